Context: an optimization exercise on an open-source flow, tuned for small area, a short achievable clock period and few clock cycles. The choices shown serve that exercise and are no tape-out recipe. RTL that was checked went through simulation tests only; none was proved equivalent to the original. The runs stand in the order in which they began. Some may have run side by side, so a run need not build on the results above it, and the first need not be the original design. Not every run is shown, and edits may drop behaviour that the tests do not exercise. For runs 2, 10, 14, 15, 17, 20, 22 to 26, 34 to 38 and 41, only the layout was checked, not whether the RTL still works.

### config.mk
export PLATFORM = sky130hd
export DESIGN_NAME = std_fp_smult_pipe
export DESIGN_NICKNAME = std_fp_smult_pipe
export VERILOG_FILES = /design/flow/design.v
export SDC_FILE = /design/flow/constraint.sdc
export NUM_CORES = 4
export LEC_CHECK = 0
export CAP_MARGIN = 20
export CORE_MARGIN = 2
export CORE_UTILIZATION = 40
export SLEW_MARGIN = 20
### constraint.sdc
create_clock -name core_clock -period 7.5 [get_ports {clk}]
set_input_delay 1.5000 -clock core_clock [delete_from_list [all_inputs] [get_ports {clk}]]
set_output_delay 1.5000 -clock core_clock [all_outputs]
set_load 0.01 [all_outputs]
### design.v
module std_fp_mult_pipe #(
    parameter WIDTH = 32,
    parameter INT_WIDTH = 16,
    parameter FRAC_WIDTH = 16,
    parameter SIGNED = 0
) (
    input  logic [WIDTH-1:0] left,
    input  logic [WIDTH-1:0] right,
    input  logic             go,
    input  logic             clk,
    input  logic             reset,
    output logic [WIDTH-1:0] out,
    output logic             done
);
  logic [WIDTH-1:0]          rtmp;
  logic [WIDTH-1:0]          ltmp;
  logic [(WIDTH << 1) - 1:0] out_tmp;
  logic done_buf[2:0];
  assign done = done_buf[2];
  assign out = out_tmp[(WIDTH << 1) - INT_WIDTH - 1 : WIDTH - INT_WIDTH];
  logic start;
  assign start = go & done_buf[0] == 0 & done_buf[1] == 0;
  always_ff @(posedge clk) begin
    if (start)
      done_buf[0] <= 1;
    else
      done_buf[0] <= 0;
  end
  always_ff @(posedge clk) begin
    if (go) begin
      done_buf[2] <= done_buf[1];
      done_buf[1] <= done_buf[0];
    end else begin
      done_buf[2] <= 0;
      done_buf[1] <= 0;
    end
  end
  always_ff @(posedge clk) begin
    if (reset) begin
      rtmp <= 0;
      ltmp <= 0;
      out_tmp <= 0;
    end else if (go) begin
      if (SIGNED) begin
        rtmp <= $signed(right);
        ltmp <= $signed(left);
        out_tmp <= $signed(
          { {WIDTH{ltmp[WIDTH-1]}}, ltmp} *
          { {WIDTH{rtmp[WIDTH-1]}}, rtmp}
        );
      end else begin
        rtmp <= right;
        ltmp <= left;
        out_tmp <= ltmp * rtmp;
      end
    end else begin
      rtmp <= 0;
      ltmp <= 0;
      out_tmp <= out_tmp;
    end
  end
endmodule
module std_fp_smult_pipe #(
    parameter WIDTH = 32,
    parameter INT_WIDTH = 16,
    parameter FRAC_WIDTH = 16
) (
    input  [WIDTH-1:0]              left,
    input  [WIDTH-1:0]              right,
    input  logic                    reset,
    input  logic                    go,
    input  logic                    clk,
    output logic [WIDTH-1:0]        out,
    output logic                    done
);
  std_fp_mult_pipe #(
    .WIDTH(WIDTH),
    .INT_WIDTH(INT_WIDTH),
    .FRAC_WIDTH(FRAC_WIDTH),
    .SIGNED(1)
  ) comp (
    .clk(clk),
    .done(done),
    .reset(reset),
    .go(go),
    .left(left),
    .right(right),
    .out(out)
  );
endmodule
### run.sh
#!/bin/bash
# synth_recipe.tcl (not shown) runs the flow's synth.tcl, then flattens the netlist and writes it again
# the make line also repeats each setting of config.mk as NAME=value (left out here)
make -C /OpenROAD-flow-scripts/flow DESIGN_CONFIG=/design/flow/config.mk WORK_HOME=/design/flow/orfs CLKGATE_MAP_FILE= SYNTH_SCRIPT=/design/flow/synth_recipe.tcl finish
==> results of run 1 <==
## cell usage in the layout, fill, tap and decap left out, types with 9 or more instances in the layout
master,netlist,routed
a21o_1,25,25
a21oi_1,37,34
and2_1,532,532
buf_12,0,38
buf_4,0,105
clkbuf_16,0,10
clkdlybuf4s50_1,0,97
dfxtp_1,99,86
dfxtp_2,0,12
fa_1,838,838
ha_1,163,162
inv_1,786,785
mux2i_1,20,20
nand2_1,446,446
nand2b_1,14,14
nand3_1,10,10
nand4_1,9,9
nor2_1,38,36
nor2b_1,14,13
o21ai_0,23,22
xnor2_1,47,47
xor2_1,20,20
## per-layer routing
metal / vias to the layer above / track usage, %
li1: 9778 / -
met1: 11500 / 28.5
met2: 373 / 37.5
met3: 67 / 2.09
met4: 0 / 5.98
met5: - / 0
## through the flow
step                      TNS, ns  hold slack [ns]  instances  setup WS, ns  utilization, %
after floorplan                 0            0.389       3391         0.216               -
after detailed placement  -0.0381            0.405       4492       -0.0381            44.3
after global routing      -0.0477            0.436       4509       -0.0365            44.8
final                           0            0.412       4509         0.236            44.8
after CTS                       0            0.417       4508        0.0108            44.7
after global placement          0            0.397       4492        0.0427            44.3
## worst min-delay path by stage
stage	start	to	slack, ns	cells past startpoint
after CTS	comp.done_buf[1]	comp.done_buf[0]	0.42	1
after global placement	comp.done_buf[0]	comp.done_buf[0]	0.40	1
final	comp.done_buf[1]	comp.done_buf[0]	0.41	1
after floorplan	comp.done_buf[1]	comp.done_buf[0]	0.39	1
after global routing	comp.done_buf[1]	comp.done_buf[0]	0.44	1
after detailed placement	comp.done_buf[1]	comp.done_buf[0]	0.40	1
## worst reg2reg max path: stages, from the launching register on
cell     delay (ns)
dfxtp_1        0.36
buf_12         0.21
buf_4          0.22
and2_1         0.15
fa_1           0.44
fa_1           0.42
fa_1           0.49
inv_1          0.05
fa_1           0.47
inv_1          0.05
fa_1           0.49
fa_1           0.51
fa_1           0.54
fa_1           0.43
ha_1           0.30
a21oi_1        0.28
o21ai_0        0.25
nor2_1         0.18
a31oi_1        0.14
buf_4          0.19
o21ai_0        0.19
nand2_1        0.09
and2_1         0.19
or3_1          0.31
a31o_2         0.24
## cells by family after synthesis
group | share of synthesized area (%)
DFF | 6.24
muxes | 0.630
xor gates and xnor gates | 1.85
buffers and inverters | 11.6
AOI/OAI and AO/OA | 2.74
adders and majority gates | 59.2
and+or+nand+nor | 17.8
## registers in the layout, summed over array words and instances, names as in the netlist
| register | flops |
|---|---|
| comp.done_buf | 3 |
| comp.ltmp | 32 |
| comp.out_tmp | 32 |
| comp.rtmp | 32 |
## layout make-up
| class | count | area share, % |
|---|---|---|
| Sequential cell | 99 | 5.66 |
| Clock inverter | 6 | 0.163 |
| Multi-Input combinational cell | 2313 | 74.1 |
| Clock buffer | 10 | 0.676 |
| Tap cell | 1050 | 3.72 |
| Inverter | 786 | 8.34 |
| Timing Repair Buffer | 245 | 7.30 |
## repair_timing
item | CTS | global route
gates resized for setup | 2 | 38
pin swaps | 0 | 2
gates cloned | 0 | 1
setup endpoints to repair | 2 | 16
==> results list, run 1 <==
- Vias in the first global route: 24100
* Time the final worst path needs with I/O delays and setup: 7.26 ns
- Final number of setup-violating endpoints: 0
* Overall die area: a little over 80000 sq um
- Global-route wire length before repair: about 140000 microns
* Setup repair after global routing missed its margin: yes
- The final count of hold timing violations is 0.
- The number of setup buffers added after CTS is 0.
- By area the synthesized netlist is led by fa_1, and2_1, inv_1, ha_1, dfxtp_1.
- Count of vias placed by the detailed router: 21700
- The HPWL after detailed placement is roughly 70000 microns.
- Final WL: 82700 microns
- During placement, the flow inserted port buffers numbering 99.
- Number of clock buffers inserted by TritonCTS: 9
- Compared with the post-synthesis result, the final layout area differs by 11.3%.
- Static timing analysis puts the maximum clock frequency at about 140 MHz.
* Most frequent cell after synthesis: fa_1
- Top cells by count, synth: fa_1, inv_1, and2_1
- Counting buffers and inverters, the worst setup path is 24 cells deep.
- Clock-pin slew was measured on the worst setup and hold paths at 0.09 ns.
* Post-Synthesis Cell Area: 31800 sq um
* Total non-filler cell area in the finished layout: 35400 sq um
* Area used by sequential logic in the layout: roughly 2000 sq um
- Arrival @ worst endpoint: 7.58 ns
- The initial utilization of the core area, before any placement, comes to 40.3%.
- Met3 layer wire length in the routed design: roughly 2800 microns
- The die is between 200 and 300 microns tall.
- In this run the cell area measured after placement is between 30000 and 40000 sq um.
- Traced cell by cell, the critical path runs through buf_12 -> buf_4 -> and2_1 -> fa_1 -> fa_1 -> fa_1 -> inv_1 -> fa_1 -> inv_1 -> fa_1 -> fa_1 -> fa_1 -> fa_1 -> ha_1 -> a21oi_1 -> o21ai_0 -> nor2_1 -> a31oi_1 -> buf_4 -> o21ai_0 -> nand2_1 -> and2_1 -> or3_1 -> a31o_2.
- Slowest stage cell, crit path: fa_1
- The clock drives 99 sinks.
- Worst setup slack for register-to-register paths: 0.24 ns
* Post-synthesis cell type count: slightly above 50
* Worst setup SP type: register
* Final weighted congestion in routability-driven placement: 0.868
- By startpoint and endpoint, the worst setup path is classified as register to register.
- Required time worst endpoint: 7.81 ns
- Cell taking the most area after synthesis: fa_1
* Root buffer cell: clkbuf_16
- Cell repeated most along the worst path: fa_1
- Among cell families on the critical path, the largest total delay comes from adder cells.
- Clock tree from TritonCTS: built
- Number of storage elements in the synthesis netlist: 99
* Sum of routed wire segments on met1: 35400 microns
* Clk Latency, worst-skew pair: 0.41 ns
* Largest incremental delay on the critical path: 0.54 ns
- First-pass iteration count of the detailed router: 5
- Number of top-level design ports: 100
* EDFF count, synth: 0
- Critical path buffer and inverter count: 5
* Fin nets: 4522
- For the pin with the worst max-slew slack, the measured transition is 0.883 ns.
- The post-route netlist has under 10% of its cells at a drive strength greater than 1.
- Routed wire length on met2: 42500 microns
- Avg Synthesized Cell Area: 9.37 sq um
* Area of combinational cells with multiple inputs: 26200 sq um
* Die width: 286 microns
- Aggregate global-route resource usage: 21.5%
- The critical path starts at comp.ltmp[8].
* Number of antenna cells inserted: 0
- Crit path capture: comp.out_tmp[43]
* Via density per instance: 4.81
* Most used DFF post-synth: dfxtp_1
- In the synthesized netlist, the number of instances is between 3000 and 4000.
- Measured in cells, the most critical reg-to-reg path has a length of 24.
- In this run the worst path has a maximum fanout of 28.
* Sequential cell area fraction in the yosys report: 6.24%
- Classification of the worst-slack hold path: register to register
* Reg2Reg Capture Point: comp.out_tmp[43]
* Initial antenna violation count: 0
* Worst Skew: 0.0114 ns
- After detailed routing, the average wire length per cell comes to between 15 and 20 microns.
- Summed over its instances, the top area cell type makes up a little over half of the synthesized netlist area.
- Worst slew margin: 41.1%
* Top sig layer: met4
- The floorplan has slightly above 100 rows.
- Number of max-slew violations in the final report: 0
- For this run the aggregate overflow at the end of global routing stands at 0.
- Maximum number of pins on one net before global-route repair: 60
* H-Tree Level Count: 3
* Drt first-iter violations: 1050
- Worst setup EP type: register
- Run status: no timing/DRC/antenna violations
* Final worst path period share: 96.9%
- The tool flagged a number of max-cap violations equal to 0.
- The clock passes through at most 2 buffers.
* Area of the core region: 78900 sq um
* FILL cells: 7698
* # hold bufs at CTS: 0
* Fraction of registers with async set/reset: 0%
* Number of design rule violations left after detail routing: 0
- Synth Warn #: 2
* Origin of the critical flop-to-flop path: comp.ltmp[8]
* Final ANT Viol Nets: 0
Testbench counts, summed over its fixed seeds: cycles 12,008.
Power of run 1 is not shown: the default activity estimate is doubtful for this run.
## Run 2: large edit since run 1, in outline
design.v: 90 -> 2708 lines; modules unchanged: 0
  std_fp_smult_pipe: edited, 28 -> 2708 lines, not shown
  removed: std_fp_mult_pipe
==> run 2 against run 1 <==
- design area is 11% lower
- still clean
- cell count increased by 9.2%
- synthesized cell count increased by 25%
- die area shrank 5.6%
- sequential cell count is 33 lower
==> results list, run 2 <==
- Run status: no timing/DRC/antenna violations (unchanged)
* Worst setup SP type: input pin (was register)
- Setup repair after global routing missed its margin: no (was yes)
* Max Cap Viol: 0 (unchanged)
- Max Clock Freq: 155 MHz (was 138 MHz)
- The category of the most critical setup path is input pin to register (was register to register).
- The most common library cell in the layout ignoring fill and taps was nand2_1 (was fa_1).
* Initial standard-cell utilization of the core: 40.3% (about the same)
- The number of flops mapped to enable cells by yosys was 0 (unchanged).
* Die height: 278 microns (was 286 microns)
* Fin nets: 4474 (was 4522)
- Post-CTS setup buffer count: 0 (unchanged)
- The number of setup violations in the final report came to 0 (unchanged).
- Number of clock buffers inserted by TritonCTS: 9 (unchanged)
- Post-Synthesis Cell Area: 30000 sq um (was 31800 sq um)
- Top cells by count, synth: nand2_1, clkbuf_1, a21oi_1 (was fa_1, inv_1, and2_1).
- The slew at the pin closest to its max-slew limit came to 1.05 ns (was 0.883 ns).
- Share of the synthesized area in the top cell type: 24.9% (was 52.8%)
- Area of the core region: 74300 sq um (was 78900 sq um)
- Required time worst endpoint: 7.76 ns (was 7.81 ns)
- The layout cell share with drive strength beyond 1 was 6.63% (was 5.90%).
- The total die area came to 77100 sq um (was 81700 sq um).
- The worst max-slew margin expressed relative to the limit was 30.1% (was 41.1%).
- Top area cells in the synthesized netlist: fa_1, nand2_1, maj3_1, a21oi_1, clkbuf_1 (was fa_1, and2_1, inv_1, ha_1, dfxtp_1).
- Classification of the worst-slack hold path: input pin to register (was register to register)
- CTS-repair resized insts: 0 (was 2)
- The post-route minimum period was 6.44 ns (was 7.26 ns).
* GRT Residual Overflow: 0 (unchanged)
- Clk pin slew, worst setup/hold paths: 0.06 ns (was 0.09 ns)
- Area used by sequential logic in the layout: 1320 sq um (was 2000 sq um)
- Initial antenna violation count: 6 (was 0)
- The horizontal extent of the die is 278 microns (was 286 microns).
- The wire length of the first global-routing pass came to 179000 microns (was 135000 microns).
* Clock tree from TritonCTS: built (unchanged)
- Critical-path maximum fanout: 13 (was 28)
- The most common cell in the synthesized netlist is nand2_1 (was fa_1).
* Fraction of registers with async set/reset: 0% (unchanged)
- The relative area change from synthesis to final layout was 5.44% (was 11.3%).
* Std cell rows: 100 (was 103)
- Number of top-level design ports: 100 (unchanged)
- The most used flip-flop cell after synthesis is dfxtp_1 (unchanged).
* Final ANT Viol Nets: 0 (unchanged)
- The final count of hold timing violations is 0 (unchanged).
- H-Tree Level Count: 3 (unchanged)
* Total negative slack: 0 ns (unchanged)
- The root cell of the clock tree was clkbuf_16 (unchanged).
- Final worst path period share: 85.8% (was 96.9%)
* Aggregate global-route resource usage: 30.0% (was 21.5%)
* Final weighted congestion in routability-driven placement: 0.935 (was 0.868)
* Half-perimeter wire length after placement: 87400 microns (was 69800 microns)
- Maximum number of pins on one net before global-route repair: 184 (was 60)
- The number of buffers added on ports was 99 (unchanged).
- Highest-count cells in the layout ignoring fill and taps: nand2_1, a21oi_1, fa_1 (was fa_1, inv_1, and2_1).
- Via density per instance: 6.26 (was 4.81)
* Post-synthesis cell count: 4224 (was 3391)
- Number of storage elements in the synthesis netlist: 66 (was 99)
- Area of combinational cells with multiple inputs: 25200 sq um (was 26200 sq um)
- The total via count after detailed routing was 30800 (was 21700).
* Number of design rule violations left after detail routing: 0 (unchanged)
- The endpoint type of the worst setup path was a register (unchanged).
- The first-pass iteration count of the detailed router is 6 (was 5).
* Drt first-iter violations: 4059 (was 1050)
- The total clock sinks came to 66 (was 99).
* Cell taking the most area after synthesis: fa_1 (unchanged)
* Arrival @ worst endpoint: 6.69 ns (was 7.58 ns)
- The number of fill cells is 7708 (was 7698).
* Final WL: 117000 microns (was 82700 microns)
* Avg Synthesized Cell Area: 7.09 sq um (was 9.37 sq um)
- Top flop regs: ra x32, rb x32 (was comp.ltmp x32, comp.out_tmp x32, comp.rtmp x32)
* Maximum buffer depth of the clock tree: 2 (unchanged)
- Mean routed wirelength per cell: 23.8 microns (was 18.3 microns)
* Post-synthesis cell type count: 67 (was 51)
- Sequential cell area fraction in the yosys report: 4.41% (was 6.24%)
- Vias in the first global route: 27900 (was 24100)
- The yosys synthesis warning count came to 1 (was 2).
- Number of max-slew violations in the final report: 0 (unchanged)
- # hold bufs at CTS: 0 (unchanged)
run 2: cell types whose count changed after synthesis, moves of 153 or more:
cell and change:
nor2_1 +153, o21ai_0 +234, nand2_1 +174, and2_1 -507
clkbuf_1 +262, maj3_1 +189, a21oi_1 +338, o22ai_1 +188
fa_1 -466, inv_1 -423, a22oi_1 +196
run 2: path summary, 6_finish.rpt:
| check | start | to | slack, ns | cells past startpoint |
|---|---|---|---|---|
| setup / recovery | right[20] | rb[13] | 1.06 | 15 |
| hold / removal | reset | done_r | 1.68 | 2 |
run 2: cells by family (layout without fill, tap and decap cells):
group                    after synthesis  after routing  share of synthesized area [%]
multiplexers                          18             18                          0.605
other                                  0              5                              0
flip-flops                            66             66                           4.41
XOR/XNOR                              73             73                           2.13
AO/OA/AOI/OAI                       1423           1423                           31.0
adder cells (fa/ha/maj)              651            651                           34.9
buffers and inverters                932            658                           11.7
AND/OR/NAND/NOR                     1061           1061                           15.3
run 2: worst max-delay path: stages:
cell	delay (ns)
clkdlybuf4s50_1	0.67
buf_4	0.33
nor2b_1	0.52
nand2_1	0.10
o21ai_0	0.10
nand2_1	0.08
o221ai_1	0.16
fa_1	0.50
fa_1	0.44
fa_1	0.43
fa_1	0.46
fa_1	0.51
fa_1	0.54
inv_1	0.04
ha_1	0.30
run 2: metrics by stage:
stage | worst slack, ns | util, % | instance area, sq um | hold WS, ns | instances
floorplan | 1.44 | - | 30000 | 1.57 | 4224
global placement | 0.783 | 42.1 | 31300 | 2.03 | 4903
detailed placement | 0.711 | 42.1 | 31300 | 2.07 | 4903
CTS | 1.12 | 42.5 | 31600 | 1.66 | 4919
global route | 0.788 | 42.5 | 31600 | 1.69 | 4924
finish | 1.06 | 42.5 | 31600 | 1.68 | 4924
run 2: layer usage:
layer | part of all wire [%] | wire length (microns) | track usage (%)
met1 | 41 | 48400 | 41.5
met2 | 45 | 52200 | 46.1
met3 | 8.3 | 9750 | 3.36
met4 | 5.8 | 6780 | 15.9
met5 | 0.011 | 13 | 0
run 2: cell type report:
class	count	area share, %
clock buffer	10	0.725
timing repair buffer	275	7.06
inverter	367	4.36
antenna	5	0.0396
tap	969	3.84
sequential	66	4.18
multi-input combinational	3226	79.7
clock inverter	6	0.135
Power of run 2 is not shown: the default activity estimate is doubtful for this run.
## Run 3: large edit since run 2, in outline
design.v: 2708 -> 3254 lines; modules unchanged: 0
  std_fp_smult_pipe: edited, 2708 -> 3237 lines, not shown
  mul_fa: new, 4 lines, not shown
  mul_x: new, 3 lines
  mul_s: new, 3 lines
  mul_sn: new, 3 lines, not shown
  mul_ha: new, 4 lines, not shown
==> module mul_x as of run 3 <==
module mul_x (input a, input n, output y);
  assign y = a ^ n;
endmodule
==> module mul_s as of run 3 <==
module mul_s (input a, input b, input p, input q, output y);
  assign y = (a & p) | (b & q);
endmodule
--- a/config.mk
+++ b/config.mk
@@ -9,3 +9,4 @@
 export CORE_MARGIN = 2
 export CORE_UTILIZATION = 40
 export SLEW_MARGIN = 20
+export SYNTH_HIERARCHICAL = 1
==> run 3 against run 2 <==
- global-route usage decreased by 3.0 points
- area after synthesis decreased by 32%
- largest cell class unchanged
- first-iteration DRC count decreased by 59%
==> results list, run 3 <==
- Run status: no timing/DRC/antenna violations (unchanged).
- The post-route minimum period is 6.41 ns (was 6.44 ns).
* Clk pin slew, worst setup/hold paths: 0.05 ns (was 0.06 ns)
- Top flop regs: ra x32, rb x32 (unchanged).
- Aggregate global-route resource usage: 27.1% (was 30.0%)
* FILL cells: 4821 (was 7708)
- Setup repair after global routing missed its margin: no (unchanged).
- The horizontal extent of the die came to 230 microns (was 278 microns).
- Final number of setup-violating endpoints: 0 (unchanged)
- Post-synthesis cell type count: 59 (was 67)
* Mean routed wirelength per cell: 26.5 microns (was 23.8 microns)
- Number of placed instances, taps included: 2684 (was 4903)
* Global-route wire length before repair: 109000 microns (was 179000 microns)
* Clock Sinks: 66 (unchanged)
* Worst setup EP type: register (unchanged)
* CTS-repair resized insts: 0 (unchanged)
* Fraction of final layout cells sized beyond drive strength 1: 8.79% (was 6.63%)
* Sequential cell area fraction in the yosys report: 6.46% (was 4.41%)
* Crit path capture: rb[13] (unchanged)
* Number of antenna cells inserted: 0 (was 5)
- Max Clock Freq: 156 MHz (was 155 MHz)
* Final ANT Viol Nets: 0 (unchanged)
- Die height: 230 microns (was 278 microns)
- The area share of the largest cell type after synthesis came to 37.0% (was 24.9%).
- The starting density of the core is 40.7% (was 40.3%).
- The number of instances in the synthesized netlist came to 1816 (was 4224).
- Worst setup SP type: input pin (unchanged)
- Highest-count cells in the layout ignoring fill and taps: xor2_1, a22o_1, fa_1 (was nand2_1, a21oi_1, fa_1)
* Leading cell type in the layout, fill and taps excluded: xor2_1 (was nand2_1)
- Cell taking the most area after synthesis: fa_1 (unchanged)
- Maximum number of pins on one net before global-route repair: 34 (was 184)
- The total of hold buffers inserted after clock tree synthesis came to 0 (unchanged).
- The number of flops mapped to enable cells by yosys came to 0 (unchanged).
* Layout area overhead: 14.6% (was 5.44%)
- Largest incremental delay on the critical path: 0.59 ns (was 0.67 ns)
- Arrival @ worst endpoint: 6.64 ns (was 6.69 ns)
* H-Tree Level Count: 3 (unchanged)
- The post-detailed-route DRC marker count was 0 (unchanged).
* Fin nets: 2574 (was 4474)
* GRT Residual Overflow: 0 (unchanged)
- The worst-case clock buffer depth is 2 (unchanged).
- The average via count per standard cell was 6.20 (was 6.26).
- Std cell rows: 82 (was 100)
- The number of buffers added on ports was 99 (unchanged).
- The count of placed standard cells in the final layout, fillers left out is 2697 (was 4924).
* Number of max-slew violations in the final report: 0 (unchanged)
* Root buffer cell: clkbuf_16 (unchanged)
- The mean instance size in the synthesized netlist is 11.3 sq um (was 7.09 sq um).
- Top cells by count, synth: xor2_1, a22o_1, fa_1 (was nand2_1, clkbuf_1, a21oi_1).
* Max Cap Viol: 0 (unchanged)
* Cell repeated most along the worst path: fa_1 (unchanged)
- Worst slew margin: 28.9% (was 30.1%)
- Most frequent cell after synthesis: xor2_1 (was nand2_1)
- The maximum fanout count along the critical path is 13 (unchanged).
- Final hold vios: 0 (unchanged)
- Clock tree from TritonCTS: built (unchanged)
- The number of CTS-inserted buffers was 9 (unchanged).
- The routability-driven placement congestion ratio came to 0.933 (was 0.935).
* CP cell instances: clkdlybuf4s50_1 -> ha_1 -> nor2b_4 -> buf_4 -> xor2_1 -> a22o_1 -> fa_1 -> fa_1 -> fa_1 -> fa_1 -> fa_1 -> fa_1 -> ha_1 (was clkdlybuf4s50_1 -> buf_4 -> nor2b_1 -> nand2_1 -> o21ai_0 -> nand2_1 -> o221ai_1 -> fa_1 -> fa_1 -> fa_1 -> fa_1 -> fa_1 -> fa_1 -> inv_1 -> ha_1)
* Required time worst endpoint: 7.73 ns (was 7.76 ns)
* Startpoint of the worst setup timing path: right[17] (was right[20])
- Most used DFF post-synth: dfxtp_1 (unchanged)
- The total half-perimeter wirelength after legalization and detailed placement was 59100 microns (was 87400 microns).
- Classification of the worst-slack hold path: input pin to register (unchanged)
- The yosys synthesis warning count is 7 (was 1).
- The first-pass iteration count of the detailed router is 5 (was 6).
- Total negative slack: 0 ns (unchanged)
* Number of top-level design ports: 100 (unchanged)
- Number of storage elements in the synthesis netlist: 66 (unchanged)
- Area of the core region: 50300 sq um (was 74300 sq um)
- The number of global-route vias before repair is 17600 (was 27900).
- Worst-Margin Slew: 1.07 ns (was 1.05 ns)
- Count of vias placed by the detailed router: 16700 (was 30800)
- The post-synthesis instance area is 20400 sq um (was 30000 sq um).
* Final worst path period share: 85.5% (was 85.8%)
- Fraction of registers with async set/reset: 0% (unchanged)
- Overall die area: 52900 sq um (was 77100 sq um)
- The cell type of the slowest stage on the worst timing path is nor2b_4 (was clkdlybuf4s50_1).
- Drt first-iter violations: 1672 (was 4059)
- The buffers inserted during post-CTS setup optimization was 0 (unchanged).
* Initial antenna violation count: 0 (was 6)
- Worst setup path class: input pin to register (unchanged)
- Final WL: 71300 microns (was 117000 microns)
- Top area cells in the synthesized netlist: fa_1, xor2_1, a22o_1, ha_1, dfxtp_1 (was fa_1, nand2_1, maj3_1, a21oi_1, clkbuf_1)
[run 3: cell types whose count changed in the layout (fill, tap and decap cells not counted), sizes merged, moves of 170 or more]
cell | previous run | this run
nand2 | 620 | 20
a22o | 2 | 456
xor2 | 37 | 475
a21oi | 376 | 39
inv | 364 | 37
o21ai | 258 | 37
o22ai | 192 | 0
maj3 | 189 | 0
a22oi | 196 | 8
nor2 | 191 | 21
[run 3: cell type report]
class / count / area [sq um] / share of cell area (%)
tap: 672 / 841 / 3.59
timing repair buffer: 208 / 1820 / 7.76
multi-input combinational: 1701 / 19100 / 81.4
clock buffer: 9 / 225 / 0.961
clock inverter: 4 / 22.5 / 0.0961
inverter: 37 / 139 / 0.593
sequential: 66 / 1320 / 5.64
[run 3: layer usage]
layer	GRT usage, %	part of all wire [%]	vias to the layer above
met3	4.24	7.7	131
met5	0	0	-
li1	-	-	7130
met1	37.6	44	8623
met2	43.2	45	833
met4	8.93	3.2	0
[run 3: modules after synthesis, one instance, submodules excluded]
module             times used  cells  flops+latches  cell area, sq um
mul_fa                    377      1              0              20.0
mul_ha                     38      1              0              12.5
mul_s                     456      1              0              8.76
mul_sn                      8      1              0              12.5
mul_x                     464      1              0              8.76
std_fp_smult_pipe           1    473             66              4260
[run 3: stage by stage]
step	utilization [%]	cell area [sq um]	setup WS, ns	hold slack, ns
2_1_floorplan	-	20400	0.00257	1.57
3_3_place_gp	46.1	23200	0.877	2.03
3_5_place_dp	46.1	23200	0.797	2.05
4_1_cts	46.6	23400	1.14	1.67
5_1_grt	46.6	23400	0.956	1.70
6_report	46.6	23400	1.09	1.68
[run 3: worst min path at each step]
stage               start      to  slack, ns  cells past startpoint
floorplan           reset  done_r       1.57                      1
global placement    reset  done_r       2.03                      2
detailed placement  reset  done_r       2.05                      2
CTS                 reset  done_r       1.67                      2
global route        reset  done_r       1.70                      2
finish              reset  done_r       1.68                      2
[run 3: critical path, delay by kind of cell]
family,cells,cell delay [ns]
xor gates and xnor gates,1,0.11
AOI/OAI and AO/OA,1,0.29
adders and majority gates,8,3.30
and+or+nand+nor,1,0.59
buffers and inverters,2,0.83
[run 3: logic make-up after synthesis]
kind of cell             Yosys count  share of synthesized area (%)
adder cells (fa/ha/maj)          484                           43.5
XOR/XNOR                         493                           21.1
flip-flops                        66                           6.46
AO/OA/AOI/OAI                    598                           24.5
AND/OR/NAND/NOR                  126                           3.47
buffers and inverters             49                          0.973
Testbench counts for the RTL of run 3, summed over its fixed seeds: cycles 4,008.
Power of run 3 is not shown: the default activity estimate is doubtful for this run.
--- run 4: outline of the changes from run 3 ---
design.v: 3254 -> 3399 lines; modules unchanged: 5
  std_fp_smult_pipe: edited, 3237 -> 3382 lines, shown in part
==> module std_fp_smult_pipe, changes in run 4, first 40 of 2087 lines <==
@@ -11,7 +11,13 @@
     output logic [WIDTH-1:0]        out,
     output logic                    done
 );
-  wire [15:0] neg, negz, one, two;
+  logic done_r;
+  always_ff @(posedge clk) begin
+    if (reset) done_r <= 1'b0;
+    else done_r <= go;
+  end
+  assign done = done_r;
+  wire [15:0] one, two, negz;
   wire xs0_0;
   wire xs0_1;
   wire xs0_2;
@@ -1788,43 +1794,126 @@
   wire c846;
   wire s847;
   wire c848;
-  assign neg[0] = right[1];
-  assign negz[0] = right[1] & ~(right[0] & 1'b0);
+  wire s849;
+  wire c850;
+  wire s851;
+  wire c852;
+  logic r16_0;
+  logic r16_1;
+  logic r17_0;
+  logic r17_1;
+  logic r18_0;
+  logic r18_1;
+  logic r19_0;
+  logic r19_1;
+  logic r19_2;
+  logic r20_0;
+  logic r20_1;
+  logic r21_0;
+  logic r21_1;
+  logic r22_0;
+  logic r22_1;
==> run 4 against run 3 <==
- non-clock buffer count decreased by 45
- first-iteration DRC count is 7.8% lower
- cell count down 0.96%
- synthesized cell count grew 0.28%
- setup slack improved by 0.37 ns
- critical path depth decreased by 3
- still clean on timing, DRC and antenna
- hold slack lost 0.037 ns
==> results list, run 4 <==
- Run status: no timing/DRC/antenna violations (unchanged).
- The number of H-tree levels came to 3 (unchanged).
- Synth Warn #: 7 (unchanged)
- CP cell instances: fa_1 -> fa_1 -> ha_1 -> nand2_1 -> or3_1 -> o211ai_1 -> a31o_2 -> a21oi_1 -> xnor2_1 -> clkdlybuf4s50_1 (was clkdlybuf4s50_1 -> ha_1 -> nor2b_4 -> buf_4 -> xor2_1 -> a22o_1 -> fa_1 -> fa_1 -> fa_1 -> fa_1 -> fa_1 -> fa_1 -> ha_1).
- Avg Synthesized Cell Area: 11.3 sq um (about the same)
* Aggregate global-route resource usage: 27.0% (was 27.1%)
- The async set-reset flop share out of synthesis came to 0% (unchanged).
- The number of setup violations in the final report is 0 (unchanged).
* Final hold vios: 0 (unchanged)
- The number of instances resized during post-cts repair came to 0 (unchanged).
* Clock Sinks: 81 (was 66)
- Worst setup path class: register to output port (was input pin to register)
- The cell type of the slowest stage on the worst timing path was o211ai_1 (was nor2b_4).
- Fraction of final layout cells sized beyond drive strength 1: 6.48% (was 8.79%)
- The starting DRC count in detailed routing is 1542 (was 1672).
* Number of clock buffers inserted by TritonCTS: 9 (unchanged)
- Number of design rule violations left after detail routing: 0 (unchanged)
- Overall die area: 53400 sq um (was 52900 sq um)
- Number of storage elements in the synthesis netlist: 81 (was 66)
* Global-route wire length before repair: 109000 microns (about the same)
* Most used DFF post-synth: dfxtp_1 (unchanged)
* Met2 layer usage reported by global route: 44.0% (was 43.2%)
- The post-synthesis instance area was 20600 sq um (was 20400 sq um).
- Number of antenna cells inserted: 0 (unchanged)
- Critical-path maximum fanout: 8 (was 13)
- Post-synthesis cell type count: 51 (was 59)
* Arrival @ worst endpoint: 4.54 ns (was 6.64 ns)
- Maximum buffer depth of the clock tree: 2 (unchanged)
- The count of nets after finishing was 2539 (was 2574).
- The post-layout worst setup margin came to 1.46 ns (was 1.09 ns).
- The root cell of the clock tree is clkbuf_16 (unchanged).
- The worst endpoint required time came to 6.00 ns (was 7.73 ns).
- The average via count per standard cell is 6.18 (was 6.20).
- The met3 track utilization from global routing is 4.15% (was 4.24%).
- The fmax is 166 MHz (was 156 MHz).
- Area of the core region: 51200 sq um (was 50300 sq um)
- The total via count after detailed routing was 16500 (was 16700).
* Worst-Margin Slew: 1.22 ns (was 1.07 ns)
- The total number of placement rows is 83 (was 82).
- EDFF count, synth: 0 (unchanged)
- Number of max-slew violations in the final report: 0 (unchanged)
- The worst max-slew margin expressed relative to the limit is 18.4% (was 28.9%).
- Initial standard-cell utilization of the core: 40.3% (was 40.7%)
* # hold bufs at CTS: 0 (unchanged)
* Clock tree from TritonCTS: built (unchanged)
- The endpoint type of the worst setup path is an output port (was register).
- The element type at the critical path start was a register (was input pin).
* Most frequent cell after synthesis: xor2_1 (unchanged)
* Half-perimeter wire length after placement: 58200 microns (was 59100 microns)
* Layout area overhead: 12.5% (was 14.6%)
- The total negative slack came to 0 ns (unchanged).
* Top cells by count, synth: xor2_1, a22o_1, fa_1 (unchanged)
* Highest-count cells in the layout ignoring fill and taps: xor2_1, a22o_1, fa_1 (unchanged)
- The worst setup timing slack at the placement stage is 1.35 ns (was 0.797 ns).
* GRT Residual Overflow: 0 (unchanged)
* Final weighted congestion in routability-driven placement: 0.950 (was 0.933)
* Initial antenna violation count: 1 (was 0)
- The biggest area consumer among synthesized cells was fa_1 (unchanged).
- Met1 routing resource usage after global routing: 36.6% (was 37.6%)
* Clk pin slew, worst setup/hold paths: 0.07 ns (was 0.05 ns)
- Die height: 231 microns (was 230 microns)
- Largest incremental delay on the critical path: 0.63 ns (was 0.59 ns)
* Layer with the highest usage after global routing: met2 (unchanged)
- The path category of the worst min-delay check is input pin to register (unchanged).
* Setup repair after global routing missed its margin: no (unchanged)
- Sequential cell area fraction in the yosys report: 7.86% (was 6.46%)
- Category of cells accounting for the largest share of critical-path delay: adder cells (unchanged)
- The number of instances in the synthesized netlist is 1821 (was 1816).
- The number of buffers added on ports was 99 (unchanged).
- The number of global-route vias before repair is 17200 (was 17600).
- Cell repeated most along the worst path: fa_1 (unchanged)
* Mean routed wirelength per cell: 26.6 microns (was 26.5 microns)
- The pin count of the biggest net entering global routing is 39 (was 34).
- Top area cells in the synthesized netlist: fa_1, xor2_1, a22o_1, dfxtp_1, ha_1 (was fa_1, xor2_1, a22o_1, ha_1, dfxtp_1).
* Critical path buffer and inverter count: 1 (was 2)
- Number of top-level design ports: 100 (unchanged)
* Max Cap Viol: 0 (unchanged)
- Time the final worst path needs with I/O delays and setup: 6.04 ns (was 6.41 ns)
- The count of nets left with antenna violations after detail routing came to 0 (unchanged).
- Final worst path period share: 80.5% (was 85.5%)
- Post-CTS setup buffer count: 0 (unchanged)
- First-pass iteration count of the detailed router: 7 (was 5)
- Leading cell type in the layout, fill and taps excluded: xor2_1 (unchanged)
- Share of the synthesized area in the top cell type: 36.6% (was 37.0%)
- The total routed wirelength came to 71100 microns (was 71300 microns).
- The horizontal extent of the die was 231 microns (was 230 microns).
run 4: cell count changes in the layout (fill, tap and decap cells not counted), sizes merged, moves of 5 or more:
cell,previous run,this run
buf,110,79
o211ai,2,7
dfxtp,66,81
nor2,21,11
inv,37,42
a21o,19,14
clkdlybuf4s50,98,84
nor3,3,11
nand2b,20,15
run 4: per-module statistics from Yosys (local to each module, per instance):
module | area [sq um] | cells inside | copies in the design
mul_ha | 12.5 | 1 | 41
std_fp_smult_pipe | 4440 | 476 | 1
mul_fa | 20.0 | 1 | 376
mul_s | 8.76 | 1 | 456
mul_sn | 12.5 | 1 | 8
mul_x | 8.76 | 1 | 464
run 4: metrics by stage:
step | area, sq um | std cells | hold WS [ns] | util, %
2_1_floorplan | 20600 | 1821 | 1.57 | -
3_3_place_gp | 22900 | 2655 | 2.02 | 44.8
3_5_place_dp | 22900 | 2655 | 2.04 | 44.8
4_1_cts | 23200 | 2671 | 1.63 | 45.4
5_1_grt | 23200 | 2671 | 1.67 | 45.4
6_report | 23200 | 2671 | 1.65 | 45.4
run 4: logic make-up (layout without fill, tap and decap cells):
kind of cell / count (synthesis) / in the layout / synth area share (%)
buffers and inverters: 51 / 221 / 1.04
DFF: 81 / 81 / 7.86
xor gates and xnor gates: 496 / 496 / 21.0
AOI/OAI and AO/OA: 584 / 584 / 23.6
and+or+nand+nor: 123 / 123 / 3.33
adders and majority gates: 486 / 486 / 43.2
run 4: path summary, 6_finish.rpt:
check	start	endpoint	slack (ns)	cells after the start
worst min-delay path	reset	done_r	1.65	2
worst max-delay path	r33_0	out[31]	1.46	10
run 4: final cells by class:
type,instances,area (sq um)
multi-input combinational,1689,18900
timing repair buffer,163,1400
sequential,81,1620
clock inverter,4,51.3
clock buffer,12,256
inverter,42,158
fill,4802,28000
tap,680,851
run 4: routing by layer:
layer / part of all wire [%] / vias up / routed length (microns)
met3: 7.0 / 145 / 4950
met2: 46 / 805 / 33100
met1: 43 / 8516 / 30400
li1: - / 7046 / -
met5: 0 / - / 0
met4: 3.8 / 0 / 2690
Testbench counts for the RTL of run 4, summed over its fixed seeds: cycles 4,008.
Power of run 4 is not shown: the default activity estimate is doubtful for this run.
==> inputs of run 5 (changes only) <==
--- a/config.mk
+++ b/config.mk
@@ -8,5 +8,6 @@
 export CAP_MARGIN = 20
 export CORE_MARGIN = 2
 export CORE_UTILIZATION = 40
+export SETUP_SLACK_MARGIN = 2.0
 export SLEW_MARGIN = 20
 export SYNTH_HIERARCHICAL = 1
==> run 5 against run 4 <==
- first-iteration DRC count is 14% higher
- via count rose by 1.1%
- sequential share of layout area down 0.13 points
- sequential cell count is the same
- global-route usage up 0.16 points
- non-clock buffer count grew 16
- synthesized cell count unchanged
- wire length rose by 3.3%
- setup slack better by 0.62 ns
- die area stayed put
- design area increased by 1.9%
- critical path type is now input pin to register
==> results list, run 5 <==
- Top area cells in the synthesized netlist: fa_1, xor2_1, a22o_1, dfxtp_1, ha_1 (unchanged).
- Post-synthesis cell count: 1821 (unchanged)
- The number of placed I/O pins is 100 (unchanged).
* Fin nets: 2558 (was 2539)
- The maximum fanout count along the critical path came to 11 (was 8).
- The root cell of the clock tree is clkbuf_16 (unchanged).
* Dominant combinational cell family by area after synthesis: adder cells (unchanged)
- Synth Warn #: 7 (unchanged)
- Top sig layer: met4 (unchanged)
- Clock tree from TritonCTS: built (unchanged)
- Final hold vios: 0 (unchanged)
- Multiplexer share of the synthesized area: 0% (unchanged)
- The relative area change from synthesis to final layout was 14.7% (was 12.5%).
* Initial standard-cell utilization of the core: 40.3% (unchanged)
- The endpoint with the worst hold slack is done_r (unchanged).
* Run status: no timing/DRC/antenna violations (unchanged)
- Half-perimeter wire length after placement: 58200 microns (about the same)
- Clk pin slew, worst setup/hold paths: 0.06 ns (was 0.07 ns)
- The fmax was 185 MHz (was 166 MHz).
- Initial antenna violation count: 0 (was 1)
- The mean instance size in the synthesized netlist came to 11.3 sq um (unchanged).
- Die height: 231 microns (unchanged)
- Most used DFF post-synth: dfxtp_1 (unchanged)
- The total die area is 53400 sq um (unchanged).
- Setup repair after global routing missed its margin: yes (was no)
- The number of setup violations in the final report is 0 (unchanged).
* Top cells by count, synth: xor2_1, a22o_1, fa_1 (unchanged)
- The worst max-slew margin expressed relative to the limit was 20.1% (was 18.4%).
- Post-synthesis cell type count: 51 (unchanged)
- Count of input and output buffers: 99 (unchanged)
* Number of storage elements in the synthesis netlist: 81 (unchanged)
* Worst setup SP type: input pin (was register)
* Maximum number of pins on one net before global-route repair: 39 (unchanged)
- Number of design rule violations left after detail routing: 0 (unchanged)
- Global-route wire length before repair: 109000 microns (about the same)
- The overall track demand over capacity in global routing was 27.2% (was 27.0%).
- The post-synthesis instance area came to 20600 sq um (unchanged).
- Highest-count cells in the layout ignoring fill and taps: xor2_1, a22o_1, fa_1 (unchanged)
- The ratio of final minimum period to clock period is 72.3% (was 80.5%).
- The number of H-tree levels came to 3 (unchanged).
- The cell type of the slowest stage on the worst timing path is o21ai_1 (was o211ai_1).
* Std cell rows: 83 (unchanged)
- Sum of routed wire segments on met1: 31300 microns (was 30400 microns)
- Time the final worst path needs with I/O delays and setup: 5.42 ns (was 6.04 ns)
- The biggest area consumer among synthesized cells is fa_1 (unchanged).
* Routed wire length on met2: 34100 microns (was 33100 microns)
* Synthesized-area fraction occupied by ao, oa, aoi and oai cells: 23.6% (unchanged)
- The horizontal extent of the die came to 231 microns (unchanged).
- Number of max-slew violations in the final report: 0 (unchanged)
- The xor-xnor portion of the synthesized cell area came to 21.0% (unchanged).
* Area of the core region: 51200 sq um (unchanged)
* Max Cap Viol: 0 (unchanged)
- Area of combinational cells with multiple inputs: 19200 sq um (was 18900 sq um)
* Mean routed wirelength per cell: 27.3 microns (was 26.6 microns)
- Worst setup EP type: register (was output port)
- Post-synthesis adder-cell area fraction: 43.2% (unchanged)
- The number of CTS-inserted buffers was 9 (unchanged).
* Critical path buffer and inverter count: 2 (was 1)
- The total clock sinks is 81 (unchanged).
* Number of antenna cells inserted: 0 (unchanged)
- Final ANT Viol Nets: 0 (unchanged)
- Final WL: 73500 microns (was 71100 microns)
* CP cell instances: clkdlybuf4s50_1 -> o21ai_1 -> buf_4 -> a22o_1 -> fa_1 -> fa_1 -> fa_1 -> fa_1 -> fa_1 (was fa_1 -> fa_1 -> ha_1 -> nand2_1 -> or3_1 -> o211ai_1 -> a31o_2 -> a21oi_1 -> xnor2_1 -> clkdlybuf4s50_1)
- Number of cells on the worst hold path: 2 (unchanged)
* Classification of the worst-slack hold path: input pin to register (unchanged)
- Final weighted congestion in routability-driven placement: 0.904 (was 0.950)
- The simple logic cell fraction of the synthesized area is 3.33% (unchanged).
- The critical path's most frequent cell is fa_1 (unchanged).
- The worst-case clock buffer depth was 2 (unchanged).
- Met3 layer wire length in the routed design: 5490 microns (was 4950 microns)
- The total negative slack came to 0 ns (unchanged).
- # hold bufs at CTS: 0 (unchanged)
* Worst-Margin Slew: 1.20 ns (was 1.22 ns)
- The most common cell in the synthesized netlist was xor2_1 (unchanged).
* Arrival @ worst endpoint: 5.65 ns (was 4.54 ns)
- Vias in the first global route: 17200 (about the same)
- Sequential cell area fraction in the yosys report: 7.86% (unchanged)
- The first-pass iteration count of the detailed router is 5 (was 7).
- The worst endpoint required time came to 7.74 ns (was 6.00 ns).
* GRT Residual Overflow: 0 (unchanged)
- The layout cell share with drive strength beyond 1 was 8.56% (was 6.48%).
- HP Start: reset (unchanged)
* EDFF count, synth: 0 (unchanged)
* Drt first-iter violations: 1753 (was 1542)
* Area used by sequential logic in the layout: 1620 sq um (unchanged)
- The area share of the largest cell type after synthesis came to 36.6% (unchanged).
- The category of the most critical setup path was input pin to register (was register to output port).
* Leading cell type in the layout, fill and taps excluded: xor2_1 (unchanged)
- The total via count after detailed routing is 16700 (was 16500).
- The number of fill cells is 4772 (was 4802).
- Fraction of registers with async set/reset: 0% (unchanged)
- Category of cells accounting for the largest share of critical-path delay: adder cells (unchanged)
- The average via count per standard cell came to 6.21 (was 6.18).
- Largest incremental delay on the critical path: 0.89 ns (was 0.63 ns)
==> run 5: worst max-delay path by stage <==
stage,cells past startpoint,startpoint,to
4_1_cts,12,r31_0,out[31]
3_3_place_gp,13,right[2],rc
3_5_place_dp,13,right[2],rc
6_report,9,right[29],r43_1
2_1_floorplan,8,right[12],r27_1
5_1_grt,12,r29_0,out[28]
==> run 5: kinds of logic (layout without fill, tap and decap cells) <==
| kind of cell | count (synthesis) | in the layout |
|---|---|---|
| simple gates | 123 | 123 |
| compound gates | 584 | 587 |
| xor+xnor | 496 | 496 |
| flops | 81 | 81 |
| buf+inv | 51 | 237 |
| fa+ha+maj | 486 | 486 |
==> run 5: layout make-up <==
cell class | count | area share (%)
Inverter | 42 | 0.666
Clock buffer | 13 | 1.06
Tap cell | 680 | 3.59
Clock inverter | 3 | 0.169
Sequential cell | 81 | 6.85
Timing Repair Buffer | 179 | 6.75
Multi-Input combinational cell | 1692 | 80.9
==> run 5: through the flow <==
step / instances / worst slack [ns] / hold slack (ns) / util, % / instance area (sq um)
2_1_floorplan: 1821 / 2.05 / 1.57 / - / 20700
3_3_place_gp: 2654 / 1.30 / 2.03 / 44.8 / 22900
3_5_place_dp: 2654 / 1.35 / 2.04 / 44.7 / 22900
4_1_cts: 2679 / 1.95 / 1.63 / 45.6 / 23400
5_1_grt: 2690 / 1.90 / 1.66 / 46.3 / 23700
6_report: 2690 / 2.08 / 1.66 / 46.3 / 23700
==> run 5: metal layers <==
layer	track usage [%]	vias to the layer above
met5	0	-
met2	44.4	910
li1	-	7096
met3	4.33	126
met1	36.9	8568
met4	8.89	0
==> run 5: what timing repair did <==
| item | in CTS | in global routing |
|---|---|---|
| pin swaps | 8 | 9 |
| endpoints found under the setup margin | 22 | 33 |
| gates resized for setup | 24 | 47 |
| cloned | 1 | 2 |
| setup buffers | 8 | 9 |
==> run 5: modules after synthesis (local to each module, per instance) <==
module	cell area, sq um	cells inside	flops+latches	copies in the design
mul_x	8.76	1	0	464
mul_sn	12.5	1	0	8
mul_s	8.76	1	0	456
std_fp_smult_pipe	4440	476	81	1
mul_ha	12.5	1	0	41
mul_fa	20.0	1	0	376
Power of run 5 is not shown: the default activity estimate is doubtful for this run.
==> inputs of run 6 (changes only) <==
--- a/config.mk
+++ b/config.mk
@@ -8,6 +8,6 @@
 export CAP_MARGIN = 20
 export CORE_MARGIN = 2
 export CORE_UTILIZATION = 40
-export SETUP_SLACK_MARGIN = 2.0
+export SETUP_SLACK_MARGIN = 3.0
 export SLEW_MARGIN = 20
 export SYNTH_HIERARCHICAL = 1
==> run 6 against run 5 <==
- die area did not move
- critical path depth increased by 1
- setup slack improved by 0.39 ns
- design area is 21% higher
- first-iteration DRC count increased by 55%
- synthesized cell count did not move
- cell count grew 9.4%
==> results list, run 6 <==
* Run status: no timing/DRC/antenna violations (unchanged)
* Half-perimeter wire length after placement: 58400 microns (was 58200 microns)
- Fin nets: 2811 (was 2558)
* GRT Residual Overflow: 0 (unchanged)
* Fraction of registers with async set/reset: 0% (unchanged)
- Worst setup EP type: output port (was register)
* Root buffer cell: clkbuf_16 (unchanged)
* Final weighted congestion in routability-driven placement: 0.918 (was 0.904)
* Fraction of final layout cells sized beyond drive strength 1: 34.5% (was 8.56%)
- Post-Synthesis Cell Area: 20600 sq um (unchanged)
- Clock Sinks: 81 (unchanged)
* Maximum number of pins on one net before global-route repair: 32 (was 39)
- The total via count after detailed routing came to 19200 (was 16700).
- Required time worst endpoint: 6.00 ns (was 7.74 ns)
- Post-synthesis cell type count: 51 (unchanged)
- EDFF count, synth: 0 (unchanged)
- The ratio of final minimum period to clock period was 67.1% (was 72.3%).
* Number of top-level design ports: 100 (unchanged)
- The area share of the largest cell type after synthesis is 36.6% (unchanged).
* Mean routed wirelength per cell: 31.4 microns (was 27.3 microns)
- The post-detailed-route DRC marker count is 0 (unchanged).
- Number of cells on the worst hold path: 2 (unchanged)
- The element type at the critical path start was a register (was input pin).
- Drt first-iter violations: 2722 (was 1753)
- The launch point of the worst hold path is reset (unchanged).
* Most used DFF post-synth: dfxtp_1 (unchanged)
* H-Tree Level Count: 3 (unchanged)
- Dpl ws: 1.56 ns (was 1.35 ns)
* Most frequent cell after synthesis: xor2_1 (unchanged)
- Classification of the worst-slack hold path: input pin to register (unchanged)
- The total die area came to 53400 sq um (unchanged).
- Post-synthesis cell count: 1821 (unchanged)
- Top cells by count, synth: xor2_1, a22o_1, fa_1 (unchanged)
* Initial standard-cell utilization of the core: 40.3% (unchanged)
* Aggregate global-route resource usage: 33.6% (was 27.2%)
- The maximum fanout count along the critical path was 4 (was 11).
* Avg Synthesized Cell Area: 11.3 sq um (unchanged)
- The total of hold buffers inserted after clock tree synthesis was 0 (unchanged).
- Worst setup path class: register to output port (was input pin to register)
- The wire length of the first global-routing pass is 131000 microns (was 109000 microns).
- Number of storage elements in the synthesis netlist: 81 (unchanged)
- Final WL: 92500 microns (was 73500 microns)
* Worst-Margin Slew: 0.715 ns (was 1.20 ns)
- The number of maximum-capacitance violations was 0 (unchanged).
* Clock tree from TritonCTS: built (unchanged)
- The endpoint with the worst hold slack is done_r (unchanged).
- Arrival @ worst endpoint: 3.53 ns (was 5.65 ns)
* Number of clock buffers inserted by TritonCTS: 9 (unchanged)
- Number of antenna cells inserted: 0 (unchanged)
* Top area cells in the synthesized netlist: fa_1, xor2_1, a22o_1, dfxtp_1, ha_1 (unchanged)
- The sequential-to-total area share from yosys stat is 7.86% (unchanged).
* Vias in the first global route: 19700 (was 17200)
- Count of input and output buffers: 99 (unchanged)
- Worst slew margin: 52.0% (was 20.1%)
- Leading cell type in the layout, fill and taps excluded: xor2_1 (unchanged)
* Time the final worst path needs with I/O delays and setup: 5.03 ns (was 5.42 ns)
- Area used by sequential logic in the layout: 1630 sq um (was 1620 sq um)
- Met3 usage: 9.58% (was 4.33%)
- The worst-case clock buffer depth came to 2 (unchanged).
- The yosys synthesis warning count is 7 (unchanged).
* Die height: 231 microns (unchanged)
- First-pass iteration count of the detailed router: 8 (was 5)
- Highest-count cells in the layout ignoring fill and taps: xor2_1, a22o_1, fa_1 (unchanged).
- The area of the multi-input gates was 20900 sq um (was 19200 sq um).
- The number of fill cells is 4201 (was 4772).
- The count of nets left with antenna violations after detail routing is 0 (unchanged).
- Std cell rows: 83 (unchanged)
* Max Clock Freq: 199 MHz (was 185 MHz)
- The initial antenna violation count is 1 (was 0).
- Met2 layer usage reported by global route: 51.6% (was 44.4%)
- Number of max-slew violations in the final report: 0 (unchanged)
- Layout area overhead: 38.9% (was 14.7%)
* Cell taking the most area after synthesis: fa_1 (unchanged)
- Via density per instance: 6.52 (was 6.21)
- The area of the placeable core came to 51200 sq um (unchanged).
- The global routing's busiest layer is met2 (unchanged).
* Final number of setup-violating endpoints: 0 (unchanged)
- Setup repair after global routing missed its margin: yes (unchanged)
- Total negative slack: 0 ns (unchanged)
- Clk pin slew, worst setup/hold paths: 0.06 ns (about the same)
- Final hold vios: 0 (unchanged)
* Met1 routing resource usage after global routing: 41.8% (was 36.9%)
- Die width: 231 microns (unchanged)
* Worst path setup slack after routing: 2.47 ns (was 2.08 ns)
[run 6: cell counts after synthesis]
Identical to the previous run, type by type.
[run 6: layout make-up]
cell class / instances / share of cell area [%]
Multi-Input combinational cell: 1710 / 72.8
Sequential cell: 81 / 5.68
Clock inverter: 2 / 0.0436
Clock buffer: 13 / 0.943
Timing Repair Buffer: 414 / 17.0
Inverter: 42 / 0.550
Tap cell: 680 / 2.97
[run 6: per-module statistics from Yosys, one instance, submodules excluded]
module	flip-flops and latches	cells inside	copies in the design
std_fp_smult_pipe	81	476	1
mul_s	0	1	456
mul_sn	0	1	8
mul_ha	0	1	41
mul_x	0	1	464
mul_fa	0	1	376
[run 6: metal layers]
metal	vias up	routed length [microns]
li1	7625	-
met1	9606	33700
met2	1519	40300
met3	429	11100
met4	2	7270
met5	-	16
[run 6: repair_timing]
action	in CTS	in global routing
setup buffers	173	72
gates cloned	37	4
gates resized for setup	698	138
pin swaps	180	131
endpoints found under the setup margin	105	73
[run 6: logic make-up after synthesis]
kind of cell | count (synthesis) | share of synthesized area [%]
AND/OR/NAND/NOR | 123 | 3.33
AO/OA/AOI/OAI | 584 | 23.6
adder cells (fa/ha/maj) | 486 | 43.2
buffers and inverters | 51 | 1.04
flip-flops | 81 | 7.86
XOR/XNOR | 496 | 21.0
[run 6: worst max-delay path: stages, from the launching register on]
cell,delay (ns)
dfxtp_2,0.32
fa_2,0.38
fa_2,0.46
ha_4,0.31
nand4_1,0.18
or3_4,0.45
o2111ai_4,0.32
a31oi_1,0.17
o21bai_1,0.23
xor2_1,0.18
buf_2,0.15
[run 6: stage by stage]
step | instance area [sq um] | instances | util [%] | hold WS [ns]
after global routing | 28700 | 2942 | 56.0 | 1.65
after floorplan | 21100 | 1821 | - | 1.57
after detailed placement | 23200 | 2641 | 45.4 | 2.05
after CTS | 27500 | 2866 | 53.7 | 1.63
after global placement | 23200 | 2640 | 45.3 | 2.02
final | 28700 | 2942 | 56.0 | 1.65
[run 6: how the worst max path moves through the flow]
stage / startpoint / endpoint / slack, ns / cells past startpoint
finish: r31_2 / out[30] / 2.47 / 10
global route: r35_0 / out[30] / 2.36 / 10
CTS: r35_0 / out[31] / 2.42 / 11
detailed placement: right[2] / rc / 1.56 / 14
global placement: right[2] / rc / 1.52 / 14
floorplan: right[2] / rc / 2.53 / 13
Power of run 6 is not shown: the default activity estimate is doubtful for this run.
==> inputs of run 7 (changes only) <==
--- a/config.mk
+++ b/config.mk
@@ -8,6 +8,6 @@
 export CAP_MARGIN = 20
 export CORE_MARGIN = 2
 export CORE_UTILIZATION = 40
-export SETUP_SLACK_MARGIN = 3.0
+export SETUP_SLACK_MARGIN = 4.0
 export SLEW_MARGIN = 20
 export SYNTH_HIERARCHICAL = 1
==> run 7 against run 6 <==
- still clean
- area after synthesis did not move
- sequential share of layout area fell by 0.15 points
- wire length rose by 3.9%
- highest routed layer unchanged
==> results list, run 7 <==
- Max Cap Viol: 0 (unchanged)
- The category of cells accounting for the largest share of critical-path delay was adder cells (unchanged).
* Aggregate global-route resource usage: 35.5% (was 33.6%)
- The mean instance size in the synthesized netlist came to 11.3 sq um (unchanged).
- Clk pin slew, worst setup/hold paths: 0.06 ns (about the same)
- Sequential cell area fraction in the yosys report: 7.86% (unchanged)
- Highest-count cells in the layout ignoring fill and taps: xor2_1, a22o_1, fa_2 (was xor2_1, a22o_1, fa_1).
- First-pass iteration count of the detailed router: 5 (was 8)
- The post-route minimum period is 4.98 ns (was 5.03 ns).
* Leading cell type in the layout, fill and taps excluded: xor2_1 (unchanged)
* Global-route wire length before repair: 137000 microns (was 131000 microns)
- The number of flops mapped to enable cells by yosys is 0 (unchanged).
* Cell taking the most area after synthesis: fa_1 (unchanged)
- Top cells by count, synth: xor2_1, a22o_1, fa_1 (unchanged).
* Die width: 231 microns (unchanged)
- Required time worst endpoint: 6.00 ns (about the same)
- The peak per-stage delay on the critical path came to 0.57 ns (was 0.46 ns).
* Post-synthesis cell type count: 51 (unchanged)
- Final worst path period share: 66.4% (was 67.1%)
* Count of vias placed by the detailed router: 19400 (was 19200)
- # hold bufs at CTS: 0 (unchanged)
* Startpoint of the worst setup timing path: r31_2 (unchanged)
- The post-route standard cell area excluding fillers was 29500 sq um (was 28700 sq um).
* Classification of the worst-slack hold path: input pin to register (unchanged)
* Clock tree from TritonCTS: built (unchanged)
* Post-Synthesis Cell Area: 20600 sq um (unchanged)
- HP Start: reset (unchanged)
* Mean routed wirelength per cell: 32.4 microns (was 31.4 microns)
- The number of setup violations in the final report was 0 (unchanged).
- The number of buffers added on ports came to 99 (unchanged).
* Cell Area, Placed: 23800 sq um (was 23200 sq um)
- The cell type of the slowest stage on the worst timing path is fa_2 (unchanged).
- Number of clock buffers inserted by TritonCTS: 9 (unchanged)
* GRT Residual Overflow: 0 (unchanged)
- Number of storage elements in the synthesis netlist: 81 (unchanged)
- H-Tree Level Count: 3 (unchanged)
- The die outline height came to 231 microns (unchanged).
* Layout area overhead: 42.7% (was 38.9%)
- The total negative slack is 0 ns (unchanged).
- The element type at the critical path start was a register (unchanged).
- Top area cells in the synthesized netlist: fa_1, xor2_1, a22o_1, dfxtp_1, ha_1 (unchanged)
- Run status: no timing/DRC/antenna violations (unchanged)
* CP cell instances: fa_2 -> fa_2 -> ha_4 -> buf_6 -> a21oi_4 -> o21ai_1 -> a31oi_1 -> o211ai_1 -> buf_4 -> a31o_4 -> a21oi_4 -> xnor2_2 -> buf_2 (was fa_2 -> fa_2 -> ha_4 -> nand4_1 -> or3_4 -> o2111ai_4 -> a31oi_1 -> o21bai_1 -> xor2_1 -> buf_2)
* Vias in the first global route: 20000 (was 19700)
* Overall die area: 53400 sq um (unchanged)
- The total routed wirelength is 96100 microns (was 92500 microns).
- Worst setup path class: register to output port (unchanged)
* Number of max-slew violations in the final report: 0 (unchanged)
* Max Clock Freq: 201 MHz (was 199 MHz)
- The maximum fanout count along the critical path came to 5 (was 4).
* Area of the core region: 51200 sq um (unchanged)
* Worst setup EP type: output port (unchanged)
- Final weighted congestion in routability-driven placement: 0.935 (was 0.918)
- The root cell of the clock tree was clkbuf_16 (unchanged).
- The buffer and inverter count on the worst path was 3 (was 1).
* Arrival @ worst endpoint: 3.48 ns (was 3.53 ns)
* Maximum number of pins on one net before global-route repair: 35 (was 32)
- Most frequent cell after synthesis: xor2_1 (unchanged)
* Synth Warn #: 7 (unchanged)
- The total half-perimeter wirelength after legalization and detailed placement is 58400 microns (about the same).
- Worst slew margin: 54.1% (was 52.0%)
- The starting DRC count in detailed routing came to 2541 (was 2722).
* Setup repair after global routing missed its margin: yes (unchanged)
* Fraction of registers with async set/reset: 0% (unchanged)
- The post-detailed-route DRC marker count was 0 (unchanged).
- The count of nets after finishing came to 2829 (was 2811).
* Final ANT Viol Nets: 0 (unchanged)
* Post-synthesis cell count: 1821 (unchanged)
- Via density per instance: 6.55 (was 6.52)
- Share of the synthesized area in the top cell type: 36.6% (unchanged)
- Worst-Margin Slew: 0.689 ns (was 0.715 ns)
- Initial standard-cell utilization of the core: 40.3% (unchanged)
* Number of top-level design ports: 100 (unchanged)
- Std cell rows: 83 (unchanged)
- Fraction of final layout cells sized beyond drive strength 1: 39.7% (was 34.5%)
- The final count of hold timing violations was 0 (unchanged).
- Clock Sinks: 81 (unchanged)
- Maximum buffer depth of the clock tree: 2 (unchanged)
- The most used flip-flop cell after synthesis is dfxtp_1 (unchanged).
- Initial antenna violation count: 2 (was 1)
[run 7: cell type report]
| class | instances | area, sq um |
|---|---|---|
| clock buffers | 11 | 253 |
| inverters | 42 | 160 |
| repair buffers | 431 | 5160 |
| fillers | 4117 | 21700 |
| multi-input cells | 1711 | 21300 |
| well taps | 680 | 851 |
| clock inverters | 5 | 77.6 |
| flip-flops and latches | 81 | 1630 |
| diodes | 1 | 2.50 |
[run 7: path summary, 6_finish.rpt]
kind | end | cells after the start | slack (ns)
worst min-delay path | done_r | 2 | 1.65
worst max-delay path | out[31] | 13 | 2.52
[run 7: repair_timing]
item	CTS	global route
pin swaps	270	151
gates resized for setup	785	108
endpoints found under the hold margin	0	0
cloned	43	1
setup buffers	219	38
setup endpoints to repair	110	109
[run 7: stage by stage]
step	hold WS [ns]	setup WS [ns]	instances	utilization [%]
after floorplan	1.57	2.54	1821	-
after global placement	2.03	1.53	2643	46.5
after detailed placement	2.05	1.50	2644	46.5
after CTS	1.63	2.54	2922	56.0
after global routing	1.65	2.45	2961	57.5
final	1.65	2.52	2962	57.5
[run 7: per-module statistics from Yosys, one instance, submodules excluded]
module | cells inside | times used
mul_x | 1 | 464
mul_s | 1 | 456
mul_sn | 1 | 8
std_fp_smult_pipe | 476 | 1
mul_ha | 1 | 41
mul_fa | 1 | 376
[run 7: kinds of logic after synthesis]
kind of cell | count (synthesis) | synth area share, %
DFF | 81 | 7.86
xor gates and xnor gates | 496 | 21.0
adders and majority gates | 486 | 43.2
buffers and inverters | 51 | 1.04
and+or+nand+nor | 123 | 3.33
AOI/OAI and AO/OA | 584 | 23.6
[run 7: routing by layer]
| metal | routed length [microns] | vias to the layer above | part of all wire [%] | global-route usage (%) |
|---|---|---|---|---|
| li1 | - | 7686 | - | - |
| met1 | 36300 | 9853 | 38 | 45.5 |
| met2 | 41100 | 1520 | 43 | 53.5 |
| met3 | 11800 | 342 | 12 | 10.2 |
| met4 | 6900 | 2 | 7.2 | 20.5 |
| met5 | 13 | - | 0.014 | 0.919 |
Power of run 7 is not shown: the default activity estimate is doubtful for this run.
==> inputs of run 8 (changes only) <==
--- a/config.mk
+++ b/config.mk
@@ -8,6 +8,7 @@
 export CAP_MARGIN = 20
 export CORE_MARGIN = 2
 export CORE_UTILIZATION = 40
-export SETUP_SLACK_MARGIN = 4.0
+export SETUP_SLACK_MARGIN = 2.5
 export SLEW_MARGIN = 20
 export SYNTH_HIERARCHICAL = 1
+export TNS_END_PERCENT = 0
==> run 8 against run 7 <==
- non-clock buffer count is 227 lower
- core utilization is 11 points lower
- wire length is 20% lower
- highest routed layer is now met4
- fmax is 6.7% lower
- via count is 11% lower
- sequential cell count stayed put
- critical endpoint is now r27_1
- still clean
- sequential share of layout area is 1.2 points higher
- global-route usage is 6.6 points lower
==> results list, run 8 <==
* Initial antenna violation count: 0 (was 2)
* Count of input and output buffers: 99 (unchanged)
* Fraction of registers with async set/reset: 0% (unchanged)
- The clock tree from TritonCTS was built (unchanged).
* Area of the core region: 51200 sq um (unchanged)
* Overall die area: 53400 sq um (unchanged)
- The cell type of the slowest stage on the worst timing path is dlygate4sd2_1 (was fa_2).
- Mean routed wirelength per cell: 28.1 microns (was 32.4 microns)
- Leading cell type in the layout, fill and taps excluded: xor2_1 (unchanged)
* Worst setup SP type: input pin (was register)
- The total global routing overflow was 0 (unchanged).
- Worst setup EP type: register (was output port)
- The post-route minimum period was 5.34 ns (was 4.98 ns).
- The most common cell in the synthesized netlist was xor2_1 (unchanged).
* Category of cells accounting for the largest share of critical-path delay: adder cells (unchanged)
- Max Clock Freq: 187 MHz (was 201 MHz)
- The layout cell share with drive strength beyond 1 is 10.9% (was 39.7%).
- EDFF count, synth: 0 (unchanged)
* Maximum number of pins on one net before global-route repair: 39 (was 35)
- The category of the most critical setup path was input pin to register (was register to output port).
* Global-route wire length before repair: 115000 microns (was 137000 microns)
- Largest incremental delay on the critical path: 0.92 ns (was 0.57 ns)
- Final ANT Viol Nets: 0 (unchanged)
- The relative area change from synthesis to final layout came to 16.6% (was 42.7%).
* Clock Sinks: 81 (unchanged)
* Number of max-slew violations in the final report: 0 (unchanged)
* Hold endpoint: done_r (unchanged)
- The most used flip-flop cell after synthesis was dfxtp_1 (unchanged).
- The sequential-to-total area share from yosys stat is 7.86% (unchanged).
- Run status: no timing/DRC/antenna violations (unchanged).
- Initial standard-cell utilization of the core: 40.3% (unchanged)
* Fin nets: 2589 (was 2829)
* HP Start: reset (unchanged)
- Number of top-level design ports: 100 (unchanged)
- Final weighted congestion in routability-driven placement: 0.914 (was 0.935)
- # hold bufs at CTS: 0 (unchanged)
- Vias in the first global route: 18000 (was 20000)
* Cell repeated most along the worst path: fa_1
- The count of cells along the worst hold path came to 2 (unchanged).
* Synth Warn #: 7 (unchanged)
- Worst slew margin: 18.2% (was 54.1%)
* Number of design rule violations left after detail routing: 0 (unchanged)
- The root cell of the clock tree was clkbuf_16 (unchanged).
- Clk pin slew, worst setup/hold paths: 0.06 ns (about the same)
- The number of instances in the synthesized netlist came to 1821 (unchanged).
- The maximum fanout count along the critical path was 11 (was 5).
- Post-synthesis cell type count: 51 (unchanged)
* Cell taking the most area after synthesis: fa_1 (unchanged)
* Avg Synthesized Cell Area: 11.3 sq um (unchanged)
* First-pass iteration count of the detailed router: 5 (unchanged)
- Share of the synthesized area in the top cell type: 36.6% (unchanged)
- Top area cells in the synthesized netlist: fa_1, xor2_1, a22o_1, dfxtp_1, ha_1 (unchanged).
- Final WL: 76500 microns (was 96100 microns)
- The number of setup violations in the final report is 0 (unchanged).
* Top cells by count, synth: xor2_1, a22o_1, fa_1 (unchanged)
- The number of CTS-inserted buffers was 9 (unchanged).
* Final hold vios: 0 (unchanged)
* H-Tree Level Count: 3 (unchanged)
- The count of state elements after synthesis came to 81 (unchanged).
* CP cell instances: dlygate4sd2_1 -> buf_4 -> xor2_1 -> a22o_1 -> fa_1 -> fa_1 -> fa_1 -> fa_1 -> fa_1 (was fa_2 -> fa_2 -> ha_4 -> buf_6 -> a21oi_4 -> o21ai_1 -> a31oi_1 -> o211ai_1 -> buf_4 -> a31o_4 -> a21oi_4 -> xnor2_2 -> buf_2)
- Highest-count cells in the layout ignoring fill and taps: xor2_1, a22o_1, fa_1 (was xor2_1, a22o_1, fa_2)
- The number of diodes was 0 (was 1).
- Die height: 231 microns (unchanged)
- The buffer and inverter count on the worst path came to 2 (was 3).
- The critical path data arrival time came to 5.60 ns (was 3.48 ns).
* Post-Synthesis Cell Area: 20600 sq um (unchanged)
- Setup repair after global routing missed its margin: yes (unchanged).
- The worst endpoint required time was 7.76 ns (was 6.00 ns).
- The slew at the pin closest to its max-slew limit came to 1.23 ns (was 0.689 ns).
- The total negative slack was 0 ns (unchanged).
- Max Cap Viol: 0 (unchanged)
* Drt first-iter violations: 1848 (was 2541)
* Maximum buffer depth of the clock tree: 2 (unchanged)
- Die width: 231 microns (unchanged)
* Half-perimeter wire length after placement: 57600 microns (was 58400 microns)
- The average via count per standard cell came to 6.33 (was 6.55).
* Aggregate global-route resource usage: 28.9% (was 35.5%)
- The total number of placement rows came to 83 (unchanged).
- The path category of the worst min-delay check was input pin to register (unchanged).
* Count of vias placed by the detailed router: 17200 (was 19400)
- The ratio of final minimum period to clock period came to 71.2% (was 66.4%).
-- run 8: per-stage QoR --
step	std cells	hold slack, ns	worst slack (ns)	cell area (sq um)	utilization, %
5_1_grt	2720	1.66	2.11	24100	47.0
3_5_place_dp	2655	2.05	1.48	23000	44.8
6_report	2720	1.66	2.16	24100	47.0
4_1_cts	2718	1.64	2.23	24000	46.9
3_3_place_gp	2655	2.03	1.41	23000	44.8
2_1_floorplan	1821	1.57	2.47	20700	-
-- run 8: modules after synthesis, one instance, submodules excluded --
module             area, sq um  flops+latches  times used
mul_s                     8.76              0         456
mul_x                     8.76              0         464
std_fp_smult_pipe         4440             81           1
mul_sn                    12.5              0           8
mul_fa                    20.0              0         376
mul_ha                    12.5              0          41
-- run 8: how the worst max path moves through the flow --
stage / start / to / slack [ns] / cells after the start
after floorplan: right[5] / rc / 2.47 / 13
after detailed placement: right[6] / rc / 1.48 / 14
after global placement: right[6] / rc / 1.41 / 14
after CTS: right[12] / r27_1 / 2.23 / 9
after global routing: right[7] / rc / 2.11 / 13
final: left[21] / r27_1 / 2.16 / 9
-- run 8: per-layer routing --
metal	wire, microns	GRT usage (%)
met5	0	0
met4	2660	10.2
met3	6530	5.63
met2	35600	47.1
met1	31700	38.3
-- run 8: cell families (layout without fill, tap and decap cells) --
family | after synthesis | count (layout) | synth area share (%)
AO/OA/AOI/OAI | 584 | 592 | 23.6
XOR/XNOR | 496 | 496 | 21.0
adder cells (fa/ha/maj) | 486 | 486 | 43.2
buffers and inverters | 51 | 261 | 1.04
flip-flops | 81 | 81 | 7.86
AND/OR/NAND/NOR | 123 | 124 | 3.33
-- run 8: area by class of cell --
type / instances / area (sq um)
Fill cell: 4659 / 27100
Clock inverter: 5 / 33.8
Clock buffer: 10 / 229
Timing Repair Buffer: 204 / 1780
Inverter: 42 / 158
Multi-Input combinational cell: 1698 / 19400
Tap cell: 680 / 851
Sequential cell: 81 / 1620
-- run 8: what timing repair did --
action / 4_1_cts / 5_1_grt
setup endpoints to repair: 85 / 87
gates resized for setup: 112 / 12
pin swaps: 25 / 1
setup buffers: 39 / 2
cloned: 9 / 0
Power of run 8 is not shown: the default activity estimate is doubtful for this run.
==> inputs of run 9 (changes only) <==
--- a/config.mk
+++ b/config.mk
@@ -7,8 +7,8 @@
 export LEC_CHECK = 0
 export CAP_MARGIN = 20
 export CORE_MARGIN = 2
-export CORE_UTILIZATION = 40
-export SETUP_SLACK_MARGIN = 2.5
+export CORE_UTILIZATION = 60
+export PLACE_DENSITY = 0.7
+export SETUP_SLACK_MARGIN = 2.0
 export SLEW_MARGIN = 20
 export SYNTH_HIERARCHICAL = 1
-export TNS_END_PERCENT = 0
==> run 9 against run 8 <==
- count of clock-buffer cells in the layout up 4
- sequential share of layout area up 0.21 points
- sequential cell count unchanged
- global-route usage up 11 points
- synthesized cell count unchanged
- core utilization up 22 points
==> results list, run 9 <==
- Std cell rows: 67 (was 83)
- First-pass iteration count of the detailed router: 6 (was 5)
- The count of placed standard cells in the final layout, fillers left out was 2454 (was 2720).
- Final ANT Viol Nets: 0 (unchanged)
* Aggregate global-route resource usage: 40.0% (was 28.9%)
* Time the final worst path needs with I/O delays and setup: 5.51 ns (was 5.34 ns)
- The worst endpoint required time is 7.75 ns (was 7.76 ns).
* Clock tree from TritonCTS: built (unchanged)
- Critical path buffer and inverter count: 1 (was 2)
* CP cell instances: clkdlybuf4s50_1 -> xor2_1 -> a22o_1 -> fa_1 -> fa_1 -> fa_1 -> fa_1 -> fa_1 (was dlygate4sd2_1 -> buf_4 -> xor2_1 -> a22o_1 -> fa_1 -> fa_1 -> fa_1 -> fa_1 -> fa_1)
* Slowest stage cell, crit path: clkdlybuf4s50_1 (was dlygate4sd2_1)
- Top area cells in the synthesized netlist: fa_1, xor2_1, a22o_1, dfxtp_1, ha_1 (unchanged)
* Half-perimeter wire length after placement: 54900 microns (was 57600 microns)
- The number of fill cells was 2695 (was 4659).
- The yosys synthesis warning count was 7 (unchanged).
- The maximum fanout count along the critical path is 13 (was 11).
* Most used DFF post-synth: dfxtp_1 (unchanged)
* Area used by sequential logic in the layout: 1620 sq um (unchanged)
- Initial antenna violation count: 1 (was 0)
- Maximum number of pins on one net before global-route repair: 40 (was 39)
- The peak per-stage delay on the critical path was 1.18 ns (was 0.92 ns).
* Arrival @ worst endpoint: 5.75 ns (was 5.60 ns)
- Worst setup path class: input pin to register (unchanged)
- The total clock sinks is 81 (unchanged).
- The ratio of final minimum period to clock period came to 73.4% (was 71.2%).
- Leading cell type in the layout, fill and taps excluded: xor2_1 (unchanged)
- The total of hold buffers inserted after clock tree synthesis is 0 (unchanged).
- The count of unique library cells instantiated by Yosys was 51 (unchanged).
- Mean routed wirelength per cell: 28.8 microns (was 28.1 microns)
* Run status: no timing/DRC/antenna violations (unchanged)
- Overall die area: 35900 sq um (was 53400 sq um)
* Maximum buffer depth of the clock tree: 2 (unchanged)
- Top cells by count, synth: xor2_1, a22o_1, fa_1 (unchanged)
- The total via count after detailed routing was 17100 (was 17200).
- Number of max-slew violations in the final report: 0 (unchanged)
- Cell repeated most along the worst path: fa_1 (unchanged)
- Layout area overhead: 13.1% (was 16.6%)
* Via density per instance: 6.97 (was 6.33)
- Most frequent cell after synthesis: xor2_1 (unchanged)
- Setup repair after global routing missed its margin: yes (unchanged).
* Classification of the worst-slack hold path: input pin to register (unchanged)
- The biggest area consumer among synthesized cells was fa_1 (unchanged).
- The total negative slack came to 0 ns (unchanged).
- Root buffer cell: clkbuf_16 (unchanged)
- Post-synthesis cell count: 1821 (unchanged)
- The number of flops mapped to enable cells by yosys is 0 (unchanged).
- Max Clock Freq: 182 MHz (was 187 MHz)
* Number of placed instances, taps included: 2424 (was 2655)
- The endpoint type of the worst setup path was a register (unchanged).
* Worst slew margin: 20.1% (was 18.2%)
- Sequential cell area fraction in the yosys report: 7.86% (unchanged)
- Max Cap Viol: 0 (unchanged)
* Final hold vios: 0 (unchanged)
* Avg Synthesized Cell Area: 11.3 sq um (unchanged)
- GRT Residual Overflow: 0 (unchanged)
- Clk pin slew, worst setup/hold paths: 0.06 ns (about the same)
- Number of design rule violations left after detail routing: 0 (unchanged)
* Share of the synthesized area in the top cell type: 36.6% (unchanged)
- Highest-count cells in the layout ignoring fill and taps: xor2_1, a22o_1, fa_1 (unchanged).
- The number of setup violations in the final report came to 0 (unchanged).
- The placed instance area is 22700 sq um (was 23000 sq um).
* Fin nets: 2552 (was 2589)
- The post-synthesis instance area came to 20600 sq um (unchanged).
* Worst setup SP type: input pin (unchanged)
- The slew at the pin closest to its max-slew limit came to 1.20 ns (was 1.23 ns).
* Final weighted congestion in routability-driven placement: 0.955 (was 0.914)
- Fraction of final layout cells sized beyond drive strength 1: 8.18% (was 10.9%)
* Die height: 189 microns (was 231 microns)
* Count of input and output buffers: 99 (unchanged)
- The async set-reset flop share out of synthesis is 0% (unchanged).
- The total routed wirelength is 70700 microns (was 76500 microns).
- Total non-filler cell area in the finished layout: 23300 sq um (was 24100 sq um)
- The number of placed I/O pins was 100 (unchanged).
* Number of storage elements in the synthesis netlist: 81 (unchanged)
- The number of global-route vias before repair is 17800 (was 18000).
* Area of the core region: 33700 sq um (was 51200 sq um)
* Die width: 189 microns (was 231 microns)
* H-Tree Level Count: 3 (unchanged)
- The starting density of the core came to 61.2% (was 40.3%).
- The category of cells accounting for the largest share of critical-path delay is adder cells (unchanged).
* Final hold slack: 1.66 ns (about the same)
- Area of combinational cells with multiple inputs: 19100 sq um (was 19400 sq um)
- Drt first-iter violations: 1982 (was 1848)
- Global-route wire length before repair: 107000 microns (was 115000 microns)
- Number of clock buffers inserted by TritonCTS: 9 (unchanged)
[run 9: cell types whose count changed in the layout (fill, tap and decap cells not counted), sizes merged, moves of 2 or more]
cell	previous run	this run
clkbuf	11	16
o21ai	41	34
buf	121	87
dlygate4sd2	20	4
diode	0	2
clkinvlp	2	0
clkdlybuf4s50	60	72
clkinv	3	1
dlymetal6s2s	1	10
[run 9: area by class of cell]
class / count / area share, %
Clock buffer: 14 / 1.17
Tap cell: 448 / 2.40
Timing Repair Buffer: 175 / 6.72
Clock inverter: 2 / 0.150
Multi-Input combinational cell: 1690 / 81.9
Antenna cell: 2 / 0.0214
Sequential cell: 81 / 6.95
Inverter: 42 / 0.676
[run 9: Yosys stat by module (local to each module, per instance)]
module             copies in the design  flops+latches
mul_x                               464              0
mul_s                               456              0
mul_sn                                8              0
mul_fa                              376              0
std_fp_smult_pipe                     1             81
mul_ha                               41              0
[run 9: timing repair]
action | 4_1_cts | 5_1_grt
gates resized for setup | 33 | 36
pin swaps | 12 | 6
cloned | 1 | 0
setup buffers | 7 | 4
setup endpoints to repair | 37 | 24
[run 9: layer usage]
layer / global-route usage [%] / wire length [microns] / vias up
met5: 0 / 0 / -
met4: 19.8 / 3850 / 0
met3: 9.66 / 7520 / 200
met2: 59.9 / 30400 / 1211
met1: 54.5 / 28900 / 8610
li1: - / - / 7077
[run 9: kinds of logic (layout without fill, tap and decap cells)]
group                    count (synthesis)  count (layout)  synth area share, %
AND/OR/NAND/NOR                        123             123                 3.33
adder cells (fa/ha/maj)                486             486                 43.2
buffers and inverters                   51             233                 1.04
AO/OA/AOI/OAI                          584             585                 23.6
other                                    0               2                    0
flip-flops                              81              81                 7.86
XOR/XNOR                               496             496                 21.0
[run 9: worst paths after layout]
path     start     end  slack, ns  depth (start not counted)
max   left[22]   r27_1       1.99                          8
min      reset  done_r       1.66                          2
[run 9: stage by stage]
| step | utilization, % | setup slack, ns |
|---|---|---|
| 6_report | 69.2 | 1.99 |
| 5_1_grt | 69.2 | 1.90 |
| 4_1_cts | 68.7 | 1.92 |
| 3_5_place_dp | 67.2 | 1.09 |
| 3_3_place_gp | 67.2 | 1.12 |
| 2_1_floorplan | - | 2.05 |
Power of run 9 is not shown: the default activity estimate is doubtful for this run.
--- run 10: outline of the changes from run 9 ---
design.v: 3399 -> 3467 lines; modules unchanged: 5
  std_fp_smult_pipe: edited, 3382 -> 3446 lines, not shown
  mul_enc: new, 4 lines
==> module mul_enc as of run 10 <==
module mul_enc (input b2, input b1, input b0, output one, output two);
  assign one = b1 ^ b0;
  assign two = (b2 & ~b1 & ~b0) | (~b2 & b1 & b0);
endmodule
--- a/config.mk
+++ b/config.mk
@@ -7,8 +7,7 @@
 export LEC_CHECK = 0
 export CAP_MARGIN = 20
 export CORE_MARGIN = 2
-export CORE_UTILIZATION = 60
-export PLACE_DENSITY = 0.7
+export CORE_UTILIZATION = 40
 export SETUP_SLACK_MARGIN = 2.0
 export SLEW_MARGIN = 20
 export SYNTH_HIERARCHICAL = 1
==> run 10 against run 9 <==
- core utilization shrank 24 points
- still clean on timing, DRC and antenna
- design area grew 4.2%
- fmax shrank 2.4%
==> results list, run 10 <==
- Run status: no timing/DRC/antenna violations (unchanged)
* Root buffer cell: clkbuf_16 (unchanged)
- Clock tree from TritonCTS: built (unchanged)
- The overall track demand over capacity in global routing was 25.0% (was 40.0%).
- The clock slew at the register clock pins of the worst setup and hold paths is 0.07 ns (was 0.06 ns).
- The critical path data arrival time came to 5.87 ns (was 5.75 ns).
- The total die area was 56000 sq um (was 35900 sq um).
- Top area cells in the synthesized netlist: fa_1, xor2_1, a22o_1, dfxtp_1, ha_1 (unchanged)
- The routed length per instance came to 25.0 microns (was 28.8 microns).
* Global-route wire length before repair: 107000 microns (about the same)
* Critical-path maximum fanout: 11 (was 13)
* Worst setup path class: input pin to register (unchanged)
- Number of placed instances, taps included: 2790 (was 2424)
* HP Start: reset (unchanged)
- The endpoint type of the worst setup path was a register (unchanged).
- The most common cell in the synthesized netlist is xor2_1 (unchanged).
* Sequential cell area fraction in the yosys report: 7.49% (was 7.86%)
* Setup repair after global routing missed its margin: yes (unchanged)
* Final hold vios: 0 (unchanged)
* Cell taking the most area after synthesis: fa_1 (unchanged)
- The layout cell share with drive strength beyond 1 is 7.77% (was 8.18%).
* Number of max-slew violations in the final report: 0 (unchanged)
- Std cell rows: 85 (was 67)
* Die height: 237 microns (was 189 microns)
* Number of design rule violations left after detail routing: 0 (unchanged)
* Layout area overhead: 12.4% (was 13.1%)
- Final number of setup-violating endpoints: 0 (unchanged)
* Fraction of registers with async set/reset: 0% (unchanged)
* Maximum buffer depth of the clock tree: 2 (unchanged)
* Core Util, Final: 45.3% (was 69.2%)
- Time the final worst path needs with I/O delays and setup: 5.64 ns (was 5.51 ns)
- First-pass iteration count of the detailed router: 5 (was 6)
- Final ANT Viol Nets: 0 (unchanged)
* Final WL: 70300 microns (was 70700 microns)
* Vias in the first global route: 17200 (was 17800)
- The starting DRC count in detailed routing came to 1699 (was 1982).
- The worst endpoint required time was 7.73 ns (was 7.75 ns).
- Highest-count cells in the layout ignoring fill and taps: xor2_1, a22o_1, fa_1 (unchanged)
- The fmax is 177 MHz (was 182 MHz).
* Area of the core region: 53700 sq um (was 33700 sq um)
- Cell Area, Placed: 23800 sq um (was 22700 sq um)
- The count of placed standard cells in the final layout, fillers left out came to 2806 (was 2454).
* Leading cell type in the layout, fill and taps excluded: xor2_1 (unchanged)
- EDFF count, synth: 0 (unchanged)
* Number of clock buffers inserted by TritonCTS: 9 (unchanged)
* Avg Synthesized Cell Area: 11.1 sq um (was 11.3 sq um)
- The total half-perimeter wirelength after legalization and detailed placement is 58800 microns (was 54900 microns).
* Most used DFF post-synth: dfxtp_1 (unchanged)
- Initial standard-cell utilization of the core: 40.3% (was 61.2%)
- The initial antenna violation count was 0 (was 1).
- Fin nets: 2643 (was 2552)
* Worst setup SP type: input pin (unchanged)
* Die width: 237 microns (was 189 microns)
- The number of instances in the synthesized netlist was 1944 (was 1821).
- Worst slew margin: 24.0% (was 20.1%)
* Number of storage elements in the synthesis netlist: 81 (unchanged)
* Top cells by count, synth: xor2_1, a22o_1, fa_1 (unchanged)
* Number of antenna cells inserted: 0 (was 2)
* Number of cells on the worst hold path: 2 (unchanged)
- Post-Synthesis Cell Area: 21600 sq um (was 20600 sq um)
- Post-CTS setup buffer count: 0 (was 7)
* Clock Sinks: 81 (unchanged)
* Post-synthesis cell type count: 51 (unchanged)
- The total negative slack was 0 ns (unchanged).
* Final worst path period share: 75.2% (was 73.4%)
- The path category of the worst min-delay check is input pin to register (unchanged).
* Count of input and output buffers: 99 (unchanged)
- H-Tree Level Count: 3 (unchanged)
- The pin count of the biggest net entering global routing came to 41 (was 40).
- # hold bufs at CTS: 0 (unchanged)
- Total non-filler cell area in the finished layout: 24300 sq um (was 23300 sq um)
* Number of top-level design ports: 100 (unchanged)
- Worst-Margin Slew: 1.14 ns (was 1.20 ns)
* Hold endpoint: done_r (unchanged)
* Final weighted congestion in routability-driven placement: 0.925 (was 0.955)
- GRT Residual Overflow: 0 (unchanged)
- The area share of the largest cell type after synthesis was 34.9% (was 36.6%).
* Synth Warn #: 7 (unchanged)
* Count of vias placed by the detailed router: 16900 (was 17100)
- FILL cells: 4997 (was 2695)
- The average via count per standard cell was 6.02 (was 6.97).
* Max Cap Viol: 0 (unchanged)
## run 10: layer usage
metal  track usage [%]  vias to the layer above  routed length (microns)
met4              6.21                        0                     1450
li1                  -                     7424                        -
met5                 0                        -                        0
met3              2.70                       75                     4540
met2              39.7                      694                    31800
met1              36.6                     8697                    32500
## run 10: worst max path at each step
stage          startpoint  endpoint  slack [ns]
5_1_grt          right[6]     r34_1        1.82
3_5_place_dp     right[1]        rc        1.32
4_1_cts          right[0]        rc        1.87
6_report         right[6]     r32_1        1.86
3_3_place_gp     right[1]        rc        1.40
2_1_floorplan    right[0]        rc        2.61
## run 10: cell type report
class	count	area, sq um	area share [%]
clock buffers	9	225	0.926
clock inverters	7	52.6	0.216
inverters	37	139	0.571
multi-input cells	1831	20100	82.7
flip-flops and latches	81	1620	6.67
well taps	696	871	3.58
repair buffers	145	1300	5.36
## run 10: worst max-delay path: stages
cell and delay (ns):
clkdlybuf4s50_1 0.78, xor2_1 0.86, a22o_1 0.31, fa_1 0.49, fa_1 0.53, fa_1 0.43, fa_1 0.54, fa_1 0.41
## run 10: repair_timing
action	in CTS	in global routing
gates resized for setup	15	34
pin swaps	0	1
setup endpoints to repair	16	38
## run 10: logic make-up after synthesis
group	count (synthesis)	share of synthesized area, %
other	1	0.0173
adders and majority gates	471	40.3
DFF	81	7.49
muxes	2	0.0925
xor gates and xnor gates	544	22.0
AOI/OAI and AO/OA	635	25.5
buffers and inverters	40	0.694
and+or+nand+nor	170	3.89
## run 10: metrics by stage
| step | hold slack [ns] | worst slack [ns] |
|---|---|---|
| finish | 1.66 | 1.86 |
| global route | 1.68 | 1.82 |
| CTS | 1.64 | 1.87 |
| detailed placement | 2.04 | 1.32 |
| global placement | 2.03 | 1.40 |
| floorplan | 1.57 | 2.61 |
## run 10: Yosys stat by module (local to each module, per instance)
module	cells inside	times used	flip-flops and latches
std_fp_smult_pipe	407	1	81
mul_enc	4	48	0
mul_fa	1	376	0
mul_ha	1	41	0
mul_sn	1	8	0
mul_s	1	456	0
mul_x	1	464	0
Power of run 10 is not shown: the default activity estimate is doubtful for this run.
==> inputs of run 11 (changes only) <==
==> design.v: back to that of run 4 <==
==> flow/run.sh (new file) <==
#!/bin/bash
# Layout flow: the standard ORFS flow (standard.sh, unchanged synthesis),
# with extra ORFS variables from flow/extra.env (port buffer cell choice and
# timing-repair options). Each tool's full output is in orfs/logs/...; the
# make output is in standard.log.
set -euo pipefail
here=$(pwd)
set -a
source "$here/flow/extra.env"
set +a
bash "$here/standard.sh" > "$here/standard.log" 2>&1
==> flow/extra.env (new file) <==
BUFFER_PORTS_ARGS="-buffer_cell sky130_fd_sc_hd__buf_2"
==> standard.sh (new file) <==
#!/bin/bash
# synth_recipe.tcl (not shown) runs the flow's synth.tcl, then flattens the netlist and writes it again
# the make line also repeats each setting of config.mk as NAME=value (left out here)
make -C /OpenROAD-flow-scripts/flow DESIGN_CONFIG=/design/flow/config.mk WORK_HOME=/design/flow/orfs CLKGATE_MAP_FILE= SYNTH_SCRIPT=/design/flow/synth_recipe.tcl "${@:-finish}"
removed: run.sh
==> run 11 against run 10 <==
- core utilization down 0.87 points
- synthesized cell count down 6.3%
- setup slack better by 0.26 ns
- sequential cell count unchanged
- fmax up 4.9%
==> results list, run 11 <==
- Run status: no timing/DRC/antenna violations (unchanged)
- The total negative slack is 0 ns (unchanged).
- The pin count of the biggest net entering global routing was 40 (was 41).
- Max Clock Freq: 186 MHz (was 177 MHz)
- The starting density of the core was 40.3% (about the same).
- The total number of placement rows is 83 (was 85).
- The post-route minimum period came to 5.38 ns (was 5.64 ns).
- Global-route wire length before repair: 108000 microns (was 107000 microns)
- Setup repair after global routing missed its margin: yes (unchanged)
* Synth Warn #: 7 (unchanged)
- The count of unique library cells instantiated by Yosys came to 51 (unchanged).
- The critical path data arrival time is 5.69 ns (was 5.87 ns).
- Final ANT Viol Nets: 0 (unchanged)
- The initial antenna violation count was 1 (was 0).
- The number of buffers added on ports is 99 (unchanged).
- Worst setup EP type: register (unchanged)
- Final weighted congestion in routability-driven placement: 0.905 (was 0.925)
- The first-pass iteration count of the detailed router was 5 (unchanged).
- The most common cell in the synthesized netlist is xor2_1 (unchanged).
* Share of the synthesized area in the top cell type: 36.6% (was 34.9%)
- The clock tree from TritonCTS is built (unchanged).
- Top cells by count, synth: xor2_1, a22o_1, fa_1 (unchanged).
- The category of cells accounting for the largest share of critical-path delay was adder cells (unchanged).
* Worst-Margin Slew: 1.17 ns (was 1.14 ns)
- Vias in the first global route: 17300 (was 17200)
* Final worst path period share: 71.7% (was 75.2%)
* Final WL: 70800 microns (was 70300 microns)
- Final hold vios: 0 (unchanged)
- The count of state elements after synthesis came to 81 (unchanged).
- The count of nets after finishing came to 2520 (was 2643).
- The total die area is 53400 sq um (was 56000 sq um).
- The cell type of the slowest stage on the worst timing path is fa_1 (was xor2_1).
* Total non-filler cell area in the finished layout: 22700 sq um (was 24300 sq um)
- Clk pin slew, worst setup/hold paths: 0.08 ns (was 0.07 ns)
- The overall track demand over capacity in global routing came to 26.9% (was 25.0%).
- Root buffer cell: clkbuf_16 (unchanged)
* Max Cap Viol: 0 (unchanged)
- Post-synthesis cell count: 1821 (was 1944)
- Number of design rule violations left after detail routing: 0 (unchanged)
- Cell taking the most area after synthesis: fa_1 (unchanged)
* Drt first-iter violations: 1589 (was 1699)
- Half-perimeter wire length after placement: 55800 microns (was 58800 microns)
- The number of placed I/O pins is 100 (unchanged).
* Mean routed wirelength per cell: 26.7 microns (was 25.0 microns)
- The most common library cell in the layout ignoring fill and taps is xor2_1 (unchanged).
- Layout area overhead: 10.2% (was 12.4%)
* GRT Residual Overflow: 0 (unchanged)
- The number of flops mapped to enable cells by yosys was 0 (unchanged).
- Worst setup SP type: input pin (unchanged)
* Avg Synthesized Cell Area: 11.3 sq um (was 11.1 sq um)
- CP cell instances: buf_2 -> nand2b_1 -> o21ai_4 -> buf_4 -> a22o_1 -> fa_1 -> fa_1 -> fa_1 -> ha_1 -> ha_1 -> nand3_1 -> nor3_1 -> o31ai_1 -> a211oi_1 (was clkdlybuf4s50_1 -> xor2_1 -> a22o_1 -> fa_1 -> fa_1 -> fa_1 -> fa_1 -> fa_1)
* Cell Area, Placed: 22300 sq um (was 23800 sq um)
* Number of clock buffers inserted by TritonCTS: 9 (unchanged)
- Top area cells in the synthesized netlist: fa_1, xor2_1, a22o_1, dfxtp_1, ha_1 (unchanged)
* Largest incremental delay on the critical path: 0.52 ns (was 0.86 ns)
- The total clock sinks is 81 (unchanged).
* Die width: 231 microns (was 237 microns)
- The total of hold buffers inserted after clock tree synthesis came to 0 (unchanged).
* Worst slew margin: 22.0% (was 24.0%)
* Most used DFF post-synth: dfxtp_1 (unchanged)
- Final number of setup-violating endpoints: 0 (unchanged)
- The async set-reset flop share out of synthesis was 0% (unchanged).
* H-Tree Level Count: 3 (unchanged)
- Area of the core region: 51200 sq um (was 53700 sq um)
* Die height: 231 microns (was 237 microns)
* Number of max-slew violations in the final report: 0 (unchanged)
- The sequential-to-total area share from yosys stat is 7.86% (was 7.49%).
- The category of the most critical setup path is input pin to register (unchanged).
* Classification of the worst-slack hold path: input pin to register (unchanged)
- Fraction of final layout cells sized beyond drive strength 1: 9.84% (was 7.77%)
- Count of vias placed by the detailed router: 16400 (was 16900)
* HP Start: reset (unchanged)
- Required time worst endpoint: 7.81 ns (was 7.73 ns)
* Highest-count cells in the layout ignoring fill and taps: xor2_1, a22o_1, fa_1 (unchanged)
- Via density per instance: 6.19 (was 6.02)
- The buffer and inverter count on the worst path was 2 (was 1).
* Startpoint of the worst setup timing path: right[9] (was right[6])
- Post-Synthesis Cell Area: 20600 sq um (was 21600 sq um)
- The maximum fanout count along the critical path was 19 (was 11).
* Maximum buffer depth of the clock tree: 2 (unchanged)
- Cell repeated most along the worst path: fa_1 (unchanged)
-- run 11: cell types whose count changed after synthesis, moves of 15 or more --
cell	before	now
a21boi_0	16	1
ha_1	94	109
xor2_1	523	477
nand3b_1	0	15
o22ai_2	48	0
nor2b_1	4	21
nand2b_1	50	15
nand2_1	74	24
o21ai_0	13	29
-- run 11: per-module statistics from Yosys (local to each module, per instance) --
module             flops+latches  cells  times used  cell area (sq um)
std_fp_smult_pipe             81    476           1               4440
mul_fa                         0      1         376               20.0
mul_ha                         0      1          41               12.5
mul_sn                         0      1           8               12.5
mul_s                          0      1         456               8.76
mul_x                          0      1         464               8.76
-- run 11: final timing paths --
path     end  slack, ns  cells after the start
max       rc       2.12                     14
min   done_r       1.27                      2
-- run 11: area by class of cell --
type | instances | area (sq um)
Multi-Input combinational cell | 1689 | 18900
Timing Repair Buffer | 144 | 843
Inverter | 42 | 158
Clock inverter | 7 | 93.8
Tap cell | 680 | 851
Antenna cell | 1 | 2.50
Sequential cell | 81 | 1620
Clock buffer | 9 | 225
Fill cell | 4755 | 28500
-- run 11: metal layers --
| layer | wire length (microns) | global-route usage, % |
|---|---|---|
| met2 | 32400 | 43.2 |
| met5 | 0 | 0 |
| met4 | 2680 | 10.0 |
| met1 | 30500 | 36.4 |
| met3 | 5180 | 4.42 |
-- run 11: logic make-up (layout without fill, tap and decap cells) --
kind of cell             count (synthesis)  in the layout  synth area share (%)
buffers and inverters                   51            202                  1.04
AND/OR/NAND/NOR                        123            123                  3.33
other                                    0              1                     0
AO/OA/AOI/OAI                          584            584                  23.6
adder cells (fa/ha/maj)                486            486                  43.2
XOR/XNOR                               496            496                  21.0
flip-flops                              81             81                  7.86
-- run 11: per-stage QoR --
stage	utilization (%)	hold WS, ns	setup slack [ns]	instances
2_1_floorplan	-	1.57	2.05	1821
3_3_place_gp	43.6	1.65	1.06	2634
3_5_place_dp	43.6	1.66	1.04	2634
4_1_cts	44.3	1.26	1.97	2652
5_1_grt	44.4	1.27	1.93	2653
6_report	44.4	1.27	2.12	2653
-- run 11: timing repair --
action / 4_1_cts / 5_1_grt
gates resized for setup: 2 / 10
setup buffers: 2 / 0
setup endpoints to repair: 27 / 27
pin swaps: 1 / 0
Testbench counts for the RTL of run 11, summed over its fixed seeds: cycles 4,008.
Power of run 11 is not shown: the default activity estimate is doubtful for this run.
==> inputs of run 12 (changes only) <==
--- a/config.mk
+++ b/config.mk
@@ -8,6 +8,6 @@
 export CAP_MARGIN = 20
 export CORE_MARGIN = 2
 export CORE_UTILIZATION = 40
-export SETUP_SLACK_MARGIN = 2.0
+export SETUP_SLACK_MARGIN = 3.0
 export SLEW_MARGIN = 20
 export SYNTH_HIERARCHICAL = 1
==> run 12 against run 11 <==
- cell count grew 6.2%
- via count grew 10%
- setup slack gained 0.42 ns
- die area is the same
- core utilization grew 7.9 points
- non-clock buffer count grew 153
- sequential share of layout area shrank 1.1 points
- area after synthesis is the same
- wire length grew 21%
- count of clock-buffer cells in the layout grew 1
==> results list, run 12 <==
* Number of max-slew violations in the final report: 0 (unchanged)
- The number of global-route vias before repair was 18800 (was 17300).
* Category of cells accounting for the largest share of critical-path delay: adder cells (unchanged)
- The total global routing overflow is 0 (unchanged).
- The cell type of the slowest stage on the worst timing path was fa_1 (unchanged).
- The total clock sinks was 81 (unchanged).
- The worst hold-check slack is 1.27 ns (about the same).
- Worst setup EP type: output port (was register)
- Cell taking the most area after synthesis: fa_1 (unchanged)
- Sequential cell area fraction in the yosys report: 7.86% (unchanged)
* Number of design rule violations left after detail routing: 0 (unchanged)
- Mean routed wirelength per cell: 30.3 microns (was 26.7 microns)
* Number of cells on the worst hold path: 2 (unchanged)
- Half-perimeter wire length after placement: 55100 microns (was 55800 microns)
- Std cell rows: 83 (unchanged)
- Time the final worst path needs with I/O delays and setup: 4.96 ns (was 5.38 ns)
- Run status: no timing/DRC/antenna violations (unchanged)
- Count of input and output buffers: 99 (unchanged)
- Hold endpoint: done_r (unchanged)
* Arrival @ worst endpoint: 3.46 ns (was 5.69 ns)
- HP Start: reset (unchanged)
- The clock tree from TritonCTS is built (unchanged).
- The most used flip-flop cell after synthesis is dfxtp_1 (unchanged).
* Post-synthesis cell type count: 51 (unchanged)
- EDFF count, synth: 0 (unchanged)
* Fraction of registers with async set/reset: 0% (unchanged)
- Top cells by count, synth: xor2_1, a22o_1, fa_1 (unchanged).
* Aggregate global-route resource usage: 31.7% (was 26.9%)
- The post-synthesis instance area came to 20600 sq um (unchanged).
- The count of nets left with antenna violations after detail routing came to 0 (unchanged).
* Clk pin slew, worst setup/hold paths: 0.07 ns (was 0.08 ns)
* Total negative slack: 0 ns (unchanged)
- The slew at the pin closest to its max-slew limit is 0.706 ns (was 1.17 ns).
- The category of the most critical setup path is register to output port (was input pin to register).
- The total routed wirelength came to 85400 microns (was 70800 microns).
* Die height: 231 microns (unchanged)
- Highest-count cells in the layout ignoring fill and taps: xor2_1, a22o_1, fa_1 (unchanged).
- Dpl ws: 1.41 ns (was 1.04 ns)
* Maximum buffer depth of the clock tree: 2 (unchanged)
- Required time worst endpoint: 6.00 ns (was 7.81 ns)
* Drt first-iter violations: 1939 (was 1589)
- Setup repair after global routing missed its margin: yes (unchanged)
- Worst setup SP type: register (was input pin)
- The first-pass iteration count of the detailed router came to 7 (was 5).
* Number of antenna cells inserted: 0 (was 1)
- Number of storage elements in the synthesis netlist: 81 (unchanged)
* # hold bufs at CTS: 0 (unchanged)
* Area of the core region: 51200 sq um (unchanged)
- CP cell instances: fa_2 -> fa_1 -> ha_4 -> nand4_1 -> buf_4 -> o31ai_4 -> a31oi_2 -> buf_4 -> nor2_4 -> a211oi_4 -> o311ai_2 -> xnor2_1 -> buf_2 (was buf_2 -> nand2b_1 -> o21ai_4 -> buf_4 -> a22o_1 -> fa_1 -> fa_1 -> fa_1 -> ha_1 -> ha_1 -> nand3_1 -> nor3_1 -> o31ai_1 -> a211oi_1)
- The initial antenna violation count was 0 (was 1).
* H-Tree Level Count: 3 (unchanged)
- Cell repeated most along the worst path: buf_4 (was fa_1)
- Critical path buffer and inverter count: 3 (was 2)
- Final hold vios: 0 (unchanged)
- The post-layout worst setup margin was 2.54 ns (was 2.12 ns).
- Overall die area: 53400 sq um (unchanged)
- The yosys synthesis warning count came to 7 (unchanged).
- Top area cells in the synthesized netlist: fa_1, xor2_1, a22o_1, dfxtp_1, ha_1 (unchanged)
- The average via count per standard cell was 6.44 (was 6.19).
* Largest incremental delay on the critical path: 0.48 ns (was 0.52 ns)
* Critical-path maximum fanout: 5 (was 19)
- Final number of setup-violating endpoints: 0 (unchanged)
* Core Util, Final: 52.3% (was 44.4%)
* Initial standard-cell utilization of the core: 40.3% (unchanged)
- The worst max-slew margin expressed relative to the limit is 52.8% (was 22.0%).
- Leading cell type in the layout, fill and taps excluded: xor2_1 (unchanged)
* Global-route wire length before repair: 125000 microns (was 108000 microns)
- Die width: 231 microns (unchanged)
* Most frequent cell after synthesis: xor2_1 (unchanged)
- The number of instances in the synthesized netlist was 1821 (unchanged).
* Number of top-level design ports: 100 (unchanged)
- Classification of the worst-slack hold path: input pin to register (unchanged)
* Layout area overhead: 29.9% (was 10.2%)
* Max Clock Freq: 201 MHz (was 186 MHz)
- Count of vias placed by the detailed router: 18100 (was 16400)
* Avg Synthesized Cell Area: 11.3 sq um (unchanged)
- The number of maximum-capacitance violations was 0 (unchanged).
- The ratio of final minimum period to clock period was 66.2% (was 71.7%).
- Root buffer cell: clkbuf_16 (unchanged)
- The count of nets after finishing was 2686 (was 2520).
- Share of the synthesized area in the top cell type: 36.6% (unchanged)
- The routability-driven placement congestion ratio came to 0.911 (was 0.905).
* Number of clock buffers inserted by TritonCTS: 9 (unchanged)
- The pin count of the biggest net entering global routing was 35 (was 40).
- Fraction of final layout cells sized beyond drive strength 1: 29.4% (was 9.84%)
-- run 12: cell counts after synthesis --
Identical to the previous run, type by type.
-- run 12: metrics by stage --
stage	area [sq um]	cells
CTS	26000	2792
floorplan	21100	1821
global route	26800	2818
global placement	22600	2616
finish	26800	2818
detailed placement	22600	2616
-- run 12: cell type report --
type                       count  area, sq um
inverter                      42          158
clock inverter                 6          114
clock buffer                  10          239
sequential                    81         1630
timing repair buffer         297         3330
tap                          680          851
fill                        4424        24400
multi-input combinational   1702        20500
-- run 12: worst max path at each step --
stage | startpoint | endpoint | slack [ns] | cells past startpoint
after floorplan | right[2] | rc | 2.53 | 13
after global placement | right[1] | rc | 1.53 | 12
after detailed placement | right[1] | rc | 1.41 | 12
after CTS | r33_0 | out[31] | 2.46 | 11
after global routing | r31_2 | out[31] | 2.41 | 11
final | r31_2 | out[29] | 2.54 | 13
-- run 12: timing repair --
action / in CTS / in global routing
endpoints found under the setup margin: 101 / 73
gates resized for setup: 305 / 119
cloned: 23 / 0
pin swaps: 124 / 79
endpoints found under the hold margin: 0 / 0
setup buffers: 137 / 26
-- run 12: cells by family (layout without fill, tap and decap cells) --
logic type | after synthesis | count (layout) | synth area share, %
flops | 81 | 81 | 7.86
simple gates | 123 | 123 | 3.33
compound gates | 584 | 597 | 23.6
buf+inv | 51 | 355 | 1.04
xor+xnor | 496 | 496 | 21.0
fa+ha+maj | 486 | 486 | 43.2
-- run 12: per-layer routing --
| layer | global-route usage, % | share of wire [%] |
|---|---|---|
| met1 | 39.5 | 39 |
| met2 | 49.5 | 44 |
| met3 | 8.33 | 10 |
| met4 | 19.0 | 6.7 |
| met5 | 0 | 0 |
-- run 12: per-module statistics from Yosys (local to each module, per instance) --
module / cell area [sq um] / cells / times used / flops+latches
mul_fa: 20.0 / 1 / 376 / 0
mul_ha: 12.5 / 1 / 41 / 0
std_fp_smult_pipe: 4440 / 476 / 1 / 81
mul_s: 8.76 / 1 / 456 / 0
mul_sn: 12.5 / 1 / 8 / 0
mul_x: 8.76 / 1 / 464 / 0
Power of run 12 is not shown: the default activity estimate is doubtful for this run.
==> inputs of run 13 (changes only) <==
--- a/config.mk
+++ b/config.mk
@@ -8,6 +8,6 @@
 export CAP_MARGIN = 20
 export CORE_MARGIN = 2
 export CORE_UTILIZATION = 40
-export SETUP_SLACK_MARGIN = 3.0
+export SETUP_SLACK_MARGIN = 2.5
 export SLEW_MARGIN = 20
 export SYNTH_HIERARCHICAL = 1
==> run 13 against run 12 <==
- hold slack better by 0.018 ns
- critical path depth is 1 lower
- sequential share of layout area increased by 0.72 points
- non-clock buffer count shrank 104
- global-route usage is 3.6 points lower
- first-iteration DRC count decreased by 17%
- via count decreased by 5.5%
- count of clock-buffer cells in the layout did not move
- critical endpoint is now out[27]
- die area stayed put
- still clean on timing, DRC and antenna
- cell count decreased by 4.0%
- design area is 11% lower
==> results list, run 13 <==
- The number of setup violations in the final report was 0 (unchanged).
- The count of state elements after synthesis was 81 (unchanged).
- Mean routed wirelength per cell: 28.0 microns (was 30.3 microns)
- Fraction of registers with async set/reset: 0% (unchanged)
- The clock slew at the register clock pins of the worst setup and hold paths came to 0.06 ns (was 0.07 ns).
- Initial antenna violation count: 0 (unchanged)
* Share of the synthesized area in the top cell type: 36.6% (unchanged)
- The post-route minimum period came to 5.05 ns (was 4.96 ns).
- The wire length of the first global-routing pass is 112000 microns (was 125000 microns).
* Fraction of final layout cells sized beyond drive strength 1: 14.5% (was 29.4%)
* Aggregate global-route resource usage: 28.1% (was 31.7%)
- Count of vias placed by the detailed router: 17100 (was 18100)
* Run status: no timing/DRC/antenna violations (unchanged)
- Final WL: 75700 microns (was 85400 microns)
* Post-synthesis cell type count: 51 (unchanged)
- Top cells by count, synth: xor2_1, a22o_1, fa_1 (unchanged)
- Top area cells in the synthesized netlist: fa_1, xor2_1, a22o_1, dfxtp_1, ha_1 (unchanged)
- The most common library cell in the layout ignoring fill and taps is xor2_1 (unchanged).
- Area of the core region: 51200 sq um (unchanged)
- The starting density of the core came to 40.3% (unchanged).
* Via density per instance: 6.34 (was 6.44)
- Avg Synthesized Cell Area: 11.3 sq um (unchanged)
- Worst setup SP type: register (unchanged)
- The category of the most critical setup path was register to output port (unchanged).
* Std cell rows: 83 (unchanged)
- The number of flops mapped to enable cells by yosys was 0 (unchanged).
- Highest-count cells in the layout ignoring fill and taps: xor2_1, a22o_1, fa_1 (unchanged).
* Worst slew margin: 36.1% (was 52.8%)
- Die height: 231 microns (unchanged)
* Drt first-iter violations: 1616 (was 1939)
- Final weighted congestion in routability-driven placement: 0.931 (was 0.911)
* Most used DFF post-synth: dfxtp_1 (unchanged)
- Clock tree from TritonCTS: built (unchanged)
- Total negative slack: 0 ns (unchanged)
- The sequential-to-total area share from yosys stat was 7.86% (unchanged).
- Fin nets: 2575 (was 2686)
- The ratio of final minimum period to clock period came to 67.4% (was 66.2%).
- The yosys synthesis warning count was 7 (unchanged).
* Setup repair after global routing missed its margin: yes (unchanged)
- The total of hold buffers inserted after clock tree synthesis is 0 (unchanged).
- The final-report max-slew violation count was 0 (unchanged).
- The fmax was 198 MHz (was 201 MHz).
- The critical path data arrival time came to 3.55 ns (was 3.46 ns).
- Classification of the worst-slack hold path: input pin to register (unchanged)
- Number of antenna cells inserted: 0 (unchanged)
* Critical-path maximum fanout: 7 (was 5)
* Required time worst endpoint: 6.00 ns (about the same)
- The root cell of the clock tree is clkbuf_16 (unchanged).
- Number of top-level design ports: 100 (unchanged)
- Count of input and output buffers: 99 (unchanged)
- The most common cell in the synthesized netlist is xor2_1 (unchanged).
- Final ANT Viol Nets: 0 (unchanged)
* Overall die area: 53400 sq um (unchanged)
- The slew at the pin closest to its max-slew limit came to 0.959 ns (was 0.706 ns).
- The first-pass iteration count of the detailed router is 5 (was 7).
* GRT Residual Overflow: 0 (unchanged)
* Die width: 231 microns (unchanged)
- The endpoint type of the worst setup path was an output port (unchanged).
- The number of global-route vias before repair was 17800 (was 18800).
- Clock Sinks: 81 (unchanged)
* Maximum buffer depth of the clock tree: 2 (unchanged)
- The number of CTS-inserted buffers is 9 (unchanged).
* Layout area overhead: 15.9% (was 29.9%)
- Maximum number of pins on one net before global-route repair: 41 (was 35)
- Half-perimeter wire length after placement: 55600 microns (was 55100 microns)
- The final count of hold timing violations was 0 (unchanged).
- The number of maximum-capacitance violations is 0 (unchanged).
- The number of instances in the synthesized netlist is 1821 (unchanged).
- Number of design rule violations left after detail routing: 0 (unchanged)
- H-Tree Level Count: 3 (unchanged)
- The biggest area consumer among synthesized cells is fa_1 (unchanged).
- Post-Synthesis Cell Area: 20600 sq um (unchanged)
-- run 13: logic make-up after synthesis --
| logic type | share of synthesized area [%] |
|---|---|
| buffers and inverters | 1.04 |
| AO/OA/AOI/OAI | 23.6 |
| XOR/XNOR | 21.0 |
| flip-flops | 7.86 |
| AND/OR/NAND/NOR | 3.33 |
| adder cells (fa/ha/maj) | 43.2 |
-- run 13: critical path, stage by stage (launching register included) --
cell and delay [ns]:
dfxtp_2 0.32, fa_2 0.38, fa_1 0.51, ha_4 0.33
nand4_1 0.18, or3_4 0.45, o211ai_1 0.17, buf_4 0.18
buf_6 0.12, o21ai_4 0.06, o21ai_1 0.18, xor2_1 0.15
buf_2 0.14
-- run 13: path summary, 6_finish.rpt --
check,end,depth (start not counted),startpoint
max,out[27],12,r31_2
min,done_r,2,reset
-- run 13: what timing repair did --
item                       CTS  global route
pin swaps                   15            30
gates cloned                10             1
resized for setup           77            65
buffers inserted            30            22
setup endpoints to repair   83            35
-- run 13: per-layer routing --
layer / wire, microns / track usage (%) / vias up
li1: - / - / 7143
met1: 31500 / 37.7 / 8829
met2: 34600 / 44.3 / 968
met3: 6010 / 5.08 / 203
met4: 3540 / 12.5 / 2
met5: 64 / 0.919 / -
-- run 13: metrics by stage --
step	setup slack [ns]	instance area (sq um)	util (%)	cells	hold WS (ns)
global route	2.36	23900	46.7	2706	1.28
CTS	2.34	23500	45.8	2683	1.27
floorplan	2.47	20700	-	1821	1.57
global placement	1.37	22300	43.6	2628	1.65
detailed placement	1.35	22300	43.6	2628	1.66
finish	2.45	23900	46.7	2706	1.29
-- run 13: layout make-up --
| cell class | count | area (sq um) |
|---|---|---|
| sequential | 81 | 1620 |
| fill | 4765 | 27300 |
| clock buffer | 10 | 229 |
| inverter | 42 | 158 |
| clock inverter | 5 | 81.3 |
| tap | 680 | 851 |
| timing repair buffer | 193 | 1630 |
| multi-input combinational | 1695 | 19300 |
-- run 13: per-module statistics from Yosys (local to each module, per instance) --
module,flip-flops and latches,area (sq um),cells
mul_ha,0,12.5,1
mul_fa,0,20.0,1
mul_x,0,8.76,1
std_fp_smult_pipe,81,4440,476
mul_sn,0,12.5,1
mul_s,0,8.76,1
Power of run 13 is not shown: the default activity estimate is doubtful for this run.
## Run 14: large edit since run 13, in outline
design.v: 3399 -> 3704 lines; modules unchanged: 5
  std_fp_smult_pipe: edited, 3382 -> 3677 lines, not shown
  mul_xor2: new, 3 lines
  mul_and2: new, 3 lines
  mul_enc: new, 4 lines
==> module mul_xor2 as of run 14 <==
module mul_xor2 (input a, input b, output y);
  assign y = a ^ b;
endmodule
==> module mul_and2 as of run 14 <==
module mul_and2 (input a, input b, output y);
  assign y = a & b;
endmodule
==> module mul_enc as of run 14 <==
module mul_enc (input b2, input b1, input b0, output one, output two);
  assign one = b1 ^ b0;
  assign two = (b2 & ~b1 & ~b0) | (~b2 & b1 & b0);
endmodule
==> run 14 against run 13 <==
- still clean
- wire length decreased by 3.5%
- core utilization is 0.88 points lower
- area after synthesis fell by 0.44%
- design area shrank 2.1%
- via count decreased by 3.0%
- setup slack worse by 0.0094 ns
==> results list, run 14 <==
* Max Cap Viol: 0 (unchanged)
* Worst setup SP type: input pin (was register)
* Routed wire length on met2: 33800 microns (was 34600 microns)
- The final-report max-slew violation count was 0 (unchanged).
* Share of the synthesized area in the top cell type: 36.6% (about the same)
- Final WL: 73100 microns (was 75700 microns)
- Die height: 231 microns (about the same)
- The clock slew at the register clock pins of the worst setup and hold paths is 0.09 ns (was 0.06 ns).
- GRT Residual Overflow: 0 (unchanged)
* Top area cells in the synthesized netlist: fa_1, xor2_1, a22o_1, dfxtp_1, ha_1 (unchanged)
* Setup repair after global routing missed its margin: yes (unchanged)
- The wire length of the first global-routing pass was 108000 microns (was 112000 microns).
- The first-pass iteration count of the detailed router is 5 (unchanged).
- The worst-case clock buffer depth came to 2 (unchanged).
- The count of unique library cells instantiated by Yosys was 46 (was 51).
* HP Start: reset (unchanged)
* Sum of routed wire segments on met1: 28800 microns (was 31500 microns)
* Mean routed wirelength per cell: 27.6 microns (was 28.0 microns)
- The total via count after detailed routing came to 16600 (was 17100).
- The layout cell share with drive strength beyond 1 was 14.1% (was 14.5%).
* Leading cell type in the layout, fill and taps excluded: xor2_1 (unchanged)
* Initial antenna violation count: 1 (was 0)
- The number of placed I/O pins was 100 (unchanged).
- The fmax came to 197 MHz (was 198 MHz).
- Root buffer cell: clkbuf_16 (unchanged)
- Run status: no timing/DRC/antenna violations (unchanged)
- Count of input and output buffers: 99 (unchanged)
- The top routing layer in use is met5 (unchanged).
- The length of routed met3 wiring was 6830 microns (was 6010 microns).
- Synth Warn #: 7 (unchanged)
- The sequential-to-total area share from yosys stat came to 8.09% (was 7.86%).
- Via density per instance: 6.29 (was 6.34)
- Aggregate global-route resource usage: 27.1% (was 28.1%)
* Final hold vios: 0 (unchanged)
- Avg Synthesized Cell Area: 11.5 sq um (was 11.3 sq um)
- The worst max-slew margin expressed relative to the limit was 41.7% (was 36.1%).
* Die width: 231 microns (about the same)
- Top cells by count, synth: xor2_1, a22o_1, fa_1 (unchanged)
- The cell type of the slowest stage on the worst timing path was fa_1 (unchanged).
- Cell repeated most along the worst path: fa_1
- Final number of setup-violating endpoints: 0 (unchanged)
- The critical path data arrival time is 5.35 ns (was 3.55 ns).
- The count of nets left with antenna violations after detail routing was 0 (unchanged).
* Overall die area: 53200 sq um (was 53400 sq um)
- The number of flops mapped to enable cells by yosys was 0 (unchanged).
* Number of antenna cells inserted: 0 (unchanged)
* Layout area overhead: 14.0% (was 15.9%)
- Fraction of registers with async set/reset: 0% (unchanged)
* Number of clock buffers inserted by TritonCTS: 9 (unchanged)
- CP cell instances: clkbuf_4 -> buf_8 -> xor2_1 -> a22o_1 -> fa_1 -> fa_1 -> fa_1 -> fa_1 -> ha_1 -> ha_1 -> a2111oi_2 -> a21oi_1 (was fa_2 -> fa_1 -> ha_4 -> nand4_1 -> or3_4 -> o211ai_1 -> buf_4 -> buf_6 -> o21ai_4 -> o21ai_1 -> xor2_1 -> buf_2).
- Classification of the worst-slack hold path: input pin to register (unchanged)
- The post-route minimum period was 5.06 ns (was 5.05 ns).
- The peak per-stage delay on the critical path was 0.51 ns (about the same).
- The most used flip-flop cell after synthesis was dfxtp_1 (unchanged).
* Cell taking the most area after synthesis: fa_1 (unchanged)
* Std cell rows: 83 (unchanged)
- Post-synthesis cell count: 1790 (was 1821)
- Total negative slack: 0 ns (unchanged)
- Fin nets: 2487 (was 2575)
- Drt first-iter violations: 1777 (was 1616)
* Vias in the first global route: 17600 (was 17800)
- Post-Synthesis Cell Area: 20500 sq um (was 20600 sq um)
- Number of design rule violations left after detail routing: 0 (unchanged)
- H-Tree Level Count: 3 (unchanged)
* Worst-Margin Slew: 0.871 ns (was 0.959 ns)
- Worst setup path class: input pin to register (was register to output port)
- FILL cells: 4856 (was 4765)
- # hold bufs at CTS: 0 (unchanged)
- Clock Sinks: 83 (was 81)
* Half-perimeter wire length after placement: 51800 microns (was 55600 microns)
* Final worst path period share: 67.5% (was 67.4%)
* Startpoint of the worst setup timing path: right[5] (was r31_2)
* Initial standard-cell utilization of the core: 40.2% (was 40.3%)
* Maximum number of pins on one net before global-route repair: 41 (unchanged)
* Required time worst endpoint: 7.79 ns (was 6.00 ns)
- The endpoint type of the worst setup path was a register (was output port).
- Final weighted congestion in routability-driven placement: 0.900 (was 0.931)
* Area of the core region: 51100 sq um (was 51200 sq um)
* Clock tree from TritonCTS: built (unchanged)
- The count of state elements after synthesis was 83 (was 81).
- The most common cell in the synthesized netlist was xor2_1 (unchanged).
- Highest-count cells in the layout ignoring fill and taps: xor2_1, a22o_1, fa_1 (unchanged)
- Critical-path maximum fanout: 30 (was 7)
[run 14: cell types whose count changed in the layout (fill, tap and decap cells not counted), sizes merged, moves of 4 or more]
cell and delta:
xor2 +26, a211oi -4, a21o -8, nand3 -5
nand2 -16, and2 +29, a21oi -15, clkbuf -6
o21ai -11, nor3 -9, ha -24, nand4 -6
[run 14: cells by family after synthesis]
kind of cell	share of synthesized area, %
AOI/OAI and AO/OA	22.5
xor gates and xnor gates	22.3
adders and majority gates	41.8
and+or+nand+nor	3.44
DFF	8.09
buffers and inverters	1.92
[run 14: per-layer routing]
metal,vias up,global-route usage (%)
met3,219,6.08
met2,1028,43.7
li1,6850,-
met5,-,0
met1,8540,34.2
met4,2,13.3
[run 14: metrics by stage]
step | worst slack, ns | instances | utilization [%] | instance area (sq um) | hold slack [ns]
2_1_floorplan | 2.49 | 1790 | - | 20700 | 1.57
3_3_place_gp | 1.39 | 2571 | 43.2 | 22100 | 1.66
3_5_place_dp | 1.38 | 2571 | 43.2 | 22100 | 1.66
4_1_cts | 2.39 | 2619 | 45.0 | 23000 | 1.24
5_1_grt | 2.32 | 2644 | 45.8 | 23400 | 1.26
6_report | 2.44 | 2644 | 45.8 | 23400 | 1.27
[run 14: worst max-delay path: cells and delay by family]
family | cells | cell delay (ns)
AOI/OAI and AO/OA | 3 | 0.77
xor gates and xnor gates | 1 | 0.15
adders and majority gates | 6 | 2.29
buffers and inverters | 2 | 0.62
[run 14: final timing paths]
check | slack, ns | cells after the start | endpoint
setup / recovery | 2.44 | 12 | rc
hold / removal | 1.27 | 2 | done_r
[run 14: final cells by class]
cell class	count	area (sq um)	share of cell area [%]
clock buffers	9	225	0.962
clock inverters	7	98.8	0.422
inverters	41	154	0.657
multi-input cells	1642	19000	81.0
flip-flops and latches	83	1660	7.10
well taps	680	851	3.63
repair buffers	182	1460	6.25
[run 14: timing repair]
item	CTS	global route
pin swaps	19	20
resized for setup	53	32
buffers inserted	24	20
setup endpoints to repair	78	42
cloned	8	5
[run 14: per-module statistics from Yosys (local to each module, per instance), a selection]
module | cells inside | area [sq um] | copies in the design | flip-flops and latches
mul_ha | 1 | 12.5 | 42 | 0
mul_xor2 | 1 | 8.76 | 32 | 0
mul_fa | 1 | 20.0 | 376 | 0
std_fp_smult_pipe | 381 | 3860 | 1 | 83
mul_s | 1 | 8.76 | 456 | 0
mul_x | 1 | 8.76 | 464 | 0
mul_sn | 1 | 12.5 | 8 | 0
Power of run 14 is not shown: the default activity estimate is doubtful for this run.
--- run 15: outline of the changes from run 14 ---
design.v: 3704 -> 3736 lines; modules unchanged: 8
  std_fp_smult_pipe: edited, 3677 -> 3709 lines, not shown
==> run 15 against run 14 <==
- still clean
- global-route usage decreased by 1.6 points
- first-iteration DRC count decreased by 10%
- core utilization about the same
- sequential cell count unchanged
- cell count increased by 2.5%
- wire length decreased by 5.6%
- hold slack got worse by 0.012 ns
- highest routed layer unchanged
==> results list, run 15 <==
* Run status: no timing/DRC/antenna violations (unchanged)
- Most frequent cell after synthesis: xor2_1 (unchanged)
- Top area cells in the synthesized netlist: fa_1, xor2_1, a22o_1, dfxtp_1, ha_1 (unchanged)
- Final WL: 69000 microns (was 73100 microns)
- The total negative slack is 0 ns (unchanged).
- The count of cells along the worst hold path came to 2 (unchanged).
- Classification of the worst-slack hold path: input pin to register (unchanged)
- The biggest area consumer among synthesized cells is fa_1 (unchanged).
- Number of max-slew violations in the final report: 0 (unchanged)
- Critical-path maximum fanout: 3 (was 30)
- Initial standard-cell utilization of the core: 40.3% (was 40.2%)
- The number of global-route vias before repair is 17100 (was 17600).
* Max Clock Freq: 200 MHz (was 197 MHz)
* Number of clock buffers inserted by TritonCTS: 9 (unchanged)
- The mean instance size in the synthesized netlist was 11.4 sq um (was 11.5 sq um).
- Sequential cell area fraction in the yosys report: 7.88% (was 8.09%)
- The worst endpoint required time came to 6.00 ns (was 7.79 ns).
- The routed length per instance came to 25.4 microns (was 27.6 microns).
- The count of nets after finishing is 2530 (was 2487).
- Leading cell type in the layout, fill and taps excluded: xor2_1 (unchanged)
- The count of nets left with antenna violations after detail routing was 0 (unchanged).
- Setup repair after global routing missed its margin: yes (unchanged).
- Highest-count cells in the layout ignoring fill and taps: xor2_1, a22o_1, fa_1 (unchanged).
* Root buffer cell: clkbuf_16 (unchanged)
- The die outline height came to 234 microns (was 231 microns).
- The cell type of the slowest stage on the worst timing path was fa_1 (unchanged).
- Clk pin slew, worst setup/hold paths: 0.06 ns (was 0.09 ns)
- The routability-driven placement congestion ratio came to 0.905 (was 0.900).
- The number of flops mapped to enable cells by yosys came to 0 (unchanged).
- The total die area was 54600 sq um (was 53200 sq um).
- Worst slew margin: 39.7% (was 41.7%)
* HP Start: reset (unchanged)
- Final hold slack: 1.26 ns (was 1.27 ns)
- Fraction of final layout cells sized beyond drive strength 1: 14.3% (was 14.1%)
- The element type at the critical path start is a register (was input pin).
- The slew at the pin closest to its max-slew limit was 0.902 ns (was 0.871 ns).
* Critical path buffer and inverter count: 3 (was 2)
- The number of buffers added on ports is 99 (unchanged).
- Number of top-level design ports: 100 (unchanged)
- The worst-case clock buffer depth came to 2 (unchanged).
* Layout area overhead: 13.8% (was 14.0%)
- Dpl ws: 1.40 ns (was 1.38 ns)
- Post-Synthesis Cell Area: 21100 sq um (was 20500 sq um)
- The count of placed standard cells in the final layout, fillers left out is 2711 (was 2644).
- The endpoint with the worst hold slack is done_r (unchanged).
- The total global routing overflow came to 0 (unchanged).
- The clock tree from TritonCTS is built (unchanged).
* Clock Sinks: 83 (unchanged)
- Largest incremental delay on the critical path: 0.56 ns (was 0.51 ns)
- Number of design rule violations left after detail routing: 0 (unchanged)
- Share of the synthesized area in the top cell type: 35.7% (was 36.6%)
- CP cell instances: fa_1 -> fa_1 -> xor2_2 -> buf_4 -> a21o_1 -> a21oi_2 -> o211ai_4 -> buf_12 -> a31oi_4 -> nor2b_2 -> a31o_1 -> xor2_1 -> buf_2 (was clkbuf_4 -> buf_8 -> xor2_1 -> a22o_1 -> fa_1 -> fa_1 -> fa_1 -> fa_1 -> ha_1 -> ha_1 -> a2111oi_2 -> a21oi_1)
* Aggregate global-route resource usage: 25.4% (was 27.1%)
- Post-synthesis cell type count: 46 (unchanged)
- Number of placed instances, taps included: 2654 (was 2571)
- Std cell rows: 84 (was 83)
* Final number of setup-violating endpoints: 0 (unchanged)
- The async set-reset flop share out of synthesis came to 0% (unchanged).
- The starting DRC count in detailed routing came to 1591 (was 1777).
- Top cells by count, synth: xor2_1, a22o_1, fa_1 (unchanged).
- The count of state elements after synthesis came to 83 (unchanged).
- Via density per instance: 6.10 (was 6.29)
- The category of cells accounting for the largest share of critical-path delay was adder cells (unchanged).
* Maximum number of pins on one net before global-route repair: 32 (was 41)
- Synth Warn #: 7 (unchanged)
- The initial antenna violation count was 2 (was 1).
* Global-route wire length before repair: 104000 microns (was 108000 microns)
- The horizontal extent of the die is 234 microns (was 231 microns).
- The total half-perimeter wirelength after legalization and detailed placement was 54100 microns (was 51800 microns).
- The critical path's most frequent cell is fa_1 (unchanged).
- The number of fill cells came to 4901 (was 4856).
- The final count of hold timing violations came to 0 (unchanged).
- Area of the core region: 52300 sq um (was 51100 sq um)
- The first-pass iteration count of the detailed router is 5 (unchanged).
* Max Cap Viol: 0 (unchanged)
* Time the final worst path needs with I/O delays and setup: 4.99 ns (was 5.06 ns)
- The number of H-tree levels was 3 (unchanged).
- Post-synthesis cell count: 1858 (was 1790)
- The total of hold buffers inserted after clock tree synthesis is 0 (unchanged).
- The post-layout worst setup margin came to 2.51 ns (was 2.44 ns).
- Final worst path period share: 66.6% (was 67.5%)
* Arrival @ worst endpoint: 3.49 ns (was 5.35 ns)
* Worst setup path class: register to output port (was input pin to register)
- The endpoint type of the worst setup path was an output port (was register).
- The total via count after detailed routing is 16500 (was 16600).
- Most used DFF post-synth: dfxtp_1 (unchanged)
[run 15: cell count changes after synthesis, moves of 17 or more]
cell,before,now
nand2_1,8,41
xor2_1,503,535
o22ai_2,0,32
nand2b_1,17,34
nor2b_1,20,3
[run 15: modules after synthesis, one instance, submodules excluded]
module / flops+latches / cells inside
std_fp_smult_pipe: 83 / 321
mul_fa: 0 / 1
mul_xor2: 0 / 1
mul_and2: 0 / 1
mul_enc: 0 / 4
mul_sn: 0 / 1
mul_x: 0 / 1
mul_s: 0 / 1
mul_ha: 0 / 1
[run 15: per-stage QoR]
stage,utilization [%],cell area [sq um]
after floorplan,-,21100
after global placement,43.1,22600
after detailed placement,43.1,22600
after CTS,45.0,23600
after global routing,45.9,24000
final,45.9,24000
[run 15: final cells by class]
class / count / area, sq um / area share (%)
inverters: 41 / 154 / 0.641
diodes: 1 / 2.50 / 0.0104
flip-flops and latches: 83 / 1670 / 6.94
well taps: 688 / 861 / 3.59
multi-input cells: 1710 / 19600 / 81.8
repair buffers: 172 / 1340 / 5.57
clock inverters: 5 / 106 / 0.443
clock buffers: 11 / 253 / 1.05
[run 15: how the worst max path moves through the flow]
stage	start	endpoint	slack (ns)	cells after the start
3_3_place_gp	right[9]	r29_1	1.50	11
2_1_floorplan	right[0]	rc	2.56	13
5_1_grt	r34_0	out[27]	2.32	13
3_5_place_dp	right[9]	r29_1	1.40	11
4_1_cts	r28_2	out[27]	2.43	13
6_report	r34_0	out[27]	2.51	13
[run 15: cells by family (layout without fill, tap and decap cells)]
family | Yosys count | count (layout) | share of synthesized area, %
compound gates | 567 | 570 | 24.0
xor+xnor | 555 | 555 | 23.0
fa+ha+maj | 446 | 446 | 39.8
buf+inv | 73 | 229 | 1.87
flops | 83 | 83 | 7.88
other cells | 1 | 7 | 0.0178
simple gates | 133 | 133 | 3.39
[run 15: repair_timing]
action | in CTS | in global routing
endpoints found under the setup margin | 88 | 40
setup buffers | 21 | 16
pin swaps | 22 | 26
cloned | 0 | 3
gates resized for setup | 75 | 61
[run 15: routing by layer]
metal / share of wire [%] / vias to the layer above / global-route usage (%)
li1: - / 7043 / -
met1: 42 / 8539 / 34.8
met2: 47 / 834 / 41.0
met3: 7.9 / 131 / 4.09
met4: 3.0 / 2 / 8.15
met5: 0.019 / - / 0
Power of run 15 is not shown: the default activity estimate is doubtful for this run.
--- run 16: outline of the changes from run 15 ---
design.v: 3736 -> 3697 lines; modules unchanged: 8
  std_fp_smult_pipe: edited, 3709 -> 3670 lines, shown in part
==> module std_fp_smult_pipe as of run 16, first 19 of 3670 lines <==
module std_fp_smult_pipe #(
    parameter WIDTH = 32,
    parameter INT_WIDTH = 16,
    parameter FRAC_WIDTH = 16
) (
    input  [WIDTH-1:0]              left,
    input  [WIDTH-1:0]              right,
    input  logic                    reset,
    input  logic                    go,
    input  logic                    clk,
    output logic [WIDTH-1:0]        out,
    output logic                    done
);
  logic done_r;
  always_ff @(posedge clk) begin
    if (reset) done_r <= 1'b0;
    else done_r <= go;
  end
  assign done = done_r;
--- a/config.mk
+++ b/config.mk
@@ -8,6 +8,6 @@
 export CAP_MARGIN = 20
 export CORE_MARGIN = 2
 export CORE_UTILIZATION = 40
-export SETUP_SLACK_MARGIN = 2.5
+export SETUP_SLACK_MARGIN = 2.75
 export SLEW_MARGIN = 20
 export SYNTH_HIERARCHICAL = 1
==> run 16 against run 15 <==
- via count up 1.0%
- hold slack hardly changed
- critical path type unchanged
- global-route usage up 2.6 points
- still clean on timing, DRC and antenna
- sequential cell count down 2
==> results list, run 16 <==
* Run status: no timing/DRC/antenna violations (unchanged)
- Top cells by count, synth: xor2_1, a22o_1, fa_1 (unchanged).
- HP Start: reset (unchanged)
- The total clock sinks is 81 (was 83).
* Number of design rule violations left after detail routing: 0 (unchanged)
- The count of unique library cells instantiated by Yosys came to 46 (unchanged).
- Most used DFF post-synth: dfxtp_1 (unchanged)
* Fraction of registers with async set/reset: 0% (unchanged)
- The worst-case clock buffer depth is 2 (unchanged).
- The number of instances in the synthesized netlist was 1787 (was 1858).
- Die height: 230 microns (was 234 microns)
* Classification of the worst-slack hold path: input pin to register (unchanged)
- The slew at the pin closest to its max-slew limit was 0.758 ns (was 0.902 ns).
- The ratio of final minimum period to clock period is 65.6% (was 66.6%).
- Worst slew margin: 49.2% (was 39.7%)
- The total half-perimeter wirelength after legalization and detailed placement was 52300 microns (was 54100 microns).
- Final weighted congestion in routability-driven placement: 0.903 (was 0.905)
- Overall die area: 53100 sq um (was 54600 sq um)
- First-pass iteration count of the detailed router: 5 (unchanged)
- The area of the placeable core is 50400 sq um (was 52300 sq um).
* Worst setup SP type: register (unchanged)
- The yosys synthesis warning count was 7 (unchanged).
* Number of antenna cells inserted: 0 (was 1)
* Final number of setup-violating endpoints: 0 (unchanged)
- The biggest area consumer among synthesized cells was fa_1 (unchanged).
- Top area cells in the synthesized netlist: fa_1, xor2_1, a22o_1, dfxtp_1, ha_1 (unchanged)
- Count of input and output buffers: 99 (unchanged)
- The starting density of the core was 40.7% (was 40.3%).
- Max Cap Viol: 0 (unchanged)
- Final hold vios: 0 (unchanged)
* Cell repeated most along the worst path: fa_1 (unchanged)
- Via density per instance: 6.34 (was 6.10)
* Clock tree from TritonCTS: built (unchanged)
* Synthesized-area fraction occupied by ao, oa, aoi and oai cells: 22.5% (was 24.0%)
- The worst setup timing slack at the placement stage is 1.40 ns (about the same).
* Setup repair after global routing missed its margin: yes (unchanged)
- The horizontal extent of the die is 230 microns (was 234 microns).
- The xor-xnor portion of the synthesized cell area is 22.3% (was 23.0%).
* Final ANT Viol Nets: 0 (unchanged)
- Required time worst endpoint: 6.00 ns (about the same)
- The fmax was 203 MHz (was 200 MHz).
- Dominant combinational cell family by area after synthesis: adder cells (unchanged)
- H-Tree Level Count: 3 (unchanged)
- Sequential cell area fraction in the yosys report: 7.91% (was 7.88%)
* Highest-count cells in the layout ignoring fill and taps: xor2_1, a22o_1, fa_1 (unchanged)
- The pin count of the biggest net entering global routing is 42 (was 32).
- The synthesized-area fraction occupied by adder cells is 41.9% (was 39.8%).
- The maximum fanout count along the critical path came to 3 (unchanged).
* Multiplexer share of the synthesized area: 0% (unchanged)
- The count of cells along the worst hold path was 2 (unchanged).
- The most common library cell in the layout ignoring fill and taps is xor2_1 (unchanged).
* Avg Synthesized Cell Area: 11.5 sq um (was 11.4 sq um)
* Vias in the first global route: 17800 (was 17100)
- The relative area change from synthesis to final layout was 16.0% (was 13.8%).
* Largest incremental delay on the critical path: 0.50 ns (was 0.56 ns)
- Count of vias placed by the detailed router: 16700 (was 16500)
- The simple logic cell fraction of the synthesized area is 3.45% (was 3.39%).
- The post-synthesis instance area came to 20500 sq um (was 21100 sq um).
- Time the final worst path needs with I/O delays and setup: 4.92 ns (was 4.99 ns)
- Hold endpoint: done_r (unchanged)
* Drt first-iter violations: 1869 (was 1591)
- Worst path setup slack after routing: 2.58 ns (was 2.51 ns)
- EDFF count, synth: 0 (unchanged)
- The count of nets after finishing is 2488 (was 2530).
- The cell type of the slowest stage on the worst timing path is fa_1 (unchanged).
* Number of clock buffers inserted by TritonCTS: 9 (unchanged)
- The number of placed I/O pins was 100 (unchanged).
* Share of the synthesized area in the top cell type: 36.7% (was 35.7%)
- Std cell rows: 82 (was 84)
- Number of max-slew violations in the final report: 0 (unchanged)
- CP cell instances: fa_1 -> fa_1 -> xor2_2 -> buf_4 -> a21o_1 -> a21oi_2 -> o211ai_4 -> buf_12 -> a31oi_4 -> nor2b_2 -> a31o_1 -> xor2_1 -> buf_2 (unchanged)
* Total negative slack: 0 ns (unchanged)
* Root buffer cell: clkbuf_16 (unchanged)
* GRT Residual Overflow: 0 (unchanged)
- Initial antenna violation count: 1 (was 2)
* Arrival @ worst endpoint: 3.42 ns (was 3.49 ns)
- The total routed wirelength is 74400 microns (was 69000 microns).
* Mean routed wirelength per cell: 28.2 microns (was 25.4 microns)
* Worst setup path class: register to output port (unchanged)
- The wire length of the first global-routing pass was 111000 microns (was 104000 microns).
- Most frequent cell after synthesis: xor2_1 (unchanged)
- Worst setup EP type: output port (unchanged)
* Aggregate global-route resource usage: 28.0% (was 25.4%)
- Fraction of final layout cells sized beyond drive strength 1: 15.5% (was 14.3%)
- Number of storage elements in the synthesis netlist: 81 (was 83)
- Clk pin slew, worst setup/hold paths: 0.06 ns (about the same)
## run 16: what timing repair did
| item | in CTS | in global routing |
|---|---|---|
| setup buffers | 36 | 15 |
| pin swaps | 24 | 9 |
| endpoints found under the hold margin | 0 | 0 |
| gates resized for setup | 99 | 35 |
| cloned | 11 | 3 |
| hold buffers | 0 | 0 |
| endpoints found under the setup margin | 92 | 53 |
## run 16: layout make-up
class                           count  area [sq um]
Clock buffer                       11           243
Inverter                           41           154
Fill cell                        4637         26600
Multi-Input combinational cell   1642         19200
Tap cell                          672           841
Sequential cell                    81          1620
Clock inverter                      5           103
Timing Repair Buffer              186          1640
## run 16: kinds of logic after synthesis
group | after synthesis
buffers and inverters | 73
adder cells (fa/ha/maj) | 460
flip-flops | 81
AO/OA/AOI/OAI | 534
AND/OR/NAND/NOR | 116
XOR/XNOR | 523
## run 16: worst max-delay path by stage
stage          slack, ns     start      end
3_5_place_dp        1.40  right[1]       rc
3_3_place_gp        1.47  right[1]       rc
5_1_grt             2.39     r33_0  out[31]
6_report            2.58     r33_0  out[27]
2_1_floorplan       2.55  right[2]       rc
4_1_cts             2.58     r30_2  out[27]
## run 16: routing by layer
metal	up-vias	global-route usage [%]	part of all wire, %
li1	6848	-	-
met1	8623	35.6	40
met2	1045	45.8	46
met3	204	6.34	9.4
met4	2	12.0	4.3
met5	-	0	0.017
## run 16: worst max-delay path, delay by kind of cell, from the launching register on
family / cells / cell delay, ns
AO/OA/AOI/OAI: 5 / 0.91
flip-flops: 1 / 0.32
AND/OR/NAND/NOR: 1 / 0.08
adder cells (fa/ha/maj): 2 / 0.93
XOR/XNOR: 2 / 0.36
buffers and inverters: 3 / 0.45
## run 16: modules after synthesis (local to each module, per instance)
module	cells	area, sq um	copies in the design
std_fp_smult_pipe	379	3820	1
mul_ha	1	12.5	41
mul_and2	1	6.26	31
mul_s	1	8.76	456
mul_sn	1	12.5	8
mul_xor2	1	8.76	32
mul_fa	1	20.0	376
mul_x	1	8.76	464
## run 16: through the flow
stage          hold slack, ns  instances  instance area, sq um  utilization (%)
5_1_grt                  1.26       2638                 23800             47.2
3_5_place_dp             1.66       2557                 22000             43.8
2_1_floorplan            1.57       1787                 20700                -
3_3_place_gp             1.66       2557                 22000             43.8
6_report                 1.26       2638                 23800             47.2
4_1_cts                  1.24       2620                 23400             46.5
Testbench counts for the RTL of run 16, summed over its fixed seeds: cycles 4,008.
Power of run 16 is not shown: the default activity estimate is doubtful for this run.
==> inputs of run 17 (changes only) <==
--- a/design.v
+++ b/design.v
@@ -1817,10 +1817,14 @@
   logic r23_1;
   logic r24_0;
   logic r24_1;
+  logic r24_2;
+  logic r24_3;
   logic r25_0;
   logic r25_1;
   logic r26_0;
   logic r26_1;
+  logic r26_2;
+  logic r26_3;
   logic r27_0;
   logic r27_1;
   logic r28_0;
@@ -1838,24 +1842,29 @@
   logic r31_2;
   logic r32_0;
   logic r32_1;
+  logic r32_2;
+  logic r32_3;
   logic r33_0;
   logic r33_1;
-  logic r33_2;
-  logic r33_3;
   logic r34_0;
   logic r34_1;
+  logic r34_2;
+  logic r34_3;
+  logic r34_4;
   logic r35_0;
   logic r35_1;
-  logic r35_2;
-  logic r35_3;
   logic r36_0;
   logic r36_1;
+  logic r36_2;
+  logic r36_3;
+  logic r36_4;
   logic r37_0;
   logic r37_1;
-  logic r37_2;
-  logic r37_3;
   logic r38_0;
   logic r38_1;
+  logic r38_2;
+  logic r38_3;
+  logic r38_4;
   logic r39_0;
   logic r39_1;
   logic r40_0;
@@ -2991,268 +3000,265 @@
   mul_fa us269 (.a(s261), .b(c244), .c(s263), .s(s269), .co(c270));
   mul_fa us271 (.a(s265), .b(c246), .c(s267), .s(s271), .co(c272));
   mul_fa us273 (.a(c248), .b(s269), .c(c250), .s(s273), .co(c274));
-  mul_fa us275 (.a(s271), .b(c252), .c(s273), .s(s275), .co(c276));
-  mul_fa us277 (.a(pp0_25), .b(pp1_23), .c(pp2_21), .s(s277), .co(c278));
-  mul_fa us279 (.a(pp3_19), .b(pp4_17), .c(pp5_15), .s(s279), .co(c280));
-  mul_fa us281 (.a(pp6_13), .b(pp7_11), .c(pp8_9), .s(s281), .co(c282));
-  mul_fa us283 (.a(pp9_7), .b(pp10_5), .c(pp11_3), .s(s283), .co(c284));
-  mul_fa us285 (.a(pp12_1), .b(c256), .c(c258), .s(s285), .co(c286));
-  mul_fa us287 (.a(c260), .b(c262), .c(s277), .s(s287), .co(c288));
-  mul_fa us289 (.a(s279), .b(s281), .c(s283), .s(s289), .co(c290));
-  mul_fa us291 (.a(c264), .b(c266), .c(s285), .s(s291), .co(c292));
-  mul_fa us293 (.a(c268), .b(s287), .c(s289), .s(s293), .co(c294));
-  mul_fa us295 (.a(c270), .b(s291), .c(c272), .s(s295), .co(c296));
-  mul_fa us297 (.a(s293), .b(c274), .c(s295), .s(s297), .co(c298));
-  mul_fa us299 (.a(negz[13]), .b(pp0_26), .c(pp1_24), .s(s299), .co(c300));
-  mul_fa us301 (.a(pp2_22), .b(pp3_20), .c(pp4_18), .s(s301), .co(c302));
-  mul_fa us303 (.a(pp5_16), .b(pp6_14), .c(pp7_12), .s(s303), .co(c304));
-  mul_fa us305 (.a(pp8_10), .b(pp9_8), .c(pp10_6), .s(s305), .co(c306));
-  mul_fa us307 (.a(pp11_4), .b(pp12_2), .c(pp13_0), .s(s307), .co(c308));
-  mul_fa us309 (.a(c278), .b(c280), .c(c282), .s(s309), .co(c310));
-  mul_fa us311 (.a(c284), .b(s299), .c(s301), .s(s311), .co(c312));
-  mul_fa us313 (.a(s303), .b(s305), .c(s307), .s(s313), .co(c314));
-  mul_fa us315 (.a(c286), .b(s309), .c(c288), .s(s315), .co(c316));
-  mul_fa us317 (.a(c290), .b(s311), .c(s313), .s(s317), .co(c318));
-  mul_fa us319 (.a(c292), .b(c294), .c(s315), .s(s319), .co(c320));
-  mul_fa us321 (.a(s317), .b(c296), .c(s319), .s(s321), .co(c322));
-  mul_fa us323 (.a(pp0_27), .b(pp1_25), .c(pp2_23), .s(s323), .co(c324));
-  mul_fa us325 (.a(pp3_21), .b(pp4_19), .c(pp5_17), .s(s325), .co(c326));
-  mul_fa us327 (.a(pp6_15), .b(pp7_13), .c(pp8_11), .s(s327), .co(c328));
-  mul_fa us329 (.a(pp9_9), .b(pp10_7), .c(pp11_5), .s(s329), .co(c330));
-  mul_fa us331 (.a(pp12_3), .b(pp13_1), .c(c300), .s(s331), .co(c332));
-  mul_fa us333 (.a(c302), .b(c304), .c(c306), .s(s333), .co(c334));
-  mul_fa us335 (.a(c308), .b(s323), .c(s325), .s(s335), .co(c336));
-  mul_fa us337 (.a(s327), .b(s329), .c(c310), .s(s337), .co(c338));
-  mul_fa us339 (.a(s331), .b(s333), .c(c312), .s(s339), .co(c340));
-  mul_fa us341 (.a(c314), .b(s335), .c(s337), .s(s341), .co(c342));
-  mul_fa us343 (.a(c316), .b(c318), .c(s339), .s(s343), .co(c344));
-  mul_fa us345 (.a(s341), .b(c320), .c(s343), .s(s345), .co(c346));
-  mul_fa us347 (.a(negz[14]), .b(pp0_28), .c(pp1_26), .s(s347), .co(c348));
-  mul_fa us349 (.a(pp2_24), .b(pp3_22), .c(pp4_20), .s(s349), .co(c350));
-  mul_fa us351 (.a(pp5_18), .b(pp6_16), .c(pp7_14), .s(s351), .co(c352));
-  mul_fa us353 (.a(pp8_12), .b(pp9_10), .c(pp10_8), .s(s353), .co(c354));
-  mul_fa us355 (.a(pp11_6), .b(pp12_4), .c(pp13_2), .s(s355), .co(c356));
-  mul_fa us357 (.a(pp14_0), .b(c324), .c(c326), .s(s357), .co(c358));
-  mul_fa us359 (.a(c328), .b(c330), .c(s347), .s(s359), .co(c360));
-  mul_fa us361 (.a(s349), .b(s351), .c(s353), .s(s361), .co(c362));
-  mul_fa us363 (.a(s355), .b(c332), .c(c334), .s(s363), .co(c364));
-  mul_fa us365 (.a(s357), .b(c336), .c(s359), .s(s365), .co(c366));
-  mul_fa us367 (.a(s361), .b(c338), .c(s363), .s(s367), .co(c368));
-  mul_fa us369 (.a(c340), .b(s365), .c(c342), .s(s369), .co(c370));
-  mul_fa us371 (.a(pp0_29), .b(pp1_27), .c(pp2_25), .s(s371), .co(c372));
-  mul_fa us373 (.a(pp3_23), .b(pp4_21), .c(pp5_19), .s(s373), .co(c374));
-  mul_fa us375 (.a(pp6_17), .b(pp7_15), .c(pp8_13), .s(s375), .co(c376));
-  mul_fa us377 (.a(pp9_11), .b(pp10_9), .c(pp11_7), .s(s377), .co(c378));
-  mul_fa us379 (.a(pp12_5), .b(pp13_3), .c(pp14_1), .s(s379), .co(c380));
-  mul_fa us381 (.a(c348), .b(c350), .c(c352), .s(s381), .co(c382));
-  mul_fa us383 (.a(c354), .b(c356), .c(s371), .s(s383), .co(c384));
-  mul_fa us385 (.a(s373), .b(s375), .c(s377), .s(s385), .co(c386));
-  mul_fa us387 (.a(s379), .b(c358), .c(s381), .s(s387), .co(c388));
-  mul_fa us389 (.a(c360), .b(c362), .c(s383), .s(s389), .co(c390));
-  mul_fa us391 (.a(s385), .b(c364), .c(s387), .s(s391), .co(c392));
-  mul_fa us393 (.a(c366), .b(s389), .c(c368), .s(s393), .co(c394));
-  mul_fa us395 (.a(negz[15]), .b(pp0_30), .c(pp1_28), .s(s395), .co(c396));
-  mul_fa us397 (.a(pp2_26), .b(pp3_24), .c(pp4_22), .s(s397), .co(c398));
-  mul_fa us399 (.a(pp5_20), .b(pp6_18), .c(pp7_16), .s(s399), .co(c400));
-  mul_fa us401 (.a(pp8_14), .b(pp9_12), .c(pp10_10), .s(s401), .co(c402));
-  mul_fa us403 (.a(pp11_8), .b(pp12_6), .c(pp13_4), .s(s403), .co(c404));
-  mul_fa us405 (.a(pp14_2), .b(pp15_0), .c(c372), .s(s405), .co(c406));
-  mul_fa us407 (.a(c374), .b(c376), .c(c378), .s(s407), .co(c408));
-  mul_fa us409 (.a(c380), .b(s395), .c(s397), .s(s409), .co(c410));
-  mul_fa us411 (.a(s399), .b(s401), .c(s403), .s(s411), .co(c412));
-  mul_fa us413 (.a(c382), .b(s405), .c(s407), .s(s413), .co(c414));
-  mul_fa us415 (.a(c384), .b(c386), .c(s409), .s(s415), .co(c416));
-  mul_fa us417 (.a(s411), .b(c388), .c(s413), .s(s417), .co(c418));
-  mul_fa us419 (.a(c390), .b(s415), .c(c392), .s(s419), .co(c420));
-  mul_fa us421 (.a(pp0_31), .b(pp1_29), .c(pp2_27), .s(s421), .co(c422));
-  mul_fa us423 (.a(pp3_25), .b(pp4_23), .c(pp5_21), .s(s423), .co(c424));
-  mul_fa us425 (.a(pp6_19), .b(pp7_17), .c(pp8_15), .s(s425), .co(c426));
-  mul_fa us427 (.a(pp9_13), .b(pp10_11), .c(pp11_9), .s(s427), .co(c428));
-  mul_fa us429 (.a(pp12_7), .b(pp13_5), .c(pp14_3), .s(s429), .co(c430));
-  mul_fa us431 (.a(pp15_1), .b(c396), .c(c398), .s(s431), .co(c432));
-  mul_fa us433 (.a(c400), .b(c402), .c(c404), .s(s433), .co(c434));
-  mul_fa us435 (.a(s421), .b(s423), .c(s425), .s(s435), .co(c436));
-  mul_fa us437 (.a(s427), .b(s429), .c(c406), .s(s437), .co(c438));
-  mul_fa us439 (.a(c408), .b(s431), .c(s433), .s(s439), .co(c440));
-  mul_fa us441 (.a(c410), .b(c412), .c(s435), .s(s441), .co(c442));
-  mul_fa us443 (.a(c414), .b(s437), .c(s439), .s(s443), .co(c444));
-  mul_fa us445 (.a(c416), .b(s441), .c(c418), .s(s445), .co(c446));
-  assign s447 = ~(pp0_32 ^ pp1_30);
-  assign c448 = pp0_32 | pp1_30;
-  mul_fa us449 (.a(pp2_28), .b(pp3_26), .c(pp4_24), .s(s449), .co(c450));
-  mul_fa us451 (.a(pp5_22), .b(pp6_20), .c(pp7_18), .s(s451), .co(c452));
-  mul_fa us453 (.a(pp8_16), .b(pp9_14), .c(pp10_12), .s(s453), .co(c454));
-  mul_fa us455 (.a(pp11_10), .b(pp12_8), .c(pp13_6), .s(s455), .co(c456));
-  mul_fa us457 (.a(pp14_4), .b(pp15_2), .c(c422), .s(s457), .co(c458));
-  mul_fa us459 (.a(c424), .b(c426), .c(c428), .s(s459), .co(c460));
-  mul_fa us461 (.a(c430), .b(s447), .c(s449), .s(s461), .co(c462));
-  mul_fa us463 (.a(s451), .b(s453), .c(s455), .s(s463), .co(c464));
-  mul_fa us465 (.a(c432), .b(c434), .c(s457), .s(s465), .co(c466));
-  mul_fa us467 (.a(s459), .b(c436), .c(s461), .s(s467), .co(c468));
-  mul_fa us469 (.a(s463), .b(c438), .c(c440), .s(s469), .co(c470));
-  mul_fa us471 (.a(s465), .b(c442), .c(s467), .s(s471), .co(c472));
-  mul_fa us473 (.a(c444), .b(s469), .c(s471), .s(s473), .co(c474));
-  assign s475 = ~(pp1_31 ^ pp2_29);
-  assign c476 = pp1_31 | pp2_29;
-  mul_fa us477 (.a(pp3_27), .b(pp4_25), .c(pp5_23), .s(s477), .co(c478));
-  mul_fa us479 (.a(pp6_21), .b(pp7_19), .c(pp8_17), .s(s479), .co(c480));
-  mul_fa us481 (.a(pp9_15), .b(pp10_13), .c(pp11_11), .s(s481), .co(c482));
-  mul_fa us483 (.a(pp12_9), .b(pp13_7), .c(pp14_5), .s(s483), .co(c484));
-  mul_fa us485 (.a(pp15_3), .b(c448), .c(c450), .s(s485), .co(c486));
-  mul_fa us487 (.a(c452), .b(c454), .c(c456), .s(s487), .co(c488));
-  mul_fa us489 (.a(s475), .b(s477), .c(s479), .s(s489), .co(c490));
-  mul_fa us491 (.a(s481), .b(s483), .c(c458), .s(s491), .co(c492));
-  mul_fa us493 (.a(c460), .b(s485), .c(s487), .s(s493), .co(c494));
-  mul_fa us495 (.a(c462), .b(c464), .c(s489), .s(s495), .co(c496));
-  mul_fa us497 (.a(c466), .b(s491), .c(s493), .s(s497), .co(c498));
-  mul_fa us499 (.a(c468), .b(s495), .c(c470), .s(s499), .co(c500));
-  mul_fa us501 (.a(pp1_32), .b(pp2_30), .c(pp3_28), .s(s501), .co(c502));
-  mul_fa us503 (.a(pp4_26), .b(pp5_24), .c(pp6_22), .s(s503), .co(c504));
-  mul_fa us505 (.a(pp7_20), .b(pp8_18), .c(pp9_16), .s(s505), .co(c506));
-  mul_fa us507 (.a(pp10_14), .b(pp11_12), .c(pp12_10), .s(s507), .co(c508));
-  mul_fa us509 (.a(pp13_8), .b(pp14_6), .c(pp15_4), .s(s509), .co(c510));
-  mul_fa us511 (.a(c476), .b(c478), .c(c480), .s(s511), .co(c512));
-  mul_fa us513 (.a(c482), .b(c484), .c(s501), .s(s513), .co(c514));
-  mul_fa us515 (.a(s503), .b(s505), .c(s507), .s(s515), .co(c516));
-  mul_fa us517 (.a(s509), .b(c486), .c(c488), .s(s517), .co(c518));
-  mul_fa us519 (.a(s511), .b(c490), .c(s513), .s(s519), .co(c520));
-  mul_fa us521 (.a(s515), .b(c492), .c(c494), .s(s521), .co(c522));
-  mul_fa us523 (.a(s517), .b(c496), .c(s519), .s(s523), .co(c524));
-  mul_fa us525 (.a(c498), .b(s521), .c(s523), .s(s525), .co(c526));
-  assign s527 = ~(pp2_31 ^ pp3_29);
-  assign c528 = pp2_31 | pp3_29;
-  mul_fa us529 (.a(pp4_27), .b(pp5_25), .c(pp6_23), .s(s529), .co(c530));
-  mul_fa us531 (.a(pp7_21), .b(pp8_19), .c(pp9_17), .s(s531), .co(c532));
-  mul_fa us533 (.a(pp10_15), .b(pp11_13), .c(pp12_11), .s(s533), .co(c534));
-  mul_fa us535 (.a(pp13_9), .b(pp14_7), .c(pp15_5), .s(s535), .co(c536));
-  mul_fa us537 (.a(c502), .b(c504), .c(c506), .s(s537), .co(c538));
-  mul_fa us539 (.a(c508), .b(c510), .c(s527), .s(s539), .co(c540));
-  mul_fa us541 (.a(s529), .b(s531), .c(s533), .s(s541), .co(c542));
-  mul_fa us543 (.a(s535), .b(c512), .c(s537), .s(s543), .co(c544));
-  mul_fa us545 (.a(c514), .b(c516), .c(s539), .s(s545), .co(c546));
-  mul_fa us547 (.a(s541), .b(c518), .c(s543), .s(s547), .co(c548));
-  mul_fa us549 (.a(c520), .b(s545), .c(c522), .s(s549), .co(c550));
-  mul_fa us551 (.a(pp2_32), .b(pp3_30), .c(pp4_28), .s(s551), .co(c552));
-  mul_fa us553 (.a(pp5_26), .b(pp6_24), .c(pp7_22), .s(s553), .co(c554));
-  mul_fa us555 (.a(pp8_20), .b(pp9_18), .c(pp10_16), .s(s555), .co(c556));
-  mul_fa us557 (.a(pp11_14), .b(pp12_12), .c(pp13_10), .s(s557), .co(c558));
-  mul_fa us559 (.a(pp14_8), .b(pp15_6), .c(c528), .s(s559), .co(c560));
-  mul_fa us561 (.a(c530), .b(c532), .c(c534), .s(s561), .co(c562));
-  mul_fa us563 (.a(c536), .b(s551), .c(s553), .s(s563), .co(c564));
-  mul_fa us565 (.a(s555), .b(s557), .c(c538), .s(s565), .co(c566));
-  mul_fa us567 (.a(s559), .b(s561), .c(c540), .s(s567), .co(c568));
-  mul_fa us569 (.a(c542), .b(s563), .c(c544), .s(s569), .co(c570));
-  mul_fa us571 (.a(s565), .b(c546), .c(s567), .s(s571), .co(c572));
-  mul_fa us573 (.a(c548), .b(s569), .c(s571), .s(s573), .co(c574));
-  assign s575 = ~(pp3_31 ^ pp4_29);
-  assign c576 = pp3_31 | pp4_29;
-  mul_fa us577 (.a(pp5_27), .b(pp6_25), .c(pp7_23), .s(s577), .co(c578));
-  mul_fa us579 (.a(pp8_21), .b(pp9_19), .c(pp10_17), .s(s579), .co(c580));
-  mul_fa us581 (.a(pp11_15), .b(pp12_13), .c(pp13_11), .s(s581), .co(c582));
-  mul_fa us583 (.a(pp14_9), .b(pp15_7), .c(c552), .s(s583), .co(c584));
-  mul_fa us585 (.a(c554), .b(c556), .c(c558), .s(s585), .co(c586));
-  mul_fa us587 (.a(s575), .b(s577), .c(s579), .s(s587), .co(c588));
-  mul_fa us589 (.a(s581), .b(c560), .c(c562), .s(s589), .co(c590));
-  mul_fa us591 (.a(s583), .b(s585), .c(c564), .s(s591), .co(c592));
-  mul_fa us593 (.a(s587), .b(c566), .c(s589), .s(s593), .co(c594));
-  mul_fa us595 (.a(c568), .b(s591), .c(c570), .s(s595), .co(c596));
-  mul_fa us597 (.a(pp3_32), .b(pp4_30), .c(pp5_28), .s(s597), .co(c598));
-  mul_fa us599 (.a(pp6_26), .b(pp7_24), .c(pp8_22), .s(s599), .co(c600));
-  mul_fa us601 (.a(pp9_20), .b(pp10_18), .c(pp11_16), .s(s601), .co(c602));
-  mul_fa us603 (.a(pp12_14), .b(pp13_12), .c(pp14_10), .s(s603), .co(c604));
-  mul_fa us605 (.a(pp15_8), .b(c576), .c(c578), .s(s605), .co(c606));
-  mul_fa us607 (.a(c580), .b(c582), .c(s597), .s(s607), .co(c608));
-  mul_fa us609 (.a(s599), .b(s601), .c(s603), .s(s609), .co(c610));
-  mul_fa us611 (.a(c584), .b(c586), .c(s605), .s(s611), .co(c612));
-  mul_fa us613 (.a(c588), .b(s607), .c(s609), .s(s613), .co(c614));
-  mul_fa us615 (.a(c590), .b(c592), .c(s611), .s(s615), .co(c616));
-  mul_fa us617 (.a(s613), .b(c594), .c(s615), .s(s617), .co(c618));
-  assign s619 = ~(pp4_31 ^ pp5_29);
-  assign c620 = pp4_31 | pp5_29;
-  mul_fa us621 (.a(pp6_27), .b(pp7_25), .c(pp8_23), .s(s621), .co(c622));
-  mul_fa us623 (.a(pp9_21), .b(pp10_19), .c(pp11_17), .s(s623), .co(c624));
-  mul_fa us625 (.a(pp12_15), .b(pp13_13), .c(pp14_11), .s(s625), .co(c626));
-  mul_fa us627 (.a(pp15_9), .b(c598), .c(c600), .s(s627), .co(c628));
-  mul_fa us629 (.a(c602), .b(c604), .c(s619), .s(s629), .co(c630));
-  mul_fa us631 (.a(s621), .b(s623), .c(s625), .s(s631), .co(c632));
-  mul_fa us633 (.a(c606), .b(s627), .c(c608), .s(s633), .co(c634));
-  mul_fa us635 (.a(c610), .b(s629), .c(s631), .s(s635), .co(c636));
-  mul_fa us637 (.a(c612), .b(c614), .c(s633), .s(s637), .co(c638));
-  mul_fa us639 (.a(s635), .b(c616), .c(s637), .s(s639), .co(c640));
-  mul_fa us641 (.a(pp4_32), .b(pp5_30), .c(pp6_28), .s(s641), .co(c642));
-  mul_fa us643 (.a(pp7_26), .b(pp8_24), .c(pp9_22), .s(s643), .co(c644));
-  mul_fa us645 (.a(pp10_20), .b(pp11_18), .c(pp12_16), .s(s645), .co(c646));
-  mul_fa us647 (.a(pp13_14), .b(pp14_12), .c(pp15_10), .s(s647), .co(c648));
-  mul_fa us649 (.a(c620), .b(c622), .c(c624), .s(s649), .co(c650));
-  mul_fa us651 (.a(c626), .b(s641), .c(s643), .s(s651), .co(c652));
-  mul_fa us653 (.a(s645), .b(s647), .c(c628), .s(s653), .co(c654));
-  mul_fa us655 (.a(s649), .b(c630), .c(c632), .s(s655), .co(c656));
-  mul_fa us657 (.a(s651), .b(s653), .c(c634), .s(s657), .co(c658));
-  mul_fa us659 (.a(c636), .b(s655), .c(c638), .s(s659), .co(c660));
-  assign s661 = ~(pp5_31 ^ pp6_29);
-  assign c662 = pp5_31 | pp6_29;
-  mul_fa us663 (.a(pp7_27), .b(pp8_25), .c(pp9_23), .s(s663), .co(c664));
-  mul_fa us665 (.a(pp10_21), .b(pp11_19), .c(pp12_17), .s(s665), .co(c666));
-  mul_fa us667 (.a(pp13_15), .b(pp14_13), .c(pp15_11), .s(s667), .co(c668));
-  mul_fa us669 (.a(c642), .b(c644), .c(c646), .s(s669), .co(c670));
-  mul_fa us671 (.a(c648), .b(s661), .c(s663), .s(s671), .co(c672));
-  mul_fa us673 (.a(s665), .b(s667), .c(c650), .s(s673), .co(c674));
-  mul_fa us675 (.a(s669), .b(c652), .c(s671), .s(s675), .co(c676));
-  mul_fa us677 (.a(c654), .b(s673), .c(c656), .s(s677), .co(c678));
-  mul_fa us679 (.a(s675), .b(c658), .c(s677), .s(s679), .co(c680));
-  mul_fa us681 (.a(pp5_32), .b(pp6_30), .c(pp7_28), .s(s681), .co(c682));
-  mul_fa us683 (.a(pp8_26), .b(pp9_24), .c(pp10_22), .s(s683), .co(c684));
-  mul_fa us685 (.a(pp11_20), .b(pp12_18), .c(pp13_16), .s(s685), .co(c686));
-  mul_fa us687 (.a(pp14_14), .b(pp15_12), .c(c662), .s(s687), .co(c688));
-  mul_fa us689 (.a(c664), .b(c666), .c(c668), .s(s689), .co(c690));
-  mul_fa us691 (.a(s681), .b(s683), .c(s685), .s(s691), .co(c692));
-  mul_fa us693 (.a(c670), .b(s687), .c(s689), .s(s693), .co(c694));
-  mul_fa us695 (.a(c672), .b(s691), .c(c674), .s(s695), .co(c696));
-  mul_fa us697 (.a(s693), .b(c676), .c(s695), .s(s697), .co(c698));
-  assign s699 = ~(pp6_31 ^ pp7_29);
-  assign c700 = pp6_31 | pp7_29;
-  mul_fa us701 (.a(pp8_27), .b(pp9_25), .c(pp10_23), .s(s701), .co(c702));
-  mul_fa us703 (.a(pp11_21), .b(pp12_19), .c(pp13_17), .s(s703), .co(c704));
-  mul_fa us705 (.a(pp14_15), .b(pp15_13), .c(c682), .s(s705), .co(c706));
-  mul_fa us707 (.a(c684), .b(c686), .c(s699), .s(s707), .co(c708));
-  mul_fa us709 (.a(s701), .b(s703), .c(c688), .s(s709), .co(c710));
-  mul_fa us711 (.a(c690), .b(s705), .c(c692), .s(s711), .co(c712));
-  mul_fa us713 (.a(s707), .b(c694), .c(s709), .s(s713), .co(c714));
-  mul_fa us715 (.a(s711), .b(c696), .c(s713), .s(s715), .co(c716));
-  mul_fa us717 (.a(pp6_32), .b(pp7_30), .c(pp8_28), .s(s717), .co(c718));
-  mul_fa us719 (.a(pp9_26), .b(pp10_24), .c(pp11_22), .s(s719), .co(c720));
-  mul_fa us721 (.a(pp12_20), .b(pp13_18), .c(pp14_16), .s(s721), .co(c722));
-  mul_fa us723 (.a(pp15_14), .b(c700), .c(c702), .s(s723), .co(c724));
-  mul_fa us725 (.a(c704), .b(s717), .c(s719), .s(s725), .co(c726));
-  mul_fa us727 (.a(s721), .b(c706), .c(s723), .s(s727), .co(c728));
-  mul_fa us729 (.a(c708), .b(s725), .c(c710), .s(s729), .co(c730));
-  mul_fa us731 (.a(c712), .b(s727), .c(c714), .s(s731), .co(c732));
-  assign s733 = ~(pp7_31 ^ pp8_29);
-  assign c734 = pp7_31 | pp8_29;
-  mul_fa us735 (.a(pp9_27), .b(pp10_25), .c(pp11_23), .s(s735), .co(c736));
-  mul_fa us737 (.a(pp12_21), .b(pp13_19), .c(pp14_17), .s(s737), .co(c738));
-  mul_fa us739 (.a(pp15_15), .b(c718), .c(c720), .s(s739), .co(c740));
-  mul_fa us741 (.a(c722), .b(s733), .c(s735), .s(s741), .co(c742));
-  mul_fa us743 (.a(s737), .b(c724), .c(s739), .s(s743), .co(c744));
-  mul_fa us745 (.a(c726), .b(s741), .c(c728), .s(s745), .co(c746));
-  mul_fa us747 (.a(s743), .b(c730), .c(s745), .s(s747), .co(c748));
-  mul_fa us749 (.a(pp7_32), .b(pp8_30), .c(pp9_28), .s(s749), .co(c750));
-  mul_fa us751 (.a(pp10_26), .b(pp11_24), .c(pp12_22), .s(s751), .co(c752));
-  mul_fa us753 (.a(pp13_20), .b(pp14_18), .c(pp15_16), .s(s753), .co(c754));
-  mul_fa us755 (.a(c734), .b(c736), .c(c738), .s(s755), .co(c756));
-  mul_fa us757 (.a(s749), .b(s751), .c(s753), .s(s757), .co(c758));
-  mul_fa us759 (.a(c740), .b(s755), .c(c742), .s(s759), .co(c760));
-  mul_fa us761 (.a(s757), .b(c744), .c(s759), .s(s761), .co(c762));
-  mul_ha us763 (.a(c746), .b(s761), .s(s763), .co(c764));
-  assign s765 = ~(pp8_31 ^ pp9_29);
-  assign c766 = pp8_31 | pp9_29;
-  mul_fa us767 (.a(pp10_27), .b(pp11_25), .c(pp12_23), .s(s767), .co(c768));
-  mul_fa us769 (.a(pp13_21), .b(pp14_19), .c(pp15_17), .s(s769), .co(c770));
-  mul_fa us771 (.a(c750), .b(c752), .c(c754), .s(s771), .co(c772));
-  mul_fa us773 (.a(s765), .b(s767), .c(s769), .s(s773), .co(c774));
-  mul_fa us775 (.a(c756), .b(s771), .c(c758), .s(s775), .co(c776));
-  mul_fa us777 (.a(s773), .b(c760), .c(s775), .s(s777), .co(c778));
-  mul_ha us779 (.a(c762), .b(s777), .s(s779), .co(c780));
+  mul_fa us275 (.a(pp0_25), .b(pp1_23), .c(pp2_21), .s(s275), .co(c276));
+  mul_fa us277 (.a(pp3_19), .b(pp4_17), .c(pp5_15), .s(s277), .co(c278));
+  mul_fa us279 (.a(pp6_13), .b(pp7_11), .c(pp8_9), .s(s279), .co(c280));
+  mul_fa us281 (.a(pp9_7), .b(pp10_5), .c(pp11_3), .s(s281), .co(c282));
+  mul_fa us283 (.a(pp12_1), .b(c256), .c(c258), .s(s283), .co(c284));
+  mul_fa us285 (.a(c260), .b(c262), .c(s275), .s(s285), .co(c286));
+  mul_fa us287 (.a(s277), .b(s279), .c(s281), .s(s287), .co(c288));
+  mul_fa us289 (.a(c264), .b(c266), .c(s283), .s(s289), .co(c290));
+  mul_fa us291 (.a(c268), .b(s285), .c(s287), .s(s291), .co(c292));
+  mul_fa us293 (.a(c270), .b(s289), .c(c272), .s(s293), .co(c294));
+  mul_ha us295 (.a(s291), .b(c274), .s(s295), .co(c296));
+  mul_fa us297 (.a(negz[13]), .b(pp0_26), .c(pp1_24), .s(s297), .co(c298));
+  mul_fa us299 (.a(pp2_22), .b(pp3_20), .c(pp4_18), .s(s299), .co(c300));
+  mul_fa us301 (.a(pp5_16), .b(pp6_14), .c(pp7_12), .s(s301), .co(c302));
+  mul_fa us303 (.a(pp8_10), .b(pp9_8), .c(pp10_6), .s(s303), .co(c304));
+  mul_fa us305 (.a(pp11_4), .b(pp12_2), .c(pp13_0), .s(s305), .co(c306));
+  mul_fa us307 (.a(c276), .b(c278), .c(c280), .s(s307), .co(c308));
+  mul_fa us309 (.a(c282), .b(s297), .c(s299), .s(s309), .co(c310));
+  mul_fa us311 (.a(s301), .b(s303), .c(s305), .s(s311), .co(c312));
+  mul_fa us313 (.a(c284), .b(s307), .c(c286), .s(s313), .co(c314));
+  mul_fa us315 (.a(c288), .b(s309), .c(s311), .s(s315), .co(c316));
+  mul_fa us317 (.a(c290), .b(c292), .c(s313), .s(s317), .co(c318));
+  mul_fa us319 (.a(pp0_27), .b(pp1_25), .c(pp2_23), .s(s319), .co(c320));
+  mul_fa us321 (.a(pp3_21), .b(pp4_19), .c(pp5_17), .s(s321), .co(c322));
+  mul_fa us323 (.a(pp6_15), .b(pp7_13), .c(pp8_11), .s(s323), .co(c324));
+  mul_fa us325 (.a(pp9_9), .b(pp10_7), .c(pp11_5), .s(s325), .co(c326));
+  mul_fa us327 (.a(pp12_3), .b(pp13_1), .c(c298), .s(s327), .co(c328));
+  mul_fa us329 (.a(c300), .b(c302), .c(c304), .s(s329), .co(c330));
+  mul_fa us331 (.a(c306), .b(s319), .c(s321), .s(s331), .co(c332));
+  mul_fa us333 (.a(s323), .b(s325), .c(c308), .s(s333), .co(c334));
+  mul_fa us335 (.a(s327), .b(s329), .c(c310), .s(s335), .co(c336));
+  mul_fa us337 (.a(c312), .b(s331), .c(s333), .s(s337), .co(c338));
+  mul_fa us339 (.a(c314), .b(c316), .c(s335), .s(s339), .co(c340));
+  mul_ha us341 (.a(s337), .b(c318), .s(s341), .co(c342));
+  mul_fa us343 (.a(negz[14]), .b(pp0_28), .c(pp1_26), .s(s343), .co(c344));
+  mul_fa us345 (.a(pp2_24), .b(pp3_22), .c(pp4_20), .s(s345), .co(c346));
+  mul_fa us347 (.a(pp5_18), .b(pp6_16), .c(pp7_14), .s(s347), .co(c348));
+  mul_fa us349 (.a(pp8_12), .b(pp9_10), .c(pp10_8), .s(s349), .co(c350));
+  mul_fa us351 (.a(pp11_6), .b(pp12_4), .c(pp13_2), .s(s351), .co(c352));
+  mul_fa us353 (.a(pp14_0), .b(c320), .c(c322), .s(s353), .co(c354));
+  mul_fa us355 (.a(c324), .b(c326), .c(s343), .s(s355), .co(c356));
+  mul_fa us357 (.a(s345), .b(s347), .c(s349), .s(s357), .co(c358));
+  mul_fa us359 (.a(s351), .b(c328), .c(c330), .s(s359), .co(c360));
+  mul_fa us361 (.a(s353), .b(c332), .c(s355), .s(s361), .co(c362));
+  mul_fa us363 (.a(s357), .b(c334), .c(s359), .s(s363), .co(c364));
+  mul_fa us365 (.a(c336), .b(s361), .c(c338), .s(s365), .co(c366));
+  mul_fa us367 (.a(pp0_29), .b(pp1_27), .c(pp2_25), .s(s367), .co(c368));
+  mul_fa us369 (.a(pp3_23), .b(pp4_21), .c(pp5_19), .s(s369), .co(c370));
+  mul_fa us371 (.a(pp6_17), .b(pp7_15), .c(pp8_13), .s(s371), .co(c372));
+  mul_fa us373 (.a(pp9_11), .b(pp10_9), .c(pp11_7), .s(s373), .co(c374));
+  mul_fa us375 (.a(pp12_5), .b(pp13_3), .c(pp14_1), .s(s375), .co(c376));
+  mul_fa us377 (.a(c344), .b(c346), .c(c348), .s(s377), .co(c378));
+  mul_fa us379 (.a(c350), .b(c352), .c(s367), .s(s379), .co(c380));
+  mul_fa us381 (.a(s369), .b(s371), .c(s373), .s(s381), .co(c382));
+  mul_fa us383 (.a(s375), .b(c354), .c(s377), .s(s383), .co(c384));
+  mul_fa us385 (.a(c356), .b(c358), .c(s379), .s(s385), .co(c386));
+  mul_fa us387 (.a(s381), .b(c360), .c(s383), .s(s387), .co(c388));
+  mul_fa us389 (.a(c362), .b(s385), .c(c364), .s(s389), .co(c390));
+  mul_fa us391 (.a(negz[15]), .b(pp0_30), .c(pp1_28), .s(s391), .co(c392));
+  mul_fa us393 (.a(pp2_26), .b(pp3_24), .c(pp4_22), .s(s393), .co(c394));
+  mul_fa us395 (.a(pp5_20), .b(pp6_18), .c(pp7_16), .s(s395), .co(c396));
+  mul_fa us397 (.a(pp8_14), .b(pp9_12), .c(pp10_10), .s(s397), .co(c398));
+  mul_fa us399 (.a(pp11_8), .b(pp12_6), .c(pp13_4), .s(s399), .co(c400));
+  mul_fa us401 (.a(pp14_2), .b(pp15_0), .c(c368), .s(s401), .co(c402));
+  mul_fa us403 (.a(c370), .b(c372), .c(c374), .s(s403), .co(c404));
+  mul_fa us405 (.a(c376), .b(s391), .c(s393), .s(s405), .co(c406));
+  mul_fa us407 (.a(s395), .b(s397), .c(s399), .s(s407), .co(c408));
+  mul_fa us409 (.a(c378), .b(s401), .c(s403), .s(s409), .co(c410));
+  mul_fa us411 (.a(c380), .b(c382), .c(s405), .s(s411), .co(c412));
+  mul_fa us413 (.a(s407), .b(c384), .c(s409), .s(s413), .co(c414));
+  mul_fa us415 (.a(c386), .b(s411), .c(c388), .s(s415), .co(c416));
+  mul_fa us417 (.a(pp0_31), .b(pp1_29), .c(pp2_27), .s(s417), .co(c418));
+  mul_fa us419 (.a(pp3_25), .b(pp4_23), .c(pp5_21), .s(s419), .co(c420));
+  mul_fa us421 (.a(pp6_19), .b(pp7_17), .c(pp8_15), .s(s421), .co(c422));
+  mul_fa us423 (.a(pp9_13), .b(pp10_11), .c(pp11_9), .s(s423), .co(c424));
+  mul_fa us425 (.a(pp12_7), .b(pp13_5), .c(pp14_3), .s(s425), .co(c426));
+  mul_fa us427 (.a(pp15_1), .b(c392), .c(c394), .s(s427), .co(c428));
+  mul_fa us429 (.a(c396), .b(c398), .c(c400), .s(s429), .co(c430));
+  mul_fa us431 (.a(s417), .b(s419), .c(s421), .s(s431), .co(c432));
+  mul_fa us433 (.a(s423), .b(s425), .c(c402), .s(s433), .co(c434));
+  mul_fa us435 (.a(c404), .b(s427), .c(s429), .s(s435), .co(c436));
+  mul_fa us437 (.a(c406), .b(c408), .c(s431), .s(s437), .co(c438));
+  mul_fa us439 (.a(c410), .b(s433), .c(s435), .s(s439), .co(c440));
+  mul_fa us441 (.a(c412), .b(s437), .c(c414), .s(s441), .co(c442));
+  assign s443 = ~(pp0_32 ^ pp1_30);
+  assign c444 = pp0_32 | pp1_30;
+  mul_fa us445 (.a(pp2_28), .b(pp3_26), .c(pp4_24), .s(s445), .co(c446));
+  mul_fa us447 (.a(pp5_22), .b(pp6_20), .c(pp7_18), .s(s447), .co(c448));
+  mul_fa us449 (.a(pp8_16), .b(pp9_14), .c(pp10_12), .s(s449), .co(c450));
+  mul_fa us451 (.a(pp11_10), .b(pp12_8), .c(pp13_6), .s(s451), .co(c452));
+  mul_fa us453 (.a(pp14_4), .b(pp15_2), .c(c418), .s(s453), .co(c454));
+  mul_fa us455 (.a(c420), .b(c422), .c(c424), .s(s455), .co(c456));
+  mul_fa us457 (.a(c426), .b(s443), .c(s445), .s(s457), .co(c458));
+  mul_fa us459 (.a(s447), .b(s449), .c(s451), .s(s459), .co(c460));
+  mul_fa us461 (.a(c428), .b(c430), .c(s453), .s(s461), .co(c462));
+  mul_fa us463 (.a(s455), .b(c432), .c(s457), .s(s463), .co(c464));
+  mul_fa us465 (.a(s459), .b(c434), .c(c436), .s(s465), .co(c466));
+  mul_fa us467 (.a(s461), .b(c438), .c(s463), .s(s467), .co(c468));
+  assign s469 = ~(pp1_31 ^ pp2_29);
+  assign c470 = pp1_31 | pp2_29;
+  mul_fa us471 (.a(pp3_27), .b(pp4_25), .c(pp5_23), .s(s471), .co(c472));
+  mul_fa us473 (.a(pp6_21), .b(pp7_19), .c(pp8_17), .s(s473), .co(c474));
+  mul_fa us475 (.a(pp9_15), .b(pp10_13), .c(pp11_11), .s(s475), .co(c476));
+  mul_fa us477 (.a(pp12_9), .b(pp13_7), .c(pp14_5), .s(s477), .co(c478));
+  mul_fa us479 (.a(pp15_3), .b(c444), .c(c446), .s(s479), .co(c480));
+  mul_fa us481 (.a(c448), .b(c450), .c(c452), .s(s481), .co(c482));
+  mul_fa us483 (.a(s469), .b(s471), .c(s473), .s(s483), .co(c484));
+  mul_fa us485 (.a(s475), .b(s477), .c(c454), .s(s485), .co(c486));
+  mul_fa us487 (.a(c456), .b(s479), .c(s481), .s(s487), .co(c488));
+  mul_fa us489 (.a(c458), .b(c460), .c(s483), .s(s489), .co(c490));
+  mul_fa us491 (.a(c462), .b(s485), .c(s487), .s(s491), .co(c492));
+  mul_fa us493 (.a(c464), .b(s489), .c(c466), .s(s493), .co(c494));
+  mul_ha us495 (.a(s491), .b(c468), .s(s495), .co(c496));
+  mul_fa us497 (.a(pp1_32), .b(pp2_30), .c(pp3_28), .s(s497), .co(c498));
+  mul_fa us499 (.a(pp4_26), .b(pp5_24), .c(pp6_22), .s(s499), .co(c500));
+  mul_fa us501 (.a(pp7_20), .b(pp8_18), .c(pp9_16), .s(s501), .co(c502));
+  mul_fa us503 (.a(pp10_14), .b(pp11_12), .c(pp12_10), .s(s503), .co(c504));
+  mul_fa us505 (.a(pp13_8), .b(pp14_6), .c(pp15_4), .s(s505), .co(c506));
+  mul_fa us507 (.a(c470), .b(c472), .c(c474), .s(s507), .co(c508));
+  mul_fa us509 (.a(c476), .b(c478), .c(s497), .s(s509), .co(c510));
+  mul_fa us511 (.a(s499), .b(s501), .c(s503), .s(s511), .co(c512));
+  mul_fa us513 (.a(s505), .b(c480), .c(c482), .s(s513), .co(c514));
+  mul_fa us515 (.a(s507), .b(c484), .c(s509), .s(s515), .co(c516));
+  mul_fa us517 (.a(s511), .b(c486), .c(c488), .s(s517), .co(c518));
+  mul_fa us519 (.a(s513), .b(c490), .c(s515), .s(s519), .co(c520));
+  assign s521 = ~(pp2_31 ^ pp3_29);
+  assign c522 = pp2_31 | pp3_29;
+  mul_fa us523 (.a(pp4_27), .b(pp5_25), .c(pp6_23), .s(s523), .co(c524));
+  mul_fa us525 (.a(pp7_21), .b(pp8_19), .c(pp9_17), .s(s525), .co(c526));
+  mul_fa us527 (.a(pp10_15), .b(pp11_13), .c(pp12_11), .s(s527), .co(c528));
+  mul_fa us529 (.a(pp13_9), .b(pp14_7), .c(pp15_5), .s(s529), .co(c530));
+  mul_fa us531 (.a(c498), .b(c500), .c(c502), .s(s531), .co(c532));
+  mul_fa us533 (.a(c504), .b(c506), .c(s521), .s(s533), .co(c534));
+  mul_fa us535 (.a(s523), .b(s525), .c(s527), .s(s535), .co(c536));
+  mul_fa us537 (.a(s529), .b(c508), .c(s531), .s(s537), .co(c538));
+  mul_fa us539 (.a(c510), .b(c512), .c(s533), .s(s539), .co(c540));
+  mul_fa us541 (.a(s535), .b(c514), .c(s537), .s(s541), .co(c542));
+  mul_fa us543 (.a(c516), .b(s539), .c(c518), .s(s543), .co(c544));
+  mul_ha us545 (.a(s541), .b(c520), .s(s545), .co(c546));
+  mul_fa us547 (.a(pp2_32), .b(pp3_30), .c(pp4_28), .s(s547), .co(c548));
+  mul_fa us549 (.a(pp5_26), .b(pp6_24), .c(pp7_22), .s(s549), .co(c550));
+  mul_fa us551 (.a(pp8_20), .b(pp9_18), .c(pp10_16), .s(s551), .co(c552));
+  mul_fa us553 (.a(pp11_14), .b(pp12_12), .c(pp13_10), .s(s553), .co(c554));
+  mul_fa us555 (.a(pp14_8), .b(pp15_6), .c(c522), .s(s555), .co(c556));
+  mul_fa us557 (.a(c524), .b(c526), .c(c528), .s(s557), .co(c558));
+  mul_fa us559 (.a(c530), .b(s547), .c(s549), .s(s559), .co(c560));
+  mul_fa us561 (.a(s551), .b(s553), .c(c532), .s(s561), .co(c562));
+  mul_fa us563 (.a(s555), .b(s557), .c(c534), .s(s563), .co(c564));
+  mul_fa us565 (.a(c536), .b(s559), .c(c538), .s(s565), .co(c566));
+  mul_fa us567 (.a(s561), .b(c540), .c(s563), .s(s567), .co(c568));
+  assign s569 = ~(pp3_31 ^ pp4_29);
+  assign c570 = pp3_31 | pp4_29;
+  mul_fa us571 (.a(pp5_27), .b(pp6_25), .c(pp7_23), .s(s571), .co(c572));
+  mul_fa us573 (.a(pp8_21), .b(pp9_19), .c(pp10_17), .s(s573), .co(c574));
+  mul_fa us575 (.a(pp11_15), .b(pp12_13), .c(pp13_11), .s(s575), .co(c576));
+  mul_fa us577 (.a(pp14_9), .b(pp15_7), .c(c548), .s(s577), .co(c578));
+  mul_fa us579 (.a(c550), .b(c552), .c(c554), .s(s579), .co(c580));
+  mul_fa us581 (.a(s569), .b(s571), .c(s573), .s(s581), .co(c582));
+  mul_fa us583 (.a(s575), .b(c556), .c(c558), .s(s583), .co(c584));
+  mul_fa us585 (.a(s577), .b(s579), .c(c560), .s(s585), .co(c586));
+  mul_fa us587 (.a(s581), .b(c562), .c(s583), .s(s587), .co(c588));
+  mul_fa us589 (.a(c564), .b(s585), .c(c566), .s(s589), .co(c590));
+  mul_ha us591 (.a(s587), .b(c568), .s(s591), .co(c592));
+  mul_fa us593 (.a(pp3_32), .b(pp4_30), .c(pp5_28), .s(s593), .co(c594));
+  mul_fa us595 (.a(pp6_26), .b(pp7_24), .c(pp8_22), .s(s595), .co(c596));
+  mul_fa us597 (.a(pp9_20), .b(pp10_18), .c(pp11_16), .s(s597), .co(c598));
+  mul_fa us599 (.a(pp12_14), .b(pp13_12), .c(pp14_10), .s(s599), .co(c600));
+  mul_fa us601 (.a(pp15_8), .b(c570), .c(c572), .s(s601), .co(c602));
+  mul_fa us603 (.a(c574), .b(c576), .c(s593), .s(s603), .co(c604));
+  mul_fa us605 (.a(s595), .b(s597), .c(s599), .s(s605), .co(c606));
+  mul_fa us607 (.a(c578), .b(c580), .c(s601), .s(s607), .co(c608));
+  mul_fa us609 (.a(c582), .b(s603), .c(s605), .s(s609), .co(c610));
+  mul_fa us611 (.a(c584), .b(c586), .c(s607), .s(s611), .co(c612));
+  assign s613 = ~(pp4_31 ^ pp5_29);
+  assign c614 = pp4_31 | pp5_29;
+  mul_fa us615 (.a(pp6_27), .b(pp7_25), .c(pp8_23), .s(s615), .co(c616));
+  mul_fa us617 (.a(pp9_21), .b(pp10_19), .c(pp11_17), .s(s617), .co(c618));
+  mul_fa us619 (.a(pp12_15), .b(pp13_13), .c(pp14_11), .s(s619), .co(c620));
+  mul_fa us621 (.a(pp15_9), .b(c594), .c(c596), .s(s621), .co(c622));
+  mul_fa us623 (.a(c598), .b(c600), .c(s613), .s(s623), .co(c624));
+  mul_fa us625 (.a(s615), .b(s617), .c(s619), .s(s625), .co(c626));
+  mul_fa us627 (.a(c602), .b(s621), .c(c604), .s(s627), .co(c628));
+  mul_fa us629 (.a(c606), .b(s623), .c(s625), .s(s629), .co(c630));
+  mul_fa us631 (.a(c608), .b(c610), .c(s627), .s(s631), .co(c632));
+  mul_ha us633 (.a(s629), .b(c612), .s(s633), .co(c634));
+  mul_fa us635 (.a(pp4_32), .b(pp5_30), .c(pp6_28), .s(s635), .co(c636));
+  mul_fa us637 (.a(pp7_26), .b(pp8_24), .c(pp9_22), .s(s637), .co(c638));
+  mul_fa us639 (.a(pp10_20), .b(pp11_18), .c(pp12_16), .s(s639), .co(c640));
+  mul_fa us641 (.a(pp13_14), .b(pp14_12), .c(pp15_10), .s(s641), .co(c642));
+  mul_fa us643 (.a(c614), .b(c616), .c(c618), .s(s643), .co(c644));
+  mul_fa us645 (.a(c620), .b(s635), .c(s637), .s(s645), .co(c646));
+  mul_fa us647 (.a(s639), .b(s641), .c(c622), .s(s647), .co(c648));
+  mul_fa us649 (.a(s643), .b(c624), .c(c626), .s(s649), .co(c650));
+  mul_fa us651 (.a(s645), .b(s647), .c(c628), .s(s651), .co(c652));
+  mul_fa us653 (.a(c630), .b(s649), .c(c632), .s(s653), .co(c654));
+  assign s655 = ~(pp5_31 ^ pp6_29);
+  assign c656 = pp5_31 | pp6_29;
+  mul_fa us657 (.a(pp7_27), .b(pp8_25), .c(pp9_23), .s(s657), .co(c658));
+  mul_fa us659 (.a(pp10_21), .b(pp11_19), .c(pp12_17), .s(s659), .co(c660));
+  mul_fa us661 (.a(pp13_15), .b(pp14_13), .c(pp15_11), .s(s661), .co(c662));
+  mul_fa us663 (.a(c636), .b(c638), .c(c640), .s(s663), .co(c664));
+  mul_fa us665 (.a(c642), .b(s655), .c(s657), .s(s665), .co(c666));
+  mul_fa us667 (.a(s659), .b(s661), .c(c644), .s(s667), .co(c668));
+  mul_fa us669 (.a(s663), .b(c646), .c(s665), .s(s669), .co(c670));
+  mul_fa us671 (.a(c648), .b(s667), .c(c650), .s(s671), .co(c672));
+  mul_fa us673 (.a(s669), .b(c652), .c(s671), .s(s673), .co(c674));
+  mul_fa us675 (.a(pp5_32), .b(pp6_30), .c(pp7_28), .s(s675), .co(c676));
+  mul_fa us677 (.a(pp8_26), .b(pp9_24), .c(pp10_22), .s(s677), .co(c678));
+  mul_fa us679 (.a(pp11_20), .b(pp12_18), .c(pp13_16), .s(s679), .co(c680));
+  mul_fa us681 (.a(pp14_14), .b(pp15_12), .c(c656), .s(s681), .co(c682));
+  mul_fa us683 (.a(c658), .b(c660), .c(c662), .s(s683), .co(c684));
+  mul_fa us685 (.a(s675), .b(s677), .c(s679), .s(s685), .co(c686));
+  mul_fa us687 (.a(c664), .b(s681), .c(s683), .s(s687), .co(c688));
+  mul_fa us689 (.a(c666), .b(s685), .c(c668), .s(s689), .co(c690));
+  mul_fa us691 (.a(s687), .b(c670), .c(s689), .s(s691), .co(c692));
+  assign s693 = ~(pp6_31 ^ pp7_29);
+  assign c694 = pp6_31 | pp7_29;
+  mul_fa us695 (.a(pp8_27), .b(pp9_25), .c(pp10_23), .s(s695), .co(c696));
+  mul_fa us697 (.a(pp11_21), .b(pp12_19), .c(pp13_17), .s(s697), .co(c698));
+  mul_fa us699 (.a(pp14_15), .b(pp15_13), .c(c676), .s(s699), .co(c700));
+  mul_fa us701 (.a(c678), .b(c680), .c(s693), .s(s701), .co(c702));
+  mul_fa us703 (.a(s695), .b(s697), .c(c682), .s(s703), .co(c704));
+  mul_fa us705 (.a(c684), .b(s699), .c(c686), .s(s705), .co(c706));
+  mul_fa us707 (.a(s701), .b(c688), .c(s703), .s(s707), .co(c708));
+  mul_fa us709 (.a(s705), .b(c690), .c(s707), .s(s709), .co(c710));
+  mul_fa us711 (.a(pp6_32), .b(pp7_30), .c(pp8_28), .s(s711), .co(c712));
+  mul_fa us713 (.a(pp9_26), .b(pp10_24), .c(pp11_22), .s(s713), .co(c714));
+  mul_fa us715 (.a(pp12_20), .b(pp13_18), .c(pp14_16), .s(s715), .co(c716));
+  mul_fa us717 (.a(pp15_14), .b(c694), .c(c696), .s(s717), .co(c718));
+  mul_fa us719 (.a(c698), .b(s711), .c(s713), .s(s719), .co(c720));
+  mul_fa us721 (.a(s715), .b(c700), .c(s717), .s(s721), .co(c722));
+  mul_fa us723 (.a(c702), .b(s719), .c(c704), .s(s723), .co(c724));
+  mul_fa us725 (.a(c706), .b(s721), .c(c708), .s(s725), .co(c726));
+  assign s727 = ~(pp7_31 ^ pp8_29);
+  assign c728 = pp7_31 | pp8_29;
+  mul_fa us729 (.a(pp9_27), .b(pp10_25), .c(pp11_23), .s(s729), .co(c730));
+  mul_fa us731 (.a(pp12_21), .b(pp13_19), .c(pp14_17), .s(s731), .co(c732));
+  mul_fa us733 (.a(pp15_15), .b(c712), .c(c714), .s(s733), .co(c734));
+  mul_fa us735 (.a(c716), .b(s727), .c(s729), .s(s735), .co(c736));
+  mul_fa us737 (.a(s731), .b(c718), .c(s733), .s(s737), .co(c738));
+  mul_fa us739 (.a(c720), .b(s735), .c(c722), .s(s739), .co(c740));
+  mul_fa us741 (.a(s737), .b(c724), .c(s739), .s(s741), .co(c742));
+  mul_fa us743 (.a(pp7_32), .b(pp8_30), .c(pp9_28), .s(s743), .co(c744));
+  mul_fa us745 (.a(pp10_26), .b(pp11_24), .c(pp12_22), .s(s745), .co(c746));
+  mul_fa us747 (.a(pp13_20), .b(pp14_18), .c(pp15_16), .s(s747), .co(c748));
+  mul_fa us749 (.a(c728), .b(c730), .c(c732), .s(s749), .co(c750));
+  mul_fa us751 (.a(s743), .b(s745), .c(s747), .s(s751), .co(c752));
+  mul_fa us753 (.a(c734), .b(s749), .c(c736), .s(s753), .co(c754));
+  mul_fa us755 (.a(s751), .b(c738), .c(s753), .s(s755), .co(c756));
+  mul_ha us757 (.a(c740), .b(s755), .s(s757), .co(c758));
+  assign s759 = ~(pp8_31 ^ pp9_29);
+  assign c760 = pp8_31 | pp9_29;
+  mul_fa us761 (.a(pp10_27), .b(pp11_25), .c(pp12_23), .s(s761), .co(c762));
+  mul_fa us763 (.a(pp13_21), .b(pp14_19), .c(pp15_17), .s(s763), .co(c764));
+  mul_fa us765 (.a(c744), .b(c746), .c(c748), .s(s765), .co(c766));
+  mul_fa us767 (.a(s759), .b(s761), .c(s763), .s(s767), .co(c768));
+  mul_fa us769 (.a(c750), .b(s765), .c(c752), .s(s769), .co(c770));
+  mul_fa us771 (.a(s767), .b(c754), .c(s769), .s(s771), .co(c772));
+  mul_ha us773 (.a(c756), .b(s771), .s(s773), .co(c774));
   wire [15:0] la = {c98, c84, s81, c60, c50, c40, s37, c24, c18, s15, c8, s5, c2, pp1_0, pp0_1, negz[0]};
   wire [15:0] lb = {s111, s97, s83, s71, s59, s49, s39, s31, s23, s17, s11, s7, s3, s1, 1'b0, pp0_0};
   wire [16:0] lsum = {1'b0, la} + {1'b0, lb};
@@ -3275,98 +3281,110 @@
     r22_1 <= s233;
     r23_0 <= c234;
     r23_1 <= s253;
-    r24_0 <= c254;
-    r24_1 <= s275;
-    r25_0 <= c276;
-    r25_1 <= s297;
-    r26_0 <= c298;
-    r26_1 <= s321;
-    r27_0 <= c322;
-    r27_1 <= s345;
-    r28_0 <= s367;
-    r28_1 <= c344;
-    r28_2 <= s369;
-    r28_3 <= c346;
-    r29_0 <= s391;
-    r29_1 <= c370;
-    r29_2 <= s393;
-    r30_0 <= s417;
-    r30_1 <= c394;
-    r30_2 <= s419;
-    r31_0 <= s443;
-    r31_1 <= c420;
-    r31_2 <= s445;
-    r32_0 <= c446;
-    r32_1 <= s473;
-    r33_0 <= s497;
-    r33_1 <= c472;
-    r33_2 <= s499;
-    r33_3 <= c474;
-    r34_0 <= c500;
-    r34_1 <= s525;
-    r35_0 <= s547;
-    r35_1 <= c524;
-    r35_2 <= s549;
-    r35_3 <= c526;
-    r36_0 <= c550;
-    r36_1 <= s573;
-    r37_0 <= s593;
-    r37_1 <= c572;
-    r37_2 <= s595;
-    r37_3 <= c574;
-    r38_0 <= c596;
-    r38_1 <= s617;
-    r39_0 <= c618;
-    r39_1 <= s639;
-    r40_0 <= s657;
-    r40_1 <= c640;
-    r40_2 <= s659;
-    r41_0 <= c660;
-    r41_1 <= s679;
-    r42_0 <= c678;
-    r42_1 <= s697;
-    r42_2 <= c680;
-    r43_0 <= c698;
-    r43_1 <= s715;
-    r44_0 <= s729;
-    r44_1 <= c716;
-    r44_2 <= s731;
-    r45_0 <= c732;
-    r45_1 <= s747;
-    r46_0 <= s763;
-    r46_1 <= c748;
-    r47_0 <= c764;
-    r47_1 <= s779;
+    r24_0 <= s271;
+    r24_1 <= c252;
+    r24_2 <= s273;
+    r24_3 <= c254;
+    r25_0 <= s293;
+    r25_1 <= s295;
+    r26_0 <= s315;
+    r26_1 <= c294;
+    r26_2 <= s317;
+    r26_3 <= c296;
+    r27_0 <= s339;
+    r27_1 <= s341;
+    r28_0 <= s363;
+    r28_1 <= c340;
+    r28_2 <= c342;
+    r28_3 <= s365;
+    r29_0 <= s387;
+    r29_1 <= c366;
+    r29_2 <= s389;
+    r30_0 <= s413;
+    r30_1 <= c390;
+    r30_2 <= s415;
+    r31_0 <= s439;
+    r31_1 <= c416;
+    r31_2 <= s441;
+    r32_0 <= c440;
+    r32_1 <= s465;
+    r32_2 <= s467;
+    r32_3 <= c442;
+    r33_0 <= s495;
+    r33_1 <= s493;
+    r34_0 <= c492;
+    r34_1 <= s517;
+    r34_2 <= s519;
+    r34_3 <= c496;
+    r34_4 <= c494;
+    r35_0 <= s545;
+    r35_1 <= s543;
+    r36_0 <= c542;
+    r36_1 <= s565;
+    r36_2 <= s567;
+    r36_3 <= c546;
+    r36_4 <= c544;
+    r37_0 <= s591;
+    r37_1 <= s589;
+    r38_0 <= s609;
+    r38_1 <= c588;
+    r38_2 <= s611;
+    r38_3 <= c592;
+    r38_4 <= c590;
+    r39_0 <= s631;
+    r39_1 <= s633;
+    r40_0 <= s651;
+    r40_1 <= c634;
+    r40_2 <= s653;
+    r41_0 <= c654;
+    r41_1 <= s673;
+    r42_0 <= c672;
+    r42_1 <= s691;
+    r42_2 <= c674;
+    r43_0 <= c692;
+    r43_1 <= s709;
+    r44_0 <= s723;
+    r44_1 <= c710;
+    r44_2 <= s725;
+    r45_0 <= c726;
+    r45_1 <= s741;
+    r46_0 <= s757;
+    r46_1 <= c742;
+    r47_0 <= c758;
+    r47_1 <= s773;
     rc <= lcarry;
   end
-  mul_ha us781 (.a(r19_0), .b(r19_1), .s(s781), .co(c782));
-  mul_ha us783 (.a(r20_0), .b(r20_1), .s(s783), .co(c784));
-  mul_ha us785 (.a(r21_0), .b(r21_1), .s(s785), .co(c786));
-  mul_ha us787 (.a(r22_0), .b(r22_1), .s(s787), .co(c788));
-  mul_ha us789 (.a(r23_0), .b(r23_1), .s(s789), .co(c790));
-  mul_ha us791 (.a(r24_0), .b(r24_1), .s(s791), .co(c792));
-  mul_ha us793 (.a(r25_0), .b(r25_1), .s(s793), .co(c794));
-  mul_ha us795 (.a(r26_0), .b(r26_1), .s(s795), .co(c796));
-  mul_ha us797 (.a(r27_0), .b(r27_1), .s(s797), .co(c798));
-  mul_fa us799 (.a(r28_0), .b(r28_1), .c(r28_2), .s(s799), .co(c800));
-  mul_ha us801 (.a(r28_3), .b(c798), .s(s801), .co(c802));
-  mul_fa us803 (.a(r29_0), .b(r29_1), .c(r29_2), .s(s803), .co(c804));
-  mul_ha us805 (.a(c800), .b(s803), .s(s805), .co(c806));
-  mul_fa us807 (.a(r30_0), .b(r30_1), .c(r30_2), .s(s807), .co(c808));
-  mul_ha us809 (.a(c804), .b(s807), .s(s809), .co(c810));
-  mul_fa us811 (.a(r31_0), .b(r31_1), .c(r31_2), .s(s811), .co(c812));
-  mul_ha us813 (.a(c808), .b(s811), .s(s813), .co(c814));
-  mul_fa us815 (.a(r32_0), .b(r32_1), .c(c812), .s(s815), .co(c816));
-  mul_fa us817 (.a(r33_0), .b(r33_1), .c(r33_2), .s(s817), .co(c818));
-  mul_ha us819 (.a(r33_3), .b(s817), .s(s819), .co(c820));
-  mul_fa us821 (.a(r34_0), .b(r34_1), .c(c818), .s(s821), .co(c822));
-  mul_fa us823 (.a(r35_0), .b(r35_1), .c(r35_2), .s(s823), .co(c824));
-  mul_ha us825 (.a(r35_3), .b(s823), .s(s825), .co(c826));
-  mul_fa us827 (.a(r36_0), .b(r36_1), .c(c824), .s(s827), .co(c828));
-  mul_fa us829 (.a(r37_0), .b(r37_1), .c(r37_2), .s(s829), .co(c830));
-  mul_ha us831 (.a(r37_3), .b(s829), .s(s831), .co(c832));
-  mul_fa us833 (.a(r38_0), .b(r38_1), .c(c830), .s(s833), .co(c834));
-  mul_ha us835 (.a(r39_0), .b(r39_1), .s(s835), .co(c836));
+  mul_ha us775 (.a(r19_0), .b(r19_1), .s(s775), .co(c776));
+  mul_ha us777 (.a(r20_0), .b(r20_1), .s(s777), .co(c778));
+  mul_ha us779 (.a(r21_0), .b(r21_1), .s(s779), .co(c780));
+  mul_ha us781 (.a(r22_0), .b(r22_1), .s(s781), .co(c782));
+  mul_ha us783 (.a(r23_0), .b(r23_1), .s(s783), .co(c784));
+  mul_fa us785 (.a(r24_0), .b(r24_1), .c(r24_2), .s(s785), .co(c786));
+  mul_ha us787 (.a(r24_3), .b(c784), .s(s787), .co(c788));
+  mul_fa us789 (.a(r25_0), .b(r25_1), .c(c786), .s(s789), .co(c790));
+  mul_fa us791 (.a(r26_0), .b(r26_1), .c(r26_2), .s(s791), .co(c792));
+  mul_ha us793 (.a(r26_3), .b(s791), .s(s793), .co(c794));
+  mul_fa us795 (.a(r27_0), .b(r27_1), .c(c792), .s(s795), .co(c796));
+  mul_fa us797 (.a(r28_0), .b(r28_1), .c(r28_2), .s(s797), .co(c798));
+  mul_ha us799 (.a(r28_3), .b(s797), .s(s799), .co(c800));
+  mul_fa us801 (.a(r29_0), .b(r29_1), .c(r29_2), .s(s801), .co(c802));
+  mul_ha us803 (.a(c798), .b(s801), .s(s803), .co(c804));
+  mul_fa us805 (.a(r30_0), .b(r30_1), .c(r30_2), .s(s805), .co(c806));
+  mul_ha us807 (.a(c802), .b(s805), .s(s807), .co(c808));
+  mul_fa us809 (.a(r31_0), .b(r31_1), .c(r31_2), .s(s809), .co(c810));
+  mul_ha us811 (.a(c806), .b(s809), .s(s811), .co(c812));
+  mul_fa us813 (.a(r32_0), .b(r32_1), .c(r32_2), .s(s813), .co(c814));
+  mul_fa us815 (.a(r32_3), .b(c810), .c(s813), .s(s815), .co(c816));
+  mul_fa us817 (.a(r33_0), .b(r33_1), .c(c814), .s(s817), .co(c818));
+  mul_fa us819 (.a(r34_0), .b(r34_1), .c(r34_2), .s(s819), .co(c820));
+  mul_fa us821 (.a(r34_3), .b(r34_4), .c(s819), .s(s821), .co(c822));
+  mul_fa us823 (.a(r35_0), .b(r35_1), .c(c820), .s(s823), .co(c824));
+  mul_fa us825 (.a(r36_0), .b(r36_1), .c(r36_2), .s(s825), .co(c826));
+  mul_fa us827 (.a(r36_3), .b(r36_4), .c(s825), .s(s827), .co(c828));
+  mul_fa us829 (.a(r37_0), .b(r37_1), .c(c826), .s(s829), .co(c830));
+  mul_fa us831 (.a(r38_0), .b(r38_1), .c(r38_2), .s(s831), .co(c832));
+  mul_fa us833 (.a(r38_3), .b(r38_4), .c(s831), .s(s833), .co(c834));
+  mul_fa us835 (.a(r39_0), .b(r39_1), .c(c832), .s(s835), .co(c836));
   mul_fa us837 (.a(r40_0), .b(r40_1), .c(r40_2), .s(s837), .co(c838));
   mul_ha us839 (.a(r41_0), .b(r41_1), .s(s839), .co(c840));
   mul_fa us841 (.a(r42_0), .b(r42_1), .c(r42_2), .s(s841), .co(c842));
@@ -3375,8 +3393,8 @@
   mul_ha us847 (.a(r45_0), .b(r45_1), .s(s847), .co(c848));
   mul_ha us849 (.a(r46_0), .b(r46_1), .s(s849), .co(c850));
   mul_ha us851 (.a(r47_0), .b(r47_1), .s(s851), .co(c852));
-  wire [31:0] fa_row = {c850, c848, s847, c844, s843, c840, s839, c836, s835, c832, s831, c826, s825, c820, s819, c814, c810, c806, c802, s799, c796, c794, c792, c790, c788, c786, c784, c782, r19_2, r18_0, r17_0, r16_0};
-  wire [31:0] fb_row = {s851, s849, c846, s845, c842, s841, c838, s837, c834, s833, c828, s827, c822, s821, c816, s815, s813, s809, s805, s801, s797, s795, s793, s791, s789, s787, s785, s783, s781, r18_1, r17_1, r16_1};
+  wire [31:0] fa_row = {c850, c848, s847, c844, s843, c840, s839, s837, c834, c830, c828, c824, c822, c818, c816, c812, c808, c804, c800, s799, c794, s793, c788, s785, c782, c780, c778, c776, r19_2, r18_0, r17_0, r16_0};
+  wire [31:0] fb_row = {s851, s849, c846, s845, c842, s841, c838, c836, s835, s833, s829, s827, s823, s821, s817, s815, s811, s807, s803, c796, s795, c790, s789, s787, s783, s781, s779, s777, s775, r18_1, r17_1, r16_1};
   wire fp0, fg0;
   mul_xor2 ufp0 (.a(r16_0), .b(r16_1), .y(fp0));
   mul_and2 ufg0 (.a(r16_0), .b(r16_1), .y(fg0));
@@ -3387,71 +3405,71 @@
   mul_xor2 ufp2 (.a(r18_0), .b(r18_1), .y(fp2));
   mul_and2 ufg2 (.a(r18_0), .b(r18_1), .y(fg2));
   wire fp3, fg3;
-  mul_xor2 ufp3 (.a(r19_2), .b(s781), .y(fp3));
-  mul_and2 ufg3 (.a(r19_2), .b(s781), .y(fg3));
+  mul_xor2 ufp3 (.a(r19_2), .b(s775), .y(fp3));
+  mul_and2 ufg3 (.a(r19_2), .b(s775), .y(fg3));
   wire fp4, fg4;
-  mul_xor2 ufp4 (.a(c782), .b(s783), .y(fp4));
-  mul_and2 ufg4 (.a(c782), .b(s783), .y(fg4));
+  mul_xor2 ufp4 (.a(c776), .b(s777), .y(fp4));
+  mul_and2 ufg4 (.a(c776), .b(s777), .y(fg4));
   wire fp5, fg5;
-  mul_xor2 ufp5 (.a(c784), .b(s785), .y(fp5));
-  mul_and2 ufg5 (.a(c784), .b(s785), .y(fg5));
+  mul_xor2 ufp5 (.a(c778), .b(s779), .y(fp5));
+  mul_and2 ufg5 (.a(c778), .b(s779), .y(fg5));
   wire fp6, fg6;
-  mul_xor2 ufp6 (.a(c786), .b(s787), .y(fp6));
-  mul_and2 ufg6 (.a(c786), .b(s787), .y(fg6));
+  mul_xor2 ufp6 (.a(c780), .b(s781), .y(fp6));
+  mul_and2 ufg6 (.a(c780), .b(s781), .y(fg6));
   wire fp7, fg7;
-  mul_xor2 ufp7 (.a(c788), .b(s789), .y(fp7));
-  mul_and2 ufg7 (.a(c788), .b(s789), .y(fg7));
+  mul_xor2 ufp7 (.a(c782), .b(s783), .y(fp7));
+  mul_and2 ufg7 (.a(c782), .b(s783), .y(fg7));
   wire fp8, fg8;
-  mul_xor2 ufp8 (.a(c790), .b(s791), .y(fp8));
-  mul_and2 ufg8 (.a(c790), .b(s791), .y(fg8));
+  mul_xor2 ufp8 (.a(s785), .b(s787), .y(fp8));
+  mul_and2 ufg8 (.a(s785), .b(s787), .y(fg8));
   wire fp9, fg9;
-  mul_xor2 ufp9 (.a(c792), .b(s793), .y(fp9));
-  mul_and2 ufg9 (.a(c792), .b(s793), .y(fg9));
+  mul_xor2 ufp9 (.a(c788), .b(s789), .y(fp9));
+  mul_and2 ufg9 (.a(c788), .b(s789), .y(fg9));
   wire fp10, fg10;
-  mul_xor2 ufp10 (.a(c794), .b(s795), .y(fp10));
-  mul_and2 ufg10 (.a(c794), .b(s795), .y(fg10));
+  mul_xor2 ufp10 (.a(s793), .b(c790), .y(fp10));
+  mul_and2 ufg10 (.a(s793), .b(c790), .y(fg10));
   wire fp11, fg11;
-  mul_xor2 ufp11 (.a(c796), .b(s797), .y(fp11));
-  mul_and2 ufg11 (.a(c796), .b(s797), .y(fg11));
+  mul_xor2 ufp11 (.a(c794), .b(s795), .y(fp11));
+  mul_and2 ufg11 (.a(c794), .b(s795), .y(fg11));
   wire fp12, fg12;
-  mul_xor2 ufp12 (.a(s799), .b(s801), .y(fp12));
-  mul_and2 ufg12 (.a(s799), .b(s801), .y(fg12));
+  mul_xor2 ufp12 (.a(s799), .b(c796), .y(fp12));
+  mul_and2 ufg12 (.a(s799), .b(c796), .y(fg12));
   wire fp13, fg13;
-  mul_xor2 ufp13 (.a(c802), .b(s805), .y(fp13));
-  mul_and2 ufg13 (.a(c802), .b(s805), .y(fg13));
+  mul_xor2 ufp13 (.a(c800), .b(s803), .y(fp13));
+  mul_and2 ufg13 (.a(c800), .b(s803), .y(fg13));
   wire fp14, fg14;
-  mul_xor2 ufp14 (.a(c806), .b(s809), .y(fp14));
-  mul_and2 ufg14 (.a(c806), .b(s809), .y(fg14));
+  mul_xor2 ufp14 (.a(c804), .b(s807), .y(fp14));
+  mul_and2 ufg14 (.a(c804), .b(s807), .y(fg14));
   wire fp15, fg15;
-  mul_xor2 ufp15 (.a(c810), .b(s813), .y(fp15));
-  mul_and2 ufg15 (.a(c810), .b(s813), .y(fg15));
+  mul_xor2 ufp15 (.a(c808), .b(s811), .y(fp15));
+  mul_and2 ufg15 (.a(c808), .b(s811), .y(fg15));
   wire fp16, fg16;
-  mul_xor2 ufp16 (.a(c814), .b(s815), .y(fp16));
-  mul_and2 ufg16 (.a(c814), .b(s815), .y(fg16));
+  mul_xor2 ufp16 (.a(c812), .b(s815), .y(fp16));
+  mul_and2 ufg16 (.a(c812), .b(s815), .y(fg16));
   wire fp17, fg17;
-  mul_xor2 ufp17 (.a(s819), .b(c816), .y(fp17));
-  mul_and2 ufg17 (.a(s819), .b(c816), .y(fg17));
+  mul_xor2 ufp17 (.a(c816), .b(s817), .y(fp17));
+  mul_and2 ufg17 (.a(c816), .b(s817), .y(fg17));
   wire fp18, fg18;
-  mul_xor2 ufp18 (.a(c820), .b(s821), .y(fp18));
-  mul_and2 ufg18 (.a(c820), .b(s821), .y(fg18));
+  mul_xor2 ufp18 (.a(c818), .b(s821), .y(fp18));
+  mul_and2 ufg18 (.a(c818), .b(s821), .y(fg18));
   wire fp19, fg19;
-  mul_xor2 ufp19 (.a(s825), .b(c822), .y(fp19));
-  mul_and2 ufg19 (.a(s825), .b(c822), .y(fg19));
+  mul_xor2 ufp19 (.a(c822), .b(s823), .y(fp19));
+  mul_and2 ufg19 (.a(c822), .b(s823), .y(fg19));
   wire fp20, fg20;
-  mul_xor2 ufp20 (.a(c826), .b(s827), .y(fp20));
-  mul_and2 ufg20 (.a(c826), .b(s827), .y(fg20));
+  mul_xor2 ufp20 (.a(c824), .b(s827), .y(fp20));
+  mul_and2 ufg20 (.a(c824), .b(s827), .y(fg20));
   wire fp21, fg21;
-  mul_xor2 ufp21 (.a(s831), .b(c828), .y(fp21));
-  mul_and2 ufg21 (.a(s831), .b(c828), .y(fg21));
+  mul_xor2 ufp21 (.a(c828), .b(s829), .y(fp21));
+  mul_and2 ufg21 (.a(c828), .b(s829), .y(fg21));
   wire fp22, fg22;
-  mul_xor2 ufp22 (.a(c832), .b(s833), .y(fp22));
-  mul_and2 ufg22 (.a(c832), .b(s833), .y(fg22));
+  mul_xor2 ufp22 (.a(c830), .b(s833), .y(fp22));
+  mul_and2 ufg22 (.a(c830), .b(s833), .y(fg22));
   wire fp23, fg23;
-  mul_xor2 ufp23 (.a(s835), .b(c834), .y(fp23));
-  mul_and2 ufg23 (.a(s835), .b(c834), .y(fg23));
+  mul_xor2 ufp23 (.a(c834), .b(s835), .y(fp23));
+  mul_and2 ufg23 (.a(c834), .b(s835), .y(fg23));
   wire fp24, fg24;
-  mul_xor2 ufp24 (.a(c836), .b(s837), .y(fp24));
-  mul_and2 ufg24 (.a(c836), .b(s837), .y(fg24));
+  mul_xor2 ufp24 (.a(s837), .b(c836), .y(fp24));
+  mul_and2 ufg24 (.a(s837), .b(c836), .y(fg24));
   wire fp25, fg25;
   mul_xor2 ufp25 (.a(s839), .b(c838), .y(fp25));
   mul_and2 ufg25 (.a(s839), .b(c838), .y(fg25));
--- a/config.mk
+++ b/config.mk
@@ -8,6 +8,6 @@
 export CAP_MARGIN = 20
 export CORE_MARGIN = 2
 export CORE_UTILIZATION = 40
-export SETUP_SLACK_MARGIN = 2.75
+export SETUP_SLACK_MARGIN = 2.5
 export SLEW_MARGIN = 20
 export SYNTH_HIERARCHICAL = 1
==> run 17 against run 16 <==
- still clean
- via count shrank 3.2%
- design area is 2.2% lower
- core utilization down 1.8 points
- critical endpoint is now out[23]
==> results list, run 17 <==
- The number of diodes is 0 (unchanged).
- The buffer and inverter count on the worst path was 5 (was 3).
- Setup repair after global routing missed its margin: yes (unchanged)
* Mean routed wirelength per cell: 26.1 microns (was 28.2 microns)
- Classification of the worst-slack hold path: input pin to register (unchanged)
- Most frequent cell after synthesis: xor2_1 (unchanged)
* Dpl ws: 1.66 ns (was 1.40 ns)
- The worst endpoint required time was 6.00 ns (about the same).
- Final ANT Viol Nets: 0 (unchanged)
* Most used DFF post-synth: dfxtp_1 (unchanged)
- The layout cell share with drive strength beyond 1 came to 13.1% (was 15.5%).
- The mean instance size in the synthesized netlist was 11.5 sq um (about the same).
- The number of CTS-inserted buffers is 9 (unchanged).
- The post-detailed-route DRC marker count was 0 (unchanged).
* Met1 routing resource usage after global routing: 33.9% (was 35.6%)
* Final weighted congestion in routability-driven placement: 0.885 (was 0.903)
* Final number of setup-violating endpoints: 0 (unchanged)
- Post-Layout Cell Count: 2626 (was 2638)
- Cell taking the most area after synthesis: fa_1 (unchanged)
* Fin nets: 2469 (was 2488)
- Via density per instance: 6.17 (was 6.34)
* Root buffer cell: clkbuf_16 (unchanged)
- The total half-perimeter wirelength after legalization and detailed placement came to 52100 microns (was 52300 microns).
- The ratio of final minimum period to clock period came to 69.1% (was 65.6%).
- The number of buffers added on ports was 99 (unchanged).
* Top cells by count, synth: xor2_1, a22o_1, fa_1 (unchanged)
- The number of flops mapped to enable cells by yosys is 0 (unchanged).
- The overall track demand over capacity in global routing came to 26.1% (was 28.0%).
- Worst slew margin: 26.7% (was 49.2%)
* Area of the core region: 51200 sq um (was 50400 sq um)
- The maximum fanout count along the critical path came to 3 (unchanged).
- Fraction of registers with async set/reset: 0% (unchanged)
- The total number of placement rows came to 83 (was 82).
- The number of maximum-capacitance violations was 0 (unchanged).
- Number of placed instances, taps included: 2582 (was 2557)
* Worst setup EP type: output port (unchanged)
* Share of the synthesized area in the top cell type: 36.4% (was 36.7%)
- The total via count after detailed routing is 16200 (was 16700).
- Category of cells accounting for the largest share of critical-path delay: compound AO/OA/AOI/OAI gates (was adder cells)
* CP cell instances: fa_2 -> fa_2 -> xor2_2 -> buf_4 -> a21oi_4 -> o21ai_4 -> a221oi_4 -> o211ai_4 -> buf_12 -> buf_4 -> buf_6 -> a21oi_4 -> o21bai_4 -> a21oi_2 -> xnor2_1 -> buf_2 (was fa_1 -> fa_1 -> xor2_2 -> buf_4 -> a21o_1 -> a21oi_2 -> o211ai_4 -> buf_12 -> a31oi_4 -> nor2b_2 -> a31o_1 -> xor2_1 -> buf_2)
- The number of H-tree levels was 3 (unchanged).
- The pin count of the biggest net entering global routing is 40 (was 42).
* Clock tree from TritonCTS: built (unchanged)
- Met2 layer usage reported by global route: 43.2% (was 45.8%)
* Die width: 231 microns (was 230 microns)
- Leading cell type in the layout, fill and taps excluded: xor2_1 (unchanged)
* Max Clock Freq: 193 MHz (was 203 MHz)
- Number of max-slew violations in the final report: 0 (unchanged)
- Worst path setup slack after routing: 2.32 ns (was 2.58 ns)
* Post-synthesis cell count: 1796 (was 1787)
- Total negative slack: 0 ns (unchanged)
- Largest incremental delay on the critical path: 0.57 ns (was 0.50 ns)
* Die height: 231 microns (was 230 microns)
* Number of top-level design ports: 100 (unchanged)
* Total non-filler cell area in the finished layout: 23300 sq um (was 23800 sq um)
- The first-pass iteration count of the detailed router is 5 (unchanged).
* Number of storage elements in the synthesis netlist: 90 (was 81)
* Synth Warn #: 7 (unchanged)
* Time the final worst path needs with I/O delays and setup: 5.18 ns (was 4.92 ns)
* Sequential cell area fraction in the yosys report: 8.71% (was 7.91%)
* Drt first-iter violations: 1557 (was 1869)
* Overall die area: 53500 sq um (was 53100 sq um)
* Worst setup SP type: register (unchanged)
- The initial antenna violation count was 0 (was 1).
- Initial standard-cell utilization of the core: 40.4% (was 40.7%)
- Highest-count cells in the layout ignoring fill and taps: xor2_1, a22o_1, fa_1 (unchanged)
* Slowest stage cell, crit path: fa_2 (was fa_1)
* # hold bufs at CTS: 0 (unchanged)
- Final hold vios: 0 (unchanged)
* Post-synthesis cell type count: 46 (unchanged)
- The total clock sinks was 90 (was 81).
- Arrival @ worst endpoint: 3.68 ns (was 3.42 ns)
* Cell Area, Placed: 22200 sq um (was 22000 sq um)
- Clk pin slew, worst setup/hold paths: 0.06 ns (about the same)
* Final WL: 68600 microns (was 74400 microns)
- Layer with the highest usage after global routing: met2 (unchanged)
* Worst-Margin Slew: 1.10 ns (was 0.758 ns)
* Run status: no timing/DRC/antenna violations (unchanged)
- Met3 usage: 4.43% (was 6.34%)
- The total global routing overflow is 0 (unchanged).
- The post-synthesis instance area came to 20700 sq um (was 20500 sq um).
- Top area cells in the synthesized netlist: fa_1, xor2_1, a22o_1, dfxtp_1, ha_1 (unchanged)
- The category of the most critical setup path is register to output port (unchanged).
- The worst-case clock buffer depth was 2 (unchanged).
- The relative area change from synthesis to final layout is 12.5% (was 16.0%).
- Vias in the first global route: 17200 (was 17800)
* Global-route wire length before repair: 105000 microns (was 111000 microns)
-- run 17: cell types whose count changed after synthesis, sizes merged --
cell / before / now
dfxtp: 81 / 90
-- run 17: layout make-up --
cell class                 instances  area (sq um)
timing repair buffer             164          1280
multi-input combinational       1636         18900
fill                            4852         27900
clock inverter                     5          78.8
tap                              680           851
sequential                        90          1800
inverter                          41           154
clock buffer                      10           239
-- run 17: repair_timing --
action | 4_1_cts | 5_1_grt
pin swaps | 19 | 16
setup buffers | 17 | 6
setup endpoints to repair | 51 | 29
endpoints found under the hold margin | 0 | 0
cloned | 4 | 2
resized for setup | 57 | 47
-- run 17: Yosys stat by module (local to each module, per instance) --
| module | times used | area, sq um |
|---|---|---|
| mul_and2 | 31 | 6.26 |
| mul_fa | 376 | 20.0 |
| mul_ha | 41 | 12.5 |
| mul_s | 456 | 8.76 |
| mul_sn | 8 | 12.5 |
| mul_x | 464 | 8.76 |
| mul_xor2 | 32 | 8.76 |
| std_fp_smult_pipe | 1 | 4000 |
-- run 17: kinds of logic after synthesis --
kind of cell	after synthesis	synth area share, %
AOI/OAI and AO/OA	534	22.3
xor gates and xnor gates	523	22.2
adders and majority gates	460	41.5
DFF	90	8.71
and+or+nand+nor	116	3.42
buffers and inverters	73	1.91
-- run 17: metal layers --
layer | wire, microns | part of all wire, % | vias to the layer above
li1 | - | - | 6774
met1 | 28200 | 41 | 8417
met2 | 32500 | 47 | 853
met3 | 5220 | 7.6 | 151
met4 | 2680 | 3.9 | 0
met5 | 0 | 0 | -
-- run 17: worst paths after layout --
check  cells after the start  endpoint  start  slack, ns
max                       16   out[23]  r24_2       2.32
min                        2    done_r  reset       1.26
-- run 17: metrics by stage --
| stage | utilization [%] | hold WS, ns |
|---|---|---|
| floorplan | - | 1.57 |
| global placement | 43.3 | 1.66 |
| detailed placement | 43.3 | 1.66 |
| CTS | 44.9 | 1.24 |
| global route | 45.4 | 1.26 |
| finish | 45.4 | 1.26 |
Power of run 17 is not shown: the default activity estimate is doubtful for this run.
==> inputs of run 18 (changes only) <==
==> design.v: back to that of run 16 <==
--- a/config.mk
+++ b/config.mk
@@ -5,6 +5,7 @@
 export SDC_FILE = /design/flow/constraint.sdc
 export NUM_CORES = 4
 export LEC_CHECK = 0
+export ABC_CLOCK_PERIOD_IN_PS = 2500
 export CAP_MARGIN = 20
 export CORE_MARGIN = 2
 export CORE_UTILIZATION = 40
==> run 18 against run 17 <==
- die area down 0.86%
- non-clock buffer count up 15
- count of clock-buffer cells in the layout up 2
- global-route usage up 0.70 points
- sequential cell count down 9
- largest cell class unchanged
- first-iteration DRC count up 0.96%
- core utilization up 0.74 points
- area after synthesis down 0.87%
==> results list, run 18 <==
- Critical-path maximum fanout: 18 (was 3)
* Highest-count cells in the layout ignoring fill and taps: xor2_1, a22o_1, fa_1 (unchanged)
* Maximum number of pins on one net before global-route repair: 41 (was 40)
- The initial antenna violation count came to 1 (was 0).
* Via density per instance: 6.19 (was 6.17)
- Cell taking the most area after synthesis: fa_1 (unchanged)
* Arrival @ worst endpoint: 5.24 ns (was 3.68 ns)
* Post-Synthesis Cell Area: 20500 sq um (was 20700 sq um)
* Clock Sinks: 81 (was 90)
- Area of the core region: 50400 sq um (was 51200 sq um)
- The number of global-route vias before repair came to 17500 (was 17200).
- The number of CTS-inserted buffers came to 9 (unchanged).
* Global-route wire length before repair: 107000 microns (was 105000 microns)
- The number of buffers added on ports is 99 (unchanged).
- The horizontal extent of the die was 230 microns (was 231 microns).
- The element type at the critical path start is an input pin (was register).
- The area share of the largest cell type after synthesis is 36.7% (was 36.4%).
- The layout cell share with drive strength beyond 1 came to 14.0% (was 13.1%).
- The count of nets after finishing came to 2478 (was 2469).
- Maximum buffer depth of the clock tree: 2 (unchanged)
- Most used DFF post-synth: dfxtp_1 (unchanged)
- Sequential cell area fraction in the yosys report: 7.91% (was 8.71%)
- The category of the most critical setup path is input pin to register (was register to output port).
* Number of max-slew violations in the final report: 0 (unchanged)
* Initial standard-cell utilization of the core: 40.7% (was 40.4%)
* Drt first-iter violations: 1572 (was 1557)
- Final number of setup-violating endpoints: 0 (unchanged)
* Number of top-level design ports: 100 (unchanged)
- Worst slew margin: 47.3% (was 26.7%)
- H-Tree Level Count: 3 (unchanged)
- Classification of the worst-slack hold path: input pin to register (unchanged)
* Die height: 230 microns (was 231 microns)
- The number of instances in the synthesized netlist is 1787 (was 1796).
- The most common library cell in the layout ignoring fill and taps is xor2_1 (unchanged).
- Final ANT Viol Nets: 0 (unchanged)
* Top area cells in the synthesized netlist: fa_1, xor2_1, a22o_1, dfxtp_1, ha_1 (unchanged)
* Top cells by count, synth: xor2_1, a22o_1, fa_1 (unchanged)
- The number of diodes was 0 (unchanged).
- The count of unique library cells instantiated by Yosys came to 46 (unchanged).
- Max Clock Freq: 200 MHz (was 193 MHz)
- EDFF count, synth: 0 (unchanged)
* Clock tree from TritonCTS: built (unchanged)
- Clk pin slew, worst setup/hold paths: 0.06 ns (about the same)
* Required time worst endpoint: 7.74 ns (was 6.00 ns)
- The first-pass iteration count of the detailed router was 6 (was 5).
- Count of vias placed by the detailed router: 16300 (was 16200)
* Final worst path period share: 66.6% (was 69.1%)
* Layout area overhead: 13.5% (was 12.5%)
* Std cell rows: 82 (was 83)
* Synth Warn #: 7 (unchanged)
- Worst-Margin Slew: 0.790 ns (was 1.10 ns)
- Half-perimeter wire length after placement: 52300 microns (was 52100 microns)
- Overall die area: 53100 sq um (was 53500 sq um)
- Number of design rule violations left after detail routing: 0 (unchanged)
- Max Cap Viol: 0 (unchanged)
* Final hold vios: 0 (unchanged)
- The async set-reset flop share out of synthesis was 0% (unchanged).
* Most frequent cell after synthesis: xor2_1 (unchanged)
- The count of state elements after synthesis is 81 (was 90).
- Root buffer cell: clkbuf_16 (unchanged)
- Run status: no timing/DRC/antenna violations (unchanged)
- The total negative slack came to 0 ns (unchanged).
- Worst setup EP type: register (was output port)
- The routability-driven placement congestion ratio is 0.933 (was 0.885).
- The routed length per instance is 27.1 microns (was 26.1 microns).
* Setup repair after global routing missed its margin: yes (unchanged)
* Aggregate global-route resource usage: 26.8% (was 26.1%)
* Time the final worst path needs with I/O delays and setup: 5.00 ns (was 5.18 ns)
- The total global routing overflow was 0 (unchanged).
- The mean instance size in the synthesized netlist is 11.5 sq um (about the same).
* Final WL: 71300 microns (was 68600 microns)
## run 18: cell types whose count changed in the layout (fill, tap and decap cells not counted), sizes merged
| cell | before | now |
|---|---|---|
| clkinv | 3 | 1 |
| o21ai | 23 | 26 |
| dfxtp | 90 | 81 |
| clkbuf | 25 | 32 |
| bufinv | 2 | 0 |
| clkinvlp | 0 | 3 |
| bufbuf | 1 | 0 |
| buf | 148 | 159 |
## run 18: per-module statistics from Yosys (local to each module, per instance)
module,flops+latches,times used,area [sq um],cells
mul_ha,0,41,12.5,1
mul_xor2,0,32,8.76,1
mul_s,0,456,8.76,1
mul_fa,0,376,20.0,1
mul_x,0,464,8.76,1
mul_and2,0,31,6.26,1
std_fp_smult_pipe,81,1,3820,379
mul_sn,0,8,12.5,1
## run 18: worst paths after layout
path | from | endpoint | slack [ns] | depth (start not counted)
worst min-delay path | reset | done_r | 1.27 | 2
worst max-delay path | right[21] | r27_1 | 2.50 | 9
## run 18: cells by family after synthesis
family,share of synthesized area [%]
AOI/OAI and AO/OA,22.5
xor gates and xnor gates,22.3
adders and majority gates,41.9
and+or+nand+nor,3.45
DFF,7.91
buffers and inverters,1.92
## run 18: per-stage QoR
stage	std cells	worst slack, ns	area, sq um	hold WS (ns)	util, %
floorplan	1787	2.47	20600	1.57	-
global placement	2564	1.66	22000	1.66	43.7
detailed placement	2564	1.61	22000	1.66	43.7
CTS	2610	2.33	22800	1.25	45.2
global route	2628	2.43	23300	1.25	46.2
finish	2628	2.50	23300	1.27	46.2
## run 18: cell type report
cell class,count,area [sq um]
well taps,672,841
clock inverters,4,27.5
flip-flops and latches,81,1620
clock buffers,12,256
multi-input cells,1639,19000
repair buffers,179,1390
fillers,4650,27100
inverters,41,154
## run 18: repair_timing
action | CTS | global route
hold buffers | 0 | 0
resized for setup | 41 | 65
setup endpoints to repair | 50 | 43
pin swaps | 9 | 20
cloned | 6 | 3
buffers inserted | 24 | 15
endpoints found under the hold margin | 0 | 0
## run 18: per-layer routing
layer	vias to the layer above	GRT usage, %	part of all wire, %
li1	6817	-	-
met5	-	0	0
met2	863	43.8	47
met1	8417	34.8	41
met4	0	10.9	4.1
met3	162	5.51	8.1
## run 18: critical path, stage by stage
cell and delay, ns:
buf_4 0.29, nand2b_1 0.26, o21ai_4 0.61, a22o_1 0.25, fa_1 0.45, fa_1 0.50, fa_1 0.40, fa_1 0.54
fa_1 0.41
Testbench counts for the RTL of run 18, summed over its fixed seeds: cycles 4,008.
Power of run 18 is not shown: the default activity estimate is doubtful for this run.
==> inputs of run 19 (changes only) <==
--- a/config.mk
+++ b/config.mk
@@ -5,10 +5,9 @@
 export SDC_FILE = /design/flow/constraint.sdc
 export NUM_CORES = 4
 export LEC_CHECK = 0
-export ABC_CLOCK_PERIOD_IN_PS = 2500
 export CAP_MARGIN = 20
 export CORE_MARGIN = 2
-export CORE_UTILIZATION = 40
+export CORE_UTILIZATION = 55
 export SETUP_SLACK_MARGIN = 2.5
 export SLEW_MARGIN = 20
 export SYNTH_HIERARCHICAL = 1
==> run 19 against run 18 <==
- cell count is 7.6% lower
- setup slack got worse by 0.0065 ns
- fmax fell by 0.13%
- core utilization grew 17 points
- still clean on timing, DRC and antenna
- first-iteration DRC count up 15%
- synthesized cell count unchanged
- count of clock-buffer cells in the layout down 2
==> results list, run 19 <==
* Via density per instance: 6.82 (was 6.19)
* H-Tree Level Count: 3 (unchanged)
- The critical path data arrival time is 5.27 ns (was 5.24 ns).
- The path category of the worst min-delay check is input pin to register (unchanged).
- Area of the core region: 36700 sq um (was 50400 sq um)
- The area share of the largest cell type after synthesis is 36.7% (unchanged).
- The layout cell share with drive strength beyond 1 was 14.2% (was 14.0%).
* Count of input and output buffers: 99 (unchanged)
- Mean routed wirelength per cell: 29.9 microns (was 27.1 microns)
- The post-route minimum period is 5.00 ns (about the same).
* Final worst path period share: 66.7% (was 66.6%)
- Number of antenna cells inserted: 0 (unchanged)
- The routability-driven placement congestion ratio is 0.932 (was 0.933).
- The endpoint type of the worst setup path was a register (unchanged).
* Post-Synthesis Cell Area: 20500 sq um (unchanged)
* Initial antenna violation count: 0 (was 1)
- Number of top-level design ports: 100 (unchanged)
* Worst slew margin: 34.1% (was 47.3%)
- Global-route wire length before repair: 107000 microns (about the same)
* Most used DFF post-synth: dfxtp_1 (unchanged)
- GRT Residual Overflow: 0 (unchanged)
- Sequential cell area fraction in the yosys report: 7.91% (unchanged)
- Required time worst endpoint: 7.77 ns (was 7.74 ns)
- The final count of hold timing violations was 0 (unchanged).
- The number of global-route vias before repair came to 17100 (was 17500).
* First-pass iteration count of the detailed router: 5 (was 6)
- Crit path capture: rc (was r27_1)
- Top cells by count, synth: xor2_1, a22o_1, fa_1 (unchanged).
- Highest-count cells in the layout ignoring fill and taps: xor2_1, a22o_1, fa_1 (unchanged)
- The total die area came to 38800 sq um (was 53100 sq um).
- EDFF count, synth: 0 (unchanged)
- The clock slew at the register clock pins of the worst setup and hold paths is 0.07 ns (was 0.06 ns).
- The async set-reset flop share out of synthesis came to 0% (unchanged).
- Top area cells in the synthesized netlist: fa_1, xor2_1, a22o_1, dfxtp_1, ha_1 (unchanged).
- Post-synthesis cell count: 1787 (unchanged)
- The post-detailed-route DRC marker count was 0 (unchanged).
* Setup repair after global routing missed its margin: yes (unchanged)
- Synth Warn #: 7 (unchanged)
- CP cell instances: buf_2 -> xor2_1 -> a22o_1 -> fa_1 -> fa_1 -> fa_1 -> ha_1 -> ha_1 -> ha_1 -> a2111oi_1 -> a21oi_1 (was buf_4 -> nand2b_1 -> o21ai_4 -> a22o_1 -> fa_1 -> fa_1 -> fa_1 -> fa_1 -> fa_1).
- Run status: no timing/DRC/antenna violations (unchanged)
- Most frequent cell after synthesis: xor2_1 (unchanged)
- The total routed wirelength was 72700 microns (was 71300 microns).
- The count of state elements after synthesis is 81 (unchanged).
- Drt first-iter violations: 1803 (was 1572)
* # hold bufs at CTS: 0 (unchanged)
- The count of nets left with antenna violations after detail routing was 0 (unchanged).
- The die outline height came to 197 microns (was 230 microns).
- Number of max-slew violations in the final report: 0 (unchanged)
- The total negative slack is 0 ns (unchanged).
* Cell taking the most area after synthesis: fa_1 (unchanged)
- The total clock sinks came to 81 (unchanged).
- Worst-Margin Slew: 0.988 ns (was 0.790 ns)
- Maximum buffer depth of the clock tree: 2 (unchanged)
- Count of vias placed by the detailed router: 16600 (was 16300)
* Number of clock buffers inserted by TritonCTS: 9 (unchanged)
- Startpoint of the worst setup timing path: left[5] (was right[21])
- Root buffer cell: clkbuf_16 (unchanged)
- The maximum fanout count along the critical path came to 16 (was 18).
* Worst setup SP type: input pin (unchanged)
- Half-perimeter wire length after placement: 52700 microns (was 52300 microns)
* Critical path depth: 11 (was 9)
- Aggregate global-route resource usage: 37.8% (was 26.8%)
- Slowest stage cell, crit path: fa_1 (was o21ai_4)
- The most common library cell in the layout ignoring fill and taps is xor2_1 (unchanged).
- The number of maximum-capacitance violations is 0 (unchanged).
* Worst setup path class: input pin to register (unchanged)
- Layout area overhead: 12.4% (was 13.5%)
* Std cell rows: 70 (was 82)
* Avg Synthesized Cell Area: 11.5 sq um (unchanged)
- Clock tree from TritonCTS: built (unchanged)
- Max Clock Freq: 200 MHz (about the same)
- The horizontal extent of the die is 197 microns (was 230 microns).
- Maximum number of pins on one net before global-route repair: 41 (unchanged)
* Post-synthesis cell type count: 46 (unchanged)
* Initial standard-cell utilization of the core: 55.9% (was 40.7%)
- Fin nets: 2484 (was 2478)
- The peak per-stage delay on the critical path is 0.57 ns (was 0.61 ns).
- Category of cells accounting for the largest share of critical-path delay: adder cells (unchanged)
- Final number of setup-violating endpoints: 0 (unchanged)
- The buffer and inverter count on the worst path came to 1 (unchanged).
[run 19: cell counts after synthesis]
No cell type changed its count.
[run 19: per-module statistics from Yosys (local to each module, per instance)]
module / cell area (sq um) / copies in the design
std_fp_smult_pipe: 3820 / 1
mul_fa: 20.0 / 376
mul_ha: 12.5 / 41
mul_sn: 12.5 / 8
mul_s: 8.76 / 456
mul_x: 8.76 / 464
mul_xor2: 8.76 / 32
mul_and2: 6.26 / 31
[run 19: metrics by stage]
step	setup slack (ns)	hold WS (ns)	cell area, sq um	cells	utilization (%)
6_report	2.50	1.27	23000	2429	62.8
5_1_grt	2.36	1.26	23000	2429	62.8
4_1_cts	2.36	1.26	22600	2406	61.6
3_5_place_dp	1.38	1.66	21800	2365	59.4
3_3_place_gp	1.40	1.66	21800	2365	59.4
2_1_floorplan	2.47	1.57	20600	1787	-
[run 19: cells by family (layout without fill, tap and decap cells)]
| family | Yosys count | count (layout) | synth area share [%] |
|---|---|---|---|
| AND/OR/NAND/NOR | 116 | 116 | 3.45 |
| XOR/XNOR | 523 | 523 | 22.3 |
| buffers and inverters | 73 | 242 | 1.92 |
| flip-flops | 81 | 81 | 7.91 |
| AO/OA/AOI/OAI | 534 | 539 | 22.5 |
| adder cells (fa/ha/maj) | 460 | 460 | 41.9 |
[run 19: area by class of cell]
class                   instances  area (sq um)
clock buffers                  10           239
fillers                      3033         13700
multi-input cells            1638         18900
repair buffers                186          1440
inverters                      41           154
flip-flops and latches         81          1620
well taps                     468           586
clock inverters                 5          56.3
[run 19: how the worst min path moves through the flow]
| stage | depth (start not counted) | endpoint | slack [ns] | start |
|---|---|---|---|---|
| 2_1_floorplan | 1 | done_r | 1.57 | reset |
| 3_3_place_gp | 2 | done_r | 1.66 | reset |
| 3_5_place_dp | 2 | done_r | 1.66 | reset |
| 4_1_cts | 2 | done_r | 1.26 | reset |
| 5_1_grt | 2 | done_r | 1.26 | reset |
| 6_report | 2 | done_r | 1.27 | reset |
[run 19: what timing repair did]
action	in CTS	in global routing
gates resized for setup	53	45
pin swaps	16	20
endpoints found under the setup margin	79	32
cloned	7	2
hold endpoints to repair	0	0
setup buffers	19	21
[run 19: metal layers]
| layer | global-route usage, % | vias to the layer above | wire, microns |
|---|---|---|---|
| li1 | - | 6823 | - |
| met1 | 52.0 | 8511 | 29900 |
| met2 | 57.2 | 1061 | 31500 |
| met3 | 9.66 | 171 | 8270 |
| met4 | 15.2 | 0 | 3030 |
| met5 | 0 | - | 0 |
Power of run 19 is not shown: the default activity estimate is doubtful for this run.
==> inputs of run 20 (changes only) <==
--- a/design.v
+++ b/design.v
@@ -3476,162 +3476,260 @@
   wire fG0c = fg0 | (fp0 & rc);
   wire fG0_1 = fg1 | (fp1 & fG0c);
   wire fP0_1 = fp1 & fp0;
+  wire fG0_2 = fg2 | (fp2 & fg1);
+  wire fP0_2 = fp2 & fp1;
   wire fG0_3 = fg3 | (fp3 & fg2);
   wire fP0_3 = fp3 & fp2;
+  wire fG0_4 = fg4 | (fp4 & fg3);
+  wire fP0_4 = fp4 & fp3;
   wire fG0_5 = fg5 | (fp5 & fg4);
   wire fP0_5 = fp5 & fp4;
+  wire fG0_6 = fg6 | (fp6 & fg5);
+  wire fP0_6 = fp6 & fp5;
   wire fG0_7 = fg7 | (fp7 & fg6);
   wire fP0_7 = fp7 & fp6;
+  wire fG0_8 = fg8 | (fp8 & fg7);
+  wire fP0_8 = fp8 & fp7;
   wire fG0_9 = fg9 | (fp9 & fg8);
   wire fP0_9 = fp9 & fp8;
+  wire fG0_10 = fg10 | (fp10 & fg9);
+  wire fP0_10 = fp10 & fp9;
   wire fG0_11 = fg11 | (fp11 & fg10);
   wire fP0_11 = fp11 & fp10;
+  wire fG0_12 = fg12 | (fp12 & fg11);
+  wire fP0_12 = fp12 & fp11;
   wire fG0_13 = fg13 | (fp13 & fg12);
   wire fP0_13 = fp13 & fp12;
+  wire fG0_14 = fg14 | (fp14 & fg13);
+  wire fP0_14 = fp14 & fp13;
   wire fG0_15 = fg15 | (fp15 & fg14);
   wire fP0_15 = fp15 & fp14;
+  wire fG0_16 = fg16 | (fp16 & fg15);
+  wire fP0_16 = fp16 & fp15;
   wire fG0_17 = fg17 | (fp17 & fg16);
   wire fP0_17 = fp17 & fp16;
+  wire fG0_18 = fg18 | (fp18 & fg17);
+  wire fP0_18 = fp18 & fp17;
   wire fG0_19 = fg19 | (fp19 & fg18);
   wire fP0_19 = fp19 & fp18;
+  wire fG0_20 = fg20 | (fp20 & fg19);
+  wire fP0_20 = fp20 & fp19;
   wire fG0_21 = fg21 | (fp21 & fg20);
   wire fP0_21 = fp21 & fp20;
+  wire fG0_22 = fg22 | (fp22 & fg21);
+  wire fP0_22 = fp22 & fp21;
   wire fG0_23 = fg23 | (fp23 & fg22);
   wire fP0_23 = fp23 & fp22;
+  wire fG0_24 = fg24 | (fp24 & fg23);
+  wire fP0_24 = fp24 & fp23;
   wire fG0_25 = fg25 | (fp25 & fg24);
   wire fP0_25 = fp25 & fp24;
+  wire fG0_26 = fg26 | (fp26 & fg25);
+  wire fP0_26 = fp26 & fp25;
   wire fG0_27 = fg27 | (fp27 & fg26);
   wire fP0_27 = fp27 & fp26;
+  wire fG0_28 = fg28 | (fp28 & fg27);
+  wire fP0_28 = fp28 & fp27;
   wire fG0_29 = fg29 | (fp29 & fg28);
   wire fP0_29 = fp29 & fp28;
+  wire fG0_30 = fg30 | (fp30 & fg29);
+  wire fP0_30 = fp30 & fp29;
   wire fG0_31 = fg31 | (fp31 & fg30);
   wire fP0_31 = fp31 & fp30;
-  wire fG1_2 = fg2 | (fp2 & fG0_1);
-  wire fP1_2 = fp2 & fP0_1;
+  wire fG1_2 = fG0_2 | (fP0_2 & fG0c);
+  wire fP1_2 = fP0_2 & fp0;
   wire fG1_3 = fG0_3 | (fP0_3 & fG0_1);
   wire fP1_3 = fP0_3 & fP0_1;
-  wire fG1_6 = fg6 | (fp6 & fG0_5);
-  wire fP1_6 = fp6 & fP0_5;
+  wire fG1_4 = fG0_4 | (fP0_4 & fG0_2);
+  wire fP1_4 = fP0_4 & fP0_2;
+  wire fG1_5 = fG0_5 | (fP0_5 & fG0_3);
+  wire fP1_5 = fP0_5 & fP0_3;
+  wire fG1_6 = fG0_6 | (fP0_6 & fG0_4);
+  wire fP1_6 = fP0_6 & fP0_4;
   wire fG1_7 = fG0_7 | (fP0_7 & fG0_5);
   wire fP1_7 = fP0_7 & fP0_5;
-  wire fG1_10 = fg10 | (fp10 & fG0_9);
-  wire fP1_10 = fp10 & fP0_9;
+  wire fG1_8 = fG0_8 | (fP0_8 & fG0_6);
+  wire fP1_8 = fP0_8 & fP0_6;
+  wire fG1_9 = fG0_9 | (fP0_9 & fG0_7);
+  wire fP1_9 = fP0_9 & fP0_7;
+  wire fG1_10 = fG0_10 | (fP0_10 & fG0_8);
+  wire fP1_10 = fP0_10 & fP0_8;
   wire fG1_11 = fG0_11 | (fP0_11 & fG0_9);
   wire fP1_11 = fP0_11 & fP0_9;
-  wire fG1_14 = fg14 | (fp14 & fG0_13);
-  wire fP1_14 = fp14 & fP0_13;
+  wire fG1_12 = fG0_12 | (fP0_12 & fG0_10);
+  wire fP1_12 = fP0_12 & fP0_10;
+  wire fG1_13 = fG0_13 | (fP0_13 & fG0_11);
+  wire fP1_13 = fP0_13 & fP0_11;
+  wire fG1_14 = fG0_14 | (fP0_14 & fG0_12);
+  wire fP1_14 = fP0_14 & fP0_12;
   wire fG1_15 = fG0_15 | (fP0_15 & fG0_13);
   wire fP1_15 = fP0_15 & fP0_13;
-  wire fG1_18 = fg18 | (fp18 & fG0_17);
-  wire fP1_18 = fp18 & fP0_17;
+  wire fG1_16 = fG0_16 | (fP0_16 & fG0_14);
+  wire fP1_16 = fP0_16 & fP0_14;
+  wire fG1_17 = fG0_17 | (fP0_17 & fG0_15);
+  wire fP1_17 = fP0_17 & fP0_15;
+  wire fG1_18 = fG0_18 | (fP0_18 & fG0_16);
+  wire fP1_18 = fP0_18 & fP0_16;
   wire fG1_19 = fG0_19 | (fP0_19 & fG0_17);
   wire fP1_19 = fP0_19 & fP0_17;
-  wire fG1_22 = fg22 | (fp22 & fG0_21);
-  wire fP1_22 = fp22 & fP0_21;
+  wire fG1_20 = fG0_20 | (fP0_20 & fG0_18);
+  wire fP1_20 = fP0_20 & fP0_18;
+  wire fG1_21 = fG0_21 | (fP0_21 & fG0_19);
+  wire fP1_21 = fP0_21 & fP0_19;
+  wire fG1_22 = fG0_22 | (fP0_22 & fG0_20);
+  wire fP1_22 = fP0_22 & fP0_20;
   wire fG1_23 = fG0_23 | (fP0_23 & fG0_21);
   wire fP1_23 = fP0_23 & fP0_21;
-  wire fG1_26 = fg26 | (fp26 & fG0_25);
-  wire fP1_26 = fp26 & fP0_25;
+  wire fG1_24 = fG0_24 | (fP0_24 & fG0_22);
+  wire fP1_24 = fP0_24 & fP0_22;
+  wire fG1_25 = fG0_25 | (fP0_25 & fG0_23);
+  wire fP1_25 = fP0_25 & fP0_23;
+  wire fG1_26 = fG0_26 | (fP0_26 & fG0_24);
+  wire fP1_26 = fP0_26 & fP0_24;
   wire fG1_27 = fG0_27 | (fP0_27 & fG0_25);
   wire fP1_27 = fP0_27 & fP0_25;
-  wire fG1_30 = fg30 | (fp30 & fG0_29);
-  wire fP1_30 = fp30 & fP0_29;
+  wire fG1_28 = fG0_28 | (fP0_28 & fG0_26);
+  wire fP1_28 = fP0_28 & fP0_26;
+  wire fG1_29 = fG0_29 | (fP0_29 & fG0_27);
+  wire fP1_29 = fP0_29 & fP0_27;
+  wire fG1_30 = fG0_30 | (fP0_30 & fG0_28);
+  wire fP1_30 = fP0_30 & fP0_28;
   wire fG1_31 = fG0_31 | (fP0_31 & fG0_29);
   wire fP1_31 = fP0_31 & fP0_29;
-  wire fG2_4 = fg4 | (fp4 & fG1_3);
-  wire fP2_4 = fp4 & fP1_3;
-  wire fG2_5 = fG0_5 | (fP0_5 & fG1_3);
-  wire fP2_5 = fP0_5 & fP1_3;
-  wire fG2_6 = fG1_6 | (fP1_6 & fG1_3);
-  wire fP2_6 = fP1_6 & fP1_3;
+  wire fG2_4 = fG1_4 | (fP1_4 & fG0c);
+  wire fP2_4 = fP1_4 & fp0;
+  wire fG2_5 = fG1_5 | (fP1_5 & fG0_1);
+  wire fP2_5 = fP1_5 & fP0_1;
+  wire fG2_6 = fG1_6 | (fP1_6 & fG1_2);
+  wire fP2_6 = fP1_6 & fP1_2;
   wire fG2_7 = fG1_7 | (fP1_7 & fG1_3);
   wire fP2_7 = fP1_7 & fP1_3;
-  wire fG2_12 = fg12 | (fp12 & fG1_11);
-  wire fP2_12 = fp12 & fP1_11;
-  wire fG2_13 = fG0_13 | (fP0_13 & fG1_11);
-  wire fP2_13 = fP0_13 & fP1_11;
-  wire fG2_14 = fG1_14 | (fP1_14 & fG1_11);
-  wire fP2_14 = fP1_14 & fP1_11;
+  wire fG2_8 = fG1_8 | (fP1_8 & fG1_4);
+  wire fP2_8 = fP1_8 & fP1_4;
+  wire fG2_9 = fG1_9 | (fP1_9 & fG1_5);
+  wire fP2_9 = fP1_9 & fP1_5;
+  wire fG2_10 = fG1_10 | (fP1_10 & fG1_6);
+  wire fP2_10 = fP1_10 & fP1_6;
+  wire fG2_11 = fG1_11 | (fP1_11 & fG1_7);
+  wire fP2_11 = fP1_11 & fP1_7;
+  wire fG2_12 = fG1_12 | (fP1_12 & fG1_8);
+  wire fP2_12 = fP1_12 & fP1_8;
+  wire fG2_13 = fG1_13 | (fP1_13 & fG1_9);
+  wire fP2_13 = fP1_13 & fP1_9;
+  wire fG2_14 = fG1_14 | (fP1_14 & fG1_10);
+  wire fP2_14 = fP1_14 & fP1_10;
   wire fG2_15 = fG1_15 | (fP1_15 & fG1_11);
   wire fP2_15 = fP1_15 & fP1_11;
-  wire fG2_20 = fg20 | (fp20 & fG1_19);
-  wire fP2_20 = fp20 & fP1_19;
-  wire fG2_21 = fG0_21 | (fP0_21 & fG1_19);
-  wire fP2_21 = fP0_21 & fP1_19;
-  wire fG2_22 = fG1_22 | (fP1_22 & fG1_19);
-  wire fP2_22 = fP1_22 & fP1_19;
+  wire fG2_16 = fG1_16 | (fP1_16 & fG1_12);
+  wire fP2_16 = fP1_16 & fP1_12;
+  wire fG2_17 = fG1_17 | (fP1_17 & fG1_13);
+  wire fP2_17 = fP1_17 & fP1_13;
+  wire fG2_18 = fG1_18 | (fP1_18 & fG1_14);
+  wire fP2_18 = fP1_18 & fP1_14;
+  wire fG2_19 = fG1_19 | (fP1_19 & fG1_15);
+  wire fP2_19 = fP1_19 & fP1_15;
+  wire fG2_20 = fG1_20 | (fP1_20 & fG1_16);
+  wire fP2_20 = fP1_20 & fP1_16;
+  wire fG2_21 = fG1_21 | (fP1_21 & fG1_17);
+  wire fP2_21 = fP1_21 & fP1_17;
+  wire fG2_22 = fG1_22 | (fP1_22 & fG1_18);
+  wire fP2_22 = fP1_22 & fP1_18;
   wire fG2_23 = fG1_23 | (fP1_23 & fG1_19);
   wire fP2_23 = fP1_23 & fP1_19;
-  wire fG2_28 = fg28 | (fp28 & fG1_27);
-  wire fP2_28 = fp28 & fP1_27;
-  wire fG2_29 = fG0_29 | (fP0_29 & fG1_27);
-  wire fP2_29 = fP0_29 & fP1_27;
-  wire fG2_30 = fG1_30 | (fP1_30 & fG1_27);
-  wire fP2_30 = fP1_30 & fP1_27;
+  wire fG2_24 = fG1_24 | (fP1_24 & fG1_20);
+  wire fP2_24 = fP1_24 & fP1_20;
+  wire fG2_25 = fG1_25 | (fP1_25 & fG1_21);
+  wire fP2_25 = fP1_25 & fP1_21;
+  wire fG2_26 = fG1_26 | (fP1_26 & fG1_22);
+  wire fP2_26 = fP1_26 & fP1_22;
+  wire fG2_27 = fG1_27 | (fP1_27 & fG1_23);
+  wire fP2_27 = fP1_27 & fP1_23;
+  wire fG2_28 = fG1_28 | (fP1_28 & fG1_24);
+  wire fP2_28 = fP1_28 & fP1_24;
+  wire fG2_29 = fG1_29 | (fP1_29 & fG1_25);
+  wire fP2_29 = fP1_29 & fP1_25;
+  wire fG2_30 = fG1_30 | (fP1_30 & fG1_26);
+  wire fP2_30 = fP1_30 & fP1_26;
   wire fG2_31 = fG1_31 | (fP1_31 & fG1_27);
   wire fP2_31 = fP1_31 & fP1_27;
-  wire fG3_8 = fg8 | (fp8 & fG2_7);
-  wire fP3_8 = fp8 & fP2_7;
-  wire fG3_9 = fG0_9 | (fP0_9 & fG2_7);
-  wire fP3_9 = fP0_9 & fP2_7;
-  wire fG3_10 = fG1_10 | (fP1_10 & fG2_7);
-  wire fP3_10 = fP1_10 & fP2_7;
-  wire fG3_11 = fG1_11 | (fP1_11 & fG2_7);
-  wire fP3_11 = fP1_11 & fP2_7;
-  wire fG3_12 = fG2_12 | (fP2_12 & fG2_7);
-  wire fP3_12 = fP2_12 & fP2_7;
-  wire fG3_13 = fG2_13 | (fP2_13 & fG2_7);
-  wire fP3_13 = fP2_13 & fP2_7;
-  wire fG3_14 = fG2_14 | (fP2_14 & fG2_7);
-  wire fP3_14 = fP2_14 & fP2_7;
+  wire fG3_8 = fG2_8 | (fP2_8 & fG0c);
+  wire fP3_8 = fP2_8 & fp0;
+  wire fG3_9 = fG2_9 | (fP2_9 & fG0_1);
+  wire fP3_9 = fP2_9 & fP0_1;
+  wire fG3_10 = fG2_10 | (fP2_10 & fG1_2);
+  wire fP3_10 = fP2_10 & fP1_2;
+  wire fG3_11 = fG2_11 | (fP2_11 & fG1_3);
+  wire fP3_11 = fP2_11 & fP1_3;
+  wire fG3_12 = fG2_12 | (fP2_12 & fG2_4);
+  wire fP3_12 = fP2_12 & fP2_4;
+  wire fG3_13 = fG2_13 | (fP2_13 & fG2_5);
+  wire fP3_13 = fP2_13 & fP2_5;
+  wire fG3_14 = fG2_14 | (fP2_14 & fG2_6);
+  wire fP3_14 = fP2_14 & fP2_6;
   wire fG3_15 = fG2_15 | (fP2_15 & fG2_7);
   wire fP3_15 = fP2_15 & fP2_7;
-  wire fG3_24 = fg24 | (fp24 & fG2_23);
-  wire fP3_24 = fp24 & fP2_23;
-  wire fG3_25 = fG0_25 | (fP0_25 & fG2_23);
-  wire fP3_25 = fP0_25 & fP2_23;
-  wire fG3_26 = fG1_26 | (fP1_26 & fG2_23);
-  wire fP3_26 = fP1_26 & fP2_23;
-  wire fG3_27 = fG1_27 | (fP1_27 & fG2_23);
-  wire fP3_27 = fP1_27 & fP2_23;
-  wire fG3_28 = fG2_28 | (fP2_28 & fG2_23);
-  wire fP3_28 = fP2_28 & fP2_23;
-  wire fG3_29 = fG2_29 | (fP2_29 & fG2_23);
-  wire fP3_29 = fP2_29 & fP2_23;
-  wire fG3_30 = fG2_30 | (fP2_30 & fG2_23);
-  wire fP3_30 = fP2_30 & fP2_23;
+  wire fG3_16 = fG2_16 | (fP2_16 & fG2_8);
+  wire fP3_16 = fP2_16 & fP2_8;
+  wire fG3_17 = fG2_17 | (fP2_17 & fG2_9);
+  wire fP3_17 = fP2_17 & fP2_9;
+  wire fG3_18 = fG2_18 | (fP2_18 & fG2_10);
+  wire fP3_18 = fP2_18 & fP2_10;
+  wire fG3_19 = fG2_19 | (fP2_19 & fG2_11);
+  wire fP3_19 = fP2_19 & fP2_11;
+  wire fG3_20 = fG2_20 | (fP2_20 & fG2_12);
+  wire fP3_20 = fP2_20 & fP2_12;
+  wire fG3_21 = fG2_21 | (fP2_21 & fG2_13);
+  wire fP3_21 = fP2_21 & fP2_13;
+  wire fG3_22 = fG2_22 | (fP2_22 & fG2_14);
+  wire fP3_22 = fP2_22 & fP2_14;
+  wire fG3_23 = fG2_23 | (fP2_23 & fG2_15);
+  wire fP3_23 = fP2_23 & fP2_15;
+  wire fG3_24 = fG2_24 | (fP2_24 & fG2_16);
+  wire fP3_24 = fP2_24 & fP2_16;
+  wire fG3_25 = fG2_25 | (fP2_25 & fG2_17);
+  wire fP3_25 = fP2_25 & fP2_17;
+  wire fG3_26 = fG2_26 | (fP2_26 & fG2_18);
+  wire fP3_26 = fP2_26 & fP2_18;
+  wire fG3_27 = fG2_27 | (fP2_27 & fG2_19);
+  wire fP3_27 = fP2_27 & fP2_19;
+  wire fG3_28 = fG2_28 | (fP2_28 & fG2_20);
+  wire fP3_28 = fP2_28 & fP2_20;
+  wire fG3_29 = fG2_29 | (fP2_29 & fG2_21);
+  wire fP3_29 = fP2_29 & fP2_21;
+  wire fG3_30 = fG2_30 | (fP2_30 & fG2_22);
+  wire fP3_30 = fP2_30 & fP2_22;
   wire fG3_31 = fG2_31 | (fP2_31 & fG2_23);
   wire fP3_31 = fP2_31 & fP2_23;
-  wire fG4_16 = fg16 | (fp16 & fG3_15);
-  wire fP4_16 = fp16 & fP3_15;
-  wire fG4_17 = fG0_17 | (fP0_17 & fG3_15);
-  wire fP4_17 = fP0_17 & fP3_15;
-  wire fG4_18 = fG1_18 | (fP1_18 & fG3_15);
-  wire fP4_18 = fP1_18 & fP3_15;
-  wire fG4_19 = fG1_19 | (fP1_19 & fG3_15);
-  wire fP4_19 = fP1_19 & fP3_15;
-  wire fG4_20 = fG2_20 | (fP2_20 & fG3_15);
-  wire fP4_20 = fP2_20 & fP3_15;
-  wire fG4_21 = fG2_21 | (fP2_21 & fG3_15);
-  wire fP4_21 = fP2_21 & fP3_15;
-  wire fG4_22 = fG2_22 | (fP2_22 & fG3_15);
-  wire fP4_22 = fP2_22 & fP3_15;
-  wire fG4_23 = fG2_23 | (fP2_23 & fG3_15);
-  wire fP4_23 = fP2_23 & fP3_15;
-  wire fG4_24 = fG3_24 | (fP3_24 & fG3_15);
-  wire fP4_24 = fP3_24 & fP3_15;
-  wire fG4_25 = fG3_25 | (fP3_25 & fG3_15);
-  wire fP4_25 = fP3_25 & fP3_15;
-  wire fG4_26 = fG3_26 | (fP3_26 & fG3_15);
-  wire fP4_26 = fP3_26 & fP3_15;
-  wire fG4_27 = fG3_27 | (fP3_27 & fG3_15);
-  wire fP4_27 = fP3_27 & fP3_15;
-  wire fG4_28 = fG3_28 | (fP3_28 & fG3_15);
-  wire fP4_28 = fP3_28 & fP3_15;
-  wire fG4_29 = fG3_29 | (fP3_29 & fG3_15);
-  wire fP4_29 = fP3_29 & fP3_15;
-  wire fG4_30 = fG3_30 | (fP3_30 & fG3_15);
-  wire fP4_30 = fP3_30 & fP3_15;
+  wire fG4_16 = fG3_16 | (fP3_16 & fG0c);
+  wire fP4_16 = fP3_16 & fp0;
+  wire fG4_17 = fG3_17 | (fP3_17 & fG0_1);
+  wire fP4_17 = fP3_17 & fP0_1;
+  wire fG4_18 = fG3_18 | (fP3_18 & fG1_2);
+  wire fP4_18 = fP3_18 & fP1_2;
+  wire fG4_19 = fG3_19 | (fP3_19 & fG1_3);
+  wire fP4_19 = fP3_19 & fP1_3;
+  wire fG4_20 = fG3_20 | (fP3_20 & fG2_4);
+  wire fP4_20 = fP3_20 & fP2_4;
+  wire fG4_21 = fG3_21 | (fP3_21 & fG2_5);
+  wire fP4_21 = fP3_21 & fP2_5;
+  wire fG4_22 = fG3_22 | (fP3_22 & fG2_6);
+  wire fP4_22 = fP3_22 & fP2_6;
+  wire fG4_23 = fG3_23 | (fP3_23 & fG2_7);
+  wire fP4_23 = fP3_23 & fP2_7;
+  wire fG4_24 = fG3_24 | (fP3_24 & fG3_8);
+  wire fP4_24 = fP3_24 & fP3_8;
+  wire fG4_25 = fG3_25 | (fP3_25 & fG3_9);
+  wire fP4_25 = fP3_25 & fP3_9;
+  wire fG4_26 = fG3_26 | (fP3_26 & fG3_10);
+  wire fP4_26 = fP3_26 & fP3_10;
+  wire fG4_27 = fG3_27 | (fP3_27 & fG3_11);
+  wire fP4_27 = fP3_27 & fP3_11;
+  wire fG4_28 = fG3_28 | (fP3_28 & fG3_12);
+  wire fP4_28 = fP3_28 & fP3_12;
+  wire fG4_29 = fG3_29 | (fP3_29 & fG3_13);
+  wire fP4_29 = fP3_29 & fP3_13;
+  wire fG4_30 = fG3_30 | (fP3_30 & fG3_14);
+  wire fP4_30 = fP3_30 & fP3_14;
   wire fG4_31 = fG3_31 | (fP3_31 & fG3_15);
   wire fP4_31 = fP3_31 & fP3_15;
   wire fs0 = fp0 ^ rc;
--- a/config.mk
+++ b/config.mk
@@ -7,7 +7,7 @@
 export LEC_CHECK = 0
 export CAP_MARGIN = 20
 export CORE_MARGIN = 2
-export CORE_UTILIZATION = 55
+export CORE_UTILIZATION = 40
 export SETUP_SLACK_MARGIN = 2.5
 export SLEW_MARGIN = 20
 export SYNTH_HIERARCHICAL = 1
==> run 20 against run 19 <==
- still clean on timing, DRC and antenna
- count of clock-buffer cells in the layout is the same
- design area is 2.7% higher
- hold slack gained 0.0060 ns
- non-clock buffer count down 27
- sequential cell count is the same
- setup slack better by 0.041 ns
- via count rose by 3.4%
- first-iteration DRC count down 4.2%
- fmax rose by 0.82%
- area after synthesis rose by 2.8%
- sequential share of layout area down 0.19 points
==> results list, run 20 <==
- The die outline height came to 234 microns (was 197 microns).
- Die width: 234 microns (was 197 microns)
* Slowest stage cell, crit path: fa_1 (unchanged)
* Clock Sinks: 81 (unchanged)
- The final count of hold timing violations is 0 (unchanged).
* GRT Residual Overflow: 0 (unchanged)
* Number of storage elements in the synthesis netlist: 81 (unchanged)
* Highest-count cells in the layout ignoring fill and taps: xor2_1, a22o_1, fa_1 (unchanged)
* Overall die area: 54600 sq um (was 38800 sq um)
- Arrival @ worst endpoint: 5.21 ns (was 5.27 ns)
- The total of hold buffers inserted after clock tree synthesis is 0 (unchanged).
* Most used DFF post-synth: dfxtp_1 (unchanged)
- The element type at the critical path start is an input pin (unchanged).
* Fraction of registers with async set/reset: 0% (unchanged)
* Number of clock buffers inserted by TritonCTS: 9 (unchanged)
* Top area cells in the synthesized netlist: fa_1, xor2_1, a22o_1, dfxtp_1, ha_1 (unchanged)
- The fmax came to 202 MHz (was 200 MHz).
- The peak per-stage delay on the critical path is 0.58 ns (was 0.57 ns).
* Share of the synthesized area in the top cell type: 35.7% (was 36.7%)
- CP cell instances: buf_2 -> ha_2 -> a22o_1 -> fa_1 -> fa_1 -> fa_1 -> fa_1 -> fa_1 (was buf_2 -> xor2_1 -> a22o_1 -> fa_1 -> fa_1 -> fa_1 -> ha_1 -> ha_1 -> ha_1 -> a2111oi_1 -> a21oi_1)
- Run status: no timing/DRC/antenna violations (unchanged)
- The clock tree from TritonCTS is built (unchanged).
- Max Cap Viol: 0 (unchanged)
* H-Tree Level Count: 3 (unchanged)
- Initial standard-cell utilization of the core: 40.3% (was 55.9%)
- Top cells by count, synth: xor2_1, a22o_1, fa_1 (unchanged)
- The most common cell in the synthesized netlist is xor2_1 (unchanged).
* Number of max-slew violations in the final report: 0 (unchanged)
- The maximum fanout count along the critical path was 22 (was 16).
- Mean routed wirelength per cell: 26.7 microns (was 29.9 microns)
- The total number of placement rows came to 84 (was 70).
- The starting DRC count in detailed routing is 1727 (was 1803).
- The post-route minimum period came to 4.96 ns (was 5.00 ns).
- The worst endpoint required time was 7.75 ns (was 7.77 ns).
- The slew at the pin closest to its max-slew limit was 0.899 ns (was 0.988 ns).
* Final ANT Viol Nets: 0 (unchanged)
- The count of unique library cells instantiated by Yosys came to 51 (was 46).
- The number of buffers added on ports is 99 (unchanged).
- The path category of the worst min-delay check is input pin to register (unchanged).
* Maximum buffer depth of the clock tree: 2 (unchanged)
- The overall track demand over capacity in global routing came to 26.6% (was 37.8%).
* Clk pin slew, worst setup/hold paths: 0.06 ns (was 0.07 ns)
- The relative area change from synthesis to final layout is 12.3% (was 12.4%).
- The area of the placeable core came to 52300 sq um (was 36700 sq um).
* Worst slew margin: 40.1% (was 34.1%)
- Post-synthesis cell count: 1909 (was 1787)
* Worst setup EP type: register (unchanged)
* Synth Warn #: 7 (unchanged)
- The average via count per standard cell is 6.26 (was 6.82).
* First-pass iteration count of the detailed router: 6 (was 5)
* Setup repair after global routing missed its margin: yes (unchanged)
- Worst setup path class: input pin to register (unchanged)
* Vias in the first global route: 17700 (was 17100)
* Fin nets: 2566 (was 2484)
* Sequential cell area fraction in the yosys report: 7.69% (was 7.91%)
* Number of antenna cells inserted: 0 (unchanged)
- Initial antenna violation count: 0 (unchanged)
- The total half-perimeter wirelength after legalization and detailed placement is 55500 microns (was 52700 microns).
* Avg Synthesized Cell Area: 11.0 sq um (was 11.5 sq um)
- Count of vias placed by the detailed router: 17100 (was 16600)
- The root cell of the clock tree was clkbuf_16 (unchanged).
* Post-Synthesis Cell Area: 21100 sq um (was 20500 sq um)
- Cell repeated most along the worst path: fa_1
- The wire length of the first global-routing pass was 109000 microns (was 107000 microns).
- Final WL: 73100 microns (was 72700 microns)
- Final worst path period share: 66.1% (was 66.7%)
- The number of placed I/O pins is 100 (unchanged).
* Total negative slack: 0 ns (unchanged)
* Number of design rule violations left after detail routing: 0 (unchanged)
- Maximum number of pins on one net before global-route repair: 42 (was 41)
- Final number of setup-violating endpoints: 0 (unchanged)
- Final weighted congestion in routability-driven placement: 0.925 (was 0.932)
* Leading cell type in the layout, fill and taps excluded: xor2_1 (unchanged)
* Cell taking the most area after synthesis: fa_1 (unchanged)
* Fraction of final layout cells sized beyond drive strength 1: 12.8% (was 14.2%)
* EDFF count, synth: 0 (unchanged)
run 20: final timing paths:
path | startpoint | endpoint | slack, ns | depth (start not counted)
min | reset | done_r | 1.28 | 2
max | right[25] | r32_1 | 2.54 | 8
run 20: metrics by stage:
step                hold slack [ns]  instances  worst slack [ns]  cell area [sq um]  utilization (%)
floorplan                      1.57       1909              2.49              21200                -
global placement               1.65       2689              1.27              22500             43.1
detailed placement             1.66       2690              1.27              22600             43.1
CTS                            1.26       2715              2.40              23200             44.3
global route                   1.28       2736              2.46              23700             45.2
finish                         1.28       2736              2.54              23700             45.2
run 20: cells by family (layout without fill, tap and decap cells):
family	Yosys count	in the layout	share of synthesized area, %
compound gates	591	594	23.3
xor+xnor	523	523	21.7
fa+ha+maj	456	456	40.5
buf+inv	79	215	2.09
flops	81	81	7.69
mux	2	2	0.0950
simple gates	177	177	4.59
run 20: what timing repair did:
item	CTS	global route
setup buffers	7	19
cloned	2	2
pin swaps	5	13
resized for setup	49	63
endpoints found under the setup margin	82	34
endpoints found under the hold margin	0	0
run 20: cell type report:
class / instances / area [sq um]
multi-input cells: 1752 / 19600
clock buffers: 10 / 229
inverters: 40 / 150
well taps: 688 / 861
clock inverters: 6 / 67.6
flip-flops and latches: 81 / 1620
fillers: 4968 / 28700
repair buffers: 159 / 1140
run 20: per-module statistics from Yosys, one instance, submodules excluded, a selection:
module	cell area (sq um)	times used	flip-flops and latches
mul_and2	6.26	31	0
mul_fa	20.0	376	0
mul_ha	12.5	41	0
mul_sn	12.5	8	0
mul_xor2	8.76	32	0
std_fp_smult_pipe	4410	1	81
run 20: metal layers:
metal  global-route usage (%)  part of all wire [%]  vias up  wire (microns)
li1                         -                     -     7196               -
met3                     5.00                   8.0      157            5870
met5                        0                     0        -               0
met4                     9.00                   3.5        0            2520
met2                     42.8                    46      946           33800
met1                     35.8                    42     8826           30900
run 20: critical path, delay by kind of cell:
kind	cells	cell delay [ns]
AOI/OAI and AO/OA	1	0.32
adders and majority gates	6	2.96
buffers and inverters	1	0.38
Power of run 20 is not shown: the default activity estimate is doubtful for this run.
==> inputs of run 21 (changes only) <==
==> design.v: back to that of run 16 <==
--- a/config.mk
+++ b/config.mk
@@ -5,9 +5,9 @@
 export SDC_FILE = /design/flow/constraint.sdc
 export NUM_CORES = 4
 export LEC_CHECK = 0
-export CAP_MARGIN = 20
+export CAP_MARGIN = 5
 export CORE_MARGIN = 2
 export CORE_UTILIZATION = 40
 export SETUP_SLACK_MARGIN = 2.5
-export SLEW_MARGIN = 20
+export SLEW_MARGIN = 5
 export SYNTH_HIERARCHICAL = 1
==> run 21 against run 20 <==
- hold slack worse by 0.0015 ns
- critical path depth increased by 1
- cell count decreased by 3.9%
- critical endpoint is now r27_1
- first-iteration DRC count is 9.0% lower
==> results list, run 21 <==
* Run status: no timing/DRC/antenna violations (unchanged)
* Classification of the worst-slack hold path: input pin to register (unchanged)
- The total of hold buffers inserted after clock tree synthesis is 0 (unchanged).
- Max Clock Freq: 200 MHz (was 202 MHz)
- The initial antenna violation count was 1 (was 0).
- Top cells by count, synth: xor2_1, a22o_1, fa_1 (unchanged).
- Worst setup path class: input pin to register (unchanged)
- Total negative slack: 0 ns (unchanged)
- The clock slew at the register clock pins of the worst setup and hold paths is 0.06 ns (about the same).
- Fin nets: 2478 (was 2566)
- Post-synthesis cell type count: 46 (was 51)
- Worst setup EP type: register (unchanged)
* Die width: 230 microns (was 234 microns)
- The worst max-slew margin expressed relative to the limit is 47.3% (was 40.1%).
- Dpl ws: 1.61 ns (was 1.27 ns)
- Core Util, Final: 46.2% (was 45.2%)
- Max Cap Viol: 0 (unchanged)
* Number of design rule violations left after detail routing: 0 (unchanged)
- Most used DFF post-synth: dfxtp_1 (unchanged)
- Fraction of registers with async set/reset: 0% (unchanged)
- The worst endpoint required time was 7.74 ns (was 7.75 ns).
* Final worst path period share: 66.6% (was 66.1%)
- The average via count per standard cell is 6.19 (was 6.26).
* Number of antenna cells inserted: 0 (unchanged)
- The final-report max-slew violation count is 0 (unchanged).
- Number of top-level design ports: 100 (unchanged)
- Setup repair after global routing missed its margin: yes (unchanged).
- The area share of the largest cell type after synthesis came to 36.7% (was 35.7%).
* Mean routed wirelength per cell: 27.1 microns (was 26.7 microns)
- The worst hold-check slack was 1.27 ns (was 1.28 ns).
- Die height: 230 microns (was 234 microns)
- Synth Warn #: 7 (unchanged)
- Cell taking the most area after synthesis: fa_1 (unchanged)
* Vias in the first global route: 17500 (was 17700)
- Number of clock buffers inserted by TritonCTS: 9 (unchanged)
* Worst setup SP type: input pin (unchanged)
* Half-perimeter wire length after placement: 52300 microns (was 55500 microns)
- Synthesized-area fraction occupied by ao, oa, aoi and oai cells: 22.5% (was 23.3%)
- Final number of setup-violating endpoints: 0 (unchanged)
- The most common library cell in the layout ignoring fill and taps was xor2_1 (unchanged).
- The total via count after detailed routing came to 16300 (was 17100).
- Final WL: 71300 microns (was 73100 microns)
- The overall track demand over capacity in global routing was 26.8% (was 26.6%).
- The layout cell share with drive strength beyond 1 came to 14.0% (was 12.8%).
- Sequential cell area fraction in the yosys report: 7.91% (was 7.69%)
- H-Tree Level Count: 3 (unchanged)
- GRT Residual Overflow: 0 (unchanged)
- The total die area is 53100 sq um (was 54600 sq um).
* Final ANT Viol Nets: 0 (unchanged)
- Maximum number of pins on one net before global-route repair: 41 (was 42)
- Multiplexer share of the synthesized area: 0% (was 0.0950%)
- The total clock sinks was 81 (unchanged).
- Simple-gate portion of the synthesized area: 3.45% (was 4.59%)
- The wire length of the first global-routing pass is 107000 microns (was 109000 microns).
* Post-Synthesis Cell Area: 20500 sq um (was 21100 sq um)
- The number of buffers added on ports came to 99 (unchanged).
- The starting density of the core came to 40.7% (was 40.3%).
- The launch point of the worst hold path is reset (unchanged).
* Layout area overhead: 13.5% (was 12.3%)
* Arrival @ worst endpoint: 5.24 ns (was 5.21 ns)
- Final hold vios: 0 (unchanged)
- First-pass iteration count of the detailed router: 6 (unchanged)
* Most frequent cell after synthesis: xor2_1 (unchanged)
- The post-layout worst setup margin came to 2.50 ns (was 2.54 ns).
- Std cell rows: 82 (was 84)
- The number of flops mapped to enable cells by yosys is 0 (unchanged).
- Highest-count cells in the layout ignoring fill and taps: xor2_1, a22o_1, fa_1 (unchanged).
- The routability-driven placement congestion ratio came to 0.933 (was 0.925).
- Post-synthesis cell count: 1787 (was 1909)
* Number of storage elements in the synthesis netlist: 81 (unchanged)
- Critical-path maximum fanout: 18 (was 22)
* Post-synthesis adder-cell area fraction: 41.9% (was 40.5%)
- Time the final worst path needs with I/O delays and setup: 5.00 ns (was 4.96 ns)
* Worst-Margin Slew: 0.790 ns (was 0.899 ns)
- The starting DRC count in detailed routing was 1572 (was 1727).
- Top area cells in the synthesized netlist: fa_1, xor2_1, a22o_1, dfxtp_1, ha_1 (unchanged).
- The area of the placeable core is 50400 sq um (was 52300 sq um).
- Clock tree from TritonCTS: built (unchanged)
* Root buffer cell: clkbuf_16 (unchanged)
* Xor and xnor fraction of the mapped netlist area: 22.3% (was 21.7%)
- Hold endpoint: done_r (unchanged)
* Dominant combinational cell family by area after synthesis: adder cells (unchanged)
* Avg Synthesized Cell Area: 11.5 sq um (was 11.0 sq um)
* Number of cells on the worst hold path: 2 (unchanged)
* Maximum buffer depth of the clock tree: 2 (unchanged)
## run 21: changes by cell type after synthesis, sizes merged, moves of 7 or more
cell / change
nand2: -27
nor2: -11
nor3: -8
o21ai: -18
nand3: -7
a21oi: -27
## run 21: what timing repair did
item | 4_1_cts | 5_1_grt
endpoints found under the setup margin | 50 | 43
pin swaps | 9 | 20
gates cloned | 6 | 3
resized for setup | 41 | 65
buffers inserted | 24 | 15
## run 21: cell families after synthesis
kind of cell | after synthesis
AOI/OAI and AO/OA | 534
xor gates and xnor gates | 523
and+or+nand+nor | 116
adders and majority gates | 460
buffers and inverters | 73
DFF | 81
## run 21: metrics by stage
stage | std cells | instance area (sq um)
after detailed placement | 2564 | 22000
after CTS | 2610 | 22800
final | 2628 | 23300
after floorplan | 1787 | 20600
after global routing | 2628 | 23300
after global placement | 2564 | 22000
## run 21: cell type report
class / count / area [sq um]
flip-flops and latches: 81 / 1620
well taps: 672 / 841
clock buffers: 12 / 256
multi-input cells: 1639 / 19000
inverters: 41 / 154
clock inverters: 4 / 27.5
repair buffers: 179 / 1390
fillers: 4650 / 27100
## run 21: how the worst max path moves through the flow
stage / from / slack, ns / cells after the start / to
CTS: right[5] / 2.33 / 12 / rc
finish: right[21] / 2.50 / 9 / r27_1
global route: r30_2 / 2.43 / 13 / out[31]
floorplan: right[9] / 2.47 / 10 / rc
global placement: right[11] / 1.66 / 14 / rc
detailed placement: right[11] / 1.61 / 14 / rc
## run 21: critical path, cell delays in order
cell and delay (ns):
buf_4 0.29, nand2b_1 0.26, o21ai_4 0.61, a22o_1 0.25, fa_1 0.45, fa_1 0.50, fa_1 0.40, fa_1 0.54
fa_1 0.41
## run 21: routing by layer
metal  routed length (microns)  GRT usage, %
met5                         0             0
met4                      2910          10.9
met3                      5790          5.51
met2                     33400          43.8
met1                     29200          34.8
## run 21: modules after synthesis, one instance, submodules excluded
module / flip-flops and latches / area, sq um / copies in the design / cells
mul_fa: 0 / 20.0 / 376 / 1
mul_s: 0 / 8.76 / 456 / 1
mul_sn: 0 / 12.5 / 8 / 1
mul_ha: 0 / 12.5 / 41 / 1
std_fp_smult_pipe: 81 / 3820 / 1 / 379
mul_x: 0 / 8.76 / 464 / 1
mul_and2: 0 / 6.26 / 31 / 1
mul_xor2: 0 / 8.76 / 32 / 1
Testbench counts for the RTL of run 21, summed over its fixed seeds: cycles 4,008.
Power of run 21 is not shown: the default activity estimate is doubtful for this run.
==> run 22: too many edits to list; what changed since run 21 <==
design.v: 3697 -> 3731 lines; modules unchanged: 8
  std_fp_smult_pipe: edited, 3670 -> 3704 lines, shown in part
==> module std_fp_smult_pipe, changes in run 22, first 29 of 1187 lines <==
@@ -1800,33 +1800,43 @@
   wire c852;
   logic r16_0;
   logic r16_1;
+  logic r16_2;
   logic r17_0;
   logic r17_1;
+  logic r17_2;
   logic r18_0;
   logic r18_1;
+  logic r18_2;
   logic r19_0;
   logic r19_1;
   logic r19_2;
   logic r20_0;
   logic r20_1;
+  logic r20_2;
   logic r21_0;
   logic r21_1;
+  logic r21_2;
   logic r22_0;
   logic r22_1;
+  logic r22_2;
   logic r23_0;
   logic r23_1;
+  logic r23_2;
   logic r24_0;
   logic r24_1;
+  logic r24_2;
--- a/config.mk
+++ b/config.mk
@@ -5,9 +5,9 @@
 export SDC_FILE = /design/flow/constraint.sdc
 export NUM_CORES = 4
 export LEC_CHECK = 0
-export CAP_MARGIN = 5
+export CAP_MARGIN = 20
 export CORE_MARGIN = 2
 export CORE_UTILIZATION = 40
 export SETUP_SLACK_MARGIN = 2.5
-export SLEW_MARGIN = 5
+export SLEW_MARGIN = 20
 export SYNTH_HIERARCHICAL = 1
==> run 22 against run 21 <==
- highest routed layer unchanged
- fmax fell by 0.49%
- non-clock buffer count rose by 2
- via count fell by 0.10%
- design area rose by 1.2%
- wire length fell by 0.68%
- setup slack got worse by 0.025 ns
- sequential share of layout area rose by 1.4 points
- die area rose by 1.6%
- core utilization fell by 0.38 points
- hold slack got worse by 0.022 ns
- still clean
==> results list, run 22 <==
* Highest-count cells in the layout ignoring fill and taps: xor2_1, a22o_1, fa_1 (unchanged)
- Slowest stage cell, crit path: fa_1 (was o21ai_4)
- The clock tree from TritonCTS was built (unchanged).
- The total via count after detailed routing was 16200 (was 16300).
- Initial antenna violation count: 0 (was 1)
* Post-synthesis cell type count: 44 (was 46)
- The worst-case clock buffer depth came to 2 (unchanged).
- The routability-driven placement congestion ratio was 0.955 (was 0.933).
- Final number of setup-violating endpoints: 0 (unchanged)
- The total die area came to 53900 sq um (was 53100 sq um).
* Global-route wire length before repair: 107000 microns (about the same)
* Number of storage elements in the synthesis netlist: 98 (was 81)
- The endpoint type of the worst setup path is an output port (was register).
- Post-Synthesis Cell Area: 20800 sq um (was 20500 sq um)
- The most used flip-flop cell after synthesis was dfxtp_1 (unchanged).
- The horizontal extent of the die came to 232 microns (was 230 microns).
- The number of placed I/O pins came to 100 (unchanged).
* Number of design rule violations left after detail routing: 0 (unchanged)
- The element type at the critical path start is a register (was input pin).
- The total clock sinks is 98 (was 81).
- The number of H-tree levels is 3 (unchanged).
- Avg Synthesized Cell Area: 11.6 sq um (was 11.5 sq um)
- Sequential cell area fraction in the yosys report: 9.42% (was 7.91%)
- Total negative slack: 0 ns (unchanged)
* CP cell instances: fa_1 -> xor2_1 -> nand3_1 -> nor2_2 -> a221oi_4 -> o211ai_4 -> a31oi_4 -> buf_6 -> buf_6 -> o21ai_2 -> xor2_1 -> buf_2 (was buf_4 -> nand2b_1 -> o21ai_4 -> a22o_1 -> fa_1 -> fa_1 -> fa_1 -> fa_1 -> fa_1)
- The category of the most critical setup path is register to output port (was input pin to register).
* GRT Residual Overflow: 0 (unchanged)
- The number of buffers added on ports came to 99 (unchanged).
- The ratio of final minimum period to clock period came to 66.9% (was 66.6%).
- The average via count per standard cell came to 6.14 (was 6.19).
* Category of cells accounting for the largest share of critical-path delay: compound AO/OA/AOI/OAI gates (was adder cells)
- The post-route minimum period is 5.02 ns (was 5.00 ns).
- Top cells by count, synth: xor2_1, a22o_1, fa_1 (unchanged)
- The fmax was 199 MHz (was 200 MHz).
* Initial standard-cell utilization of the core: 40.5% (was 40.7%)
- Run status: no timing/DRC/antenna violations (unchanged)
- # hold bufs at CTS: 0 (unchanged)
* Leading cell type in the layout, fill and taps excluded: xor2_1 (unchanged)
- Setup repair after global routing missed its margin: yes (unchanged).
- The number of instances in the synthesized netlist was 1800 (was 1787).
* Max Cap Viol: 0 (unchanged)
- The number of diodes was 0 (unchanged).
- The critical path data arrival time is 3.52 ns (was 5.24 ns).
- The total routed wirelength is 70800 microns (was 71300 microns).
- The overall track demand over capacity in global routing was 26.7% (was 26.8%).
* Die height: 232 microns (was 230 microns)
- Synth Warn #: 7 (unchanged)
* Required time worst endpoint: 6.00 ns (was 7.74 ns)
- Maximum number of pins on one net before global-route repair: 38 (was 41)
* Root buffer cell: clkbuf_16 (unchanged)
- The worst setup timing slack at the placement stage came to 1.60 ns (was 1.61 ns).
- Worst slew margin: 22.4% (was 47.3%)
* Mean routed wirelength per cell: 26.7 microns (was 27.1 microns)
- The maximum fanout count along the critical path is 4 (was 18).
* Most frequent cell after synthesis: xor2_1 (unchanged)
* Number of cells on the worst hold path: 2 (unchanged)
* Worst path setup slack after routing: 2.48 ns (was 2.50 ns)
- Std cell rows: 83 (was 82)
- The starting DRC count in detailed routing came to 1531 (was 1572).
- The area share of the largest cell type after synthesis came to 36.4% (was 36.7%).
- The layout cell share with drive strength beyond 1 came to 14.2% (was 14.0%).
* Final hold vios: 0 (unchanged)
* Largest incremental delay on the critical path: 0.57 ns (was 0.61 ns)
* EDFF count, synth: 0 (unchanged)
- Final ANT Viol Nets: 0 (unchanged)
- The area of the placeable core is 51400 sq um (was 50400 sq um).
- The biggest area consumer among synthesized cells is fa_1 (unchanged).
* Critical path depth: 12 (was 9)
* Fin nets: 2489 (was 2478)
- The async set-reset flop share out of synthesis was 0% (unchanged).
- The first-pass iteration count of the detailed router is 6 (unchanged).
- Worst-Margin Slew: 1.16 ns (was 0.790 ns)
- Classification of the worst-slack hold path: input pin to register (unchanged)
- Layout area overhead: 13.1% (was 13.5%)
- Top area cells in the synthesized netlist: fa_1, xor2_1, a22o_1, dfxtp_1, ha_1 (unchanged)
- The clock slew at the register clock pins of the worst setup and hold paths was 0.07 ns (was 0.06 ns).
* Half-perimeter wire length after placement: 54300 microns (was 52300 microns)
- Final hold slack: 1.25 ns (was 1.27 ns)
* Number of clock buffers inserted by TritonCTS: 9 (unchanged)
* Vias in the first global route: 17500 (about the same)
- The final-report max-slew violation count is 0 (unchanged).
* Critical path buffer and inverter count: 3 (was 1)
==> run 22: cell types whose count changed after synthesis, sizes merged, moves of 2 or more <==
cell / previous run / this run
inv: 41 / 39
dfxtp: 81 / 98
o21ai: 20 / 22
ha: 84 / 80
fa: 376 / 379
nor2: 11 / 9
==> run 22: Yosys stat by module, one instance, submodules excluded <==
| module | copies in the design | area (sq um) |
|---|---|---|
| std_fp_smult_pipe | 1 | 4130 |
| mul_fa | 379 | 20.0 |
| mul_ha | 38 | 12.5 |
| mul_sn | 8 | 12.5 |
| mul_s | 456 | 8.76 |
| mul_x | 464 | 8.76 |
| mul_xor2 | 32 | 8.76 |
| mul_and2 | 31 | 6.26 |
==> run 22: path summary, 6_finish.rpt <==
kind	start	to	slack [ns]
worst min-delay path	reset	done_r	1.25
worst max-delay path	r26_0	out[26]	2.48
==> run 22: cell families after synthesis <==
family / after synthesis / share of synthesized area (%)
adder cells (fa/ha/maj): 459 / 41.2
AND/OR/NAND/NOR: 115 / 3.37
XOR/XNOR: 522 / 22.0
AO/OA/AOI/OAI: 535 / 22.2
flip-flops: 98 / 9.42
buffers and inverters: 71 / 1.86
==> run 22: cell type report <==
type / count / area, sq um
Sequential cell: 98 / 1970
Tap cell: 680 / 851
Multi-Input combinational cell: 1634 / 18900
Timing Repair Buffer: 181 / 1390
Clock buffer: 11 / 233
Inverter: 39 / 146
Fill cell: 4818 / 27900
Clock inverter: 4 / 27.5
==> run 22: through the flow <==
step	util, %	cell area (sq um)	cells
after floorplan	-	20900	1800
after global placement	43.6	22400	2596
after detailed placement	43.6	22400	2596
after CTS	45.1	23200	2629
after global routing	45.8	23500	2647
final	45.8	23500	2647
==> run 22: layer usage <==
| metal | global-route usage, % | share of wire [%] | up-vias |
|---|---|---|---|
| li1 | - | - | 6830 |
| met1 | 34.5 | 41 | 8426 |
| met2 | 43.7 | 47 | 827 |
| met3 | 4.80 | 7.6 | 159 |
| met4 | 11.5 | 4.2 | 0 |
| met5 | 0 | 0 | - |
==> run 22: what timing repair did <==
| action | 4_1_cts | 5_1_grt |
|---|---|---|
| buffers inserted | 11 | 17 |
| gates cloned | 7 | 1 |
| pin swaps | 20 | 23 |
| setup endpoints to repair | 52 | 35 |
| gates resized for setup | 58 | 45 |
Power of run 22 is not shown: the default activity estimate is doubtful for this run.
--- run 23: outline of the changes from run 22 ---
design.v: 3731 -> 3742 lines; modules unchanged: 8
  std_fp_smult_pipe: edited, 3704 -> 3704 lines, not shown
  mul_enc3: new, 5 lines, not shown
  mul_s3: new, 3 lines
  mul_s3n: new, 3 lines
==> module mul_s3 as of run 23 <==
module mul_s3 (input a, input b, input p, input pn, input t, output y);
  assign y = (a & p) | (b & pn & t);
endmodule
==> module mul_s3n as of run 23 <==
module mul_s3n (input a, input b, input p, input pn, input t, output y);
  assign y = ~((a & p) | (b & pn & t));
endmodule
==> run 23 against run 22 <==
- critical endpoint is now out[27]
- wire length increased by 8.2%
- synthesized cell count shrank 0.50%
- sequential share of layout area down 0.35 points
- hold slack worse by 0.0069 ns
- global-route usage up 0.85 points
- die area up 2.4%
- non-clock buffer count is 8 higher
- setup slack got worse by 0.033 ns
- design area rose by 4.1%
- cell count grew 0.38%
==> results list, run 23 <==
* Run status: no timing/DRC/antenna violations (unchanged)
- Count of input and output buffers: 99 (unchanged)
- The synthesized-area fraction occupied by adder cells came to 39.4% (was 41.2%).
- The category of cells accounting for the largest share of critical-path delay is compound AO/OA/AOI/OAI gates (unchanged).
* Worst setup SP type: register (unchanged)
- Worst slew margin: 27.6% (was 22.4%)
- Total negative slack: 0 ns (unchanged)
* Via density per instance: 6.66 (was 6.14)
- Mean routed wirelength per cell: 28.8 microns (was 26.7 microns)
- The xor-xnor portion of the synthesized cell area came to 23.4% (was 22.0%).
- Maximum buffer depth of the clock tree: 2 (unchanged)
- The wire length of the first global-routing pass came to 116000 microns (was 107000 microns).
* Critical path buffer and inverter count: 2 (was 3)
* Clock tree from TritonCTS: built (unchanged)
* Sequential cell area fraction in the yosys report: 9.19% (was 9.42%)
* Top cells by count, synth: xor2_1, a32o_1, fa_1 (was xor2_1, a22o_1, fa_1)
- EDFF count, synth: 0 (unchanged)
- The die outline height was 235 microns (was 232 microns).
- Number of antenna cells inserted: 0 (unchanged)
- The number of CTS-inserted buffers is 9 (unchanged).
- The total number of placement rows is 84 (was 83).
- Share of the synthesized area in the top cell type: 35.6% (was 36.4%)
- Clk pin slew, worst setup/hold paths: 0.08 ns (was 0.07 ns)
- Final hold slack: 1.25 ns (about the same)
* Met3 layer wire length in the routed design: 6770 microns (was 5400 microns)
- The pin count of the biggest net entering global routing is 39 (was 38).
- Synthesized-area fraction occupied by ao, oa, aoi and oai cells: 24.3% (was 22.2%)
- The met2 wirelength from detailed routing came to 36100 microns (was 33300 microns).
- Most used DFF post-synth: dfxtp_1 (unchanged)
* Setup repair after global routing missed its margin: yes (unchanged)
* Layout area overhead: 14.8% (was 13.1%)
* Count of vias placed by the detailed router: 17700 (was 16200)
- HP Start: reset (unchanged)
- The multiplexer fraction of the synthesized cell area came to 0% (unchanged).
- The critical path data arrival time was 3.55 ns (was 3.52 ns).
- Initial standard-cell utilization of the core: 40.5% (about the same)
* Cell repeated most along the worst path: ha_1
- The total clock sinks was 98 (unchanged).
- The number of global-route vias before repair is 18500 (was 17500).
- The total die area is 55200 sq um (was 53900 sq um).
* Post-synthesis cell type count: 45 (was 44)
- The count of state elements after synthesis came to 98 (unchanged).
- Time the final worst path needs with I/O delays and setup: 5.05 ns (was 5.02 ns)
- Synth Warn #: 7 (unchanged)
- Top area cells in the synthesized netlist: fa_1, xor2_1, a32o_1, dfxtp_1, ha_1 (was fa_1, xor2_1, a22o_1, dfxtp_1, ha_1).
- Number of design rule violations left after detail routing: 0 (unchanged)
* Post-synthesis cell count: 1791 (was 1800)
- The initial antenna violation count came to 0 (unchanged).
- The routability-driven placement congestion ratio was 0.899 (was 0.955).
- Hold endpoint: done_r (unchanged)
- The post-synthesis instance area came to 21300 sq um (was 20800 sq um).
- Most frequent cell after synthesis: xor2_1 (unchanged)
- The count of cells along the worst hold path is 2 (unchanged).
* Max Clock Freq: 198 MHz (was 199 MHz)
* Largest incremental delay on the critical path: 0.32 ns (was 0.57 ns)
- The ratio of final minimum period to clock period was 67.4% (was 66.9%).
* Critical-path maximum fanout: 3 (was 4)
- The cell type of the slowest stage on the worst timing path is dfxtp_1 (was fa_1).
* H-Tree Level Count: 3 (unchanged)
- Sum of routed wire segments on met1: 30500 microns (was 29100 microns)
- The most common library cell in the layout ignoring fill and taps was xor2_1 (unchanged).
- CP cell instances: ha_1 -> xor2_1 -> ha_1 -> or2_2 -> ha_1 -> o211ai_1 -> buf_4 -> a211oi_4 -> o2111ai_2 -> o211ai_4 -> a31oi_4 -> nor2b_2 -> a31o_1 -> xor2_1 -> buf_2 (was fa_1 -> xor2_1 -> nand3_1 -> nor2_2 -> a221oi_4 -> o211ai_4 -> a31oi_4 -> buf_6 -> buf_6 -> o21ai_2 -> xor2_1 -> buf_2)
- GRT Residual Overflow: 0 (unchanged)
* Fin nets: 2475 (was 2489)
- The number of placed I/O pins was 100 (unchanged).
- Max Cap Viol: 0 (unchanged)
- The path category of the worst min-delay check was input pin to register (unchanged).
- The slew at the pin closest to its max-slew limit came to 1.09 ns (was 1.16 ns).
- Simple-gate portion of the synthesized area: 1.93% (was 3.37%)
- Highest-count cells in the layout ignoring fill and taps: xor2_1, a32o_1, fa_1 (was xor2_1, a22o_1, fa_1).
* Cell taking the most area after synthesis: fa_1 (unchanged)
* Fraction of final layout cells sized beyond drive strength 1: 14.4% (was 14.2%)
- Top sig layer: met4 (unchanged)
* Number of max-slew violations in the final report: 0 (unchanged)
- Post-Layout Cell Count: 2657 (was 2647)
* Final hold vios: 0 (unchanged)
* Root buffer cell: clkbuf_16 (unchanged)
- The endpoint type of the worst setup path was an output port (unchanged).
- The dominant combinational cell family by area after synthesis is adder cells (unchanged).
* Area of the core region: 52700 sq um (was 51400 sq um)
- The total half-perimeter wirelength after legalization and detailed placement came to 57400 microns (was 54300 microns).
- Final ANT Viol Nets: 0 (unchanged)
* # hold bufs at CTS: 0 (unchanged)
- The category of the most critical setup path was register to output port (unchanged).
- The total routed wirelength came to 76600 microns (was 70800 microns).
- The starting DRC count in detailed routing came to 2326 (was 1531).
- Die width: 235 microns (was 232 microns)
- The overall track demand over capacity in global routing came to 27.5% (was 26.7%).
* First-pass iteration count of the detailed router: 7 (was 6)
* Required time worst endpoint: 6.00 ns (about the same)
- The cell count after placement is 2609 (was 2596).
* Avg Synthesized Cell Area: 11.9 sq um (was 11.6 sq um)
* Final number of setup-violating endpoints: 0 (unchanged)
- Fraction of registers with async set/reset: 0% (unchanged)
==> run 23: layout make-up <==
cell class | instances | area (sq um)
clock buffers | 10 | 239
well taps | 688 | 861
repair buffers | 189 | 1540
multi-input cells | 1627 | 19700
fillers | 4886 | 28200
inverters | 39 | 146
flip-flops and latches | 98 | 1960
clock inverters | 6 | 55.1
==> run 23: cell families (layout without fill, tap and decap cells) <==
logic type	Yosys count	in the layout
AO/OA/AOI/OAI	535	535
XOR/XNOR	570	574
AND/OR/NAND/NOR	72	72
flip-flops	98	98
buffers and inverters	71	244
adder cells (fa/ha/maj)	444	444
other	1	2
==> run 23: worst max-delay path by stage <==
stage / start / to / slack (ns) / cells past startpoint
CTS: r17_0 / out[31] / 2.31 / 13
floorplan: right[17] / r32_2 / 2.51 / 7
global route: r17_0 / out[31] / 2.17 / 13
global placement: right[1] / rc / 1.61 / 15
detailed placement: right[1] / rc / 1.62 / 15
finish: r16_0 / out[27] / 2.45 / 15
==> run 23: per-module statistics from Yosys (local to each module, per instance) <==
module / cells / area, sq um
mul_fa: 1 / 20.0
mul_and2: 1 / 6.26
mul_xor2: 1 / 8.76
mul_s3: 1 / 10.0
mul_s3n: 1 / 8.76
mul_x: 1 / 8.76
std_fp_smult_pipe: 335 / 3690
mul_ha: 1 / 12.5
mul_enc3: 3 / 26.3
==> run 23: repair_timing <==
action / in CTS / in global routing
setup buffers: 13 / 10
gates cloned: 4 / 5
endpoints found under the hold margin: 0 / 0
pin swaps: 12 / 10
gates resized for setup: 41 / 63
setup endpoints to repair: 49 / 32
==> run 23: per-layer routing <==
layer	GRT usage, %	vias up
li1	-	7250
met1	35.9	9159
met2	44.8	1084
met3	5.52	194
met4	11.0	0
met5	0	-
==> run 23: stage by stage <==
| step | util [%] | setup slack (ns) | cell area [sq um] |
|---|---|---|---|
| 6_report | 46.5 | 2.45 | 24500 |
| 5_1_grt | 46.5 | 2.17 | 24500 |
| 4_1_cts | 45.7 | 2.31 | 24100 |
| 3_5_place_dp | 44.5 | 1.62 | 23400 |
| 3_3_place_gp | 44.5 | 1.61 | 23400 |
| 2_1_floorplan | - | 2.51 | 21700 |
Power of run 23 is not shown: the default activity estimate is doubtful for this run.
==> run 24: too many edits to list; what changed since run 23 <==
design.v: 3742 -> 3774 lines; modules unchanged: 11
  std_fp_smult_pipe: edited, 3704 -> 3736 lines, not shown
==> run 24 against run 23 <==
- design area grew 0.42%
- global-route usage shrank 0.36 points
- hold slack gained 0.013 ns
- core utilization shrank 0.81 points
- still clean on timing, DRC and antenna
- die area grew 1.9%
- area after synthesis grew 2.0%
- count of clock-buffer cells in the layout is the same
- sequential cell count is the same
- wire length shrank 1.1%
==> results list, run 24 <==
- Run status: no timing/DRC/antenna violations (unchanged)
- Die width: 237 microns (was 235 microns)
* Fin nets: 2517 (was 2475)
* Root buffer cell: clkbuf_16 (unchanged)
- The routed length per instance is 28.0 microns (was 28.8 microns).
- Worst-Margin Slew: 1.09 ns (about the same)
* Max Cap Viol: 0 (unchanged)
* Time the final worst path needs with I/O delays and setup: 5.07 ns (was 5.05 ns)
- GRT Residual Overflow: 0 (unchanged)
- Drt first-iter violations: 2165 (was 2326)
- Maximum buffer depth of the clock tree: 2 (unchanged)
- The category of the most critical setup path is input pin to register (was register to output port).
* # hold bufs at CTS: 0 (unchanged)
- The number of fill cells came to 5007 (was 4886).
- The count of placed standard cells in the final layout, fillers left out is 2707 (was 2657).
- Vias in the first global route: 18100 (was 18500)
- The path category of the worst min-delay check was input pin to register (unchanged).
- The endpoint type of the worst setup path is a register (was output port).
- The wire length of the first global-routing pass is 114000 microns (was 116000 microns).
- Aggregate global-route resource usage: 27.2% (was 27.5%)
* Total negative slack: 0 ns (unchanged)
* Top cells by count, synth: xor2_1, a32o_1, fa_1 (unchanged)
- The most common library cell in the layout ignoring fill and taps is xor2_1 (unchanged).
- The area taken by flip-flops and latches is 1960 sq um (about the same).
- The pin count of the biggest net entering global routing was 34 (was 39).
* Final worst path period share: 67.6% (was 67.4%)
* Sequential cell area fraction in the yosys report: 9.02% (was 9.19%)
- The area of the multi-input gates was 20100 sq um (was 19700 sq um).
- Number of placed instances, taps included: 2668 (was 2609)
- The count of nets left with antenna violations after detail routing is 0 (unchanged).
* Max Clock Freq: 197 MHz (was 198 MHz)
* Via density per instance: 6.51 (was 6.66)
* Initial standard-cell utilization of the core: 40.4% (was 40.5%)
- Clock tree from TritonCTS: built (unchanged)
- CP cell instances: buf_2 -> xor2_1 -> a32o_1 -> fa_1 -> fa_1 -> fa_1 -> ha_1 -> ha_1 -> ha_1 -> and3_1 -> nand3_1 -> o21a_1 -> o21ai_0 (was ha_1 -> xor2_1 -> ha_1 -> or2_2 -> ha_1 -> o211ai_1 -> buf_4 -> a211oi_4 -> o2111ai_2 -> o211ai_4 -> a31oi_4 -> nor2b_2 -> a31o_1 -> xor2_1 -> buf_2).
* Setup repair after global routing missed its margin: yes (unchanged)
- Post-synthesis cell count: 1839 (was 1791)
* Layout area overhead: 13.1% (was 14.8%)
* Post-Synthesis Cell Area: 21800 sq um (was 21300 sq um)
- EDFF count, synth: 0 (unchanged)
* Most frequent cell after synthesis: xor2_1 (unchanged)
* Slowest stage cell, crit path: buf_2 (was dfxtp_1)
- Avg Synthesized Cell Area: 11.8 sq um (was 11.9 sq um)
- The total clock sinks is 98 (unchanged).
* Count of vias placed by the detailed router: 17600 (was 17700)
- The total number of placement rows is 85 (was 84).
* Number of max-slew violations in the final report: 0 (unchanged)
- The async set-reset flop share out of synthesis is 0% (unchanged).
- The number of diodes was 0 (unchanged).
* Final number of setup-violating endpoints: 0 (unchanged)
- The total routed wirelength was 75800 microns (was 76600 microns).
- Arrival @ worst endpoint: 5.41 ns (was 3.55 ns)
* Post-synthesis cell type count: 45 (unchanged)
- Area of the core region: 53800 sq um (was 52700 sq um)
- Top area cells in the synthesized netlist: fa_1, xor2_1, a32o_1, dfxtp_1, ha_1 (unchanged)
* Highest-count cells in the layout ignoring fill and taps: xor2_1, a32o_1, fa_1 (unchanged)
- The worst endpoint required time is 7.83 ns (was 6.00 ns).
- Number of clock buffers inserted by TritonCTS: 9 (unchanged)
- Clk pin slew, worst setup/hold paths: 0.09 ns (was 0.08 ns)
- The worst max-slew margin expressed relative to the limit is 26.5% (was 27.6%).
- Most used DFF post-synth: dfxtp_1 (unchanged)
- The layout cell share with drive strength beyond 1 was 14.1% (was 14.4%).
- Final weighted congestion in routability-driven placement: 0.927 (was 0.899)
* Number of cells on the worst hold path: 2 (unchanged)
- The first-pass iteration count of the detailed router came to 8 (was 7).
* Die height: 237 microns (was 235 microns)
- Half-perimeter wire length after placement: 59900 microns (was 57400 microns)
- Number of storage elements in the synthesis netlist: 98 (unchanged)
- Number of top-level design ports: 100 (unchanged)
- Share of the synthesized area in the top cell type: 34.9% (was 35.6%)
- The yosys synthesis warning count is 7 (unchanged).
- The number of H-tree levels is 3 (unchanged).
* Worst setup SP type: input pin (was register)
- The biggest area consumer among synthesized cells is fa_1 (unchanged).
- The post-detailed-route DRC marker count came to 0 (unchanged).
* Largest incremental delay on the critical path: 0.61 ns (was 0.32 ns)
* Count of input and output buffers: 99 (unchanged)
* Final hold vios: 0 (unchanged)
- The maximum fanout count along the critical path came to 16 (was 3).
- The total die area is 56300 sq um (was 55200 sq um).
- The initial antenna violation count is 0 (unchanged).
==> run 24: cell count changes in the layout (fill, tap and decap cells not counted), moves of 4 or more <==
cell       change
xor2_1        +25
clkbuf_16      -5
buf_4         +27
buf_6          -9
buf_12         -7
xor2_4         -5
xor2_2         +9
buf_8          -4
buf_2          -5
xnor2_1       +18
==> run 24: critical path: cells and delay by family <==
family | cells | cell delay (ns)
AO/OA/AOI/OAI | 3 | 0.70
XOR/XNOR | 1 | 0.20
adder cells (fa/ha/maj) | 6 | 2.13
buffers and inverters | 1 | 0.61
AND/OR/NAND/NOR | 2 | 0.23
==> run 24: kinds of logic after synthesis <==
logic type | Yosys count | synth area share [%]
xor gates and xnor gates | 618 | 24.9
AOI/OAI and AO/OA | 535 | 23.8
adders and majority gates | 444 | 38.6
DFF | 98 | 9.02
and+or+nand+nor | 72 | 1.89
buffers and inverters | 71 | 1.78
other | 1 | 0.0172
==> run 24: routing by layer <==
metal	GRT usage, %	wire [microns]	share of wire [%]
met1	37.5	32200	42
met2	42.6	34400	45
met3	4.94	6220	8.2
met4	10.2	2980	3.9
met5	0	0	0
==> run 24: timing repair <==
action                                  in CTS  in global routing
resized for setup                           79                 24
endpoints found under the setup margin      47                 40
setup buffers                                6                 17
cloned                                       0                  0
hold endpoints to repair                     0                  0
pin swaps                                   19                 17
==> run 24: per-stage QoR <==
step                setup slack [ns]  hold WS [ns]  cell area, sq um  utilization, %
finish                          2.43          1.26             24600            45.7
global route                    2.29          1.25             24600            45.7
CTS                             2.33          1.24             24300            45.2
detailed placement              1.61          1.68             23500            43.7
global placement                1.63          1.68             23500            43.6
floorplan                       2.61          1.57             21900               -
==> run 24: modules after synthesis (local to each module, per instance) <==
module	flip-flops and latches	cells inside	cell area, sq um
mul_s3	0	1	10.0
mul_and2	0	1	6.26
mul_s3n	0	1	8.76
mul_enc3	0	3	26.3
mul_ha	0	1	12.5
std_fp_smult_pipe	98	335	3690
mul_xor2	0	1	8.76
mul_fa	0	1	20.0
mul_x	0	1	8.76
==> run 24: final timing paths <==
path	start	to
worst max-delay path	left[3]	rc
worst min-delay path	reset	done_r
==> run 24: final cells by class <==
class	count	share of cell area (%)
sequential	98	7.98
clock buffer	10	0.930
tap	696	3.54
multi-input combinational	1673	81.6
inverter	39	0.595
timing repair buffer	185	5.05
clock inverter	6	0.295
Power of run 24 is not shown: the default activity estimate is doubtful for this run.
--- run 25: outline of the changes from run 24 ---
design.v: 3774 -> 3708 lines; modules unchanged: 11
  std_fp_smult_pipe: edited, 3736 -> 3670 lines, not shown
==> run 25 against run 24 <==
- still clean on timing, DRC and antenna
- setup slack better by 0.083 ns
- design area down 3.4%
- sequential share of layout area down 1.2 points
- synthesized cell count down 2.6%
- critical path depth down 1
- critical path type unchanged
==> results list, run 25 <==
* Number of placed instances, taps included: 2583 (was 2668)
- The sequential-to-total area share from yosys stat is 7.89% (was 9.02%).
- Mean routed wirelength per cell: 29.4 microns (was 28.0 microns)
- Root buffer cell: clkbuf_16 (unchanged)
- Synth Warn #: 7 (unchanged)
- The most common library cell in the layout ignoring fill and taps is xor2_1 (unchanged).
- The number of diodes is 0 (unchanged).
* Arrival @ worst endpoint: 5.27 ns (was 5.41 ns)
- Die height: 231 microns (was 237 microns)
- The count of placed standard cells in the final layout, fillers left out came to 2667 (was 2707).
* Layer with the highest usage after global routing: met2 (unchanged)
* Overall die area: 53200 sq um (was 56300 sq um)
- Max Cap Viol: 0 (unchanged)
* Die width: 231 microns (was 237 microns)
* Cell taking the most area after synthesis: fa_1 (unchanged)
* Half-perimeter wire length after placement: 52700 microns (was 59900 microns)
- Initial antenna violation count: 1 (was 0)
* Run status: no timing/DRC/antenna violations (unchanged)
* Fin nets: 2497 (was 2517)
- Number of storage elements in the synthesis netlist: 81 (was 98)
* Vias in the first global route: 17900 (was 18100)
- Number of cells on the worst hold path: 2 (unchanged)
- The total number of placement rows is 83 (was 85).
* Max Clock Freq: 200 MHz (was 197 MHz)
- The total clock sinks was 81 (was 98).
- Initial standard-cell utilization of the core: 40.3% (was 40.4%)
* Final number of setup-violating endpoints: 0 (unchanged)
- The post-detailed-route DRC marker count was 0 (unchanged).
- The number of placed I/O pins is 100 (unchanged).
* Number of max-slew violations in the final report: 0 (unchanged)
* Drt first-iter violations: 2107 (was 2165)
- Required time worst endpoint: 7.78 ns (was 7.83 ns)
- The worst max-slew margin expressed relative to the limit was 24.8% (was 26.5%).
* Final hold vios: 0 (unchanged)
- First-pass iteration count of the detailed router: 5 (was 8)
- Final worst path period share: 66.5% (was 67.6%)
- The count of nets left with antenna violations after detail routing is 0 (unchanged).
- The launch point of the worst hold path was reset (unchanged).
* Top area cells in the synthesized netlist: fa_1, xor2_1, a22o_1, dfxtp_1, ha_1 (was fa_1, xor2_1, a32o_1, dfxtp_1, ha_1)
- Post-Synthesis Cell Area: 20500 sq um (was 21800 sq um)
* Met3 usage: 7.11% (was 4.94%)
* Worst setup EP type: register (unchanged)
* Highest-count cells in the layout ignoring fill and taps: xor2_1, a22o_1, fa_1 (was xor2_1, a32o_1, fa_1)
- The global routing usage on met2 is 44.9% (was 42.6%).
* Setup repair after global routing missed its margin: yes (unchanged)
- The total via count after detailed routing came to 17100 (was 17600).
- The number of instances in the synthesized netlist was 1791 (was 1839).
* Post-synthesis cell type count: 46 (was 45)
- Hold endpoint: done_r (unchanged)
- Worst-Margin Slew: 1.13 ns (was 1.09 ns)
- The routing usage on met1 was 38.9% (was 37.5%).
* Maximum buffer depth of the clock tree: 2 (unchanged)
- The async set-reset flop share out of synthesis is 0% (unchanged).
* Time the final worst path needs with I/O delays and setup: 4.99 ns (was 5.07 ns)
- Most frequent cell after synthesis: xor2_1 (unchanged)
- The pin count of the biggest net entering global routing came to 42 (was 34).
- Count of input and output buffers: 99 (unchanged)
- Final WL: 78400 microns (was 75800 microns)
- The relative area change from synthesis to final layout was 15.8% (was 13.1%).
- Total negative slack: 0 ns (unchanged)
- Most used DFF post-synth: dfxtp_1 (unchanged)
* Area of the core region: 51000 sq um (was 53800 sq um)
- Final weighted congestion in routability-driven placement: 0.917 (was 0.927)
- Global-route wire length before repair: 116000 microns (was 114000 microns)
- Number of clock buffers inserted by TritonCTS: 9 (unchanged)
- The area share of the largest cell type after synthesis was 36.6% (was 34.9%).
- Classification of the worst-slack hold path: input pin to register (unchanged)
- The maximum fanout count along the critical path was 31 (was 16).
- The total global routing overflow is 0 (unchanged).
- The average via count per standard cell was 6.42 (was 6.51).
* Top cells by count, synth: xor2_1, a22o_1, fa_1 (was xor2_1, a32o_1, fa_1)
* Fraction of final layout cells sized beyond drive strength 1: 15.9% (was 14.1%)
- Final hold slack: 1.27 ns (was 1.26 ns)
- EDFF count, synth: 0 (unchanged)
* Avg Synthesized Cell Area: 11.5 sq um (was 11.8 sq um)
- The clock slew at the register clock pins of the worst setup and hold paths is 0.07 ns (was 0.09 ns).
- The clock tree from TritonCTS was built (unchanged).
* Worst setup path class: input pin to register (unchanged)
- Worst setup SP type: input pin (unchanged)
* H-Tree Level Count: 3 (unchanged)
- Aggregate global-route resource usage: 29.5% (was 27.2%)
run 25: changes by cell type after synthesis, sizes merged, moves of 4 or more:
cell | previous run | this run
xor2 | 567 | 519
a22oi | 0 | 8
a32oi | 8 | 0
xnor2 | 51 | 20
ha | 65 | 69
nand2 | 10 | 25
nand2b | 3 | 18
dfxtp | 98 | 81
a32o | 456 | 0
o22ai | 0 | 16
a22o | 0 | 456
run 25: per-module statistics from Yosys, one instance, submodules excluded:
module             copies in the design  flops+latches  cells inside  cell area [sq um]
mul_and2                             31              0             1               6.26
mul_enc                              16              0             4               31.3
mul_fa                              376              0             1               20.0
mul_ha                               41              0             1               12.5
mul_s                               456              0             1               8.76
mul_sn                                8              0             1               12.5
mul_x                               464              0             1               8.76
mul_xor2                             32              0             1               8.76
std_fp_smult_pipe                     1             81           319               3370
run 25: repair_timing:
item / in CTS / in global routing
endpoints found under the setup margin: 77 / 26
buffers inserted: 45 / 8
gates resized for setup: 61 / 39
cloned: 15 / 3
hold buffers: 0 / 0
pin swaps: 30 / 9
run 25: worst max-delay path, cell delays in order:
cell and delay, ns:
buf_6 0.25, buf_12 0.26, xor2_1 0.30, a22o_1 0.22
fa_1 0.46, fa_1 0.45, fa_1 0.54, fa_1 0.43
ha_1 0.29, ha_1 0.29, a21oi_1 0.15, o21ai_1 0.09
run 25: worst max path at each step:
stage | start | endpoint | slack [ns] | cells after the start
2_1_floorplan | right[2] | rc | 2.50 | 13
3_3_place_gp | right[9] | rc | 1.38 | 14
3_5_place_dp | right[9] | rc | 1.37 | 14
4_1_cts | r35_0 | out[31] | 2.48 | 12
5_1_grt | r33_0 | out[31] | 2.37 | 12
6_report | right[3] | rc | 2.51 | 12
run 25: per-layer routing:
layer	share of wire (%)	wire [microns]
met5	0.017	13
met4	5.3	4180
met3	11	8300
met2	44	34400
met1	40	31500
run 25: cell families (layout without fill, tap and decap cells):
group | after synthesis | in the layout | synth area share [%]
buffers and inverters | 73 | 252 | 1.92
and+or+nand+nor | 101 | 101 | 2.70
adders and majority gates | 445 | 445 | 40.9
xor gates and xnor gates | 539 | 545 | 23.0
DFF | 81 | 81 | 7.89
AOI/OAI and AO/OA | 551 | 560 | 23.6
other | 1 | 3 | 0.0183
run 25: area by class of cell:
type	instances	area, sq um
fill	4658	27200
multi-input combinational	1654	19300
timing repair buffer	198	1630
sequential	81	1620
tap	680	851
clock buffer	12	246
inverter	41	154
clock inverter	1	5.00
run 25: stage by stage:
stage	setup WS, ns	area [sq um]	util (%)
detailed placement	1.37	22200	43.6
finish	2.51	23800	46.6
CTS	2.48	23400	46.0
global route	2.37	23800	46.6
floorplan	2.50	20800	-
global placement	1.38	22200	43.6
Power of run 25 is not shown: the default activity estimate is doubtful for this run.
==> inputs of run 26 (changes only) <==
--- a/design.v
+++ b/design.v
@@ -3255,8 +3255,135 @@
   mul_ha us779 (.a(c762), .b(s777), .s(s779), .co(c780));
   wire [15:0] la = {c98, c84, s81, c60, c50, c40, s37, c24, c18, s15, c8, s5, c2, pp1_0, pp0_1, negz[0]};
   wire [15:0] lb = {s111, s97, s83, s71, s59, s49, s39, s31, s23, s17, s11, s7, s3, s1, 1'b0, pp0_0};
-  wire [16:0] lsum = {1'b0, la} + {1'b0, lb};
-  wire lcarry = lsum[16];
+  wire lp0, lg0;
+  mul_xor2 ulp0 (.a(negz[0]), .b(pp0_0), .y(lp0));
+  mul_and2 ulg0 (.a(negz[0]), .b(pp0_0), .y(lg0));
+  wire lp1, lg1;
+  mul_xor2 ulp1 (.a(pp0_1), .b(1'b0), .y(lp1));
+  mul_and2 ulg1 (.a(pp0_1), .b(1'b0), .y(lg1));
+  wire lp2, lg2;
+  mul_xor2 ulp2 (.a(pp1_0), .b(s1), .y(lp2));
+  mul_and2 ulg2 (.a(pp1_0), .b(s1), .y(lg2));
+  wire lp3, lg3;
+  mul_xor2 ulp3 (.a(c2), .b(s3), .y(lp3));
+  mul_and2 ulg3 (.a(c2), .b(s3), .y(lg3));
+  wire lp4, lg4;
+  mul_xor2 ulp4 (.a(s5), .b(s7), .y(lp4));
+  mul_and2 ulg4 (.a(s5), .b(s7), .y(lg4));
+  wire lp5, lg5;
+  mul_xor2 ulp5 (.a(c8), .b(s11), .y(lp5));
+  mul_and2 ulg5 (.a(c8), .b(s11), .y(lg5));
+  wire lp6, lg6;
+  mul_xor2 ulp6 (.a(s15), .b(s17), .y(lp6));
+  mul_and2 ulg6 (.a(s15), .b(s17), .y(lg6));
+  wire lp7, lg7;
+  mul_xor2 ulp7 (.a(c18), .b(s23), .y(lp7));
+  mul_and2 ulg7 (.a(c18), .b(s23), .y(lg7));
+  wire lp8, lg8;
+  mul_xor2 ulp8 (.a(c24), .b(s31), .y(lp8));
+  mul_and2 ulg8 (.a(c24), .b(s31), .y(lg8));
+  wire lp9, lg9;
+  mul_xor2 ulp9 (.a(s37), .b(s39), .y(lp9));
+  mul_and2 ulg9 (.a(s37), .b(s39), .y(lg9));
+  wire lp10, lg10;
+  mul_xor2 ulp10 (.a(c40), .b(s49), .y(lp10));
+  mul_and2 ulg10 (.a(c40), .b(s49), .y(lg10));
+  wire lp11, lg11;
+  mul_xor2 ulp11 (.a(c50), .b(s59), .y(lp11));
+  mul_and2 ulg11 (.a(c50), .b(s59), .y(lg11));
+  wire lp12, lg12;
+  mul_xor2 ulp12 (.a(c60), .b(s71), .y(lp12));
+  mul_and2 ulg12 (.a(c60), .b(s71), .y(lg12));
+  wire lp13, lg13;
+  mul_xor2 ulp13 (.a(s81), .b(s83), .y(lp13));
+  mul_and2 ulg13 (.a(s81), .b(s83), .y(lg13));
+  wire lp14, lg14;
+  mul_xor2 ulp14 (.a(c84), .b(s97), .y(lp14));
+  mul_and2 ulg14 (.a(c84), .b(s97), .y(lg14));
+  wire lp15, lg15;
+  mul_xor2 ulp15 (.a(c98), .b(s111), .y(lp15));
+  mul_and2 ulg15 (.a(c98), .b(s111), .y(lg15));
+  wire lG0_1 = lg1 | (lp1 & lg0);
+  wire lP0_1 = lp1 & lp0;
+  wire lG0_3 = lg3 | (lp3 & lg2);
+  wire lP0_3 = lp3 & lp2;
+  wire lG0_5 = lg5 | (lp5 & lg4);
+  wire lP0_5 = lp5 & lp4;
+  wire lG0_7 = lg7 | (lp7 & lg6);
+  wire lP0_7 = lp7 & lp6;
+  wire lG0_9 = lg9 | (lp9 & lg8);
+  wire lP0_9 = lp9 & lp8;
+  wire lG0_11 = lg11 | (lp11 & lg10);
+  wire lP0_11 = lp11 & lp10;
+  wire lG0_13 = lg13 | (lp13 & lg12);
+  wire lP0_13 = lp13 & lp12;
+  wire lG0_15 = lg15 | (lp15 & lg14);
+  wire lP0_15 = lp15 & lp14;
+  wire lG1_2 = lg2 | (lp2 & lG0_1);
+  wire lP1_2 = lp2 & lP0_1;
+  wire lG1_3 = lG0_3 | (lP0_3 & lG0_1);
+  wire lP1_3 = lP0_3 & lP0_1;
+  wire lG1_6 = lg6 | (lp6 & lG0_5);
+  wire lP1_6 = lp6 & lP0_5;
+  wire lG1_7 = lG0_7 | (lP0_7 & lG0_5);
+  wire lP1_7 = lP0_7 & lP0_5;
+  wire lG1_10 = lg10 | (lp10 & lG0_9);
+  wire lP1_10 = lp10 & lP0_9;
+  wire lG1_11 = lG0_11 | (lP0_11 & lG0_9);
+  wire lP1_11 = lP0_11 & lP0_9;
+  wire lG1_14 = lg14 | (lp14 & lG0_13);
+  wire lP1_14 = lp14 & lP0_13;
+  wire lG1_15 = lG0_15 | (lP0_15 & lG0_13);
+  wire lP1_15 = lP0_15 & lP0_13;
+  wire lG2_4 = lg4 | (lp4 & lG1_3);
+  wire lP2_4 = lp4 & lP1_3;
+  wire lG2_5 = lG0_5 | (lP0_5 & lG1_3);
+  wire lP2_5 = lP0_5 & lP1_3;
+  wire lG2_6 = lG1_6 | (lP1_6 & lG1_3);
+  wire lP2_6 = lP1_6 & lP1_3;
+  wire lG2_7 = lG1_7 | (lP1_7 & lG1_3);
+  wire lP2_7 = lP1_7 & lP1_3;
+  wire lG2_12 = lg12 | (lp12 & lG1_11);
+  wire lP2_12 = lp12 & lP1_11;
+  wire lG2_13 = lG0_13 | (lP0_13 & lG1_11);
+  wire lP2_13 = lP0_13 & lP1_11;
+  wire lG2_14 = lG1_14 | (lP1_14 & lG1_11);
+  wire lP2_14 = lP1_14 & lP1_11;
+  wire lG2_15 = lG1_15 | (lP1_15 & lG1_11);
+  wire lP2_15 = lP1_15 & lP1_11;
+  wire lG3_8 = lg8 | (lp8 & lG2_7);
+  wire lP3_8 = lp8 & lP2_7;
+  wire lG3_9 = lG0_9 | (lP0_9 & lG2_7);
+  wire lP3_9 = lP0_9 & lP2_7;
+  wire lG3_10 = lG1_10 | (lP1_10 & lG2_7);
+  wire lP3_10 = lP1_10 & lP2_7;
+  wire lG3_11 = lG1_11 | (lP1_11 & lG2_7);
+  wire lP3_11 = lP1_11 & lP2_7;
+  wire lG3_12 = lG2_12 | (lP2_12 & lG2_7);
+  wire lP3_12 = lP2_12 & lP2_7;
+  wire lG3_13 = lG2_13 | (lP2_13 & lG2_7);
+  wire lP3_13 = lP2_13 & lP2_7;
+  wire lG3_14 = lG2_14 | (lP2_14 & lG2_7);
+  wire lP3_14 = lP2_14 & lP2_7;
+  wire lG3_15 = lG2_15 | (lP2_15 & lG2_7);
+  wire lP3_15 = lP2_15 & lP2_7;
+  wire ls0 = lp0 ^ 1'b0;
+  wire ls1 = lp1 ^ lg0;
+  wire ls2 = lp2 ^ lG0_1;
+  wire ls3 = lp3 ^ lG1_2;
+  wire ls4 = lp4 ^ lG1_3;
+  wire ls5 = lp5 ^ lG2_4;
+  wire ls6 = lp6 ^ lG2_5;
+  wire ls7 = lp7 ^ lG2_6;
+  wire ls8 = lp8 ^ lG2_7;
+  wire ls9 = lp9 ^ lG3_8;
+  wire ls10 = lp10 ^ lG3_9;
+  wire ls11 = lp11 ^ lG3_10;
+  wire ls12 = lp12 ^ lG3_11;
+  wire ls13 = lp13 ^ lG3_12;
+  wire ls14 = lp14 ^ lG3_13;
+  wire ls15 = lp15 ^ lG3_14;
+  wire lcarry = lG3_15;
   always_ff @(posedge clk) begin
     r16_0 <= c112;
     r16_1 <= s127;
==> run 26 against run 25 <==
- still clean on timing, DRC and antenna
- fmax increased by 0.36%
- area after synthesis increased by 0.38%
- first-iteration DRC count decreased by 13%
- count of clock-buffer cells in the layout decreased by 2
- die area increased by 0.37%
==> results list, run 26 <==
- The category of cells accounting for the largest share of critical-path delay is adder cells (unchanged).
* Final weighted congestion in routability-driven placement: 0.916 (was 0.917)
* Sequential cell area fraction in the yosys report: 7.87% (was 7.89%)
- Required time worst endpoint: 7.79 ns (was 7.78 ns)
- The clock slew at the register clock pins of the worst setup and hold paths was 0.07 ns (about the same).
* Setup repair after global routing missed its margin: yes (unchanged)
- The total global routing overflow is 0 (unchanged).
- The ratio of final minimum period to clock period came to 66.3% (was 66.5%).
* Worst setup EP type: register (unchanged)
- The dominant combinational cell family by area after synthesis is adder cells (unchanged).
- HP Start: reset (unchanged)
- Maximum buffer depth of the clock tree: 2 (unchanged)
* Initial standard-cell utilization of the core: 40.4% (was 40.3%)
- The worst max-slew margin expressed relative to the limit was 32.5% (was 24.8%).
* Std cell rows: 83 (unchanged)
- The final count of hold timing violations is 0 (unchanged).
* Post-Synthesis Cell Area: 20600 sq um (was 20500 sq um)
* Classification of the worst-slack hold path: input pin to register (unchanged)
* Simple-gate portion of the synthesized area: 3.26% (was 2.70%)
* Max Cap Viol: 0 (unchanged)
- The critical path data arrival time came to 5.26 ns (was 5.27 ns).
- Highest-count cells in the layout ignoring fill and taps: xor2_1, a22o_1, fa_1 (unchanged)
* Number of antenna cells inserted: 0 (unchanged)
- H-Tree Level Count: 3 (unchanged)
* Worst setup path class: input pin to register (unchanged)
- The biggest area consumer among synthesized cells is fa_1 (unchanged).
- Number of storage elements in the synthesis netlist: 81 (unchanged)
- The synthesized-area fraction occupied by adder cells is 39.8% (was 40.9%).
- The total negative slack came to 0 ns (unchanged).
- The mean instance size in the synthesized netlist came to 11.4 sq um (was 11.5 sq um).
- The placed instance area is 22400 sq um (was 22200 sq um).
* Leading cell type in the layout, fill and taps excluded: xor2_1 (unchanged)
- Drt first-iter violations: 1828 (was 2107)
- The cell type of the slowest stage on the worst timing path is fa_1 (unchanged).
- The count of unique library cells instantiated by Yosys was 43 (was 46).
- The total routed wirelength is 78000 microns (was 78400 microns).
- The slew at the pin closest to its max-slew limit is 1.01 ns (was 1.13 ns).
* Xor and xnor fraction of the mapped netlist area: 23.5% (was 23.0%)
* EDFF count, synth: 0 (unchanged)
* Number of clock buffers inserted by TritonCTS: 9 (unchanged)
- The layout cell share with drive strength beyond 1 was 15.6% (was 15.9%).
* Global-route wire length before repair: 115000 microns (was 116000 microns)
- Via density per instance: 6.38 (was 6.42)
- The count of nets left with antenna violations after detail routing came to 0 (unchanged).
* Worst setup SP type: input pin (unchanged)
- The post-detailed-route DRC marker count came to 0 (unchanged).
* Synth Warn #: 7 (unchanged)
* Aggregate global-route resource usage: 29.2% (was 29.5%)
* Final number of setup-violating endpoints: 0 (unchanged)
* Critical path buffer and inverter count: 2 (unchanged)
- The number of global-route vias before repair was 17600 (was 17900).
- Post-synthesis cell count: 1812 (was 1791)
- Fraction of registers with async set/reset: 0% (unchanged)
* Most frequent cell after synthesis: xor2_1 (unchanged)
* Count of input and output buffers: 99 (unchanged)
- The peak per-stage delay on the critical path was 0.52 ns (was 0.54 ns).
- Run status: no timing/DRC/antenna violations (unchanged)
- The critical path's most frequent cell is fa_1 (unchanged).
- The post-route minimum period was 4.97 ns (was 4.99 ns).
- Share of the synthesized area in the top cell type: 36.5% (was 36.6%)
* Synthesized-area fraction occupied by ao, oa, aoi and oai cells: 23.6% (about the same)
- Clock tree from TritonCTS: built (unchanged)
- Die height: 231 microns (about the same)
* Top area cells in the synthesized netlist: fa_1, xor2_1, a22o_1, dfxtp_1, ha_1 (unchanged)
- The number of placed I/O pins was 100 (unchanged).
* FILL cells: 4725 (was 4658)
* Clock Sinks: 81 (unchanged)
- The maximum fanout count along the critical path was 28 (was 31).
- Startpoint of the worst setup timing path: right[7] (was right[3])
- Total non-filler cell area in the finished layout: 24200 sq um (was 23800 sq um)
* First-pass iteration count of the detailed router: 5 (unchanged)
- The total via count after detailed routing was 17200 (was 17100).
- The final-report max-slew violation count came to 0 (unchanged).
- Maximum number of pins on one net before global-route repair: 40 (was 42)
- The multiplexer fraction of the synthesized cell area was 0% (unchanged).
* Most used DFF post-synth: dfxtp_1 (unchanged)
- Top cells by count, synth: xor2_1, a22o_1, fa_1 (unchanged)
* CP cell instances: buf_4 -> buf_8 -> xor2_1 -> a22o_1 -> fa_1 -> fa_1 -> fa_1 -> fa_1 -> ha_1 -> xor2_2 -> nand4_1 -> nor2_1 -> a21oi_1 -> nand2_1 (was buf_6 -> buf_12 -> xor2_1 -> a22o_1 -> fa_1 -> fa_1 -> fa_1 -> fa_1 -> ha_1 -> ha_1 -> a21oi_1 -> o21ai_1)
- The area of the placeable core was 51100 sq um (was 51000 sq um).
- The total half-perimeter wirelength after legalization and detailed placement came to 53100 microns (was 52700 microns).
- The horizontal extent of the die was 231 microns (about the same).
* Root buffer cell: clkbuf_16 (unchanged)
- The count of nets after finishing came to 2511 (was 2497).
- The total die area came to 53400 sq um (was 53200 sq um).
* Mean routed wirelength per cell: 28.9 microns (was 29.4 microns)
* Initial antenna violation count: 1 (unchanged)
* Layout area overhead: 17.2% (was 15.8%)
- Max Clock Freq: 201 MHz (was 200 MHz)
==> run 26: layout make-up <==
type / count / area (sq um) / area share [%]
Clock buffer: 10 / 239 / 0.989
Clock inverter: 6 / 115 / 0.477
Inverter: 41 / 154 / 0.637
Multi-Input combinational cell: 1677 / 19400 / 80.5
Sequential cell: 81 / 1620 / 6.72
Tap cell: 680 / 851 / 3.52
Timing Repair Buffer: 203 / 1730 / 7.14
==> run 26: metrics by stage <==
stage / utilization (%) / worst slack, ns / std cells / hold slack [ns]
final: 47.3 / 2.53 / 2698 / 1.26
after global routing: 47.3 / 2.40 / 2698 / 1.26
after CTS: 46.5 / 2.46 / 2682 / 1.23
after detailed placement: 43.8 / 1.52 / 2607 / 1.66
after global placement: 43.8 / 1.56 / 2607 / 1.65
after floorplan: - / 2.37 / 1816 / 1.57
==> run 26: routing by layer <==
metal / global-route usage (%) / part of all wire, %
met3: 6.96 / 11
met5: 0 / 0.0090
met4: 15.3 / 5.8
met1: 38.2 / 39
met2: 44.9 / 44
==> run 26: worst paths after layout <==
check	endpoint	slack [ns]	cells past startpoint
worst max-delay path	rc	2.53	14
worst min-delay path	done_r	1.26	2
==> run 26: cell families (layout without fill, tap and decap cells) <==
| kind of cell | count (synthesis) | in the layout |
|---|---|---|
| AOI/OAI and AO/OA | 552 | 561 |
| xor gates and xnor gates | 554 | 560 |
| adders and majority gates | 431 | 431 |
| buffers and inverters | 73 | 260 |
| DFF | 81 | 81 |
| other | 1 | 5 |
| and+or+nand+nor | 120 | 120 |
==> run 26: repair_timing <==
item,in CTS,in global routing
hold buffers,0,0
gates resized for setup,57,50
gates cloned,16,1
pin swaps,26,17
setup endpoints to repair,77,34
buffers inserted,43,15
==> run 26: modules after synthesis (local to each module, per instance) <==
module	flip-flops and latches	times used
mul_and2	0	47
mul_enc	0	16
mul_fa	0	376
mul_ha	0	41
mul_s	0	456
mul_sn	0	8
mul_x	0	464
mul_xor2	0	47
std_fp_smult_pipe	81	1
Power of run 26 is not shown: the default activity estimate is doubtful for this run.
==> inputs of run 27 (changes only) <==
==> design.v: back to that of run 16 <==
==> flow/run.sh (replaced) <==
#!/bin/bash
# Layout flow: the standard ORFS flow (standard.sh, unchanged synthesis),
# run stage by stage with extra ORFS variables from flow/extra.env: the port
# buffer cell and the setup-repair margin of each stage (MARGIN_FP for the
# floorplan sizing, MARGIN_CTS after clock-tree synthesis, MARGIN_GRT after
# global routing). Each tool's full output is in orfs/logs/...; the make output
# of each stage is in standard_<stage>.log.
set -euo pipefail
here=$(pwd)
set -a
source "$here/flow/extra.env"
set +a
SETUP_SLACK_MARGIN=$MARGIN_FP bash "$here/standard.sh" synth > "$here/standard_synth.log" 2>&1
SETUP_SLACK_MARGIN=$MARGIN_FP bash "$here/standard.sh" floorplan > "$here/standard_floorplan.log" 2>&1
SETUP_SLACK_MARGIN=$MARGIN_CTS bash "$here/standard.sh" place > "$here/standard_place.log" 2>&1
SETUP_SLACK_MARGIN=$MARGIN_CTS bash "$here/standard.sh" cts > "$here/standard_cts.log" 2>&1
SETUP_SLACK_MARGIN=$MARGIN_GRT bash "$here/standard.sh" finish > "$here/standard_finish.log" 2>&1
==> flow/extra.env (replaced) <==
BUFFER_PORTS_ARGS="-buffer_cell sky130_fd_sc_hd__buf_2"
MARGIN_FP=3.5
MARGIN_CTS=2.5
MARGIN_GRT=2.5
--- a/config.mk
+++ b/config.mk
@@ -8,6 +8,5 @@
 export CAP_MARGIN = 20
 export CORE_MARGIN = 2
 export CORE_UTILIZATION = 40
-export SETUP_SLACK_MARGIN = 2.5
 export SLEW_MARGIN = 20
 export SYNTH_HIERARCHICAL = 1
==> run 27 against run 26 <==
- wire length down 6.3%
- area after synthesis down 0.59%
- first-iteration DRC count rose by 1.3%
- synthesized cell count is 1.4% lower
- via count is 4.1% lower
- count of clock-buffer cells in the layout grew 1
- hold slack better by 0.0075 ns
- non-clock buffer count fell by 48
- setup slack improved by 0.017 ns
- die area shrank 0.58%
- design area shrank 2.1%
==> results list, run 27 <==
- The initial antenna violation count is 1 (unchanged).
- Final number of setup-violating endpoints: 0 (unchanged)
- Post-synthesis cell type count: 46 (was 43)
- The starting density of the core was 40.7% (was 40.4%).
- The peak per-stage delay on the critical path was 0.51 ns (was 0.52 ns).
- Fin nets: 2457 (was 2511)
- Fraction of registers with async set/reset: 0% (unchanged)
* Number of top-level design ports: 100 (unchanged)
- Clock Sinks: 81 (unchanged)
- Classification of the worst-slack hold path: input pin to register (unchanged)
- Via density per instance: 6.33 (was 6.38)
- The die outline height came to 230 microns (was 231 microns).
- Max Clock Freq: 202 MHz (was 201 MHz)
* H-Tree Level Count: 3 (unchanged)
* Clock tree from TritonCTS: built (unchanged)
- Root buffer cell: clkbuf_16 (unchanged)
* EDFF count, synth: 0 (unchanged)
- The worst max-slew margin expressed relative to the limit was 34.8% (was 32.5%).
* FILL cells: 4624 (was 4725)
- The slew at the pin closest to its max-slew limit is 0.977 ns (was 1.01 ns).
- Fraction of final layout cells sized beyond drive strength 1: 20.6% (was 15.6%)
* Share of the synthesized area in the top cell type: 36.7% (was 36.5%)
* Critical-path maximum fanout: 5 (was 28)
* Cell repeated most along the worst path: o211ai_4 (was fa_1)
* Vias in the first global route: 17600 (about the same)
- Synth Warn #: 7 (unchanged)
* Overall die area: 53100 sq um (was 53400 sq um)
- The category of cells accounting for the largest share of critical-path delay is compound AO/OA/AOI/OAI gates (was adder cells).
- The most used flip-flop cell after synthesis is dfxtp_1 (unchanged).
- Count of input and output buffers: 99 (unchanged)
- The post-route minimum period came to 4.96 ns (was 4.97 ns).
- The element type at the critical path start is a register (was input pin).
- CP cell instances: fa_1 -> ha_4 -> xor2_4 -> nand3_2 -> o211ai_2 -> a221oi_4 -> o211ai_4 -> buf_12 -> nand3_4 -> o211ai_4 -> a31oi_4 -> xnor2_2 -> buf_2 (was buf_4 -> buf_8 -> xor2_1 -> a22o_1 -> fa_1 -> fa_1 -> fa_1 -> fa_1 -> ha_1 -> xor2_2 -> nand4_1 -> nor2_1 -> a21oi_1 -> nand2_1).
* Worst setup path class: register to output port (was input pin to register)
* Global-route wire length before repair: 108000 microns (was 115000 microns)
- Area used by sequential logic in the layout: 1620 sq um (about the same)
- Worst setup EP type: output port (was register)
- Number of max-slew violations in the final report: 0 (unchanged)
- Maximum number of pins on one net before global-route repair: 36 (was 40)
* Final weighted congestion in routability-driven placement: 0.898 (was 0.916)
- The total of hold buffers inserted after clock tree synthesis was 0 (unchanged).
- The sequential-to-total area share from yosys stat is 7.91% (was 7.87%).
* Number of design rule violations left after detail routing: 0 (unchanged)
- The number of diodes came to 0 (unchanged).
- The total half-perimeter wirelength after legalization and detailed placement came to 52400 microns (was 53100 microns).
* Critical path buffer and inverter count: 2 (unchanged)
* Number of clock buffers inserted by TritonCTS: 9 (unchanged)
* Count of vias placed by the detailed router: 16500 (was 17200)
- The first-pass iteration count of the detailed router is 5 (unchanged).
- Required time worst endpoint: 6.00 ns (was 7.79 ns)
- Final worst path period share: 66.1% (was 66.3%)
- The count of state elements after synthesis was 81 (unchanged).
- Top cells by count, synth: xor2_1, a22o_1, fa_1 (unchanged)
* Area of the core region: 50400 sq um (was 51100 sq um)
- Post-Layout Cell Count: 2606 (was 2698)
* Layout area overhead: 15.4% (was 17.2%)
- The total number of placement rows came to 82 (was 83).
* Area of combinational cells with multiple inputs: 19600 sq um (was 19400 sq um)
- Drt first-iter violations: 1851 (was 1828)
- The cell count after placement came to 2552 (was 2607).
* Final WL: 73200 microns (was 78000 microns)
- The routed length per instance was 28.1 microns (was 28.9 microns).
* Final ANT Viol Nets: 0 (unchanged)
* Leading cell type in the layout, fill and taps excluded: xor2_1 (unchanged)
* Post-synthesis cell count: 1787 (was 1812)
- Avg Synthesized Cell Area: 11.5 sq um (was 11.4 sq um)
- Highest-count cells in the layout ignoring fill and taps: xor2_1, a22o_1, fa_1 (unchanged).
- Final hold vios: 0 (unchanged)
* GRT Residual Overflow: 0 (unchanged)
* Run status: no timing/DRC/antenna violations (unchanged)
* Total negative slack: 0 ns (unchanged)
* Clk pin slew, worst setup/hold paths: 0.08 ns (was 0.07 ns)
- Maximum buffer depth of the clock tree: 2 (unchanged)
- The number of maximum-capacitance violations is 0 (unchanged).
* Setup repair after global routing missed its margin: yes (unchanged)
- Arrival @ worst endpoint: 3.46 ns (was 5.26 ns)
- Top area cells in the synthesized netlist: fa_1, xor2_1, a22o_1, dfxtp_1, ha_1 (unchanged)
- Cell taking the most area after synthesis: fa_1 (unchanged)
- The cell type of the slowest stage on the worst timing path was fa_1 (unchanged).
* Post-Synthesis Cell Area: 20500 sq um (was 20600 sq um)
* Aggregate global-route resource usage: 27.1% (was 29.2%)
- The horizontal extent of the die was 230 microns (was 231 microns).
- The most common cell in the synthesized netlist is xor2_1 (unchanged).
==> run 27: changes by cell type after synthesis, moves of 13 or more <==
cell      previous run  this run
a21boi_0            15         1
and2_1              47        31
ha_1                55        84
nand2_1             25         8
nand3b_1             0        15
nor2b_1              4        20
o21ai_0              4        17
o22ai_2             16         0
xor2_1             534       503
==> run 27: layout make-up <==
cell class	instances	share of cell area, %
inverter	41	0.651
multi-input combinational	1642	82.7
tap	672	3.55
sequential	81	6.85
clock inverter	4	0.217
timing repair buffer	155	4.97
clock buffer	11	1.07
==> run 27: path summary, 6_finish.rpt <==
kind | from | endpoint | depth (start not counted)
worst max-delay path | r30_0 | out[31] | 13
worst min-delay path | reset | done_r | 2
==> run 27: logic make-up after synthesis <==
| family | share of synthesized area [%] |
|---|---|
| adder cells (fa/ha/maj) | 41.9 |
| XOR/XNOR | 22.3 |
| flip-flops | 7.91 |
| AND/OR/NAND/NOR | 3.45 |
| AO/OA/AOI/OAI | 22.5 |
| buffers and inverters | 1.92 |
==> run 27: modules after synthesis, one instance, submodules excluded <==
module / flip-flops and latches / copies in the design
mul_fa: 0 / 376
std_fp_smult_pipe: 81 / 1
mul_ha: 0 / 41
mul_xor2: 0 / 32
mul_s: 0 / 456
mul_x: 0 / 464
mul_and2: 0 / 31
mul_sn: 0 / 8
==> run 27: repair_timing <==
item                       CTS  global route
gates resized for setup     29            42
pin swaps                   18            15
setup buffers               14            14
cloned                       6             5
setup endpoints to repair   34            17
==> run 27: metal layers <==
layer | vias up | GRT usage, % | part of all wire [%]
met2 | 978 | 44.2 | 46
met1 | 8582 | 36.1 | 41
met4 | 2 | 9.52 | 3.5
met5 | - | 0 | 0.018
li1 | 6773 | - | -
met3 | 168 | 5.13 | 8.9
==> run 27: metrics by stage <==
step	worst slack (ns)	util, %	hold WS (ns)	cell area [sq um]
after CTS	2.48	46.2	1.24	23300
after global placement	1.76	45.0	1.65	22700
final	2.54	47.0	1.27	23700
after floorplan	2.60	-	1.57	21400
after global routing	2.40	47.0	1.26	23700
after detailed placement	1.76	45.0	1.66	22700
Testbench counts for the RTL of run 27, summed over its fixed seeds: cycles 4,008.
Power of run 27 is not shown: the default activity estimate is doubtful for this run.
==> inputs of run 28 (changes only) <==
==> flow/run.sh (replaced) <==
#!/bin/bash
# Layout flow: the standard ORFS flow (standard.sh, unchanged synthesis),
# with extra ORFS variables from flow/extra.env (port buffer cell choice and
# timing-repair options). Each tool's full output is in orfs/logs/...; the
# make output is in standard.log.
set -euo pipefail
here=$(pwd)
set -a
source "$here/flow/extra.env"
set +a
bash "$here/standard.sh" > "$here/standard.log" 2>&1
==> flow/extra.env (replaced) <==
BUFFER_PORTS_ARGS="-buffer_cell sky130_fd_sc_hd__buf_2"
--- a/config.mk
+++ b/config.mk
@@ -8,5 +8,6 @@
 export CAP_MARGIN = 20
 export CORE_MARGIN = 2
 export CORE_UTILIZATION = 40
+export SETUP_SLACK_MARGIN = 2.5
 export SLEW_MARGIN = 20
 export SYNTH_HIERARCHICAL = 1
==> run 28 against run 27 <==
- wire length shrank 2.6%
- sequential cell count stayed put
- die area unchanged
- non-clock buffer count rose by 24
- fmax decreased by 0.80%
- hold slack improved by 0.0092 ns
==> results list, run 28 <==
* Number of design rule violations left after detail routing: 0 (unchanged)
- The final-report max-slew violation count came to 0 (unchanged).
- Clock Sinks: 81 (unchanged)
* Final WL: 71300 microns (was 73200 microns)
* Count of vias placed by the detailed router: 16300 (was 16500)
- Post-synthesis cell count: 1787 (unchanged)
- The post-route minimum period came to 5.00 ns (was 4.96 ns).
- Number of antenna cells inserted: 0 (unchanged)
- The worst hold-check slack was 1.27 ns (about the same).
- Final hold vios: 0 (unchanged)
- The mean instance size in the synthesized netlist is 11.5 sq um (unchanged).
* Max Cap Viol: 0 (unchanged)
* Overall die area: 53100 sq um (unchanged)
- The endpoint type of the worst setup path was a register (was output port).
* Aggregate global-route resource usage: 26.8% (was 27.1%)
- Drt first-iter violations: 1572 (was 1851)
- The total number of placement rows was 82 (unchanged).
- The worst endpoint required time came to 7.74 ns (was 6.00 ns).
- First-pass iteration count of the detailed router: 6 (was 5)
* HP Start: reset (unchanged)
- Run status: no timing/DRC/antenna violations (unchanged).
- Root buffer cell: clkbuf_16 (unchanged)
- Worst setup path class: input pin to register (was register to output port)
- Fin nets: 2478 (was 2457)
- Clk pin slew, worst setup/hold paths: 0.06 ns (was 0.08 ns)
- Critical path depth: 9 (was 13)
- Total negative slack: 0 ns (unchanged)
- The cell count after placement is 2564 (was 2552).
- Final ANT Viol Nets: 0 (unchanged)
* Via density per instance: 6.19 (was 6.33)
- Highest-count cells in the layout ignoring fill and taps: xor2_1, a22o_1, fa_1 (unchanged).
* Die height: 230 microns (unchanged)
* H-Tree Level Count: 3 (unchanged)
- The category of cells accounting for the largest share of critical-path delay is adder cells (was compound AO/OA/AOI/OAI gates).
* # hold bufs at CTS: 0 (unchanged)
- The worst-case clock buffer depth is 2 (unchanged).
* Critical path buffer and inverter count: 1 (was 2)
- EDFF count, synth: 0 (unchanged)
* Initial standard-cell utilization of the core: 40.7% (unchanged)
* Worst setup SP type: input pin (was register)
- The sequential-to-total area share from yosys stat is 7.91% (unchanged).
- The async set-reset flop share out of synthesis is 0% (unchanged).
* Arrival @ worst endpoint: 5.24 ns (was 3.46 ns)
- Classification of the worst-slack hold path: input pin to register (unchanged)
* Mean routed wirelength per cell: 27.1 microns (was 28.1 microns)
- The cell type of the slowest stage on the worst timing path was o21ai_4 (was fa_1).
- The wire length of the first global-routing pass was 107000 microns (was 108000 microns).
- The number of setup violations in the final report came to 0 (unchanged).
* Most frequent cell after synthesis: xor2_1 (unchanged)
- Vias in the first global route: 17500 (was 17600)
* Hold endpoint: done_r (unchanged)
- FILL cells: 4650 (was 4624)
- Cell taking the most area after synthesis: fa_1 (unchanged)
* Final worst path period share: 66.6% (was 66.1%)
- Cell repeated most along the worst path: fa_1 (was o211ai_4)
* Final weighted congestion in routability-driven placement: 0.933 (was 0.898)
- The relative area change from synthesis to final layout is 13.5% (was 15.4%).
* Worst-Margin Slew: 0.790 ns (was 0.977 ns)
- The area share of the largest cell type after synthesis is 36.7% (unchanged).
- The count of unique library cells instantiated by Yosys was 46 (unchanged).
* Leading cell type in the layout, fill and taps excluded: xor2_1 (unchanged)
- Critical-path maximum fanout: 18 (was 5)
- The fmax is 200 MHz (was 202 MHz).
* Number of storage elements in the synthesis netlist: 81 (unchanged)
* Fraction of final layout cells sized beyond drive strength 1: 14.0% (was 20.6%)
* Number of top-level design ports: 100 (unchanged)
- Top area cells in the synthesized netlist: fa_1, xor2_1, a22o_1, dfxtp_1, ha_1 (unchanged)
* Maximum number of pins on one net before global-route repair: 41 (was 36)
- Count of input and output buffers: 99 (unchanged)
* CP cell instances: buf_4 -> nand2b_1 -> o21ai_4 -> a22o_1 -> fa_1 -> fa_1 -> fa_1 -> fa_1 -> fa_1 (was fa_1 -> ha_4 -> xor2_4 -> nand3_2 -> o211ai_2 -> a221oi_4 -> o211ai_4 -> buf_12 -> nand3_4 -> o211ai_4 -> a31oi_4 -> xnor2_2 -> buf_2)
* Number of cells on the worst hold path: 2 (unchanged)
* Number of clock buffers inserted by TritonCTS: 9 (unchanged)
- Most used DFF post-synth: dfxtp_1 (unchanged)
- Area of combinational cells with multiple inputs: 19000 sq um (was 19600 sq um)
* Post-Layout Cell Count: 2628 (was 2606)
* Setup repair after global routing missed its margin: yes (unchanged)
- The peak per-stage delay on the critical path came to 0.61 ns (was 0.51 ns).
- The total global routing overflow came to 0 (unchanged).
- Initial antenna violation count: 1 (unchanged)
* Area of the core region: 50400 sq um (unchanged)
* Clock tree from TritonCTS: built (unchanged)
- Half-perimeter wire length after placement: 52300 microns (was 52400 microns)
- Area used by sequential logic in the layout: 1620 sq um (unchanged)
* Post-Synthesis Cell Area: 20500 sq um (unchanged)
- Worst slew margin: 47.3% (was 34.8%)
* Synth Warn #: 7 (unchanged)
* Die width: 230 microns (unchanged)
- Top cells by count, synth: xor2_1, a22o_1, fa_1 (unchanged).
## run 28: metrics by stage
stage / area, sq um / utilization (%) / worst slack (ns)
after floorplan: 20600 / - / 2.47
final: 23300 / 46.2 / 2.50
after detailed placement: 22000 / 43.7 / 1.61
after global placement: 22000 / 43.7 / 1.66
after CTS: 22800 / 45.2 / 2.33
after global routing: 23300 / 46.2 / 2.43
## run 28: per-module statistics from Yosys, one instance, submodules excluded, excerpt
| module | cell area (sq um) | cells | flops+latches | copies in the design |
|---|---|---|---|---|
| mul_ha | 12.5 | 1 | 0 | 41 |
| mul_sn | 12.5 | 1 | 0 | 8 |
| mul_xor2 | 8.76 | 1 | 0 | 32 |
| mul_x | 8.76 | 1 | 0 | 464 |
| mul_s | 8.76 | 1 | 0 | 456 |
| mul_and2 | 6.26 | 1 | 0 | 31 |
## run 28: how the worst max path moves through the flow
stage | startpoint | endpoint | slack, ns
after floorplan | right[9] | rc | 2.47
after global placement | right[11] | rc | 1.66
after detailed placement | right[11] | rc | 1.61
after CTS | right[5] | rc | 2.33
after global routing | r30_2 | out[31] | 2.43
final | right[21] | r27_1 | 2.50
## run 28: cells by family (layout without fill, tap and decap cells)
kind of cell	count (synthesis)	count (layout)	synth area share [%]
AOI/OAI and AO/OA	534	540	22.5
xor gates and xnor gates	523	523	22.3
adders and majority gates	460	460	41.9
buffers and inverters	73	236	1.92
DFF	81	81	7.91
and+or+nand+nor	116	116	3.45
## run 28: cell type report
cell class / count / share of cell area [%]
multi-input combinational: 1639 / 81.5
sequential: 81 / 6.97
timing repair buffer: 179 / 5.99
tap: 672 / 3.61
clock buffer: 12 / 1.10
inverter: 41 / 0.662
clock inverter: 4 / 0.118
## run 28: metal layers
| layer | wire (microns) | GRT usage [%] |
|---|---|---|
| met1 | 29200 | 34.8 |
| met2 | 33400 | 43.8 |
| met3 | 5790 | 5.51 |
| met4 | 2910 | 10.9 |
| met5 | 0 | 0 |
## run 28: timing repair
action,in CTS,in global routing
gates cloned,6,3
setup endpoints to repair,50,43
resized for setup,41,65
buffers inserted,24,15
pin swaps,9,20
Power of run 28 is not shown: the default activity estimate is doubtful for this run.
==> inputs of run 29 (changes only) <==
==> flow/extra.env (replaced) <==
BUFFER_PORTS_ARGS="-buffer_cell sky130_fd_sc_hd__buf_2"
SETUP_MOVE_SEQUENCE="unbuffer,sizeup,swap,vt_swap"
==> run 29 against run 28 <==
- synthesized cell count unchanged
- critical path depth increased by 2
- setup slack got worse by 0.17 ns
- first-iteration DRC count decreased by 3.3%
- sequential cell count unchanged
- sequential share of layout area increased by 0.15 points
- wire length decreased by 5.4%
- fmax decreased by 3.3%
- cell count decreased by 1.8%
- area after synthesis unchanged
- critical path type unchanged
==> results list, run 29 <==
- Top area cells in the synthesized netlist: fa_1, xor2_1, a22o_1, dfxtp_1, ha_1 (unchanged)
- The category of the most critical setup path was input pin to register (unchanged).
* Max Clock Freq: 194 MHz (was 200 MHz)
- Clock Sinks: 81 (unchanged)
- The starting DRC count in detailed routing came to 1520 (was 1572).
- The buffers inserted during post-CTS setup optimization came to 0 (was 24).
- The number of buffers added on ports was 99 (unchanged).
- The total global routing overflow was 0 (unchanged).
- The count of unique library cells instantiated by Yosys came to 46 (unchanged).
* Area of the core region: 50400 sq um (unchanged)
- The horizontal extent of the die is 230 microns (unchanged).
- # hold bufs at CTS: 0 (unchanged)
- FILL cells: 4688 (was 4650)
- The peak per-stage delay on the critical path is 0.59 ns (was 0.61 ns).
- The total via count after detailed routing came to 15800 (was 16300).
- The most common cell in the synthesized netlist was xor2_1 (unchanged).
* Final weighted congestion in routability-driven placement: 0.933 (unchanged)
- The wire length of the first global-routing pass came to 104000 microns (was 107000 microns).
* Max Cap Viol: 0 (unchanged)
* Number of antenna cells inserted: 0 (unchanged)
* Slowest stage cell, crit path: buf_2 (was o21ai_4)
- The count of nets after finishing was 2430 (was 2478).
- The count of state elements after synthesis was 81 (unchanged).
- CP cell instances: buf_2 -> xor2_1 -> a22o_1 -> fa_1 -> fa_1 -> fa_1 -> fa_1 -> ha_1 -> ha_1 -> a2111oi_4 -> a21oi_1 (was buf_4 -> nand2b_1 -> o21ai_4 -> a22o_1 -> fa_1 -> fa_1 -> fa_1 -> fa_1 -> fa_1)
- The area share of the largest cell type after synthesis was 36.7% (unchanged).
- The initial antenna violation count was 1 (unchanged).
- Die height: 230 microns (unchanged)
- The path category of the worst min-delay check is input pin to register (unchanged).
* Worst-Margin Slew: 1.13 ns (was 0.790 ns)
- Fraction of registers with async set/reset: 0% (unchanged)
- Final WL: 67400 microns (was 71300 microns)
* Number of design rule violations left after detail routing: 0 (unchanged)
* Setup repair after global routing missed its margin: yes (unchanged)
- The number of placed I/O pins is 100 (unchanged).
* First-pass iteration count of the detailed router: 5 (was 6)
- Number of clock buffers inserted by TritonCTS: 9 (unchanged)
- The post-synthesis instance area is 20500 sq um (unchanged).
- Overall die area: 53100 sq um (unchanged)
- Worst slew margin: 24.2% (was 47.3%)
- Most used DFF post-synth: dfxtp_1 (unchanged)
* Highest-count cells in the layout ignoring fill and taps: xor2_1, a22o_1, fa_1 (unchanged)
- The ratio of final minimum period to clock period was 68.8% (was 66.6%).
* Final ANT Viol Nets: 0 (unchanged)
- Maximum number of pins on one net before global-route repair: 40 (was 41)
- Area of combinational cells with multiple inputs: 18900 sq um (was 19000 sq um)
- The clock slew at the register clock pins of the worst setup and hold paths is 0.08 ns (was 0.06 ns).
- The critical path data arrival time is 5.45 ns (was 5.24 ns).
* Final hold vios: 0 (unchanged)
- Fraction of final layout cells sized beyond drive strength 1: 12.2% (was 14.0%)
- Worst setup SP type: input pin (unchanged)
* Critical-path maximum fanout: 16 (was 18)
* Half-perimeter wire length after placement: 52300 microns (unchanged)
* Met1 routing resource usage after global routing: 33.5% (was 34.8%)
* Met3 usage: 4.98% (was 5.51%)
* Number of max-slew violations in the final report: 0 (unchanged)
* Area used by sequential logic in the layout: 1620 sq um (unchanged)
- Clock tree from TritonCTS: built (unchanged)
- The biggest area consumer among synthesized cells was fa_1 (unchanged).
- The most common library cell in the layout ignoring fill and taps is xor2_1 (unchanged).
- Std cell rows: 82 (unchanged)
- Run status: no timing/DRC/antenna violations (unchanged)
- The endpoint type of the worst setup path was a register (unchanged).
* Required time worst endpoint: 7.79 ns (was 7.74 ns)
- The overall track demand over capacity in global routing is 25.8% (was 26.8%).
* Top cells by count, synth: xor2_1, a22o_1, fa_1 (unchanged)
* Time the final worst path needs with I/O delays and setup: 5.16 ns (was 5.00 ns)
- The relative area change from synthesis to final layout came to 11.1% (was 13.5%).
* Met2 layer usage reported by global route: 42.6% (was 43.8%)
- The total negative slack was 0 ns (unchanged).
- The yosys synthesis warning count is 7 (unchanged).
* Maximum buffer depth of the clock tree: 2 (unchanged)
- Category of cells accounting for the largest share of critical-path delay: adder cells (unchanged)
* H-Tree Level Count: 3 (unchanged)
- The routed length per instance was 26.1 microns (was 27.1 microns).
- Initial standard-cell utilization of the core: 40.7% (unchanged)
* EDFF count, synth: 0 (unchanged)
* Sequential cell area fraction in the yosys report: 7.91% (unchanged)
- Post-synthesis cell count: 1787 (unchanged)
* Critical path buffer and inverter count: 1 (unchanged)
- The average via count per standard cell came to 6.14 (was 6.19).
* Root buffer cell: clkbuf_16 (unchanged)
- Avg Synthesized Cell Area: 11.5 sq um (unchanged)
* Cell repeated most along the worst path: fa_1 (unchanged)
- The number of setup violations in the final report was 0 (unchanged).
- Vias in the first global route: 17200 (was 17500)
* Layer with the highest usage after global routing: met2 (unchanged)
==> run 29: stage by stage <==
step,cells,setup WS (ns),utilization [%],hold WS [ns],area (sq um)
2_1_floorplan,1787,2.47,-,1.57,20600
3_3_place_gp,2564,1.66,43.7,1.66,22000
3_5_place_dp,2564,1.61,43.7,1.66,22000
4_1_cts,2580,2.43,44.8,1.25,22600
5_1_grt,2580,2.30,45.2,1.25,22800
6_report,2580,2.34,45.2,1.27,22800
==> run 29: area by class of cell <==
cell class | count | area share [%]
inverter | 41 | 0.676
clock buffer | 12 | 1.13
multi-input combinational | 1633 | 83.0
clock inverter | 4 | 0.121
sequential | 81 | 7.12
tap | 672 | 3.69
timing repair buffer | 137 | 4.24
==> run 29: kinds of logic (layout without fill, tap and decap cells) <==
family,after synthesis,in the layout,share of synthesized area (%)
fa+ha+maj,460,460,41.9
xor+xnor,523,523,22.3
compound gates,534,534,22.5
simple gates,116,116,3.45
flops,81,81,7.91
buf+inv,73,194,1.92
==> run 29: path summary, 6_finish.rpt <==
kind	startpoint	endpoint	slack (ns)	cells past startpoint
setup / recovery	left[8]	rc	2.34	11
hold / removal	reset	done_r	1.27	2
==> run 29: repair_timing <==
item / CTS / global route
gates resized for setup: 56 / 48
setup endpoints to repair: 50 / 31
pin swaps: 30 / 37
==> run 29: Yosys stat by module, one instance, submodules excluded <==
module / flops+latches / times used
std_fp_smult_pipe: 81 / 1
mul_xor2: 0 / 32
mul_and2: 0 / 31
mul_sn: 0 / 8
mul_ha: 0 / 41
mul_fa: 0 / 376
mul_s: 0 / 456
mul_x: 0 / 464
==> run 29: metal layers <==
layer  wire [microns]  share of wire, %  vias up
met1            27900                41     8193
met5                0                 0        -
met4             2460               3.7        0
met3             5250               7.8      139
li1                 -                 -     6710
met2            31800                47      801
Power of run 29 is not shown: the default activity estimate is doubtful for this run.
==> inputs of run 30 (changes only) <==
==> flow/extra.env (replaced) <==
BUFFER_PORTS_ARGS="-buffer_cell sky130_fd_sc_hd__buf_4"
--- a/config.mk
+++ b/config.mk
@@ -8,6 +8,6 @@
 export CAP_MARGIN = 20
 export CORE_MARGIN = 2
 export CORE_UTILIZATION = 40
-export SETUP_SLACK_MARGIN = 2.5
+export SETUP_SLACK_MARGIN = 2.75
 export SLEW_MARGIN = 20
 export SYNTH_HIERARCHICAL = 1
==> run 30 against run 29 <==
- still clean on timing, DRC and antenna
- wire length is 12% higher
- area after synthesis stayed put
- core utilization is 3.6 points higher
- fmax is 4.8% higher
- count of clock-buffer cells in the layout is 2 lower
- critical path type is now register to output port
- largest cell class unchanged
==> results list, run 30 <==
* Run status: no timing/DRC/antenna violations (unchanged)
- The clock slew at the register clock pins of the worst setup and hold paths is 0.06 ns (was 0.08 ns).
- The biggest area consumer among synthesized cells is fa_1 (unchanged).
- The yosys synthesis warning count came to 7 (unchanged).
- The slew at the pin closest to its max-slew limit came to 0.780 ns (was 1.13 ns).
- Highest-count cells in the layout ignoring fill and taps: xor2_1, a22o_1, fa_1 (unchanged)
- Worst setup path class: register to output port (was input pin to register)
* Sequential cell area fraction in the yosys report: 7.91% (unchanged)
- Top area cells in the synthesized netlist: fa_1, xor2_1, a22o_1, dfxtp_1, ha_1 (unchanged).
* Aggregate global-route resource usage: 27.3% (was 25.8%)
- Layout area overhead: 19.9% (was 11.1%)
- The pin count of the biggest net entering global routing came to 42 (was 40).
- The multiplexer fraction of the synthesized cell area is 0% (unchanged).
* Max Clock Freq: 203 MHz (was 194 MHz)
* Worst setup EP type: output port (was register)
* Most frequent cell after synthesis: xor2_1 (unchanged)
- Final hold vios: 0 (unchanged)
- Clock Sinks: 81 (unchanged)
* Avg Synthesized Cell Area: 11.5 sq um (unchanged)
- Via density per instance: 6.37 (was 6.14)
- The number of diodes was 0 (unchanged).
* First-pass iteration count of the detailed router: 6 (was 5)
- H-Tree Level Count: 3 (unchanged)
* Worst path setup slack after routing: 2.57 ns (was 2.34 ns)
- Worst slew margin: 47.8% (was 24.2%)
* Fin nets: 2510 (was 2430)
- Final worst path period share: 65.7% (was 68.8%)
* Final number of setup-violating endpoints: 0 (unchanged)
- Share of the synthesized area in the top cell type: 36.7% (unchanged)
* Simple-gate portion of the synthesized area: 3.45% (unchanged)
* Final WL: 75400 microns (was 67400 microns)
- Classification of the worst-slack hold path: input pin to register (unchanged)
- Setup repair after global routing missed its margin: yes (unchanged).
* Leading cell type in the layout, fill and taps excluded: xor2_1 (unchanged)
* Die width: 230 microns (unchanged)
* Mean routed wirelength per cell: 28.3 microns (was 26.1 microns)
- The clock tree from TritonCTS is built (unchanged).
- Post-synthesis adder-cell area fraction: 41.9% (unchanged)
- The number of maximum-capacitance violations came to 0 (unchanged).
* Top cells by count, synth: xor2_1, a22o_1, fa_1 (unchanged)
- The number of global-route vias before repair is 17600 (was 17200).
- Final weighted congestion in routability-driven placement: 0.869 (was 0.933)
- Die height: 230 microns (unchanged)
- Fraction of registers with async set/reset: 0% (unchanged)
- FILL cells: 4561 (was 4688)
* Fraction of final layout cells sized beyond drive strength 1: 17.3% (was 12.2%)
- The total half-perimeter wirelength after legalization and detailed placement was 50800 microns (was 52300 microns).
- The starting DRC count in detailed routing was 2002 (was 1520).
- Number of placed instances, taps included: 2544 (was 2564)
* Global-route wire length before repair: 109000 microns (was 104000 microns)
- The count of nets left with antenna violations after detail routing came to 0 (unchanged).
- The number of instances in the synthesized netlist was 1787 (unchanged).
- Number of storage elements in the synthesis netlist: 81 (unchanged)
* Count of input and output buffers: 99 (unchanged)
- The worst endpoint required time was 6.00 ns (was 7.79 ns).
* Worst setup SP type: register (was input pin)
- Std cell rows: 82 (unchanged)
* Initial standard-cell utilization of the core: 40.7% (unchanged)
- The worst setup timing slack at the placement stage is 1.64 ns (was 1.61 ns).
- Synthesized-area fraction occupied by ao, oa, aoi and oai cells: 22.5% (unchanged)
* Number of max-slew violations in the final report: 0 (unchanged)
- The worst-case clock buffer depth came to 2 (unchanged).
* Post-synthesis cell type count: 46 (unchanged)
- Overall die area: 53100 sq um (unchanged)
- Most used DFF post-synth: dfxtp_1 (unchanged)
* Area of the core region: 50400 sq um (unchanged)
- Xor and xnor fraction of the mapped netlist area: 22.3% (unchanged)
- Post-Layout Cell Count: 2660 (was 2580)
* Number of top-level design ports: 100 (unchanged)
* EDFF count, synth: 0 (unchanged)
- The post-route minimum period came to 4.93 ns (was 5.16 ns).
- Count of vias placed by the detailed router: 17000 (was 15800)
- The total negative slack came to 0 ns (unchanged).
* Critical-path maximum fanout: 4 (was 16)
* GRT Residual Overflow: 0 (unchanged)
* Dominant combinational cell family by area after synthesis: adder cells (unchanged)
- The critical path data arrival time is 3.43 ns (was 5.45 ns).
- Initial antenna violation count: 1 (unchanged)
- Post-Synthesis Cell Area: 20500 sq um (unchanged)
- The number of CTS-inserted buffers came to 9 (unchanged).
- Number of design rule violations left after detail routing: 0 (unchanged)
- Root buffer cell: clkbuf_16 (unchanged)
[run 30: what timing repair did]
item,in CTS,in global routing
pin swaps,30,32
cloned,13,11
endpoints found under the setup margin,82,42
resized for setup,87,71
setup buffers,42,34
hold buffers,0,0
[run 30: layer usage]
metal	track usage, %	share of wire (%)	routed length (microns)
met1	35.9	39	29700
met2	44.4	46	34500
met3	6.05	10	7850
met4	9.68	4.4	3340
met5	0	0	0
[run 30: logic make-up after synthesis]
logic type      count (synthesis)
compound gates                534
xor+xnor                      523
fa+ha+maj                     460
simple gates                  116
flops                          81
buf+inv                        73
[run 30: through the flow]
step / util, % / instance area, sq um / hold slack (ns)
finish: 48.8 / 24600 / 1.27
global route: 48.8 / 24600 / 1.26
CTS: 47.0 / 23700 / 1.25
detailed placement: 44.1 / 22200 / 1.66
global placement: 44.1 / 22200 / 1.66
floorplan: - / 20700 / 1.57
[run 30: layout make-up]
cell class | count | area, sq um | share of cell area, %
Clock buffer | 10 | 239 | 0.972
Clock inverter | 6 | 67.6 | 0.275
Inverter | 41 | 154 | 0.626
Multi-Input combinational cell | 1645 | 19400 | 78.7
Sequential cell | 81 | 1620 | 6.60
Tap cell | 672 | 841 | 3.42
Timing Repair Buffer | 205 | 2300 | 9.37
[run 30: modules after synthesis (local to each module, per instance)]
| module | times used | cells inside | area, sq um |
|---|---|---|---|
| mul_and2 | 31 | 1 | 6.26 |
| mul_fa | 376 | 1 | 20.0 |
| mul_ha | 41 | 1 | 12.5 |
| mul_s | 456 | 1 | 8.76 |
| mul_sn | 8 | 1 | 12.5 |
| mul_x | 464 | 1 | 8.76 |
| mul_xor2 | 32 | 1 | 8.76 |
| std_fp_smult_pipe | 1 | 379 | 3820 |
[run 30: critical path: stages (launching register included)]
cell and delay [ns]:
dfxtp_2 0.32, fa_1 0.51, ha_4 0.32, xor2_4 0.25, nand3_4 0.14, o211ai_4 0.24
a221oi_4 0.10, o211ai_4 0.22, buf_12 0.15, nand3_4 0.11, o211ai_2 0.25, a31oi_1 0.12
xnor2_1 0.17, buf_4 0.14
[run 30: worst paths after layout]
| kind | depth (start not counted) | start | end |
|---|---|---|---|
| worst max-delay path | 13 | r30_2 | out[31] |
| worst min-delay path | 2 | reset | done_r |
Power of run 30 is not shown: the default activity estimate is doubtful for this run.
==> inputs of run 31 (changes only) <==
==> flow/extra.env (replaced) <==
BUFFER_PORTS_ARGS="-buffer_cell sky130_fd_sc_hd__buf_4"
SETUP_MOVE_SEQUENCE="unbuffer,sizeup,swap,vt_swap"
--- a/config.mk
+++ b/config.mk
@@ -8,6 +8,6 @@
 export CAP_MARGIN = 20
 export CORE_MARGIN = 2
 export CORE_UTILIZATION = 40
-export SETUP_SLACK_MARGIN = 2.75
+export SETUP_SLACK_MARGIN = 3.0
 export SLEW_MARGIN = 20
 export SYNTH_HIERARCHICAL = 1
==> run 31 against run 30 <==
- synthesized cell count unchanged
- first-iteration DRC count decreased by 21%
- cell count decreased by 4.0%
- hold slack got worse by 0.0018 ns
- global-route usage decreased by 1.9 points
- area after synthesis unchanged
- critical path depth decreased by 1
- count of clock-buffer cells in the layout unchanged
- setup slack got worse by 0.19 ns
- wire length decreased by 11%
==> results list, run 31 <==
- Count of input and output buffers: 99 (unchanged)
- EDFF count, synth: 0 (unchanged)
- The relative area change from synthesis to final layout came to 15.2% (was 19.9%).
- The starting density of the core came to 40.7% (unchanged).
- HP Start: reset (unchanged)
- The total negative slack is 0 ns (unchanged).
* Setup repair after global routing missed its margin: yes (unchanged)
- Time the final worst path needs with I/O delays and setup: 5.12 ns (was 4.93 ns)
* Post-synthesis cell count: 1787 (unchanged)
* Hold endpoint: done_r (unchanged)
- The count of state elements after synthesis came to 81 (unchanged).
- The first-pass iteration count of the detailed router was 5 (was 6).
* Clock Sinks: 81 (unchanged)
- The total via count after detailed routing came to 15900 (was 17000).
- Top area cells in the synthesized netlist: fa_1, xor2_1, a22o_1, dfxtp_1, ha_1 (unchanged).
- The worst-case clock buffer depth is 2 (unchanged).
* Sequential cell area fraction in the yosys report: 7.91% (unchanged)
- Max Clock Freq: 195 MHz (was 203 MHz)
* CP cell instances: buf_16 -> nand2b_4 -> o21ai_4 -> a22o_1 -> fa_1 -> fa_2 -> fa_1 -> fa_1 -> ha_4 -> ha_2 -> a2111oi_4 -> a21oi_2 (was fa_1 -> ha_4 -> xor2_4 -> nand3_4 -> o211ai_4 -> a221oi_4 -> o211ai_4 -> buf_12 -> nand3_4 -> o211ai_2 -> a31oi_1 -> xnor2_1 -> buf_4)
* Overall die area: 53100 sq um (unchanged)
- Area of the core region: 50400 sq um (unchanged)
- The count of nets left with antenna violations after detail routing came to 0 (unchanged).
- Top cells by count, synth: xor2_1, a22o_1, fa_1 (unchanged)
- The buffers inserted during post-CTS setup optimization is 0 (was 42).
* Fraction of final layout cells sized beyond drive strength 1: 19.9% (was 17.3%)
* Synth Warn #: 7 (unchanged)
- Share of the synthesized area in the top cell type: 36.7% (unchanged)
- The cell that appears most often on the critical path is fa_1.
- Via density per instance: 6.21 (was 6.37)
* Post-synthesis cell type count: 46 (unchanged)
* Std cell rows: 82 (unchanged)
- Final worst path period share: 68.2% (was 65.7%)
* Clk pin slew, worst setup/hold paths: 0.09 ns (was 0.06 ns)
- The horizontal extent of the die was 230 microns (unchanged).
* Die height: 230 microns (unchanged)
- The number of diodes came to 0 (unchanged).
- The cell type of the slowest stage on the worst timing path is o21ai_4 (was fa_1).
- The number of setup violations in the final report came to 0 (unchanged).
- The most common library cell in the layout ignoring fill and taps is xor2_1 (unchanged).
* Number of clock buffers inserted by TritonCTS: 9 (unchanged)
- The peak per-stage delay on the critical path came to 0.71 ns (was 0.51 ns).
- Fin nets: 2403 (was 2510)
* Drt first-iter violations: 1587 (was 2002)
* Vias in the first global route: 16900 (was 17600)
- Arrival @ worst endpoint: 5.41 ns (was 3.43 ns)
* Fraction of registers with async set/reset: 0% (unchanged)
- The path category of the worst min-delay check was input pin to register (unchanged).
- The category of the most critical setup path was input pin to register (was register to output port).
- The final-report max-slew violation count is 0 (unchanged).
- Cell taking the most area after synthesis: fa_1 (unchanged)
* Aggregate global-route resource usage: 25.5% (was 27.3%)
* Max Cap Viol: 0 (unchanged)
- The wire length of the first global-routing pass was 102000 microns (was 109000 microns).
* Post-Synthesis Cell Area: 20500 sq um (unchanged)
- The number of H-tree levels came to 3 (unchanged).
* Final weighted congestion in routability-driven placement: 0.897 (was 0.869)
- The total half-perimeter wirelength after legalization and detailed placement was 50200 microns (was 50800 microns).
- Clock tree from TritonCTS: built (unchanged)
* # hold bufs at CTS: 0 (unchanged)
- The total routed wirelength came to 66800 microns (was 75400 microns).
* Number of cells on the worst hold path: 2 (unchanged)
* Worst slew margin: 24.3% (was 47.8%)
* Most frequent cell after synthesis: xor2_1 (unchanged)
* Worst setup SP type: input pin (was register)
* Root buffer cell: clkbuf_16 (unchanged)
- Number of top-level design ports: 100 (unchanged)
- The maximum fanout count along the critical path came to 40 (was 4).
- The worst endpoint required time came to 7.79 ns (was 6.00 ns).
- Run status: no timing/DRC/antenna violations (unchanged)
- Mean routed wirelength per cell: 26.2 microns (was 28.3 microns)
- The post-detailed-route DRC marker count came to 0 (unchanged).
* Avg Synthesized Cell Area: 11.5 sq um (unchanged)
- Worst-Margin Slew: 1.13 ns (was 0.780 ns)
- Highest-count cells in the layout ignoring fill and taps: xor2_1, a22o_1, fa_1 (unchanged).
- Worst setup EP type: register (was output port)
* Most used DFF post-synth: dfxtp_1 (unchanged)
- Final hold vios: 0 (unchanged)
- The pin count of the biggest net entering global routing was 41 (was 42).
- The initial antenna violation count came to 0 (was 1).
* GRT Residual Overflow: 0 (unchanged)
==> run 31: final cells by class <==
cell class / count / area [sq um]
inverter: 41 / 154
tap: 672 / 841
timing repair buffer: 110 / 1110
clock inverter: 6 / 68.8
multi-input combinational: 1633 / 19600
clock buffer: 10 / 229
fill: 4628 / 26800
sequential: 81 / 1620
==> run 31: cell families (layout without fill, tap and decap cells) <==
kind of cell	after synthesis	count (layout)	synth area share, %
compound gates	534	534	22.5
xor+xnor	523	523	22.3
fa+ha+maj	460	460	41.9
buf+inv	73	167	1.92
flops	81	81	7.91
simple gates	116	116	3.45
==> run 31: metrics by stage <==
stage	utilization, %	setup slack [ns]	area [sq um]	hold slack, ns	instances
finish	46.9	2.38	23600	1.27	2553
global placement	44.5	1.68	22400	1.66	2537
floorplan	-	2.60	21000	1.57	1787
detailed placement	44.5	1.64	22400	1.66	2537
CTS	46.4	2.43	23400	1.25	2553
global route	46.9	2.22	23600	1.26	2553
==> run 31: metal layers <==
metal / GRT usage, % / vias to the layer above / wire length [microns]
li1: - / 6647 / -
met1: 33.8 / 8294 / 28100
met2: 41.4 / 774 / 31300
met3: 4.68 / 140 / 5190
met4: 9.52 / 0 / 2250
met5: 0 / - / 0
==> run 31: Yosys stat by module, one instance, submodules excluded, excerpt <==
module,times used,cells,area [sq um],flops+latches
mul_and2,31,1,6.26,0
mul_fa,376,1,20.0,0
mul_s,456,1,8.76,0
mul_sn,8,1,12.5,0
mul_x,464,1,8.76,0
mul_xor2,32,1,8.76,0
std_fp_smult_pipe,1,379,3820,81
==> run 31: worst max-delay path by stage <==
stage,slack [ns],startpoint,end,cells after the start
6_report,2.38,right[3],rc,12
5_1_grt,2.22,right[3],rc,15
4_1_cts,2.43,right[3],rc,12
3_5_place_dp,1.64,right[7],rc,12
3_3_place_gp,1.68,right[7],rc,12
2_1_floorplan,2.60,right[2],rc,11
==> run 31: critical path, delay by kind of cell <==
family / cells / cell delay [ns]
buf+inv: 1 / 0.22
compound gates: 4 / 1.35
fa+ha+maj: 6 / 2.22
simple gates: 1 / 0.08
==> run 31: what timing repair did <==
action	4_1_cts	5_1_grt
cloned	0	0
pin swaps	126	106
resized for setup	151	65
setup endpoints to repair	102	85
Power of run 31 is not shown: the default activity estimate is doubtful for this run.
==> inputs of run 32 (changes only) <==
==> flow/extra.env (replaced) <==
BUFFER_PORTS_ARGS="-buffer_cell sky130_fd_sc_hd__buf_4"
--- a/config.mk
+++ b/config.mk
@@ -8,6 +8,7 @@
 export CAP_MARGIN = 20
 export CORE_MARGIN = 2
 export CORE_UTILIZATION = 40
-export SETUP_SLACK_MARGIN = 3.0
+export PLACE_DENSITY = 0.8
+export SETUP_SLACK_MARGIN = 2.5
 export SLEW_MARGIN = 20
 export SYNTH_HIERARCHICAL = 1
==> run 32 against run 31 <==
- cell count up 1.6%
- global-route usage down 0.47 points
- setup slack better by 0.14 ns
- first-iteration DRC count up 41%
- critical path depth down 1
- highest routed layer unchanged
- core utilization down 0.81 points
- synthesized cell count unchanged
- die area unchanged
==> results list, run 32 <==
- The worst max-slew margin expressed relative to the limit is 48.5% (was 24.3%).
- The path category of the worst min-delay check is input pin to register (unchanged).
- The number of placed I/O pins came to 100 (unchanged).
* Top area cells in the synthesized netlist: fa_1, xor2_1, a22o_1, dfxtp_1, ha_1 (unchanged)
* Number of cells on the worst hold path: 2 (unchanged)
- Cell taking the most area after synthesis: fa_1 (unchanged)
- The routed length per instance was 25.8 microns (was 26.2 microns).
- The slew at the pin closest to its max-slew limit was 0.769 ns (was 1.13 ns).
* Std cell rows: 82 (unchanged)
- The layout cell share with drive strength beyond 1 came to 12.2% (was 19.9%).
- Max Clock Freq: 201 MHz (was 195 MHz)
- Maximum buffer depth of the clock tree: 2 (unchanged)
- Run status: no timing/DRC/antenna violations (unchanged)
- The worst setup path startpoint was right[23] (was right[3]).
- The total via count after detailed routing is 16700 (was 15900).
* Aggregate global-route resource usage: 25.0% (was 25.5%)
- Number of antenna cells inserted: 0 (unchanged)
* Final ANT Viol Nets: 0 (unchanged)
* Arrival @ worst endpoint: 5.21 ns (was 5.41 ns)
- The pin count of the biggest net entering global routing came to 41 (unchanged).
* Sequential cell area fraction in the yosys report: 7.91% (unchanged)
- Top cells by count, synth: xor2_1, a22o_1, fa_1 (unchanged)
* First-pass iteration count of the detailed router: 6 (was 5)
* Top sig layer: met4 (unchanged)
- The post-detailed-route DRC marker count is 0 (unchanged).
- Count of input and output buffers: 99 (unchanged)
- Total negative slack: 0 ns (unchanged)
- Fin nets: 2443 (was 2403)
- Root buffer cell: clkbuf_16 (unchanged)
- Sum of routed wire segments on met1: 25000 microns (was 28100 microns)
- Met3 layer wire length in the routed design: 7310 microns (was 5190 microns)
- Setup repair after global routing missed its margin: yes (unchanged)
* Vias in the first global route: 17700 (was 16900)
- The most common cell in the synthesized netlist was xor2_1 (unchanged).
* Hold endpoint: done_r (unchanged)
* Fraction of registers with async set/reset: 0% (unchanged)
* Required time worst endpoint: 7.74 ns (was 7.79 ns)
* GRT Residual Overflow: 0 (unchanged)
* Final number of setup-violating endpoints: 0 (unchanged)
- Final WL: 66900 microns (was 66800 microns)
- Avg Synthesized Cell Area: 11.5 sq um (unchanged)
* Leading cell type in the layout, fill and taps excluded: xor2_1 (unchanged)
- The total die area came to 53100 sq um (unchanged).
* EDFF count, synth: 0 (unchanged)
* Number of clock buffers inserted by TritonCTS: 9 (unchanged)
- Highest-count cells in the layout ignoring fill and taps: xor2_1, a22o_1, fa_1 (unchanged)
* H-Tree Level Count: 3 (unchanged)
- Synth Warn #: 7 (unchanged)
- The post-synthesis instance area was 20500 sq um (unchanged).
* Layout area overhead: 13.2% (was 15.2%)
- The clock slew at the register clock pins of the worst setup and hold paths is 0.06 ns (was 0.09 ns).
- The average via count per standard cell is 6.44 (was 6.21).
- The met2 wirelength from detailed routing is 30800 microns (was 31300 microns).
- The element type at the critical path start is an input pin (unchanged).
* Most used DFF post-synth: dfxtp_1 (unchanged)
* Half-perimeter wire length after placement: 48900 microns (was 50200 microns)
- The post-route minimum period is 4.97 ns (was 5.12 ns).
- The endpoint type of the worst setup path is a register (unchanged).
- The final count of hold timing violations was 0 (unchanged).
* Clock Sinks: 81 (unchanged)
- The starting density of the core came to 40.7% (unchanged).
- The count of state elements after synthesis came to 81 (unchanged).
- Number of max-slew violations in the final report: 0 (unchanged)
- Die height: 230 microns (unchanged)
- Worst setup path class: input pin to register (unchanged)
- The number of fill cells was 4450 (was 4628).
- The horizontal extent of the die is 230 microns (unchanged).
- The area of the placeable core is 50400 sq um (unchanged).
* Post-synthesis cell count: 1787 (unchanged)
- Global-route wire length before repair: 102000 microns (about the same)
* Clock tree from TritonCTS: built (unchanged)
- Critical-path maximum fanout: 33 (was 40)
- The routability-driven placement congestion ratio was 0.955 (was 0.897).
* Drt first-iter violations: 2230 (was 1587)
- Post-synthesis cell type count: 46 (unchanged)
* Max Cap Viol: 0 (unchanged)
- Share of the synthesized area in the top cell type: 36.7% (unchanged)
* HP Start: reset (unchanged)
- Initial antenna violation count: 0 (unchanged)
- Final worst path period share: 66.3% (was 68.2%)
-- run 32: worst max-delay path by stage --
stage / slack (ns) / cells past startpoint / to
6_report: 2.53 / 11 / r32_1
5_1_grt: 2.45 / 13 / out[27]
4_1_cts: 2.48 / 13 / rc
3_5_place_dp: 1.61 / 12 / rc
3_3_place_gp: 1.56 / 12 / rc
2_1_floorplan: 2.47 / 10 / rc
-- run 32: metal layers --
metal  up-vias  global-route usage (%)
li1       6743                       -
met1      8375                    30.4
met2      1266                    40.9
met3       314                    6.44
met4         0                    12.7
met5         -                       0
-- run 32: repair_timing --
item | in CTS | in global routing
resized for setup | 41 | 47
gates cloned | 4 | 3
setup buffers | 8 | 13
pin swaps | 7 | 19
endpoints found under the setup margin | 70 | 33
hold buffers | 0 | 0
-- run 32: cells by family (layout without fill, tap and decap cells) --
logic type,Yosys count,after routing,synth area share [%]
AND/OR/NAND/NOR,116,116,3.45
buffers and inverters,73,203,1.92
AO/OA/AOI/OAI,534,538,22.5
flip-flops,81,81,7.91
XOR/XNOR,523,523,22.3
adder cells (fa/ha/maj),460,460,41.9
-- run 32: stage by stage --
step / hold slack (ns) / cells / utilization [%] / cell area (sq um) / worst slack (ns)
floorplan: 1.57 / 1787 / - / 20600 / 2.47
global placement: 1.66 / 2549 / 43.9 / 22100 / 1.56
detailed placement: 1.66 / 2549 / 43.9 / 22100 / 1.61
CTS: 1.26 / 2577 / 45.2 / 22800 / 2.48
global route: 1.27 / 2593 / 46.1 / 23200 / 2.45
finish: 1.28 / 2593 / 46.1 / 23200 / 2.53
-- run 32: cell type report --
type / instances / area (sq um) / share of cell area (%)
well taps: 672 / 841 / 3.62
multi-input cells: 1637 / 18900 / 81.5
clock inverters: 5 / 55.1 / 0.237
flip-flops and latches: 81 / 1620 / 6.99
inverters: 41 / 154 / 0.663
repair buffers: 146 / 1370 / 5.91
clock buffers: 11 / 243 / 1.05
-- run 32: worst max-delay path, cell delays in order --
cell and delay, ns:
buf_6 0.35, nand3b_1 0.25, buf_4 0.19, o21ai_4 0.13, buf_4 0.18, a22o_1 0.18
fa_1 0.42, fa_1 0.49, fa_1 0.59, fa_1 0.44, fa_1 0.43
-- run 32: Yosys stat by module, one instance, submodules excluded --
module             times used  cell area (sq um)
mul_xor2                   32               8.76
mul_sn                      8               12.5
mul_ha                     41               12.5
mul_and2                   31               6.26
mul_x                     464               8.76
std_fp_smult_pipe           1               3820
mul_s                     456               8.76
mul_fa                    376               20.0
Power of run 32 is not shown: the default activity estimate is doubtful for this run.
==> inputs of run 33 (changes only) <==
--- a/config.mk
+++ b/config.mk
@@ -8,7 +8,6 @@
 export CAP_MARGIN = 20
 export CORE_MARGIN = 2
 export CORE_UTILIZATION = 40
-export PLACE_DENSITY = 0.8
 export SETUP_SLACK_MARGIN = 2.5
 export SLEW_MARGIN = 20
 export SYNTH_HIERARCHICAL = 1
==> run 33 against run 32 <==
- non-clock buffer count unchanged
- design area about the same
- global-route usage rose by 0.87 points
- wire length is 2.9% higher
- highest routed layer unchanged
==> results list, run 33 <==
- Run status: no timing/DRC/antenna violations (unchanged)
- Fin nets: 2444 (was 2443)
- Worst setup path class: input pin to register (unchanged)
- The count of state elements after synthesis is 81 (unchanged).
* Top area cells in the synthesized netlist: fa_1, xor2_1, a22o_1, dfxtp_1, ha_1 (unchanged)
* Maximum buffer depth of the clock tree: 2 (unchanged)
- The peak per-stage delay on the critical path is 0.58 ns (was 0.59 ns).
- The async set-reset flop share out of synthesis was 0% (unchanged).
- Final WL: 68800 microns (was 66900 microns)
- Arrival @ worst endpoint: 5.22 ns (was 5.21 ns)
* Crit path capture: r27_1 (was r32_1)
* Number of clock buffers inserted by TritonCTS: 9 (unchanged)
- The most common cell in the synthesized netlist is xor2_1 (unchanged).
* Max Cap Viol: 0 (unchanged)
- CP cell instances: buf_8 -> ha_2 -> buf_4 -> a22o_1 -> fa_1 -> fa_1 -> fa_1 -> fa_1 -> fa_1 (was buf_6 -> nand3b_1 -> buf_4 -> o21ai_4 -> buf_4 -> a22o_1 -> fa_1 -> fa_1 -> fa_1 -> fa_1 -> fa_1)
* Final weighted congestion in routability-driven placement: 0.887 (was 0.955)
- The biggest area consumer among synthesized cells is fa_1 (unchanged).
- The number of buffers added on ports is 99 (unchanged).
- Avg Synthesized Cell Area: 11.5 sq um (unchanged)
* Highest-count cells in the layout ignoring fill and taps: xor2_1, a22o_1, fa_1 (unchanged)
* EDFF count, synth: 0 (unchanged)
- Critical path depth: 9 (was 11)
- Required time worst endpoint: 7.76 ns (was 7.74 ns)
* Final hold vios: 0 (unchanged)
* Critical path buffer and inverter count: 2 (was 3)
* Layout area overhead: 13.2% (about the same)
* Category of cells accounting for the largest share of critical-path delay: adder cells (unchanged)
* Drt first-iter violations: 1628 (was 2230)
* Time the final worst path needs with I/O delays and setup: 4.96 ns (was 4.97 ns)
* Setup repair after global routing missed its margin: yes (unchanged)
- The worst max-slew margin expressed relative to the limit is 51.7% (was 48.5%).
- The clock tree from TritonCTS is built (unchanged).
- Final number of setup-violating endpoints: 0 (unchanged)
* Number of top-level design ports: 100 (unchanged)
- The routed length per instance is 26.5 microns (was 25.8 microns).
- Synth Warn #: 7 (unchanged)
- Final worst path period share: 66.2% (was 66.3%)
- The number of fill cells is 4718 (was 4450).
- Overall die area: 53100 sq um (unchanged)
* Top cells by count, synth: xor2_1, a22o_1, fa_1 (unchanged)
- The overall track demand over capacity in global routing is 25.9% (was 25.0%).
- The clock slew at the register clock pins of the worst setup and hold paths came to 0.06 ns (about the same).
* Number of antenna cells inserted: 0 (unchanged)
- Startpoint of the worst setup timing path: right[21] (was right[23])
- Via density per instance: 6.25 (was 6.44)
- Cell repeated most along the worst path: fa_1 (unchanged)
* Critical-path maximum fanout: 36 (was 33)
- Post-synthesis cell type count: 46 (unchanged)
* Max Clock Freq: 201 MHz (about the same)
- Number of max-slew violations in the final report: 0 (unchanged)
* Most used DFF post-synth: dfxtp_1 (unchanged)
- The total via count after detailed routing was 16200 (was 16700).
- # hold bufs at CTS: 0 (unchanged)
* Worst setup SP type: input pin (unchanged)
- Global-route wire length before repair: 104000 microns (was 102000 microns)
- The path category of the worst min-delay check is input pin to register (unchanged).
- Die width: 230 microns (unchanged)
- Slowest stage cell, crit path: fa_1 (unchanged)
* Clock Sinks: 81 (unchanged)
- The initial antenna violation count is 0 (unchanged).
* H-Tree Level Count: 3 (unchanged)
* Initial standard-cell utilization of the core: 40.7% (unchanged)
- Total negative slack: 0 ns (unchanged)
- The total half-perimeter wirelength after legalization and detailed placement was 50300 microns (was 48900 microns).
* Post-Synthesis Cell Area: 20500 sq um (unchanged)
- Die height: 230 microns (unchanged)
* First-pass iteration count of the detailed router: 5 (was 6)
- Post-synthesis cell count: 1787 (unchanged)
- Vias in the first global route: 17100 (was 17700)
- Number of design rule violations left after detail routing: 0 (unchanged)
- Worst setup EP type: register (unchanged)
* Share of the synthesized area in the top cell type: 36.7% (unchanged)
- GRT Residual Overflow: 0 (unchanged)
- The most common library cell in the layout ignoring fill and taps was xor2_1 (unchanged).
- The pin count of the biggest net entering global routing was 42 (was 41).
- The sequential-to-total area share from yosys stat is 7.91% (unchanged).
- The layout cell share with drive strength beyond 1 is 12.4% (was 12.2%).
- Area of the core region: 50400 sq um (unchanged)
- The slew at the pin closest to its max-slew limit was 0.721 ns (was 0.769 ns).
- Std cell rows: 82 (unchanged)
- The count of nets left with antenna violations after detail routing came to 0 (unchanged).
- Root buffer cell: clkbuf_16 (unchanged)
[run 33: changes by cell type in the layout (fill, tap and decap cells not counted), moves of 2 or more]
cell      delta
clkbuf_8     -2
buf_6        +5
o21ai_2      +2
buf_8        -2
inv_6        +3
[run 33: through the flow]
stage	utilization [%]	setup slack, ns	hold slack (ns)	std cells	area [sq um]
after floorplan	-	2.47	1.57	1787	20600
after global placement	44.0	1.50	1.66	2551	22200
after detailed placement	44.0	1.44	1.66	2551	22200
after CTS	45.4	2.49	1.23	2587	22900
after global routing	46.1	2.43	1.24	2594	23200
final	46.1	2.54	1.26	2594	23200
[run 33: routing by layer]
layer	vias up	wire length, microns	part of all wire [%]	GRT usage (%)
met4	0	2280	3.3	9.40
met5	-	0	0	0
li1	6730	-	-	-
met2	853	32000	46	41.7
met1	8488	28800	42	34.8
met3	154	5770	8.4	4.59
[run 33: per-module statistics from Yosys, one instance, submodules excluded]
| module | copies in the design | cells inside | cell area, sq um |
|---|---|---|---|
| mul_and2 | 31 | 1 | 6.26 |
| mul_fa | 376 | 1 | 20.0 |
| mul_ha | 41 | 1 | 12.5 |
| mul_s | 456 | 1 | 8.76 |
| mul_sn | 8 | 1 | 12.5 |
| mul_x | 464 | 1 | 8.76 |
| mul_xor2 | 32 | 1 | 8.76 |
| std_fp_smult_pipe | 1 | 379 | 3820 |
[run 33: layout make-up]
cell class                      instances  area [sq um]  area share (%)
Clock buffer                            9           225           0.971
Clock inverter                          7          77.6           0.334
Inverter                               41           154           0.663
Multi-Input combinational cell       1638         18900            81.7
Sequential cell                        81          1620            7.00
Tap cell                              672           841            3.62
Timing Repair Buffer                  146          1340            5.76
[run 33: what timing repair did]
| item | 4_1_cts | 5_1_grt |
|---|---|---|
| hold endpoints to repair | 0 | 0 |
| endpoints found under the setup margin | 55 | 31 |
| resized for setup | 43 | 43 |
| cloned | 5 | 3 |
| setup buffers | 15 | 4 |
| pin swaps | 10 | 17 |
[run 33: cells by family (layout without fill, tap and decap cells)]
family | after synthesis | in the layout | synth area share (%)
and+or+nand+nor | 116 | 116 | 3.45
adders and majority gates | 460 | 460 | 41.9
DFF | 81 | 81 | 7.91
xor gates and xnor gates | 523 | 523 | 22.3
buffers and inverters | 73 | 203 | 1.92
AOI/OAI and AO/OA | 534 | 539 | 22.5
[run 33: worst min-delay path by stage]
| stage | slack [ns] | to | from | depth (start not counted) |
|---|---|---|---|---|
| 2_1_floorplan | 1.57 | done_r | reset | 1 |
| 3_3_place_gp | 1.66 | done_r | reset | 2 |
| 3_5_place_dp | 1.66 | done_r | reset | 2 |
| 4_1_cts | 1.23 | done_r | reset | 2 |
| 5_1_grt | 1.24 | done_r | reset | 2 |
| 6_report | 1.26 | done_r | reset | 2 |
Power of run 33 is not shown: the default activity estimate is doubtful for this run.
==> inputs of run 34 (changes only) <==
==> design.v: back to that of run 22 <==
--- a/config.mk
+++ b/config.mk
@@ -8,6 +8,6 @@
 export CAP_MARGIN = 20
 export CORE_MARGIN = 2
 export CORE_UTILIZATION = 40
-export SETUP_SLACK_MARGIN = 2.5
+export SETUP_SLACK_MARGIN = 2.75
 export SLEW_MARGIN = 20
 export SYNTH_HIERARCHICAL = 1
==> run 34 against run 33 <==
- core utilization increased by 0.89 points
- sequential cell count is 17 higher
- count of clock-buffer cells in the layout is 2 higher
- area after synthesis is 1.6% higher
- via count fell by 0.35%
- non-clock buffer count grew 36
- wire length rose by 1.8%
- critical endpoint is now out[31]
==> results list, run 34 <==
- Number of max-slew violations in the final report: 0 (unchanged)
- The first-pass iteration count of the detailed router was 5 (unchanged).
- The total negative slack was 0 ns (unchanged).
* Dpl ws: 1.64 ns (was 1.44 ns)
- Mean routed wirelength per cell: 26.5 microns (about the same)
- The most common library cell in the layout ignoring fill and taps is xor2_1 (unchanged).
- The number of flops mapped to enable cells by yosys is 0 (unchanged).
- Worst setup EP type: output port (was register)
- The most common cell in the synthesized netlist is xor2_1 (unchanged).
* Fraction of registers with async set/reset: 0% (unchanged)
- The total clock sinks was 98 (was 81).
* Drt first-iter violations: 1581 (was 1628)
* Fin nets: 2490 (was 2444)
- Worst setup SP type: register (was input pin)
* Final worst path period share: 67.4% (was 66.2%)
- The count of nets left with antenna violations after detail routing is 0 (unchanged).
* Required time worst endpoint: 6.00 ns (was 7.76 ns)
- The path category of the worst min-delay check was input pin to register (unchanged).
- The area of the placeable core came to 51400 sq um (was 50400 sq um).
- Number of storage elements in the synthesis netlist: 98 (was 81)
- The number of setup violations in the final report is 0 (unchanged).
- The horizontal extent of the die is 232 microns (was 230 microns).
- Max Clock Freq: 198 MHz (was 201 MHz)
- The post-synthesis instance area came to 20800 sq um (was 20500 sq um).
- Top area cells in the synthesized netlist: fa_1, xor2_1, a22o_1, dfxtp_1, ha_1 (unchanged)
- The total via count after detailed routing was 16200 (about the same).
* Half-perimeter wire length after placement: 51400 microns (was 50300 microns)
- Top sig layer: met4 (unchanged)
- The number of placed I/O pins came to 100 (unchanged).
* Highest-count cells in the layout ignoring fill and taps: xor2_1, a22o_1, fa_1 (unchanged)
- The worst max-slew margin expressed relative to the limit came to 48.1% (was 51.7%).
* Area used by sequential logic in the layout: 1970 sq um (was 1620 sq um)
- Layout area overhead: 15.9% (was 13.2%)
* Avg Synthesized Cell Area: 11.6 sq um (was 11.5 sq um)
* Clk pin slew, worst setup/hold paths: 0.07 ns (was 0.06 ns)
- Slowest stage cell, crit path: fa_1 (unchanged)
- Final hold slack: 1.26 ns (about the same)
- Max Cap Viol: 0 (unchanged)
- The post-detailed-route DRC marker count came to 0 (unchanged).
- Die height: 232 microns (was 230 microns)
- The routability-driven placement congestion ratio was 0.898 (was 0.887).
- The area share of the largest cell type after synthesis was 36.4% (was 36.7%).
* Met3 layer wire length in the routed design: 5820 microns (was 5770 microns)
- The number of buffers added on ports came to 99 (unchanged).
- The starting density of the core came to 40.5% (was 40.7%).
- Worst path setup slack after routing: 2.44 ns (was 2.54 ns)
- Via density per instance: 6.10 (was 6.25)
- Setup repair after global routing missed its margin: yes (unchanged).
- The layout cell share with drive strength beyond 1 was 14.9% (was 12.4%).
- Arrival @ worst endpoint: 3.56 ns (was 5.22 ns)
- Worst setup path class: register to output port (was input pin to register)
* Overall die area: 53900 sq um (was 53100 sq um)
* Cell repeated most along the worst path: buf_4 (was fa_1)
- The area of the multi-input gates was 19100 sq um (was 18900 sq um).
- Final WL: 70100 microns (was 68800 microns)
* Vias in the first global route: 17200 (was 17100)
- Std cell rows: 83 (was 82)
* Top cells by count, synth: xor2_1, a22o_1, fa_1 (unchanged)
* Sequential cell area fraction in the yosys report: 9.42% (was 7.91%)
- Critical-path maximum fanout: 3 (was 36)
- The number of diodes is 0 (unchanged).
* Largest incremental delay on the critical path: 0.59 ns (was 0.58 ns)
- Post-synthesis cell count: 1800 (was 1787)
- The wire length the detailed router placed on met1 was 28900 microns (was 28800 microns).
- The pin count of the biggest net entering global routing came to 42 (unchanged).
- FILL cells: 4703 (was 4718)
- Aggregate global-route resource usage: 26.1% (was 25.9%)
* Initial antenna violation count: 1 (was 0)
- The yosys synthesis warning count is 7 (unchanged).
- Root buffer cell: clkbuf_16 (unchanged)
- Cell taking the most area after synthesis: fa_1 (unchanged)
- The total of hold buffers inserted after clock tree synthesis was 0 (unchanged).
- H-Tree Level Count: 3 (unchanged)
- Global-route wire length before repair: 105000 microns (was 104000 microns)
- GRT Residual Overflow: 0 (unchanged)
- The met2 wirelength from detailed routing is 32700 microns (was 32000 microns).
- CP cell instances: fa_1 -> xor2_2 -> ha_4 -> o211ai_1 -> buf_4 -> a211oi_2 -> buf_4 -> o2111ai_4 -> o211ai_4 -> nand3_4 -> o211ai_4 -> a31oi_4 -> xnor2_1 -> buf_4 (was buf_8 -> ha_2 -> buf_4 -> a22o_1 -> fa_1 -> fa_1 -> fa_1 -> fa_1 -> fa_1)
- The clock tree from TritonCTS was built (unchanged).
- The number of CTS-inserted buffers was 9 (unchanged).
- Time the final worst path needs with I/O delays and setup: 5.06 ns (was 4.96 ns)
- Most used DFF post-synth: dfxtp_1 (unchanged)
- The worst-case clock buffer depth is 2 (unchanged).
- Final hold vios: 0 (unchanged)
* Worst-Margin Slew: 0.775 ns (was 0.721 ns)
- Run status: no timing/DRC/antenna violations (unchanged)
- The count of unique library cells instantiated by Yosys is 44 (was 46).
-- run 34: cell count changes after synthesis, sizes merged, moves of 2 or more --
cell	previous run	this run
o21ai	20	22
ha	84	80
fa	376	379
inv	41	39
dfxtp	81	98
nor2	11	9
-- run 34: worst paths after layout --
path | endpoint | slack (ns) | cells after the start | from
worst min-delay path | done_r | 1.26 | 2 | reset
worst max-delay path | out[31] | 2.44 | 14 | r17_0
-- run 34: Yosys stat by module, one instance, submodules excluded --
module,flip-flops and latches,cells
std_fp_smult_pipe,98,392
mul_fa,0,1
mul_ha,0,1
mul_sn,0,1
mul_s,0,1
mul_x,0,1
mul_xor2,0,1
mul_and2,0,1
-- run 34: final cells by class --
| class | count | area share (%) |
|---|---|---|
| Clock buffer | 11 | 1.01 |
| Clock inverter | 5 | 0.150 |
| Inverter | 39 | 0.607 |
| Multi-Input combinational cell | 1634 | 79.0 |
| Sequential cell | 98 | 8.15 |
| Tap cell | 680 | 3.53 |
| Timing Repair Buffer | 182 | 7.60 |
-- run 34: kinds of logic (layout without fill, tap and decap cells) --
logic type	count (synthesis)	after routing	share of synthesized area, %
buffers and inverters	71	237	1.86
adder cells (fa/ha/maj)	459	459	41.2
XOR/XNOR	522	522	22.0
AND/OR/NAND/NOR	115	115	3.37
flip-flops	98	98	9.42
AO/OA/AOI/OAI	535	538	22.2
-- run 34: per-layer routing --
metal	track usage, %	vias to the layer above
met2	42.4	777
met4	9.94	0
met5	0	-
met3	5.54	141
met1	34.1	8412
li1	-	6838
-- run 34: worst max-delay path: cells and delay by family, from the launching register on --
kind | cells | cell delay [ns]
AO/OA/AOI/OAI | 6 | 1.03
adder cells (fa/ha/maj) | 2 | 0.75
AND/OR/NAND/NOR | 1 | 0.17
XOR/XNOR | 2 | 0.39
flip-flops | 1 | 0.32
buffers and inverters | 3 | 0.49
-- run 34: metrics by stage --
stage                     util (%)  instance area [sq um]  std cells
after floorplan                  -                  21000       1800
after global placement        43.9                  22500       2574
after detailed placement      43.9                  22500       2574
after CTS                     45.7                  23500       2617
after global routing          47.0                  24100       2649
final                         47.0                  24100       2649
-- run 34: timing repair --
action	in CTS	in global routing
gates cloned	4	7
resized for setup	66	51
endpoints found under the hold margin	0	0
setup endpoints to repair	73	55
pin swaps	32	35
setup buffers	23	25
Power of run 34 is not shown: the default activity estimate is doubtful for this run.
==> inputs of run 35 (changes only) <==
--- a/design.v
+++ b/design.v
@@ -3510,162 +3510,260 @@
   wire fG0c = fg0 | (fp0 & rc);
   wire fG0_1 = fg1 | (fp1 & fG0c);
   wire fP0_1 = fp1 & fp0;
+  wire fG0_2 = fg2 | (fp2 & fg1);
+  wire fP0_2 = fp2 & fp1;
   wire fG0_3 = fg3 | (fp3 & fg2);
   wire fP0_3 = fp3 & fp2;
+  wire fG0_4 = fg4 | (fp4 & fg3);
+  wire fP0_4 = fp4 & fp3;
   wire fG0_5 = fg5 | (fp5 & fg4);
   wire fP0_5 = fp5 & fp4;
+  wire fG0_6 = fg6 | (fp6 & fg5);
+  wire fP0_6 = fp6 & fp5;
   wire fG0_7 = fg7 | (fp7 & fg6);
   wire fP0_7 = fp7 & fp6;
+  wire fG0_8 = fg8 | (fp8 & fg7);
+  wire fP0_8 = fp8 & fp7;
   wire fG0_9 = fg9 | (fp9 & fg8);
   wire fP0_9 = fp9 & fp8;
+  wire fG0_10 = fg10 | (fp10 & fg9);
+  wire fP0_10 = fp10 & fp9;
   wire fG0_11 = fg11 | (fp11 & fg10);
   wire fP0_11 = fp11 & fp10;
+  wire fG0_12 = fg12 | (fp12 & fg11);
+  wire fP0_12 = fp12 & fp11;
   wire fG0_13 = fg13 | (fp13 & fg12);
   wire fP0_13 = fp13 & fp12;
+  wire fG0_14 = fg14 | (fp14 & fg13);
+  wire fP0_14 = fp14 & fp13;
   wire fG0_15 = fg15 | (fp15 & fg14);
   wire fP0_15 = fp15 & fp14;
+  wire fG0_16 = fg16 | (fp16 & fg15);
+  wire fP0_16 = fp16 & fp15;
   wire fG0_17 = fg17 | (fp17 & fg16);
   wire fP0_17 = fp17 & fp16;
+  wire fG0_18 = fg18 | (fp18 & fg17);
+  wire fP0_18 = fp18 & fp17;
   wire fG0_19 = fg19 | (fp19 & fg18);
   wire fP0_19 = fp19 & fp18;
+  wire fG0_20 = fg20 | (fp20 & fg19);
+  wire fP0_20 = fp20 & fp19;
   wire fG0_21 = fg21 | (fp21 & fg20);
   wire fP0_21 = fp21 & fp20;
+  wire fG0_22 = fg22 | (fp22 & fg21);
+  wire fP0_22 = fp22 & fp21;
   wire fG0_23 = fg23 | (fp23 & fg22);
   wire fP0_23 = fp23 & fp22;
+  wire fG0_24 = fg24 | (fp24 & fg23);
+  wire fP0_24 = fp24 & fp23;
   wire fG0_25 = fg25 | (fp25 & fg24);
   wire fP0_25 = fp25 & fp24;
+  wire fG0_26 = fg26 | (fp26 & fg25);
+  wire fP0_26 = fp26 & fp25;
   wire fG0_27 = fg27 | (fp27 & fg26);
   wire fP0_27 = fp27 & fp26;
+  wire fG0_28 = fg28 | (fp28 & fg27);
+  wire fP0_28 = fp28 & fp27;
   wire fG0_29 = fg29 | (fp29 & fg28);
   wire fP0_29 = fp29 & fp28;
+  wire fG0_30 = fg30 | (fp30 & fg29);
+  wire fP0_30 = fp30 & fp29;
   wire fG0_31 = fg31 | (fp31 & fg30);
   wire fP0_31 = fp31 & fp30;
-  wire fG1_2 = fg2 | (fp2 & fG0_1);
-  wire fP1_2 = fp2 & fP0_1;
+  wire fG1_2 = fG0_2 | (fP0_2 & fG0c);
+  wire fP1_2 = fP0_2 & fp0;
   wire fG1_3 = fG0_3 | (fP0_3 & fG0_1);
   wire fP1_3 = fP0_3 & fP0_1;
-  wire fG1_6 = fg6 | (fp6 & fG0_5);
-  wire fP1_6 = fp6 & fP0_5;
+  wire fG1_4 = fG0_4 | (fP0_4 & fG0_2);
+  wire fP1_4 = fP0_4 & fP0_2;
+  wire fG1_5 = fG0_5 | (fP0_5 & fG0_3);
+  wire fP1_5 = fP0_5 & fP0_3;
+  wire fG1_6 = fG0_6 | (fP0_6 & fG0_4);
+  wire fP1_6 = fP0_6 & fP0_4;
   wire fG1_7 = fG0_7 | (fP0_7 & fG0_5);
   wire fP1_7 = fP0_7 & fP0_5;
-  wire fG1_10 = fg10 | (fp10 & fG0_9);
-  wire fP1_10 = fp10 & fP0_9;
+  wire fG1_8 = fG0_8 | (fP0_8 & fG0_6);
+  wire fP1_8 = fP0_8 & fP0_6;
+  wire fG1_9 = fG0_9 | (fP0_9 & fG0_7);
+  wire fP1_9 = fP0_9 & fP0_7;
+  wire fG1_10 = fG0_10 | (fP0_10 & fG0_8);
+  wire fP1_10 = fP0_10 & fP0_8;
   wire fG1_11 = fG0_11 | (fP0_11 & fG0_9);
   wire fP1_11 = fP0_11 & fP0_9;
-  wire fG1_14 = fg14 | (fp14 & fG0_13);
-  wire fP1_14 = fp14 & fP0_13;
+  wire fG1_12 = fG0_12 | (fP0_12 & fG0_10);
+  wire fP1_12 = fP0_12 & fP0_10;
+  wire fG1_13 = fG0_13 | (fP0_13 & fG0_11);
+  wire fP1_13 = fP0_13 & fP0_11;
+  wire fG1_14 = fG0_14 | (fP0_14 & fG0_12);
+  wire fP1_14 = fP0_14 & fP0_12;
   wire fG1_15 = fG0_15 | (fP0_15 & fG0_13);
   wire fP1_15 = fP0_15 & fP0_13;
-  wire fG1_18 = fg18 | (fp18 & fG0_17);
-  wire fP1_18 = fp18 & fP0_17;
+  wire fG1_16 = fG0_16 | (fP0_16 & fG0_14);
+  wire fP1_16 = fP0_16 & fP0_14;
+  wire fG1_17 = fG0_17 | (fP0_17 & fG0_15);
+  wire fP1_17 = fP0_17 & fP0_15;
+  wire fG1_18 = fG0_18 | (fP0_18 & fG0_16);
+  wire fP1_18 = fP0_18 & fP0_16;
   wire fG1_19 = fG0_19 | (fP0_19 & fG0_17);
   wire fP1_19 = fP0_19 & fP0_17;
-  wire fG1_22 = fg22 | (fp22 & fG0_21);
-  wire fP1_22 = fp22 & fP0_21;
+  wire fG1_20 = fG0_20 | (fP0_20 & fG0_18);
+  wire fP1_20 = fP0_20 & fP0_18;
+  wire fG1_21 = fG0_21 | (fP0_21 & fG0_19);
+  wire fP1_21 = fP0_21 & fP0_19;
+  wire fG1_22 = fG0_22 | (fP0_22 & fG0_20);
+  wire fP1_22 = fP0_22 & fP0_20;
   wire fG1_23 = fG0_23 | (fP0_23 & fG0_21);
   wire fP1_23 = fP0_23 & fP0_21;
-  wire fG1_26 = fg26 | (fp26 & fG0_25);
-  wire fP1_26 = fp26 & fP0_25;
+  wire fG1_24 = fG0_24 | (fP0_24 & fG0_22);
+  wire fP1_24 = fP0_24 & fP0_22;
+  wire fG1_25 = fG0_25 | (fP0_25 & fG0_23);
+  wire fP1_25 = fP0_25 & fP0_23;
+  wire fG1_26 = fG0_26 | (fP0_26 & fG0_24);
+  wire fP1_26 = fP0_26 & fP0_24;
   wire fG1_27 = fG0_27 | (fP0_27 & fG0_25);
   wire fP1_27 = fP0_27 & fP0_25;
-  wire fG1_30 = fg30 | (fp30 & fG0_29);
-  wire fP1_30 = fp30 & fP0_29;
+  wire fG1_28 = fG0_28 | (fP0_28 & fG0_26);
+  wire fP1_28 = fP0_28 & fP0_26;
+  wire fG1_29 = fG0_29 | (fP0_29 & fG0_27);
+  wire fP1_29 = fP0_29 & fP0_27;
+  wire fG1_30 = fG0_30 | (fP0_30 & fG0_28);
+  wire fP1_30 = fP0_30 & fP0_28;
   wire fG1_31 = fG0_31 | (fP0_31 & fG0_29);
   wire fP1_31 = fP0_31 & fP0_29;
-  wire fG2_4 = fg4 | (fp4 & fG1_3);
-  wire fP2_4 = fp4 & fP1_3;
-  wire fG2_5 = fG0_5 | (fP0_5 & fG1_3);
-  wire fP2_5 = fP0_5 & fP1_3;
-  wire fG2_6 = fG1_6 | (fP1_6 & fG1_3);
-  wire fP2_6 = fP1_6 & fP1_3;
+  wire fG2_4 = fG1_4 | (fP1_4 & fG0c);
+  wire fP2_4 = fP1_4 & fp0;
+  wire fG2_5 = fG1_5 | (fP1_5 & fG0_1);
+  wire fP2_5 = fP1_5 & fP0_1;
+  wire fG2_6 = fG1_6 | (fP1_6 & fG1_2);
+  wire fP2_6 = fP1_6 & fP1_2;
   wire fG2_7 = fG1_7 | (fP1_7 & fG1_3);
   wire fP2_7 = fP1_7 & fP1_3;
-  wire fG2_12 = fg12 | (fp12 & fG1_11);
-  wire fP2_12 = fp12 & fP1_11;
-  wire fG2_13 = fG0_13 | (fP0_13 & fG1_11);
-  wire fP2_13 = fP0_13 & fP1_11;
-  wire fG2_14 = fG1_14 | (fP1_14 & fG1_11);
-  wire fP2_14 = fP1_14 & fP1_11;
+  wire fG2_8 = fG1_8 | (fP1_8 & fG1_4);
+  wire fP2_8 = fP1_8 & fP1_4;
+  wire fG2_9 = fG1_9 | (fP1_9 & fG1_5);
+  wire fP2_9 = fP1_9 & fP1_5;
+  wire fG2_10 = fG1_10 | (fP1_10 & fG1_6);
+  wire fP2_10 = fP1_10 & fP1_6;
+  wire fG2_11 = fG1_11 | (fP1_11 & fG1_7);
+  wire fP2_11 = fP1_11 & fP1_7;
+  wire fG2_12 = fG1_12 | (fP1_12 & fG1_8);
+  wire fP2_12 = fP1_12 & fP1_8;
+  wire fG2_13 = fG1_13 | (fP1_13 & fG1_9);
+  wire fP2_13 = fP1_13 & fP1_9;
+  wire fG2_14 = fG1_14 | (fP1_14 & fG1_10);
+  wire fP2_14 = fP1_14 & fP1_10;
   wire fG2_15 = fG1_15 | (fP1_15 & fG1_11);
   wire fP2_15 = fP1_15 & fP1_11;
-  wire fG2_20 = fg20 | (fp20 & fG1_19);
-  wire fP2_20 = fp20 & fP1_19;
-  wire fG2_21 = fG0_21 | (fP0_21 & fG1_19);
-  wire fP2_21 = fP0_21 & fP1_19;
-  wire fG2_22 = fG1_22 | (fP1_22 & fG1_19);
-  wire fP2_22 = fP1_22 & fP1_19;
+  wire fG2_16 = fG1_16 | (fP1_16 & fG1_12);
+  wire fP2_16 = fP1_16 & fP1_12;
+  wire fG2_17 = fG1_17 | (fP1_17 & fG1_13);
+  wire fP2_17 = fP1_17 & fP1_13;
+  wire fG2_18 = fG1_18 | (fP1_18 & fG1_14);
+  wire fP2_18 = fP1_18 & fP1_14;
+  wire fG2_19 = fG1_19 | (fP1_19 & fG1_15);
+  wire fP2_19 = fP1_19 & fP1_15;
+  wire fG2_20 = fG1_20 | (fP1_20 & fG1_16);
+  wire fP2_20 = fP1_20 & fP1_16;
+  wire fG2_21 = fG1_21 | (fP1_21 & fG1_17);
+  wire fP2_21 = fP1_21 & fP1_17;
+  wire fG2_22 = fG1_22 | (fP1_22 & fG1_18);
+  wire fP2_22 = fP1_22 & fP1_18;
   wire fG2_23 = fG1_23 | (fP1_23 & fG1_19);
   wire fP2_23 = fP1_23 & fP1_19;
-  wire fG2_28 = fg28 | (fp28 & fG1_27);
-  wire fP2_28 = fp28 & fP1_27;
-  wire fG2_29 = fG0_29 | (fP0_29 & fG1_27);
-  wire fP2_29 = fP0_29 & fP1_27;
-  wire fG2_30 = fG1_30 | (fP1_30 & fG1_27);
-  wire fP2_30 = fP1_30 & fP1_27;
+  wire fG2_24 = fG1_24 | (fP1_24 & fG1_20);
+  wire fP2_24 = fP1_24 & fP1_20;
+  wire fG2_25 = fG1_25 | (fP1_25 & fG1_21);
+  wire fP2_25 = fP1_25 & fP1_21;
+  wire fG2_26 = fG1_26 | (fP1_26 & fG1_22);
+  wire fP2_26 = fP1_26 & fP1_22;
+  wire fG2_27 = fG1_27 | (fP1_27 & fG1_23);
+  wire fP2_27 = fP1_27 & fP1_23;
+  wire fG2_28 = fG1_28 | (fP1_28 & fG1_24);
+  wire fP2_28 = fP1_28 & fP1_24;
+  wire fG2_29 = fG1_29 | (fP1_29 & fG1_25);
+  wire fP2_29 = fP1_29 & fP1_25;
+  wire fG2_30 = fG1_30 | (fP1_30 & fG1_26);
+  wire fP2_30 = fP1_30 & fP1_26;
   wire fG2_31 = fG1_31 | (fP1_31 & fG1_27);
   wire fP2_31 = fP1_31 & fP1_27;
-  wire fG3_8 = fg8 | (fp8 & fG2_7);
-  wire fP3_8 = fp8 & fP2_7;
-  wire fG3_9 = fG0_9 | (fP0_9 & fG2_7);
-  wire fP3_9 = fP0_9 & fP2_7;
-  wire fG3_10 = fG1_10 | (fP1_10 & fG2_7);
-  wire fP3_10 = fP1_10 & fP2_7;
-  wire fG3_11 = fG1_11 | (fP1_11 & fG2_7);
-  wire fP3_11 = fP1_11 & fP2_7;
-  wire fG3_12 = fG2_12 | (fP2_12 & fG2_7);
-  wire fP3_12 = fP2_12 & fP2_7;
-  wire fG3_13 = fG2_13 | (fP2_13 & fG2_7);
-  wire fP3_13 = fP2_13 & fP2_7;
-  wire fG3_14 = fG2_14 | (fP2_14 & fG2_7);
-  wire fP3_14 = fP2_14 & fP2_7;
+  wire fG3_8 = fG2_8 | (fP2_8 & fG0c);
+  wire fP3_8 = fP2_8 & fp0;
+  wire fG3_9 = fG2_9 | (fP2_9 & fG0_1);
+  wire fP3_9 = fP2_9 & fP0_1;
+  wire fG3_10 = fG2_10 | (fP2_10 & fG1_2);
+  wire fP3_10 = fP2_10 & fP1_2;
+  wire fG3_11 = fG2_11 | (fP2_11 & fG1_3);
+  wire fP3_11 = fP2_11 & fP1_3;
+  wire fG3_12 = fG2_12 | (fP2_12 & fG2_4);
+  wire fP3_12 = fP2_12 & fP2_4;
+  wire fG3_13 = fG2_13 | (fP2_13 & fG2_5);
+  wire fP3_13 = fP2_13 & fP2_5;
+  wire fG3_14 = fG2_14 | (fP2_14 & fG2_6);
+  wire fP3_14 = fP2_14 & fP2_6;
   wire fG3_15 = fG2_15 | (fP2_15 & fG2_7);
   wire fP3_15 = fP2_15 & fP2_7;
-  wire fG3_24 = fg24 | (fp24 & fG2_23);
-  wire fP3_24 = fp24 & fP2_23;
-  wire fG3_25 = fG0_25 | (fP0_25 & fG2_23);
-  wire fP3_25 = fP0_25 & fP2_23;
-  wire fG3_26 = fG1_26 | (fP1_26 & fG2_23);
-  wire fP3_26 = fP1_26 & fP2_23;
-  wire fG3_27 = fG1_27 | (fP1_27 & fG2_23);
-  wire fP3_27 = fP1_27 & fP2_23;
-  wire fG3_28 = fG2_28 | (fP2_28 & fG2_23);
-  wire fP3_28 = fP2_28 & fP2_23;
-  wire fG3_29 = fG2_29 | (fP2_29 & fG2_23);
-  wire fP3_29 = fP2_29 & fP2_23;
-  wire fG3_30 = fG2_30 | (fP2_30 & fG2_23);
-  wire fP3_30 = fP2_30 & fP2_23;
+  wire fG3_16 = fG2_16 | (fP2_16 & fG2_8);
+  wire fP3_16 = fP2_16 & fP2_8;
+  wire fG3_17 = fG2_17 | (fP2_17 & fG2_9);
+  wire fP3_17 = fP2_17 & fP2_9;
+  wire fG3_18 = fG2_18 | (fP2_18 & fG2_10);
+  wire fP3_18 = fP2_18 & fP2_10;
+  wire fG3_19 = fG2_19 | (fP2_19 & fG2_11);
+  wire fP3_19 = fP2_19 & fP2_11;
+  wire fG3_20 = fG2_20 | (fP2_20 & fG2_12);
+  wire fP3_20 = fP2_20 & fP2_12;
+  wire fG3_21 = fG2_21 | (fP2_21 & fG2_13);
+  wire fP3_21 = fP2_21 & fP2_13;
+  wire fG3_22 = fG2_22 | (fP2_22 & fG2_14);
+  wire fP3_22 = fP2_22 & fP2_14;
+  wire fG3_23 = fG2_23 | (fP2_23 & fG2_15);
+  wire fP3_23 = fP2_23 & fP2_15;
+  wire fG3_24 = fG2_24 | (fP2_24 & fG2_16);
+  wire fP3_24 = fP2_24 & fP2_16;
+  wire fG3_25 = fG2_25 | (fP2_25 & fG2_17);
+  wire fP3_25 = fP2_25 & fP2_17;
+  wire fG3_26 = fG2_26 | (fP2_26 & fG2_18);
+  wire fP3_26 = fP2_26 & fP2_18;
+  wire fG3_27 = fG2_27 | (fP2_27 & fG2_19);
+  wire fP3_27 = fP2_27 & fP2_19;
+  wire fG3_28 = fG2_28 | (fP2_28 & fG2_20);
+  wire fP3_28 = fP2_28 & fP2_20;
+  wire fG3_29 = fG2_29 | (fP2_29 & fG2_21);
+  wire fP3_29 = fP2_29 & fP2_21;
+  wire fG3_30 = fG2_30 | (fP2_30 & fG2_22);
+  wire fP3_30 = fP2_30 & fP2_22;
   wire fG3_31 = fG2_31 | (fP2_31 & fG2_23);
   wire fP3_31 = fP2_31 & fP2_23;
-  wire fG4_16 = fg16 | (fp16 & fG3_15);
-  wire fP4_16 = fp16 & fP3_15;
-  wire fG4_17 = fG0_17 | (fP0_17 & fG3_15);
-  wire fP4_17 = fP0_17 & fP3_15;
-  wire fG4_18 = fG1_18 | (fP1_18 & fG3_15);
-  wire fP4_18 = fP1_18 & fP3_15;
-  wire fG4_19 = fG1_19 | (fP1_19 & fG3_15);
-  wire fP4_19 = fP1_19 & fP3_15;
-  wire fG4_20 = fG2_20 | (fP2_20 & fG3_15);
-  wire fP4_20 = fP2_20 & fP3_15;
-  wire fG4_21 = fG2_21 | (fP2_21 & fG3_15);
-  wire fP4_21 = fP2_21 & fP3_15;
-  wire fG4_22 = fG2_22 | (fP2_22 & fG3_15);
-  wire fP4_22 = fP2_22 & fP3_15;
-  wire fG4_23 = fG2_23 | (fP2_23 & fG3_15);
-  wire fP4_23 = fP2_23 & fP3_15;
-  wire fG4_24 = fG3_24 | (fP3_24 & fG3_15);
-  wire fP4_24 = fP3_24 & fP3_15;
-  wire fG4_25 = fG3_25 | (fP3_25 & fG3_15);
-  wire fP4_25 = fP3_25 & fP3_15;
-  wire fG4_26 = fG3_26 | (fP3_26 & fG3_15);
-  wire fP4_26 = fP3_26 & fP3_15;
-  wire fG4_27 = fG3_27 | (fP3_27 & fG3_15);
-  wire fP4_27 = fP3_27 & fP3_15;
-  wire fG4_28 = fG3_28 | (fP3_28 & fG3_15);
-  wire fP4_28 = fP3_28 & fP3_15;
-  wire fG4_29 = fG3_29 | (fP3_29 & fG3_15);
-  wire fP4_29 = fP3_29 & fP3_15;
-  wire fG4_30 = fG3_30 | (fP3_30 & fG3_15);
-  wire fP4_30 = fP3_30 & fP3_15;
+  wire fG4_16 = fG3_16 | (fP3_16 & fG0c);
+  wire fP4_16 = fP3_16 & fp0;
+  wire fG4_17 = fG3_17 | (fP3_17 & fG0_1);
+  wire fP4_17 = fP3_17 & fP0_1;
+  wire fG4_18 = fG3_18 | (fP3_18 & fG1_2);
+  wire fP4_18 = fP3_18 & fP1_2;
+  wire fG4_19 = fG3_19 | (fP3_19 & fG1_3);
+  wire fP4_19 = fP3_19 & fP1_3;
+  wire fG4_20 = fG3_20 | (fP3_20 & fG2_4);
+  wire fP4_20 = fP3_20 & fP2_4;
+  wire fG4_21 = fG3_21 | (fP3_21 & fG2_5);
+  wire fP4_21 = fP3_21 & fP2_5;
+  wire fG4_22 = fG3_22 | (fP3_22 & fG2_6);
+  wire fP4_22 = fP3_22 & fP2_6;
+  wire fG4_23 = fG3_23 | (fP3_23 & fG2_7);
+  wire fP4_23 = fP3_23 & fP2_7;
+  wire fG4_24 = fG3_24 | (fP3_24 & fG3_8);
+  wire fP4_24 = fP3_24 & fP3_8;
+  wire fG4_25 = fG3_25 | (fP3_25 & fG3_9);
+  wire fP4_25 = fP3_25 & fP3_9;
+  wire fG4_26 = fG3_26 | (fP3_26 & fG3_10);
+  wire fP4_26 = fP3_26 & fP3_10;
+  wire fG4_27 = fG3_27 | (fP3_27 & fG3_11);
+  wire fP4_27 = fP3_27 & fP3_11;
+  wire fG4_28 = fG3_28 | (fP3_28 & fG3_12);
+  wire fP4_28 = fP3_28 & fP3_12;
+  wire fG4_29 = fG3_29 | (fP3_29 & fG3_13);
+  wire fP4_29 = fP3_29 & fP3_13;
+  wire fG4_30 = fG3_30 | (fP3_30 & fG3_14);
+  wire fP4_30 = fP3_30 & fP3_14;
   wire fG4_31 = fG3_31 | (fP3_31 & fG3_15);
   wire fP4_31 = fP3_31 & fP3_15;
   wire fs0 = fp0 ^ rc;
@@ -3716,6 +3814,17 @@
 module mul_and2 (input a, input b, output y);
   assign y = a & b;
 endmodule
+module mul_enc3 (input b2, input b1, input b0, output one, output onen, output t);
+  assign one = b1 ^ b0;
+  assign onen = ~(b1 ^ b0);
+  assign t = b2 ^ b1;
+endmodule
+module mul_s3 (input a, input b, input p, input pn, input t, output y);
+  assign y = (a & p) | (b & pn & t);
+endmodule
+module mul_s3n (input a, input b, input p, input pn, input t, output y);
+  assign y = ~((a & p) | (b & pn & t));
+endmodule
 module mul_enc (input b2, input b1, input b0, output one, output two);
   assign one = b1 ^ b0;
   assign two = (b2 & ~b1 & ~b0) | (~b2 & b1 & b0);
==> run 35 against run 34 <==
- core utilization is 0.41 points higher
- critical path type unchanged
- cell count up 4.8%
- synthesized cell count grew 6.9%
- wire length increased by 5.3%
==> results list, run 35 <==
- GRT Residual Overflow: 0 (unchanged)
- Number of max-slew violations in the final report: 0 (unchanged)
- Initial standard-cell utilization of the core: 40.6% (was 40.5%)
- Share of the synthesized area in the top cell type: 35.4% (was 36.4%)
- The number of H-tree levels came to 3 (unchanged).
- The overall track demand over capacity in global routing is 25.4% (was 26.1%).
* Count of vias placed by the detailed router: 17300 (was 16200)
- Number of top-level design ports: 100 (unchanged)
* Synthesized-area fraction occupied by ao, oa, aoi and oai cells: 22.9% (was 22.2%)
* Most used DFF post-synth: dfxtp_1 (unchanged)
- Total negative slack: 0 ns (unchanged)
- The number of instances in the synthesized netlist is 1924 (was 1800).
* Number of storage elements in the synthesis netlist: 98 (unchanged)
- Final weighted congestion in routability-driven placement: 0.889 (was 0.898)
- Worst slew margin: 43.6% (was 48.1%)
- Root buffer cell: clkbuf_16 (unchanged)
- The most common library cell in the layout ignoring fill and taps was xor2_1 (unchanged).
- The clock slew at the register clock pins of the worst setup and hold paths was 0.09 ns (was 0.07 ns).
* Final ANT Viol Nets: 0 (unchanged)
* First-pass iteration count of the detailed router: 6 (was 5)
* Most frequent cell after synthesis: xor2_1 (unchanged)
* Cell taking the most area after synthesis: fa_1 (unchanged)
* Via density per instance: 6.21 (was 6.10)
* Final hold vios: 0 (unchanged)
* Fraction of final layout cells sized beyond drive strength 1: 14.7% (was 14.9%)
- Post-synthesis adder-cell area fraction: 39.9% (was 41.2%)
* Worst setup SP type: register (unchanged)
- Number of placed instances, taps included: 2684 (was 2574)
- Initial antenna violation count: 0 (was 1)
* Simple-gate portion of the synthesized area: 4.59% (was 3.37%)
* EDFF count, synth: 0 (unchanged)
- The critical path data arrival time came to 3.29 ns (was 3.56 ns).
* Worst setup EP type: output port (unchanged)
- Worst-Margin Slew: 0.845 ns (was 0.775 ns)
- The routed length per instance came to 26.6 microns (was 26.5 microns).
- Post-Synthesis Cell Area: 21400 sq um (was 20800 sq um)
- # hold bufs at CTS: 0 (unchanged)
* Count of input and output buffers: 99 (unchanged)
- The mean instance size in the synthesized netlist was 11.1 sq um (was 11.6 sq um).
* Max Cap Viol: 0 (unchanged)
* Std cell rows: 84 (was 83)
* Critical-path maximum fanout: 4 (was 3)
- Final hold slack: 1.28 ns (was 1.26 ns)
* Die width: 235 microns (was 232 microns)
* Global-route wire length before repair: 108000 microns (was 105000 microns)
- Highest-count cells in the layout ignoring fill and taps: xor2_1, a22o_1, fa_1 (unchanged).
- The fmax came to 209 MHz (was 198 MHz).
- The number of fill cells was 4864 (was 4703).
- Final worst path period share: 63.9% (was 67.4%)
- The count of placed standard cells in the final layout, fillers left out is 2776 (was 2649).
* Number of antenna cells inserted: 0 (unchanged)
- Top area cells in the synthesized netlist: fa_1, xor2_1, a22o_1, dfxtp_1, ha_1 (unchanged).
* Dominant combinational cell family by area after synthesis: adder cells (unchanged)
- The area taken by flip-flops and latches came to 1970 sq um (about the same).
- Top cells by count, synth: xor2_1, a22o_1, fa_1 (unchanged)
* Worst setup path class: register to output port (unchanged)
- Setup repair after global routing missed its margin: yes (unchanged).
* Required time worst endpoint: 6.00 ns (about the same)
* Half-perimeter wire length after placement: 54600 microns (was 51400 microns)
- Overall die area: 55400 sq um (was 53900 sq um)
* Final WL: 73800 microns (was 70100 microns)
- The xor-xnor portion of the synthesized cell area was 21.3% (was 22.0%).
* Die height: 235 microns (was 232 microns)
- Maximum number of pins on one net before global-route repair: 42 (unchanged)
- The number of setup violations in the final report was 0 (unchanged).
* Maximum buffer depth of the clock tree: 2 (unchanged)
- The async set-reset flop share out of synthesis came to 0% (unchanged).
- Run status: no timing/DRC/antenna violations (unchanged)
- The starting DRC count in detailed routing is 1736 (was 1581).
- The area of the placeable core came to 52800 sq um (was 51400 sq um).
* Clock Sinks: 98 (unchanged)
- Clock tree from TritonCTS: built (unchanged)
- The number of global-route vias before repair was 17800 (was 17200).
- The sequential-to-total area share from yosys stat was 9.16% (was 9.42%).
- Area of combinational cells with multiple inputs: 19800 sq um (was 19100 sq um)
- The count of nets after finishing came to 2605 (was 2490).
* Classification of the worst-slack hold path: input pin to register (unchanged)
* Time the final worst path needs with I/O delays and setup: 4.79 ns (was 5.06 ns)
- The post-detailed-route DRC marker count was 0 (unchanged).
- The yosys synthesis warning count is 7 (unchanged).
- The number of CTS-inserted buffers came to 9 (unchanged).
- Post-synthesis cell type count: 51 (was 44)
- Layout area overhead: 16.7% (was 15.9%)
- The multiplexer fraction of the synthesized cell area was 0.0935% (was 0%).
==> run 35: metal layers <==
layer	up-vias	track usage, %	part of all wire, %
li1	7296	-	-
met1	8938	34.5	42
met3	164	4.77	8.7
met2	854	41.3	46
met5	-	0	0
met4	0	7.53	3.4
==> run 35: logic make-up after synthesis <==
group / count (synthesis)
compound gates: 590
xor+xnor: 522
fa+ha+maj: 455
buf+inv: 77
flops: 98
mux: 2
simple gates: 180
==> run 35: critical path, cell delays in order (launching register included) <==
cell and delay (ns):
dfxtp_2 0.33, fa_2 0.61, xor2_2 0.20, ha_4 0.16, o211ai_1 0.09, buf_4 0.17
a21oi_4 0.23, o2111ai_4 0.20, a21oi_4 0.25, buf_6 0.13, nand3_4 0.06, a221o_1 0.34
buf_6 0.12
==> run 35: final timing paths <==
check	start	endpoint	slack [ns]	cells after the start
min	reset	done_r	1.28	2
max	r17_2	out[24]	2.71	12
==> run 35: layout make-up <==
cell class,count,share of cell area (%)
Clock inverter,6,0.481
Tap cell,688,3.45
Inverter,38,0.571
Sequential cell,98,7.88
Multi-Input combinational cell,1757,79.3
Timing Repair Buffer,179,7.37
Clock buffer,10,0.956
==> run 35: modules after synthesis (local to each module, per instance) <==
module | area [sq um] | copies in the design | flops+latches | cells inside
std_fp_smult_pipe | 4720 | 1 | 98 | 516
mul_fa | 20.0 | 379 | 0 | 1
mul_sn | 12.5 | 8 | 0 | 1
mul_ha | 12.5 | 38 | 0 | 1
mul_and2 | 6.26 | 31 | 0 | 1
mul_xor2 | 8.76 | 32 | 0 | 1
mul_x | 8.76 | 464 | 0 | 1
mul_s | 8.76 | 456 | 0 | 1
==> run 35: repair_timing <==
item | 4_1_cts | 5_1_grt
gates resized for setup | 91 | 66
gates cloned | 7 | 9
pin swaps | 29 | 32
endpoints found under the setup margin | 91 | 41
setup buffers | 40 | 20
==> run 35: stage by stage <==
step	setup slack [ns]	cell area (sq um)	util (%)
after global placement	1.65	23000	43.5
after detailed placement	1.53	23000	43.5
after CTS	2.65	24300	46.0
final	2.71	25000	47.4
after global routing	2.56	25000	47.4
after floorplan	2.57	21600	-
Power of run 35 is not shown: the default activity estimate is doubtful for this run.
==> run 36: too many edits to list; what changed since run 35 <==
design.v: 3840 -> 3712 lines; modules unchanged: 11
  std_fp_smult_pipe: edited, 3802 -> 3674 lines, shown in part
==> module std_fp_smult_pipe, changes in run 36, first 34 of 1548 lines <==
@@ -1800,43 +1800,33 @@
   wire c852;
   logic r16_0;
   logic r16_1;
-  logic r16_2;
   logic r17_0;
   logic r17_1;
-  logic r17_2;
   logic r18_0;
   logic r18_1;
-  logic r18_2;
   logic r19_0;
   logic r19_1;
   logic r19_2;
   logic r20_0;
   logic r20_1;
-  logic r20_2;
   logic r21_0;
   logic r21_1;
-  logic r21_2;
   logic r22_0;
   logic r22_1;
-  logic r22_2;
   logic r23_0;
   logic r23_1;
-  logic r23_2;
   logic r24_0;
   logic r24_1;
-  logic r24_2;
   logic r25_0;
   logic r25_1;
-  logic r25_2;
   logic r26_0;
   logic r26_1;
--- a/config.mk
+++ b/config.mk
@@ -8,6 +8,6 @@
 export CAP_MARGIN = 20
 export CORE_MARGIN = 2
 export CORE_UTILIZATION = 40
-export SETUP_SLACK_MARGIN = 2.75
+export SETUP_SLACK_MARGIN = 2.5
 export SLEW_MARGIN = 20
 export SYNTH_HIERARCHICAL = 1
==> run 36 against run 35 <==
- still clean
- critical path depth unchanged
- cell count is 5.9% lower
- fmax fell by 4.2%
- setup slack worse by 0.21 ns
- non-clock buffer count is 25 lower
- design area is 6.9% lower
- sequential share of layout area decreased by 0.73 points
- first-iteration DRC count down 4.8%
- critical path type is now input pin to register
==> results list, run 36 <==
* Run status: no timing/DRC/antenna violations (unchanged)
- The simple logic cell fraction of the synthesized area was 3.44% (was 4.59%).
- The total via count after detailed routing is 16000 (was 17300).
- The die outline height is 231 microns (was 235 microns).
* Top area cells in the synthesized netlist: fa_1, xor2_1, a22o_1, dfxtp_1, ha_1 (unchanged)
* Number of top-level design ports: 100 (unchanged)
- Area of combinational cells with multiple inputs: 18900 sq um (was 19800 sq um)
- The number of diodes was 0 (unchanged).
- Multiplexer share of the synthesized area: 0% (was 0.0935%)
- The post-route standard cell area excluding fillers is 23300 sq um (was 25000 sq um).
- The slew at the pin closest to its max-slew limit came to 0.763 ns (was 0.845 ns).
- Required time worst endpoint: 7.78 ns (was 6.00 ns)
- The post-detailed-route DRC marker count is 0 (unchanged).
- The buffer and inverter count on the worst path was 2 (was 3).
- The maximum fanout count along the critical path was 40 (was 4).
* Std cell rows: 83 (was 84)
- The final count of hold timing violations came to 0 (unchanged).
- The ratio of final minimum period to clock period is 66.7% (was 63.9%).
- # hold bufs at CTS: 0 (unchanged)
- The clock slew at the register clock pins of the worst setup and hold paths came to 0.08 ns (was 0.09 ns).
- The total negative slack came to 0 ns (unchanged).
- The first-pass iteration count of the detailed router was 5 (was 6).
- The category of the most critical setup path is input pin to register (was register to output port).
- The count of state elements after synthesis is 83 (was 98).
- The starting density of the core was 40.3% (was 40.6%).
* Most frequent cell after synthesis: xor2_1 (unchanged)
- The routability-driven placement congestion ratio came to 0.901 (was 0.889).
- The total half-perimeter wirelength after legalization and detailed placement is 50500 microns (was 54600 microns).
- The number of global-route vias before repair came to 17300 (was 17800).
- Avg Synthesized Cell Area: 11.5 sq um (was 11.1 sq um)
- The area of the placeable core was 51000 sq um (was 52800 sq um).
- Arrival @ worst endpoint: 5.27 ns (was 3.29 ns)
- The area share of the largest cell type after synthesis was 36.7% (was 35.4%).
- The average via count per standard cell was 6.14 (was 6.21).
- The wire length of the first global-routing pass is 104000 microns (was 108000 microns).
- GRT Residual Overflow: 0 (unchanged)
- Worst setup SP type: input pin (was register)
* Root buffer cell: clkbuf_16 (unchanged)
- Area used by sequential logic in the layout: 1660 sq um (was 1970 sq um)
- Count of input and output buffers: 99 (unchanged)
- Clock Sinks: 83 (was 98)
- The cell type of the slowest stage on the worst timing path is fa_1 (was fa_2).
* Time the final worst path needs with I/O delays and setup: 5.00 ns (was 4.79 ns)
- Sequential cell area fraction in the yosys report: 8.09% (was 9.16%)
- The starting DRC count in detailed routing came to 1653 (was 1736).
- Top cells by count, synth: xor2_1, a22o_1, fa_1 (unchanged).
- The cell count after placement is 2562 (was 2684).
- Classification of the worst-slack hold path: input pin to register (unchanged)
- The overall track demand over capacity in global routing came to 25.6% (was 25.4%).
- FILL cells: 4702 (was 4864)
* Post-Layout Cell Count: 2611 (was 2776)
* Cell taking the most area after synthesis: fa_1 (unchanged)
* Clock tree from TritonCTS: built (unchanged)
- Synthesized-area fraction occupied by ao, oa, aoi and oai cells: 22.5% (was 22.9%)
- The total die area is 53200 sq um (was 55400 sq um).
- CP cell instances: buf_16 -> ha_1 -> buf_4 -> a22o_1 -> fa_1 -> fa_1 -> fa_1 -> fa_1 -> ha_1 -> ha_1 -> a2111oi_1 -> a21oi_1 (was fa_2 -> xor2_2 -> ha_4 -> o211ai_1 -> buf_4 -> a21oi_4 -> o2111ai_4 -> a21oi_4 -> buf_6 -> nand3_4 -> a221o_1 -> buf_6).
* Setup repair after global routing missed its margin: yes (unchanged)
* Largest incremental delay on the critical path: 0.52 ns (was 0.61 ns)
* Cell repeated most along the worst path: fa_1
* Final number of setup-violating endpoints: 0 (unchanged)
- Worst slew margin: 49.1% (was 43.6%)
* Post-Synthesis Cell Area: 20500 sq um (was 21400 sq um)
* Final ANT Viol Nets: 0 (unchanged)
- The number of H-tree levels came to 3 (unchanged).
- The category of cells accounting for the largest share of critical-path delay is adder cells (was compound AO/OA/AOI/OAI gates).
- Cell Area, Placed: 22200 sq um (was 23000 sq um)
- Final WL: 67700 microns (was 73800 microns)
- Post-synthesis cell count: 1789 (was 1924)
* Final hold slack: 1.27 ns (was 1.28 ns)
- EDFF count, synth: 0 (unchanged)
- The dominant combinational cell family by area after synthesis is adder cells (unchanged).
- The layout cell share with drive strength beyond 1 came to 12.8% (was 14.7%).
- The launch point of the worst hold path was reset (unchanged).
- The yosys synthesis warning count was 7 (unchanged).
* Maximum buffer depth of the clock tree: 2 (unchanged)
- The fmax came to 200 MHz (was 209 MHz).
* Xor and xnor fraction of the mapped netlist area: 22.3% (was 21.3%)
- The relative area change from synthesis to final layout is 13.2% (was 16.7%).
- The synthesized-area fraction occupied by adder cells came to 41.8% (was 39.9%).
- Highest-count cells in the layout ignoring fill and taps: xor2_1, a22o_1, fa_1 (unchanged).
- Number of max-slew violations in the final report: 0 (unchanged)
- Die width: 231 microns (was 235 microns)
* Fraction of registers with async set/reset: 0% (unchanged)
- The count of unique library cells instantiated by Yosys came to 46 (was 51).
- The number of maximum-capacitance violations was 0 (unchanged).
- Fin nets: 2453 (was 2605)
- The routed length per instance is 25.9 microns (was 26.6 microns).
- The worst setup path startpoint is right[9] (was r17_2).
- Most used DFF post-synth: dfxtp_1 (unchanged)
- The pin count of the biggest net entering global routing is 42 (unchanged).
* Number of clock buffers inserted by TritonCTS: 9 (unchanged)
- The most common library cell in the layout ignoring fill and taps was xor2_1 (unchanged).
- The initial antenna violation count is 0 (unchanged).
- Worst setup EP type: register (was output port)
==> run 36: cell count changes in the layout (fill, tap and decap cells not counted), moves of 14 or more <==
| cell | before | now |
|---|---|---|
| nand2_1 | 35 | 8 |
| a21oi_1 | 36 | 14 |
| buf_6 | 19 | 2 |
| ha_1 | 57 | 71 |
==> run 36: layout make-up <==
| class | count | share of cell area [%] |
|---|---|---|
| timing repair buffer | 154 | 5.73 |
| clock buffer | 12 | 1.10 |
| sequential | 83 | 7.15 |
| tap | 680 | 3.66 |
| inverter | 41 | 0.662 |
| multi-input combinational | 1637 | 81.4 |
| clock inverter | 4 | 0.312 |
==> run 36: what timing repair did <==
item                                    4_1_cts  5_1_grt
gates resized for setup                      48       34
endpoints found under the hold margin         0        0
cloned                                        3        1
pin swaps                                    21       22
endpoints found under the setup margin       61       33
buffers inserted                             20        9
==> run 36: path summary, 6_finish.rpt <==
kind / end / depth (start not counted)
setup / recovery: rc / 12
hold / removal: done_r / 2
==> run 36: modules after synthesis, one instance, submodules excluded <==
module	flip-flops and latches	times used	area, sq um	cells
mul_x	0	464	8.76	1
mul_s	0	456	8.76	1
mul_and2	0	31	6.26	1
mul_ha	0	41	12.5	1
std_fp_smult_pipe	83	1	3860	381
mul_sn	0	8	12.5	1
mul_xor2	0	32	8.76	1
mul_fa	0	376	20.0	1
==> run 36: logic make-up after synthesis <==
logic type,Yosys count
adders and majority gates,460
and+or+nand+nor,116
AOI/OAI and AO/OA,534
DFF,83
xor gates and xnor gates,523
buffers and inverters,73
==> run 36: per-stage QoR <==
stage,utilization [%],setup WS (ns)
finish,45.6,2.50
global route,45.6,2.36
CTS,45.0,2.42
detailed placement,43.5,1.41
global placement,43.5,1.50
floorplan,-,2.47
==> run 36: per-layer routing <==
metal | track usage [%] | share of wire [%] | vias to the layer above
li1 | - | - | 6757
met1 | 34.3 | 42 | 8307
met2 | 41.3 | 46 | 826
met3 | 5.46 | 8.7 | 153
met4 | 8.57 | 3.0 | 0
met5 | 0 | 0 | -
Power of run 36 is not shown: the default activity estimate is doubtful for this run.
--- run 37: outline of the changes from run 36 ---
design.v: 3712 -> 3714 lines; modules unchanged: 11
  std_fp_smult_pipe: edited, 3674 -> 3676 lines, shown in part
==> module std_fp_smult_pipe, changes in run 37, first 49 of 1086 lines <==
@@ -1798,6 +1798,10 @@
   wire c850;
   wire s851;
   wire c852;
+  wire s853;
+  wire c854;
+  wire s855;
+  wire c856;
   logic r16_0;
   logic r16_1;
   logic r17_0;
@@ -1806,9 +1810,9 @@
   logic r18_1;
   logic r19_0;
   logic r19_1;
-  logic r19_2;
   logic r20_0;
   logic r20_1;
+  logic r20_2;
   logic r21_0;
   logic r21_1;
   logic r22_0;
@@ -1829,29 +1833,27 @@
   logic r28_3;
   logic r29_0;
   logic r29_1;
-  logic r29_2;
   logic r30_0;
   logic r30_1;
   logic r30_2;
+  logic r30_3;
   logic r31_0;
   logic r31_1;
-  logic r31_2;
   logic r32_0;
   logic r32_1;
   logic r32_2;
-  logic r32_3;
   logic r33_0;
   logic r33_1;
+  logic r33_2;
+  logic r33_3;
   logic r34_0;
   logic r34_1;
-  logic r34_2;
-  logic r34_3;
-  logic r34_4;
   logic r35_0;
   logic r35_1;
==> run 37 against run 36 <==
- die area about the same
- critical path depth increased by 2
- critical endpoint is now out[27]
- non-clock buffer count increased by 11
- largest cell class unchanged
==> results list, run 37 <==
* Worst setup SP type: register (was input pin)
- Slowest stage cell, crit path: fa_2 (was fa_1)
- The total clock sinks was 81 (was 83).
* Final WL: 70100 microns (was 67700 microns)
- The area share of the largest cell type after synthesis is 36.7% (about the same).
- Vias in the first global route: 17200 (was 17300)
* Post-synthesis cell type count: 46 (unchanged)
* Clock tree from TritonCTS: built (unchanged)
* Worst-Margin Slew: 0.756 ns (was 0.763 ns)
- Post-Synthesis Cell Area: 20500 sq um (about the same)
- Die height: 231 microns (about the same)
- Post-synthesis cell count: 1789 (unchanged)
* Area of the core region: 51000 sq um (unchanged)
* Total negative slack: 0 ns (unchanged)
* Top cells by count, synth: xor2_1, a22o_1, fa_1 (unchanged)
- Synth Warn #: 7 (unchanged)
- Count of vias placed by the detailed router: 16300 (was 16000)
- Leading cell type in the layout, fill and taps excluded: xor2_1 (unchanged)
* Count of input and output buffers: 99 (unchanged)
- CP cell instances: fa_2 -> fa_2 -> xor2_2 -> buf_4 -> nand3_4 -> o211ai_4 -> a221oi_4 -> o211ai_4 -> buf_12 -> a31oi_4 -> nor2b_2 -> a31o_1 -> xor2_1 -> buf_4 (was buf_16 -> ha_1 -> buf_4 -> a22o_1 -> fa_1 -> fa_1 -> fa_1 -> fa_1 -> ha_1 -> ha_1 -> a2111oi_1 -> a21oi_1).
- Highest-count cells in the layout ignoring fill and taps: xor2_1, a22o_1, fa_1 (unchanged)
- Time the final worst path needs with I/O delays and setup: 4.98 ns (was 5.00 ns)
- Die width: 231 microns (about the same)
* Avg Synthesized Cell Area: 11.5 sq um (about the same)
- Worst setup EP type: output port (was register)
- The ratio of final minimum period to clock period came to 66.4% (was 66.7%).
- The sequential-to-total area share from yosys stat was 7.90% (was 8.09%).
- The total die area came to 53100 sq um (was 53200 sq um).
- Mean routed wirelength per cell: 26.7 microns (was 25.9 microns)
- The fmax came to 201 MHz (was 200 MHz).
- The total of hold buffers inserted after clock tree synthesis is 0 (unchanged).
* Most used DFF post-synth: dfxtp_1 (unchanged)
- The total global routing overflow was 0 (unchanged).
- Fin nets: 2468 (was 2453)
- The starting density of the core was 40.2% (was 40.3%).
- The overall track demand over capacity in global routing was 26.2% (was 25.6%).
- Final weighted congestion in routability-driven placement: 0.888 (was 0.901)
- Number of top-level design ports: 100 (unchanged)
- Half-perimeter wire length after placement: 50200 microns (was 50500 microns)
- The final count of hold timing violations came to 0 (unchanged).
- EDFF count, synth: 0 (unchanged)
- Startpoint of the worst setup timing path: r28_2 (was right[9])
- The relative area change from synthesis to final layout came to 14.7% (was 13.2%).
- Clk pin slew, worst setup/hold paths: 0.06 ns (was 0.08 ns)
* Required time worst endpoint: 6.00 ns (was 7.78 ns)
* Drt first-iter violations: 1576 (was 1653)
- Arrival @ worst endpoint: 3.48 ns (was 5.27 ns)
- Cell taking the most area after synthesis: fa_1 (unchanged)
- Worst setup path class: register to output port (was input pin to register)
- The number of CTS-inserted buffers was 9 (unchanged).
* Most frequent cell after synthesis: xor2_1 (unchanged)
- Setup repair after global routing missed its margin: yes (unchanged)
- Number of max-slew violations in the final report: 0 (unchanged)
- The layout cell share with drive strength beyond 1 was 13.5% (was 12.8%).
- Largest incremental delay on the critical path: 0.57 ns (was 0.52 ns)
* Max Cap Viol: 0 (unchanged)
* Run status: no timing/DRC/antenna violations (unchanged)
- The average via count per standard cell came to 6.20 (was 6.14).
* HP Start: reset (unchanged)
- Top area cells in the synthesized netlist: fa_1, xor2_1, a22o_1, dfxtp_1, ha_1 (unchanged).
- First-pass iteration count of the detailed router: 5 (unchanged)
* Final ANT Viol Nets: 0 (unchanged)
* Worst slew margin: 49.4% (was 49.1%)
* Maximum number of pins on one net before global-route repair: 42 (unchanged)
- Number of storage elements in the synthesis netlist: 81 (was 83)
* Fraction of registers with async set/reset: 0% (unchanged)
- Classification of the worst-slack hold path: input pin to register (unchanged)
- H-Tree Level Count: 3 (unchanged)
* Std cell rows: 83 (unchanged)
- Initial antenna violation count: 0 (unchanged)
* Maximum buffer depth of the clock tree: 2 (unchanged)
- Final number of setup-violating endpoints: 0 (unchanged)
- The wire length of the first global-routing pass was 105000 microns (was 104000 microns).
- The maximum fanout count along the critical path is 3 (was 40).
* Number of design rule violations left after detail routing: 0 (unchanged)
- The root cell of the clock tree was clkbuf_16 (unchanged).
run 37: cell count changes in the layout (fill, tap and decap cells not counted), sizes merged:
cell      change
diode         +1
clkbuf        +2
buf           +6
clkinv        +3
bufinv        -1
ha            +2
clkinvlp      -1
dfxtp         -2
o21ai         +2
inv           +2
run 37: cells by family (layout without fill, tap and decap cells):
group	count (synthesis)	count (layout)	share of synthesized area [%]
fa+ha+maj	462	462	41.9
other cells	0	1	0
buf+inv	73	222	1.92
flops	81	81	7.90
simple gates	116	116	3.44
xor+xnor	523	523	22.3
compound gates	534	540	22.5
run 37: worst paths after layout:
path,endpoint,cells after the start,slack [ns]
worst max-delay path,out[27],14,2.52
worst min-delay path,done_r,2,1.27
run 37: stage by stage:
step / worst slack, ns / hold WS (ns) / utilization, % / std cells / area (sq um)
floorplan: 2.47 / 1.57 / - / 1789 / 20600
global placement: 1.47 / 1.66 / 43.4 / 2559 / 22200
detailed placement: 1.40 / 1.66 / 43.4 / 2559 / 22200
CTS: 2.44 / 1.23 / 45.1 / 2605 / 23000
global route: 2.34 / 1.26 / 46.2 / 2624 / 23500
finish: 2.52 / 1.27 / 46.2 / 2625 / 23500
run 37: final cells by class:
class / instances / area [sq um]
Antenna cell: 1 / 2.50
Timing Repair Buffer: 165 / 1620
Sequential cell: 81 / 1630
Multi-Input combinational cell: 1641 / 19000
Tap cell: 680 / 851
Fill cell: 4707 / 27400
Clock buffer: 9 / 225
Inverter: 41 / 154
Clock inverter: 7 / 78.8
run 37: metal layers:
| metal | share of wire, % | routed length, microns | up-vias | global-route usage, % |
|---|---|---|---|---|
| met3 | 8.3 | 5810 | 154 | 4.53 |
| li1 | - | - | 6797 | - |
| met2 | 47 | 32700 | 874 | 42.5 |
| met1 | 41 | 28900 | 8447 | 34.9 |
| met5 | 0 | 0 | - | 0 |
| met4 | 3.7 | 2610 | 0 | 9.70 |
run 37: modules after synthesis, one instance, submodules excluded:
module	flops+latches	times used	cell area, sq um
mul_and2	0	31	6.26
mul_fa	0	376	20.0
mul_ha	0	43	12.5
mul_s	0	456	8.76
mul_sn	0	8	12.5
mul_x	0	464	8.76
mul_xor2	0	32	8.76
std_fp_smult_pipe	81	1	3820
run 37: worst max-delay path: cells and delay by family (launching register included):
kind                     cells  cell delay (ns)
buffers and inverters        3             0.47
AND/OR/NAND/NOR              2             0.16
XOR/XNOR                     2             0.24
AO/OA/AOI/OAI                5             0.96
flip-flops                   1             0.32
adder cells (fa/ha/maj)      2             0.95
run 37: repair_timing:
| item | 4_1_cts | 5_1_grt |
|---|---|---|
| buffers inserted | 25 | 13 |
| gates resized for setup | 53 | 51 |
| pin swaps | 19 | 23 |
| setup endpoints to repair | 77 | 36 |
| cloned | 5 | 6 |
Power of run 37 is not shown: the default activity estimate is doubtful for this run.
==> inputs of run 38 (changes only) <==
==> design.v: back to that of run 25 <==
==> run 38 against run 37 <==
- die area hardly changed
- synthesized cell count is 0.11% higher
- count of clock-buffer cells in the layout is 4 higher
- via count is 0.42% higher
- wire length is 1.0% higher
- area after synthesis hardly changed
==> results list, run 38 <==
- Run status: no timing/DRC/antenna violations (unchanged).
- Worst slew margin: 35.8% (was 49.4%)
- Cell taking the most area after synthesis: fa_1 (unchanged)
* Slowest stage cell, crit path: fa_1 (was fa_2)
* Critical-path maximum fanout: 42 (was 3)
- Maximum number of pins on one net before global-route repair: 44 (was 42)
- The final-report max-slew violation count is 0 (unchanged).
- The xor-xnor portion of the synthesized cell area was 23.0% (was 22.3%).
* Count of input and output buffers: 99 (unchanged)
- Time the final worst path needs with I/O delays and setup: 5.06 ns (was 4.98 ns)
- Area of the core region: 51000 sq um (unchanged)
- Clock tree from TritonCTS: built (unchanged)
* Final worst path period share: 67.5% (was 66.4%)
* Initial standard-cell utilization of the core: 40.3% (was 40.2%)
- Final WL: 70800 microns (was 70100 microns)
- The number of flops mapped to enable cells by yosys is 0 (unchanged).
- Clock Sinks: 81 (unchanged)
* Highest-count cells in the layout ignoring fill and taps: xor2_1, a22o_1, fa_1 (unchanged)
- The final count of hold timing violations is 0 (unchanged).
- The path category of the worst min-delay check is input pin to register (unchanged).
- Post-synthesis cell count: 1791 (was 1789)
* Root buffer cell: clkbuf_16 (unchanged)
* Critical path buffer and inverter count: 2 (was 3)
- GRT Residual Overflow: 0 (unchanged)
* Dominant combinational cell family by area after synthesis: adder cells (unchanged)
- The number of CTS-inserted buffers was 9 (unchanged).
- Fraction of final layout cells sized beyond drive strength 1: 14.1% (was 13.5%)
* Die width: 231 microns (about the same)
- Final ANT Viol Nets: 0 (unchanged)
* H-Tree Level Count: 3 (unchanged)
- Die height: 231 microns (about the same)
- The most common library cell in the layout ignoring fill and taps is xor2_1 (unchanged).
* Routed wire length on met2: 32400 microns (was 32700 microns)
- The wire length of the first global-routing pass is 107000 microns (was 105000 microns).
- The number of placed I/O pins came to 100 (unchanged).
* Worst setup path class: input pin to register (was register to output port)
- The element type at the critical path start was an input pin (was register).
- The number of diodes was 0 (was 1).
- Total negative slack: 0 ns (unchanged)
- Maximum buffer depth of the clock tree: 2 (unchanged)
- Post-synthesis cell type count: 46 (unchanged)
- Avg Synthesized Cell Area: 11.5 sq um (about the same)
- The clock slew at the register clock pins of the worst setup and hold paths came to 0.07 ns (was 0.06 ns).
- The wire length the detailed router placed on met1 was 30100 microns (was 28900 microns).
* Post-synthesis adder-cell area fraction: 40.9% (was 41.9%)
- The endpoint type of the worst setup path was a register (was output port).
* Number of storage elements in the synthesis netlist: 81 (unchanged)
* Simple-gate portion of the synthesized area: 2.70% (was 3.44%)
- The slew at the pin closest to its max-slew limit was 0.962 ns (was 0.756 ns).
- Setup repair after global routing missed its margin: yes (unchanged)
* Multiplexer share of the synthesized area: 0% (unchanged)
- Half-perimeter wire length after placement: 51200 microns (was 50200 microns)
* First-pass iteration count of the detailed router: 5 (unchanged)
- The category of cells accounting for the largest share of critical-path delay is adder cells (was compound AO/OA/AOI/OAI gates).
* Number of design rule violations left after detail routing: 0 (unchanged)
* CP cell instances: clkbuf_8 -> nand2_1 -> o22ai_4 -> buf_4 -> a22o_1 -> fa_1 -> fa_1 -> fa_1 -> fa_1 -> ha_1 -> ha_1 -> a21oi_1 -> o21ai_1 (was fa_2 -> fa_2 -> xor2_2 -> buf_4 -> nand3_4 -> o211ai_4 -> a221oi_4 -> o211ai_4 -> buf_12 -> a31oi_4 -> nor2b_2 -> a31o_1 -> xor2_1 -> buf_4)
* Fraction of registers with async set/reset: 0% (unchanged)
* Final weighted congestion in routability-driven placement: 0.905 (was 0.888)
- Overall die area: 53200 sq um (was 53100 sq um)
- Most frequent cell after synthesis: xor2_1 (unchanged)
* Sequential cell area fraction in the yosys report: 7.89% (was 7.90%)
- The worst endpoint required time is 7.78 ns (was 6.00 ns).
- Largest incremental delay on the critical path: 0.52 ns (was 0.57 ns)
- The number of global-route vias before repair came to 16900 (was 17200).
- Top cells by count, synth: xor2_1, a22o_1, fa_1 (unchanged).
- Via density per instance: 6.20 (about the same)
- The initial antenna violation count is 0 (unchanged).
* Arrival @ worst endpoint: 5.34 ns (was 3.48 ns)
- The overall track demand over capacity in global routing came to 26.9% (was 26.2%).
* Top sig layer: met4 (unchanged)
* Final number of setup-violating endpoints: 0 (unchanged)
* Fin nets: 2465 (was 2468)
- Mean routed wirelength per cell: 26.9 microns (was 26.7 microns)
- The fmax is 198 MHz (was 201 MHz).
- The most used flip-flop cell after synthesis was dfxtp_1 (unchanged).
- The yosys synthesis warning count was 7 (unchanged).
- Top area cells in the synthesized netlist: fa_1, xor2_1, a22o_1, dfxtp_1, ha_1 (unchanged).
* # hold bufs at CTS: 0 (unchanged)
* Cell repeated most along the worst path: fa_1
* Met3 layer wire length in the routed design: 6100 microns (was 5810 microns)
- Synthesized-area fraction occupied by ao, oa, aoi and oai cells: 23.6% (was 22.5%)
- Max Cap Viol: 0 (unchanged)
- Std cell rows: 83 (unchanged)
- The post-synthesis instance area came to 20500 sq um (about the same).
- Count of vias placed by the detailed router: 16300 (about the same)
- The starting DRC count in detailed routing was 1808 (was 1576).
* Layout area overhead: 14.8% (was 14.7%)
* Share of the synthesized area in the top cell type: 36.6% (was 36.7%)
## run 38: cell types whose count changed in the layout (fill, tap and decap cells not counted), sizes merged, moves of 12 or more
cell,before,now
a21boi,1,15
nor2b,21,4
xor2,503,525
o21ai,26,7
buf,159,171
nand2,8,25
ha,86,69
nand3b,15,0
o22ai,0,19
## run 38: what timing repair did
action,4_1_cts,5_1_grt
gates cloned,8,1
setup buffers,38,5
endpoints found under the setup margin,67,33
gates resized for setup,38,29
pin swaps,27,11
hold endpoints to repair,0,0
## run 38: modules after synthesis (local to each module, per instance), a selection
| module | cells | copies in the design | flip-flops and latches |
|---|---|---|---|
| mul_fa | 1 | 376 | 0 |
| mul_sn | 1 | 8 | 0 |
| mul_ha | 1 | 41 | 0 |
| mul_s | 1 | 456 | 0 |
| mul_x | 1 | 464 | 0 |
| mul_xor2 | 1 | 32 | 0 |
## run 38: per-stage QoR
step                hold WS [ns]  std cells  instance area (sq um)  util, %  worst slack [ns]
global placement            1.65       2570                  22400     43.9              1.57
detailed placement          1.66       2570                  22400     43.9              1.50
global route                1.26       2635                  23600     46.2              2.34
finish                      1.27       2635                  23600     46.2              2.44
floorplan                   1.57       1793                  20800        -              2.50
CTS                         1.24       2629                  23400     45.8              2.46
## run 38: final cells by class
cell class / instances / area [sq um]
fillers: 4690 / 27400
multi-input cells: 1648 / 19200
flip-flops and latches: 81 / 1620
repair buffers: 172 / 1500
well taps: 680 / 851
clock buffers: 13 / 270
inverters: 41 / 154
## run 38: worst paths after layout
check / start / end / slack, ns / depth (start not counted)
worst max-delay path: right[9] / rc / 2.44 / 13
worst min-delay path: reset / done_r / 1.27 / 2
## run 38: metal layers
metal  up-vias  global-route usage (%)
li1       6801                       -
met1      8494                    37.4
met2       905                    42.6
met3       140                    4.61
met4         0                    9.15
met5         -                       0
## run 38: cells by family (layout without fill, tap and decap cells)
logic type / Yosys count / count (layout)
other cells: 1 / 3
flops: 81 / 81
buf+inv: 73 / 226
xor+xnor: 539 / 545
simple gates: 101 / 101
fa+ha+maj: 445 / 445
compound gates: 551 / 554
Power of run 38 is not shown: the default activity estimate is doubtful for this run.
==> inputs of run 39 (changes only) <==
==> design.v: back to that of run 16 <==
--- a/config.mk
+++ b/config.mk
@@ -8,6 +8,8 @@
 export CAP_MARGIN = 20
 export CORE_MARGIN = 2
 export CORE_UTILIZATION = 40
+export CTS_BUF_LIST = sky130_fd_sc_hd__clkbuf_8
+export CTS_CLUSTER_SIZE = 30
 export SETUP_SLACK_MARGIN = 2.5
 export SLEW_MARGIN = 20
 export SYNTH_HIERARCHICAL = 1
==> run 39 against run 38 <==
- core utilization is 0.50 points lower
- setup slack better by 0.078 ns
- hold slack worse by 0.060 ns
- design area is 2.3% lower
- area after synthesis is 0.21% lower
- first-iteration DRC count hardly changed
- wire length is 3.7% lower
- sequential share of layout area is 0.17 points higher
- highest routed layer unchanged
- non-clock buffer count is 25 lower
- critical path depth is 4 lower
- sequential cell count stayed put
- synthesized cell count is 0.22% lower
==> results list, run 39 <==
- Run status: no timing/DRC/antenna violations (unchanged)
- FILL cells: 4732 (was 4690)
- The worst-case clock buffer depth came to 2 (unchanged).
- Mean routed wirelength per cell: 26.3 microns (was 26.9 microns)
- Routed wire length on met2: 31700 microns (was 32400 microns)
- The endpoint with the worst hold slack is done_r (unchanged).
- Initial antenna violation count: 0 (unchanged)
- Share of the synthesized area in the top cell type: 36.7% (was 36.6%)
- The buffer and inverter count on the worst path is 2 (unchanged).
* Top sig layer: met4 (unchanged)
- Most frequent cell after synthesis: xor2_1 (unchanged)
* Number of design rule violations left after detail routing: 0 (unchanged)
- Worst setup path class: input pin to register (unchanged)
- The mean instance size in the synthesized netlist was 11.5 sq um (about the same).
- Via density per instance: 6.21 (was 6.20)
- The core occupancy in the finished layout was 45.7% (was 46.2%).
- Met3 layer wire length in the routed design: 5580 microns (was 6100 microns)
* Most used DFF post-synth: dfxtp_1 (unchanged)
- The layout cell share with drive strength beyond 1 came to 12.7% (was 14.1%).
- Startpoint of the worst setup timing path: right[21] (was right[9])
- The horizontal extent of the die is 230 microns (was 231 microns).
* Post-Synthesis Cell Area: 20500 sq um (about the same)
- The die outline height is 230 microns (was 231 microns).
- The worst endpoint required time is 7.81 ns (was 7.78 ns).
- Half-perimeter wire length after placement: 50300 microns (was 51200 microns)
* Clock tree from TritonCTS: built (unchanged)
- The overall track demand over capacity in global routing was 25.8% (was 26.9%).
* Count of input and output buffers: 99 (unchanged)
* HP Start: reset (unchanged)
* Setup repair after global routing missed its margin: yes (unchanged)
- Number of top-level design ports: 100 (unchanged)
- The fmax is 201 MHz (was 198 MHz).
- The area of the placeable core is 50400 sq um (was 51000 sq um).
- Critical-path maximum fanout: 37 (was 42)
- The final count of hold timing violations is 0 (unchanged).
* Fraction of registers with async set/reset: 0% (unchanged)
* Worst slew margin: 51.0% (was 35.8%)
- Highest-count cells in the layout ignoring fill and taps: xor2_1, a22o_1, fa_1 (unchanged).
- The ratio of final minimum period to clock period is 66.5% (was 67.5%).
- Top cells by count, synth: xor2_1, a22o_1, fa_1 (unchanged).
- The critical path's most frequent cell was fa_1 (unchanged).
- Top area cells in the synthesized netlist: fa_1, xor2_1, a22o_1, dfxtp_1, ha_1 (unchanged).
- The worst setup timing slack at the placement stage is 1.44 ns (was 1.50 ns).
* Clk pin slew, worst setup/hold paths: 0.08 ns (was 0.07 ns)
- Number of cells on the worst hold path: 2 (unchanged)
- Arrival @ worst endpoint: 5.29 ns (was 5.34 ns)
- Synth Warn #: 7 (unchanged)
- Overall die area: 53100 sq um (was 53200 sq um)
- The number of instances in the synthesized netlist was 1787 (was 1791).
* Largest incremental delay on the critical path: 0.58 ns (was 0.52 ns)
* Classification of the worst-slack hold path: input pin to register (unchanged)
- The total number of placement rows was 82 (was 83).
- Worst path setup slack after routing: 2.52 ns (was 2.44 ns)
- The total global routing overflow is 0 (unchanged).
- The number of flops mapped to enable cells by yosys came to 0 (unchanged).
* Final ANT Viol Nets: 0 (unchanged)
* Final number of setup-violating endpoints: 0 (unchanged)
* Number of max-slew violations in the final report: 0 (unchanged)
- The wire length the detailed router placed on met1 was 28700 microns (was 30100 microns).
- Max Cap Viol: 0 (unchanged)
- Critical path depth: 9 (was 13)
* Number of clock buffers inserted by TritonCTS: 9 (unchanged)
- Fin nets: 2446 (was 2465)
* Vias in the first global route: 17100 (was 16900)
- Sequential cell area fraction in the yosys report: 7.91% (was 7.89%)
- The starting density of the core came to 40.7% (was 40.3%).
- The root cell of the clock tree was clkbuf_8 (was clkbuf_16).
- The category of cells accounting for the largest share of critical-path delay was adder cells (unchanged).
- Cell taking the most area after synthesis: fa_1 (unchanged)
* Number of antenna cells inserted: 0 (unchanged)
- First-pass iteration count of the detailed router: 5 (unchanged)
- Worst setup EP type: register (unchanged)
* Total non-filler cell area in the finished layout: 23000 sq um (was 23600 sq um)
* Clock Sinks: 81 (unchanged)
- The post-route minimum period was 4.98 ns (was 5.06 ns).
* Drt first-iter violations: 1809 (was 1808)
* Final weighted congestion in routability-driven placement: 0.887 (was 0.905)
* Leading cell type in the layout, fill and taps excluded: xor2_1 (unchanged)
- Number of storage elements in the synthesis netlist: 81 (unchanged)
- Cell Area, Placed: 22200 sq um (was 22400 sq um)
- The pin count of the biggest net entering global routing came to 42 (was 44).
* Worst-Margin Slew: 0.735 ns (was 0.962 ns)
- Final WL: 68200 microns (was 70800 microns)
- Post-synthesis cell type count: 46 (unchanged)
- H-Tree Level Count: 3 (unchanged)
- The cell type of the slowest stage on the worst timing path was fa_1 (unchanged).
- The wire length of the first global-routing pass was 104000 microns (was 107000 microns).
- The relative area change from synthesis to final layout is 12.4% (was 14.8%).
- The element type at the critical path start is an input pin (unchanged).
- Count of vias placed by the detailed router: 16100 (was 16300)
- CP cell instances: clkbuf_8 -> ha_2 -> buf_4 -> a22o_1 -> fa_1 -> fa_1 -> fa_1 -> fa_1 -> fa_1 (was clkbuf_8 -> nand2_1 -> o22ai_4 -> buf_4 -> a22o_1 -> fa_1 -> fa_1 -> fa_1 -> fa_1 -> ha_1 -> ha_1 -> a21oi_1 -> o21ai_1)
* Total negative slack: 0 ns (unchanged)
[run 39: cell types whose count changed in the layout (fill, tap and decap cells not counted), moves of 7 or more]
cell / change
buf_4: -26
buf_6: +7
xor2_2: -12
o22ai_4: -15
clkbuf_16: -9
o21ai_2: +9
xor2_4: -7
nor2b_1: +16
nand3b_1: +15
nand2_1: -17
o21ai_4: +10
a21boi_0: -14
[run 39: worst max path at each step]
stage,to,slack (ns)
after floorplan,rc,2.47
after global placement,rc,1.50
after detailed placement,rc,1.44
after CTS,rc,2.42
after global routing,out[31],2.40
final,r27_1,2.52
[run 39: layout make-up]
type,instances,area (sq um),area share (%)
Multi-Input combinational cell,1639,19000,82.3
Sequential cell,81,1630,7.05
Timing Repair Buffer,147,1260,5.49
Tap cell,672,841,3.65
Inverter,41,154,0.668
Clock buffer,9,124,0.538
Clock inverter,7,77.6,0.337
[run 39: modules after synthesis, one instance, submodules excluded]
| module | cells | area, sq um |
|---|---|---|
| mul_xor2 | 1 | 8.76 |
| mul_and2 | 1 | 6.26 |
| mul_s | 1 | 8.76 |
| mul_fa | 1 | 20.0 |
| mul_sn | 1 | 12.5 |
| mul_x | 1 | 8.76 |
| std_fp_smult_pipe | 379 | 3820 |
| mul_ha | 1 | 12.5 |
[run 39: cell families (layout without fill, tap and decap cells)]
logic type	after synthesis	count (layout)	share of synthesized area, %
XOR/XNOR	523	523	22.3
AND/OR/NAND/NOR	116	116	3.45
adder cells (fa/ha/maj)	460	460	41.9
flip-flops	81	81	7.91
buffers and inverters	73	204	1.92
AO/OA/AOI/OAI	534	540	22.5
[run 39: stage by stage]
step                hold WS, ns  instances
global route               1.19       2596
finish                     1.21       2596
CTS                        1.16       2586
detailed placement         1.66       2551
global placement           1.66       2551
floorplan                  1.57       1787
[run 39: what timing repair did]
action                     CTS  global route
resized for setup           41            46
hold buffers                 0             0
setup endpoints to repair   44            37
cloned                       4             2
pin swaps                   14            20
setup buffers               15             8
[run 39: metal layers]
metal,vias to the layer above,GRT usage (%)
met2,855,41.8
li1,6738,-
met3,138,4.24
met4,0,9.35
met5,-,0
met1,8391,34.8
Testbench counts for the RTL of run 39, summed over its fixed seeds: cycles 4,008.
Power of run 39 is not shown: the default activity estimate is doubtful for this run.
==> inputs of run 40 (changes only) <==
--- a/config.mk
+++ b/config.mk
@@ -8,8 +8,7 @@
 export CAP_MARGIN = 20
 export CORE_MARGIN = 2
 export CORE_UTILIZATION = 40
-export CTS_BUF_LIST = sky130_fd_sc_hd__clkbuf_8
-export CTS_CLUSTER_SIZE = 30
+export GPL_TIMING_DRIVEN = 0
 export SETUP_SLACK_MARGIN = 2.5
 export SLEW_MARGIN = 20
 export SYNTH_HIERARCHICAL = 1
==> run 40 against run 39 <==
- still clean on timing, DRC and antenna
- critical path depth rose by 1
- wire length is 2.5% higher
- fmax rose by 0.52%
- cell count increased by 1.7%
- setup slack improved by 0.026 ns
- non-clock buffer count up 44
==> results list, run 40 <==
- Startpoint of the worst setup timing path: right[27] (was right[21])
* Synth Warn #: 7 (unchanged)
- The maximum fanout count along the critical path came to 29 (was 37).
- Leading cell type in the layout, fill and taps excluded: xor2_1 (unchanged)
- Worst setup EP type: register (unchanged)
- The horizontal extent of the die was 230 microns (unchanged).
- CP cell instances: buf_6 -> nand3b_1 -> o21ai_2 -> buf_4 -> a22o_1 -> fa_1 -> fa_1 -> fa_1 -> fa_1 -> fa_1 (was clkbuf_8 -> ha_2 -> buf_4 -> a22o_1 -> fa_1 -> fa_1 -> fa_1 -> fa_1 -> fa_1).
- The total die area is 53100 sq um (unchanged).
* Cell repeated most along the worst path: fa_1 (unchanged)
- The count of state elements after synthesis was 81 (unchanged).
* # hold bufs at CTS: 0 (unchanged)
- Layout area overhead: 16.3% (was 12.4%)
- The post-synthesis instance area came to 20500 sq um (unchanged).
* Initial standard-cell utilization of the core: 40.7% (unchanged)
- Std cell rows: 82 (unchanged)
- The area of the placeable core was 50400 sq um (unchanged).
* Top area cells in the synthesized netlist: fa_1, xor2_1, a22o_1, dfxtp_1, ha_1 (unchanged)
- Clock tree from TritonCTS: built (unchanged)
- The number of flops mapped to enable cells by yosys was 0 (unchanged).
- Sequential cell area fraction in the yosys report: 7.91% (unchanged)
- The total negative slack came to 0 ns (unchanged).
- The element type at the critical path start is an input pin (unchanged).
- The total global routing overflow was 0 (unchanged).
* Highest-count cells in the layout ignoring fill and taps: xor2_1, a22o_1, fa_1 (unchanged)
* Run status: no timing/DRC/antenna violations (unchanged)
* Share of the synthesized area in the top cell type: 36.7% (unchanged)
- The die outline height came to 230 microns (unchanged).
* Top cells by count, synth: xor2_1, a22o_1, fa_1 (unchanged)
- The count of unique library cells instantiated by Yosys is 46 (unchanged).
* Global-route wire length before repair: 106000 microns (was 104000 microns)
* Post-synthesis cell count: 1787 (unchanged)
- The routability-driven placement congestion ratio was 0.881 (was 0.887).
* First-pass iteration count of the detailed router: 6 (was 5)
- Largest incremental delay on the critical path: 0.54 ns (was 0.58 ns)
* Max Clock Freq: 202 MHz (was 201 MHz)
- The worst max-slew margin expressed relative to the limit came to 43.4% (was 51.0%).
- Required time worst endpoint: 7.75 ns (was 7.81 ns)
- Number of clock buffers inserted by TritonCTS: 9 (unchanged)
* Clock Sinks: 81 (unchanged)
- The worst-case clock buffer depth is 2 (unchanged).
* Most used DFF post-synth: dfxtp_1 (unchanged)
- Half-perimeter wire length after placement: 49500 microns (was 50300 microns)
* Fraction of final layout cells sized beyond drive strength 1: 15.0% (was 12.7%)
- Most frequent cell after synthesis: xor2_1 (unchanged)
* Root buffer cell: clkbuf_16 (was clkbuf_8)
* Via density per instance: 6.23 (was 6.21)
* Aggregate global-route resource usage: 26.3% (was 25.8%)
- The count of nets left with antenna violations after detail routing was 0 (unchanged).
- The number of buffers added on ports was 99 (unchanged).
* Clk pin slew, worst setup/hold paths: 0.06 ns (was 0.08 ns)
- The async set-reset flop share out of synthesis was 0% (unchanged).
* Final number of setup-violating endpoints: 0 (unchanged)
* Maximum number of pins on one net before global-route repair: 42 (unchanged)
- The number of fill cells was 4650 (was 4732).
* Slowest stage cell, crit path: fa_1 (unchanged)
- The number of maximum-capacitance violations is 0 (unchanged).
- The total routed wirelength came to 69900 microns (was 68200 microns).
- Avg Synthesized Cell Area: 11.5 sq um (unchanged)
- Fin nets: 2492 (was 2446)
* Worst-Margin Slew: 0.849 ns (was 0.735 ns)
- The final-report max-slew violation count is 0 (unchanged).
* Number of top-level design ports: 100 (unchanged)
* Number of antenna cells inserted: 0 (unchanged)
* Classification of the worst-slack hold path: input pin to register (unchanged)
- Final worst path period share: 66.1% (was 66.5%)
- Vias in the first global route: 17400 (was 17100)
* Mean routed wirelength per cell: 26.5 microns (was 26.3 microns)
- Cell taking the most area after synthesis: fa_1 (unchanged)
- The final count of hold timing violations is 0 (unchanged).
- H-Tree Level Count: 3 (unchanged)
- Worst setup path class: input pin to register (unchanged)
* Time the final worst path needs with I/O delays and setup: 4.96 ns (was 4.98 ns)
- The starting DRC count in detailed routing came to 1855 (was 1809).
- Initial antenna violation count: 0 (unchanged)
- Count of vias placed by the detailed router: 16500 (was 16100)
* Arrival @ worst endpoint: 5.21 ns (was 5.29 ns)
- Number of design rule violations left after detail routing: 0 (unchanged)
- Setup repair after global routing missed its margin: yes (unchanged)
* HP Start: reset (unchanged)
run 40: cell counts after synthesis:
No cell type changed its count.
run 40: per-layer routing:
metal,routed length [microns],share of wire (%),up-vias,global-route usage [%]
met5,0,0,-,0
met4,2780,4.0,0,10.7
met3,6520,9.3,187,5.83
met2,32000,46,961,42.0
met1,28600,41,8468,34.5
li1,-,-,6842,-
run 40: worst paths after layout:
check	endpoint	cells past startpoint
worst max-delay path	r43_1	10
worst min-delay path	done_r	2
run 40: critical path, delay by kind of cell:
| kind | cells | cell delay (ns) |
|---|---|---|
| adders and majority gates | 5 | 2.29 |
| buffers and inverters | 2 | 0.52 |
| AOI/OAI and AO/OA | 2 | 0.45 |
| and+or+nand+nor | 1 | 0.40 |
run 40: cell type report:
class	count	area [sq um]	area share, %
well taps	672	841	3.53
multi-input cells	1641	19100	80.1
clock buffers	10	239	1.00
inverters	41	154	0.645
flip-flops and latches	81	1620	6.81
repair buffers	159	1600	6.70
clock inverters	4	45.0	0.189
plain buffers	32	240	1.01
run 40: repair_timing:
| action | 4_1_cts | 5_1_grt |
|---|---|---|
| gates resized for setup | 58 | 33 |
| setup buffers | 40 | 8 |
| pin swaps | 24 | 19 |
| gates cloned | 7 | 4 |
| setup endpoints to repair | 63 | 35 |
run 40: logic make-up (layout without fill, tap and decap cells):
logic type,after synthesis,count (layout),share of synthesized area (%)
flip-flops,81,81,7.91
AND/OR/NAND/NOR,116,117,3.45
XOR/XNOR,523,523,22.3
adder cells (fa/ha/maj),460,460,41.9
AO/OA/AOI/OAI,534,541,22.5
buffers and inverters,73,246,1.92
run 40: modules after synthesis, one instance, submodules excluded:
module,cell area [sq um],cells,times used
mul_ha,12.5,1,41
mul_s,8.76,1,456
mul_xor2,8.76,1,32
mul_x,8.76,1,464
mul_sn,12.5,1,8
mul_and2,6.26,1,31
mul_fa,20.0,1,376
std_fp_smult_pipe,3820,379,1
run 40: stage by stage:
step           setup WS (ns)  hold slack, ns  area [sq um]  instances  utilization (%)
6_report                2.54            1.27         23800       2640             47.3
5_1_grt                 2.43            1.25         23800       2640             47.3
4_1_cts                 2.48            1.24         23500       2628             46.7
3_5_place_dp            1.39            1.66         22500       2567             44.6
3_3_place_gp            1.09            1.66         22200       2558             44.0
2_1_floorplan           2.47            1.57         20600       1787                -
Power of run 40 is not shown: the default activity estimate is doubtful for this run.
## Run 41: large edit since run 40, in outline
design.v: 3697 -> 3729 lines; modules unchanged: 8
  std_fp_smult_pipe: edited, 3670 -> 3702 lines, not shown
--- a/config.mk
+++ b/config.mk
@@ -8,7 +8,6 @@
 export CAP_MARGIN = 20
 export CORE_MARGIN = 2
 export CORE_UTILIZATION = 40
-export GPL_TIMING_DRIVEN = 0
 export SETUP_SLACK_MARGIN = 2.5
 export SLEW_MARGIN = 20
 export SYNTH_HIERARCHICAL = 1
==> run 41 against run 40 <==
- still clean on timing, DRC and antenna
- setup slack gained 0.013 ns
- via count about the same
- wire length fell by 2.0%
- design area is 0.34% higher
- non-clock buffer count is 30 lower
- core utilization down 1.5 points
- hold slack worse by 0.0057 ns
- global-route usage is 0.78 points lower
- synthesized cell count grew 3.8%
- die area increased by 2.6%
- critical path type unchanged
- highest routed layer unchanged
==> results list, run 41 <==
- Run status: no timing/DRC/antenna violations (unchanged)
* Aggregate global-route resource usage: 25.5% (was 26.3%)
- Top cells by count, synth: xor2_1, a22o_1, fa_1 (unchanged)
- The pin count of the biggest net entering global routing came to 47 (was 42).
- The most common library cell in the layout ignoring fill and taps was xor2_1 (unchanged).
* Clock Sinks: 81 (unchanged)
* Number of max-slew violations in the final report: 0 (unchanged)
* Most used DFF post-synth: dfxtp_1 (unchanged)
- The final count of hold timing violations came to 0 (unchanged).
* Worst setup SP type: input pin (unchanged)
- Total negative slack: 0 ns (unchanged)
- Post-Synthesis Cell Area: 21000 sq um (was 20500 sq um)
* Final number of setup-violating endpoints: 0 (unchanged)
* Vias in the first global route: 17200 (was 17400)
* Most frequent cell after synthesis: xor2_1 (unchanged)
* GRT Residual Overflow: 0 (unchanged)
- Count of vias placed by the detailed router: 16500 (about the same)
- The number of instances in the synthesized netlist came to 1855 (was 1787).
- Clk pin slew, worst setup/hold paths: 0.07 ns (was 0.06 ns)
- The post-route standard cell area excluding fillers is 23900 sq um (was 23800 sq um).
- Max Clock Freq: 202 MHz (about the same)
- Number of top-level design ports: 100 (unchanged)
- The die outline height is 233 microns (was 230 microns).
- The path category of the worst min-delay check was input pin to register (unchanged).
* Final ANT Viol Nets: 0 (unchanged)
* Count of input and output buffers: 99 (unchanged)
* Clock tree from TritonCTS: built (unchanged)
- The count of cells along the worst hold path came to 2 (unchanged).
* # hold bufs at CTS: 0 (unchanged)
- The layout cell share with drive strength beyond 1 was 13.4% (was 15.0%).
- Final hold slack: 1.26 ns (was 1.27 ns)
* Fraction of registers with async set/reset: 0% (unchanged)
- Die width: 233 microns (was 230 microns)
- The routability-driven placement congestion ratio was 0.911 (was 0.881).
- The count of nets after finishing was 2514 (was 2492).
* Number of storage elements in the synthesis netlist: 81 (unchanged)
- The initial antenna violation count came to 0 (unchanged).
- The area share of the largest cell type after synthesis is 35.8% (was 36.7%).
- Time the final worst path needs with I/O delays and setup: 4.95 ns (was 4.96 ns)
- Synth Warn #: 7 (unchanged)
* Post-synthesis cell type count: 46 (unchanged)
- Root buffer cell: clkbuf_16 (unchanged)
- Worst setup EP type: register (unchanged)
- The number of diodes came to 0 (unchanged).
- Cell taking the most area after synthesis: fa_1 (unchanged)
- The starting density of the core came to 40.3% (was 40.7%).
- Via density per instance: 6.11 (was 6.23)
- Top area cells in the synthesized netlist: fa_1, xor2_1, a22o_1, dfxtp_1, ha_1 (unchanged).
- The number of CTS-inserted buffers came to 9 (unchanged).
* Required time worst endpoint: 7.76 ns (was 7.75 ns)
- The ratio of final minimum period to clock period is 65.9% (was 66.1%).
- Setup repair after global routing missed its margin: yes (unchanged)
- Layout area overhead: 13.7% (was 16.3%)
* Critical-path maximum fanout: 26 (was 29)
- The critical path data arrival time came to 5.21 ns (about the same).
* Global-route wire length before repair: 104000 microns (was 106000 microns)
- Worst-Margin Slew: 0.880 ns (was 0.849 ns)
* Maximum buffer depth of the clock tree: 2 (unchanged)
* Drt first-iter violations: 1650 (was 1855)
- Highest-count cells in the layout ignoring fill and taps: xor2_1, a22o_1, fa_1 (unchanged).
- EDFF count, synth: 0 (unchanged)
* Final WL: 68500 microns (was 69900 microns)
- Sequential cell area fraction in the yosys report: 7.71% (was 7.91%)
* Number of placed instances, taps included: 2635 (was 2567)
- The number of maximum-capacitance violations was 0 (unchanged).
- Half-perimeter wire length after placement: 53400 microns (was 49500 microns)
- Avg Synthesized Cell Area: 11.3 sq um (was 11.5 sq um)
* First-pass iteration count of the detailed router: 5 (was 6)
- The area of the placeable core was 52200 sq um (was 50400 sq um).
* Worst slew margin: 41.1% (was 43.4%)
- Worst setup path class: input pin to register (unchanged)
* Std cell rows: 84 (was 82)
- Cell Area, Placed: 22600 sq um (was 22500 sq um)
- Number of design rule violations left after detail routing: 0 (unchanged)
- Mean routed wirelength per cell: 25.4 microns (was 26.5 microns)
- Overall die area: 54400 sq um (was 53100 sq um)
- The number of H-tree levels was 3 (unchanged).
- The count of placed standard cells in the final layout, fillers left out came to 2695 (was 2640).
==> run 41: logic make-up (layout without fill, tap and decap cells) <==
logic type | after synthesis | in the layout | share of synthesized area [%]
DFF | 81 | 81 | 7.71
buffers and inverters | 73 | 218 | 1.87
and+or+nand+nor | 133 | 133 | 3.40
xor gates and xnor gates | 555 | 555 | 23.1
AOI/OAI and AO/OA | 567 | 569 | 24.0
other | 1 | 6 | 0.0178
adders and majority gates | 445 | 445 | 39.9
==> run 41: repair_timing <==
| item | 4_1_cts | 5_1_grt |
|---|---|---|
| cloned | 0 | 2 |
| gates resized for setup | 55 | 41 |
| endpoints found under the setup margin | 45 | 33 |
| pin swaps | 14 | 16 |
| buffers inserted | 17 | 25 |
==> run 41: cell type report <==
class	instances	area, sq um
Timing Repair Buffer	161	1410
Inverter	41	154
Tap cell	688	861
Clock buffer	10	239
Fill cell	4829	28300
Sequential cell	81	1620
Multi-Input combinational cell	1708	19600
Clock inverter	6	42.5
==> run 41: Yosys stat by module (local to each module, per instance) <==
module             cells  copies in the design
mul_sn                 1                     8
mul_s                  1                   456
mul_xor2               1                    32
mul_and2               1                    31
mul_fa                 1                   376
std_fp_smult_pipe    319                     1
mul_x                  1                   464
mul_enc                4                    32
mul_ha                 1                    41
==> run 41: stage by stage <==
stage | util [%] | setup slack, ns
4_1_cts | 44.9 | 2.43
6_report | 45.8 | 2.55
3_3_place_gp | 43.3 | 1.38
3_5_place_dp | 43.3 | 1.48
2_1_floorplan | - | 2.56
5_1_grt | 45.8 | 2.42
==> run 41: worst max-delay path, stage by stage <==
cell and delay, ns:
buf_8 0.23, nand2b_1 0.10, o22ai_2 0.62, a22o_1 0.33
fa_1 0.47, fa_1 0.47, fa_1 0.50, fa_1 0.53
fa_1 0.41
==> run 41: final timing paths <==
check	from	slack, ns	endpoint
worst max-delay path	right[3]	2.55	r32_1
worst min-delay path	reset	1.26	done_r
==> run 41: layer usage <==
layer / GRT usage (%) / share of wire (%) / up-vias
li1: - / - / 6982
met1: 34.9 / 43 / 8494
met2: 40.6 / 46 / 853
met3: 4.59 / 8.2 / 136
met4: 8.46 / 3.2 / 0
met5: 0 / 0 / -
Power of run 41 is not shown: the default activity estimate is doubtful for this run.

==> what the ideal ports hide <==
In the flow no input, the clock included, has a driving cell. The finished layouts below were timed again as built, in two steps.
Step 1 sets driving cells, clkbuf_16 on the clock port and buf_2 on the other inputs (assumed; they add their load-dependent delay and slew).
Step 2 also shifts input and output timing later by t, the mid clock arrival at the registers, as if the neighbouring blocks saw the same clock.
Slacks: ideal ports / drivers / drivers and shift; pairs: ideal ports / drivers.
run | shift t [ns] | setup WS [ns] | latest minus earliest clock arrival (ns) | cell pins on the clock port's net
run 1 | 0.475 | 0.236 / 0.236 / 0.236 | 0.011 / 0.011 | 1
run 2 | 0.448 | 1.063 / 1.071 / 0.623 | 0.020 / 0.021 | 1
run 3 | 0.415 | 1.090 / 1.125 / 0.710 | 0.027 / 0.027 | 1
run 4 | 0.432 | 1.462 / 1.406 / 1.475 | 0.021 / 0.021 | 1
run 5 | 0.439 | 2.081 / 2.033 / 1.658 | 0.018 / 0.018 | 1
run 6 | 0.442 | 2.470 / 2.415 / 2.266 | 0.019 / 0.018 | 1
run 7 | 0.439 | 2.518 / 2.462 / 2.251 | 0.020 / 0.020 | 1
run 8 | 0.442 | 2.158 / 2.192 / 1.750 | 0.018 / 0.018 | 1
run 9 | 0.429 | 1.993 / 1.949 / 1.591 | 0.016 / 0.016 | 1
run 10 | 0.410 | 1.858 / 1.886 / 1.476 | 0.027 / 0.026 | 1
run 11 | 0.434 | 2.119 / 2.153 / 1.720 | 0.022 / 0.022 | 1
run 12 | 0.433 | 2.535 / 2.477 / 2.233 | 0.025 / 0.025 | 1
run 13 | 0.424 | 2.446 / 2.393 / 2.124 | 0.025 / 0.025 | 1
run 14 | 0.437 | 2.436 / 2.463 / 2.026 | 0.032 / 0.032 | 1
run 15 | 0.440 | 2.507 / 2.450 / 2.136 | 0.013 / 0.013 | 1
run 16 | 0.441 | 2.576 / 2.522 / 2.138 | 0.025 / 0.026 | 1
run 17 | 0.440 | 2.318 / 2.261 / 2.151 | 0.024 / 0.024 | 1
run 18 | 0.438 | 2.505 / 2.507 / 2.069 | 0.028 / 0.028 | 1
run 19 | 0.431 | 2.498 / 2.449 / 2.101 | 0.014 / 0.014 | 1
run 20 | 0.439 | 2.539 / 2.500 / 2.143 | 0.017 / 0.017 | 1
run 21 | 0.438 | 2.505 / 2.507 / 2.069 | 0.028 / 0.028 | 1
run 22 | 0.457 | 2.480 / 2.421 / 2.148 | 0.025 / 0.025 | 1
run 23 | 0.451 | 2.447 / 2.390 / 2.081 | 0.015 / 0.015 | 1
run 24 | 0.456 | 2.427 / 2.418 / 1.996 | 0.027 / 0.026 | 1
run 25 | 0.444 | 2.510 / 2.470 / 2.085 | 0.016 / 0.016 | 1
run 26 | 0.441 | 2.528 / 2.506 / 2.100 | 0.012 / 0.012 | 1
run 27 | 0.446 | 2.545 / 2.483 / 2.158 | 0.027 / 0.028 | 1
run 28 | 0.438 | 2.505 / 2.507 / 2.069 | 0.028 / 0.028 | 1
run 29 | 0.438 | 2.337 / 2.368 / 1.931 | 0.028 / 0.027 | 1
run 30 | 0.441 | 2.573 / 2.518 / 2.203 | 0.028 / 0.028 | 1
run 31 | 0.443 | 2.383 / 2.336 / 1.893 | 0.032 / 0.032 | 1
run 32 | 0.423 | 2.526 / 2.420 / 1.997 | 0.025 / 0.025 | 1
run 33 | 0.441 | 2.537 / 2.516 / 2.075 | 0.022 / 0.022 | 1
run 34 | 0.454 | 2.443 / 2.385 / 2.214 | 0.023 / 0.024 | 1
run 35 | 0.421 | 2.709 / 2.641 / 2.219 | 0.022 / 0.023 | 1
run 36 | 0.435 | 2.501 / 2.462 / 2.045 | 0.026 / 0.026 | 1
run 37 | 0.438 | 2.519 / 2.456 / 2.018 | 0.028 / 0.027 | 1
run 38 | 0.427 | 2.437 / 2.458 / 2.030 | 0.017 / 0.017 | 1
run 39 | 0.490 | 2.515 / 2.482 / 2.015 | 0.036 / 0.036 | 1
run 40 | 0.438 | 2.541 / 2.441 / 2.003 | 0.028 / 0.028 | 1
run 41 | 0.438 | 2.554 / 2.549 / 2.111 | 0.024 / 0.024 | 1
After both steps setup and hold are still met in every run listed. For run 40, which loses most, drivers alone change the setup slack by -0.100 ns; drivers and shift together by -0.538 ns.
